From an optimization exercise on the open Yosys and OpenROAD flow, aimed at small area; shortcuts taken in it are not production practice. The RTL was checked by simulation tests, not by an equivalence proof against the original design. Order is by start time. A run may have started before the one above it ended, and the first run may already hold edits. Some runs may be left out. An edit can pass the tests and still lose a function that they never use.

## design/flow/design.v

```verilog
module InputIEEE_8_23_to_8_23(clk, rst, X, R);
   input             clk;
   input             rst;
   input [31:0]      X;
   output [8+23+2:0] R;
   wire [7:0]        expX;
   wire [22:0]       fracX;
   wire              sX;
   wire              expZero;
   wire              expInfty;
   wire              fracZero;
   wire              reprSubNormal;
   wire [22:0]       sfracX;
   wire [22:0]       fracR;
   wire [7:0]        expR;
   wire              infinity;
   wire              zero;
   wire              NaN;
   wire [1:0]        exnR;
	assign expX = X[30:23];
   assign fracX = X[22:0];
   assign sX = X[31];
   assign expZero = (expX == 8'b00000000) ? 1'b1 : 
                    1'b0;
   assign expInfty = (expX == 8'b11111111) ? 1'b1 : 
                     1'b0;
   assign fracZero = (fracX == 23'b00000000000000000000000) ? 1'b1 : 
                     1'b0;
   assign reprSubNormal = fracX[22];
   assign sfracX = ((expZero == 1'b1 & reprSubNormal == 1'b1)) ? {fracX[21:0], 1'b0} : 
                   fracX;
   assign fracR = sfracX;
   assign expR = expX;
   assign infinity = expInfty & fracZero;
   assign zero = expZero & (~reprSubNormal);
   assign NaN = expInfty & (~fracZero);
   assign exnR = (zero == 1'b1) ? 2'b00 : 
                 (infinity == 1'b1) ? 2'b10 : 
                 (NaN == 1'b1) ? 2'b11 : 
                 2'b01;		 
   assign R = {exnR, sX, expR, fracR};
endmodule
module OutputIEEE_8_23_to_8_23(clk, rst, X, R);
   input            clk;
   input            rst;
   input [8+23+2:0] X;
   output [31:0]    R;
   wire [7:0]       expX;
   wire [22:0]      fracX;
   wire [1:0]       exnX;
   wire             sX;
   wire             expZero;
   wire [22:0]      sfracX;
   wire [22:0]      fracR;
   wire [7:0]       expR;
   assign expX = X[30:23];
   assign fracX = X[22:0];
   assign exnX = X[33:32];
   assign sX = ((exnX == 2'b01 | exnX == 2'b10 | exnX == 2'b00)) ? X[31] : 
               1'b0;
   assign expZero = (expX == 8'b00000000) ? 1'b1 : 
                    1'b0;
   assign sfracX = ((exnX == 2'b00)) ? 23'b00000000000000000000000 : 
                   ((expZero == 1'b1 & exnX == 2'b01)) ? {1'b1, fracX[22:1]} : 
                   ((exnX == 2'b01)) ? fracX : 
                   {22'b0000000000000000000000, exnX[0]};
   assign fracR = sfracX;
   assign expR = ((exnX == 2'b00)) ? 8'b00000000 : 
                 ((exnX == 2'b01)) ? expX : 
                 8'b11111111;
   assign R = {sX, expR, fracR};
endmodule
module IntAdder_42_f300_uid15(clk, rst, X, Y, Cin, R);
   input         clk;
   input         rst;
   input [41:0]  X;
   input [41:0]  Y;
   input         Cin;
   output [41:0] R;
	assign R = X + Y + Cin;
endmodule
module IntMultiplier_UsingDSP_24_24_48_unsigned_uid4(clk, rst, X, Y, R);
   input         clk;
   input         rst;
   input [23:0]  X;
   input [23:0]  Y;
   output [47:0] R;
   wire [23:0]   XX_m5;
   wire [23:0]   YY_m5;
   wire [40:0]   DSP_bh6_ch0_0;
   wire          heap_bh6_w47_0;
   reg           heap_bh6_w47_0_d1;
   wire          heap_bh6_w46_0;
   reg           heap_bh6_w46_0_d1;
   wire          heap_bh6_w45_0;
   reg           heap_bh6_w45_0_d1;
   wire          heap_bh6_w44_0;
   reg           heap_bh6_w44_0_d1;
   wire          heap_bh6_w43_0;
   reg           heap_bh6_w43_0_d1;
   wire          heap_bh6_w42_0;
   reg           heap_bh6_w42_0_d1;
   wire          heap_bh6_w41_0;
   reg           heap_bh6_w41_0_d1;
   wire          heap_bh6_w40_0;
   reg           heap_bh6_w40_0_d1;
   wire          heap_bh6_w39_0;
   reg           heap_bh6_w39_0_d1;
   wire          heap_bh6_w38_0;
   reg           heap_bh6_w38_0_d1;
   wire          heap_bh6_w37_0;
   reg           heap_bh6_w37_0_d1;
   wire          heap_bh6_w36_0;
   reg           heap_bh6_w36_0_d1;
   wire          heap_bh6_w35_0;
   reg           heap_bh6_w35_0_d1;
   wire          heap_bh6_w34_0;
   reg           heap_bh6_w34_0_d1;
   wire          heap_bh6_w33_0;
   reg           heap_bh6_w33_0_d1;
   wire          heap_bh6_w32_0;
   reg           heap_bh6_w32_0_d1;
   wire          heap_bh6_w31_0;
   reg           heap_bh6_w31_0_d1;
   wire          heap_bh6_w30_0;
   reg           heap_bh6_w30_0_d1;
   wire          heap_bh6_w29_0;
   reg           heap_bh6_w29_0_d1;
   wire          heap_bh6_w28_0;
   reg           heap_bh6_w28_0_d1;
   wire          heap_bh6_w27_0;
   reg           heap_bh6_w27_0_d1;
   wire          heap_bh6_w26_0;
   reg           heap_bh6_w26_0_d1;
   wire          heap_bh6_w25_0;
   reg           heap_bh6_w25_0_d1;
   wire          heap_bh6_w24_0;
   reg           heap_bh6_w24_0_d1;
   wire          heap_bh6_w23_0;
   reg           heap_bh6_w23_0_d1;
   wire          heap_bh6_w22_0;
   reg           heap_bh6_w22_0_d1;
   wire          heap_bh6_w21_0;
   reg           heap_bh6_w21_0_d1;
   wire          heap_bh6_w20_0;
   reg           heap_bh6_w20_0_d1;
   wire          heap_bh6_w19_0;
   reg           heap_bh6_w19_0_d1;
   wire          heap_bh6_w18_0;
   reg           heap_bh6_w18_0_d1;
   wire          heap_bh6_w17_0;
   reg           heap_bh6_w17_0_d1;
   wire          heap_bh6_w16_0;
   reg           heap_bh6_w16_0_d1;
   wire          heap_bh6_w15_0;
   reg           heap_bh6_w15_0_d1;
   wire          heap_bh6_w14_0;
   reg           heap_bh6_w14_0_d1;
   wire          heap_bh6_w13_0;
   reg           heap_bh6_w13_0_d1;
   wire          heap_bh6_w12_0;
   reg           heap_bh6_w12_0_d1;
   wire          heap_bh6_w11_0;
   reg           heap_bh6_w11_0_d1;
   wire          heap_bh6_w10_0;
   reg           heap_bh6_w10_0_d1;
   wire          heap_bh6_w9_0;
   reg           heap_bh6_w9_0_d1;
   wire          heap_bh6_w8_0;
   reg           heap_bh6_w8_0_d1;
   wire          heap_bh6_w7_0;
   reg           heap_bh6_w7_0_d1;
   wire [40:0]   DSP_bh6_ch1_0;
   wire          heap_bh6_w30_1;
   reg           heap_bh6_w30_1_d1;
   wire          heap_bh6_w29_1;
   reg           heap_bh6_w29_1_d1;
   wire          heap_bh6_w28_1;
   reg           heap_bh6_w28_1_d1;
   wire          heap_bh6_w27_1;
   reg           heap_bh6_w27_1_d1;
   wire          heap_bh6_w26_1;
   reg           heap_bh6_w26_1_d1;
   wire          heap_bh6_w25_1;
   reg           heap_bh6_w25_1_d1;
   wire          heap_bh6_w24_1;
   reg           heap_bh6_w24_1_d1;
   wire          heap_bh6_w23_1;
   reg           heap_bh6_w23_1_d1;
   wire          heap_bh6_w22_1;
   reg           heap_bh6_w22_1_d1;
   wire          heap_bh6_w21_1;
   reg           heap_bh6_w21_1_d1;
   wire          heap_bh6_w20_1;
   reg           heap_bh6_w20_1_d1;
   wire          heap_bh6_w19_1;
   reg           heap_bh6_w19_1_d1;
   wire          heap_bh6_w18_1;
   reg           heap_bh6_w18_1_d1;
   wire          heap_bh6_w17_1;
   reg           heap_bh6_w17_1_d1;
   wire          heap_bh6_w16_1;
   reg           heap_bh6_w16_1_d1;
   wire          heap_bh6_w15_1;
   reg           heap_bh6_w15_1_d1;
   wire          heap_bh6_w14_1;
   reg           heap_bh6_w14_1_d1;
   wire          heap_bh6_w13_1;
   reg           heap_bh6_w13_1_d1;
   wire          heap_bh6_w12_1;
   reg           heap_bh6_w12_1_d1;
   wire          heap_bh6_w11_1;
   reg           heap_bh6_w11_1_d1;
   wire          heap_bh6_w10_1;
   reg           heap_bh6_w10_1_d1;
   wire          heap_bh6_w9_1;
   reg           heap_bh6_w9_1_d1;
   wire          heap_bh6_w8_1;
   reg           heap_bh6_w8_1_d1;
   wire          heap_bh6_w7_1;
   reg           heap_bh6_w7_1_d1;
   wire          heap_bh6_w6_0;
   wire          heap_bh6_w5_0;
   wire          heap_bh6_w4_0;
   wire          heap_bh6_w3_0;
   wire          heap_bh6_w2_0;
   wire          heap_bh6_w1_0;
   wire          heap_bh6_w0_0;
   wire [41:0]   finalAdderIn0_bh6;
   wire [41:0]   finalAdderIn1_bh6;
   wire          finalAdderCin_bh6;
   wire [41:0]   finalAdderOut_bh6;
   wire [6:0]    tempR_bh6_0;
   reg [6:0]     tempR_bh6_0_d1;
   wire [48:0]   CompressionResult6;
   always @(posedge clk)
      begin
         heap_bh6_w47_0_d1 <= heap_bh6_w47_0;
         heap_bh6_w46_0_d1 <= heap_bh6_w46_0;
         heap_bh6_w45_0_d1 <= heap_bh6_w45_0;
         heap_bh6_w44_0_d1 <= heap_bh6_w44_0;
         heap_bh6_w43_0_d1 <= heap_bh6_w43_0;
         heap_bh6_w42_0_d1 <= heap_bh6_w42_0;
         heap_bh6_w41_0_d1 <= heap_bh6_w41_0;
         heap_bh6_w40_0_d1 <= heap_bh6_w40_0;
         heap_bh6_w39_0_d1 <= heap_bh6_w39_0;
         heap_bh6_w38_0_d1 <= heap_bh6_w38_0;
         heap_bh6_w37_0_d1 <= heap_bh6_w37_0;
         heap_bh6_w36_0_d1 <= heap_bh6_w36_0;
         heap_bh6_w35_0_d1 <= heap_bh6_w35_0;
         heap_bh6_w34_0_d1 <= heap_bh6_w34_0;
         heap_bh6_w33_0_d1 <= heap_bh6_w33_0;
         heap_bh6_w32_0_d1 <= heap_bh6_w32_0;
         heap_bh6_w31_0_d1 <= heap_bh6_w31_0;
         heap_bh6_w30_0_d1 <= heap_bh6_w30_0;
         heap_bh6_w29_0_d1 <= heap_bh6_w29_0;
         heap_bh6_w28_0_d1 <= heap_bh6_w28_0;
         heap_bh6_w27_0_d1 <= heap_bh6_w27_0;
         heap_bh6_w26_0_d1 <= heap_bh6_w26_0;
         heap_bh6_w25_0_d1 <= heap_bh6_w25_0;
         heap_bh6_w24_0_d1 <= heap_bh6_w24_0;
         heap_bh6_w23_0_d1 <= heap_bh6_w23_0;
         heap_bh6_w22_0_d1 <= heap_bh6_w22_0;
         heap_bh6_w21_0_d1 <= heap_bh6_w21_0;
         heap_bh6_w20_0_d1 <= heap_bh6_w20_0;
         heap_bh6_w19_0_d1 <= heap_bh6_w19_0;
         heap_bh6_w18_0_d1 <= heap_bh6_w18_0;
         heap_bh6_w17_0_d1 <= heap_bh6_w17_0;
         heap_bh6_w16_0_d1 <= heap_bh6_w16_0;
         heap_bh6_w15_0_d1 <= heap_bh6_w15_0;
         heap_bh6_w14_0_d1 <= heap_bh6_w14_0;
         heap_bh6_w13_0_d1 <= heap_bh6_w13_0;
         heap_bh6_w12_0_d1 <= heap_bh6_w12_0;
         heap_bh6_w11_0_d1 <= heap_bh6_w11_0;
         heap_bh6_w10_0_d1 <= heap_bh6_w10_0;
         heap_bh6_w9_0_d1 <= heap_bh6_w9_0;
         heap_bh6_w8_0_d1 <= heap_bh6_w8_0;
         heap_bh6_w7_0_d1 <= heap_bh6_w7_0;
         heap_bh6_w30_1_d1 <= heap_bh6_w30_1;
         heap_bh6_w29_1_d1 <= heap_bh6_w29_1;
         heap_bh6_w28_1_d1 <= heap_bh6_w28_1;
         heap_bh6_w27_1_d1 <= heap_bh6_w27_1;
         heap_bh6_w26_1_d1 <= heap_bh6_w26_1;
         heap_bh6_w25_1_d1 <= heap_bh6_w25_1;
         heap_bh6_w24_1_d1 <= heap_bh6_w24_1;
         heap_bh6_w23_1_d1 <= heap_bh6_w23_1;
         heap_bh6_w22_1_d1 <= heap_bh6_w22_1;
         heap_bh6_w21_1_d1 <= heap_bh6_w21_1;
         heap_bh6_w20_1_d1 <= heap_bh6_w20_1;
         heap_bh6_w19_1_d1 <= heap_bh6_w19_1;
         heap_bh6_w18_1_d1 <= heap_bh6_w18_1;
         heap_bh6_w17_1_d1 <= heap_bh6_w17_1;
         heap_bh6_w16_1_d1 <= heap_bh6_w16_1;
         heap_bh6_w15_1_d1 <= heap_bh6_w15_1;
         heap_bh6_w14_1_d1 <= heap_bh6_w14_1;
         heap_bh6_w13_1_d1 <= heap_bh6_w13_1;
         heap_bh6_w12_1_d1 <= heap_bh6_w12_1;
         heap_bh6_w11_1_d1 <= heap_bh6_w11_1;
         heap_bh6_w10_1_d1 <= heap_bh6_w10_1;
         heap_bh6_w9_1_d1 <= heap_bh6_w9_1;
         heap_bh6_w8_1_d1 <= heap_bh6_w8_1;
         heap_bh6_w7_1_d1 <= heap_bh6_w7_1;
         tempR_bh6_0_d1 <= tempR_bh6_0;
      end
   assign XX_m5 = X;
   assign YY_m5 = Y;
   assign DSP_bh6_ch0_0 = (XX_m5[23:0]) * (YY_m5[23:7]);
   assign heap_bh6_w47_0 = DSP_bh6_ch0_0[40];
   assign heap_bh6_w46_0 = DSP_bh6_ch0_0[39];
   assign heap_bh6_w45_0 = DSP_bh6_ch0_0[38];
   assign heap_bh6_w44_0 = DSP_bh6_ch0_0[37];
   assign heap_bh6_w43_0 = DSP_bh6_ch0_0[36];
   assign heap_bh6_w42_0 = DSP_bh6_ch0_0[35];
   assign heap_bh6_w41_0 = DSP_bh6_ch0_0[34];
   assign heap_bh6_w40_0 = DSP_bh6_ch0_0[33];
   assign heap_bh6_w39_0 = DSP_bh6_ch0_0[32];
   assign heap_bh6_w38_0 = DSP_bh6_ch0_0[31];
   assign heap_bh6_w37_0 = DSP_bh6_ch0_0[30];
   assign heap_bh6_w36_0 = DSP_bh6_ch0_0[29];
   assign heap_bh6_w35_0 = DSP_bh6_ch0_0[28];
   assign heap_bh6_w34_0 = DSP_bh6_ch0_0[27];
   assign heap_bh6_w33_0 = DSP_bh6_ch0_0[26];
   assign heap_bh6_w32_0 = DSP_bh6_ch0_0[25];
   assign heap_bh6_w31_0 = DSP_bh6_ch0_0[24];
   assign heap_bh6_w30_0 = DSP_bh6_ch0_0[23];
   assign heap_bh6_w29_0 = DSP_bh6_ch0_0[22];
   assign heap_bh6_w28_0 = DSP_bh6_ch0_0[21];
   assign heap_bh6_w27_0 = DSP_bh6_ch0_0[20];
   assign heap_bh6_w26_0 = DSP_bh6_ch0_0[19];
   assign heap_bh6_w25_0 = DSP_bh6_ch0_0[18];
   assign heap_bh6_w24_0 = DSP_bh6_ch0_0[17];
   assign heap_bh6_w23_0 = DSP_bh6_ch0_0[16];
   assign heap_bh6_w22_0 = DSP_bh6_ch0_0[15];
   assign heap_bh6_w21_0 = DSP_bh6_ch0_0[14];
   assign heap_bh6_w20_0 = DSP_bh6_ch0_0[13];
   assign heap_bh6_w19_0 = DSP_bh6_ch0_0[12];
   assign heap_bh6_w18_0 = DSP_bh6_ch0_0[11];
   assign heap_bh6_w17_0 = DSP_bh6_ch0_0[10];
   assign heap_bh6_w16_0 = DSP_bh6_ch0_0[9];
   assign heap_bh6_w15_0 = DSP_bh6_ch0_0[8];
   assign heap_bh6_w14_0 = DSP_bh6_ch0_0[7];
   assign heap_bh6_w13_0 = DSP_bh6_ch0_0[6];
   assign heap_bh6_w12_0 = DSP_bh6_ch0_0[5];
   assign heap_bh6_w11_0 = DSP_bh6_ch0_0[4];
   assign heap_bh6_w10_0 = DSP_bh6_ch0_0[3];
   assign heap_bh6_w9_0 = DSP_bh6_ch0_0[2];
   assign heap_bh6_w8_0 = DSP_bh6_ch0_0[1];
   assign heap_bh6_w7_0 = DSP_bh6_ch0_0[0];
   assign DSP_bh6_ch1_0 = (XX_m5[23:0]) * ({YY_m5[6:0], 10'b0000000000});
   assign heap_bh6_w30_1 = DSP_bh6_ch1_0[40];
   assign heap_bh6_w29_1 = DSP_bh6_ch1_0[39];
   assign heap_bh6_w28_1 = DSP_bh6_ch1_0[38];
   assign heap_bh6_w27_1 = DSP_bh6_ch1_0[37];
   assign heap_bh6_w26_1 = DSP_bh6_ch1_0[36];
   assign heap_bh6_w25_1 = DSP_bh6_ch1_0[35];
   assign heap_bh6_w24_1 = DSP_bh6_ch1_0[34];
   assign heap_bh6_w23_1 = DSP_bh6_ch1_0[33];
   assign heap_bh6_w22_1 = DSP_bh6_ch1_0[32];
   assign heap_bh6_w21_1 = DSP_bh6_ch1_0[31];
   assign heap_bh6_w20_1 = DSP_bh6_ch1_0[30];
   assign heap_bh6_w19_1 = DSP_bh6_ch1_0[29];
   assign heap_bh6_w18_1 = DSP_bh6_ch1_0[28];
   assign heap_bh6_w17_1 = DSP_bh6_ch1_0[27];
   assign heap_bh6_w16_1 = DSP_bh6_ch1_0[26];
   assign heap_bh6_w15_1 = DSP_bh6_ch1_0[25];
   assign heap_bh6_w14_1 = DSP_bh6_ch1_0[24];
   assign heap_bh6_w13_1 = DSP_bh6_ch1_0[23];
   assign heap_bh6_w12_1 = DSP_bh6_ch1_0[22];
   assign heap_bh6_w11_1 = DSP_bh6_ch1_0[21];
   assign heap_bh6_w10_1 = DSP_bh6_ch1_0[20];
   assign heap_bh6_w9_1 = DSP_bh6_ch1_0[19];
   assign heap_bh6_w8_1 = DSP_bh6_ch1_0[18];
   assign heap_bh6_w7_1 = DSP_bh6_ch1_0[17];
   assign heap_bh6_w6_0 = DSP_bh6_ch1_0[16];
   assign heap_bh6_w5_0 = DSP_bh6_ch1_0[15];
   assign heap_bh6_w4_0 = DSP_bh6_ch1_0[14];
   assign heap_bh6_w3_0 = DSP_bh6_ch1_0[13];
   assign heap_bh6_w2_0 = DSP_bh6_ch1_0[12];
   assign heap_bh6_w1_0 = DSP_bh6_ch1_0[11];
   assign heap_bh6_w0_0 = DSP_bh6_ch1_0[10];
   assign finalAdderIn0_bh6 = {1'b0, heap_bh6_w47_0_d1, heap_bh6_w46_0_d1, heap_bh6_w45_0_d1, heap_bh6_w44_0_d1, heap_bh6_w43_0_d1, heap_bh6_w42_0_d1, heap_bh6_w41_0_d1, heap_bh6_w40_0_d1, heap_bh6_w39_0_d1, heap_bh6_w38_0_d1, heap_bh6_w37_0_d1, heap_bh6_w36_0_d1, heap_bh6_w35_0_d1, heap_bh6_w34_0_d1, heap_bh6_w33_0_d1, heap_bh6_w32_0_d1, heap_bh6_w31_0_d1, heap_bh6_w30_1_d1, heap_bh6_w29_1_d1, heap_bh6_w28_1_d1, heap_bh6_w27_1_d1, heap_bh6_w26_1_d1, heap_bh6_w25_1_d1, heap_bh6_w24_1_d1, heap_bh6_w23_1_d1, heap_bh6_w22_1_d1, heap_bh6_w21_1_d1, heap_bh6_w20_1_d1, heap_bh6_w19_1_d1, heap_bh6_w18_1_d1, heap_bh6_w17_1_d1, heap_bh6_w16_1_d1, heap_bh6_w15_1_d1, heap_bh6_w14_1_d1, heap_bh6_w13_1_d1, heap_bh6_w12_1_d1, heap_bh6_w11_1_d1, heap_bh6_w10_1_d1, heap_bh6_w9_1_d1, heap_bh6_w8_1_d1, heap_bh6_w7_1_d1};
   assign finalAdderIn1_bh6 = {1'b0, 1'b0, 1'b0, 1'b0, 1'b0, 1'b0, 1'b0, 1'b0, 1'b0, 1'b0, 1'b0, 1'b0, 1'b0, 1'b0, 1'b0, 1'b0, 1'b0, 1'b0, heap_bh6_w30_0_d1, heap_bh6_w29_0_d1, heap_bh6_w28_0_d1, heap_bh6_w27_0_d1, heap_bh6_w26_0_d1, heap_bh6_w25_0_d1, heap_bh6_w24_0_d1, heap_bh6_w23_0_d1, heap_bh6_w22_0_d1, heap_bh6_w21_0_d1, heap_bh6_w20_0_d1, heap_bh6_w19_0_d1, heap_bh6_w18_0_d1, heap_bh6_w17_0_d1, heap_bh6_w16_0_d1, heap_bh6_w15_0_d1, heap_bh6_w14_0_d1, heap_bh6_w13_0_d1, heap_bh6_w12_0_d1, heap_bh6_w11_0_d1, heap_bh6_w10_0_d1, heap_bh6_w9_0_d1, heap_bh6_w8_0_d1, heap_bh6_w7_0_d1};
   assign finalAdderCin_bh6 = 1'b0;
   IntAdder_42_f300_uid15 Adder_final6_0(.clk(clk), .rst(rst), .Cin(finalAdderCin_bh6), .R(finalAdderOut_bh6), .X(finalAdderIn0_bh6), .Y(finalAdderIn1_bh6));
   assign tempR_bh6_0 = {heap_bh6_w6_0, heap_bh6_w5_0, heap_bh6_w4_0, heap_bh6_w3_0, heap_bh6_w2_0, heap_bh6_w1_0, heap_bh6_w0_0};
   assign CompressionResult6 = {finalAdderOut_bh6, tempR_bh6_0_d1};
   assign R = CompressionResult6[47:0];
endmodule
module IntAdder_33_f300_uid23(clk, rst, X, Y, Cin, R);
   input         clk;
   input         rst;
   input [32:0]  X;
   input [32:0]  Y;
   input         Cin;
   output [32:0] R;
   reg [32:0]    X_d1;
   reg [32:0]    Y_d1;
   reg           Cin_d1;
   always @(posedge clk)
      begin
         X_d1 <= X;
         Y_d1 <= Y;
         Cin_d1 <= Cin;
      end
   assign R = X_d1 + Y_d1 + Cin_d1;
endmodule
module FPMultiplier_8_23_8_23_8_23_uid2(clk, rst, X, Y, R);
   input             clk;
   input             rst;
   input [8+23+2:0]  X;
   input [8+23+2:0]  Y;
   output [8+23+2:0] R;
   wire              sign;
   reg               sign_d1;
   reg               sign_d2;
   wire [7:0]        expX;
   wire [7:0]        expY;
   wire [9:0]        expSumPreSub;
   wire [9:0]        bias;
   wire [9:0]        expSum;
   reg [9:0]         expSum_d1;
   wire [23:0]       sigX;
   wire [23:0]       sigY;
   wire [47:0]       sigProd;
   wire [3:0]        excSel;
   wire [1:0]        exc;
   reg [1:0]         exc_d1;
   reg [1:0]         exc_d2;
   wire              norm;
   wire [9:0]        expPostNorm;
   wire [47:0]       sigProdExt;
   wire [32:0]       expSig;
   wire              sticky;
   wire              guard;
   wire              round;
   wire [32:0]       expSigPostRound;
   wire [1:0]        excPostNorm;
   wire [1:0]        finalExc;
   always @(posedge clk)
      begin
         sign_d1 <= sign;
         sign_d2 <= sign_d1;
         expSum_d1 <= expSum;
         exc_d1 <= exc;
         exc_d2 <= exc_d1;
      end
   assign sign = X[31] ^ Y[31];
   assign expX = X[30:23];
   assign expY = Y[30:23];
   assign expSumPreSub = ({2'b00, expX}) + ({2'b00, expY});
   assign bias = 10'd127;
   assign expSum = expSumPreSub - bias;
   assign sigX = {1'b1, X[22:0]};
   assign sigY = {1'b1, Y[22:0]};
   IntMultiplier_UsingDSP_24_24_48_unsigned_uid4 SignificandMultiplication(.clk(clk), .rst(rst), .R(sigProd), .X(sigX), .Y(sigY));
   assign excSel = {X[33:32], Y[33:32]};
   assign exc = (excSel == 4'b0000 || excSel == 4'b0001 || excSel == 4'b0100) ? 2'b00 : 
                (excSel == 4'b0101) ? 2'b01 : 
                (excSel == 4'b0110 || excSel == 4'b1001 || excSel == 4'b1010) ? 2'b10 : 
                2'b11;
   assign norm = sigProd[47];
   assign expPostNorm = expSum_d1 + ({9'b000000000, norm});
   assign sigProdExt = (norm == 1'b1) ? {sigProd[46:0], 1'b0} : 
                       {sigProd[45:0], 2'b00};
   assign expSig = {expPostNorm, sigProdExt[47:25]};
   assign sticky = sigProdExt[24];
   assign guard = (sigProdExt[23:0] == 24'b000000000000000000000000) ? 1'b0 : 
                  1'b1;
   assign round = sticky & ((guard & (~(sigProdExt[25]))) | (sigProdExt[25]));
   IntAdder_33_f300_uid23 RoundingAdder(.clk(clk), .rst(rst), .Cin(round), .R(expSigPostRound), .X(expSig), .Y(33'b000000000000000000000000000000000));
   assign excPostNorm = (expSigPostRound[32:31] == 2'b00) ? 2'b01 : 
                        (expSigPostRound[32:31] == 2'b01) ? 2'b10 : 
                        (expSigPostRound[32:31] == 2'b11 || expSigPostRound[32:31] == 2'b10) ? 2'b00 : 
                        2'b11;
   assign finalExc = (exc_d2 == 2'b11 || exc_d2 == 2'b10 || exc_d2 == 2'b00) ? exc_d2 : 
                     excPostNorm;
   assign R = {finalExc, sign_d2, expSigPostRound[30:0]};
endmodule
module FPAddSub_8_23_uid2_RightShifter(clk, rst, X, S, R);
   input         clk;
   input         rst;
   input [23:0]  X;
   input [4:0]   S;
   output [49:0] R;
   wire [23:0]   level0;
   wire [4:0]    ps;
   wire [24:0]   level1;
   wire [26:0]   level2;
   wire [30:0]   level3;
   wire [38:0]   level4;
   wire [54:0]   level5;
	assign level0 = X;
   assign ps = S;
   assign level1 = (ps[0] == 1'b1) ? {1'b0, level0} : 
                   {level0, 1'b0};
   assign level2 = (ps[1] == 1'b1) ? {2'b00, level1} : 
                   {level1, 2'b00};
   assign level3 = (ps[2] == 1'b1) ? {4'b0000, level2} : 
                   {level2, 4'b0000};
   assign level4 = (ps[3] == 1'b1) ? {8'b00000000, level3} : 
                   {level3, 8'b00000000};
   assign level5 = (ps[4] == 1'b1) ? {16'b0000000000000000, level4} : 
                   {level4, 16'b0000000000000000};
   assign R = level5[54:5];
endmodule
module IntAdder_27_f180_uid7(clk, rst, X, Y, Cin, R);
   input         clk;
   input         rst;
   input [26:0]  X;
   input [26:0]  Y;
   input         Cin;
   output [26:0] R;
   assign R = X + Y + Cin;
endmodule
module LZCShifter_28_to_28_counting_32_uid15(clk, rst, I, Count, O);
   input         clk;
   input         rst;
   input [27:0]  I;
   output [4:0]  Count;
   output [27:0] O;
   wire [27:0]   level5;
   wire          count4;
   reg           count4_d1;
   wire [27:0]   level4;
   wire          count3;
   reg           count3_d1;
   wire [27:0]   level3;
   wire          count2;
   reg           count2_d1;
   wire [27:0]   level2;
   reg [27:0]    level2_d1;
   wire          count1;
   wire [27:0]   level1;
   wire          count0;
   wire [27:0]   level0;
   wire [4:0]    sCount;
   always @(posedge clk)
      begin
         count4_d1 <= count4;
         count3_d1 <= count3;
         count2_d1 <= count2;
         level2_d1 <= level2;
      end
   assign level5 = I;
   assign count4 = (level5[27:12] == 16'b0000000000000000) ? 1'b1 : 
                   1'b0;
   assign level4 = (count4 == 1'b0) ? level5[27:0] : 
                   {level5[11:0], 16'b0000000000000000};
   assign count3 = (level4[27:20] == 8'b00000000) ? 1'b1 : 
                   1'b0;
   assign level3 = (count3 == 1'b0) ? level4[27:0] : 
                   {level4[19:0], 8'b00000000};
   assign count2 = (level3[27:24] == 4'b0000) ? 1'b1 : 
                   1'b0;
   assign level2 = (count2 == 1'b0) ? level3[27:0] : 
                   {level3[23:0], 4'b0000};
   assign count1 = (level2_d1[27:26] == 2'b00) ? 1'b1 : 
                   1'b0;
   assign level1 = (count1 == 1'b0) ? level2_d1[27:0] : 
                   {level2_d1[25:0], 2'b00};
   assign count0 = (level1[27] == 1'b0) ? 1'b1 : 
                   1'b0;
   assign level0 = (count0 == 1'b0) ? level1[27:0] : 
                   {level1[26:0], 1'b0};
   assign O = level0;
   assign sCount = {count4_d1, count3_d1, count2_d1, count1, count0};
   assign Count = sCount;
endmodule
module IntAdder_34_f180_uid18(clk, rst, X, Y, Cin, R);
   input         clk;
   input         rst;
   input [33:0]  X;
   input [33:0]  Y;
   input         Cin;
   output [33:0] R;
	assign R = X + Y + Cin;
endmodule
module FPAddSub_8_23_uid2(clk, rst, X, Y, Radd, Rsub);
   input             clk;
   input             rst;
   input [8+23+2:0]  X;
   input [8+23+2:0]  Y;
   output [8+23+2:0] Radd;
   output [8+23+2:0] Rsub;
   wire [32:0]       excExpFracX;
   wire [32:0]       excExpFracY;
   wire [8:0]        eXmeY;
   wire [8:0]        eYmeX;
   wire              swap;
   wire [33:0]       newX;
   reg [33:0]        newX_d1;
   wire [33:0]       newY;
   wire [7:0]        expX;
   reg [7:0]         expX_d1;
   wire [1:0]        excX;
   wire [1:0]        excY;
   wire              signX;
   wire              signY;
   wire              diffSigns;
   reg               diffSigns_d1;
   reg               diffSigns_d2;
   reg               diffSigns_d3;
   reg               diffSigns_d4;
   wire [5:0]        sXsYExnXY;
   wire [23:0]       fracY;
   wire [1:0]        excRtRAdd;
   reg [1:0]         excRtRAdd_d1;
   reg [1:0]         excRtRAdd_d2;
   reg [1:0]         excRtRAdd_d3;
   reg [1:0]         excRtRAdd_d4;
   wire [1:0]        excRtRSub;
   reg [1:0]         excRtRSub_d1;
   reg [1:0]         excRtRSub_d2;
   reg [1:0]         excRtRSub_d3;
   reg [1:0]         excRtRSub_d4;
   wire              signRAdd;
   reg               signRAdd_d1;
   reg               signRAdd_d2;
   reg               signRAdd_d3;
   reg               signRAdd_d4;
   wire              signRSub;
   reg               signRSub_d1;
   reg               signRSub_d2;
   reg               signRSub_d3;
   reg               signRSub_d4;
   wire [8:0]        expDiff;
   wire              shiftedOut;
   wire [4:0]        shiftVal;
   wire [49:0]       shiftedFracY;
   reg [49:0]        shiftedFracY_d1;
   wire              sticky;
   reg               sticky_d1;
   wire [26:0]       shiftedFracYext;
   wire [26:0]       fracYAdd;
   wire [26:0]       fracYSub;
   wire [26:0]       fracX;
   wire              cInFracAdderSub;
   wire [26:0]       fracAdderResultAdd;
   wire [26:0]       fracAdderResultSub;
   reg [26:0]        fracAdderResultSub_d1;
   wire [9:0]        extendedExp;
   wire [9:0]        extendedExpInc;
   reg [9:0]         extendedExpInc_d1;
   reg [9:0]         extendedExpInc_d2;
   wire [27:0]       fracGRSSub;
   wire [4:0]        nZerosNew;
   wire [27:0]       shiftedFracSub;
   wire [9:0]        updatedExpSub;
   wire              eqdiffsign;
   reg               eqdiffsign_d1;
   wire [33:0]       expFracSub;
   wire              stkSub;
   wire              rndSub;
   wire              grdSub;
   wire              lsbSub;
   wire              addToRoundBitSub;
   wire [33:0]       RoundedExpFracSub;
   reg [33:0]        RoundedExpFracSub_d1;
   wire [1:0]        upExcSub;
   wire [22:0]       fracRSub;
   wire [7:0]        expRSub;
   wire [1:0]        excRtEffSub;
   wire [3:0]        exExpExcSub;
   wire [1:0]        excRt2Sub;
   wire [1:0]        excRSub;
   wire [30:0]       computedRSub;
   wire [27:0]       fracGRSAdd;
   wire [23:0]       updatedFracAdd;
   wire [9:0]        updatedExpAdd;
   wire [33:0]       expFracAdd;
   wire              stkAdd;
   wire              rndAdd;
   wire              grdAdd;
   wire              lsbAdd;
   wire              addToRoundBitAdd;
   wire [33:0]       RoundedExpFracAdd;
   reg [33:0]        RoundedExpFracAdd_d1;
   wire [1:0]        upExcAdd;
   wire [22:0]       fracRAdd;
   wire [7:0]        expRAdd;
   wire [1:0]        excRtEffAdd;
   wire [3:0]        exExpExcAdd;
   wire [1:0]        excRt2Add;
   wire [1:0]        excRAdd;
   reg [1:0]         excRAdd_d1;
   reg [1:0]         excRAdd_d2;
   wire [30:0]       computedRAdd;
   reg [30:0]        computedRAdd_d1;
   reg [30:0]        computedRAdd_d2;
   always @(posedge clk)
      begin
         newX_d1 <= newX;
         expX_d1 <= expX;
         diffSigns_d1 <= diffSigns;
         diffSigns_d2 <= diffSigns_d1;
         diffSigns_d3 <= diffSigns_d2;
         diffSigns_d4 <= diffSigns_d3;
         excRtRAdd_d1 <= excRtRAdd;
         excRtRAdd_d2 <= excRtRAdd_d1;
         excRtRAdd_d3 <= excRtRAdd_d2;
         excRtRAdd_d4 <= excRtRAdd_d3;
         excRtRSub_d1 <= excRtRSub;
         excRtRSub_d2 <= excRtRSub_d1;
         excRtRSub_d3 <= excRtRSub_d2;
         excRtRSub_d4 <= excRtRSub_d3;
         signRAdd_d1 <= signRAdd;
         signRAdd_d2 <= signRAdd_d1;
         signRAdd_d3 <= signRAdd_d2;
         signRAdd_d4 <= signRAdd_d3;
         signRSub_d1 <= signRSub;
         signRSub_d2 <= signRSub_d1;
         signRSub_d3 <= signRSub_d2;
         signRSub_d4 <= signRSub_d3;
         shiftedFracY_d1 <= shiftedFracY;
         sticky_d1 <= sticky;
         fracAdderResultSub_d1 <= fracAdderResultSub;
         extendedExpInc_d1 <= extendedExpInc;
         extendedExpInc_d2 <= extendedExpInc_d1;
         eqdiffsign_d1 <= eqdiffsign;
         RoundedExpFracSub_d1 <= RoundedExpFracSub;
         RoundedExpFracAdd_d1 <= RoundedExpFracAdd;
         excRAdd_d1 <= excRAdd;
         excRAdd_d2 <= excRAdd_d1;
         computedRAdd_d1 <= computedRAdd;
         computedRAdd_d2 <= computedRAdd_d1;
      end
   assign excExpFracX = {X[33:32], X[30:0]};
   assign excExpFracY = {Y[33:32], Y[30:0]};
   assign eXmeY = ({1'b0, X[30:23]}) - ({1'b0, Y[30:23]});
   assign eYmeX = ({1'b0, Y[30:23]}) - ({1'b0, X[30:23]});
   assign swap = (excExpFracX >= excExpFracY) ? 1'b0 : 
                 1'b1;
   assign newX = (swap == 1'b0) ? X : 
                 Y;
   assign newY = (swap == 1'b0) ? Y : 
                 X;
   assign expX = newX[30:23];
   assign excX = newX[33:32];
   assign excY = newY[33:32];
   assign signX = newX[31];
   assign signY = newY[31];
   assign diffSigns = signX ^ signY;
   assign sXsYExnXY = {signX, signY, excX, excY};
   assign fracY = (excY == 2'b00) ? 24'b000000000000000000000000 : 
                  ({1'b1, newY[22:0]});
   assign excRtRAdd = (sXsYExnXY == 6'b000000 || sXsYExnXY == 6'b010000 || sXsYExnXY == 6'b100000 || sXsYExnXY == 6'b110000) ? 2'b00 : 
                      (sXsYExnXY == 6'b000101 || sXsYExnXY == 6'b010101 || sXsYExnXY == 6'b100101 || sXsYExnXY == 6'b110101 || sXsYExnXY == 6'b000100 || sXsYExnXY == 6'b010100 || sXsYExnXY == 6'b100100 || sXsYExnXY == 6'b110100 || sXsYExnXY == 6'b000001 || sXsYExnXY == 6'b010001 || sXsYExnXY == 6'b100001 || sXsYExnXY == 6'b110001) ? 2'b01 : 
                      (sXsYExnXY == 6'b111010 || sXsYExnXY == 6'b001010 || sXsYExnXY == 6'b001000 || sXsYExnXY == 6'b011000 || sXsYExnXY == 6'b101000 || sXsYExnXY == 6'b111000 || sXsYExnXY == 6'b000010 || sXsYExnXY == 6'b010010 || sXsYExnXY == 6'b100010 || sXsYExnXY == 6'b110010 || sXsYExnXY == 6'b001001 || sXsYExnXY == 6'b011001 || sXsYExnXY == 6'b101001 || sXsYExnXY == 6'b111001 || sXsYExnXY == 6'b000110 || sXsYExnXY == 6'b010110 || sXsYExnXY == 6'b100110 || sXsYExnXY == 6'b110110) ? 2'b10 : 
                      2'b11;
   assign excRtRSub = (sXsYExnXY == 6'b000000 || sXsYExnXY == 6'b010000 || sXsYExnXY == 6'b100000 || sXsYExnXY == 6'b110000) ? 2'b00 : 
                      (sXsYExnXY == 6'b000101 || sXsYExnXY == 6'b010101 || sXsYExnXY == 6'b100101 || sXsYExnXY == 6'b110101 || sXsYExnXY == 6'b000100 || sXsYExnXY == 6'b010100 || sXsYExnXY == 6'b100100 || sXsYExnXY == 6'b110100 || sXsYExnXY == 6'b000001 || sXsYExnXY == 6'b010001 || sXsYExnXY == 6'b100001 || sXsYExnXY == 6'b110001) ? 2'b01 : 
                      (sXsYExnXY == 6'b001000 || sXsYExnXY == 6'b011000 || sXsYExnXY == 6'b101000 || sXsYExnXY == 6'b111000 || sXsYExnXY == 6'b000010 || sXsYExnXY == 6'b010010 || sXsYExnXY == 6'b100010 || sXsYExnXY == 6'b110010 || sXsYExnXY == 6'b001001 || sXsYExnXY == 6'b011001 || sXsYExnXY == 6'b101001 || sXsYExnXY == 6'b111001 || sXsYExnXY == 6'b000110 || sXsYExnXY == 6'b010110 || sXsYExnXY == 6'b100110 || sXsYExnXY == 6'b110110 || sXsYExnXY == 6'b101010 || sXsYExnXY == 6'b011010) ? 2'b10 : 
                      2'b11;
   assign signRAdd = ((sXsYExnXY == 6'b100000 | sXsYExnXY == 6'b010000)) ? 1'b0 : 
                     signX;
   assign signRSub = ((sXsYExnXY == 6'b000000 | sXsYExnXY == 6'b110000)) ? 1'b0 : 
                     (signX & ((~swap))) | (((~signX)) & swap);
   assign expDiff = ((swap == 1'b0)) ? eXmeY : 
                    eYmeX;
   assign shiftedOut = ((expDiff >= 25)) ? 1'b1 : 
                       1'b0;
   assign shiftVal = (shiftedOut == 1'b0) ? expDiff[4:0] : 
                     5'b11010;
   FPAddSub_8_23_uid2_RightShifter RightShifterComponent(.clk(clk), .rst(rst), .R(shiftedFracY), .S(shiftVal), .X(fracY));
   assign sticky = ((shiftedFracY_d1[23:0] == 24'b000000000000000000000000)) ? 1'b0 : 
                   1'b1;
   assign shiftedFracYext = {1'b0, shiftedFracY_d1[49:24]};
   assign fracYAdd = shiftedFracYext;
   assign fracYSub = shiftedFracYext ^ 27'b111111111111111111111111111;
   assign fracX = {2'b01, (newX_d1[22:0]), 2'b00};
   assign cInFracAdderSub = (~sticky);
   IntAdder_27_f180_uid7 fracAdderAdd(.clk(clk), .rst(rst), .Cin(1'b0), .R(fracAdderResultAdd), .X(fracX), .Y(fracYAdd));
   IntAdder_27_f180_uid7 fracAdderSub(.clk(clk), .rst(rst), .Cin(cInFracAdderSub), .R(fracAdderResultSub), .X(fracX), .Y(fracYSub));
   assign extendedExp = {2'b00, expX_d1};
   assign extendedExpInc = ({2'b00, expX_d1}) + 1'b1;
   assign fracGRSSub = {fracAdderResultSub_d1, sticky_d1};
   LZCShifter_28_to_28_counting_32_uid15 LZC_component(.clk(clk), .rst(rst), .Count(nZerosNew), .I(fracGRSSub), .O(shiftedFracSub));
   assign updatedExpSub = extendedExpInc_d2 - ({5'b00000, nZerosNew});
   assign eqdiffsign = (nZerosNew == 5'b11111) ? 1'b1 : 
                       1'b0;
   assign expFracSub = {updatedExpSub, shiftedFracSub[26:3]};
   assign stkSub = shiftedFracSub[1] | shiftedFracSub[0];
   assign rndSub = shiftedFracSub[2];
   assign grdSub = shiftedFracSub[3];
   assign lsbSub = shiftedFracSub[4];
   assign addToRoundBitSub = ((lsbSub == 1'b0 & grdSub == 1'b1 & rndSub == 1'b0 & stkSub == 1'b0)) ? 1'b0 : 
                             1'b1;
   IntAdder_34_f180_uid18 roundingAdderSub(.clk(clk), .rst(rst), .Cin(addToRoundBitSub), .R(RoundedExpFracSub), .X(expFracSub), .Y(34'b0000000000000000000000000000000000));
   assign upExcSub = RoundedExpFracSub_d1[33:32];
   assign fracRSub = RoundedExpFracSub_d1[23:1];
   assign expRSub = RoundedExpFracSub_d1[31:24];
   assign excRtEffSub = ((diffSigns_d4 == 1'b1)) ? excRtRAdd_d4 : 
                        excRtRSub_d4;
   assign exExpExcSub = {upExcSub, excRtEffSub};
   assign excRt2Sub = ((exExpExcSub) == 4'b0000 || (exExpExcSub) == 4'b0100 || (exExpExcSub) == 4'b1000 || (exExpExcSub) == 4'b1100 || (exExpExcSub) == 4'b1001 || (exExpExcSub) == 4'b1101) ? 2'b00 : 
                      ((exExpExcSub) == 4'b0001) ? 2'b01 : 
                      ((exExpExcSub) == 4'b0010 || (exExpExcSub) == 4'b0110 || (exExpExcSub) == 4'b0101) ? 2'b10 : 
                      2'b11;
   assign excRSub = ((eqdiffsign_d1 == 1'b1)) ? 2'b00 : 
                    excRt2Sub;
   assign computedRSub = {expRSub, fracRSub};
   assign Rsub = ((diffSigns_d4 == 1'b0)) ? {excRSub, signRSub_d4, computedRSub} : 
                 {excRAdd_d2, signRSub_d4, computedRAdd_d2};
   assign fracGRSAdd = {fracAdderResultAdd, sticky};
   assign updatedFracAdd = ((fracAdderResultAdd[26] == 1'b1)) ? fracGRSAdd[26:3] : 
                           fracGRSAdd[25:2];
   assign updatedExpAdd = ((fracAdderResultAdd[26] == 1'b1)) ? extendedExpInc : 
                          extendedExp;
   assign expFracAdd = {updatedExpAdd, updatedFracAdd};
   assign stkAdd = fracGRSAdd[1] | fracGRSAdd[0];
   assign rndAdd = fracGRSAdd[2];
   assign grdAdd = fracGRSAdd[3];
   assign lsbAdd = fracGRSAdd[4];
   assign addToRoundBitAdd = (grdAdd & rndAdd) | (grdAdd & ((~rndAdd)) & lsbAdd) | (((~grdAdd)) & rndAdd & stkAdd) | (grdAdd & ((~rndAdd)) & stkAdd);
   IntAdder_34_f180_uid18 roundingAdderAdd(.clk(clk), .rst(rst), .Cin(addToRoundBitAdd), .R(RoundedExpFracAdd), .X(expFracAdd), .Y(34'b0000000000000000000000000000000000));
   assign upExcAdd = RoundedExpFracAdd_d1[33:32];
   assign fracRAdd = RoundedExpFracAdd_d1[23:1];
   assign expRAdd = RoundedExpFracAdd_d1[31:24];
   assign excRtEffAdd = ((diffSigns_d2 == 1'b0)) ? excRtRAdd_d2 : 
                        excRtRSub_d2;
   assign exExpExcAdd = {upExcAdd, excRtEffAdd};
   assign excRt2Add = ((exExpExcAdd) == 4'b0000 || (exExpExcAdd) == 4'b0100 || (exExpExcAdd) == 4'b1000 || (exExpExcAdd) == 4'b1100 || (exExpExcAdd) == 4'b1001) ? 2'b00 : 
                      ((exExpExcAdd) == 4'b0001) ? 2'b01 : 
                      ((exExpExcAdd) == 4'b0010 || (exExpExcAdd) == 4'b0110 || (exExpExcAdd) == 4'b0101) ? 2'b10 : 
                      2'b11;
   assign excRAdd = excRt2Add;
   assign computedRAdd = {expRAdd, fracRAdd};
   assign Radd = ((diffSigns_d4 == 1'b0)) ? {excRAdd_d2, signRAdd_d4, computedRAdd_d2} : 
                 {excRSub, signRAdd_d4, computedRSub};
endmodule
`timescale 1 ns / 1 ps
module multiply (A, B, clk, ce, result);
input wire [31:0] A,B;
input clk,ce;
output wire [31:0] result;
wire[33:0] modified_A , modified_B,modified_result ,out;
InputIEEE_8_23_to_8_23 A1 (.clk(clk),.rst(1'b0),.X(A), .R( modified_A));
InputIEEE_8_23_to_8_23 A2 (.clk(clk),.rst(1'b0),.X(B), .R( modified_B));
FPMultiplier_8_23_8_23_8_23_uid2 m(.clk(clk),.rst(~ce),.X(modified_A),.Y(modified_B),.R(out)); 
OutputIEEE_8_23_to_8_23 Out1 (.clk(clk), .rst(1'b0),.X(out),.R(result));
endmodule
`timescale 1 ns / 1 ps
module adder_subtractor (A, B,result,op,clk,ce);
input wire [31:0] A,B;
input clk ,op,ce;
output wire [31:0] result;
wire[33:0] Radd,Rsub;
wire[33:0] modified_A , modified_B,modified_result ;
InputIEEE_8_23_to_8_23 A1 (.clk(clk),.rst(1'b0),.X(A), .R( modified_A));
InputIEEE_8_23_to_8_23 A2 (.clk(clk),.rst(1'b0),.X(B), .R( modified_B));
FPAddSub_8_23_uid2 adder(clk,~ce,modified_A ,modified_B, Radd, Rsub); 
assign modified_result= op? Rsub:Radd;
OutputIEEE_8_23_to_8_23 A3 (.clk(clk),.rst(1'b0),.X(modified_result), .R( result));
endmodule
module fp_dot4 (
    input  wire         clk,
    input  wire         rst,
    input  wire         in_valid,
    input  wire [127:0] a,
    input  wire [127:0] b,
    output wire         out_valid,
    output wire [31:0]  result
);
    localparam LATENCY = 10;  
    wire [127:0] products;
    wire [31:0]  zero_one_sum;
    wire [31:0]  two_three_sum;
    genvar i;
    generate
        for (i = 0; i < 4; i = i + 1) begin : mul
            multiply m (a[32*i+31:32*i], b[32*i+31:32*i], clk, 1'b1, products[32*i+31:32*i]);
        end
    endgenerate
    adder_subtractor zero_one_adder   (products[31:0],  products[63:32],  zero_one_sum,  1'b0, clk, 1'b1);
    adder_subtractor two_three_adder  (products[95:64], products[127:96], two_three_sum, 1'b0, clk, 1'b1);
    adder_subtractor zero_to_three_adder (zero_one_sum, two_three_sum, result, 1'b0, clk, 1'b1);
    reg [LATENCY-1:0] valid_pipe;
    always @(posedge clk) begin
        if (rst)
            valid_pipe <= {LATENCY{1'b0}};
        else
            valid_pipe <= {valid_pipe[LATENCY-2:0], in_valid};
    end
    assign out_valid = valid_pipe[LATENCY-1];
endmodule
```

## design/flow/run.sh

```bash
#!/bin/bash
# synth_recipe.tcl (not shown) runs the flow's synth.tcl, then flattens the netlist and writes it again
# the make line also repeats each setting of config.mk as NAME=value (left out here)
make -C /OpenROAD-flow-scripts/flow DESIGN_CONFIG=/design/flow/config.mk WORK_HOME=/design/flow/orfs CLKGATE_MAP_FILE= SYNTH_SCRIPT=/design/flow/synth_recipe.tcl finish
```

## design/flow/config.mk

```make
export PLATFORM = sky130hd
export DESIGN_NAME = fp_dot4
export DESIGN_NICKNAME = fp_dot4
export VERILOG_FILES = /design/flow/design.v
export SDC_FILE = /design/flow/constraint.sdc
export NUM_CORES = 4
export LEC_CHECK = 0
export CAP_MARGIN = 20
export CORE_MARGIN = 2
export CORE_UTILIZATION = 40
export SLEW_MARGIN = 20
```

## design/flow/constraint.sdc

```tcl
create_clock -name core_clock -period 11.0 [get_ports {clk}]
set_input_delay 2.2000 -clock core_clock [delete_from_list [all_inputs] [get_ports {clk}]]
set_output_delay 2.2000 -clock core_clock [all_outputs]
set_load 0.01 [all_outputs]
```

==> out/qor.yml, run 1 <==
outcome:
  status: "complete, no violations"
detailed_routing:
  vias: 119000
  dr.pass1.iters: 6
  vias_per_cell: 5.30
  drcViolationCount: 0
  drt_iter0_drc: 8540
  wl_per_cell_um: 18.7
  routed_wl_mm: 419
  antenna_left: 0
setup_path:
  worstSetupPathType: "input pin to flip-flop"
  crit_arrival_ps: 10720
  crit_fanout: 24
  path_delay_family: "adder cells"
  path_depth: 32
  path_buf_inv: 7
  reg2reg_setup_slack_ps: 1180
  r2r_end: "two_three_adder.adder.shiftedFracY_d1[20]"
  cp_slowest_cell: "a211oi_1"
  worstReg2RegStart: "mul[2].m.m.RoundingAdder.X_d1[14]"
  end_kind: "flip-flop"
  required_ps: 11710
  slowest_delay_ps: 560
  worstSetupStartpointType: "input pin"
  r2r_cells: 27
  crit_top_cell: "fa_1"
timing:
  finalSetupViolCount: 0
  fmax_mhz: 99.9
  finalCritPeriodShare_pct: 91.0
  drv_slew: 0
  rsz0062_at_grt: "false"
  skew_ps: 85.9
  relSlewSlack_pct: 29.1
  hold_viol: 0
  min_period_ps: 10010
  tightest_slew_ps: 1040
cts:
  cts_hold_buf: 0
  cts_inserted_buffers: 166
  cts_tree: "yes"
  clock_latency_ps: 890
  clk_pin_slew_ps: 60
  cts-root-buf: "clkbuf_16"
  ctsLongestPathBuffers: 4
  cts_setup_buffers: 0
  clkSinkCount: 1425
  cts_max_level: 4
  post_cts_resize_count: 0
die:
  die-area_um2: 371000
  die_height_um: 609
  ioPinCount: 292
  start_util_pct: 40.1
  fp.dieW_um: 609
  core_um2: 365000
  rows: 222
grt:
  grt_pass1_vias: 119000
  grt_overflow: 0
  grt_max_degree: 77
  grt_pass1_wl_mm: 664
  grt_antenna_before_repair: 11
  grt_usage_pct: 22.3
cells_and_area:
  final_nets: 20600
  fin_util_pct: 44.4
  drive_gt1_share_pct: 6.46
  synthToLayoutAreaGrowth_pct: 10.6
logic_synthesis:
  synthesis.area_um2: 147000
  synthTopCellsByArea: "fa_1 (24%), dfxtp_1 (19%), ha_1 (9.6%), nand2_1 (6.2%), inv_1 (5.9%)"
  syn_area_per_cell_um2: 8.50
  synth_cells: 17300
  yosys_register_bits: 1425
  synth_seq_area_share_pct: 19.5
  yosysTopAreaCellShare_pct: 24.2
  yosys.area.top_type: "fa_1"
  ys_types: 107
  synthFlopType: "dfxtp_1"
  yosys_warnings: 6
  synth_edf_count: 0
  async_flop_share_pct: 0
min_path:
  min_to: "zero_to_three_adder.adder.computedRAdd_d2[25]"
  hp-start: "zero_to_three_adder.adder.computedRAdd_d1[25]"
  min_path_cells: 0
  hold_class: "flip-flop to flip-flop"
place:
  gp_congestion: 0.947
  io_buffers: 291
  post-dp-hpwl_mm: 347
flow_run:
  drv_cap: 0
==> cell usage after synthesis (25+ instances only) <==
library cell	n
nor4_1	190
o21a_1	125
a221o_1	33
o22ai_1	56
mux4_2	29
a22oi_1	36
nand3_1	335
o31ai_1	53
or2_2	80
o21ai_0	645
nor3_1	262
a211o_1	25
or3_1	94
xor2_1	278
fa_1	1772
and4_1	42
and3_1	146
nor3b_1	26
nand4_1	127
a31oi_1	94
clkbuf_1	609
o41ai_1	25
inv_1	2288
nor2b_1	164
o211ai_1	68
mux2_2	214
a21oi_1	784
dfxtp_1	1425
nand2_1	2427
nand2b_1	115
nand3b_1	25
or4_1	34
ha_1	1122
a211oi_1	110
a21boi_0	37
buf_1	71
nor2_1	1483
mux2i_1	348
clkinv_1	32
and2_1	179
a21o_1	164
o21bai_1	69
xnor2_1	560
==> layer usage <==
layer / global-route usage (%) / vias to the layer above / part of all wire (%)
met2: 37.7 / 3326 / 47
li1: - / 56900 / -
met5: 0 / - / 0.0074
met3: 2.34 / 671 / 5.3
met4: 7.93 / 6 / 3.9
met1: 29.5 / 57800 / 44
==> through the flow <==
stage / cells / area, um^2 / setup slack (ps) / TNS, ps / hold WS, ps
detailed placement: 22100 / 156000 / -16.7 / -16.7 / 312
floorplan: 17300 / 147000 / 782 / 0 / 310
finish: 22400 / 162000 / 987 / 0 / 262
CTS: 22400 / 162000 / 860 / 0 / 268
global placement: 22100 / 156000 / -481 / -1420 / 310
global route: 22400 / 162000 / 366 / 0 / 277
==> final cells by class <==
| cell class | count | area, um^2 |
|---|---|---|
| well taps | 4816 | 6030 |
| clock buffers | 214 | 4650 |
| inverters | 2326 | 8730 |
| flip-flops and latches | 1425 | 28500 |
| fillers | 36000 | 203000 |
| repair buffers | 711 | 6160 |
| clock inverters | 83 | 1170 |
| diodes | 4 | 10.0 |
| multi-input cells | 12800 | 107000 |
==> flip-flops by register name, summed over array words and instances, names as in the netlist, 40 cells and up <==
signal and cells:
mul.m.m.RoundingAdder.X_d1 132, zero_one_adder.adder.shiftedFracY_d1 50, mul.m.m.expSum_d1 40, zero_to_three_adder.adder.shiftedFracY_d1 50, two_three_adder.adder.shiftedFracY_d1 50
==> worst max path at each step <==
| stage | start | endpoint | slack, ps |
|---|---|---|---|
| finish | b[59] | flip-flop | 990 |
| global route | b[55] | flip-flop | 370 |
| detailed placement | b[90] | flip-flop | -20 |
| floorplan | b[90] | flip-flop | 780 |
| global placement | b[93] | flip-flop | -480 |
| CTS | b[90] | flip-flop | 860 |
==> worst reg2reg max path: stages (launching register included) <==
cell,delay (ps)
dfxtp_1,400
nand3_1,170
nor4_1,720
nand4_1,470
or4_1,590
and3_1,320
and3b_1,320
a21oi_1,570
inv_1,200
nor3_1,660
and3_1,410
nor2_1,70
ha_1,320
nand4_1,230
nor4_1,330
nand4_1,260
and2_1,430
or3_1,400
o311ai_0,90
o21ai_0,280
nand3b_1,310
a21oi_2,280
buf_4,380
mux2i_1,570
mux2i_1,190
o21ai_0,430
mux2i_1,200
mux2i_1,160
==> placed cells by master (no fill, tap or decap), drive strengths merged, types with 262 or more instances in the layout <==
cell and n:
a21oi 785, buf 419, clkdlybuf4s50 291, dfxtp 1425
fa 1772, ha 1122, inv 2314, mux2i 348
nand2 2427, nand3 336, nor2 1485, nor3 262
o21ai 656, xnor2 560, xor2 278
==> cell families (layout without fill, tap and decap cells) <==
group | count (synthesis) | in the layout | share of synthesized area, %
AO/OA/AOI/OAI | 2670 | 2670 | 11.6
XOR/XNOR | 838 | 838 | 5.01
adder cells (fa/ha/maj) | 2895 | 2895 | 33.8
buffers and inverters | 3028 | 3334 | 7.78
flip-flops | 1425 | 1425 | 19.5
multiplexers | 592 | 592 | 4.47
other | 1 | 7 | 0.00256
AND/OR/NAND/NOR | 5805 | 5805 | 17.9
Power of run 1 is not shown: the default activity estimate is doubtful for this run.
==> run 2, diff against run 1 <==
==> design/flow/design.v (replaced) <==
module sigmul (x, y, p);
  input  [22:0] x, y;
  output [47:0] p;
  wire pp1 = ~(x[0] & y[0]);
  wire pp2 = ~(x[0] & y[1]);
  wire pp3 = ~(x[0] & y[2]);
  wire pp4 = ~(x[0] & y[3]);
  wire pp5 = ~(x[0] & y[4]);
  wire pp6 = ~(x[0] & y[5]);
  wire pp7 = ~(x[0] & y[6]);
  wire pp8 = ~(x[0] & y[7]);
  wire pp9 = ~(x[0] & y[8]);
  wire pp10 = ~(x[0] & y[9]);
  wire pp11 = ~(x[0] & y[10]);
  wire pp12 = ~(x[0] & y[11]);
  wire pp13 = ~(x[0] & y[12]);
  wire pp14 = ~(x[0] & y[13]);
  wire pp15 = ~(x[0] & y[14]);
  wire pp16 = ~(x[0] & y[15]);
  wire pp17 = ~(x[0] & y[16]);
  wire pp18 = ~(x[0] & y[17]);
  wire pp19 = ~(x[0] & y[18]);
  wire pp20 = ~(x[0] & y[19]);
  wire pp21 = ~(x[0] & y[20]);
  wire pp22 = ~(x[0] & y[21]);
  wire pp23 = ~(x[0] & y[22]);
  wire pp24 = ~x[0];
  wire pp25 = ~(x[1] & y[0]);
  wire pp26 = ~(x[1] & y[1]);
  wire pp27 = ~(x[1] & y[2]);
  wire pp28 = ~(x[1] & y[3]);
  wire pp29 = ~(x[1] & y[4]);
  wire pp30 = ~(x[1] & y[5]);
  wire pp31 = ~(x[1] & y[6]);
  wire pp32 = ~(x[1] & y[7]);
  wire pp33 = ~(x[1] & y[8]);
  wire pp34 = ~(x[1] & y[9]);
  wire pp35 = ~(x[1] & y[10]);
  wire pp36 = ~(x[1] & y[11]);
  wire pp37 = ~(x[1] & y[12]);
  wire pp38 = ~(x[1] & y[13]);
  wire pp39 = ~(x[1] & y[14]);
  wire pp40 = ~(x[1] & y[15]);
  wire pp41 = ~(x[1] & y[16]);
  wire pp42 = ~(x[1] & y[17]);
  wire pp43 = ~(x[1] & y[18]);
  wire pp44 = ~(x[1] & y[19]);
  wire pp45 = ~(x[1] & y[20]);
  wire pp46 = ~(x[1] & y[21]);
  wire pp47 = ~(x[1] & y[22]);
  wire pp48 = ~x[1];
  wire pp49 = ~(x[2] & y[0]);
  wire pp50 = ~(x[2] & y[1]);
  wire pp51 = ~(x[2] & y[2]);
  wire pp52 = ~(x[2] & y[3]);
  wire pp53 = ~(x[2] & y[4]);
  wire pp54 = ~(x[2] & y[5]);
  wire pp55 = ~(x[2] & y[6]);
  wire pp56 = ~(x[2] & y[7]);
  wire pp57 = ~(x[2] & y[8]);
  wire pp58 = ~(x[2] & y[9]);
  wire pp59 = ~(x[2] & y[10]);
  wire pp60 = ~(x[2] & y[11]);
  wire pp61 = ~(x[2] & y[12]);
  wire pp62 = ~(x[2] & y[13]);
  wire pp63 = ~(x[2] & y[14]);
  wire pp64 = ~(x[2] & y[15]);
  wire pp65 = ~(x[2] & y[16]);
  wire pp66 = ~(x[2] & y[17]);
  wire pp67 = ~(x[2] & y[18]);
  wire pp68 = ~(x[2] & y[19]);
  wire pp69 = ~(x[2] & y[20]);
  wire pp70 = ~(x[2] & y[21]);
  wire pp71 = ~(x[2] & y[22]);
  wire pp72 = ~x[2];
  wire pp73 = ~(x[3] & y[0]);
  wire pp74 = ~(x[3] & y[1]);
  wire pp75 = ~(x[3] & y[2]);
  wire pp76 = ~(x[3] & y[3]);
  wire pp77 = ~(x[3] & y[4]);
  wire pp78 = ~(x[3] & y[5]);
  wire pp79 = ~(x[3] & y[6]);
  wire pp80 = ~(x[3] & y[7]);
  wire pp81 = ~(x[3] & y[8]);
  wire pp82 = ~(x[3] & y[9]);
  wire pp83 = ~(x[3] & y[10]);
  wire pp84 = ~(x[3] & y[11]);
  wire pp85 = ~(x[3] & y[12]);
  wire pp86 = ~(x[3] & y[13]);
  wire pp87 = ~(x[3] & y[14]);
  wire pp88 = ~(x[3] & y[15]);
  wire pp89 = ~(x[3] & y[16]);
  wire pp90 = ~(x[3] & y[17]);
  wire pp91 = ~(x[3] & y[18]);
  wire pp92 = ~(x[3] & y[19]);
  wire pp93 = ~(x[3] & y[20]);
  wire pp94 = ~(x[3] & y[21]);
  wire pp95 = ~(x[3] & y[22]);
  wire pp96 = ~x[3];
  wire pp97 = ~(x[4] & y[0]);
  wire pp98 = ~(x[4] & y[1]);
  wire pp99 = ~(x[4] & y[2]);
  wire pp100 = ~(x[4] & y[3]);
  wire pp101 = ~(x[4] & y[4]);
  wire pp102 = ~(x[4] & y[5]);
  wire pp103 = ~(x[4] & y[6]);
  wire pp104 = ~(x[4] & y[7]);
  wire pp105 = ~(x[4] & y[8]);
  wire pp106 = ~(x[4] & y[9]);
  wire pp107 = ~(x[4] & y[10]);
  wire pp108 = ~(x[4] & y[11]);
  wire pp109 = ~(x[4] & y[12]);
  wire pp110 = ~(x[4] & y[13]);
  wire pp111 = ~(x[4] & y[14]);
  wire pp112 = ~(x[4] & y[15]);
  wire pp113 = ~(x[4] & y[16]);
  wire pp114 = ~(x[4] & y[17]);
  wire pp115 = ~(x[4] & y[18]);
  wire pp116 = ~(x[4] & y[19]);
  wire pp117 = ~(x[4] & y[20]);
  wire pp118 = ~(x[4] & y[21]);
  wire pp119 = ~(x[4] & y[22]);
  wire pp120 = ~x[4];
  wire pp121 = ~(x[5] & y[0]);
  wire pp122 = ~(x[5] & y[1]);
  wire pp123 = ~(x[5] & y[2]);
  wire pp124 = ~(x[5] & y[3]);
  wire pp125 = ~(x[5] & y[4]);
  wire pp126 = ~(x[5] & y[5]);
  wire pp127 = ~(x[5] & y[6]);
  wire pp128 = ~(x[5] & y[7]);
  wire pp129 = ~(x[5] & y[8]);
  wire pp130 = ~(x[5] & y[9]);
  wire pp131 = ~(x[5] & y[10]);
  wire pp132 = ~(x[5] & y[11]);
  wire pp133 = ~(x[5] & y[12]);
  wire pp134 = ~(x[5] & y[13]);
  wire pp135 = ~(x[5] & y[14]);
  wire pp136 = ~(x[5] & y[15]);
  wire pp137 = ~(x[5] & y[16]);
  wire pp138 = ~(x[5] & y[17]);
  wire pp139 = ~(x[5] & y[18]);
  wire pp140 = ~(x[5] & y[19]);
  wire pp141 = ~(x[5] & y[20]);
  wire pp142 = ~(x[5] & y[21]);
  wire pp143 = ~(x[5] & y[22]);
  wire pp144 = ~x[5];
  wire pp145 = ~(x[6] & y[0]);
  wire pp146 = ~(x[6] & y[1]);
  wire pp147 = ~(x[6] & y[2]);
  wire pp148 = ~(x[6] & y[3]);
  wire pp149 = ~(x[6] & y[4]);
  wire pp150 = ~(x[6] & y[5]);
  wire pp151 = ~(x[6] & y[6]);
  wire pp152 = ~(x[6] & y[7]);
  wire pp153 = ~(x[6] & y[8]);
  wire pp154 = ~(x[6] & y[9]);
  wire pp155 = ~(x[6] & y[10]);
  wire pp156 = ~(x[6] & y[11]);
  wire pp157 = ~(x[6] & y[12]);
  wire pp158 = ~(x[6] & y[13]);
  wire pp159 = ~(x[6] & y[14]);
  wire pp160 = ~(x[6] & y[15]);
  wire pp161 = ~(x[6] & y[16]);
  wire pp162 = ~(x[6] & y[17]);
  wire pp163 = ~(x[6] & y[18]);
  wire pp164 = ~(x[6] & y[19]);
  wire pp165 = ~(x[6] & y[20]);
  wire pp166 = ~(x[6] & y[21]);
  wire pp167 = ~(x[6] & y[22]);
  wire pp168 = ~x[6];
  wire pp169 = ~(x[7] & y[0]);
  wire pp170 = ~(x[7] & y[1]);
  wire pp171 = ~(x[7] & y[2]);
  wire pp172 = ~(x[7] & y[3]);
  wire pp173 = ~(x[7] & y[4]);
  wire pp174 = ~(x[7] & y[5]);
  wire pp175 = ~(x[7] & y[6]);
  wire pp176 = ~(x[7] & y[7]);
  wire pp177 = ~(x[7] & y[8]);
  wire pp178 = ~(x[7] & y[9]);
  wire pp179 = ~(x[7] & y[10]);
  wire pp180 = ~(x[7] & y[11]);
  wire pp181 = ~(x[7] & y[12]);
  wire pp182 = ~(x[7] & y[13]);
  wire pp183 = ~(x[7] & y[14]);
  wire pp184 = ~(x[7] & y[15]);
  wire pp185 = ~(x[7] & y[16]);
  wire pp186 = ~(x[7] & y[17]);
  wire pp187 = ~(x[7] & y[18]);
  wire pp188 = ~(x[7] & y[19]);
  wire pp189 = ~(x[7] & y[20]);
  wire pp190 = ~(x[7] & y[21]);
  wire pp191 = ~(x[7] & y[22]);
  wire pp192 = ~x[7];
  wire pp193 = ~(x[8] & y[0]);
  wire pp194 = ~(x[8] & y[1]);
  wire pp195 = ~(x[8] & y[2]);
  wire pp196 = ~(x[8] & y[3]);
  wire pp197 = ~(x[8] & y[4]);
  wire pp198 = ~(x[8] & y[5]);
  wire pp199 = ~(x[8] & y[6]);
  wire pp200 = ~(x[8] & y[7]);
  wire pp201 = ~(x[8] & y[8]);
  wire pp202 = ~(x[8] & y[9]);
  wire pp203 = ~(x[8] & y[10]);
  wire pp204 = ~(x[8] & y[11]);
  wire pp205 = ~(x[8] & y[12]);
  wire pp206 = ~(x[8] & y[13]);
  wire pp207 = ~(x[8] & y[14]);
  wire pp208 = ~(x[8] & y[15]);
  wire pp209 = ~(x[8] & y[16]);
  wire pp210 = ~(x[8] & y[17]);
  wire pp211 = ~(x[8] & y[18]);
  wire pp212 = ~(x[8] & y[19]);
  wire pp213 = ~(x[8] & y[20]);
  wire pp214 = ~(x[8] & y[21]);
  wire pp215 = ~(x[8] & y[22]);
  wire pp216 = ~x[8];
  wire pp217 = ~(x[9] & y[0]);
  wire pp218 = ~(x[9] & y[1]);
  wire pp219 = ~(x[9] & y[2]);
  wire pp220 = ~(x[9] & y[3]);
  wire pp221 = ~(x[9] & y[4]);
  wire pp222 = ~(x[9] & y[5]);
  wire pp223 = ~(x[9] & y[6]);
  wire pp224 = ~(x[9] & y[7]);
  wire pp225 = ~(x[9] & y[8]);
  wire pp226 = ~(x[9] & y[9]);
  wire pp227 = ~(x[9] & y[10]);
  wire pp228 = ~(x[9] & y[11]);
  wire pp229 = ~(x[9] & y[12]);
  wire pp230 = ~(x[9] & y[13]);
  wire pp231 = ~(x[9] & y[14]);
  wire pp232 = ~(x[9] & y[15]);
  wire pp233 = ~(x[9] & y[16]);
  wire pp234 = ~(x[9] & y[17]);
  wire pp235 = ~(x[9] & y[18]);
  wire pp236 = ~(x[9] & y[19]);
  wire pp237 = ~(x[9] & y[20]);
  wire pp238 = ~(x[9] & y[21]);
  wire pp239 = ~(x[9] & y[22]);
  wire pp240 = ~x[9];
  wire pp241 = ~(x[10] & y[0]);
  wire pp242 = ~(x[10] & y[1]);
  wire pp243 = ~(x[10] & y[2]);
  wire pp244 = ~(x[10] & y[3]);
  wire pp245 = ~(x[10] & y[4]);
  wire pp246 = ~(x[10] & y[5]);
  wire pp247 = ~(x[10] & y[6]);
  wire pp248 = ~(x[10] & y[7]);
  wire pp249 = ~(x[10] & y[8]);
  wire pp250 = ~(x[10] & y[9]);
  wire pp251 = ~(x[10] & y[10]);
  wire pp252 = ~(x[10] & y[11]);
  wire pp253 = ~(x[10] & y[12]);
  wire pp254 = ~(x[10] & y[13]);
  wire pp255 = ~(x[10] & y[14]);
  wire pp256 = ~(x[10] & y[15]);
  wire pp257 = ~(x[10] & y[16]);
  wire pp258 = ~(x[10] & y[17]);
  wire pp259 = ~(x[10] & y[18]);
  wire pp260 = ~(x[10] & y[19]);
  wire pp261 = ~(x[10] & y[20]);
  wire pp262 = ~(x[10] & y[21]);
  wire pp263 = ~(x[10] & y[22]);
  wire pp264 = ~x[10];
  wire pp265 = ~(x[11] & y[0]);
  wire pp266 = ~(x[11] & y[1]);
  wire pp267 = ~(x[11] & y[2]);
  wire pp268 = ~(x[11] & y[3]);
  wire pp269 = ~(x[11] & y[4]);
  wire pp270 = ~(x[11] & y[5]);
  wire pp271 = ~(x[11] & y[6]);
  wire pp272 = ~(x[11] & y[7]);
  wire pp273 = ~(x[11] & y[8]);
  wire pp274 = ~(x[11] & y[9]);
  wire pp275 = ~(x[11] & y[10]);
  wire pp276 = ~(x[11] & y[11]);
  wire pp277 = ~(x[11] & y[12]);
  wire pp278 = ~(x[11] & y[13]);
  wire pp279 = ~(x[11] & y[14]);
  wire pp280 = ~(x[11] & y[15]);
  wire pp281 = ~(x[11] & y[16]);
  wire pp282 = ~(x[11] & y[17]);
  wire pp283 = ~(x[11] & y[18]);
  wire pp284 = ~(x[11] & y[19]);
  wire pp285 = ~(x[11] & y[20]);
  wire pp286 = ~(x[11] & y[21]);
  wire pp287 = ~(x[11] & y[22]);
  wire pp288 = ~x[11];
  wire pp289 = ~(x[12] & y[0]);
  wire pp290 = ~(x[12] & y[1]);
  wire pp291 = ~(x[12] & y[2]);
  wire pp292 = ~(x[12] & y[3]);
  wire pp293 = ~(x[12] & y[4]);
  wire pp294 = ~(x[12] & y[5]);
  wire pp295 = ~(x[12] & y[6]);
  wire pp296 = ~(x[12] & y[7]);
  wire pp297 = ~(x[12] & y[8]);
  wire pp298 = ~(x[12] & y[9]);
  wire pp299 = ~(x[12] & y[10]);
  wire pp300 = ~(x[12] & y[11]);
  wire pp301 = ~(x[12] & y[12]);
  wire pp302 = ~(x[12] & y[13]);
  wire pp303 = ~(x[12] & y[14]);
  wire pp304 = ~(x[12] & y[15]);
  wire pp305 = ~(x[12] & y[16]);
  wire pp306 = ~(x[12] & y[17]);
  wire pp307 = ~(x[12] & y[18]);
  wire pp308 = ~(x[12] & y[19]);
  wire pp309 = ~(x[12] & y[20]);
  wire pp310 = ~(x[12] & y[21]);
  wire pp311 = ~(x[12] & y[22]);
  wire pp312 = ~x[12];
  wire pp313 = ~(x[13] & y[0]);
  wire pp314 = ~(x[13] & y[1]);
  wire pp315 = ~(x[13] & y[2]);
  wire pp316 = ~(x[13] & y[3]);
  wire pp317 = ~(x[13] & y[4]);
  wire pp318 = ~(x[13] & y[5]);
  wire pp319 = ~(x[13] & y[6]);
  wire pp320 = ~(x[13] & y[7]);
  wire pp321 = ~(x[13] & y[8]);
  wire pp322 = ~(x[13] & y[9]);
  wire pp323 = ~(x[13] & y[10]);
  wire pp324 = ~(x[13] & y[11]);
  wire pp325 = ~(x[13] & y[12]);
  wire pp326 = ~(x[13] & y[13]);
  wire pp327 = ~(x[13] & y[14]);
  wire pp328 = ~(x[13] & y[15]);
  wire pp329 = ~(x[13] & y[16]);
  wire pp330 = ~(x[13] & y[17]);
  wire pp331 = ~(x[13] & y[18]);
  wire pp332 = ~(x[13] & y[19]);
  wire pp333 = ~(x[13] & y[20]);
  wire pp334 = ~(x[13] & y[21]);
  wire pp335 = ~(x[13] & y[22]);
  wire pp336 = ~x[13];
  wire pp337 = ~(x[14] & y[0]);
  wire pp338 = ~(x[14] & y[1]);
  wire pp339 = ~(x[14] & y[2]);
  wire pp340 = ~(x[14] & y[3]);
  wire pp341 = ~(x[14] & y[4]);
  wire pp342 = ~(x[14] & y[5]);
  wire pp343 = ~(x[14] & y[6]);
  wire pp344 = ~(x[14] & y[7]);
  wire pp345 = ~(x[14] & y[8]);
  wire pp346 = ~(x[14] & y[9]);
  wire pp347 = ~(x[14] & y[10]);
  wire pp348 = ~(x[14] & y[11]);
  wire pp349 = ~(x[14] & y[12]);
  wire pp350 = ~(x[14] & y[13]);
  wire pp351 = ~(x[14] & y[14]);
  wire pp352 = ~(x[14] & y[15]);
  wire pp353 = ~(x[14] & y[16]);
  wire pp354 = ~(x[14] & y[17]);
  wire pp355 = ~(x[14] & y[18]);
  wire pp356 = ~(x[14] & y[19]);
  wire pp357 = ~(x[14] & y[20]);
  wire pp358 = ~(x[14] & y[21]);
  wire pp359 = ~(x[14] & y[22]);
  wire pp360 = ~x[14];
  wire pp361 = ~(x[15] & y[0]);
  wire pp362 = ~(x[15] & y[1]);
  wire pp363 = ~(x[15] & y[2]);
  wire pp364 = ~(x[15] & y[3]);
  wire pp365 = ~(x[15] & y[4]);
  wire pp366 = ~(x[15] & y[5]);
  wire pp367 = ~(x[15] & y[6]);
  wire pp368 = ~(x[15] & y[7]);
  wire pp369 = ~(x[15] & y[8]);
  wire pp370 = ~(x[15] & y[9]);
  wire pp371 = ~(x[15] & y[10]);
  wire pp372 = ~(x[15] & y[11]);
  wire pp373 = ~(x[15] & y[12]);
  wire pp374 = ~(x[15] & y[13]);
  wire pp375 = ~(x[15] & y[14]);
  wire pp376 = ~(x[15] & y[15]);
  wire pp377 = ~(x[15] & y[16]);
  wire pp378 = ~(x[15] & y[17]);
  wire pp379 = ~(x[15] & y[18]);
  wire pp380 = ~(x[15] & y[19]);
  wire pp381 = ~(x[15] & y[20]);
  wire pp382 = ~(x[15] & y[21]);
  wire pp383 = ~(x[15] & y[22]);
  wire pp384 = ~x[15];
  wire pp385 = ~(x[16] & y[0]);
  wire pp386 = ~(x[16] & y[1]);
  wire pp387 = ~(x[16] & y[2]);
  wire pp388 = ~(x[16] & y[3]);
  wire pp389 = ~(x[16] & y[4]);
  wire pp390 = ~(x[16] & y[5]);
  wire pp391 = ~(x[16] & y[6]);
  wire pp392 = ~(x[16] & y[7]);
  wire pp393 = ~(x[16] & y[8]);
  wire pp394 = ~(x[16] & y[9]);
  wire pp395 = ~(x[16] & y[10]);
  wire pp396 = ~(x[16] & y[11]);
  wire pp397 = ~(x[16] & y[12]);
  wire pp398 = ~(x[16] & y[13]);
  wire pp399 = ~(x[16] & y[14]);
  wire pp400 = ~(x[16] & y[15]);
  wire pp401 = ~(x[16] & y[16]);
  wire pp402 = ~(x[16] & y[17]);
  wire pp403 = ~(x[16] & y[18]);
  wire pp404 = ~(x[16] & y[19]);
  wire pp405 = ~(x[16] & y[20]);
  wire pp406 = ~(x[16] & y[21]);
  wire pp407 = ~(x[16] & y[22]);
  wire pp408 = ~x[16];
  wire pp409 = ~(x[17] & y[0]);
  wire pp410 = ~(x[17] & y[1]);
  wire pp411 = ~(x[17] & y[2]);
  wire pp412 = ~(x[17] & y[3]);
  wire pp413 = ~(x[17] & y[4]);
  wire pp414 = ~(x[17] & y[5]);
  wire pp415 = ~(x[17] & y[6]);
  wire pp416 = ~(x[17] & y[7]);
  wire pp417 = ~(x[17] & y[8]);
  wire pp418 = ~(x[17] & y[9]);
  wire pp419 = ~(x[17] & y[10]);
  wire pp420 = ~(x[17] & y[11]);
  wire pp421 = ~(x[17] & y[12]);
  wire pp422 = ~(x[17] & y[13]);
  wire pp423 = ~(x[17] & y[14]);
  wire pp424 = ~(x[17] & y[15]);
  wire pp425 = ~(x[17] & y[16]);
  wire pp426 = ~(x[17] & y[17]);
  wire pp427 = ~(x[17] & y[18]);
  wire pp428 = ~(x[17] & y[19]);
  wire pp429 = ~(x[17] & y[20]);
  wire pp430 = ~(x[17] & y[21]);
  wire pp431 = ~(x[17] & y[22]);
  wire pp432 = ~x[17];
  wire pp433 = ~(x[18] & y[0]);
  wire pp434 = ~(x[18] & y[1]);
  wire pp435 = ~(x[18] & y[2]);
  wire pp436 = ~(x[18] & y[3]);
  wire pp437 = ~(x[18] & y[4]);
  wire pp438 = ~(x[18] & y[5]);
  wire pp439 = ~(x[18] & y[6]);
  wire pp440 = ~(x[18] & y[7]);
  wire pp441 = ~(x[18] & y[8]);
  wire pp442 = ~(x[18] & y[9]);
  wire pp443 = ~(x[18] & y[10]);
  wire pp444 = ~(x[18] & y[11]);
  wire pp445 = ~(x[18] & y[12]);
  wire pp446 = ~(x[18] & y[13]);
  wire pp447 = ~(x[18] & y[14]);
  wire pp448 = ~(x[18] & y[15]);
  wire pp449 = ~(x[18] & y[16]);
  wire pp450 = ~(x[18] & y[17]);
  wire pp451 = ~(x[18] & y[18]);
  wire pp452 = ~(x[18] & y[19]);
  wire pp453 = ~(x[18] & y[20]);
  wire pp454 = ~(x[18] & y[21]);
  wire pp455 = ~(x[18] & y[22]);
  wire pp456 = ~x[18];
  wire pp457 = ~(x[19] & y[0]);
  wire pp458 = ~(x[19] & y[1]);
  wire pp459 = ~(x[19] & y[2]);
  wire pp460 = ~(x[19] & y[3]);
  wire pp461 = ~(x[19] & y[4]);
  wire pp462 = ~(x[19] & y[5]);
  wire pp463 = ~(x[19] & y[6]);
  wire pp464 = ~(x[19] & y[7]);
  wire pp465 = ~(x[19] & y[8]);
  wire pp466 = ~(x[19] & y[9]);
  wire pp467 = ~(x[19] & y[10]);
  wire pp468 = ~(x[19] & y[11]);
  wire pp469 = ~(x[19] & y[12]);
  wire pp470 = ~(x[19] & y[13]);
  wire pp471 = ~(x[19] & y[14]);
  wire pp472 = ~(x[19] & y[15]);
  wire pp473 = ~(x[19] & y[16]);
  wire pp474 = ~(x[19] & y[17]);
  wire pp475 = ~(x[19] & y[18]);
  wire pp476 = ~(x[19] & y[19]);
  wire pp477 = ~(x[19] & y[20]);
  wire pp478 = ~(x[19] & y[21]);
  wire pp479 = ~(x[19] & y[22]);
  wire pp480 = ~x[19];
  wire pp481 = ~(x[20] & y[0]);
  wire pp482 = ~(x[20] & y[1]);
  wire pp483 = ~(x[20] & y[2]);
  wire pp484 = ~(x[20] & y[3]);
  wire pp485 = ~(x[20] & y[4]);
  wire pp486 = ~(x[20] & y[5]);
  wire pp487 = ~(x[20] & y[6]);
  wire pp488 = ~(x[20] & y[7]);
  wire pp489 = ~(x[20] & y[8]);
  wire pp490 = ~(x[20] & y[9]);
  wire pp491 = ~(x[20] & y[10]);
  wire pp492 = ~(x[20] & y[11]);
  wire pp493 = ~(x[20] & y[12]);
  wire pp494 = ~(x[20] & y[13]);
  wire pp495 = ~(x[20] & y[14]);
  wire pp496 = ~(x[20] & y[15]);
  wire pp497 = ~(x[20] & y[16]);
  wire pp498 = ~(x[20] & y[17]);
  wire pp499 = ~(x[20] & y[18]);
  wire pp500 = ~(x[20] & y[19]);
  wire pp501 = ~(x[20] & y[20]);
  wire pp502 = ~(x[20] & y[21]);
  wire pp503 = ~(x[20] & y[22]);
  wire pp504 = ~x[20];
  wire pp505 = ~(x[21] & y[0]);
  wire pp506 = ~(x[21] & y[1]);
  wire pp507 = ~(x[21] & y[2]);
  wire pp508 = ~(x[21] & y[3]);
  wire pp509 = ~(x[21] & y[4]);
  wire pp510 = ~(x[21] & y[5]);
  wire pp511 = ~(x[21] & y[6]);
  wire pp512 = ~(x[21] & y[7]);
  wire pp513 = ~(x[21] & y[8]);
  wire pp514 = ~(x[21] & y[9]);
  wire pp515 = ~(x[21] & y[10]);
  wire pp516 = ~(x[21] & y[11]);
  wire pp517 = ~(x[21] & y[12]);
  wire pp518 = ~(x[21] & y[13]);
  wire pp519 = ~(x[21] & y[14]);
  wire pp520 = ~(x[21] & y[15]);
  wire pp521 = ~(x[21] & y[16]);
  wire pp522 = ~(x[21] & y[17]);
  wire pp523 = ~(x[21] & y[18]);
  wire pp524 = ~(x[21] & y[19]);
  wire pp525 = ~(x[21] & y[20]);
  wire pp526 = ~(x[21] & y[21]);
  wire pp527 = ~(x[21] & y[22]);
  wire pp528 = ~x[21];
  wire pp529 = ~(x[22] & y[0]);
  wire pp530 = ~(x[22] & y[1]);
  wire pp531 = ~(x[22] & y[2]);
  wire pp532 = ~(x[22] & y[3]);
  wire pp533 = ~(x[22] & y[4]);
  wire pp534 = ~(x[22] & y[5]);
  wire pp535 = ~(x[22] & y[6]);
  wire pp536 = ~(x[22] & y[7]);
  wire pp537 = ~(x[22] & y[8]);
  wire pp538 = ~(x[22] & y[9]);
  wire pp539 = ~(x[22] & y[10]);
  wire pp540 = ~(x[22] & y[11]);
  wire pp541 = ~(x[22] & y[12]);
  wire pp542 = ~(x[22] & y[13]);
  wire pp543 = ~(x[22] & y[14]);
  wire pp544 = ~(x[22] & y[15]);
  wire pp545 = ~(x[22] & y[16]);
  wire pp546 = ~(x[22] & y[17]);
  wire pp547 = ~(x[22] & y[18]);
  wire pp548 = ~(x[22] & y[19]);
  wire pp549 = ~(x[22] & y[20]);
  wire pp550 = ~(x[22] & y[21]);
  wire pp551 = ~(x[22] & y[22]);
  wire pp552 = ~x[22];
  wire pp553 = ~y[0];
  wire pp554 = ~y[1];
  wire pp555 = ~y[2];
  wire pp556 = ~y[3];
  wire pp557 = ~y[4];
  wire pp558 = ~y[5];
  wire pp559 = ~y[6];
  wire pp560 = ~y[7];
  wire pp561 = ~y[8];
  wire pp562 = ~y[9];
  wire pp563 = ~y[10];
  wire pp564 = ~y[11];
  wire pp565 = ~y[12];
  wire pp566 = ~y[13];
  wire pp567 = ~y[14];
  wire pp568 = ~y[15];
  wire pp569 = ~y[16];
  wire pp570 = ~y[17];
  wire pp571 = ~y[18];
  wire pp572 = ~y[19];
  wire pp573 = ~y[20];
  wire pp574 = ~y[21];
  wire pp575 = ~y[22];
  wire s576, c577;
  assign {c577, s576} = pp20 + pp43 + 1'b1;
  wire s578, c579;
  csa_fa u580 (pp21, pp44, pp67, s578, c579);
  wire s581, c582;
  assign {c582, s581} = pp90 + pp113 + 1'b1;
  wire s583, c584;
  csa_fa u585 (pp22, pp45, pp68, s583, c584);
  wire s586, c587;
  csa_fa u588 (pp91, pp114, pp137, s586, c587);
  wire s589, c590;
  assign {c590, s589} = pp160 + pp183 + 1'b1;
  wire s591, c592;
  csa_fa u593 (pp23, pp46, pp69, s591, c592);
  wire s594, c595;
  csa_fa u596 (pp92, pp115, pp138, s594, c595);
  wire s597, c598;
  csa_fa u599 (pp161, pp184, pp207, s597, c598);
  wire s600, c601;
  assign {c601, s600} = pp230 + pp253 + 1'b1;
  wire s602, c603;
  csa_fa u604 (pp24, pp47, pp70, s602, c603);
  wire s605, c606;
  csa_fa u607 (pp93, pp116, pp139, s605, c606);
  wire s608, c609;
  csa_fa u610 (pp162, pp185, pp208, s608, c609);
  wire s611, c612;
  csa_fa u613 (pp231, pp254, pp277, s611, c612);
  wire s614, c615;
  assign {c615, s614} = pp300 + pp323 + 1'b1;
  wire s616, c617;
  csa_fa u618 (pp48, pp71, pp94, s616, c617);
  wire s619, c620;
  csa_fa u621 (pp117, pp140, pp163, s619, c620);
  wire s622, c623;
  csa_fa u624 (pp186, pp209, pp232, s622, c623);
  wire s625, c626;
  csa_fa u627 (pp255, pp278, pp301, s625, c626);
  wire s628, c629;
  assign {c629, s628} = pp324 + pp347 + 1'b1;
  wire s630, c631;
  csa_fa u632 (pp72, pp95, pp118, s630, c631);
  wire s633, c634;
  csa_fa u635 (pp141, pp164, pp187, s633, c634);
  wire s636, c637;
  csa_fa u638 (pp210, pp233, pp256, s636, c637);
  wire s639, c640;
  csa_fa u641 (pp279, pp302, pp325, s639, c640);
  wire s642, c643;
  csa_fa u644 (pp96, pp119, pp142, s642, c643);
  wire s645, c646;
  csa_fa u647 (pp165, pp188, pp211, s645, c646);
  wire s648, c649;
  csa_fa u650 (pp234, pp257, pp280, s648, c649);
  wire s651, c652;
  csa_fa u653 (pp120, pp143, pp166, s651, c652);
  wire s654, c655;
  csa_fa u656 (pp189, pp212, pp235, s654, c655);
  wire s657, c658;
  csa_fa u659 (pp144, pp167, pp190, s657, c658);
  wire s660, c661;
  assign {c661, s660} = pp14 + pp37 + 1'b1;
  wire s662, c663;
  csa_fa u664 (pp15, pp38, pp61, s662, c663);
  wire s665, c666;
  assign {c666, s665} = pp84 + pp107 + 1'b1;
  wire s667, c668;
  csa_fa u669 (pp16, pp39, pp62, s667, c668);
  wire s670, c671;
  csa_fa u672 (pp85, pp108, pp131, s670, c671);
  wire s673, c674;
  assign {c674, s673} = pp154 + pp177 + 1'b1;
  wire s675, c676;
  csa_fa u677 (pp17, pp40, pp63, s675, c676);
  wire s678, c679;
  csa_fa u680 (pp86, pp109, pp132, s678, c679);
  wire s681, c682;
  csa_fa u683 (pp155, pp178, pp201, s681, c682);
  wire s684, c685;
  assign {c685, s684} = pp224 + pp247 + 1'b1;
  wire s686, c687;
  csa_fa u688 (pp18, pp41, pp64, s686, c687);
  wire s689, c690;
  csa_fa u691 (pp87, pp110, pp133, s689, c690);
  wire s692, c693;
  csa_fa u694 (pp156, pp179, pp202, s692, c693);
  wire s695, c696;
  csa_fa u697 (pp225, pp248, pp271, s695, c696);
  wire s698, c699;
  assign {c699, s698} = pp294 + pp317 + 1'b1;
  wire s700, c701;
  csa_fa u702 (pp19, pp42, pp65, s700, c701);
  wire s703, c704;
  csa_fa u705 (pp88, pp111, pp134, s703, c704);
  wire s706, c707;
  csa_fa u708 (pp157, pp180, pp203, s706, c707);
  wire s709, c710;
  csa_fa u711 (pp226, pp249, pp272, s709, c710);
  wire s712, c713;
  csa_fa u714 (pp295, pp318, pp341, s712, c713);
  wire s715, c716;
  assign {c716, s715} = pp364 + pp387 + 1'b1;
  wire s717, c718;
  csa_fa u719 (pp66, pp89, pp112, s717, c718);
  wire s720, c721;
  csa_fa u722 (pp135, pp158, pp181, s720, c721);
  wire s723, c724;
  csa_fa u725 (pp204, pp227, pp250, s723, c724);
  wire s726, c727;
  csa_fa u728 (pp273, pp296, pp319, s726, c727);
  wire s729, c730;
  csa_fa u731 (pp342, pp365, pp388, s729, c730);
  wire s732, c733;
  csa_fa u734 (pp411, pp434, pp457, s732, c733);
  wire s735, c736;
  csa_fa u737 (pp136, pp159, pp182, s735, c736);
  wire s738, c739;
  csa_fa u740 (pp205, pp228, pp251, s738, c739);
  wire s741, c742;
  csa_fa u743 (pp274, pp297, pp320, s741, c742);
  wire s744, c745;
  csa_fa u746 (pp343, pp366, pp389, s744, c745);
  wire s747, c748;
  csa_fa u749 (pp412, pp435, pp458, s747, c748);
  wire s750, c751;
  csa_fa u752 (pp481, s578, s581, s750, c751);
  wire s753, c754;
  csa_fa u755 (pp206, pp229, pp252, s753, c754);
  wire s756, c757;
  csa_fa u758 (pp275, pp298, pp321, s756, c757);
  wire s759, c760;
  csa_fa u761 (pp344, pp367, pp390, s759, c760);
  wire s762, c763;
  csa_fa u764 (pp413, pp436, pp459, s762, c763);
  wire s765, c766;
  csa_fa u767 (pp482, pp505, s583, s765, c766);
  wire s768, c769;
  csa_fa u770 (s586, s589, c579, s768, c769);
  wire s771, c772;
  csa_fa u773 (pp276, pp299, pp322, s771, c772);
  wire s774, c775;
  csa_fa u776 (pp345, pp368, pp391, s774, c775);
  wire s777, c778;
  csa_fa u779 (pp414, pp437, pp460, s777, c778);
  wire s780, c781;
  csa_fa u782 (pp483, pp506, pp529, s780, c781);
  wire s783, c784;
  csa_fa u785 (s591, s594, s597, s783, c784);
  wire s786, c787;
  csa_fa u788 (s600, c584, c587, s786, c787);
  wire s789, c790;
  csa_fa u791 (pp346, pp369, pp392, s789, c790);
  wire s792, c793;
  csa_fa u794 (pp415, pp438, pp461, s792, c793);
  wire s795, c796;
  csa_fa u797 (pp484, pp507, pp530, s795, c796);
  wire s798, c799;
  csa_fa u800 (pp553, s602, s605, s798, c799);
  wire s801, c802;
  csa_fa u803 (s608, s611, s614, s801, c802);
  wire s804, c805;
  csa_fa u806 (c592, c595, c598, s804, c805);
  wire s807, c808;
  csa_fa u809 (pp370, pp393, pp416, s807, c808);
  wire s810, c811;
  csa_fa u812 (pp439, pp462, pp485, s810, c811);
  wire s813, c814;
  csa_fa u815 (pp508, pp531, pp554, s813, c814);
  wire s816, c817;
  csa_fa u818 (s616, s619, s622, s816, c817);
  wire s819, c820;
  csa_fa u821 (s625, s628, c603, s819, c820);
  wire s822, c823;
  csa_fa u824 (c606, c609, c612, s822, c823);
  wire s825, c826;
  csa_fa u827 (pp348, pp371, pp394, s825, c826);
  wire s828, c829;
  csa_fa u830 (pp417, pp440, pp463, s828, c829);
  wire s831, c832;
  csa_fa u833 (pp486, pp509, pp532, s831, c832);
  wire s834, c835;
  csa_fa u836 (pp555, s630, s633, s834, c835);
  wire s837, c838;
  csa_fa u839 (s636, s639, c617, s837, c838);
  wire s840, c841;
  csa_fa u842 (c620, c623, c626, s840, c841);
  wire s843, c844;
  csa_fa u845 (pp303, pp326, pp349, s843, c844);
  wire s846, c847;
  csa_fa u848 (pp372, pp395, pp418, s846, c847);
  wire s849, c850;
  csa_fa u851 (pp441, pp464, pp487, s849, c850);
  wire s852, c853;
  csa_fa u854 (pp510, pp533, pp556, s852, c853);
  wire s855, c856;
  csa_fa u857 (s642, s645, s648, s855, c856);
  wire s858, c859;
  csa_fa u860 (c631, c634, c637, s858, c859);
  wire s861, c862;
  csa_fa u863 (pp258, pp281, pp304, s861, c862);
  wire s864, c865;
  csa_fa u866 (pp327, pp350, pp373, s864, c865);
  wire s867, c868;
  csa_fa u869 (pp396, pp419, pp442, s867, c868);
  wire s870, c871;
  csa_fa u872 (pp465, pp488, pp511, s870, c871);
  wire s873, c874;
  csa_fa u875 (pp534, pp557, s651, s873, c874);
  wire s876, c877;
  csa_fa u878 (s654, c643, c646, s876, c877);
  wire s879, c880;
  csa_fa u881 (pp213, pp236, pp259, s879, c880);
  wire s882, c883;
  csa_fa u884 (pp282, pp305, pp328, s882, c883);
  wire s885, c886;
  csa_fa u887 (pp351, pp374, pp397, s885, c886);
  wire s888, c889;
  csa_fa u890 (pp420, pp443, pp466, s888, c889);
  wire s891, c892;
  csa_fa u893 (pp489, pp512, pp535, s891, c892);
  wire s894, c895;
  csa_fa u896 (pp558, s657, c652, s894, c895);
  wire s897, c898;
  csa_fa u899 (pp168, pp191, pp214, s897, c898);
  wire s900, c901;
  csa_fa u902 (pp237, pp260, pp283, s900, c901);
  wire s903, c904;
  csa_fa u905 (pp306, pp329, pp352, s903, c904);
  wire s906, c907;
  csa_fa u908 (pp375, pp398, pp421, s906, c907);
  wire s909, c910;
  csa_fa u911 (pp444, pp467, pp490, s909, c910);
  wire s912, c913;
  csa_fa u914 (pp513, pp536, pp559, s912, c913);
  wire s915, c916;
  csa_fa u917 (pp192, pp215, pp238, s915, c916);
  wire s918, c919;
  csa_fa u920 (pp261, pp284, pp307, s918, c919);
  wire s921, c922;
  csa_fa u923 (pp330, pp353, pp376, s921, c922);
  wire s924, c925;
  csa_fa u926 (pp399, pp422, pp445, s924, c925);
  wire s927, c928;
  csa_fa u929 (pp468, pp491, pp514, s927, c928);
  wire s930, c931;
  csa_fa u932 (pp216, pp239, pp262, s930, c931);
  wire s933, c934;
  csa_fa u935 (pp285, pp308, pp331, s933, c934);
  wire s936, c937;
  csa_fa u938 (pp354, pp377, pp400, s936, c937);
  wire s939, c940;
  csa_fa u941 (pp423, pp446, pp469, s939, c940);
  wire s942, c943;
  csa_fa u944 (pp240, pp263, pp286, s942, c943);
  wire s945, c946;
  csa_fa u947 (pp309, pp332, pp355, s945, c946);
  wire s948, c949;
  csa_fa u950 (pp378, pp401, pp424, s948, c949);
  wire s951, c952;
  csa_fa u953 (pp264, pp287, pp310, s951, c952);
  wire s954, c955;
  csa_fa u956 (pp333, pp356, pp379, s954, c955);
  wire s957, c958;
  csa_fa u959 (pp288, pp311, pp334, s957, c958);
  wire s960, c961;
  assign {c961, s960} = pp10 + pp33 + 1'b1;
  wire s962, c963;
  csa_fa u964 (pp11, pp34, pp57, s962, c963);
  wire s965, c966;
  assign {c966, s965} = pp80 + pp103 + 1'b1;
  wire s967, c968;
  csa_fa u969 (pp12, pp35, pp58, s967, c968);
  wire s970, c971;
  csa_fa u972 (pp81, pp104, pp127, s970, c971);
  wire s973, c974;
  assign {c974, s973} = pp150 + pp173 + 1'b1;
  wire s975, c976;
  csa_fa u977 (pp13, pp36, pp59, s975, c976);
  wire s978, c979;
  csa_fa u980 (pp82, pp105, pp128, s978, c979);
  wire s981, c982;
  csa_fa u983 (pp151, pp174, pp197, s981, c982);
  wire s984, c985;
  assign {c985, s984} = pp220 + pp243 + 1'b1;
  wire s986, c987;
  csa_fa u988 (pp60, pp83, pp106, s986, c987);
  wire s989, c990;
  csa_fa u991 (pp129, pp152, pp175, s989, c990);
  wire s992, c993;
  csa_fa u994 (pp198, pp221, pp244, s992, c993);
  wire s995, c996;
  csa_fa u997 (pp267, pp290, pp313, s995, c996);
  wire s998, c999;
  csa_fa u1000 (pp130, pp153, pp176, s998, c999);
  wire s1001, c1002;
  csa_fa u1003 (pp199, pp222, pp245, s1001, c1002);
  wire s1004, c1005;
  csa_fa u1006 (pp268, pp291, pp314, s1004, c1005);
  wire s1007, c1008;
  csa_fa u1009 (pp337, s662, s665, s1007, c1008);
  wire s1010, c1011;
  csa_fa u1012 (pp200, pp223, pp246, s1010, c1011);
  wire s1013, c1014;
  csa_fa u1015 (pp269, pp292, pp315, s1013, c1014);
  wire s1016, c1017;
  csa_fa u1018 (pp338, pp361, s667, s1016, c1017);
  wire s1019, c1020;
  csa_fa u1021 (s670, s673, c663, s1019, c1020);
  wire s1022, c1023;
  csa_fa u1024 (pp270, pp293, pp316, s1022, c1023);
  wire s1025, c1026;
  csa_fa u1027 (pp339, pp362, pp385, s1025, c1026);
  wire s1028, c1029;
  csa_fa u1030 (s675, s678, s681, s1028, c1029);
  wire s1031, c1032;
  csa_fa u1033 (s684, c668, c671, s1031, c1032);
  wire s1034, c1035;
  csa_fa u1036 (pp340, pp363, pp386, s1034, c1035);
  wire s1037, c1038;
  csa_fa u1039 (pp409, s686, s689, s1037, c1038);
  wire s1040, c1041;
  csa_fa u1042 (s692, s695, s698, s1040, c1041);
  wire s1043, c1044;
  csa_fa u1045 (c676, c679, c682, s1043, c1044);
  wire s1046, c1047;
  csa_fa u1048 (pp410, pp433, s700, s1046, c1047);
  wire s1049, c1050;
  csa_fa u1051 (s703, s706, s709, s1049, c1050);
  wire s1052, c1053;
  csa_fa u1054 (s712, s715, c687, s1052, c1053);
  wire s1055, c1056;
  csa_fa u1057 (c690, c693, c696, s1055, c1056);
  wire s1058, c1059;
  csa_fa u1060 (s576, s717, s720, s1058, c1059);
  wire s1061, c1062;
  csa_fa u1063 (s723, s726, s729, s1061, c1062);
  wire s1064, c1065;
  csa_fa u1066 (s732, c701, c704, s1064, c1065);
  wire s1067, c1068;
  csa_fa u1069 (c707, c710, c713, s1067, c1068);
  wire s1070, c1071;
  csa_fa u1072 (c577, s735, s738, s1070, c1071);
  wire s1073, c1074;
  csa_fa u1075 (s741, s744, s747, s1073, c1074);
  wire s1076, c1077;
  csa_fa u1078 (s750, c718, c721, s1076, c1077);
  wire s1079, c1080;
  csa_fa u1081 (c724, c727, c730, s1079, c1080);
  wire s1082, c1083;
  csa_fa u1084 (c582, s753, s756, s1082, c1083);
  wire s1085, c1086;
  csa_fa u1087 (s759, s762, s765, s1085, c1086);
  wire s1088, c1089;
  csa_fa u1090 (s768, c736, c739, s1088, c1089);
  wire s1091, c1092;
  csa_fa u1093 (c742, c745, c748, s1091, c1092);
  wire s1094, c1095;
  csa_fa u1096 (c590, s771, s774, s1094, c1095);
  wire s1097, c1098;
  csa_fa u1099 (s777, s780, s783, s1097, c1098);
  wire s1100, c1101;
  csa_fa u1102 (s786, c754, c757, s1100, c1101);
  wire s1103, c1104;
  csa_fa u1105 (c760, c763, c766, s1103, c1104);
  wire s1106, c1107;
  csa_fa u1108 (c601, s789, s792, s1106, c1107);
  wire s1109, c1110;
  csa_fa u1111 (s795, s798, s801, s1109, c1110);
  wire s1112, c1113;
  csa_fa u1114 (s804, c772, c775, s1112, c1113);
  wire s1115, c1116;
  csa_fa u1117 (c778, c781, c784, s1115, c1116);
  wire s1118, c1119;
  csa_fa u1120 (c615, s807, s810, s1118, c1119);
  wire s1121, c1122;
  csa_fa u1123 (s813, s816, s819, s1121, c1122);
  wire s1124, c1125;
  csa_fa u1126 (s822, c790, c793, s1124, c1125);
  wire s1127, c1128;
  csa_fa u1129 (c796, c799, c802, s1127, c1128);
  wire s1130, c1131;
  csa_fa u1132 (c629, s825, s828, s1130, c1131);
  wire s1133, c1134;
  csa_fa u1135 (s831, s834, s837, s1133, c1134);
  wire s1136, c1137;
  csa_fa u1138 (s840, c808, c811, s1136, c1137);
  wire s1139, c1140;
  csa_fa u1141 (c814, c817, c820, s1139, c1140);
  wire s1142, c1143;
  csa_fa u1144 (c640, s843, s846, s1142, c1143);
  wire s1145, c1146;
  csa_fa u1147 (s849, s852, s855, s1145, c1146);
  wire s1148, c1149;
  csa_fa u1150 (s858, c826, c829, s1148, c1149);
  wire s1151, c1152;
  csa_fa u1153 (c832, c835, c838, s1151, c1152);
  wire s1154, c1155;
  csa_fa u1156 (c649, s861, s864, s1154, c1155);
  wire s1157, c1158;
  csa_fa u1159 (s867, s870, s873, s1157, c1158);
  wire s1160, c1161;
  csa_fa u1162 (s876, c844, c847, s1160, c1161);
  wire s1163, c1164;
  csa_fa u1165 (c850, c853, c856, s1163, c1164);
  wire s1166, c1167;
  csa_fa u1168 (c655, s879, s882, s1166, c1167);
  wire s1169, c1170;
  csa_fa u1171 (s885, s888, s891, s1169, c1170);
  wire s1172, c1173;
  csa_fa u1174 (s894, c862, c865, s1172, c1173);
  wire s1175, c1176;
  csa_fa u1177 (c868, c871, c874, s1175, c1176);
  wire s1178, c1179;
  csa_fa u1180 (c658, s897, s900, s1178, c1179);
  wire s1181, c1182;
  csa_fa u1183 (s903, s906, s909, s1181, c1182);
  wire s1184, c1185;
  csa_fa u1186 (s912, c880, c883, s1184, c1185);
  wire s1187, c1188;
  csa_fa u1189 (c886, c889, c892, s1187, c1188);
  wire s1190, c1191;
  csa_fa u1192 (pp537, pp560, s915, s1190, c1191);
  wire s1193, c1194;
  csa_fa u1195 (s918, s921, s924, s1193, c1194);
  wire s1196, c1197;
  csa_fa u1198 (s927, c898, c901, s1196, c1197);
  wire s1199, c1200;
  csa_fa u1201 (c904, c907, c910, s1199, c1200);
  wire s1202, c1203;
  csa_fa u1204 (pp492, pp515, pp538, s1202, c1203);
  wire s1205, c1206;
  csa_fa u1207 (pp561, s930, s933, s1205, c1206);
  wire s1208, c1209;
  csa_fa u1210 (s936, s939, c916, s1208, c1209);
  wire s1211, c1212;
  csa_fa u1213 (c919, c922, c925, s1211, c1212);
  wire s1214, c1215;
  csa_fa u1216 (pp447, pp470, pp493, s1214, c1215);
  wire s1217, c1218;
  csa_fa u1219 (pp516, pp539, pp562, s1217, c1218);
  wire s1220, c1221;
  csa_fa u1222 (s942, s945, s948, s1220, c1221);
  wire s1223, c1224;
  csa_fa u1225 (c931, c934, c937, s1223, c1224);
  wire s1226, c1227;
  csa_fa u1228 (pp402, pp425, pp448, s1226, c1227);
  wire s1229, c1230;
  csa_fa u1231 (pp471, pp494, pp517, s1229, c1230);
  wire s1232, c1233;
  csa_fa u1234 (pp540, pp563, s951, s1232, c1233);
  wire s1235, c1236;
  csa_fa u1237 (s954, c943, c946, s1235, c1236);
  wire s1238, c1239;
  csa_fa u1240 (pp357, pp380, pp403, s1238, c1239);
  wire s1241, c1242;
  csa_fa u1243 (pp426, pp449, pp472, s1241, c1242);
  wire s1244, c1245;
  csa_fa u1246 (pp495, pp518, pp541, s1244, c1245);
  wire s1247, c1248;
  csa_fa u1249 (pp564, s957, c952, s1247, c1248);
  wire s1250, c1251;
  csa_fa u1252 (pp312, pp335, pp358, s1250, c1251);
  wire s1253, c1254;
  csa_fa u1255 (pp381, pp404, pp427, s1253, c1254);
  wire s1256, c1257;
  csa_fa u1258 (pp450, pp473, pp496, s1256, c1257);
  wire s1259, c1260;
  csa_fa u1261 (pp519, pp542, pp565, s1259, c1260);
  wire s1262, c1263;
  csa_fa u1264 (pp336, pp359, pp382, s1262, c1263);
  wire s1265, c1266;
  csa_fa u1267 (pp405, pp428, pp451, s1265, c1266);
  wire s1268, c1269;
  csa_fa u1270 (pp474, pp497, pp520, s1268, c1269);
  wire s1271, c1272;
  csa_fa u1273 (pp360, pp383, pp406, s1271, c1272);
  wire s1274, c1275;
  csa_fa u1276 (pp429, pp452, pp475, s1274, c1275);
  wire s1277, c1278;
  csa_fa u1279 (pp384, pp407, pp430, s1277, c1278);
  wire s1280, c1281;
  assign {c1281, s1280} = pp7 + pp30 + 1'b1;
  wire s1282, c1283;
  csa_fa u1284 (pp8, pp31, pp54, s1282, c1283);
  wire s1285, c1286;
  assign {c1286, s1285} = pp77 + pp100 + 1'b1;
  wire s1287, c1288;
  csa_fa u1289 (pp9, pp32, pp55, s1287, c1288);
  wire s1290, c1291;
  csa_fa u1292 (pp78, pp101, pp124, s1290, c1291);
  wire s1293, c1294;
  assign {c1294, s1293} = pp147 + pp170 + 1'b1;
  wire s1295, c1296;
  csa_fa u1297 (pp56, pp79, pp102, s1295, c1296);
  wire s1298, c1299;
  csa_fa u1300 (pp125, pp148, pp171, s1298, c1299);
  wire s1301, c1302;
  csa_fa u1303 (pp194, pp217, s960, s1301, c1302);
  wire s1304, c1305;
  csa_fa u1306 (pp126, pp149, pp172, s1304, c1305);
  wire s1307, c1308;
  csa_fa u1309 (pp195, pp218, pp241, s1307, c1308);
  wire s1310, c1311;
  csa_fa u1312 (s962, s965, c961, s1310, c1311);
  wire s1313, c1314;
  csa_fa u1315 (pp196, pp219, pp242, s1313, c1314);
  wire s1316, c1317;
  csa_fa u1318 (pp265, s967, s970, s1316, c1317);
  wire s1319, c1320;
  csa_fa u1321 (s973, c963, c966, s1319, c1320);
  wire s1322, c1323;
  csa_fa u1324 (pp266, pp289, s975, s1322, c1323);
  wire s1325, c1326;
  csa_fa u1327 (s978, s981, s984, s1325, c1326);
  wire s1328, c1329;
  csa_fa u1330 (c968, c971, c974, s1328, c1329);
  wire s1331, c1332;
  csa_fa u1333 (s660, s986, s989, s1331, c1332);
  wire s1334, c1335;
  csa_fa u1336 (s992, s995, c976, s1334, c1335);
  wire s1337, c1338;
  csa_fa u1339 (c979, c982, c985, s1337, c1338);
  wire s1340, c1341;
  csa_fa u1342 (c661, s998, s1001, s1340, c1341);
  wire s1343, c1344;
  csa_fa u1345 (s1004, s1007, c987, s1343, c1344);
  wire s1346, c1347;
  csa_fa u1348 (c990, c993, c996, s1346, c1347);
  wire s1349, c1350;
  csa_fa u1351 (c666, s1010, s1013, s1349, c1350);
  wire s1352, c1353;
  csa_fa u1354 (s1016, s1019, c999, s1352, c1353);
  wire s1355, c1356;
  csa_fa u1357 (c1002, c1005, c1008, s1355, c1356);
  wire s1358, c1359;
  csa_fa u1360 (c674, s1022, s1025, s1358, c1359);
  wire s1361, c1362;
  csa_fa u1363 (s1028, s1031, c1011, s1361, c1362);
  wire s1364, c1365;
  csa_fa u1366 (c1014, c1017, c1020, s1364, c1365);
  wire s1367, c1368;
  csa_fa u1369 (c685, s1034, s1037, s1367, c1368);
  wire s1370, c1371;
  csa_fa u1372 (s1040, s1043, c1023, s1370, c1371);
  wire s1373, c1374;
  csa_fa u1375 (c1026, c1029, c1032, s1373, c1374);
  wire s1376, c1377;
  csa_fa u1378 (c699, s1046, s1049, s1376, c1377);
  wire s1379, c1380;
  csa_fa u1381 (s1052, s1055, c1035, s1379, c1380);
  wire s1382, c1383;
  csa_fa u1384 (c1038, c1041, c1044, s1382, c1383);
  wire s1385, c1386;
  csa_fa u1387 (c716, s1058, s1061, s1385, c1386);
  wire s1388, c1389;
  csa_fa u1390 (s1064, s1067, c1047, s1388, c1389);
  wire s1391, c1392;
  csa_fa u1393 (c1050, c1053, c1056, s1391, c1392);
  wire s1394, c1395;
  csa_fa u1396 (c733, s1070, s1073, s1394, c1395);
  wire s1397, c1398;
  csa_fa u1399 (s1076, s1079, c1059, s1397, c1398);
  wire s1400, c1401;
  csa_fa u1402 (c1062, c1065, c1068, s1400, c1401);
  wire s1403, c1404;
  csa_fa u1405 (c751, s1082, s1085, s1403, c1404);
  wire s1406, c1407;
  csa_fa u1408 (s1088, s1091, c1071, s1406, c1407);
  wire s1409, c1410;
  csa_fa u1411 (c1074, c1077, c1080, s1409, c1410);
  wire s1412, c1413;
  csa_fa u1414 (c769, s1094, s1097, s1412, c1413);
  wire s1415, c1416;
  csa_fa u1417 (s1100, s1103, c1083, s1415, c1416);
  wire s1418, c1419;
  csa_fa u1420 (c1086, c1089, c1092, s1418, c1419);
  wire s1421, c1422;
  csa_fa u1423 (c787, s1106, s1109, s1421, c1422);
  wire s1424, c1425;
  csa_fa u1426 (s1112, s1115, c1095, s1424, c1425);
  wire s1427, c1428;
  csa_fa u1429 (c1098, c1101, c1104, s1427, c1428);
  wire s1430, c1431;
  csa_fa u1432 (c805, s1118, s1121, s1430, c1431);
  wire s1433, c1434;
  csa_fa u1435 (s1124, s1127, c1107, s1433, c1434);
  wire s1436, c1437;
  csa_fa u1438 (c1110, c1113, c1116, s1436, c1437);
  wire s1439, c1440;
  csa_fa u1441 (c823, s1130, s1133, s1439, c1440);
  wire s1442, c1443;
  csa_fa u1444 (s1136, s1139, c1119, s1442, c1443);
  wire s1445, c1446;
  csa_fa u1447 (c1122, c1125, c1128, s1445, c1446);
  wire s1448, c1449;
  csa_fa u1450 (c841, s1142, s1145, s1448, c1449);
  wire s1451, c1452;
  csa_fa u1453 (s1148, s1151, c1131, s1451, c1452);
  wire s1454, c1455;
  csa_fa u1456 (c1134, c1137, c1140, s1454, c1455);
  wire s1457, c1458;
  csa_fa u1459 (c859, s1154, s1157, s1457, c1458);
  wire s1460, c1461;
  csa_fa u1462 (s1160, s1163, c1143, s1460, c1461);
  wire s1463, c1464;
  csa_fa u1465 (c1146, c1149, c1152, s1463, c1464);
  wire s1466, c1467;
  csa_fa u1468 (c877, s1166, s1169, s1466, c1467);
  wire s1469, c1470;
  csa_fa u1471 (s1172, s1175, c1155, s1469, c1470);
  wire s1472, c1473;
  csa_fa u1474 (c1158, c1161, c1164, s1472, c1473);
  wire s1475, c1476;
  csa_fa u1477 (c895, s1178, s1181, s1475, c1476);
  wire s1478, c1479;
  csa_fa u1480 (s1184, s1187, c1167, s1478, c1479);
  wire s1481, c1482;
  csa_fa u1483 (c1170, c1173, c1176, s1481, c1482);
  wire s1484, c1485;
  csa_fa u1486 (c913, s1190, s1193, s1484, c1485);
  wire s1487, c1488;
  csa_fa u1489 (s1196, s1199, c1179, s1487, c1488);
  wire s1490, c1491;
  csa_fa u1492 (c1182, c1185, c1188, s1490, c1491);
  wire s1493, c1494;
  csa_fa u1495 (c928, s1202, s1205, s1493, c1494);
  wire s1496, c1497;
  csa_fa u1498 (s1208, s1211, c1191, s1496, c1497);
  wire s1499, c1500;
  csa_fa u1501 (c1194, c1197, c1200, s1499, c1500);
  wire s1502, c1503;
  csa_fa u1504 (c940, s1214, s1217, s1502, c1503);
  wire s1505, c1506;
  csa_fa u1507 (s1220, s1223, c1203, s1505, c1506);
  wire s1508, c1509;
  csa_fa u1510 (c1206, c1209, c1212, s1508, c1509);
  wire s1511, c1512;
  csa_fa u1513 (c949, s1226, s1229, s1511, c1512);
  wire s1514, c1515;
  csa_fa u1516 (s1232, s1235, c1215, s1514, c1515);
  wire s1517, c1518;
  csa_fa u1519 (c1218, c1221, c1224, s1517, c1518);
  wire s1520, c1521;
  csa_fa u1522 (c955, s1238, s1241, s1520, c1521);
  wire s1523, c1524;
  csa_fa u1525 (s1244, s1247, c1227, s1523, c1524);
  wire s1526, c1527;
  csa_fa u1528 (c1230, c1233, c1236, s1526, c1527);
  wire s1529, c1530;
  csa_fa u1531 (c958, s1250, s1253, s1529, c1530);
  wire s1532, c1533;
  csa_fa u1534 (s1256, s1259, c1239, s1532, c1533);
  wire s1535, c1536;
  csa_fa u1537 (c1242, c1245, c1248, s1535, c1536);
  wire s1538, c1539;
  csa_fa u1540 (pp543, pp566, s1262, s1538, c1539);
  wire s1541, c1542;
  csa_fa u1543 (s1265, s1268, c1251, s1541, c1542);
  wire s1544, c1545;
  csa_fa u1546 (c1254, c1257, c1260, s1544, c1545);
  wire s1547, c1548;
  csa_fa u1549 (pp498, pp521, pp544, s1547, c1548);
  wire s1550, c1551;
  csa_fa u1552 (pp567, s1271, s1274, s1550, c1551);
  wire s1553, c1554;
  csa_fa u1555 (c1263, c1266, c1269, s1553, c1554);
  wire s1556, c1557;
  csa_fa u1558 (pp453, pp476, pp499, s1556, c1557);
  wire s1559, c1560;
  csa_fa u1561 (pp522, pp545, pp568, s1559, c1560);
  wire s1562, c1563;
  csa_fa u1564 (s1277, c1272, c1275, s1562, c1563);
  wire s1565, c1566;
  csa_fa u1567 (pp408, pp431, pp454, s1565, c1566);
  wire s1568, c1569;
  csa_fa u1570 (pp477, pp500, pp523, s1568, c1569);
  wire s1571, c1572;
  csa_fa u1573 (pp546, pp569, c1278, s1571, c1572);
  wire s1574, c1575;
  csa_fa u1576 (pp432, pp455, pp478, s1574, c1575);
  wire s1577, c1578;
  csa_fa u1579 (pp501, pp524, pp547, s1577, c1578);
  wire s1580, c1581;
  csa_fa u1582 (pp456, pp479, pp502, s1580, c1581);
  wire s1583, c1584;
  assign {c1584, s1583} = pp5 + pp28 + 1'b1;
  wire s1585, c1586;
  csa_fa u1587 (pp6, pp29, pp52, s1585, c1586);
  wire s1588, c1589;
  assign {c1589, s1588} = pp75 + pp98 + 1'b1;
  wire s1590, c1591;
  csa_fa u1592 (pp53, pp76, pp99, s1590, c1591);
  wire s1593, c1594;
  csa_fa u1595 (pp122, pp145, s1280, s1593, c1594);
  wire s1596, c1597;
  csa_fa u1598 (pp123, pp146, pp169, s1596, c1597);
  wire s1599, c1600;
  csa_fa u1601 (s1282, s1285, c1281, s1599, c1600);
  wire s1602, c1603;
  csa_fa u1604 (pp193, s1287, s1290, s1602, c1603);
  wire s1605, c1606;
  csa_fa u1607 (s1293, c1283, c1286, s1605, c1606);
  wire s1608, c1609;
  csa_fa u1610 (s1295, s1298, s1301, s1608, c1609);
  wire s1611, c1612;
  csa_fa u1613 (c1288, c1291, c1294, s1611, c1612);
  wire s1614, c1615;
  csa_fa u1616 (s1304, s1307, s1310, s1614, c1615);
  wire s1617, c1618;
  csa_fa u1619 (c1296, c1299, c1302, s1617, c1618);
  wire s1620, c1621;
  csa_fa u1622 (s1313, s1316, s1319, s1620, c1621);
  wire s1623, c1624;
  csa_fa u1625 (c1305, c1308, c1311, s1623, c1624);
  wire s1626, c1627;
  csa_fa u1628 (s1322, s1325, s1328, s1626, c1627);
  wire s1629, c1630;
  csa_fa u1631 (c1314, c1317, c1320, s1629, c1630);
  wire s1632, c1633;
  csa_fa u1634 (s1331, s1334, s1337, s1632, c1633);
  wire s1635, c1636;
  csa_fa u1637 (c1323, c1326, c1329, s1635, c1636);
  wire s1638, c1639;
  csa_fa u1640 (s1340, s1343, s1346, s1638, c1639);
  wire s1641, c1642;
  csa_fa u1643 (c1332, c1335, c1338, s1641, c1642);
  wire s1644, c1645;
  csa_fa u1646 (s1349, s1352, s1355, s1644, c1645);
  wire s1647, c1648;
  csa_fa u1649 (c1341, c1344, c1347, s1647, c1648);
  wire s1650, c1651;
  csa_fa u1652 (s1358, s1361, s1364, s1650, c1651);
  wire s1653, c1654;
  csa_fa u1655 (c1350, c1353, c1356, s1653, c1654);
  wire s1656, c1657;
  csa_fa u1658 (s1367, s1370, s1373, s1656, c1657);
  wire s1659, c1660;
  csa_fa u1661 (c1359, c1362, c1365, s1659, c1660);
  wire s1662, c1663;
  csa_fa u1664 (s1376, s1379, s1382, s1662, c1663);
  wire s1665, c1666;
  csa_fa u1667 (c1368, c1371, c1374, s1665, c1666);
  wire s1668, c1669;
  csa_fa u1670 (s1385, s1388, s1391, s1668, c1669);
  wire s1671, c1672;
  csa_fa u1673 (c1377, c1380, c1383, s1671, c1672);
  wire s1674, c1675;
  csa_fa u1676 (s1394, s1397, s1400, s1674, c1675);
  wire s1677, c1678;
  csa_fa u1679 (c1386, c1389, c1392, s1677, c1678);
  wire s1680, c1681;
  csa_fa u1682 (s1403, s1406, s1409, s1680, c1681);
  wire s1683, c1684;
  csa_fa u1685 (c1395, c1398, c1401, s1683, c1684);
  wire s1686, c1687;
  csa_fa u1688 (s1412, s1415, s1418, s1686, c1687);
  wire s1689, c1690;
  csa_fa u1691 (c1404, c1407, c1410, s1689, c1690);
  wire s1692, c1693;
  csa_fa u1694 (s1421, s1424, s1427, s1692, c1693);
  wire s1695, c1696;
  csa_fa u1697 (c1413, c1416, c1419, s1695, c1696);
  wire s1698, c1699;
  csa_fa u1700 (s1430, s1433, s1436, s1698, c1699);
  wire s1701, c1702;
  csa_fa u1703 (c1422, c1425, c1428, s1701, c1702);
  wire s1704, c1705;
  csa_fa u1706 (s1439, s1442, s1445, s1704, c1705);
  wire s1707, c1708;
  csa_fa u1709 (c1431, c1434, c1437, s1707, c1708);
  wire s1710, c1711;
  csa_fa u1712 (s1448, s1451, s1454, s1710, c1711);
  wire s1713, c1714;
  csa_fa u1715 (c1440, c1443, c1446, s1713, c1714);
  wire s1716, c1717;
  csa_fa u1718 (s1457, s1460, s1463, s1716, c1717);
  wire s1719, c1720;
  csa_fa u1721 (c1449, c1452, c1455, s1719, c1720);
  wire s1722, c1723;
  csa_fa u1724 (s1466, s1469, s1472, s1722, c1723);
  wire s1725, c1726;
  csa_fa u1727 (c1458, c1461, c1464, s1725, c1726);
  wire s1728, c1729;
  csa_fa u1730 (s1475, s1478, s1481, s1728, c1729);
  wire s1731, c1732;
  csa_fa u1733 (c1467, c1470, c1473, s1731, c1732);
  wire s1734, c1735;
  csa_fa u1736 (s1484, s1487, s1490, s1734, c1735);
  wire s1737, c1738;
  csa_fa u1739 (c1476, c1479, c1482, s1737, c1738);
  wire s1740, c1741;
  csa_fa u1742 (s1493, s1496, s1499, s1740, c1741);
  wire s1743, c1744;
  csa_fa u1745 (c1485, c1488, c1491, s1743, c1744);
  wire s1746, c1747;
  csa_fa u1748 (s1502, s1505, s1508, s1746, c1747);
  wire s1749, c1750;
  csa_fa u1751 (c1494, c1497, c1500, s1749, c1750);
  wire s1752, c1753;
  csa_fa u1754 (s1511, s1514, s1517, s1752, c1753);
  wire s1755, c1756;
  csa_fa u1757 (c1503, c1506, c1509, s1755, c1756);
  wire s1758, c1759;
  csa_fa u1760 (s1520, s1523, s1526, s1758, c1759);
  wire s1761, c1762;
  csa_fa u1763 (c1512, c1515, c1518, s1761, c1762);
  wire s1764, c1765;
  csa_fa u1766 (s1529, s1532, s1535, s1764, c1765);
  wire s1767, c1768;
  csa_fa u1769 (c1521, c1524, c1527, s1767, c1768);
  wire s1770, c1771;
  csa_fa u1772 (s1538, s1541, s1544, s1770, c1771);
  wire s1773, c1774;
  csa_fa u1775 (c1530, c1533, c1536, s1773, c1774);
  wire s1776, c1777;
  csa_fa u1778 (s1547, s1550, s1553, s1776, c1777);
  wire s1779, c1780;
  csa_fa u1781 (c1539, c1542, c1545, s1779, c1780);
  wire s1782, c1783;
  csa_fa u1784 (s1556, s1559, s1562, s1782, c1783);
  wire s1785, c1786;
  csa_fa u1787 (c1548, c1551, c1554, s1785, c1786);
  wire s1788, c1789;
  csa_fa u1790 (s1565, s1568, s1571, s1788, c1789);
  wire s1791, c1792;
  csa_fa u1793 (c1557, c1560, c1563, s1791, c1792);
  wire s1794, c1795;
  csa_fa u1796 (pp570, s1574, s1577, s1794, c1795);
  wire s1797, c1798;
  csa_fa u1799 (c1566, c1569, c1572, s1797, c1798);
  wire s1800, c1801;
  csa_fa u1802 (pp525, pp548, pp571, s1800, c1801);
  wire s1803, c1804;
  csa_fa u1805 (s1580, c1575, c1578, s1803, c1804);
  wire s1806, c1807;
  csa_fa u1808 (pp480, pp503, pp526, s1806, c1807);
  wire s1809, c1810;
  csa_fa u1811 (pp549, pp572, c1581, s1809, c1810);
  wire s1812, c1813;
  csa_fa u1814 (pp504, pp527, pp550, s1812, c1813);
  wire s1815, c1816;
  assign {c1816, s1815} = pp4 + pp27 + 1'b1;
  wire s1817, c1818;
  csa_fa u1819 (pp51, pp74, pp97, s1817, c1818);
  wire s1820, c1821;
  csa_fa u1822 (pp121, s1585, s1588, s1820, c1821);
  wire s1823, c1824;
  csa_fa u1825 (s1590, s1593, c1586, s1823, c1824);
  wire s1826, c1827;
  csa_fa u1828 (s1596, s1599, c1591, s1826, c1827);
  wire s1829, c1830;
  csa_fa u1831 (s1602, s1605, c1597, s1829, c1830);
  wire s1832, c1833;
  csa_fa u1834 (s1608, s1611, c1603, s1832, c1833);
  wire s1835, c1836;
  csa_fa u1837 (s1614, s1617, c1609, s1835, c1836);
  wire s1838, c1839;
  csa_fa u1840 (s1620, s1623, c1615, s1838, c1839);
  wire s1841, c1842;
  csa_fa u1843 (s1626, s1629, c1621, s1841, c1842);
  wire s1844, c1845;
  csa_fa u1846 (s1632, s1635, c1627, s1844, c1845);
  wire s1847, c1848;
  csa_fa u1849 (s1638, s1641, c1633, s1847, c1848);
  wire s1850, c1851;
  csa_fa u1852 (s1644, s1647, c1639, s1850, c1851);
  wire s1853, c1854;
  csa_fa u1855 (s1650, s1653, c1645, s1853, c1854);
  wire s1856, c1857;
  csa_fa u1858 (s1656, s1659, c1651, s1856, c1857);
  wire s1859, c1860;
  csa_fa u1861 (s1662, s1665, c1657, s1859, c1860);
  wire s1862, c1863;
  csa_fa u1864 (s1668, s1671, c1663, s1862, c1863);
  wire s1865, c1866;
  csa_fa u1867 (s1674, s1677, c1669, s1865, c1866);
  wire s1868, c1869;
  csa_fa u1870 (s1680, s1683, c1675, s1868, c1869);
  wire s1871, c1872;
  csa_fa u1873 (s1686, s1689, c1681, s1871, c1872);
  wire s1874, c1875;
  csa_fa u1876 (s1692, s1695, c1687, s1874, c1875);
  wire s1877, c1878;
  csa_fa u1879 (s1698, s1701, c1693, s1877, c1878);
  wire s1880, c1881;
  csa_fa u1882 (s1704, s1707, c1699, s1880, c1881);
  wire s1883, c1884;
  csa_fa u1885 (s1710, s1713, c1705, s1883, c1884);
  wire s1886, c1887;
  csa_fa u1888 (s1716, s1719, c1711, s1886, c1887);
  wire s1889, c1890;
  csa_fa u1891 (s1722, s1725, c1717, s1889, c1890);
  wire s1892, c1893;
  csa_fa u1894 (s1728, s1731, c1723, s1892, c1893);
  wire s1895, c1896;
  csa_fa u1897 (s1734, s1737, c1729, s1895, c1896);
  wire s1898, c1899;
  csa_fa u1900 (s1740, s1743, c1735, s1898, c1899);
  wire s1901, c1902;
  csa_fa u1903 (s1746, s1749, c1741, s1901, c1902);
  wire s1904, c1905;
  csa_fa u1906 (s1752, s1755, c1747, s1904, c1905);
  wire s1907, c1908;
  csa_fa u1909 (s1758, s1761, c1753, s1907, c1908);
  wire s1910, c1911;
  csa_fa u1912 (s1764, s1767, c1759, s1910, c1911);
  wire s1913, c1914;
  csa_fa u1915 (s1770, s1773, c1765, s1913, c1914);
  wire s1916, c1917;
  csa_fa u1918 (s1776, s1779, c1771, s1916, c1917);
  wire s1919, c1920;
  csa_fa u1921 (s1782, s1785, c1777, s1919, c1920);
  wire s1922, c1923;
  csa_fa u1924 (s1788, s1791, c1783, s1922, c1923);
  wire s1925, c1926;
  csa_fa u1927 (s1794, s1797, c1789, s1925, c1926);
  wire s1928, c1929;
  csa_fa u1930 (s1800, s1803, c1795, s1928, c1929);
  wire s1931, c1932;
  csa_fa u1933 (s1806, s1809, c1801, s1931, c1932);
  wire s1934, c1935;
  csa_fa u1936 (pp573, s1812, c1807, s1934, c1935);
  wire s1937, c1938;
  csa_fa u1939 (pp528, pp551, pp574, s1937, c1938);
  wire s1940, c1941;
  assign {c1941, s1940} = pp3 + pp26 + 1'b1;
  wire s1942, c1943;
  csa_fa u1944 (pp50, pp73, s1815, s1942, c1943);
  wire s1945, c1946;
  csa_fa u1947 (s1583, s1817, c1816, s1945, c1946);
  wire s1948, c1949;
  csa_fa u1950 (c1584, s1820, c1818, s1948, c1949);
  wire s1951, c1952;
  csa_fa u1953 (c1589, s1823, c1821, s1951, c1952);
  wire s1954, c1955;
  csa_fa u1956 (c1594, s1826, c1824, s1954, c1955);
  wire s1957, c1958;
  csa_fa u1959 (c1600, s1829, c1827, s1957, c1958);
  wire s1960, c1961;
  csa_fa u1962 (c1606, s1832, c1830, s1960, c1961);
  wire s1963, c1964;
  csa_fa u1965 (c1612, s1835, c1833, s1963, c1964);
  wire s1966, c1967;
  csa_fa u1968 (c1618, s1838, c1836, s1966, c1967);
  wire s1969, c1970;
  csa_fa u1971 (c1624, s1841, c1839, s1969, c1970);
  wire s1972, c1973;
  csa_fa u1974 (c1630, s1844, c1842, s1972, c1973);
  wire s1975, c1976;
  csa_fa u1977 (c1636, s1847, c1845, s1975, c1976);
  wire s1978, c1979;
  csa_fa u1980 (c1642, s1850, c1848, s1978, c1979);
  wire s1981, c1982;
  csa_fa u1983 (c1648, s1853, c1851, s1981, c1982);
  wire s1984, c1985;
  csa_fa u1986 (c1654, s1856, c1854, s1984, c1985);
  wire s1987, c1988;
  csa_fa u1989 (c1660, s1859, c1857, s1987, c1988);
  wire s1990, c1991;
  csa_fa u1992 (c1666, s1862, c1860, s1990, c1991);
  wire s1993, c1994;
  csa_fa u1995 (c1672, s1865, c1863, s1993, c1994);
  wire s1996, c1997;
  csa_fa u1998 (c1678, s1868, c1866, s1996, c1997);
  wire s1999, c2000;
  csa_fa u2001 (c1684, s1871, c1869, s1999, c2000);
  wire s2002, c2003;
  csa_fa u2004 (c1690, s1874, c1872, s2002, c2003);
  wire s2005, c2006;
  csa_fa u2007 (c1696, s1877, c1875, s2005, c2006);
  wire s2008, c2009;
  csa_fa u2010 (c1702, s1880, c1878, s2008, c2009);
  wire s2011, c2012;
  csa_fa u2013 (c1708, s1883, c1881, s2011, c2012);
  wire s2014, c2015;
  csa_fa u2016 (c1714, s1886, c1884, s2014, c2015);
  wire s2017, c2018;
  csa_fa u2019 (c1720, s1889, c1887, s2017, c2018);
  wire s2020, c2021;
  csa_fa u2022 (c1726, s1892, c1890, s2020, c2021);
  wire s2023, c2024;
  csa_fa u2025 (c1732, s1895, c1893, s2023, c2024);
  wire s2026, c2027;
  csa_fa u2028 (c1738, s1898, c1896, s2026, c2027);
  wire s2029, c2030;
  csa_fa u2031 (c1744, s1901, c1899, s2029, c2030);
  wire s2032, c2033;
  csa_fa u2034 (c1750, s1904, c1902, s2032, c2033);
  wire s2035, c2036;
  csa_fa u2037 (c1756, s1907, c1905, s2035, c2036);
  wire s2038, c2039;
  csa_fa u2040 (c1762, s1910, c1908, s2038, c2039);
  wire s2041, c2042;
  csa_fa u2043 (c1768, s1913, c1911, s2041, c2042);
  wire s2044, c2045;
  csa_fa u2046 (c1774, s1916, c1914, s2044, c2045);
  wire s2047, c2048;
  csa_fa u2049 (c1780, s1919, c1917, s2047, c2048);
  wire s2050, c2051;
  csa_fa u2052 (c1786, s1922, c1920, s2050, c2051);
  wire s2053, c2054;
  csa_fa u2055 (c1792, s1925, c1923, s2053, c2054);
  wire s2056, c2057;
  csa_fa u2058 (c1798, s1928, c1926, s2056, c2057);
  wire s2059, c2060;
  csa_fa u2061 (c1804, s1931, c1929, s2059, c2060);
  wire s2062, c2063;
  csa_fa u2064 (c1810, s1934, c1932, s2062, c2063);
  wire s2065, c2066;
  csa_fa u2067 (c1813, s1937, c1935, s2065, c2066);
  wire s2068, c2069;
  csa_fa u2070 (pp552, pp575, c1938, s2068, c2069);
  wire [47:0] an = {1'b1, 1'b0, s2068, s2065, s2062, s2059, s2056, s2053, s2050, s2047, s2044, s2041, s2038, s2035, s2032, s2029, s2026, s2023, s2020, s2017, s2014, s2011, s2008, s2005, s2002, s1999, s1996, s1993, s1990, s1987, s1984, s1981, s1978, s1975, s1972, s1969, s1966, s1963, s1960, s1957, s1954, s1951, s1948, s1945, s1942, pp49, pp2, pp1};
  wire [47:0] bn = {1'b1, c2069, c2066, c2063, c2060, c2057, c2054, c2051, c2048, c2045, c2042, c2039, c2036, c2033, c2030, c2027, c2024, c2021, c2018, c2015, c2012, c2009, c2006, c2003, c2000, c1997, c1994, c1991, c1988, c1985, c1982, c1979, c1976, c1973, c1970, c1967, c1964, c1961, c1958, c1955, c1952, c1949, c1946, c1943, c1941, s1940, pp25, 1'b1};
  wire [48:0] sn = {an, 1'b1} + {bn, 1'b1};
  assign p = ~sn[48:1];
endmodule
module csa_fa (a, b, c, s, co);
  input a, b, c;
  output s, co;
  assign {co, s} = a + b + c;
endmodule
module csa_ha (a, b, s, co);
  input a, b;
  output s, co;
  assign {co, s} = a + b;
endmodule
module booth_sel (a, b, one, two, neg, p);
  input a, b, one, two, neg;
  output p;
  assign p = ((a & one) | (b & two)) ^ neg;
endmodule
module mul_front (A, B, MS);
   input  [31:0] A, B;
   output [40:0] MS;    
   function [33:0] to_flopoco;
      input [31:0] w;
      reg expZero, expInfty, fracZero, sub;
      begin
         expZero  = (w[30:23] == 8'h00);
         expInfty = (w[30:23] == 8'hff);
         fracZero = (w[22:0] == 23'd0);
         sub = w[22];
         to_flopoco[31:23] = w[31:23];
         to_flopoco[22:0]  = (expZero & sub) ? {w[21:0], 1'b0} : w[22:0];
         to_flopoco[33:32] = (expZero & ~sub) ? 2'b00 :
                             (expInfty & fracZero) ? 2'b10 :
                             (expInfty & ~fracZero) ? 2'b11 : 2'b01;
      end
   endfunction
   wire [33:0] X = to_flopoco(A);
   wire [33:0] Y = to_flopoco(B);
   wire sign = X[31] ^ Y[31];
   wire [9:0] expSum = {2'b00, X[30:23]} + {2'b00, Y[30:23]} - 10'd127;
   wire [3:0] excSel = {X[33:32], Y[33:32]};
   wire [1:0] exc = (excSel == 4'b0000 || excSel == 4'b0001 || excSel == 4'b0100) ? 2'b00 :
                    (excSel == 4'b0101) ? 2'b01 :
                    (excSel == 4'b0110 || excSel == 4'b1001 || excSel == 4'b1010) ? 2'b10 :
                    2'b11;
   wire [47:0] P;
   sigmul sm (.x(X[22:0]), .y(Y[22:0]), .p(P));
   assign MS = {exc, sign, expSum, P[47:21], |P[20:0]};
endmodule
module mul_back (MS, result);
   input  [40:0] MS;
   output [31:0] result;
   wire [1:0] exc = MS[40:39];
   wire sign = MS[38];
   wire [9:0] expSum = MS[37:28];
   wire [47:21] P = MS[27:1];
   wire stk20 = MS[0];            
   wire norm = P[47];
   wire [9:0] expPostNorm = expSum + {9'd0, norm};
   wire [22:0] frac = norm ? P[46:24] : P[45:23];
   wire sticky = norm ? P[23] : P[22];
   wire guard = norm ? (P[22] | P[21] | stk20) : (P[21] | stk20);
   wire lsb = norm ? P[24] : P[23];
   wire round = sticky & (guard | lsb);
   wire [32:0] expSigPostRound = {expPostNorm, frac} + {32'd0, round};
   wire [1:0] excPostNorm = (expSigPostRound[32:31] == 2'b00) ? 2'b01 :
                            (expSigPostRound[32:31] == 2'b01) ? 2'b10 : 2'b00;
   wire [1:0] finalExc = (exc == 2'b11 || exc == 2'b10 || exc == 2'b00) ? exc : excPostNorm;
   wire [33:0] R = {finalExc, sign, expSigPostRound[30:0]};
   wire [1:0] exnX = R[33:32];
   wire expZero = (R[30:23] == 8'h00);
   assign result[31] = (exnX == 2'b11) ? 1'b0 : R[31];
   assign result[30:23] = (exnX == 2'b00) ? 8'h00 : (exnX == 2'b01) ? R[30:23] : 8'hff;
   assign result[22:0] = (exnX == 2'b00) ? 23'd0 :
                         (expZero & exnX == 2'b01) ? {1'b1, R[22:1]} :
                         (exnX == 2'b01) ? R[22:0] :
                         {22'd0, exnX[0]};
endmodule
module add_front (A, B, St);
   input  [31:0] A, B;
   output [38:0] St;    
   function [33:0] to_flopoco;
      input [31:0] w;
      reg expZero, expInfty, fracZero, sub;
      begin
         expZero  = (w[30:23] == 8'h00);
         expInfty = (w[30:23] == 8'hff);
         fracZero = (w[22:0] == 23'd0);
         sub = w[22];
         to_flopoco[31:23] = w[31:23];
         to_flopoco[22:0]  = (expZero & sub) ? {w[21:0], 1'b0} : w[22:0];
         to_flopoco[33:32] = (expZero & ~sub) ? 2'b00 :
                             (expInfty & fracZero) ? 2'b10 :
                             (expInfty & ~fracZero) ? 2'b11 : 2'b01;
      end
   endfunction
   wire [33:0] X = to_flopoco(A);
   wire [33:0] Y = to_flopoco(B);
   wire swap = ({X[33:32], X[30:0]} < {Y[33:32], Y[30:0]});
   wire [33:0] newX = swap ? Y : X;
   wire [33:0] newY = swap ? X : Y;
   wire [1:0] excX = newX[33:32];
   wire [1:0] excY = newY[33:32];
   wire signX = newX[31];
   wire signY = newY[31];
   wire diffSigns = signX ^ signY;
   wire [5:0] sXsYExnXY = {signX, signY, excX, excY};
   wire [1:0] excRt = (sXsYExnXY == 6'b000000 || sXsYExnXY == 6'b010000 || sXsYExnXY == 6'b100000 || sXsYExnXY == 6'b110000) ? 2'b00 :
                      (sXsYExnXY == 6'b000101 || sXsYExnXY == 6'b010101 || sXsYExnXY == 6'b100101 || sXsYExnXY == 6'b110101 || sXsYExnXY == 6'b000100 || sXsYExnXY == 6'b010100 || sXsYExnXY == 6'b100100 || sXsYExnXY == 6'b110100 || sXsYExnXY == 6'b000001 || sXsYExnXY == 6'b010001 || sXsYExnXY == 6'b100001 || sXsYExnXY == 6'b110001) ? 2'b01 :
                      (sXsYExnXY == 6'b111010 || sXsYExnXY == 6'b001010 || sXsYExnXY == 6'b001000 || sXsYExnXY == 6'b011000 || sXsYExnXY == 6'b101000 || sXsYExnXY == 6'b111000 || sXsYExnXY == 6'b000010 || sXsYExnXY == 6'b010010 || sXsYExnXY == 6'b100010 || sXsYExnXY == 6'b110010 || sXsYExnXY == 6'b001001 || sXsYExnXY == 6'b011001 || sXsYExnXY == 6'b101001 || sXsYExnXY == 6'b111001 || sXsYExnXY == 6'b000110 || sXsYExnXY == 6'b010110 || sXsYExnXY == 6'b100110 || sXsYExnXY == 6'b110110) ? 2'b10 :
                      2'b11;
   wire signR = (sXsYExnXY == 6'b100000 | sXsYExnXY == 6'b010000) ? 1'b0 : signX;
   wire [8:0] eXmeY = {1'b0, X[30:23]} - {1'b0, Y[30:23]};
   wire [8:0] eYmeX = {1'b0, Y[30:23]} - {1'b0, X[30:23]};
   wire [8:0] expDiff = swap ? eYmeX : eXmeY;
   wire [4:0] shiftVal = (expDiff >= 25) ? 5'd26 : expDiff[4:0];
   wire [23:0] fracY = (excY == 2'b00) ? 24'd0 : {1'b1, newY[22:0]};
   wire [25:0] fracYshift = {fracY, 2'b00} >> shiftVal;
   wire [23:0] stickyMask = ~(24'hffffff << ((shiftVal > 5'd2) ? (shiftVal - 5'd2) : 5'd0));
   wire sticky = |(fracY & stickyMask);
   wire [26:0] fracX = {2'b01, newX[22:0], 2'b00};
   wire [27:0] Tc = {fracX, 1'b1} + {({1'b0, fracYshift} ^ {27{diffSigns}}), diffSigns & ~sticky};
   assign St = {Tc[27:1], sticky, newX[30:23], signR, excRt};
endmodule
module add_back (St, result);
   input  [38:0] St;
   output [31:0] result;
   wire [27:0] G = St[38:11];
   wire [7:0] expX = St[10:3];
   wire signR = St[2];
   wire [1:0] excRt = St[1:0];
   wire count4 = (G[27:12] == 16'd0);
   wire [27:0] level4 = count4 ? {G[11:0], 16'd0} : G;
   wire count3 = (level4[27:20] == 8'd0);
   wire [27:0] level3 = count3 ? {level4[19:0], 8'd0} : level4;
   wire count2 = (level3[27:24] == 4'd0);
   wire [27:0] level2 = count2 ? {level3[23:0], 4'd0} : level3;
   wire count1 = (level2[27:26] == 2'd0);
   wire [27:0] level1 = count1 ? {level2[25:0], 2'd0} : level2;
   wire count0 = ~level1[27];
   wire [27:0] O = count0 ? {level1[26:0], 1'b0} : level1;
   wire [4:0] nZeros = {count4, count3, count2, count1, count0};
   wire [9:0] updatedExp = {2'b00, expX} + 10'd1 - {5'b00000, nZeros};
   wire zero = (nZeros == 5'b11111);
   wire stk = O[1] | O[0];
   wire rnd = O[2];
   wire grd = O[3];
   wire lsb = O[4];
   wire addToRoundBit = (~lsb & grd & ~rnd & ~stk) ? 1'b0 : 1'b1;
   wire [33:0] Rounded = {updatedExp, O[26:3]} + {33'd0, addToRoundBit};
   wire [3:0] exExpExc = {Rounded[33:32], excRt};
   wire [1:0] excRt2 = (exExpExc == 4'b0000 || exExpExc == 4'b0100 || exExpExc == 4'b1000 || exExpExc == 4'b1100 || exExpExc == 4'b1001 || exExpExc == 4'b1101) ? 2'b00 :
                       (exExpExc == 4'b0001) ? 2'b01 :
                       (exExpExc == 4'b0010 || exExpExc == 4'b0110 || exExpExc == 4'b0101) ? 2'b10 :
                       2'b11;
   wire [1:0] exnX = zero ? 2'b00 : excRt2;
   wire [7:0] expR = Rounded[31:24];
   wire [22:0] fracR = Rounded[23:1];
   assign result[31] = (exnX == 2'b11) ? 1'b0 : signR;
   assign result[30:23] = (exnX == 2'b00) ? 8'h00 : (exnX == 2'b01) ? expR : 8'hff;
   assign result[22:0] = (exnX == 2'b00) ? 23'd0 :
                         ((expR == 8'h00) & exnX == 2'b01) ? {1'b1, fracR[22:1]} :
                         (exnX == 2'b01) ? fracR :
                         {22'd0, exnX[0]};
endmodule
module fp_dot4 (
    input  wire         clk,
    input  wire         rst,
    input  wire         in_valid,
    input  wire [127:0] a,
    input  wire [127:0] b,
    output wire         out_valid,
    output wire [31:0]  result
);
    localparam LATENCY = 5;
    wire [163:0] ms;
    reg  [163:0] ms_r;
    wire [127:0] prod;
    reg  [127:0] prod_r;
    wire [38:0]  st01, st23, st;
    reg  [38:0]  st01_r, st23_r, st_r;
    wire [31:0]  sum01, sum23;
    reg  [31:0]  sum01_r, sum23_r;
    reg  [LATENCY-1:0] valid_pipe;
    genvar i;
    generate
        for (i = 0; i < 4; i = i + 1) begin : mul
            mul_front mf (.A(a[32*i+31:32*i]), .B(b[32*i+31:32*i]), .MS(ms[41*i+40:41*i]));
            mul_back  mb (.MS(ms_r[41*i+40:41*i]), .result(prod[32*i+31:32*i]));
        end
    endgenerate
    add_front af01 (.A(prod_r[31:0]),  .B(prod_r[63:32]),  .St(st01));
    add_front af23 (.A(prod_r[95:64]), .B(prod_r[127:96]), .St(st23));
    add_back  ab01 (.St(st01_r), .result(sum01));
    add_back  ab23 (.St(st23_r), .result(sum23));
    add_front af   (.A(sum01_r), .B(sum23_r), .St(st));
    add_back  ab   (.St(st_r), .result(result));
    always @(posedge clk) begin
        ms_r    <= ms;
        prod_r  <= prod;
        st01_r  <= st01;
        st23_r  <= st23;
        sum01_r <= sum01;
        sum23_r <= sum23;
        st_r    <= st;
    end
    always @(posedge clk) begin
        if (rst)
            valid_pipe <= {LATENCY{1'b0}};
        else
            valid_pipe <= {valid_pipe[LATENCY-2:0], in_valid};
    end
    assign out_valid = valid_pipe[LATENCY-1];
endmodule
--- a/design/flow/config.mk
+++ b/design/flow/config.mk
@@ -10,2 +10,4 @@
 export CORE_UTILIZATION = 40
 export SLEW_MARGIN = 20
+export SYNTH_HIERARCHICAL = 1
+export SYNTH_MINIMUM_KEEP_SIZE = 0
==> out/qor.yml, run 2 <==
cts:
  clkSinkCount: 478  # was 1425
  cts_max_level: 2  # was 4
  clk_pin_slew_ps: 60  # about the same
  cts_inserted_buffers: 59  # was 166
  ctsLongestPathBuffers: 3  # was 4
  cts_tree: "yes"  # unchanged
  clock_latency_ps: 730  # was 890 ps
  cts_setup_buffers: 0  # unchanged
  cts-root-buf: "clkbuf_16"  # unchanged
die:
  rows: 198  # was 222
  core_um2: 291000  # was 365000 um^2
  fp.dieW_um: 545  # was 609 um
  die_height_um: 545  # was 609 um
  start_util_pct: 40.2  # was 40.1%
  ioPinCount: 292  # unchanged
  die-area_um2: 297000  # was 371000 um^2
grt:
  grt_usage_pct: 27.3  # was 22.3%
  grt_pass1_wl_mm: 633  # was 664 mm
  grt_pass1_vias: 104000  # was 119000
  grt_overflow: 0  # unchanged
  grt_max_degree: 85  # was 77
  grt_antenna_before_repair: 12  # was 11
timing:
  tns_ps: 0  # unchanged
  hold_viol: 0  # unchanged
  finalCritPeriodShare_pct: 92.3  # was 91.0%
  relSlewSlack_pct: 24.5  # was 29.1%
  min_period_ps: 10150  # was 10010 ps
  fmax_mhz: 98.5  # was 99.9 MHz
  tightest_slew_ps: 1120  # was 1040 ps
  rsz0062_at_grt: "false"  # unchanged
  drv_slew: 0  # unchanged
  finalSetupViolCount: 0  # unchanged
  skew_ps: 89.1  # was 85.9 ps
setup_path:
  crit_arrival_ps: 7950  # was 10720 ps
  required_ps: 8800  # was 11710 ps
  cp_cell_sequence: "or4_1, nor4_4, buf_4, inv_2, o21a_4, o211ai_4, nand2_4, inv_2, ha_1, inv_1, ha_1, fa_1, nand3_1, nor2_1, and3_1, and2_1, nand2b_1, nor2_1, nand4_1, xor2_1, nor2_1, o221ai_2, o21a_1, clkdlybuf4s50_1"
  slowest_delay_ps: 840  # was 560 ps
  worstSetupPathType: "flip-flop to primary output"  # was input pin to flip-flop
  crit_top_cell: "nor2_1"  # was fa_1
  path_delay_family: "simple AND/OR/NAND/NOR gates"  # was adder cells
  worstSetupStartpointType: "flip-flop"  # was input pin
  end_kind: "primary output"  # was flip-flop
  cp_slowest_cell: "or4_1"  # was a211oi_1
  path_buf_inv: 5  # was 7
  crit_fanout: 24  # unchanged
logic_synthesis:
  ys_types: 122  # was 107
  synth_seq_area_share_pct: 8.18  # was 19.5%
  async_flop_share_pct: 0  # unchanged
  synth_most_common_cell: "nand2_1"  # unchanged
  yosysTopAreaCellShare_pct: 33.4  # was 24.2%
  synth_edf_count: 0  # unchanged
  yosys-top-cells-count: "nand2_1 (2772), fa_1 (1949), nor2_1 (1089)"  # was nand2_1 (2427), inv_1 (2288), fa_1 (1772)
  syn_area_per_cell_um2: 8.47  # was 8.50 um^2
  synthesis.area_um2: 117000  # was 147000 um^2
  yosys_warnings: 9  # was 6
  yosys.area.top_type: "fa_1"  # unchanged
  synth_cells: 13800  # was 17300
  synthTopCellsByArea: "fa_1 (33%), nand2_1 (8.9%), dfxtp_1 (8.2%), ha_1 (6.3%), mux2i_1 (3.8%)"  # was fa_1 (24%), dfxtp_1 (19%), ha_1 (9.6%), nand2_1 (6.2%), inv_1 (5.9%)
  synthFlopType: "dfxtp_1"  # unchanged
  yosys_register_bits: 478  # was 1425
cells_and_area:
  num-fill-cells: 29200  # was 36000
  synthToLayoutAreaGrowth_pct: 7.67  # was 10.6%
  largest_reg_flops: 164  # was 132
  final_common_cell: "nand2_1"  # unchanged
  final_nets: 16500  # was 20600
  drive_gt1_share_pct: 7.35  # was 6.46%
  reg_top3: "ms_r: 164 flops, prod_r: 128 flops"
  layout_common_cells: "nand2_1 (2772), fa_1 (1949), nor2_1 (1085)"  # was nand2_1 (2423), inv_1 (2288), fa_1 (1772)
  largest_register: "ms_r"  # was mul.m.m.RoundingAdder.X_d1
detailed_routing:
  wl_per_cell_um: 23.4  # was 18.7 um
  vias: 104000  # was 119000
  vias_per_cell: 5.91  # was 5.30
  drt_iter0_drc: 9889  # was 8540
  routed_wl_mm: 412  # was 419 mm
  drcViolationCount: 0  # unchanged
  antenna_left: 0  # unchanged
  dr.pass1.iters: 6  # unchanged
place:
  gp_congestion: 0.981  # was 0.947
  post-dp-hpwl_mm: 333  # was 347 mm
  io_buffers: 291  # unchanged
flow_run:
  drv_cap: 0  # unchanged
outcome:
  status: "complete, no violations"  # unchanged
min_path:
  hold_class: "flip-flop to flip-flop"  # unchanged
## run 2: worst paths after layout
path	from	to	slack [ps]	cells past startpoint
max	st_r[35]	result[31]	850	24
min	st23_r[2]	sum23_r[31]	420	1
max reg2reg	sum01_r[27]	st_r[36]	1580	30
min reg2reg	st23_r[2]	sum23_r[31]	420	1
## run 2: Yosys stat by module (local to each module, per instance)
module,flops+latches,times used,cells
add_back,0,3,584
add_front,0,3,1121
csa_fa,0,1932,1
fp_dot4,478,1,483
mul_back,0,4,299
mul_front,0,4,149
sigmul,0,4,1122
## run 2: area by class of cell
cell class	count	area, um^2	area share [%]
clock buffers	69	1570	1.25
diodes	4	10.0	0.00795
multi-input cells	11700	101000	80.0
well taps	3900	4880	3.87
clock inverters	42	578	0.459
inverters	766	2880	2.28
flip-flops and latches	478	9570	7.60
repair buffers	659	5710	4.54
## run 2: logic make-up (layout without fill, tap and decap cells)
logic type	after synthesis	after routing	share of synthesized area [%]
and+or+nand+nor	5299	5299	20.5
adders and majority gates	2540	2540	39.7
DFF	478	478	8.18
muxes	674	674	6.06
AOI/OAI and AO/OA	2573	2573	15.1
other	0	4	0
buffers and inverters	1621	1536	5.77
xor gates and xnor gates	625	625	4.71
## run 2: through the flow
| stage | area [um^2] | worst slack, ps | cells | util, % | hold slack (ps) |
|---|---|---|---|---|---|
| after floorplan | 117000 | 1670 | 13800 | - | 410 |
| after global placement | 124000 | 213 | 17500 | 42.6 | 418 |
| after detailed placement | 124000 | 217 | 17500 | 42.6 | 426 |
| after CTS | 126000 | 569 | 17600 | 43.3 | 396 |
| after global routing | 126000 | 259 | 17600 | 43.3 | 398 |
| final | 126000 | 846 | 17600 | 43.3 | 422 |
## run 2: metal layers
metal / vias up / global-route usage, % / routed length [um]
li1: 46800 / - / -
met2: 4961 / 42.9 / 184000
met3: 810 / 5.66 / 38600
met5: - / 0 / 41
met1: 51600 / 37.3 / 174000
met4: 6 / 9.18 / 15800
## run 2: repair_timing
action | CTS | global route
setup endpoints to repair | 0 | 4
hold buffers | 0 | 0
resized for setup | 0 | 1
Power of run 2 is not shown: default switching activity piles up to over one toggle a cycle in this logic, so the estimate is an artifact.
==> run 3, diff against run 2 <==
==> design/flow/design.v (replaced) <==
module sigmul (x, y, p);
  input  [22:0] x, y;
  output [47:0] p;
  wire neg1 = y[1];
  wire one2 = y[0] ^ 1'b0;
  wire two3 = (y[1] & ~y[0] & ~1'b0) | (~y[1] & y[0] & 1'b0);
  wire pp4, pp5;
  booth_sel2 u6 (x[1], x[0], 1'b0, one2, two3, neg1, pp5, pp4);
  wire pp7, pp8;
  booth_sel2 u9 (x[3], x[2], x[1], one2, two3, neg1, pp8, pp7);
  wire pp10, pp11;
  booth_sel2 u12 (x[5], x[4], x[3], one2, two3, neg1, pp11, pp10);
  wire pp13, pp14;
  booth_sel2 u15 (x[7], x[6], x[5], one2, two3, neg1, pp14, pp13);
  wire pp16, pp17;
  booth_sel2 u18 (x[9], x[8], x[7], one2, two3, neg1, pp17, pp16);
  wire pp19, pp20;
  booth_sel2 u21 (x[11], x[10], x[9], one2, two3, neg1, pp20, pp19);
  wire pp22, pp23;
  booth_sel2 u24 (x[13], x[12], x[11], one2, two3, neg1, pp23, pp22);
  wire pp25, pp26;
  booth_sel2 u27 (x[15], x[14], x[13], one2, two3, neg1, pp26, pp25);
  wire pp28, pp29;
  booth_sel2 u30 (x[17], x[16], x[15], one2, two3, neg1, pp29, pp28);
  wire pp31, pp32;
  booth_sel2 u33 (x[19], x[18], x[17], one2, two3, neg1, pp32, pp31);
  wire pp34, pp35;
  booth_sel2 u36 (x[21], x[20], x[19], one2, two3, neg1, pp35, pp34);
  wire pp37, pp38;
  booth_sel2 u39 (1'b1, x[22], x[21], one2, two3, neg1, pp38, pp37);
  wire pp40;
  booth_sel u41 (1'b0, 1'b1, one2, two3, neg1, pp40);
  wire ns42 = ~neg1;
  wire neg43 = y[3];
  wire one44 = y[2] ^ y[1];
  wire two45 = (y[3] & ~y[2] & ~y[1]) | (~y[3] & y[2] & y[1]);
  wire pp46, pp47;
  booth_sel2 u48 (x[1], x[0], 1'b0, one44, two45, neg43, pp47, pp46);
  wire pp49, pp50;
  booth_sel2 u51 (x[3], x[2], x[1], one44, two45, neg43, pp50, pp49);
  wire pp52, pp53;
  booth_sel2 u54 (x[5], x[4], x[3], one44, two45, neg43, pp53, pp52);
  wire pp55, pp56;
  booth_sel2 u57 (x[7], x[6], x[5], one44, two45, neg43, pp56, pp55);
  wire pp58, pp59;
  booth_sel2 u60 (x[9], x[8], x[7], one44, two45, neg43, pp59, pp58);
  wire pp61, pp62;
  booth_sel2 u63 (x[11], x[10], x[9], one44, two45, neg43, pp62, pp61);
  wire pp64, pp65;
  booth_sel2 u66 (x[13], x[12], x[11], one44, two45, neg43, pp65, pp64);
  wire pp67, pp68;
  booth_sel2 u69 (x[15], x[14], x[13], one44, two45, neg43, pp68, pp67);
  wire pp70, pp71;
  booth_sel2 u72 (x[17], x[16], x[15], one44, two45, neg43, pp71, pp70);
  wire pp73, pp74;
  booth_sel2 u75 (x[19], x[18], x[17], one44, two45, neg43, pp74, pp73);
  wire pp76, pp77;
  booth_sel2 u78 (x[21], x[20], x[19], one44, two45, neg43, pp77, pp76);
  wire pp79, pp80;
  booth_sel2 u81 (1'b1, x[22], x[21], one44, two45, neg43, pp80, pp79);
  wire pp82;
  booth_sel u83 (1'b0, 1'b1, one44, two45, neg43, pp82);
  wire ns84 = ~neg43;
  wire neg85 = y[5];
  wire one86 = y[4] ^ y[3];
  wire two87 = (y[5] & ~y[4] & ~y[3]) | (~y[5] & y[4] & y[3]);
  wire pp88, pp89;
  booth_sel2 u90 (x[1], x[0], 1'b0, one86, two87, neg85, pp89, pp88);
  wire pp91, pp92;
  booth_sel2 u93 (x[3], x[2], x[1], one86, two87, neg85, pp92, pp91);
  wire pp94, pp95;
  booth_sel2 u96 (x[5], x[4], x[3], one86, two87, neg85, pp95, pp94);
  wire pp97, pp98;
  booth_sel2 u99 (x[7], x[6], x[5], one86, two87, neg85, pp98, pp97);
  wire pp100, pp101;
  booth_sel2 u102 (x[9], x[8], x[7], one86, two87, neg85, pp101, pp100);
  wire pp103, pp104;
  booth_sel2 u105 (x[11], x[10], x[9], one86, two87, neg85, pp104, pp103);
  wire pp106, pp107;
  booth_sel2 u108 (x[13], x[12], x[11], one86, two87, neg85, pp107, pp106);
  wire pp109, pp110;
  booth_sel2 u111 (x[15], x[14], x[13], one86, two87, neg85, pp110, pp109);
  wire pp112, pp113;
  booth_sel2 u114 (x[17], x[16], x[15], one86, two87, neg85, pp113, pp112);
  wire pp115, pp116;
  booth_sel2 u117 (x[19], x[18], x[17], one86, two87, neg85, pp116, pp115);
  wire pp118, pp119;
  booth_sel2 u120 (x[21], x[20], x[19], one86, two87, neg85, pp119, pp118);
  wire pp121, pp122;
  booth_sel2 u123 (1'b1, x[22], x[21], one86, two87, neg85, pp122, pp121);
  wire pp124;
  booth_sel u125 (1'b0, 1'b1, one86, two87, neg85, pp124);
  wire ns126 = ~neg85;
  wire neg127 = y[7];
  wire one128 = y[6] ^ y[5];
  wire two129 = (y[7] & ~y[6] & ~y[5]) | (~y[7] & y[6] & y[5]);
  wire pp130, pp131;
  booth_sel2 u132 (x[1], x[0], 1'b0, one128, two129, neg127, pp131, pp130);
  wire pp133, pp134;
  booth_sel2 u135 (x[3], x[2], x[1], one128, two129, neg127, pp134, pp133);
  wire pp136, pp137;
  booth_sel2 u138 (x[5], x[4], x[3], one128, two129, neg127, pp137, pp136);
  wire pp139, pp140;
  booth_sel2 u141 (x[7], x[6], x[5], one128, two129, neg127, pp140, pp139);
  wire pp142, pp143;
  booth_sel2 u144 (x[9], x[8], x[7], one128, two129, neg127, pp143, pp142);
  wire pp145, pp146;
  booth_sel2 u147 (x[11], x[10], x[9], one128, two129, neg127, pp146, pp145);
  wire pp148, pp149;
  booth_sel2 u150 (x[13], x[12], x[11], one128, two129, neg127, pp149, pp148);
  wire pp151, pp152;
  booth_sel2 u153 (x[15], x[14], x[13], one128, two129, neg127, pp152, pp151);
  wire pp154, pp155;
  booth_sel2 u156 (x[17], x[16], x[15], one128, two129, neg127, pp155, pp154);
  wire pp157, pp158;
  booth_sel2 u159 (x[19], x[18], x[17], one128, two129, neg127, pp158, pp157);
  wire pp160, pp161;
  booth_sel2 u162 (x[21], x[20], x[19], one128, two129, neg127, pp161, pp160);
  wire pp163, pp164;
  booth_sel2 u165 (1'b1, x[22], x[21], one128, two129, neg127, pp164, pp163);
  wire pp166;
  booth_sel u167 (1'b0, 1'b1, one128, two129, neg127, pp166);
  wire ns168 = ~neg127;
  wire neg169 = y[9];
  wire one170 = y[8] ^ y[7];
  wire two171 = (y[9] & ~y[8] & ~y[7]) | (~y[9] & y[8] & y[7]);
  wire pp172, pp173;
  booth_sel2 u174 (x[1], x[0], 1'b0, one170, two171, neg169, pp173, pp172);
  wire pp175, pp176;
  booth_sel2 u177 (x[3], x[2], x[1], one170, two171, neg169, pp176, pp175);
  wire pp178, pp179;
  booth_sel2 u180 (x[5], x[4], x[3], one170, two171, neg169, pp179, pp178);
  wire pp181, pp182;
  booth_sel2 u183 (x[7], x[6], x[5], one170, two171, neg169, pp182, pp181);
  wire pp184, pp185;
  booth_sel2 u186 (x[9], x[8], x[7], one170, two171, neg169, pp185, pp184);
  wire pp187, pp188;
  booth_sel2 u189 (x[11], x[10], x[9], one170, two171, neg169, pp188, pp187);
  wire pp190, pp191;
  booth_sel2 u192 (x[13], x[12], x[11], one170, two171, neg169, pp191, pp190);
  wire pp193, pp194;
  booth_sel2 u195 (x[15], x[14], x[13], one170, two171, neg169, pp194, pp193);
  wire pp196, pp197;
  booth_sel2 u198 (x[17], x[16], x[15], one170, two171, neg169, pp197, pp196);
  wire pp199, pp200;
  booth_sel2 u201 (x[19], x[18], x[17], one170, two171, neg169, pp200, pp199);
  wire pp202, pp203;
  booth_sel2 u204 (x[21], x[20], x[19], one170, two171, neg169, pp203, pp202);
  wire pp205, pp206;
  booth_sel2 u207 (1'b1, x[22], x[21], one170, two171, neg169, pp206, pp205);
  wire pp208;
  booth_sel u209 (1'b0, 1'b1, one170, two171, neg169, pp208);
  wire ns210 = ~neg169;
  wire neg211 = y[11];
  wire one212 = y[10] ^ y[9];
  wire two213 = (y[11] & ~y[10] & ~y[9]) | (~y[11] & y[10] & y[9]);
  wire pp214, pp215;
  booth_sel2 u216 (x[1], x[0], 1'b0, one212, two213, neg211, pp215, pp214);
  wire pp217, pp218;
  booth_sel2 u219 (x[3], x[2], x[1], one212, two213, neg211, pp218, pp217);
  wire pp220, pp221;
  booth_sel2 u222 (x[5], x[4], x[3], one212, two213, neg211, pp221, pp220);
  wire pp223, pp224;
  booth_sel2 u225 (x[7], x[6], x[5], one212, two213, neg211, pp224, pp223);
  wire pp226, pp227;
  booth_sel2 u228 (x[9], x[8], x[7], one212, two213, neg211, pp227, pp226);
  wire pp229, pp230;
  booth_sel2 u231 (x[11], x[10], x[9], one212, two213, neg211, pp230, pp229);
  wire pp232, pp233;
  booth_sel2 u234 (x[13], x[12], x[11], one212, two213, neg211, pp233, pp232);
  wire pp235, pp236;
  booth_sel2 u237 (x[15], x[14], x[13], one212, two213, neg211, pp236, pp235);
  wire pp238, pp239;
  booth_sel2 u240 (x[17], x[16], x[15], one212, two213, neg211, pp239, pp238);
  wire pp241, pp242;
  booth_sel2 u243 (x[19], x[18], x[17], one212, two213, neg211, pp242, pp241);
  wire pp244, pp245;
  booth_sel2 u246 (x[21], x[20], x[19], one212, two213, neg211, pp245, pp244);
  wire pp247, pp248;
  booth_sel2 u249 (1'b1, x[22], x[21], one212, two213, neg211, pp248, pp247);
  wire pp250;
  booth_sel u251 (1'b0, 1'b1, one212, two213, neg211, pp250);
  wire ns252 = ~neg211;
  wire neg253 = y[13];
  wire one254 = y[12] ^ y[11];
  wire two255 = (y[13] & ~y[12] & ~y[11]) | (~y[13] & y[12] & y[11]);
  wire pp256, pp257;
  booth_sel2 u258 (x[1], x[0], 1'b0, one254, two255, neg253, pp257, pp256);
  wire pp259, pp260;
  booth_sel2 u261 (x[3], x[2], x[1], one254, two255, neg253, pp260, pp259);
  wire pp262, pp263;
  booth_sel2 u264 (x[5], x[4], x[3], one254, two255, neg253, pp263, pp262);
  wire pp265, pp266;
  booth_sel2 u267 (x[7], x[6], x[5], one254, two255, neg253, pp266, pp265);
  wire pp268, pp269;
  booth_sel2 u270 (x[9], x[8], x[7], one254, two255, neg253, pp269, pp268);
  wire pp271, pp272;
  booth_sel2 u273 (x[11], x[10], x[9], one254, two255, neg253, pp272, pp271);
  wire pp274, pp275;
  booth_sel2 u276 (x[13], x[12], x[11], one254, two255, neg253, pp275, pp274);
  wire pp277, pp278;
  booth_sel2 u279 (x[15], x[14], x[13], one254, two255, neg253, pp278, pp277);
  wire pp280, pp281;
  booth_sel2 u282 (x[17], x[16], x[15], one254, two255, neg253, pp281, pp280);
  wire pp283, pp284;
  booth_sel2 u285 (x[19], x[18], x[17], one254, two255, neg253, pp284, pp283);
  wire pp286, pp287;
  booth_sel2 u288 (x[21], x[20], x[19], one254, two255, neg253, pp287, pp286);
  wire pp289, pp290;
  booth_sel2 u291 (1'b1, x[22], x[21], one254, two255, neg253, pp290, pp289);
  wire pp292;
  booth_sel u293 (1'b0, 1'b1, one254, two255, neg253, pp292);
  wire ns294 = ~neg253;
  wire neg295 = y[15];
  wire one296 = y[14] ^ y[13];
  wire two297 = (y[15] & ~y[14] & ~y[13]) | (~y[15] & y[14] & y[13]);
  wire pp298, pp299;
  booth_sel2 u300 (x[1], x[0], 1'b0, one296, two297, neg295, pp299, pp298);
  wire pp301, pp302;
  booth_sel2 u303 (x[3], x[2], x[1], one296, two297, neg295, pp302, pp301);
  wire pp304, pp305;
  booth_sel2 u306 (x[5], x[4], x[3], one296, two297, neg295, pp305, pp304);
  wire pp307, pp308;
  booth_sel2 u309 (x[7], x[6], x[5], one296, two297, neg295, pp308, pp307);
  wire pp310, pp311;
  booth_sel2 u312 (x[9], x[8], x[7], one296, two297, neg295, pp311, pp310);
  wire pp313, pp314;
  booth_sel2 u315 (x[11], x[10], x[9], one296, two297, neg295, pp314, pp313);
  wire pp316, pp317;
  booth_sel2 u318 (x[13], x[12], x[11], one296, two297, neg295, pp317, pp316);
  wire pp319, pp320;
  booth_sel2 u321 (x[15], x[14], x[13], one296, two297, neg295, pp320, pp319);
  wire pp322, pp323;
  booth_sel2 u324 (x[17], x[16], x[15], one296, two297, neg295, pp323, pp322);
  wire pp325, pp326;
  booth_sel2 u327 (x[19], x[18], x[17], one296, two297, neg295, pp326, pp325);
  wire pp328, pp329;
  booth_sel2 u330 (x[21], x[20], x[19], one296, two297, neg295, pp329, pp328);
  wire pp331, pp332;
  booth_sel2 u333 (1'b1, x[22], x[21], one296, two297, neg295, pp332, pp331);
  wire pp334;
  booth_sel u335 (1'b0, 1'b1, one296, two297, neg295, pp334);
  wire ns336 = ~neg295;
  wire neg337 = y[17];
  wire one338 = y[16] ^ y[15];
  wire two339 = (y[17] & ~y[16] & ~y[15]) | (~y[17] & y[16] & y[15]);
  wire pp340, pp341;
  booth_sel2 u342 (x[1], x[0], 1'b0, one338, two339, neg337, pp341, pp340);
  wire pp343, pp344;
  booth_sel2 u345 (x[3], x[2], x[1], one338, two339, neg337, pp344, pp343);
  wire pp346, pp347;
  booth_sel2 u348 (x[5], x[4], x[3], one338, two339, neg337, pp347, pp346);
  wire pp349, pp350;
  booth_sel2 u351 (x[7], x[6], x[5], one338, two339, neg337, pp350, pp349);
  wire pp352, pp353;
  booth_sel2 u354 (x[9], x[8], x[7], one338, two339, neg337, pp353, pp352);
  wire pp355, pp356;
  booth_sel2 u357 (x[11], x[10], x[9], one338, two339, neg337, pp356, pp355);
  wire pp358, pp359;
  booth_sel2 u360 (x[13], x[12], x[11], one338, two339, neg337, pp359, pp358);
  wire pp361, pp362;
  booth_sel2 u363 (x[15], x[14], x[13], one338, two339, neg337, pp362, pp361);
  wire pp364, pp365;
  booth_sel2 u366 (x[17], x[16], x[15], one338, two339, neg337, pp365, pp364);
  wire pp367, pp368;
  booth_sel2 u369 (x[19], x[18], x[17], one338, two339, neg337, pp368, pp367);
  wire pp370, pp371;
  booth_sel2 u372 (x[21], x[20], x[19], one338, two339, neg337, pp371, pp370);
  wire pp373, pp374;
  booth_sel2 u375 (1'b1, x[22], x[21], one338, two339, neg337, pp374, pp373);
  wire pp376;
  booth_sel u377 (1'b0, 1'b1, one338, two339, neg337, pp376);
  wire ns378 = ~neg337;
  wire neg379 = y[19];
  wire one380 = y[18] ^ y[17];
  wire two381 = (y[19] & ~y[18] & ~y[17]) | (~y[19] & y[18] & y[17]);
  wire pp382, pp383;
  booth_sel2 u384 (x[1], x[0], 1'b0, one380, two381, neg379, pp383, pp382);
  wire pp385, pp386;
  booth_sel2 u387 (x[3], x[2], x[1], one380, two381, neg379, pp386, pp385);
  wire pp388, pp389;
  booth_sel2 u390 (x[5], x[4], x[3], one380, two381, neg379, pp389, pp388);
  wire pp391, pp392;
  booth_sel2 u393 (x[7], x[6], x[5], one380, two381, neg379, pp392, pp391);
  wire pp394, pp395;
  booth_sel2 u396 (x[9], x[8], x[7], one380, two381, neg379, pp395, pp394);
  wire pp397, pp398;
  booth_sel2 u399 (x[11], x[10], x[9], one380, two381, neg379, pp398, pp397);
  wire pp400, pp401;
  booth_sel2 u402 (x[13], x[12], x[11], one380, two381, neg379, pp401, pp400);
  wire pp403, pp404;
  booth_sel2 u405 (x[15], x[14], x[13], one380, two381, neg379, pp404, pp403);
  wire pp406, pp407;
  booth_sel2 u408 (x[17], x[16], x[15], one380, two381, neg379, pp407, pp406);
  wire pp409, pp410;
  booth_sel2 u411 (x[19], x[18], x[17], one380, two381, neg379, pp410, pp409);
  wire pp412, pp413;
  booth_sel2 u414 (x[21], x[20], x[19], one380, two381, neg379, pp413, pp412);
  wire pp415, pp416;
  booth_sel2 u417 (1'b1, x[22], x[21], one380, two381, neg379, pp416, pp415);
  wire pp418;
  booth_sel u419 (1'b0, 1'b1, one380, two381, neg379, pp418);
  wire ns420 = ~neg379;
  wire neg421 = y[21];
  wire one422 = y[20] ^ y[19];
  wire two423 = (y[21] & ~y[20] & ~y[19]) | (~y[21] & y[20] & y[19]);
  wire pp424, pp425;
  booth_sel2 u426 (x[1], x[0], 1'b0, one422, two423, neg421, pp425, pp424);
  wire pp427, pp428;
  booth_sel2 u429 (x[3], x[2], x[1], one422, two423, neg421, pp428, pp427);
  wire pp430, pp431;
  booth_sel2 u432 (x[5], x[4], x[3], one422, two423, neg421, pp431, pp430);
  wire pp433, pp434;
  booth_sel2 u435 (x[7], x[6], x[5], one422, two423, neg421, pp434, pp433);
  wire pp436, pp437;
  booth_sel2 u438 (x[9], x[8], x[7], one422, two423, neg421, pp437, pp436);
  wire pp439, pp440;
  booth_sel2 u441 (x[11], x[10], x[9], one422, two423, neg421, pp440, pp439);
  wire pp442, pp443;
  booth_sel2 u444 (x[13], x[12], x[11], one422, two423, neg421, pp443, pp442);
  wire pp445, pp446;
  booth_sel2 u447 (x[15], x[14], x[13], one422, two423, neg421, pp446, pp445);
  wire pp448, pp449;
  booth_sel2 u450 (x[17], x[16], x[15], one422, two423, neg421, pp449, pp448);
  wire pp451, pp452;
  booth_sel2 u453 (x[19], x[18], x[17], one422, two423, neg421, pp452, pp451);
  wire pp454, pp455;
  booth_sel2 u456 (x[21], x[20], x[19], one422, two423, neg421, pp455, pp454);
  wire pp457, pp458;
  booth_sel2 u459 (1'b1, x[22], x[21], one422, two423, neg421, pp458, pp457);
  wire pp460;
  booth_sel u461 (1'b0, 1'b1, one422, two423, neg421, pp460);
  wire ns462 = ~neg421;
  wire neg463 = 1'b1;
  wire one464 = y[22] ^ y[21];
  wire two465 = (1'b1 & ~y[22] & ~y[21]) | (~1'b1 & y[22] & y[21]);
  wire pp466, pp467;
  booth_sel2 u468 (x[1], x[0], 1'b0, one464, two465, neg463, pp467, pp466);
  wire pp469, pp470;
  booth_sel2 u471 (x[3], x[2], x[1], one464, two465, neg463, pp470, pp469);
  wire pp472, pp473;
  booth_sel2 u474 (x[5], x[4], x[3], one464, two465, neg463, pp473, pp472);
  wire pp475, pp476;
  booth_sel2 u477 (x[7], x[6], x[5], one464, two465, neg463, pp476, pp475);
  wire pp478, pp479;
  booth_sel2 u480 (x[9], x[8], x[7], one464, two465, neg463, pp479, pp478);
  wire pp481, pp482;
  booth_sel2 u483 (x[11], x[10], x[9], one464, two465, neg463, pp482, pp481);
  wire pp484, pp485;
  booth_sel2 u486 (x[13], x[12], x[11], one464, two465, neg463, pp485, pp484);
  wire pp487, pp488;
  booth_sel2 u489 (x[15], x[14], x[13], one464, two465, neg463, pp488, pp487);
  wire pp490, pp491;
  booth_sel2 u492 (x[17], x[16], x[15], one464, two465, neg463, pp491, pp490);
  wire pp493, pp494;
  booth_sel2 u495 (x[19], x[18], x[17], one464, two465, neg463, pp494, pp493);
  wire pp496, pp497;
  booth_sel2 u498 (x[21], x[20], x[19], one464, two465, neg463, pp497, pp496);
  wire pp499, pp500;
  booth_sel2 u501 (1'b1, x[22], x[21], one464, two465, neg463, pp500, pp499);
  wire pp502;
  booth_sel u503 (1'b0, 1'b1, one464, two465, neg463, pp502);
  wire ns504 = ~neg463;
  wire s505, c506;
  csa_ha u507 (ns42, pp80, s505, c506);
  wire s508, c509;
  csa_ha u510 (pp82, pp121, s508, c509);
  wire s511, c512;
  csa_ha u513 (pp28, pp67, s511, c512);
  wire s514, c515;
  csa_ha u516 (pp29, pp68, s514, c515);
  wire s517, c518;
  csa_fa u519 (pp31, pp70, pp109, s517, c518);
  wire s520, c521;
  csa_ha u522 (pp148, pp187, s520, c521);
  wire s523, c524;
  csa_fa u525 (pp32, pp71, pp110, s523, c524);
  wire s526, c527;
  csa_ha u528 (pp149, pp188, s526, c527);
  wire s529, c530;
  csa_fa u531 (pp34, pp73, pp112, s529, c530);
  wire s532, c533;
  csa_fa u534 (pp151, pp190, pp229, s532, c533);
  wire s535, c536;
  csa_ha u537 (pp268, pp307, s535, c536);
  wire s538, c539;
  csa_fa u540 (pp35, pp74, pp113, s538, c539);
  wire s541, c542;
  csa_fa u543 (pp152, pp191, pp230, s541, c542);
  wire s544, c545;
  csa_ha u546 (pp269, pp308, s544, c545);
  wire s547, c548;
  csa_fa u549 (pp37, pp76, pp115, s547, c548);
  wire s550, c551;
  csa_fa u552 (pp154, pp193, pp232, s550, c551);
  wire s553, c554;
  csa_fa u555 (pp271, pp310, pp349, s553, c554);
  wire s556, c557;
  csa_ha u558 (pp388, pp427, s556, c557);
  wire s559, c560;
  csa_fa u561 (pp38, pp77, pp116, s559, c560);
  wire s562, c563;
  csa_fa u564 (pp155, pp194, pp233, s562, c563);
  wire s565, c566;
  csa_fa u567 (pp272, pp311, pp350, s565, c566);
  wire s568, c569;
  csa_ha u570 (pp389, pp428, s568, c569);
  wire s571, c572;
  csa_fa u573 (pp40, pp79, pp118, s571, c572);
  wire s574, c575;
  csa_fa u576 (pp157, pp196, pp235, s574, c575);
  wire s577, c578;
  csa_fa u579 (pp274, pp313, pp352, s577, c578);
  wire s580, c581;
  csa_fa u582 (pp391, pp430, pp469, s580, c581);
  wire s583, c584;
  csa_fa u585 (pp119, pp158, pp197, s583, c584);
  wire s586, c587;
  csa_fa u588 (pp236, pp275, pp314, s586, c587);
  wire s589, c590;
  csa_fa u591 (pp353, pp392, pp431, s589, c590);
  wire s592, c593;
  assign s592 = ~(pp470 ^ x[1]);
  assign c593 = pp470 | x[1];
  wire s594, c595;
  csa_fa u596 (pp160, pp199, pp238, s594, c595);
  wire s597, c598;
  csa_fa u599 (pp277, pp316, pp355, s597, c598);
  wire s600, c601;
  csa_fa u602 (pp394, pp433, pp472, s600, c601);
  wire s603, c604;
  assign s603 = ~(x[2] ^ s508);
  assign c604 = x[2] | s508;
  wire s605, c606;
  csa_fa u607 (ns84, pp122, pp161, s605, c606);
  wire s608, c609;
  csa_fa u610 (pp200, pp239, pp278, s608, c609);
  wire s611, c612;
  csa_fa u613 (pp317, pp356, pp395, s611, c612);
  wire s614, c615;
  csa_fa u616 (pp434, pp473, x[3], s614, c615);
  wire s617, c618;
  csa_fa u619 (pp124, pp163, pp202, s617, c618);
  wire s620, c621;
  csa_fa u622 (pp241, pp280, pp319, s620, c621);
  wire s623, c624;
  csa_fa u625 (pp358, pp397, pp436, s623, c624);
  wire s626, c627;
  csa_ha u628 (pp475, x[4], s626, c627);
  wire s629, c630;
  csa_fa u631 (ns126, pp164, pp203, s629, c630);
  wire s632, c633;
  csa_fa u634 (pp242, pp281, pp320, s632, c633);
  wire s635, c636;
  csa_fa u637 (pp359, pp398, pp437, s635, c636);
  wire s638, c639;
  csa_fa u640 (pp166, pp205, pp244, s638, c639);
  wire s641, c642;
  csa_fa u643 (pp283, pp322, pp361, s641, c642);
  wire s644, c645;
  csa_ha u646 (pp400, pp439, s644, c645);
  wire s647, c648;
  csa_fa u649 (ns168, pp206, pp245, s647, c648);
  wire s650, c651;
  csa_fa u652 (pp284, pp323, pp362, s650, c651);
  wire s653, c654;
  csa_fa u655 (pp208, pp247, pp286, s653, c654);
  wire s656, c657;
  csa_ha u658 (pp325, pp364, s656, c657);
  wire s659, c660;
  csa_fa u661 (ns210, pp248, pp287, s659, c660);
  wire s662, c663;
  csa_ha u664 (pp250, pp289, s662, c663);
  wire s665, c666;
  csa_ha u667 (pp19, pp58, s665, c666);
  wire s668, c669;
  csa_ha u670 (pp20, pp59, s668, c669);
  wire s671, c672;
  csa_fa u673 (pp22, pp61, pp100, s671, c672);
  wire s674, c675;
  csa_ha u676 (pp139, pp178, s674, c675);
  wire s677, c678;
  csa_fa u679 (pp23, pp62, pp101, s677, c678);
  wire s680, c681;
  csa_ha u682 (pp140, pp179, s680, c681);
  wire s683, c684;
  csa_fa u685 (pp25, pp64, pp103, s683, c684);
  wire s686, c687;
  csa_fa u688 (pp142, pp181, pp220, s686, c687);
  wire s689, c690;
  csa_ha u691 (pp259, pp298, s689, c690);
  wire s692, c693;
  csa_fa u694 (pp26, pp65, pp104, s692, c693);
  wire s695, c696;
  csa_fa u697 (pp143, pp182, pp221, s695, c696);
  wire s698, c699;
  csa_ha u700 (pp260, pp299, s698, c699);
  wire s701, c702;
  csa_fa u703 (pp106, pp145, pp184, s701, c702);
  wire s704, c705;
  csa_fa u706 (pp223, pp262, pp301, s704, c705);
  wire s707, c708;
  csa_fa u709 (pp340, neg337, s511, s707, c708);
  wire s710, c711;
  csa_fa u712 (pp107, pp146, pp185, s710, c711);
  wire s713, c714;
  csa_fa u715 (pp224, pp263, pp302, s713, c714);
  wire s716, c717;
  csa_fa u718 (pp341, s514, c512, s716, c717);
  wire s719, c720;
  csa_fa u721 (pp226, pp265, pp304, s719, c720);
  wire s722, c723;
  csa_fa u724 (pp343, pp382, neg379, s722, c723);
  wire s725, c726;
  csa_fa u727 (s517, s520, c515, s725, c726);
  wire s728, c729;
  csa_fa u730 (pp227, pp266, pp305, s728, c729);
  wire s731, c732;
  csa_fa u733 (pp344, pp383, s523, s731, c732);
  wire s734, c735;
  csa_fa u736 (s526, c518, c521, s734, c735);
  wire s737, c738;
  csa_fa u739 (pp346, pp385, pp424, s737, c738);
  wire s740, c741;
  csa_fa u742 (neg421, s529, s532, s740, c741);
  wire s743, c744;
  csa_fa u745 (s535, c524, c527, s743, c744);
  wire s746, c747;
  csa_fa u748 (pp347, pp386, pp425, s746, c747);
  wire s749, c750;
  csa_fa u751 (s538, s541, s544, s749, c750);
  wire s752, c753;
  csa_fa u754 (c530, c533, c536, s752, c753);
  wire s755, c756;
  csa_fa u757 (pp466, neg463, s547, s755, c756);
  wire s758, c759;
  csa_fa u760 (s550, s553, s556, s758, c759);
  wire s761, c762;
  csa_fa u763 (c539, c542, c545, s761, c762);
  wire s764, c765;
  csa_fa u766 (pp467, s559, s562, s764, c765);
  wire s767, c768;
  csa_fa u769 (s565, s568, c548, s767, c768);
  wire s770, c771;
  csa_fa u772 (c551, c554, c557, s770, c771);
  wire s773, c774;
  csa_fa u775 (x[0], s571, s574, s773, c774);
  wire s776, c777;
  csa_fa u778 (s577, s580, c560, s776, c777);
  wire s779, c780;
  csa_fa u781 (c563, c566, c569, s779, c780);
  wire s782, c783;
  csa_fa u784 (s505, s583, s586, s782, c783);
  wire s785, c786;
  csa_fa u787 (s589, s592, c572, s785, c786);
  wire s788, c789;
  csa_fa u790 (c575, c578, c581, s788, c789);
  wire s791, c792;
  csa_fa u793 (c506, s594, s597, s791, c792);
  wire s794, c795;
  csa_fa u796 (s600, s603, c584, s794, c795);
  wire s797, c798;
  csa_fa u799 (c587, c590, c593, s797, c798);
  wire s800, c801;
  csa_fa u802 (c509, s605, s608, s800, c801);
  wire s803, c804;
  csa_fa u805 (s611, s614, c595, s803, c804);
  wire s806, c807;
  csa_fa u808 (c598, c601, c604, s806, c807);
  wire s809, c810;
  assign s809 = ~(s617 ^ s620);
  assign c810 = s617 | s620;
  wire s811, c812;
  csa_fa u813 (s623, s626, c606, s811, c812);
  wire s814, c815;
  csa_fa u816 (c609, c612, c615, s814, c815);
  wire s817, c818;
  csa_fa u819 (pp476, x[5], s629, s817, c818);
  wire s820, c821;
  csa_fa u822 (s632, s635, c618, s820, c821);
  wire s823, c824;
  csa_fa u825 (c621, c624, c627, s823, c824);
  wire s826, c827;
  assign s826 = ~(pp478 ^ x[6]);
  assign c827 = pp478 | x[6];
  wire s828, c829;
  csa_fa u830 (s638, s641, s644, s828, c829);
  wire s831, c832;
  csa_fa u833 (c630, c633, c636, s831, c832);
  wire s834, c835;
  csa_fa u836 (pp401, pp440, pp479, s834, c835);
  wire s837, c838;
  csa_fa u839 (x[7], s647, s650, s837, c838);
  wire s840, c841;
  csa_fa u842 (c639, c642, c645, s840, c841);
  wire s843, c844;
  csa_fa u845 (pp403, pp442, pp481, s843, c844);
  wire s846, c847;
  assign s846 = ~(x[8] ^ s653);
  assign c847 = x[8] | s653;
  wire s848, c849;
  csa_fa u850 (s656, c648, c651, s848, c849);
  wire s851, c852;
  csa_fa u853 (pp326, pp365, pp404, s851, c852);
  wire s854, c855;
  csa_fa u856 (pp443, pp482, x[9], s854, c855);
  wire s857, c858;
  csa_fa u859 (s659, c654, c657, s857, c858);
  wire s860, c861;
  csa_fa u862 (pp328, pp367, pp406, s860, c861);
  wire s863, c864;
  csa_fa u865 (pp445, pp484, x[10], s863, c864);
  wire s866, c867;
  assign s866 = ~(s662 ^ c660);
  assign c867 = s662 | c660;
  wire s868, c869;
  csa_fa u870 (ns252, pp290, pp329, s868, c869);
  wire s871, c872;
  csa_fa u873 (pp368, pp407, pp446, s871, c872);
  wire s874, c875;
  csa_fa u876 (pp485, x[11], c663, s874, c875);
  wire s877, c878;
  csa_fa u879 (pp292, pp331, pp370, s877, c878);
  wire s880, c881;
  csa_fa u882 (pp409, pp448, pp487, s880, c881);
  wire s883, c884;
  csa_ha u885 (x[12], 1'b1, s883, c884);
  wire s886, c887;
  csa_fa u888 (ns294, pp332, pp371, s886, c887);
  wire s889, c890;
  csa_fa u891 (pp410, pp449, pp488, s889, c890);
  wire s892, c893;
  csa_fa u894 (pp334, pp373, pp412, s892, c893);
  wire s895, c896;
  csa_ha u897 (pp451, pp490, s895, c896);
  wire s898, c899;
  csa_fa u900 (ns336, pp374, pp413, s898, c899);
  wire s901, c902;
  csa_ha u903 (pp376, pp415, s901, c902);
  wire s904, c905;
  csa_ha u906 (pp13, pp52, s904, c905);
  wire s907, c908;
  csa_ha u909 (pp14, pp53, s907, c908);
  wire s910, c911;
  csa_fa u912 (pp16, pp55, pp94, s910, c911);
  wire s913, c914;
  csa_ha u915 (pp133, pp172, s913, c914);
  wire s916, c917;
  csa_fa u918 (pp17, pp56, pp95, s916, c917);
  wire s919, c920;
  csa_ha u921 (pp134, pp173, s919, c920);
  wire s922, c923;
  csa_fa u924 (pp97, pp136, pp175, s922, c923);
  wire s925, c926;
  csa_fa u927 (pp214, neg211, s665, s925, c926);
  wire s928, c929;
  csa_fa u930 (pp98, pp137, pp176, s928, c929);
  wire s931, c932;
  csa_fa u933 (pp215, s668, c666, s931, c932);
  wire s934, c935;
  csa_fa u936 (pp217, pp256, neg253, s934, c935);
  wire s937, c938;
  csa_fa u939 (s671, s674, c669, s937, c938);
  wire s940, c941;
  csa_fa u942 (pp218, pp257, s677, s940, c941);
  wire s943, c944;
  csa_fa u945 (s680, c672, c675, s943, c944);
  wire s946, c947;
  csa_fa u948 (neg295, s683, s686, s946, c947);
  wire s949, c950;
  csa_fa u951 (s689, c678, c681, s949, c950);
  wire s952, c953;
  csa_fa u954 (s692, s695, s698, s952, c953);
  wire s955, c956;
  csa_fa u957 (c684, c687, c690, s955, c956);
  wire s958, c959;
  csa_fa u960 (s701, s704, s707, s958, c959);
  wire s961, c962;
  csa_fa u963 (c693, c696, c699, s961, c962);
  wire s964, c965;
  csa_fa u966 (s710, s713, s716, s964, c965);
  wire s967, c968;
  csa_fa u969 (c702, c705, c708, s967, c968);
  wire s970, c971;
  csa_fa u972 (s719, s722, s725, s970, c971);
  wire s973, c974;
  csa_fa u975 (c711, c714, c717, s973, c974);
  wire s976, c977;
  csa_fa u978 (s728, s731, s734, s976, c977);
  wire s979, c980;
  csa_fa u981 (c720, c723, c726, s979, c980);
  wire s982, c983;
  csa_fa u984 (s737, s740, s743, s982, c983);
  wire s985, c986;
  csa_fa u987 (c729, c732, c735, s985, c986);
  wire s988, c989;
  csa_fa u990 (s746, s749, s752, s988, c989);
  wire s991, c992;
  csa_fa u993 (c738, c741, c744, s991, c992);
  wire s994, c995;
  csa_fa u996 (s755, s758, s761, s994, c995);
  wire s997, c998;
  csa_fa u999 (c747, c750, c753, s997, c998);
  wire s1000, c1001;
  csa_fa u1002 (s764, s767, s770, s1000, c1001);
  wire s1003, c1004;
  csa_fa u1005 (c756, c759, c762, s1003, c1004);
  wire s1006, c1007;
  csa_fa u1008 (s773, s776, s779, s1006, c1007);
  wire s1009, c1010;
  csa_fa u1011 (c765, c768, c771, s1009, c1010);
  wire s1012, c1013;
  csa_fa u1014 (s782, s785, s788, s1012, c1013);
  wire s1015, c1016;
  csa_fa u1017 (c774, c777, c780, s1015, c1016);
  wire s1018, c1019;
  csa_fa u1020 (s791, s794, s797, s1018, c1019);
  wire s1021, c1022;
  csa_fa u1023 (c783, c786, c789, s1021, c1022);
  wire s1024, c1025;
  csa_fa u1026 (s800, s803, s806, s1024, c1025);
  wire s1027, c1028;
  csa_fa u1029 (c792, c795, c798, s1027, c1028);
  wire s1030, c1031;
  csa_fa u1032 (s809, s811, s814, s1030, c1031);
  wire s1033, c1034;
  csa_fa u1035 (c801, c804, c807, s1033, c1034);
  wire s1036, c1037;
  csa_fa u1038 (s817, s820, s823, s1036, c1037);
  wire s1039, c1040;
  csa_fa u1041 (c810, c812, c815, s1039, c1040);
  wire s1042, c1043;
  csa_fa u1044 (s826, s828, s831, s1042, c1043);
  wire s1045, c1046;
  csa_fa u1047 (c818, c821, c824, s1045, c1046);
  wire s1048, c1049;
  csa_fa u1050 (s834, s837, s840, s1048, c1049);
  wire s1051, c1052;
  csa_fa u1053 (c827, c829, c832, s1051, c1052);
  wire s1054, c1055;
  csa_fa u1056 (s843, s846, s848, s1054, c1055);
  wire s1057, c1058;
  csa_fa u1059 (c835, c838, c841, s1057, c1058);
  wire s1060, c1061;
  csa_fa u1062 (s851, s854, s857, s1060, c1061);
  wire s1063, c1064;
  csa_fa u1065 (c844, c847, c849, s1063, c1064);
  wire s1066, c1067;
  csa_fa u1068 (s860, s863, s866, s1066, c1067);
  wire s1069, c1070;
  csa_fa u1071 (c852, c855, c858, s1069, c1070);
  wire s1072, c1073;
  csa_fa u1074 (s868, s871, s874, s1072, c1073);
  wire s1075, c1076;
  csa_fa u1077 (c861, c864, c867, s1075, c1076);
  wire s1078, c1079;
  csa_fa u1080 (s877, s880, s883, s1078, c1079);
  wire s1081, c1082;
  csa_fa u1083 (c869, c872, c875, s1081, c1082);
  wire s1084, c1085;
  csa_fa u1086 (x[13], s886, s889, s1084, c1085);
  wire s1087, c1088;
  csa_fa u1089 (c878, c881, c884, s1087, c1088);
  wire s1090, c1091;
  assign s1090 = ~(x[14] ^ s892);
  assign c1091 = x[14] | s892;
  wire s1092, c1093;
  csa_fa u1094 (s895, c887, c890, s1092, c1093);
  wire s1095, c1096;
  csa_fa u1097 (pp452, pp491, x[15], s1095, c1096);
  wire s1098, c1099;
  csa_fa u1100 (s898, c893, c896, s1098, c1099);
  wire s1101, c1102;
  csa_fa u1103 (pp454, pp493, x[16], s1101, c1102);
  wire s1104, c1105;
  assign s1104 = ~(s901 ^ c899);
  assign c1105 = s901 | c899;
  wire s1106, c1107;
  csa_fa u1108 (ns378, pp416, pp455, s1106, c1107);
  wire s1109, c1110;
  csa_fa u1111 (pp494, x[17], c902, s1109, c1110);
  wire s1112, c1113;
  csa_fa u1114 (pp418, pp457, pp496, s1112, c1113);
  wire s1115, c1116;
  csa_ha u1117 (x[18], 1'b1, s1115, c1116);
  wire s1118, c1119;
  csa_fa u1120 (ns420, pp458, pp497, s1118, c1119);
  wire s1121, c1122;
  csa_ha u1123 (pp460, pp499, s1121, c1122);
  wire s1124, c1125;
  csa_ha u1126 (pp10, pp49, s1124, c1125);
  wire s1127, c1128;
  csa_ha u1129 (pp11, pp50, s1127, c1128);
  wire s1130, c1131;
  csa_fa u1132 (pp91, pp130, neg127, s1130, c1131);
  wire s1133, c1134;
  csa_fa u1135 (pp92, pp131, s907, s1133, c1134);
  wire s1136, c1137;
  csa_fa u1138 (neg169, s910, s913, s1136, c1137);
  wire s1139, c1140;
  csa_fa u1141 (s916, s919, c911, s1139, c1140);
  wire s1142, c1143;
  csa_fa u1144 (s922, s925, c917, s1142, c1143);
  wire s1145, c1146;
  csa_fa u1147 (s928, s931, c923, s1145, c1146);
  wire s1148, c1149;
  csa_fa u1150 (s934, s937, c929, s1148, c1149);
  wire s1151, c1152;
  csa_fa u1153 (s940, s943, c935, s1151, c1152);
  wire s1154, c1155;
  csa_fa u1156 (s946, s949, c941, s1154, c1155);
  wire s1157, c1158;
  csa_fa u1159 (s952, s955, c947, s1157, c1158);
  wire s1160, c1161;
  csa_fa u1162 (s958, s961, c953, s1160, c1161);
  wire s1163, c1164;
  csa_fa u1165 (s964, s967, c959, s1163, c1164);
  wire s1166, c1167;
  csa_fa u1168 (s970, s973, c965, s1166, c1167);
  wire s1169, c1170;
  csa_fa u1171 (s976, s979, c971, s1169, c1170);
  wire s1172, c1173;
  csa_fa u1174 (s982, s985, c977, s1172, c1173);
  wire s1175, c1176;
  csa_fa u1177 (s988, s991, c983, s1175, c1176);
  wire s1178, c1179;
  csa_fa u1180 (s994, s997, c989, s1178, c1179);
  wire s1181, c1182;
  csa_fa u1183 (s1000, s1003, c995, s1181, c1182);
  wire s1184, c1185;
  csa_fa u1186 (s1006, s1009, c1001, s1184, c1185);
  wire s1187, c1188;
  csa_fa u1189 (s1012, s1015, c1007, s1187, c1188);
  wire s1190, c1191;
  csa_fa u1192 (s1018, s1021, c1013, s1190, c1191);
  wire s1193, c1194;
  csa_fa u1195 (s1024, s1027, c1019, s1193, c1194);
  wire s1196, c1197;
  csa_fa u1198 (s1030, s1033, c1025, s1196, c1197);
  wire s1199, c1200;
  csa_fa u1201 (s1036, s1039, c1031, s1199, c1200);
  wire s1202, c1203;
  csa_fa u1204 (s1042, s1045, c1037, s1202, c1203);
  wire s1205, c1206;
  csa_fa u1207 (s1048, s1051, c1043, s1205, c1206);
  wire s1208, c1209;
  csa_fa u1210 (s1054, s1057, c1049, s1208, c1209);
  wire s1211, c1212;
  csa_fa u1213 (s1060, s1063, c1055, s1211, c1212);
  wire s1214, c1215;
  csa_fa u1216 (s1066, s1069, c1061, s1214, c1215);
  wire s1217, c1218;
  csa_fa u1219 (s1072, s1075, c1067, s1217, c1218);
  wire s1220, c1221;
  csa_fa u1222 (s1078, s1081, c1073, s1220, c1221);
  wire s1223, c1224;
  csa_fa u1225 (s1084, s1087, c1079, s1223, c1224);
  wire s1226, c1227;
  csa_fa u1228 (s1090, s1092, c1085, s1226, c1227);
  wire s1229, c1230;
  csa_fa u1231 (s1095, s1098, c1091, s1229, c1230);
  wire s1232, c1233;
  csa_fa u1234 (s1101, s1104, c1096, s1232, c1233);
  wire s1235, c1236;
  csa_fa u1237 (s1106, s1109, c1102, s1235, c1236);
  wire s1238, c1239;
  csa_fa u1240 (s1112, s1115, c1107, s1238, c1239);
  wire s1241, c1242;
  csa_fa u1243 (x[19], s1118, c1113, s1241, c1242);
  wire s1244, c1245;
  assign s1244 = ~(x[20] ^ s1121);
  assign c1245 = x[20] | s1121;
  wire s1246, c1247;
  csa_fa u1248 (ns462, pp500, x[21], s1246, c1247);
  wire s1249, c1250;
  csa_ha u1251 (pp502, x[22], s1249, c1250);
  wire s1252, c1253;
  csa_ha u1254 (pp7, pp46, s1252, c1253);
  wire s1255, c1256;
  csa_ha u1257 (pp8, pp47, s1255, c1256);
  wire s1258, c1259;
  csa_fa u1260 (pp88, neg85, s1124, s1258, c1259);
  wire s1261, c1262;
  csa_fa u1263 (pp89, s1127, c1125, s1261, c1262);
  wire s1264, c1265;
  csa_fa u1266 (s904, s1130, c1128, s1264, c1265);
  wire s1267, c1268;
  csa_fa u1269 (c905, s1133, c1131, s1267, c1268);
  wire s1270, c1271;
  csa_fa u1272 (c908, s1136, c1134, s1270, c1271);
  wire s1273, c1274;
  csa_fa u1275 (c914, s1139, c1137, s1273, c1274);
  wire s1276, c1277;
  csa_fa u1278 (c920, s1142, c1140, s1276, c1277);
  wire s1279, c1280;
  csa_fa u1281 (c926, s1145, c1143, s1279, c1280);
  wire s1282, c1283;
  csa_fa u1284 (c932, s1148, c1146, s1282, c1283);
  wire s1285, c1286;
  csa_fa u1287 (c938, s1151, c1149, s1285, c1286);
  wire s1288, c1289;
  csa_fa u1290 (c944, s1154, c1152, s1288, c1289);
  wire s1291, c1292;
  csa_fa u1293 (c950, s1157, c1155, s1291, c1292);
  wire s1294, c1295;
  csa_fa u1296 (c956, s1160, c1158, s1294, c1295);
  wire s1297, c1298;
  csa_fa u1299 (c962, s1163, c1161, s1297, c1298);
  wire s1300, c1301;
  csa_fa u1302 (c968, s1166, c1164, s1300, c1301);
  wire s1303, c1304;
  csa_fa u1305 (c974, s1169, c1167, s1303, c1304);
  wire s1306, c1307;
  csa_fa u1308 (c980, s1172, c1170, s1306, c1307);
  wire s1309, c1310;
  csa_fa u1311 (c986, s1175, c1173, s1309, c1310);
  wire s1312, c1313;
  csa_fa u1314 (c992, s1178, c1176, s1312, c1313);
  wire s1315, c1316;
  csa_fa u1317 (c998, s1181, c1179, s1315, c1316);
  wire s1318, c1319;
  csa_fa u1320 (c1004, s1184, c1182, s1318, c1319);
  wire s1321, c1322;
  csa_fa u1323 (c1010, s1187, c1185, s1321, c1322);
  wire s1324, c1325;
  csa_fa u1326 (c1016, s1190, c1188, s1324, c1325);
  wire s1327, c1328;
  csa_fa u1329 (c1022, s1193, c1191, s1327, c1328);
  wire s1330, c1331;
  csa_fa u1332 (c1028, s1196, c1194, s1330, c1331);
  wire s1333, c1334;
  csa_fa u1335 (c1034, s1199, c1197, s1333, c1334);
  wire s1336, c1337;
  csa_fa u1338 (c1040, s1202, c1200, s1336, c1337);
  wire s1339, c1340;
  csa_fa u1341 (c1046, s1205, c1203, s1339, c1340);
  wire s1342, c1343;
  csa_fa u1344 (c1052, s1208, c1206, s1342, c1343);
  wire s1345, c1346;
  csa_fa u1347 (c1058, s1211, c1209, s1345, c1346);
  wire s1348, c1349;
  csa_fa u1350 (c1064, s1214, c1212, s1348, c1349);
  wire s1351, c1352;
  csa_fa u1353 (c1070, s1217, c1215, s1351, c1352);
  wire s1354, c1355;
  csa_fa u1356 (c1076, s1220, c1218, s1354, c1355);
  wire s1357, c1358;
  csa_fa u1359 (c1082, s1223, c1221, s1357, c1358);
  wire s1360, c1361;
  csa_fa u1362 (c1088, s1226, c1224, s1360, c1361);
  wire s1363, c1364;
  csa_fa u1365 (c1093, s1229, c1227, s1363, c1364);
  wire s1366, c1367;
  csa_fa u1368 (c1099, s1232, c1230, s1366, c1367);
  wire s1369, c1370;
  csa_fa u1371 (c1105, s1235, c1233, s1369, c1370);
  wire s1372, c1373;
  csa_fa u1374 (c1110, s1238, c1236, s1372, c1373);
  wire s1375, c1376;
  csa_fa u1377 (c1116, s1241, c1239, s1375, c1376);
  wire s1378, c1379;
  csa_fa u1380 (c1119, s1244, c1242, s1378, c1379);
  wire s1381, c1382;
  csa_fa u1383 (c1122, s1246, c1245, s1381, c1382);
  wire s1384, c1385;
  assign s1384 = ~(s1249 ^ c1247);
  assign c1385 = s1249 | c1247;
  wire s1386, c1387;
  assign s1386 = ~(ns504 ^ c1250);
  assign c1387 = ns504 | c1250;
  wire [47:0] an = {s1386, s1384, s1381, s1378, s1375, s1372, s1369, s1366, s1363, s1360, s1357, s1354, s1351, s1348, s1345, s1342, s1339, s1336, s1333, s1330, s1327, s1324, s1321, s1318, s1315, s1312, s1309, s1306, s1303, s1300, s1297, s1294, s1291, s1288, s1285, s1282, s1279, s1276, s1273, s1270, s1267, s1264, s1261, s1258, s1255, neg43, pp5, pp4};
  wire [47:0] bn = {c1385, c1382, c1379, c1376, c1373, c1370, c1367, c1364, c1361, c1358, c1355, c1352, c1349, c1346, c1343, c1340, c1337, c1334, c1331, c1328, c1325, c1322, c1319, c1316, c1313, c1310, c1307, c1304, c1301, c1298, c1295, c1292, c1289, c1286, c1283, c1280, c1277, c1274, c1271, c1268, c1265, c1262, c1259, c1256, c1253, s1252, 1'b0, neg1};
  assign p = an + bn;
endmodule
module csa_fa (a, b, c, s, co);
  input a, b, c;
  output s, co;
  assign {co, s} = a + b + c;
endmodule
module csa_ha (a, b, s, co);
  input a, b;
  output s, co;
  assign {co, s} = a + b;
endmodule
module booth_sel2 (a, b, c, one, two, neg, p, q);
  input a, b, c, one, two, neg;
  output p, q;
  assign p = ((a & one) | (b & two)) ^ neg;
  assign q = ((b & one) | (c & two)) ^ neg;
endmodule
module booth_sel (a, b, one, two, neg, p);
  input a, b, one, two, neg;
  output p;
  assign p = ((a & one) | (b & two)) ^ neg;
endmodule
module mul_front (A, B, MS);
   input  [31:0] A, B;
   output [40:0] MS;    
   function [33:0] to_flopoco;
      input [31:0] w;
      reg expZero, expInfty, fracZero, sub;
      begin
         expZero  = (w[30:23] == 8'h00);
         expInfty = (w[30:23] == 8'hff);
         fracZero = (w[22:0] == 23'd0);
         sub = w[22];
         to_flopoco[31:23] = w[31:23];
         to_flopoco[22:0]  = (expZero & sub) ? {w[21:0], 1'b0} : w[22:0];
         to_flopoco[33:32] = (expZero & ~sub) ? 2'b00 :
                             (expInfty & fracZero) ? 2'b10 :
                             (expInfty & ~fracZero) ? 2'b11 : 2'b01;
      end
   endfunction
   wire [33:0] X = to_flopoco(A);
   wire [33:0] Y = to_flopoco(B);
   wire sign = X[31] ^ Y[31];
   wire [9:0] expSum = {2'b00, X[30:23]} + {2'b00, Y[30:23]} - 10'd127;
   wire [3:0] excSel = {X[33:32], Y[33:32]};
   wire [1:0] exc = (excSel == 4'b0000 || excSel == 4'b0001 || excSel == 4'b0100) ? 2'b00 :
                    (excSel == 4'b0101) ? 2'b01 :
                    (excSel == 4'b0110 || excSel == 4'b1001 || excSel == 4'b1010) ? 2'b10 :
                    2'b11;
   wire [47:0] P;
   sigmul sm (.x(X[22:0]), .y(Y[22:0]), .p(P));
   assign MS = {exc, sign, expSum, P[47:21], |P[20:0]};
endmodule
module mul_back (MS, result);
   input  [40:0] MS;
   output [31:0] result;
   wire [1:0] exc = MS[40:39];
   wire sign = MS[38];
   wire [9:0] expSum = MS[37:28];
   wire [47:21] P = MS[27:1];
   wire stk20 = MS[0];            
   wire norm = P[47];
   wire [22:0] frac = norm ? P[46:24] : P[45:23];
   wire sticky = norm ? P[23] : P[22];
   wire guard = norm ? (P[22] | P[21] | stk20) : (P[21] | stk20);
   wire lsb = norm ? P[24] : P[23];
   wire round = sticky & (guard | lsb);
   wire [32:0] expSigPostRound;
   wire [33:0] c;
   assign c[0] = round;
   genvar i;
   generate
      for (i = 0; i < 23; i = i + 1) begin : rf
         csa_ha h (.a(frac[i]), .b(c[i]), .s(expSigPostRound[i]), .co(c[i+1]));
      end
   endgenerate
   csa_fa e0 (.a(expSum[0]), .b(norm), .c(c[23]), .s(expSigPostRound[23]), .co(c[24]));
   generate
      for (i = 1; i < 10; i = i + 1) begin : re
         csa_ha h (.a(expSum[i]), .b(c[23+i]), .s(expSigPostRound[23+i]), .co(c[24+i]));
      end
   endgenerate
   wire [1:0] excPostNorm = (expSigPostRound[32:31] == 2'b00) ? 2'b01 :
                            (expSigPostRound[32:31] == 2'b01) ? 2'b10 : 2'b00;
   wire [1:0] finalExc = (exc == 2'b11 || exc == 2'b10 || exc == 2'b00) ? exc : excPostNorm;
   wire [33:0] R = {finalExc, sign, expSigPostRound[30:0]};
   wire [1:0] exnX = R[33:32];
   wire expZero = (R[30:23] == 8'h00);
   assign result[31] = (exnX == 2'b11) ? 1'b0 : R[31];
   assign result[30:23] = (exnX == 2'b00) ? 8'h00 : (exnX == 2'b01) ? R[30:23] : 8'hff;
   assign result[22:0] = (exnX == 2'b00) ? 23'd0 :
                         (expZero & exnX == 2'b01) ? {1'b1, R[22:1]} :
                         (exnX == 2'b01) ? R[22:0] :
                         {22'd0, exnX[0]};
endmodule
module add_front (A, B, St);
   input  [31:0] A, B;
   output [38:0] St;    
   function [33:0] to_flopoco;
      input [31:0] w;
      reg expZero, expInfty, fracZero, sub;
      begin
         expZero  = (w[30:23] == 8'h00);
         expInfty = (w[30:23] == 8'hff);
         fracZero = (w[22:0] == 23'd0);
         sub = w[22];
         to_flopoco[31:23] = w[31:23];
         to_flopoco[22:0]  = (expZero & sub) ? {w[21:0], 1'b0} : w[22:0];
         to_flopoco[33:32] = (expZero & ~sub) ? 2'b00 :
                             (expInfty & fracZero) ? 2'b10 :
                             (expInfty & ~fracZero) ? 2'b11 : 2'b01;
      end
   endfunction
   wire [33:0] X = to_flopoco(A);
   wire [33:0] Y = to_flopoco(B);
   wire swap = ({X[33:32], X[30:0]} < {Y[33:32], Y[30:0]});
   wire [33:0] newX = swap ? Y : X;
   wire [33:0] newY = swap ? X : Y;
   wire [1:0] excX = newX[33:32];
   wire [1:0] excY = newY[33:32];
   wire signX = newX[31];
   wire signY = newY[31];
   wire diffSigns = signX ^ signY;
   wire [5:0] sXsYExnXY = {signX, signY, excX, excY};
   wire [1:0] excRt = (sXsYExnXY == 6'b000000 || sXsYExnXY == 6'b010000 || sXsYExnXY == 6'b100000 || sXsYExnXY == 6'b110000) ? 2'b00 :
                      (sXsYExnXY == 6'b000101 || sXsYExnXY == 6'b010101 || sXsYExnXY == 6'b100101 || sXsYExnXY == 6'b110101 || sXsYExnXY == 6'b000100 || sXsYExnXY == 6'b010100 || sXsYExnXY == 6'b100100 || sXsYExnXY == 6'b110100 || sXsYExnXY == 6'b000001 || sXsYExnXY == 6'b010001 || sXsYExnXY == 6'b100001 || sXsYExnXY == 6'b110001) ? 2'b01 :
                      (sXsYExnXY == 6'b111010 || sXsYExnXY == 6'b001010 || sXsYExnXY == 6'b001000 || sXsYExnXY == 6'b011000 || sXsYExnXY == 6'b101000 || sXsYExnXY == 6'b111000 || sXsYExnXY == 6'b000010 || sXsYExnXY == 6'b010010 || sXsYExnXY == 6'b100010 || sXsYExnXY == 6'b110010 || sXsYExnXY == 6'b001001 || sXsYExnXY == 6'b011001 || sXsYExnXY == 6'b101001 || sXsYExnXY == 6'b111001 || sXsYExnXY == 6'b000110 || sXsYExnXY == 6'b010110 || sXsYExnXY == 6'b100110 || sXsYExnXY == 6'b110110) ? 2'b10 :
                      2'b11;
   wire signR = (sXsYExnXY == 6'b100000 | sXsYExnXY == 6'b010000) ? 1'b0 : signX;
   wire [8:0] eXmeY = {1'b0, X[30:23]} - {1'b0, Y[30:23]};
   wire [8:0] eYmeX = {1'b0, Y[30:23]} - {1'b0, X[30:23]};
   wire [8:0] expDiff = swap ? eYmeX : eXmeY;
   wire [4:0] shiftVal = (expDiff >= 25) ? 5'd26 : expDiff[4:0];
   wire [23:0] fracY = (excY == 2'b00) ? 24'd0 : {1'b1, newY[22:0]};
   wire [25:0] fracYshift = {fracY, 2'b00} >> shiftVal;
   wire [23:0] stickyMask = ~(24'hffffff << ((shiftVal > 5'd2) ? (shiftVal - 5'd2) : 5'd0));
   wire sticky = |(fracY & stickyMask);
   wire [26:0] fracX = {2'b01, newX[22:0], 2'b00};
   wire [27:0] Tc = {fracX, 1'b1} + {({1'b0, fracYshift} ^ {27{diffSigns}}), diffSigns & ~sticky};
   assign St = {Tc[27:1], sticky, newX[30:23], signR, excRt};
endmodule
module add_back (St, result);
   input  [38:0] St;
   output [31:0] result;
   wire [27:0] G = St[38:11];
   wire [7:0] expX = St[10:3];
   wire signR = St[2];
   wire [1:0] excRt = St[1:0];
   wire count4 = (G[27:12] == 16'd0);
   wire [27:0] level4 = count4 ? {G[11:0], 16'd0} : G;
   wire count3 = (level4[27:20] == 8'd0);
   wire [27:0] level3 = count3 ? {level4[19:0], 8'd0} : level4;
   wire count2 = (level3[27:24] == 4'd0);
   wire [27:0] level2 = count2 ? {level3[23:0], 4'd0} : level3;
   wire count1 = (level2[27:26] == 2'd0);
   wire [27:0] level1 = count1 ? {level2[25:0], 2'd0} : level2;
   wire count0 = ~level1[27];
   wire [27:0] O = count0 ? {level1[26:0], 1'b0} : level1;
   wire [4:0] nZeros = {count4, count3, count2, count1, count0};
   wire [9:0] updatedExp = {2'b00, expX} + 10'd1 - {5'b00000, nZeros};
   wire zero = (nZeros == 5'b11111);
   wire stk = O[1] | O[0];
   wire rnd = O[2];
   wire grd = O[3];
   wire lsb = O[4];
   wire addToRoundBit = (~lsb & grd & ~rnd & ~stk) ? 1'b0 : 1'b1;
   wire [33:0] Rounded = {updatedExp, O[26:3]} + {33'd0, addToRoundBit};
   wire [3:0] exExpExc = {Rounded[33:32], excRt};
   wire [1:0] excRt2 = (exExpExc == 4'b0000 || exExpExc == 4'b0100 || exExpExc == 4'b1000 || exExpExc == 4'b1100 || exExpExc == 4'b1001 || exExpExc == 4'b1101) ? 2'b00 :
                       (exExpExc == 4'b0001) ? 2'b01 :
                       (exExpExc == 4'b0010 || exExpExc == 4'b0110 || exExpExc == 4'b0101) ? 2'b10 :
                       2'b11;
   wire [1:0] exnX = zero ? 2'b00 : excRt2;
   wire [7:0] expR = Rounded[31:24];
   wire [22:0] fracR = Rounded[23:1];
   assign result[31] = (exnX == 2'b11) ? 1'b0 : signR;
   assign result[30:23] = (exnX == 2'b00) ? 8'h00 : (exnX == 2'b01) ? expR : 8'hff;
   assign result[22:0] = (exnX == 2'b00) ? 23'd0 :
                         ((expR == 8'h00) & exnX == 2'b01) ? {1'b1, fracR[22:1]} :
                         (exnX == 2'b01) ? fracR :
                         {22'd0, exnX[0]};
endmodule
module add_back_ripple (St, result);
   input  [38:0] St;
   output [31:0] result;
   wire [27:0] G = St[38:11];
   wire [7:0] expX = St[10:3];
   wire signR = St[2];
   wire [1:0] excRt = St[1:0];
   wire count4 = (G[27:12] == 16'd0);
   wire [27:0] level4 = count4 ? {G[11:0], 16'd0} : G;
   wire count3 = (level4[27:20] == 8'd0);
   wire [27:0] level3 = count3 ? {level4[19:0], 8'd0} : level4;
   wire count2 = (level3[27:24] == 4'd0);
   wire [27:0] level2 = count2 ? {level3[23:0], 4'd0} : level3;
   wire count1 = (level2[27:26] == 2'd0);
   wire [27:0] level1 = count1 ? {level2[25:0], 2'd0} : level2;
   wire count0 = ~level1[27];
   wire [27:0] O = count0 ? {level1[26:0], 1'b0} : level1;
   wire [4:0] nZeros = {count4, count3, count2, count1, count0};
   wire [9:0] updatedExp = {2'b00, expX} + 10'd1 - {5'b00000, nZeros};
   wire zero = (nZeros == 5'b11111);
   wire stk = O[1] | O[0];
   wire rnd = O[2];
   wire grd = O[3];
   wire lsb = O[4];
   wire addToRoundBit = (~lsb & grd & ~rnd & ~stk) ? 1'b0 : 1'b1;
   wire [33:0] Rounded;
   wire [34:0] c;
   assign c[0] = addToRoundBit;
   wire [33:0] v = {updatedExp, O[26:3]};
   genvar i;
   generate
      for (i = 0; i < 34; i = i + 1) begin : ri
         csa_ha h (.a(v[i]), .b(c[i]), .s(Rounded[i]), .co(c[i+1]));
      end
   endgenerate
   wire [3:0] exExpExc = {Rounded[33:32], excRt};
   wire [1:0] excRt2 = (exExpExc == 4'b0000 || exExpExc == 4'b0100 || exExpExc == 4'b1000 || exExpExc == 4'b1100 || exExpExc == 4'b1001 || exExpExc == 4'b1101) ? 2'b00 :
                       (exExpExc == 4'b0001) ? 2'b01 :
                       (exExpExc == 4'b0010 || exExpExc == 4'b0110 || exExpExc == 4'b0101) ? 2'b10 :
                       2'b11;
   wire [1:0] exnX = zero ? 2'b00 : excRt2;
   wire [7:0] expR = Rounded[31:24];
   wire [22:0] fracR = Rounded[23:1];
   assign result[31] = (exnX == 2'b11) ? 1'b0 : signR;
   assign result[30:23] = (exnX == 2'b00) ? 8'h00 : (exnX == 2'b01) ? expR : 8'hff;
   assign result[22:0] = (exnX == 2'b00) ? 23'd0 :
                         ((expR == 8'h00) & exnX == 2'b01) ? {1'b1, fracR[22:1]} :
                         (exnX == 2'b01) ? fracR :
                         {22'd0, exnX[0]};
endmodule
module fp_dot4 (
    input  wire         clk,
    input  wire         rst,
    input  wire         in_valid,
    input  wire [127:0] a,
    input  wire [127:0] b,
    output wire         out_valid,
    output wire [31:0]  result
);
    localparam LATENCY = 5;
    wire [163:0] ms;
    reg  [163:0] ms_r;
    wire [127:0] prod;
    reg  [127:0] prod_r;
    wire [38:0]  st01, st23, st;
    reg  [38:0]  st01_r, st23_r, st_r;
    wire [31:0]  sum01, sum23;
    reg  [31:0]  sum01_r, sum23_r;
    reg  [LATENCY-1:0] valid_pipe;
    genvar i;
    generate
        for (i = 0; i < 4; i = i + 1) begin : mul
            mul_front mf (.A(a[32*i+31:32*i]), .B(b[32*i+31:32*i]), .MS(ms[41*i+40:41*i]));
            mul_back  mb (.MS(ms_r[41*i+40:41*i]), .result(prod[32*i+31:32*i]));
        end
    endgenerate
    add_front af01 (.A(prod_r[31:0]),  .B(prod_r[63:32]),  .St(st01));
    add_front af23 (.A(prod_r[95:64]), .B(prod_r[127:96]), .St(st23));
    add_back_ripple ab01 (.St(st01_r), .result(sum01));
    add_back_ripple ab23 (.St(st23_r), .result(sum23));
    add_front af   (.A(sum01_r), .B(sum23_r), .St(st));
    add_back  ab   (.St(st_r), .result(result));
    always @(posedge clk) begin
        ms_r    <= ms;
        prod_r  <= prod;
        st01_r  <= st01;
        st23_r  <= st23;
        sum01_r <= sum01;
        sum23_r <= sum23;
        st_r    <= st;
    end
    always @(posedge clk) begin
        if (rst)
            valid_pipe <= {LATENCY{1'b0}};
        else
            valid_pipe <= {valid_pipe[LATENCY-2:0], in_valid};
    end
    assign out_valid = valid_pipe[LATENCY-1];
endmodule
==> out/qor.yml, run 3 <==
detailed_routing:
  routed_wl_mm: 371  # was 412 mm
  dr.pass1.iters: 6  # unchanged
  vias_per_cell: 6.11  # was 5.91
  drt_iter0_drc: 9436  # was 9889
  antenna_left: 0  # unchanged
  vias: 97000  # was 104000
  wl_per_cell_um: 23.4  # about the same
  drcViolationCount: 0  # unchanged
logic_synthesis:
  syn_area_per_cell_um2: 8.97  # was 8.47 um^2
  synth_cells: 11800  # was 13800
  synth_edf_count: 0  # unchanged
  yosys_warnings: 9  # unchanged
  async_flop_share_pct: 0  # unchanged
  yosys.area.top_type: "fa_1"  # unchanged
  yosysTopAreaCellShare_pct: 19.5  # was 33.4%
  ys_types: 138  # was 122
  synth_seq_area_share_pct: 9.07  # was 8.18%
  yosys.area_share.simple_pct: 12.4  # was 20.5%
  synth_compound_area_share_pct: 23.4  # was 15.1%
  synth_most_common_cell: "xnor2_1"  # was nand2_1
  synth_top_family_by_area: "adder cells"  # unchanged
  synthesis.area_um2: 105000  # was 117000 um^2
  yosys_register_bits: 478  # unchanged
  synthFlopType: "dfxtp_1"  # unchanged
  muxShareOfSynthArea_pct: 7.72  # was 6.06%
  synth_fa_ha_area_share_pct: 29.8  # was 39.7%
  synth_xor_area_share_pct: 13.9  # was 4.71%
  synthTopCellsByArea: "fa_1 (20%), xnor2_1 (12%), ha_1 (10%), dfxtp_1 (9.1%), a22oi_1 (8.3%)"  # was fa_1 (33%), nand2_1 (8.9%), dfxtp_1 (8.2%), ha_1 (6.3%), mux2i_1 (3.8%)
  yosys-top-cells-count: "xnor2_1 (1498), a22oi_1 (1170), fa_1 (1029)"  # was nand2_1 (2772), fa_1 (1949), nor2_1 (1089)
place:
  io_buffers: 291  # unchanged
  post-dp-hpwl_mm: 293  # was 333 mm
  pre_cts_ws_ps: 210  # was 217 ps
  placed_cells: 15800  # was 17500
  gp_congestion: 0.972  # was 0.981
timing:
  finalSetupViolCount: 0  # unchanged
  drv_slew: 0  # unchanged
  skew_ps: 58.5  # was 89.1 ps
  min_period_ps: 10360  # was 10150 ps
  finalCritPeriodShare_pct: 94.1  # was 92.3%
  tightest_slew_ps: 1140  # was 1120 ps
  fmax_mhz: 96.6  # was 98.5 MHz
  tns_ps: 0  # unchanged
  finalWorstSetupSlack_ps: 645  # was 846 ps
  hold_viol: 0  # unchanged
  relSlewSlack_pct: 22.9  # was 24.5%
cells_and_area:
  finalNonFillerCells: 15900  # was 17600
  final_common_cell: "xnor2_1"  # was nand2_1
  drive_gt1_share_pct: 9.73  # was 7.35%
  largest_register: "ms_r"  # unchanged
  synthToLayoutAreaGrowth_pct: 10.8  # was 7.67%
  layout_common_cells: "xnor2_1 (1498), a22oi_1 (1170), fa_1 (1029)"  # was nand2_1 (2772), fa_1 (1949), nor2_1 (1085)
  fin_util_pct: 44.6  # was 43.3%
  largest_reg_flops: 164  # unchanged
  final_nets: 14500  # was 16500
  reg_top3: "ms_r: 164 flops, prod_r: 128 flops"  # unchanged
outcome:
  status: "complete, no violations"  # unchanged
die:
  core_um2: 262000  # was 291000 um^2
  fp.dieW_um: 517  # was 545 um
  start_util_pct: 40.2  # about the same
  die-area_um2: 268000  # was 297000 um^2
  die_height_um: 517  # was 545 um
  rows: 188  # was 198
  ioPinCount: 292  # unchanged
cts:
  clk_pin_slew_ps: 60  # about the same
  ctsLongestPathBuffers: 3  # unchanged
  cts-root-buf: "clkbuf_16"  # unchanged
  clkSinkCount: 478  # unchanged
  clock_latency_ps: 700  # was 730 ps
  cts_tree: "yes"  # unchanged
  cts_max_level: 2  # unchanged
  cts_inserted_buffers: 57  # was 59
grt:
  grt_pass1_wl_mm: 576  # was 633 mm
  grt_pass1_vias: 96700  # was 104000
  grt_antenna_before_repair: 16  # was 12
  grt_max_degree: 69  # was 85
  grt_overflow: 0  # unchanged
  grt_usage_pct: 27.0  # was 27.3%
min_path:
  hold_class: "flip-flop to flip-flop"  # unchanged
  min_path_cells: 1  # unchanged
  min_to: "valid_pipe[4]"  # was sum23_r[31]
  hp-start: "valid_pipe[3]"  # was st23_r[2]
setup_path:
  crit_top_cell: "ha_1"  # was nor2_1
  path_depth: 49  # was 24
  crit_arrival_ps: 10950  # was 7950 ps
  cp_slowest_cell: "or4_1"  # unchanged
  r2r_cells: 49  # was 30
  worstSetupStartpointType: "flip-flop"  # unchanged
  required_ps: 11600  # was 8800 ps
  path_delay_family: "adder cells"  # was simple AND/OR/NAND/NOR gates
  reg2reg_setup_slack_ps: 640  # was 1580 ps
  slowest_delay_ps: 740  # was 840 ps
  crit_fanout: 11  # was 24
  end_kind: "flip-flop"  # was primary output
  worstSetupPathType: "flip-flop to flip-flop"  # was flip-flop to primary output
  worstReg2RegStart: "st01_r[38]"  # was sum01_r[27]
  r2r_end: "sum01_r[28]"  # was st_r[36]
  path_buf_inv: 4  # was 5
flow_run:
  drv_cap: 0  # unchanged
-- run 3: changes by cell type after synthesis, sizes merged, moves of 139 or more --
cell    before   now
a22oi       25  1218
clkbuf     613   203
fa        1949  1029
ha         591   867
inv        749   514
mux2       224   363
nand2     2778   658
nor2      1104   696
xnor2      365  1501
-- run 3: logic make-up after synthesis --
family | after synthesis
xor gates and xnor gates | 1667
and+or+nand+nor | 2566
buffers and inverters | 922
DFF | 478
muxes | 745
adders and majority gates | 1896
AOI/OAI and AO/OA | 3470
other | 8
-- run 3: cell type report --
type	instances	area [um^2]
tap	3515	4400
clock inverter	38	558
timing repair buffer	608	5330
sequential	478	9570
fill	25500	145000
multi-input combinational	10600	93500
antenna	4	10.0
clock buffer	69	1550
inverter	514	1930
-- run 3: worst max-delay path by stage --
stage	start	end
finish	st01_r[38]	sum01_r[28]
global route	st23_r[38]	sum23_r[11]
CTS	st23_r[38]	sum23_r[17]
detailed placement	b[124]	ms_r[148]
global placement	b[58]	ms_r[66]
floorplan	b[90]	ms_r[106]
-- run 3: modules after synthesis, one instance, submodules excluded --
module,copies in the design,cells,area [um^2],flops+latches
sigmul,4,467,3230,0
mul_back,4,138,888,0
fp_dot4,1,483,9600,478
add_back_ripple,2,342,2390,0
csa_ha,332,1,12.5,0
booth_sel,48,2,21.3,0
mul_front,4,149,1230,0
csa_fa,1016,1,20.0,0
booth_sel2,576,4,32.5,0
add_front,3,1082,7230,0
add_back,1,575,3770,0
-- run 3: routing by layer --
layer	wire length (um)	part of all wire, %	global-route usage [%]
met5	45	0.012	0
met4	13600	3.7	9.06
met3	27800	7.5	3.40
met2	168000	45	43.2
met1	162000	44	37.4
-- run 3: timing repair --
action                     4_1_cts  5_1_grt
setup endpoints to repair        0       24
buffers inserted                 0        1
resized for setup                0        2
hold buffers                     0        0
-- run 3: worst register-to-register path: cells and delay by family (launching register included) --
family,cells,cell delay [ps]
adders and majority gates,34,6360
muxes,1,360
AOI/OAI and AO/OA,6,870
buffers and inverters,4,660
and+or+nand+nor,4,1640
DFF,1,360
-- run 3: per-stage QoR --
| stage | cell area (um^2) | hold WS (ps) |
|---|---|---|
| 4_1_cts | 117000 | 445 |
| 3_5_place_dp | 115000 | 429 |
| 5_1_grt | 117000 | 447 |
| 6_report | 117000 | 442 |
| 3_3_place_gp | 115000 | 422 |
| 2_1_floorplan | 107000 | 406 |
Power of run 3 is left out for the same reason.
==> run 4, diff against run 3 <==
--- a/design/flow/config.mk
+++ b/design/flow/config.mk
@@ -8,5 +8,6 @@
 export CAP_MARGIN = 20
 export CORE_MARGIN = 2
-export CORE_UTILIZATION = 40
+export CORE_UTILIZATION = 60
+export PLACE_DENSITY = 0.72
 export SLEW_MARGIN = 20
 export SYNTH_HIERARCHICAL = 1
==> out/qor.yml, run 4 <==
outcome:
  status: "complete, no violations"  # unchanged
timing:
  fmax_mhz: 96.2  # was 96.6 MHz
  rsz0062_at_grt: "false"
  finalWorstSetupSlack_ps: 605  # was 645 ps
  tightest_slew_ps: 1110  # was 1140 ps
  finalSetupViolCount: 0  # unchanged
  hold_viol: 0  # unchanged
  relSlewSlack_pct: 25.2  # was 22.9%
  skew_ps: 60.7  # was 58.5 ps
  finalCritPeriodShare_pct: 94.5  # was 94.1%
  drv_slew: 0  # unchanged
  min_period_ps: 10390  # was 10360 ps
  tns_ps: 0  # unchanged
place:
  gp_congestion: 1.01  # was 0.972
  pre_cts_ws_ps: 46.0  # was 210 ps
  io_buffers: 291  # unchanged
  placed_area_um2: 113000  # was 115000 um^2
  post-dp-hpwl_mm: 278  # was 293 mm
logic_synthesis:
  synth_most_common_cell: "xnor2_1"  # unchanged
  syn_area_per_cell_um2: 8.97  # unchanged
  yosys_register_bits: 478  # unchanged
  synth_edf_count: 0  # unchanged
  synth_cells: 11800  # unchanged
  yosys.area.top_type: "fa_1"  # unchanged
  yosysTopAreaCellShare_pct: 19.5  # unchanged
  async_flop_share_pct: 0  # unchanged
  synthTopCellsByArea: "fa_1 (20%), xnor2_1 (12%), ha_1 (10%), dfxtp_1 (9.1%), a22oi_1 (8.3%)"  # unchanged
  yosys-top-cells-count: "xnor2_1 (1498), a22oi_1 (1170), fa_1 (1029)"  # unchanged
  ys_types: 138  # unchanged
  synth_seq_area_share_pct: 9.07  # unchanged
  yosys_warnings: 9  # unchanged
  synthFlopType: "dfxtp_1"  # unchanged
  synthesis.area_um2: 105000  # unchanged
detailed_routing:
  antenna_left: 0  # unchanged
  vias: 98900  # was 97000
  wl_per_cell_um: 24.4  # was 23.4 um
  met1_length_mm: 146  # was 162 mm
  routed_wl_mm: 357  # was 371 mm
  drcViolationCount: 0  # unchanged
  drt_iter0_drc: 11900  # was 9436
  vias_per_cell: 6.75  # was 6.11
  met2_length_mm: 155  # was 168 mm
  dr.pass1.iters: 10  # was 6
  route.met3.wl_mm: 37.6  # was 27.8 mm
  dr.max_layer_used: "met5"  # unchanged
die:
  ioPinCount: 292  # unchanged
  start_util_pct: 60.5  # was 40.2%
  fp.dieW_um: 423  # was 517 um
  rows: 153  # was 188
  core_um2: 174000  # was 262000 um^2
  die-area_um2: 179000  # was 268000 um^2
  die_height_um: 423  # was 517 um
cts:
  cts-root-buf: "clkbuf_16"  # unchanged
  clock_latency_ps: 700  # about the same
  ctsLongestPathBuffers: 3  # unchanged
  cts_max_level: 2  # unchanged
  clk_pin_slew_ps: 60  # about the same
  cts_hold_buf: 0  # unchanged
  cts_inserted_buffers: 54  # was 57
  clkSinkCount: 478  # unchanged
  cts_tree: "yes"  # unchanged
cells_and_area:
  regArea_um2: 9570  # about the same
  synthToLayoutAreaGrowth_pct: 9.03  # was 10.8%
  final_common_cell: "xnor2_1"  # unchanged
  finalInstanceArea_um2: 115000  # was 117000 um^2
  multi_input_area_um2: 93500  # about the same
  drive_gt1_share_pct: 9.37  # was 9.73%
  num-fill-cells: 14600  # was 25500
  final_nets: 14400  # was 14500
  layout_common_cells: "xnor2_1 (1498), a22oi_1 (1170), fa_1 (1029)"  # unchanged
  largest_reg_flops: 164  # unchanged
  reg_top3: "ms_r: 164 flops, prod_r: 128 flops"  # unchanged
  largest_register: "ms_r"  # unchanged
setup_path:
  crit_top_cell: "ha_1"  # unchanged
  worstReg2RegStart: "st01_r[38]"  # unchanged
  required_ps: 11620  # was 11600 ps
  r2r_cells: 49  # unchanged
  cp_slowest_cell: "or4_1"  # unchanged
  end_kind: "flip-flop"  # unchanged
  crit_arrival_ps: 11010  # was 10950 ps
  crit_fanout: 22  # was 11
  worstSetupStartpointType: "flip-flop"  # unchanged
  slowest_delay_ps: 710  # was 740 ps
  reg2reg_setup_slack_ps: 610  # was 640 ps
  r2r_end: "sum01_r[8]"  # was sum01_r[28]
  worstSetupPathType: "flip-flop to flip-flop"  # unchanged
grt:
  grt_overflow: 0  # unchanged
  grt_pass1_wl_mm: 559  # was 576 mm
  grt_max_degree: 137  # was 69
  grt_antenna_before_repair: 12  # was 16
  grt_usage_pct: 38.7  # was 27.0%
  grt_pass1_vias: 98400  # was 96700
min_path:
  min_path_cells: 1  # unchanged
  min_to: "valid_pipe[4]"  # unchanged
  hold_class: "flip-flop to flip-flop"  # unchanged
  hp-start: "valid_pipe[3]"  # unchanged
flow_run:
  drv_cap: 0  # unchanged
run 4: cell counts after synthesis:
No cell type changed its count.
run 4: worst max-delay path by stage:
stage / startpoint / to / slack, ps / cells past startpoint
after floorplan: b[90] / ms_r[106] / 670 / 24
after global placement: st23_r[35] / sum23_r[14] / 210 / 48
after detailed placement: st23_r[35] / sum23_r[2] / 50 / 48
after CTS: st23_r[35] / sum23_r[2] / 50 / 48
after global routing: st01_r[35] / sum01_r[22] / 40 / 49
final: st01_r[38] / sum01_r[8] / 610 / 49
run 4: area by class of cell:
cell class / instances / share of cell area, %
repair buffers: 563 / 4.35
well taps: 2325 / 2.53
flip-flops and latches: 478 / 8.32
inverters: 514 / 1.68
multi-input cells: 10600 / 81.3
clock buffers: 67 / 1.31
diodes: 13 / 0.0283
clock inverters: 34 / 0.471
run 4: cells by family after synthesis:
logic type / Yosys count / synth area share (%)
flip-flops: 478 / 9.07
AND/OR/NAND/NOR: 2566 / 12.4
AO/OA/AOI/OAI: 3470 / 23.4
multiplexers: 745 / 7.72
XOR/XNOR: 1667 / 13.9
adder cells (fa/ha/maj): 1896 / 29.8
buffers and inverters: 922 / 3.79
other: 8 / 0.0285
run 4: critical path: cells and delay by family (launching register included):
| family | cells | cell delay [ps] |
|---|---|---|
| and+or+nand+nor | 6 | 2250 |
| DFF | 1 | 360 |
| buffers and inverters | 4 | 540 |
| AOI/OAI and AO/OA | 5 | 860 |
| adders and majority gates | 34 | 6290 |
run 4: what timing repair did:
item,in CTS,in global routing
endpoints found under the setup margin,0,54
hold endpoints to repair,0,0
gates resized for setup,0,8
setup buffers,0,2
run 4: metrics by stage:
stage,cells,hold slack [ps],utilization [%]
finish,14600,438,66.0
global route,14600,463,66.0
CTS,14600,442,65.9
detailed placement,14500,424,64.7
global placement,14500,425,64.7
floorplan,12000,406,-
run 4: modules after synthesis (local to each module, per instance):
module	copies in the design	cells inside	flops+latches
mul_front	4	149	0
sigmul	4	467	0
booth_sel2	576	4	0
csa_fa	1016	1	0
mul_back	4	138	0
add_back_ripple	2	342	0
booth_sel	48	2	0
csa_ha	332	1	0
add_front	3	1082	0
fp_dot4	1	483	478
add_back	1	575	0
run 4: metal layers:
layer	track usage, %	up-vias
li1	-	44000
met1	52.8	47900
met2	58.6	5896
met3	7.82	1109
met4	18.0	8
met5	0	-
Power of run 4 is left out for the same reason.
==> run 5, diff against run 4 <==
--- a/design/flow/design.v
+++ b/design/flow/design.v
@@ -363,612 +363,614 @@
   wire ns504 = ~neg463;
   wire s505, c506;
-  csa_ha u507 (ns42, pp80, s505, c506);
+  csa_fa u507 (pp7, pp46, neg43, s505, c506);
   wire s508, c509;
-  csa_ha u510 (pp82, pp121, s508, c509);
+  csa_fa u510 (pp10, pp49, pp88, s508, c509);
   wire s511, c512;
-  csa_ha u513 (pp28, pp67, s511, c512);
+  csa_fa u513 (pp11, pp50, pp89, s511, c512);
   wire s514, c515;
-  csa_ha u516 (pp29, pp68, s514, c515);
+  csa_fa u516 (pp13, pp52, pp91, s514, c515);
   wire s517, c518;
-  csa_fa u519 (pp31, pp70, pp109, s517, c518);
+  csa_fa u519 (pp14, pp53, pp92, s517, c518);
   wire s520, c521;
-  csa_ha u522 (pp148, pp187, s520, c521);
+  csa_fa u522 (pp16, pp55, pp94, s520, c521);
   wire s523, c524;
-  csa_fa u525 (pp32, pp71, pp110, s523, c524);
+  csa_fa u525 (pp133, pp172, neg169, s523, c524);
   wire s526, c527;
-  csa_ha u528 (pp149, pp188, s526, c527);
+  csa_fa u528 (pp17, pp56, pp95, s526, c527);
   wire s529, c530;
-  csa_fa u531 (pp34, pp73, pp112, s529, c530);
+  csa_fa u531 (pp19, pp58, pp97, s529, c530);
   wire s532, c533;
-  csa_fa u534 (pp151, pp190, pp229, s532, c533);
+  csa_fa u534 (pp136, pp175, pp214, s532, c533);
   wire s535, c536;
-  csa_ha u537 (pp268, pp307, s535, c536);
+  csa_fa u537 (pp20, pp59, pp98, s535, c536);
   wire s538, c539;
-  csa_fa u540 (pp35, pp74, pp113, s538, c539);
+  csa_fa u540 (pp137, pp176, pp215, s538, c539);
   wire s541, c542;
-  csa_fa u543 (pp152, pp191, pp230, s541, c542);
+  csa_fa u543 (pp22, pp61, pp100, s541, c542);
   wire s544, c545;
-  csa_ha u546 (pp269, pp308, s544, c545);
+  csa_fa u546 (pp139, pp178, pp217, s544, c545);
   wire s547, c548;
-  csa_fa u549 (pp37, pp76, pp115, s547, c548);
+  csa_fa u549 (pp23, pp62, pp101, s547, c548);
   wire s550, c551;
-  csa_fa u552 (pp154, pp193, pp232, s550, c551);
+  csa_fa u552 (pp140, pp179, pp218, s550, c551);
   wire s553, c554;
-  csa_fa u555 (pp271, pp310, pp349, s553, c554);
+  csa_fa u555 (pp25, pp64, pp103, s553, c554);
   wire s556, c557;
-  csa_ha u558 (pp388, pp427, s556, c557);
+  csa_fa u558 (pp142, pp181, pp220, s556, c557);
   wire s559, c560;
-  csa_fa u561 (pp38, pp77, pp116, s559, c560);
+  csa_fa u561 (pp259, pp298, neg295, s559, c560);
   wire s562, c563;
-  csa_fa u564 (pp155, pp194, pp233, s562, c563);
+  csa_fa u564 (pp26, pp65, pp104, s562, c563);
   wire s565, c566;
-  csa_fa u567 (pp272, pp311, pp350, s565, c566);
+  csa_fa u567 (pp143, pp182, pp221, s565, c566);
   wire s568, c569;
-  csa_ha u570 (pp389, pp428, s568, c569);
+  csa_fa u570 (pp28, pp67, pp106, s568, c569);
   wire s571, c572;
-  csa_fa u573 (pp40, pp79, pp118, s571, c572);
+  csa_fa u573 (pp145, pp184, pp223, s571, c572);
   wire s574, c575;
-  csa_fa u576 (pp157, pp196, pp235, s574, c575);
+  csa_fa u576 (pp262, pp301, pp340, s574, c575);
   wire s577, c578;
-  csa_fa u579 (pp274, pp313, pp352, s577, c578);
+  csa_fa u579 (pp29, pp68, pp107, s577, c578);
   wire s580, c581;
-  csa_fa u582 (pp391, pp430, pp469, s580, c581);
+  csa_fa u582 (pp146, pp185, pp224, s580, c581);
   wire s583, c584;
-  csa_fa u585 (pp119, pp158, pp197, s583, c584);
+  csa_fa u585 (pp263, pp302, pp341, s583, c584);
   wire s586, c587;
-  csa_fa u588 (pp236, pp275, pp314, s586, c587);
+  csa_fa u588 (pp31, pp70, pp109, s586, c587);
   wire s589, c590;
-  csa_fa u591 (pp353, pp392, pp431, s589, c590);
+  csa_fa u591 (pp148, pp187, pp226, s589, c590);
   wire s592, c593;
-  assign s592 = ~(pp470 ^ x[1]);
-  assign c593 = pp470 | x[1];
-  wire s594, c595;
-  csa_fa u596 (pp160, pp199, pp238, s594, c595);
-  wire s597, c598;
-  csa_fa u599 (pp277, pp316, pp355, s597, c598);
-  wire s600, c601;
-  csa_fa u602 (pp394, pp433, pp472, s600, c601);
-  wire s603, c604;
-  assign s603 = ~(x[2] ^ s508);
-  assign c604 = x[2] | s508;
-  wire s605, c606;
-  csa_fa u607 (ns84, pp122, pp161, s605, c606);
-  wire s608, c609;
-  csa_fa u610 (pp200, pp239, pp278, s608, c609);
-  wire s611, c612;
-  csa_fa u613 (pp317, pp356, pp395, s611, c612);
-  wire s614, c615;
-  csa_fa u616 (pp434, pp473, x[3], s614, c615);
-  wire s617, c618;
-  csa_fa u619 (pp124, pp163, pp202, s617, c618);
-  wire s620, c621;
-  csa_fa u622 (pp241, pp280, pp319, s620, c621);
-  wire s623, c624;
-  csa_fa u625 (pp358, pp397, pp436, s623, c624);
-  wire s626, c627;
-  csa_ha u628 (pp475, x[4], s626, c627);
-  wire s629, c630;
-  csa_fa u631 (ns126, pp164, pp203, s629, c630);
-  wire s632, c633;
-  csa_fa u634 (pp242, pp281, pp320, s632, c633);
-  wire s635, c636;
-  csa_fa u637 (pp359, pp398, pp437, s635, c636);
-  wire s638, c639;
-  csa_fa u640 (pp166, pp205, pp244, s638, c639);
-  wire s641, c642;
-  csa_fa u643 (pp283, pp322, pp361, s641, c642);
-  wire s644, c645;
-  csa_ha u646 (pp400, pp439, s644, c645);
-  wire s647, c648;
-  csa_fa u649 (ns168, pp206, pp245, s647, c648);
-  wire s650, c651;
-  csa_fa u652 (pp284, pp323, pp362, s650, c651);
-  wire s653, c654;
-  csa_fa u655 (pp208, pp247, pp286, s653, c654);
-  wire s656, c657;
-  csa_ha u658 (pp325, pp364, s656, c657);
-  wire s659, c660;
-  csa_fa u661 (ns210, pp248, pp287, s659, c660);
-  wire s662, c663;
-  csa_ha u664 (pp250, pp289, s662, c663);
-  wire s665, c666;
-  csa_ha u667 (pp19, pp58, s665, c666);
-  wire s668, c669;
-  csa_ha u670 (pp20, pp59, s668, c669);
-  wire s671, c672;
-  csa_fa u673 (pp22, pp61, pp100, s671, c672);
-  wire s674, c675;
-  csa_ha u676 (pp139, pp178, s674, c675);
-  wire s677, c678;
-  csa_fa u679 (pp23, pp62, pp101, s677, c678);
-  wire s680, c681;
-  csa_ha u682 (pp140, pp179, s680, c681);
-  wire s683, c684;
-  csa_fa u685 (pp25, pp64, pp103, s683, c684);
-  wire s686, c687;
-  csa_fa u688 (pp142, pp181, pp220, s686, c687);
-  wire s689, c690;
-  csa_ha u691 (pp259, pp298, s689, c690);
-  wire s692, c693;
-  csa_fa u694 (pp26, pp65, pp104, s692, c693);
-  wire s695, c696;
-  csa_fa u697 (pp143, pp182, pp221, s695, c696);
-  wire s698, c699;
-  csa_ha u700 (pp260, pp299, s698, c699);
-  wire s701, c702;
-  csa_fa u703 (pp106, pp145, pp184, s701, c702);
-  wire s704, c705;
-  csa_fa u706 (pp223, pp262, pp301, s704, c705);
-  wire s707, c708;
-  csa_fa u709 (pp340, neg337, s511, s707, c708);
-  wire s710, c711;
-  csa_fa u712 (pp107, pp146, pp185, s710, c711);
-  wire s713, c714;
-  csa_fa u715 (pp224, pp263, pp302, s713, c714);
-  wire s716, c717;
-  csa_fa u718 (pp341, s514, c512, s716, c717);
-  wire s719, c720;
-  csa_fa u721 (pp226, pp265, pp304, s719, c720);
-  wire s722, c723;
-  csa_fa u724 (pp343, pp382, neg379, s722, c723);
-  wire s725, c726;
-  csa_fa u727 (s517, s520, c515, s725, c726);
-  wire s728, c729;
-  csa_fa u730 (pp227, pp266, pp305, s728, c729);
-  wire s731, c732;
-  csa_fa u733 (pp344, pp383, s523, s731, c732);
-  wire s734, c735;
-  csa_fa u736 (s526, c518, c521, s734, c735);
-  wire s737, c738;
-  csa_fa u739 (pp346, pp385, pp424, s737, c738);
-  wire s740, c741;
-  csa_fa u742 (neg421, s529, s532, s740, c741);
-  wire s743, c744;
-  csa_fa u745 (s535, c524, c527, s743, c744);
-  wire s746, c747;
-  csa_fa u748 (pp347, pp386, pp425, s746, c747);
-  wire s749, c750;
-  csa_fa u751 (s538, s541, s544, s749, c750);
-  wire s752, c753;
-  csa_fa u754 (c530, c533, c536, s752, c753);
-  wire s755, c756;
-  csa_fa u757 (pp466, neg463, s547, s755, c756);
-  wire s758, c759;
-  csa_fa u760 (s550, s553, s556, s758, c759);
+  csa_fa u594 (pp265, pp304, pp343, s592, c593);
+  wire s595, c596;
+  csa_fa u597 (pp32, pp71, pp110, s595, c596);
+  wire s598, c599;
+  csa_fa u600 (pp149, pp188, pp227, s598, c599);
+  wire s601, c602;
+  csa_fa u603 (pp266, pp305, pp344, s601, c602);
+  wire s604, c605;
+  csa_fa u606 (pp34, pp73, pp112, s604, c605);
+  wire s607, c608;
+  csa_fa u609 (pp151, pp190, pp229, s607, c608);
+  wire s610, c611;
+  csa_fa u612 (pp268, pp307, pp346, s610, c611);
+  wire s613, c614;
+  csa_fa u615 (pp385, pp424, neg421, s613, c614);
+  wire s616, c617;
+  csa_fa u618 (pp35, pp74, pp113, s616, c617);
+  wire s619, c620;
+  csa_fa u621 (pp152, pp191, pp230, s619, c620);
+  wire s622, c623;
+  csa_fa u624 (pp269, pp308, pp347, s622, c623);
+  wire s625, c626;
+  csa_fa u627 (pp37, pp76, pp115, s625, c626);
+  wire s628, c629;
+  csa_fa u630 (pp154, pp193, pp232, s628, c629);
+  wire s631, c632;
+  csa_fa u633 (pp271, pp310, pp349, s631, c632);
+  wire s634, c635;
+  csa_fa u636 (pp388, pp427, pp466, s634, c635);
+  wire s637, c638;
+  csa_fa u639 (pp38, pp77, pp116, s637, c638);
+  wire s640, c641;
+  csa_fa u642 (pp155, pp194, pp233, s640, c641);
+  wire s643, c644;
+  csa_fa u645 (pp272, pp311, pp350, s643, c644);
+  wire s646, c647;
+  csa_fa u648 (pp389, pp428, pp467, s646, c647);
+  wire s649, c650;
+  csa_fa u651 (pp40, pp79, pp118, s649, c650);
+  wire s652, c653;
+  csa_fa u654 (pp157, pp196, pp235, s652, c653);
+  wire s655, c656;
+  csa_fa u657 (pp274, pp313, pp352, s655, c656);
+  wire s658, c659;
+  csa_fa u660 (pp391, pp430, pp469, s658, c659);
+  wire s661, c662;
+  csa_fa u663 (ns42, pp80, pp119, s661, c662);
+  wire s664, c665;
+  csa_fa u666 (pp158, pp197, pp236, s664, c665);
+  wire s667, c668;
+  csa_fa u669 (pp275, pp314, pp353, s667, c668);
+  wire s670, c671;
+  csa_fa u672 (pp392, pp431, pp470, s670, c671);
+  wire s673, c674;
+  csa_fa u675 (pp82, pp121, pp160, s673, c674);
+  wire s676, c677;
+  csa_fa u678 (pp199, pp238, pp277, s676, c677);
+  wire s679, c680;
+  csa_fa u681 (pp316, pp355, pp394, s679, c680);
+  wire s682, c683;
+  csa_fa u684 (pp433, pp472, x[2], s682, c683);
+  wire s685, c686;
+  csa_fa u687 (ns84, pp122, pp161, s685, c686);
+  wire s688, c689;
+  csa_fa u690 (pp200, pp239, pp278, s688, c689);
+  wire s691, c692;
+  csa_fa u693 (pp317, pp356, pp395, s691, c692);
+  wire s694, c695;
+  csa_fa u696 (pp434, pp473, x[3], s694, c695);
+  wire s697, c698;
+  csa_fa u699 (pp124, pp163, pp202, s697, c698);
+  wire s700, c701;
+  csa_fa u702 (pp241, pp280, pp319, s700, c701);
+  wire s703, c704;
+  csa_fa u705 (pp358, pp397, pp436, s703, c704);
+  wire s706, c707;
+  assign s706 = ~(pp475 ^ x[4]);
+  assign c707 = pp475 | x[4];
+  wire s708, c709;
+  csa_fa u710 (ns126, pp164, pp203, s708, c709);
+  wire s711, c712;
+  csa_fa u713 (pp242, pp281, pp320, s711, c712);
+  wire s714, c715;
+  csa_fa u716 (pp359, pp398, pp437, s714, c715);
+  wire s717, c718;
+  csa_fa u719 (pp166, pp205, pp244, s717, c718);
+  wire s720, c721;
+  csa_fa u722 (pp283, pp322, pp361, s720, c721);
+  wire s723, c724;
+  csa_fa u725 (pp400, pp439, pp478, s723, c724);
+  wire s726, c727;
+  csa_fa u728 (ns168, pp206, pp245, s726, c727);
+  wire s729, c730;
+  csa_fa u731 (pp284, pp323, pp362, s729, c730);
+  wire s732, c733;
+  csa_fa u734 (pp401, pp440, pp479, s732, c733);
+  wire s735, c736;
+  csa_fa u737 (pp208, pp247, pp286, s735, c736);
+  wire s738, c739;
+  csa_fa u740 (pp325, pp364, pp403, s738, c739);
+  wire s741, c742;
+  csa_fa u743 (pp442, pp481, x[8], s741, c742);
+  wire s744, c745;
+  csa_fa u746 (ns210, pp248, pp287, s744, c745);
+  wire s747, c748;
+  csa_fa u749 (pp326, pp365, pp404, s747, c748);
+  wire s750, c751;
+  csa_fa u752 (pp443, pp482, x[9], s750, c751);
+  wire s753, c754;
+  csa_fa u755 (pp250, pp289, pp328, s753, c754);
+  wire s756, c757;
+  csa_fa u758 (pp367, pp406, pp445, s756, c757);
+  wire s759, c760;
+  assign s759 = ~(pp484 ^ x[10]);
+  assign c760 = pp484 | x[10];
   wire s761, c762;
-  csa_fa u763 (c539, c542, c545, s761, c762);
+  csa_fa u763 (ns252, pp290, pp329, s761, c762);
   wire s764, c765;
-  csa_fa u766 (pp467, s559, s562, s764, c765);
+  csa_fa u766 (pp368, pp407, pp446, s764, c765);
   wire s767, c768;
-  csa_fa u769 (s565, s568, c548, s767, c768);
+  csa_fa u769 (pp292, pp331, pp370, s767, c768);
   wire s770, c771;
-  csa_fa u772 (c551, c554, c557, s770, c771);
+  csa_fa u772 (pp409, pp448, pp487, s770, c771);
   wire s773, c774;
-  csa_fa u775 (x[0], s571, s574, s773, c774);
+  csa_fa u775 (ns294, pp332, pp371, s773, c774);
   wire s776, c777;
-  csa_fa u778 (s577, s580, c560, s776, c777);
+  csa_fa u778 (pp410, pp449, pp488, s776, c777);
   wire s779, c780;
-  csa_fa u781 (c563, c566, c569, s779, c780);
+  csa_fa u781 (pp334, pp373, pp412, s779, c780);
   wire s782, c783;
-  csa_fa u784 (s505, s583, s586, s782, c783);
+  csa_fa u784 (pp451, pp490, x[14], s782, c783);
   wire s785, c786;
-  csa_fa u787 (s589, s592, c572, s785, c786);
+  csa_fa u787 (ns336, pp374, pp413, s785, c786);
   wire s788, c789;
-  csa_fa u790 (c575, c578, c581, s788, c789);
+  csa_fa u790 (pp452, pp491, x[15], s788, c789);
   wire s791, c792;
-  csa_fa u793 (c506, s594, s597, s791, c792);
+  csa_fa u793 (pp376, pp415, pp454, s791, c792);
   wire s794, c795;
-  csa_fa u796 (s600, s603, c584, s794, c795);
-  wire s797, c798;
-  csa_fa u799 (c587, c590, c593, s797, c798);
-  wire s800, c801;
-  csa_fa u802 (c509, s605, s608, s800, c801);
-  wire s803, c804;
-  csa_fa u805 (s611, s614, c595, s803, c804);
-  wire s806, c807;
-  csa_fa u808 (c598, c601, c604, s806, c807);
-  wire s809, c810;
-  assign s809 = ~(s617 ^ s620);
-  assign c810 = s617 | s620;
+  assign s794 = ~(pp493 ^ x[16]);
+  assign c795 = pp493 | x[16];
+  wire s796, c797;
+  csa_fa u798 (ns378, pp416, pp455, s796, c797);
+  wire s799, c800;
+  csa_fa u801 (pp418, pp457, pp496, s799, c800);
+  wire s802, c803;
+  csa_fa u804 (ns420, pp458, pp497, s802, c803);
+  wire s805, c806;
+  csa_fa u807 (pp460, pp499, x[20], s805, c806);
+  wire s808, c809;
+  csa_fa u810 (ns462, pp500, x[21], s808, c809);
   wire s811, c812;
-  csa_fa u813 (s623, s626, c606, s811, c812);
-  wire s814, c815;
-  csa_fa u816 (c609, c612, c615, s814, c815);
-  wire s817, c818;
-  csa_fa u819 (pp476, x[5], s629, s817, c818);
-  wire s820, c821;
-  csa_fa u822 (s632, s635, c618, s820, c821);
-  wire s823, c824;
-  csa_fa u825 (c621, c624, c627, s823, c824);
-  wire s826, c827;
-  assign s826 = ~(pp478 ^ x[6]);
-  assign c827 = pp478 | x[6];
+  assign s811 = ~(pp502 ^ x[22]);
+  assign c812 = pp502 | x[22];
+  wire s813, c814;
+  csa_fa u815 (pp8, pp47, c506, s813, c814);
+  wire s816, c817;
+  csa_fa u818 (pp130, neg127, s514, s816, c817);
+  wire s819, c820;
+  csa_fa u821 (pp131, s517, c515, s819, c820);
+  wire s822, c823;
+  csa_fa u824 (s520, s523, c518, s822, c823);
+  wire s825, c826;
+  csa_fa u827 (pp134, pp173, s526, s825, c826);
   wire s828, c829;
-  csa_fa u830 (s638, s641, s644, s828, c829);
+  csa_fa u830 (neg211, s529, s532, s828, c829);
   wire s831, c832;
-  csa_fa u833 (c630, c633, c636, s831, c832);
+  csa_fa u833 (s535, s538, c530, s831, c832);
   wire s834, c835;
-  csa_fa u836 (pp401, pp440, pp479, s834, c835);
+  csa_fa u836 (pp256, neg253, s541, s834, c835);
   wire s837, c838;
-  csa_fa u839 (x[7], s647, s650, s837, c838);
+  csa_fa u839 (s544, c536, c539, s837, c838);
   wire s840, c841;
-  csa_fa u842 (c639, c642, c645, s840, c841);
+  csa_fa u842 (pp257, s547, s550, s840, c841);
   wire s843, c844;
-  csa_fa u845 (pp403, pp442, pp481, s843, c844);
+  csa_fa u845 (s553, s556, s559, s843, c844);
   wire s846, c847;
-  assign s846 = ~(x[8] ^ s653);
-  assign c847 = x[8] | s653;
-  wire s848, c849;
-  csa_fa u850 (s656, c648, c651, s848, c849);
-  wire s851, c852;
-  csa_fa u853 (pp326, pp365, pp404, s851, c852);
-  wire s854, c855;
-  csa_fa u856 (pp443, pp482, x[9], s854, c855);
-  wire s857, c858;
-  csa_fa u859 (s659, c654, c657, s857, c858);
-  wire s860, c861;
-  csa_fa u862 (pp328, pp367, pp406, s860, c861);
-  wire s863, c864;
-  csa_fa u865 (pp445, pp484, x[10], s863, c864);
-  wire s866, c867;
-  assign s866 = ~(s662 ^ c660);
-  assign c867 = s662 | c660;
-  wire s868, c869;
-  csa_fa u870 (ns252, pp290, pp329, s868, c869);
-  wire s871, c872;
-  csa_fa u873 (pp368, pp407, pp446, s871, c872);
-  wire s874, c875;
-  csa_fa u876 (pp485, x[11], c663, s874, c875);
-  wire s877, c878;
-  csa_fa u879 (pp292, pp331, pp370, s877, c878);
-  wire s880, c881;
-  csa_fa u882 (pp409, pp448, pp487, s880, c881);
-  wire s883, c884;
-  csa_ha u885 (x[12], 1'b1, s883, c884);
-  wire s886, c887;
-  csa_fa u888 (ns294, pp332, pp371, s886, c887);
-  wire s889, c890;
-  csa_fa u891 (pp410, pp449, pp488, s889, c890);
-  wire s892, c893;
-  csa_fa u894 (pp334, pp373, pp412, s892, c893);
-  wire s895, c896;
-  csa_ha u897 (pp451, pp490, s895, c896);
-  wire s898, c899;
-  csa_fa u900 (ns336, pp374, pp413, s898, c899);
-  wire s901, c902;
-  csa_ha u903 (pp376, pp415, s901, c902);
-  wire s904, c905;
-  csa_ha u906 (pp13, pp52, s904, c905);
-  wire s907, c908;
-  csa_ha u909 (pp14, pp53, s907, c908);
-  wire s910, c911;
-  csa_fa u912 (pp16, pp55, pp94, s910, c911);
-  wire s913, c914;
-  csa_ha u915 (pp133, pp172, s913, c914);
-  wire s916, c917;
-  csa_fa u918 (pp17, pp56, pp95, s916, c917);
-  wire s919, c920;
-  csa_ha u921 (pp134, pp173, s919, c920);
+  csa_fa u848 (pp260, pp299, s562, s846, c847);
+  wire s849, c850;
+  csa_fa u851 (s565, c554, c557, s849, c850);
+  wire s852, c853;
+  csa_fa u854 (neg337, s568, s571, s852, c853);
+  wire s855, c856;
+  csa_fa u857 (s574, c563, c566, s855, c856);
+  wire s858, c859;
+  csa_fa u860 (s577, s580, s583, s858, c859);
+  wire s861, c862;
+  csa_fa u863 (c569, c572, c575, s861, c862);
+  wire s864, c865;
+  csa_fa u866 (pp382, neg379, s586, s864, c865);
+  wire s867, c868;
+  csa_fa u869 (s589, s592, c578, s867, c868);
+  wire s870, c871;
+  csa_fa u872 (pp383, s595, s598, s870, c871);
+  wire s873, c874;
+  csa_fa u875 (s601, c587, c590, s873, c874);
+  wire s876, c877;
+  csa_fa u878 (s604, s607, s610, s876, c877);
+  wire s879, c880;
+  csa_fa u881 (s613, c596, c599, s879, c880);
+  wire s882, c883;
+  csa_fa u884 (pp386, pp425, s616, s882, c883);
+  wire s885, c886;
+  csa_fa u887 (s619, s622, c605, s885, c886);
+  wire s888, c889;
+  csa_fa u890 (c608, c611, c614, s888, c889);
+  wire s891, c892;
+  csa_fa u893 (neg463, s625, s628, s891, c892);
+  wire s894, c895;
+  csa_fa u896 (s631, s634, c617, s894, c895);
+  wire s897, c898;
+  csa_fa u899 (s637, s640, s643, s897, c898);
+  wire s900, c901;
+  csa_fa u902 (s646, c626, c629, s900, c901);
+  wire s903, c904;
+  csa_fa u905 (x[0], s649, s652, s903, c904);
+  wire s906, c907;
+  csa_fa u908 (s655, s658, c638, s906, c907);
+  wire s909, c910;
+  csa_fa u911 (c641, c644, c647, s909, c910);
+  wire s912, c913;
+  assign s912 = ~(x[1] ^ s661);
+  assign c913 = x[1] | s661;
+  wire s914, c915;
+  csa_fa u916 (s664, s667, s670, s914, c915);
+  wire s917, c918;
+  csa_fa u919 (c650, c653, c656, s917, c918);
+  wire s920, c921;
+  assign s920 = ~(s673 ^ s676);
+  assign c921 = s673 | s676;
   wire s922, c923;
-  csa_fa u924 (pp97, pp136, pp175, s922, c923);
+  csa_fa u924 (s679, s682, c662, s922, c923);
   wire s925, c926;
-  csa_fa u927 (pp214, neg211, s665, s925, c926);
+  csa_fa u927 (c665, c668, c671, s925, c926);
   wire s928, c929;
-  csa_fa u930 (pp98, pp137, pp176, s928, c929);
+  csa_fa u930 (s685, s688, s691, s928, c929);
   wire s931, c932;
-  csa_fa u933 (pp215, s668, c666, s931, c932);
+  csa_fa u933 (s694, c674, c677, s931, c932);
   wire s934, c935;
-  csa_fa u936 (pp217, pp256, neg253, s934, c935);
+  csa_fa u936 (s697, s700, s703, s934, c935);
   wire s937, c938;
-  csa_fa u939 (s671, s674, c669, s937, c938);
+  csa_fa u939 (s706, c686, c689, s937, c938);
   wire s940, c941;
-  csa_fa u942 (pp218, pp257, s677, s940, c941);
+  csa_fa u942 (pp476, x[5], s708, s940, c941);
   wire s943, c944;
-  csa_fa u945 (s680, c672, c675, s943, c944);
+  csa_fa u945 (s711, s714, c698, s943, c944);
   wire s946, c947;
-  csa_fa u948 (neg295, s683, s686, s946, c947);
+  csa_fa u948 (c701, c704, c707, s946, c947);
   wire s949, c950;
-  csa_fa u951 (s689, c678, c681, s949, c950);
-  wire s952, c953;
-  csa_fa u954 (s692, s695, s698, s952, c953);
-  wire s955, c956;
-  csa_fa u957 (c684, c687, c690, s955, c956);
-  wire s958, c959;
-  csa_fa u960 (s701, s704, s707, s958, c959);
-  wire s961, c962;
-  csa_fa u963 (c693, c696, c699, s961, c962);
-  wire s964, c965;
-  csa_fa u966 (s710, s713, s716, s964, c965);
-  wire s967, c968;
-  csa_fa u969 (c702, c705, c708, s967, c968);
-  wire s970, c971;
-  csa_fa u972 (s719, s722, s725, s970, c971);
-  wire s973, c974;
-  csa_fa u975 (c711, c714, c717, s973, c974);
-  wire s976, c977;
-  csa_fa u978 (s728, s731, s734, s976, c977);
-  wire s979, c980;
-  csa_fa u981 (c720, c723, c726, s979, c980);
-  wire s982, c983;
-  csa_fa u984 (s737, s740, s743, s982, c983);
+  assign s949 = ~(x[6] ^ s717);
+  assign c950 = x[6] | s717;
+  wire s951, c952;
+  csa_fa u953 (s720, s723, c709, s951, c952);
+  wire s954, c955;
+  csa_fa u956 (x[7], s726, s729, s954, c955);
+  wire s957, c958;
+  csa_fa u959 (s732, c718, c721, s957, c958);
+  wire s960, c961;
+  assign s960 = ~(s735 ^ s738);
+  assign c961 = s735 | s738;
+  wire s962, c963;
+  csa_fa u964 (s741, c727, c730, s962, c963);
+  wire s965, c966;
+  csa_fa u967 (s744, s747, s750, s965, c966);
+  wire s968, c969;
+  csa_fa u970 (c736, c739, c742, s968, c969);
+  wire s971, c972;
+  csa_fa u973 (s753, s756, s759, s971, c972);
+  wire s974, c975;
+  csa_fa u976 (c745, c748, c751, s974, c975);
+  wire s977, c978;
+  csa_fa u979 (pp485, x[11], s761, s977, c978);
+  wire s980, c981;
+  csa_fa u982 (s764, c754, c757, s980, c981);
+  wire s983, c984;
+  assign s983 = ~(x[12] ^ s767);
+  assign c984 = x[12] | s767;
   wire s985, c986;
-  csa_fa u987 (c729, c732, c735, s985, c986);
+  csa_fa u987 (s770, c762, c765, s985, c986);
   wire s988, c989;
-  csa_fa u990 (s746, s749, s752, s988, c989);
+  csa_fa u990 (x[13], s773, s776, s988, c989);
   wire s991, c992;
-  csa_fa u993 (c738, c741, c744, s991, c992);
-  wire s994, c995;
-  csa_fa u996 (s755, s758, s761, s994, c995);
-  wire s997, c998;
-  csa_fa u999 (c747, c750, c753, s997, c998);
-  wire s1000, c1001;
-  csa_fa u1002 (s764, s767, s770, s1000, c1001);
-  wire s1003, c1004;
-  csa_fa u1005 (c756, c759, c762, s1003, c1004);
-  wire s1006, c1007;
-  csa_fa u1008 (s773, s776, s779, s1006, c1007);
+  assign s991 = ~(s779 ^ s782);
+  assign c992 = s779 | s782;
+  wire s993, c994;
+  csa_fa u995 (s785, s788, c780, s993, c994);
+  wire s996, c997;
+  csa_fa u998 (s791, s794, c786, s996, c997);
+  wire s999, c1000;
+  csa_fa u1001 (pp494, x[17], s796, s999, c1000);
+  wire s1002, c1003;
+  assign s1002 = ~(x[18] ^ s799);
+  assign c1003 = x[18] | s799;
+  wire s1004, c1005;
+  csa_fa u1006 (x[19], s802, c800, s1004, c1005);
+  wire s1007, c1008;
+  assign s1007 = ~(s805 ^ c803);
+  assign c1008 = s805 | c803;
   wire s1009, c1010;
-  csa_fa u1011 (c765, c768, c771, s1009, c1010);
-  wire s1012, c1013;
-  csa_fa u1014 (s782, s785, s788, s1012, c1013);
-  wire s1015, c1016;
-  csa_fa u1017 (c774, c777, c780, s1015, c1016);
-  wire s1018, c1019;
-  csa_fa u1020 (s791, s794, s797, s1018, c1019);
-  wire s1021, c1022;
-  csa_fa u1023 (c783, c786, c789, s1021, c1022);
-  wire s1024, c1025;
-  csa_fa u1026 (s800, s803, s806, s1024, c1025);
-  wire s1027, c1028;
-  csa_fa u1029 (c792, c795, c798, s1027, c1028);
-  wire s1030, c1031;
-  csa_fa u1032 (s809, s811, s814, s1030, c1031);
-  wire s1033, c1034;
-  csa_fa u1035 (c801, c804, c807, s1033, c1034);
-  wire s1036, c1037;
-  csa_fa u1038 (s817, s820, s823, s1036, c1037);
-  wire s1039, c1040;
-  csa_fa u1041 (c810, c812, c815, s1039, c1040);
-  wire s1042, c1043;
-  csa_fa u1044 (s826, s828, s831, s1042, c1043);
-  wire s1045, c1046;
-  csa_fa u1047 (c818, c821, c824, s1045, c1046);
-  wire s1048, c1049;
-  csa_fa u1050 (s834, s837, s840, s1048, c1049);
-  wire s1051, c1052;
-  csa_fa u1053 (c827, c829, c832, s1051, c1052);
-  wire s1054, c1055;
-  csa_fa u1056 (s843, s846, s848, s1054, c1055);
-  wire s1057, c1058;
-  csa_fa u1059 (c835, c838, c841, s1057, c1058);
-  wire s1060, c1061;
-  csa_fa u1062 (s851, s854, s857, s1060, c1061);
-  wire s1063, c1064;
-  csa_fa u1065 (c844, c847, c849, s1063, c1064);
-  wire s1066, c1067;
-  csa_fa u1068 (s860, s863, s866, s1066, c1067);
-  wire s1069, c1070;
-  csa_fa u1071 (c852, c855, c858, s1069, c1070);
-  wire s1072, c1073;
-  csa_fa u1074 (s868, s871, s874, s1072, c1073);
-  wire s1075, c1076;
-  csa_fa u1077 (c861, c864, c867, s1075, c1076);
-  wire s1078, c1079;
-  csa_fa u1080 (s877, s880, s883, s1078, c1079);
-  wire s1081, c1082;
-  csa_fa u1083 (c869, c872, c875, s1081, c1082);
-  wire s1084, c1085;
-  csa_fa u1086 (x[13], s886, s889, s1084, c1085);
-  wire s1087, c1088;
-  csa_fa u1089 (c878, c881, c884, s1087, c1088);
-  wire s1090, c1091;
-  assign s1090 = ~(x[14] ^ s892);
-  assign c1091 = x[14] | s892;
+  assign s1009 = ~(ns504 ^ c812);
+  assign c1010 = ns504 | c812;
+  wire s1011, c1012;
+  csa_fa u1013 (neg85, s508, c814, s1011, c1012);
+  wire s1014, c1015;
+  csa_fa u1016 (c521, c524, s825, s1014, c1015);
+  wire s1017, c1018;
+  csa_fa u1019 (c527, s828, c826, s1017, c1018);
+  wire s1020, c1021;
+  csa_fa u1022 (c533, s831, c829, s1020, c1021);
+  wire s1023, c1024;
+  csa_fa u1025 (s834, s837, c832, s1023, c1024);
+  wire s1026, c1027;
+  csa_fa u1028 (c542, c545, s840, s1026, c1027);
+  wire s1029, c1030;
+  csa_fa u1031 (c548, c551, s843, s1029, c1030);
+  wire s1032, c1033;
+  csa_fa u1034 (c560, s846, s849, s1032, c1033);
+  wire s1035, c1036;
+  csa_fa u1037 (s852, s855, c847, s1035, c1036);
+  wire s1038, c1039;
+  csa_fa u1040 (s858, s861, c853, s1038, c1039);
+  wire s1041, c1042;
+  csa_fa u1043 (c581, c584, s864, s1041, c1042);
+  wire s1044, c1045;
+  csa_fa u1046 (s867, c859, c862, s1044, c1045);
+  wire s1047, c1048;
+  csa_fa u1049 (c593, s870, s873, s1047, c1048);
+  wire s1050, c1051;
+  csa_fa u1052 (c602, s876, s879, s1050, c1051);
+  wire s1053, c1054;
+  csa_fa u1055 (s882, s885, s888, s1053, c1054);
+  wire s1056, c1057;
+  csa_fa u1058 (c620, c623, s891, s1056, c1057);
+  wire s1059, c1060;
+  csa_fa u1061 (s894, c883, c886, s1059, c1060);
+  wire s1062, c1063;
+  csa_fa u1064 (c632, c635, s897, s1062, c1063);
+  wire s1065, c1066;
+  csa_fa u1067 (s900, c892, c895, s1065, c1066);
+  wire s1068, c1069;
+  csa_fa u1070 (s903, s906, s909, s1068, c1069);
+  wire s1071, c1072;
+  csa_fa u1073 (c659, s912, s914, s1071, c1072);
+  wire s1074, c1075;
+  csa_fa u1076 (s917, c904, c907, s1074, c1075);
+  wire s1077, c1078;
+  csa_fa u1079 (s920, s922, s925, s1077, c1078);
+  wire s1080, c1081;
+  csa_fa u1082 (c913, c915, c918, s1080, c1081);
+  wire s1083, c1084;
+  csa_fa u1085 (c680, c683, s928, s1083, c1084);
+  wire s1086, c1087;
+  csa_fa u1088 (s931, c921, c923, s1086, c1087);
+  wire s1089, c1090;
+  csa_fa u1091 (c692, c695, s934, s1089, c1090);
   wire s1092, c1093;
-  csa_fa u1094 (s895, c887, c890, s1092, c1093);
+  csa_fa u1094 (s937, c929, c932, s1092, c1093);
   wire s1095, c1096;
-  csa_fa u1097 (pp452, pp491, x[15], s1095, c1096);
+  csa_fa u1097 (s940, s943, s946, s1095, c1096);
   wire s1098, c1099;
-  csa_fa u1100 (s898, c893, c896, s1098, c1099);
+  csa_fa u1100 (c712, c715, s949, s1098, c1099);
   wire s1101, c1102;
-  csa_fa u1103 (pp454, pp493, x[16], s1101, c1102);
+  csa_fa u1103 (s951, c941, c944, s1101, c1102);
   wire s1104, c1105;
-  assign s1104 = ~(s901 ^ c899);
-  assign c1105 = s901 | c899;
-  wire s1106, c1107;
-  csa_fa u1108 (ns378, pp416, pp455, s1106, c1107);
-  wire s1109, c1110;
-  csa_fa u1111 (pp494, x[17], c902, s1109, c1110);
-  wire s1112, c1113;
-  csa_fa u1114 (pp418, pp457, pp496, s1112, c1113);
-  wire s1115, c1116;
-  csa_ha u1117 (x[18], 1'b1, s1115, c1116);
-  wire s1118, c1119;
-  csa_fa u1120 (ns420, pp458, pp497, s1118, c1119);
-  wire s1121, c1122;
-  csa_ha u1123 (pp460, pp499, s1121, c1122);
-  wire s1124, c1125;
-  csa_ha u1126 (pp10, pp49, s1124, c1125);
-  wire s1127, c1128;
-  csa_ha u1129 (pp11, pp50, s1127, c1128);
-  wire s1130, c1131;
-  csa_fa u1132 (pp91, pp130, neg127, s1130, c1131);
-  wire s1133, c1134;
-  csa_fa u1135 (pp92, pp131, s907, s1133, c1134);
-  wire s1136, c1137;
-  csa_fa u1138 (neg169, s910, s913, s1136, c1137);
-  wire s1139, c1140;
-  csa_fa u1141 (s916, s919, c911, s1139, c1140);
-  wire s1142, c1143;
-  csa_fa u1144 (s922, s925, c917, s1142, c1143);
-  wire s1145, c1146;
-  csa_fa u1147 (s928, s931, c923, s1145, c1146);
-  wire s1148, c1149;
-  csa_fa u1150 (s934, s937, c929, s1148, c1149);
-  wire s1151, c1152;
-  csa_fa u1153 (s940, s943, c935, s1151, c1152);
-  wire s1154, c1155;
-  csa_fa u1156 (s946, s949, c941, s1154, c1155);
-  wire s1157, c1158;
-  csa_fa u1159 (s952, s955, c947, s1157, c1158);
-  wire s1160, c1161;
-  csa_fa u1162 (s958, s961, c953, s1160, c1161);
-  wire s1163, c1164;
-  csa_fa u1165 (s964, s967, c959, s1163, c1164);
-  wire s1166, c1167;
-  csa_fa u1168 (s970, s973, c965, s1166, c1167);
-  wire s1169, c1170;
-  csa_fa u1171 (s976, s979, c971, s1169, c1170);
-  wire s1172, c1173;
-  csa_fa u1174 (s982, s985, c977, s1172, c1173);
-  wire s1175, c1176;
-  csa_fa u1177 (s988, s991, c983, s1175, c1176);
-  wire s1178, c1179;
-  csa_fa u1180 (s994, s997, c989, s1178, c1179);
-  wire s1181, c1182;
-  csa_fa u1183 (s1000, s1003, c995, s1181, c1182);
-  wire s1184, c1185;
-  csa_fa u1186 (s1006, s1009, c1001, s1184, c1185);
-  wire s1187, c1188;
-  csa_fa u1189 (s1012, s1015, c1007, s1187, c1188);
-  wire s1190, c1191;
-  csa_fa u1192 (s1018, s1021, c1013, s1190, c1191);
-  wire s1193, c1194;
-  csa_fa u1195 (s1024, s1027, c1019, s1193, c1194);
-  wire s1196, c1197;
-  csa_fa u1198 (s1030, s1033, c1025, s1196, c1197);
-  wire s1199, c1200;
-  csa_fa u1201 (s1036, s1039, c1031, s1199, c1200);
-  wire s1202, c1203;
-  csa_fa u1204 (s1042, s1045, c1037, s1202, c1203);
-  wire s1205, c1206;
-  csa_fa u1207 (s1048, s1051, c1043, s1205, c1206);
-  wire s1208, c1209;
-  csa_fa u1210 (s1054, s1057, c1049, s1208, c1209);
-  wire s1211, c1212;
-  csa_fa u1213 (s1060, s1063, c1055, s1211, c1212);
-  wire s1214, c1215;
-  csa_fa u1216 (s1066, s1069, c1061, s1214, c1215);
-  wire s1217, c1218;
-  csa_fa u1219 (s1072, s1075, c1067, s1217, c1218);
-  wire s1220, c1221;
-  csa_fa u1222 (s1078, s1081, c1073, s1220, c1221);
-  wire s1223, c1224;
-  csa_fa u1225 (s1084, s1087, c1079, s1223, c1224);
-  wire s1226, c1227;
-  csa_fa u1228 (s1090, s1092, c1085, s1226, c1227);
-  wire s1229, c1230;
-  csa_fa u1231 (s1095, s1098, c1091, s1229, c1230);
-  wire s1232, c1233;
-  csa_fa u1234 (s1101, s1104, c1096, s1232, c1233);
-  wire s1235, c1236;
-  csa_fa u1237 (s1106, s1109, c1102, s1235, c1236);
-  wire s1238, c1239;
-  csa_fa u1240 (s1112, s1115, c1107, s1238, c1239);
-  wire s1241, c1242;
-  csa_fa u1243 (x[19], s1118, c1113, s1241, c1242);
-  wire s1244, c1245;
-  assign s1244 = ~(x[20] ^ s1121);
-  assign c1245 = x[20] | s1121;
-  wire s1246, c1247;
-  csa_fa u1248 (ns462, pp500, x[21], s1246, c1247);
-  wire s1249, c1250;
-  csa_ha u1251 (pp502, x[22], s1249, c1250);
-  wire s1252, c1253;
-  csa_ha u1254 (pp7, pp46, s1252, c1253);
-  wire s1255, c1256;
-  csa_ha u1257 (pp8, pp47, s1255, c1256);
-  wire s1258, c1259;
-  csa_fa u1260 (pp88, neg85, s1124, s1258, c1259);
-  wire s1261, c1262;
-  csa_fa u1263 (pp89, s1127, c1125, s1261, c1262);
-  wire s1264, c1265;
-  csa_fa u1266 (s904, s1130, c1128, s1264, c1265);
-  wire s1267, c1268;
-  csa_fa u1269 (c905, s1133, c1131, s1267, c1268);
-  wire s1270, c1271;
-  csa_fa u1272 (c908, s1136, c1134, s1270, c1271);
-  wire s1273, c1274;
-  csa_fa u1275 (c914, s1139, c1137, s1273, c1274);
-  wire s1276, c1277;
-  csa_fa u1278 (c920, s1142, c1140, s1276, c1277);
-  wire s1279, c1280;
-  csa_fa u1281 (c926, s1145, c1143, s1279, c1280);
-  wire s1282, c1283;
-  csa_fa u1284 (c932, s1148, c1146, s1282, c1283);
-  wire s1285, c1286;
-  csa_fa u1287 (c938, s1151, c1149, s1285, c1286);
-  wire s1288, c1289;
-  csa_fa u1290 (c944, s1154, c1152, s1288, c1289);
-  wire s1291, c1292;
-  csa_fa u1293 (c950, s1157, c1155, s1291, c1292);
-  wire s1294, c1295;
-  csa_fa u1296 (c956, s1160, c1158, s1294, c1295);
-  wire s1297, c1298;
-  csa_fa u1299 (c962, s1163, c1161, s1297, c1298);
-  wire s1300, c1301;
-  csa_fa u1302 (c968, s1166, c1164, s1300, c1301);
-  wire s1303, c1304;
-  csa_fa u1305 (c974, s1169, c1167, s1303, c1304);
-  wire s1306, c1307;
-  csa_fa u1308 (c980, s1172, c1170, s1306, c1307);
-  wire s1309, c1310;
-  csa_fa u1311 (c986, s1175, c1173, s1309, c1310);
-  wire s1312, c1313;
-  csa_fa u1314 (c992, s1178, c1176, s1312, c1313);
-  wire s1315, c1316;
-  csa_fa u1317 (c998, s1181, c1179, s1315, c1316);
-  wire s1318, c1319;
-  csa_fa u1320 (c1004, s1184, c1182, s1318, c1319);
-  wire s1321, c1322;
-  csa_fa u1323 (c1010, s1187, c1185, s1321, c1322);
-  wire s1324, c1325;
-  csa_fa u1326 (c1016, s1190, c1188, s1324, c1325);
-  wire s1327, c1328;
-  csa_fa u1329 (c1022, s1193, c1191, s1327, c1328);
-  wire s1330, c1331;
-  csa_fa u1332 (c1028, s1196, c1194, s1330, c1331);
-  wire s1333, c1334;
-  csa_fa u1335 (c1034, s1199, c1197, s1333, c1334);
-  wire s1336, c1337;
-  csa_fa u1338 (c1040, s1202, c1200, s1336, c1337);
-  wire s1339, c1340;
-  csa_fa u1341 (c1046, s1205, c1203, s1339, c1340);
-  wire s1342, c1343;
-  csa_fa u1344 (c1052, s1208, c1206, s1342, c1343);
-  wire s1345, c1346;
-  csa_fa u1347 (c1058, s1211, c1209, s1345, c1346);
-  wire s1348, c1349;
-  csa_fa u1350 (c1064, s1214, c1212, s1348, c1349);
-  wire s1351, c1352;
-  csa_fa u1353 (c1070, s1217, c1215, s1351, c1352);
-  wire s1354, c1355;
-  csa_fa u1356 (c1076, s1220, c1218, s1354, c1355);
-  wire s1357, c1358;
-  csa_fa u1359 (c1082, s1223, c1221, s1357, c1358);
-  wire s1360, c1361;
-  csa_fa u1362 (c1088, s1226, c1224, s1360, c1361);
-  wire s1363, c1364;
-  csa_fa u1365 (c1093, s1229, c1227, s1363, c1364);
-  wire s1366, c1367;
-  csa_fa u1368 (c1099, s1232, c1230, s1366, c1367);
-  wire s1369, c1370;
-  csa_fa u1371 (c1105, s1235, c1233, s1369, c1370);
-  wire s1372, c1373;
-  csa_fa u1374 (c1110, s1238, c1236, s1372, c1373);
-  wire s1375, c1376;
-  csa_fa u1377 (c1116, s1241, c1239, s1375, c1376);
-  wire s1378, c1379;
-  csa_fa u1380 (c1119, s1244, c1242, s1378, c1379);
-  wire s1381, c1382;
-  csa_fa u1383 (c1122, s1246, c1245, s1381, c1382);
-  wire s1384, c1385;
-  assign s1384 = ~(s1249 ^ c1247);
-  assign c1385 = s1249 | c1247;
-  wire s1386, c1387;
-  assign s1386 = ~(ns504 ^ c1250);
-  assign c1387 = ns504 | c1250;
-  wire [47:0] an = {s1386, s1384, s1381, s1378, s1375, s1372, s1369, s1366, s1363, s1360, s1357, s1354, s1351, s1348, s1345, s1342, s1339, s1336, s1333, s1330, s1327, s1324, s1321, s1318, s1315, s1312, s1309, s1306, s1303, s1300, s1297, s1294, s1291, s1288, s1285, s1282, s1279, s1276, s1273, s1270, s1267, s1264, s1261, s1258, s1255, neg43, pp5, pp4};
-  wire [47:0] bn = {c1385, c1382, c1379, c1376, c1373, c1370, c1367, c1364, c1361, c1358, c1355, c1352, c1349, c1346, c1343, c1340, c1337, c1334, c1331, c1328, c1325, c1322, c1319, c1316, c1313, c1310, c1307, c1304, c1301, c1298, c1295, c1292, c1289, c1286, c1283, c1280, c1277, c1274, c1271, c1268, c1265, c1262, c1259, c1256, c1253, s1252, 1'b0, neg1};
+  csa_fa u1106 (c724, s954, s957, s1104, c1105);
+  wire s1107, c1108;
+  csa_fa u1109 (c733, s960, s962, s1107, c1108);
+  wire s1110, c1111;
+  csa_fa u1112 (s965, s968, c961, s1110, c1111);
+  wire s1113, c1114;
+  csa_fa u1115 (s971, s974, c966, s1113, c1114);
+  wire s1116, c1117;
+  csa_fa u1118 (c760, s977, s980, s1116, c1117);
+  wire s1119, c1120;
+  csa_fa u1121 (s983, s985, c978, s1119, c1120);
+  wire s1122, c1123;
+  csa_fa u1124 (c768, c771, s988, s1122, c1123);
+  wire s1125, c1126;
+  csa_fa u1127 (c774, c777, s991, s1125, c1126);
+  wire s1128, c1129;
+  csa_fa u1130 (c783, s993, c992, s1128, c1129);
+  wire s1131, c1132;
+  csa_fa u1133 (c789, s996, c994, s1131, c1132);
+  wire s1134, c1135;
+  csa_fa u1136 (c792, c795, s999, s1134, c1135);
+  wire s1137, c1138;
+  csa_fa u1139 (c797, s1002, c1000, s1137, c1138);
+  wire s1140, c1141;
+  csa_fa u1142 (s808, c806, c1008, s1140, c1141);
+  wire s1143, c1144;
+  csa_fa u1145 (s511, c509, c1012, s1143, c1144);
+  wire s1146, c1147;
+  csa_fa u1148 (c835, c838, s1026, s1146, c1147);
+  wire s1149, c1150;
+  csa_fa u1151 (c841, s1029, c1027, s1149, c1150);
+  wire s1152, c1153;
+  csa_fa u1154 (c844, s1032, c1030, s1152, c1153);
+  wire s1155, c1156;
+  csa_fa u1157 (c850, s1035, c1033, s1155, c1156);
+  wire s1158, c1159;
+  csa_fa u1160 (c856, s1038, c1036, s1158, c1159);
+  wire s1161, c1162;
+  csa_fa u1163 (s1041, s1044, c1039, s1161, c1162);
+  wire s1164, c1165;
+  csa_fa u1166 (c865, c868, s1047, s1164, c1165);
+  wire s1167, c1168;
+  csa_fa u1169 (c871, c874, s1050, s1167, c1168);
+  wire s1170, c1171;
+  csa_fa u1172 (c877, c880, s1053, s1170, c1171);
+  wire s1173, c1174;
+  csa_fa u1175 (c889, s1056, s1059, s1173, c1174);
+  wire s1176, c1177;
+  csa_fa u1178 (s1062, s1065, c1057, s1176, c1177);
+  wire s1179, c1180;
+  csa_fa u1181 (c898, c901, s1068, s1179, c1180);
+  wire s1182, c1183;
+  csa_fa u1184 (c910, s1071, s1074, s1182, c1183);
+  wire s1185, c1186;
+  csa_fa u1187 (s1077, s1080, c1072, s1185, c1186);
+  wire s1188, c1189;
+  csa_fa u1190 (c926, s1083, s1086, s1188, c1189);
+  wire s1191, c1192;
+  csa_fa u1193 (s1089, s1092, c1084, s1191, c1192);
+  wire s1194, c1195;
+  csa_fa u1196 (c935, c938, s1095, s1194, c1195);
+  wire s1197, c1198;
+  csa_fa u1199 (c947, s1098, s1101, s1197, c1198);
+  wire s1200, c1201;
+  csa_fa u1202 (c950, c952, s1104, s1200, c1201);
+  wire s1203, c1204;
+  csa_fa u1205 (c955, c958, s1107, s1203, c1204);
+  wire s1206, c1207;
+  csa_fa u1208 (c963, s1110, c1108, s1206, c1207);
+  wire s1209, c1210;
+  csa_fa u1211 (c969, s1113, c1111, s1209, c1210);
+  wire s1212, c1213;
+  csa_fa u1214 (c972, c975, s1116, s1212, c1213);
+  wire s1215, c1216;
+  csa_fa u1217 (c981, s1119, c1117, s1215, c1216);
+  wire s1218, c1219;
+  csa_fa u1220 (c984, c986, s1122, s1218, c1219);
+  wire s1221, c1222;
+  csa_fa u1223 (c989, s1125, c1123, s1221, c1222);
+  wire s1224, c1225;
+  csa_fa u1226 (c997, s1134, c1132, s1224, c1225);
+  wire s1227, c1228;
+  csa_fa u1229 (s1004, c1003, c1138, s1227, c1228);
+  wire s1230, c1231;
+  csa_fa u1232 (s811, c809, c1141, s1230, c1231);
+  wire s1233, c1234;
+  csa_fa u1235 (c512, s816, c1144, s1233, c1234);
+  wire s1236, c1237;
+  csa_fa u1238 (c1042, c1045, s1164, s1236, c1237);
+  wire s1239, c1240;
+  csa_fa u1241 (c1048, s1167, c1165, s1239, c1240);
+  wire s1242, c1243;
+  csa_fa u1244 (c1051, s1170, c1168, s1242, c1243);
+  wire s1245, c1246;
+  csa_fa u1247 (c1054, s1173, c1171, s1245, c1246);
+  wire s1248, c1249;
+  csa_fa u1250 (c1060, s1176, c1174, s1248, c1249);
+  wire s1251, c1252;
+  csa_fa u1253 (c1063, c1066, s1179, s1251, c1252);
+  wire s1254, c1255;
+  csa_fa u1256 (c1069, s1182, c1180, s1254, c1255);
+  wire s1257, c1258;
+  csa_fa u1259 (c1075, s1185, c1183, s1257, c1258);
+  wire s1260, c1261;
+  csa_fa u1262 (c1078, c1081, s1188, s1260, c1261);
+  wire s1263, c1264;
+  csa_fa u1265 (c1087, s1191, c1189, s1263, c1264);
+  wire s1266, c1267;
+  csa_fa u1268 (c1090, c1093, s1194, s1266, c1267);
+  wire s1269, c1270;
+  csa_fa u1271 (c1096, s1197, c1195, s1269, c1270);
+  wire s1272, c1273;
+  csa_fa u1274 (c1099, c1102, s1200, s1272, c1273);
+  wire s1275, c1276;
+  csa_fa u1277 (c1105, s1203, c1201, s1275, c1276);
+  wire s1278, c1279;
+  csa_fa u1280 (c1114, s1212, c1210, s1278, c1279);
+  wire s1281, c1282;
+  csa_fa u1283 (c1120, s1218, c1216, s1281, c1282);
+  wire s1284, c1285;
+  csa_fa u1286 (s1128, c1126, c1222, s1284, c1285);
+  wire s1287, c1288;
+  csa_fa u1289 (s1137, c1135, c1225, s1287, c1288);
+  wire s1290, c1291;
+  csa_fa u1292 (s1007, c1005, c1228, s1290, c1291);
+  wire s1293, c1294;
+  csa_fa u1295 (s819, c817, c1234, s1293, c1294);
+  wire s1296, c1297;
+  csa_ha u1298 (s822, c820, s1296, c1297);
+  wire s1299, c1300;
+  csa_ha u1301 (c823, s1014, s1299, c1300);
+  wire s1302, c1303;
+  csa_ha u1304 (s1017, c1015, s1302, c1303);
+  wire s1305, c1306;
+  csa_ha u1307 (s1020, c1018, s1305, c1306);
+  wire s1308, c1309;
+  csa_ha u1310 (s1023, c1021, s1308, c1309);
+  wire s1311, c1312;
+  csa_ha u1313 (c1024, s1146, s1311, c1312);
+  wire s1314, c1315;
+  csa_ha u1316 (s1149, c1147, s1314, c1315);
+  wire s1317, c1318;
+  csa_ha u1319 (s1152, c1150, s1317, c1318);
+  wire s1320, c1321;
+  csa_ha u1322 (s1155, c1153, s1320, c1321);
+  wire s1323, c1324;
+  csa_ha u1325 (s1158, c1156, s1323, c1324);
+  wire s1326, c1327;
+  csa_ha u1328 (s1161, c1159, s1326, c1327);
+  wire s1329, c1330;
+  csa_ha u1331 (c1162, s1236, s1329, c1330);
+  wire s1332, c1333;
+  csa_ha u1334 (s1239, c1237, s1332, c1333);
+  wire s1335, c1336;
+  csa_ha u1337 (s1242, c1240, s1335, c1336);
+  wire s1338, c1339;
+  csa_ha u1340 (s1245, c1243, s1338, c1339);
+  wire s1341, c1342;
+  csa_ha u1343 (s1248, c1246, s1341, c1342);
+  wire s1344, c1345;
+  csa_fa u1346 (c1177, s1251, c1249, s1344, c1345);
+  wire s1347, c1348;
+  csa_ha u1349 (s1254, c1252, s1347, c1348);
+  wire s1350, c1351;
+  csa_ha u1352 (s1257, c1255, s1350, c1351);
+  wire s1353, c1354;
+  csa_fa u1355 (c1186, s1260, c1258, s1353, c1354);
+  wire s1356, c1357;
+  csa_ha u1358 (s1263, c1261, s1356, c1357);
+  wire s1359, c1360;
+  csa_fa u1361 (c1192, s1266, c1264, s1359, c1360);
+  wire s1362, c1363;
+  csa_ha u1364 (s1269, c1267, s1362, c1363);
+  wire s1365, c1366;
+  csa_fa u1367 (c1198, s1272, c1270, s1365, c1366);
+  wire s1368, c1369;
+  csa_ha u1370 (s1275, c1273, s1368, c1369);
+  wire s1371, c1372;
+  csa_fa u1373 (s1206, c1204, c1276, s1371, c1372);
+  wire s1374, c1375;
+  csa_ha u1376 (s1209, c1207, s1374, c1375);
+  wire s1377, c1378;
+  csa_fa u1379 (s1215, c1213, c1279, s1377, c1378);
+  wire s1380, c1381;
+  csa_fa u1382 (s1221, c1219, c1282, s1380, c1381);
+  wire s1383, c1384;
+  csa_fa u1385 (s1131, c1129, c1285, s1383, c1384);
+  wire [47:0] an = {s1009, s1230, s1140, s1290, s1227, s1287, s1224, s1383, s1284, s1380, s1281, s1377, s1278, s1374, s1371, s1368, s1365, s1362, s1359, s1356, s1353, s1350, s1347, s1344, s1341, s1338, s1335, s1332, s1329, s1326, s1323, s1320, s1317, s1314, s1311, s1308, s1305, s1302, s1299, s1296, s1293, s1233, s1143, s1011, s813, s505, pp5, pp4};
+  wire [47:0] bn = {c1231, 1'b0, c1291, 1'b0, c1288, 1'b0, c1384, 1'b0, c1381, 1'b0, c1378, 1'b0, c1375, c1372, c1369, c1366, c1363, c1360, c1357, c1354, c1351, c1348, c1345, c1342, c1339, c1336, c1333, c1330, c1327, c1324, c1321, c1318, c1315, c1312, c1309, c1306, c1303, c1300, c1297, c1294, 1'b0, 1'b0, 1'b0, 1'b0, 1'b0, 1'b0, 1'b0, neg1};
   assign p = an + bn;
 endmodule
--- a/design/flow/config.mk
+++ b/design/flow/config.mk
@@ -8,6 +8,6 @@
 export CAP_MARGIN = 20
 export CORE_MARGIN = 2
-export CORE_UTILIZATION = 60
-export PLACE_DENSITY = 0.72
+export CORE_UTILIZATION = 68
+export PLACE_DENSITY = 0.78
 export SLEW_MARGIN = 20
 export SYNTH_HIERARCHICAL = 1
==> out/qor.yml, run 5 <==
outcome:
  status: "complete, no violations"  # unchanged
timing:
  finalSetupViolCount: 0  # unchanged
  finalCritPeriodShare_pct: 96.2  # was 94.5%
  rsz0062_at_grt: "true"  # was false
  drv_slew: 0  # unchanged
  hold_viol: 0  # unchanged
  fmax_mhz: 94.5  # was 96.2 MHz
  relSlewSlack_pct: 13.3  # was 25.2%
  tightest_slew_ps: 1290  # was 1110 ps
  min_period_ps: 10580  # was 10390 ps
  tns_ps: 0  # unchanged
  skew_ps: 39.0  # was 60.7 ps
place:
  io_buffers: 291  # unchanged
  post-dp-hpwl_mm: 278  # about the same
  gp_congestion: 1.04  # was 1.01
detailed_routing:
  drt_iter0_drc: 13900  # was 11900
  wl_per_cell_um: 25.3  # was 24.4 um
  vias_per_cell: 7.06  # was 6.75
  vias: 101000  # was 98900
  antenna_left: 0  # unchanged
  routed_wl_mm: 360  # was 357 mm
  drcViolationCount: 0  # unchanged
  dr.pass1.iters: 9  # was 10
cts:
  cts_tree: "yes"  # unchanged
  clock_latency_ps: 680  # was 700 ps
  cts-root-buf: "clkbuf_16"  # unchanged
  clk_pin_slew_ps: 70  # was 60 ps
  ctsLongestPathBuffers: 3  # unchanged
  cts_max_level: 2  # unchanged
  cts_inserted_buffers: 50  # was 54
  clkSinkCount: 478  # unchanged
setup_path:
  worstSetupPathType: "flip-flop to flip-flop"  # unchanged
  worstReg2RegStart: "st23_r[35]"  # was st01_r[38]
  crit_arrival_ps: 11150  # was 11010 ps
  crit_top_cell: "ha_1"  # unchanged
  r2r_end: "sum23_r[12]"  # was sum01_r[8]
  r2r_cells: 48  # was 49
  worstSetupStartpointType: "flip-flop"  # unchanged
  required_ps: 11570  # was 11620 ps
  end_kind: "flip-flop"  # unchanged
  slowest_delay_ps: 650  # was 710 ps
  reg2reg_setup_slack_ps: 420  # was 610 ps
  cp_slowest_cell: "nor4_2"  # was or4_1
  crit_fanout: 22  # unchanged
logic_synthesis:
  synth_edf_count: 0  # unchanged
  syn_area_per_cell_um2: 8.97  # about the same
  synth_seq_area_share_pct: 9.23  # was 9.07%
  synthFlopType: "dfxtp_1"  # unchanged
  synth_most_common_cell: "xnor2_1"  # unchanged
  yosys-top-cells-count: "xnor2_1 (1502), a22oi_1 (1174), fa_1 (1069)"  # was xnor2_1 (1498), a22oi_1 (1170), fa_1 (1029)
  yosys.area.top_type: "fa_1"  # unchanged
  yosysTopAreaCellShare_pct: 20.7  # was 19.5%
  synthTopCellsByArea: "fa_1 (21%), xnor2_1 (13%), ha_1 (9.4%), dfxtp_1 (9.2%), a22oi_1 (8.5%)"  # was fa_1 (20%), xnor2_1 (12%), ha_1 (10%), dfxtp_1 (9.1%), a22oi_1 (8.3%)
  ys_types: 132  # was 138
  async_flop_share_pct: 0  # unchanged
  synth_cells: 11600  # was 11800
  yosys_register_bits: 478  # unchanged
  synthesis.area_um2: 104000  # was 105000 um^2
  yosys_warnings: 9  # unchanged
die:
  die-area_um2: 156000  # was 179000 um^2
  start_util_pct: 68.3  # was 60.5%
  rows: 143  # was 153
  ioPinCount: 292  # unchanged
  core_um2: 152000  # was 174000 um^2
  die_height_um: 394  # was 423 um
  fp.dieW_um: 394  # was 423 um
cells_and_area:
  reg_top3: "ms_r: 164 flops, prod_r: 128 flops"  # unchanged
  largest_register: "ms_r"  # unchanged
  final_common_cell: "xnor2_1"  # unchanged
  synthToLayoutAreaGrowth_pct: 9.25  # was 9.03%
  drive_gt1_share_pct: 9.36  # was 9.37%
  layout_common_cells: "xnor2_1 (1502), a22oi_1 (1174), fa_1 (1069)"  # was xnor2_1 (1498), a22oi_1 (1170), fa_1 (1029)
  regArea_um2: 9570  # unchanged
  largest_reg_flops: 164  # unchanged
  final_nets: 14300  # was 14400
  num-fill-cells: 11100  # was 14600
  multi_input_area_um2: 91700  # was 93500 um^2
grt:
  grt_antenna_before_repair: 23  # was 12
  grt_max_degree: 109  # was 137
  grt_usage_pct: 44.6  # was 38.7%
  grt_overflow: 0  # unchanged
  grt_pass1_vias: 101000  # was 98400
  grt_pass1_wl_mm: 559  # about the same
min_path:
  hold_class: "flip-flop to flip-flop"  # unchanged
  hp-start: "valid_pipe[1]"  # was valid_pipe[3]
  min_to: "valid_pipe[2]"  # was valid_pipe[4]
  min_path_cells: 1  # unchanged
flow_run:
  drv_cap: 0  # unchanged
run 5: changes by cell type in the layout (fill, tap and decap cells not counted), sizes merged, moves of 16 or more:
cell	delta
o21bai	-16
buf	+64
a31oi	+24
fa	+40
o21a	-24
a21oi	-36
a21o	-44
ha	-88
nand3	+24
a211oi	-16
nor2	+16
inv	+35
run 5: Yosys stat by module, one instance, submodules excluded, excerpt:
module,copies in the design,cells inside,flip-flops and latches
add_back,1,575,0
fp_dot4,1,483,478
booth_sel,48,2,0
csa_fa,1056,1,0
add_back_ripple,2,342,0
mul_back,4,138,0
add_front,3,1082,0
run 5: worst max-delay path by stage:
stage,endpoint,slack (ps),start
4_1_cts,sum23_r[17],140,st23_r[35]
3_5_place_dp,ms_r[108],160,b[86]
3_3_place_gp,ms_r[103],140,b[86]
6_report,sum23_r[12],420,st23_r[35]
2_1_floorplan,ms_r[108],560,b[90]
5_1_grt,sum23_r[17],-100,st23_r[35]
run 5: routing by layer:
layer / routed length, um / GRT usage, % / vias to the layer above
met5: 124 / 0.0924 / -
met2: 156000 / 68.1 / 7561
met3: 49300 / 12.9 / 1661
met4: 20100 / 20.9 / 18
met1: 135000 / 58.3 / 48000
li1: - / - / 43300
run 5: timing repair:
item | 4_1_cts | 5_1_grt
setup endpoints to repair | 0 | 46
setup buffers | 0 | 5
hold buffers | 0 | 0
gates resized for setup | 0 | 2
endpoints found under the hold margin | 0 | 0
run 5: metrics by stage:
step                area [um^2]  hold WS (ps)  cells  utilization (%)  setup WS (ps)
finish                   113000           453  14200             74.6            421
global route             113000           473  14200             74.6          -98.9
CTS                      113000           453  14200             74.5            137
detailed placement       111000           422  14100             73.3            160
global placement         111000           417  14100             73.3            138
floorplan                105000           406  11800                -            563
run 5: critical path: cells and delay by family, from the launching register on:
kind,cells,cell delay (ps)
and+or+nand+nor,5,1880
buffers and inverters,3,360
adders and majority gates,34,6330
AOI/OAI and AO/OA,6,1550
DFF,1,330
run 5: cell type report:
| cell class | instances | share of cell area, % |
|---|---|---|
| inverter | 550 | 1.83 |
| clock inverter | 30 | 0.387 |
| sequential | 478 | 8.45 |
| tap | 2030 | 2.24 |
| clock buffer | 63 | 1.20 |
| antenna | 10 | 0.0221 |
| timing repair buffer | 622 | 4.85 |
| multi-input combinational | 10500 | 81.0 |
run 5: cells by family (layout without fill, tap and decap cells):
group | Yosys count | in the layout | share of synthesized area [%]
multiplexers | 745 | 745 | 7.86
flip-flops | 478 | 478 | 9.23
other | 8 | 306 | 0.0290
XOR/XNOR | 1663 | 1663 | 14.1
adder cells (fa/ha/maj) | 1848 | 1848 | 30.1
AND/OR/NAND/NOR | 2582 | 2582 | 12.6
buffers and inverters | 902 | 1265 | 3.76
AO/OA/AOI/OAI | 3326 | 3326 | 22.4
Power of run 5 is left out for the same reason.
==> run 6, diff against run 5 <==
--- a/design/flow/design.v
+++ b/design/flow/design.v
@@ -1109,8 +1109,14 @@
    wire [23:0] fracY = (excY == 2'b00) ? 24'd0 : {1'b1, newY[22:0]};
    wire [25:0] fracYshift = {fracY, 2'b00} >> shiftVal;
-   wire [23:0] stickyMask = ~(24'hffffff << ((shiftVal > 5'd2) ? (shiftVal - 5'd2) : 5'd0));
-   wire sticky = |(fracY & stickyMask);
+   reg [4:0] tz;
+   integer k;
+   always @* begin
+      tz = 5'd24;
+      for (k = 23; k >= 0; k = k - 1) if (fracY[k]) tz = k[4:0];
+   end
+   wire sticky = ({1'b0, shiftVal} > {1'b0, tz} + 6'd2);
    wire [26:0] fracX = {2'b01, newX[22:0], 2'b00};
-   wire [27:0] Tc = {fracX, 1'b1} + {({1'b0, fracYshift} ^ {27{diffSigns}}), diffSigns & ~sticky};
+   wire [27:0] Tc;
+   bk_add28 tadd (.a({fracX, 1'b1}), .b({({1'b0, fracYshift} ^ {27{diffSigns}}), diffSigns & ~sticky}), .s(Tc));
    assign St = {Tc[27:1], sticky, newX[30:23], signR, excRt};
 endmodule
@@ -1140,5 +1146,6 @@
    wire lsb = O[4];
    wire addToRoundBit = (~lsb & grd & ~rnd & ~stk) ? 1'b0 : 1'b1;
-   wire [33:0] Rounded = {updatedExp, O[26:3]} + {33'd0, addToRoundBit};
+   wire [33:0] Rounded;
+   bk_inc34 rinc (.a({updatedExp, O[26:3]}), .cin(addToRoundBit), .s(Rounded));
    wire [3:0] exExpExc = {Rounded[33:32], excRt};
    wire [1:0] excRt2 = (exExpExc == 4'b0000 || exExpExc == 4'b0100 || exExpExc == 4'b1000 || exExpExc == 4'b1100 || exExpExc == 4'b1001 || exExpExc == 4'b1101) ? 2'b00 :
@@ -1206,4 +1213,173 @@
                          {22'd0, exnX[0]};
 endmodule
+module bk_add28 (a, b, s);
+   input [27:0] a, b;
+   output [27:0] s;
+   wire [27:0] g = a & b;
+   wire [27:0] p = a ^ b;
+   wire G1 = g[1] | (p[1] & g[0]);
+   wire P1 = p[1] & p[0];
+   wire G2 = g[3] | (p[3] & g[2]);
+   wire P2 = p[3] & p[2];
+   wire G3 = g[5] | (p[5] & g[4]);
+   wire P3 = p[5] & p[4];
+   wire G4 = g[7] | (p[7] & g[6]);
+   wire P4 = p[7] & p[6];
+   wire G5 = g[9] | (p[9] & g[8]);
+   wire P5 = p[9] & p[8];
+   wire G6 = g[11] | (p[11] & g[10]);
+   wire P6 = p[11] & p[10];
+   wire G7 = g[13] | (p[13] & g[12]);
+   wire P7 = p[13] & p[12];
+   wire G8 = g[15] | (p[15] & g[14]);
+   wire P8 = p[15] & p[14];
+   wire G9 = g[17] | (p[17] & g[16]);
+   wire P9 = p[17] & p[16];
+   wire G10 = g[19] | (p[19] & g[18]);
+   wire P10 = p[19] & p[18];
+   wire G11 = g[21] | (p[21] & g[20]);
+   wire P11 = p[21] & p[20];
+   wire G12 = g[23] | (p[23] & g[22]);
+   wire P12 = p[23] & p[22];
+   wire G13 = g[25] | (p[25] & g[24]);
+   wire P13 = p[25] & p[24];
+   wire G14 = g[27] | (p[27] & g[26]);
+   wire P14 = p[27] & p[26];
+   wire G15 = G2 | (P2 & G1);
+   wire P15 = P2 & P1;
+   wire G16 = G4 | (P4 & G3);
+   wire P16 = P4 & P3;
+   wire G17 = G6 | (P6 & G5);
+   wire P17 = P6 & P5;
+   wire G18 = G8 | (P8 & G7);
+   wire P18 = P8 & P7;
+   wire G19 = G10 | (P10 & G9);
+   wire P19 = P10 & P9;
+   wire G20 = G12 | (P12 & G11);
+   wire P20 = P12 & P11;
+   wire G21 = G14 | (P14 & G13);
+   wire P21 = P14 & P13;
+   wire G22 = G16 | (P16 & G15);
+   wire P22 = P16 & P15;
+   wire G23 = G18 | (P18 & G17);
+   wire P23 = P18 & P17;
+   wire G24 = G20 | (P20 & G19);
+   wire P24 = P20 & P19;
+   wire G25 = G23 | (P23 & G22);
+   wire P25 = P23 & P22;
+   wire G26 = G24 | (P24 & G25);
+   wire P26 = P24 & P25;
+   wire G27 = G17 | (P17 & G22);
+   wire P27 = P17 & P22;
+   wire G28 = G19 | (P19 & G25);
+   wire P28 = P19 & P25;
+   wire G29 = G21 | (P21 & G26);
+   wire P29 = P21 & P26;
+   wire G30 = G3 | (P3 & G15);
+   wire P30 = P3 & P15;
+   wire G31 = G5 | (P5 & G22);
+   wire P31 = P5 & P22;
+   wire G32 = G7 | (P7 & G27);
+   wire P32 = P7 & P27;
+   wire G33 = G9 | (P9 & G25);
+   wire P33 = P9 & P25;
+   wire G34 = G11 | (P11 & G28);
+   wire P34 = P11 & P28;
+   wire G35 = G13 | (P13 & G26);
+   wire P35 = P13 & P26;
+   wire G36 = g[2] | (p[2] & G1);
+   wire P36 = p[2] & P1;
+   wire G37 = g[4] | (p[4] & G15);
+   wire P37 = p[4] & P15;
+   wire G38 = g[6] | (p[6] & G30);
+   wire P38 = p[6] & P30;
+   wire G39 = g[8] | (p[8] & G22);
+   wire P39 = p[8] & P22;
+   wire G40 = g[10] | (p[10] & G31);
+   wire P40 = p[10] & P31;
+   wire G41 = g[12] | (p[12] & G27);
+   wire P41 = p[12] & P27;
+   wire G42 = g[14] | (p[14] & G32);
+   wire P42 = p[14] & P32;
+   wire G43 = g[16] | (p[16] & G25);
+   wire P43 = p[16] & P25;
+   wire G44 = g[18] | (p[18] & G33);
+   wire P44 = p[18] & P33;
+   wire G45 = g[20] | (p[20] & G28);
+   wire P45 = p[20] & P28;
+   wire G46 = g[22] | (p[22] & G34);
+   wire P46 = p[22] & P34;
+   wire G47 = g[24] | (p[24] & G26);
+   wire P47 = p[24] & P26;
+   wire G48 = g[26] | (p[26] & G35);
+   wire P48 = p[26] & P35;
+   assign s = p ^ {G48, G35, G47, G26, G46, G34, G45, G28, G44, G33, G43, G25, G42, G32, G41, G27, G40, G31, G39, G22, G38, G30, G37, G15, G36, G1, g[0], 1'b0};
+endmodule
+module bk_inc34 (a, cin, s);
+   input [33:0] a;
+   input cin;
+   output [33:0] s;
+   wire P1 = a[1] & a[0];
+   wire P2 = a[3] & a[2];
+   wire P3 = a[5] & a[4];
+   wire P4 = a[7] & a[6];
+   wire P5 = a[9] & a[8];
+   wire P6 = a[11] & a[10];
+   wire P7 = a[13] & a[12];
+   wire P8 = a[15] & a[14];
+   wire P9 = a[17] & a[16];
+   wire P10 = a[19] & a[18];
+   wire P11 = a[21] & a[20];
+   wire P12 = a[23] & a[22];
+   wire P13 = a[25] & a[24];
+   wire P14 = a[27] & a[26];
+   wire P15 = a[29] & a[28];
+   wire P16 = a[31] & a[30];
+   wire P17 = a[33] & a[32];
+   wire P18 = P2 & P1;
+   wire P19 = P4 & P3;
+   wire P20 = P6 & P5;
+   wire P21 = P8 & P7;
+   wire P22 = P10 & P9;
+   wire P23 = P12 & P11;
+   wire P24 = P14 & P13;
+   wire P25 = P16 & P15;
+   wire P26 = P19 & P18;
+   wire P27 = P21 & P20;
+   wire P28 = P23 & P22;
+   wire P29 = P25 & P24;
+   wire P30 = P27 & P26;
+   wire P31 = P29 & P28;
+   wire P32 = P31 & P30;
+   wire P33 = P28 & P30;
+   wire P34 = P20 & P26;
+   wire P35 = P22 & P30;
+   wire P36 = P24 & P33;
+   wire P37 = P3 & P18;
+   wire P38 = P5 & P26;
+   wire P39 = P7 & P34;
+   wire P40 = P9 & P30;
+   wire P41 = P11 & P35;
+   wire P42 = P13 & P33;
+   wire P43 = P15 & P36;
+   wire P44 = P17 & P32;
+   wire P45 = a[2] & P1;
+   wire P46 = a[4] & P18;
+   wire P47 = a[6] & P37;
+   wire P48 = a[8] & P26;
+   wire P49 = a[10] & P38;
+   wire P50 = a[12] & P34;
+   wire P51 = a[14] & P39;
+   wire P52 = a[16] & P30;
+   wire P53 = a[18] & P40;
+   wire P54 = a[20] & P35;
+   wire P55 = a[22] & P41;
+   wire P56 = a[24] & P33;
+   wire P57 = a[26] & P42;
+   wire P58 = a[28] & P36;
+   wire P59 = a[30] & P43;
+   wire P60 = a[32] & P32;
+   assign s = a ^ ({P60, P32, P59, P43, P58, P36, P57, P42, P56, P33, P55, P41, P54, P35, P53, P40, P52, P30, P51, P39, P50, P34, P49, P38, P48, P26, P47, P37, P46, P18, P45, P1, a[0], 1'b1} & {34{cin}});
+endmodule
 module fp_dot4 (
     input  wire         clk,
==> out/qor.yml, run 6 <==
outcome:
  status: "complete, no violations"  # unchanged
cells_and_area:
  drive_gt1_share_pct: 10.1  # was 9.36%
  reg_top3: "ms_r: 164 flops, prod_r: 128 flops"  # unchanged
  largest_reg_flops: 164  # unchanged
  synthToLayoutAreaGrowth_pct: 9.77  # was 9.25%
  layout_common_cells: "xnor2_1 (1469), a22oi_1 (1177), fa_1 (1111)"  # was xnor2_1 (1502), a22oi_1 (1174), fa_1 (1069)
  final_nets: 13900  # was 14300
  final_common_cell: "xnor2_1"  # unchanged
  largest_register: "ms_r"  # unchanged
grt:
  top_usage_layer: "met2"  # unchanged
  met2_usage_pct: 70.5  # was 68.1%
  use_met3_pct: 10.5  # was 12.9%
  grt_pass1_wl_mm: 540  # was 559 mm
  grt_pass1_vias: 97100  # was 101000
  grt_antenna_before_repair: 13  # was 23
  grt_overflow: 0  # unchanged
  grt_max_degree: 39  # was 109
  grt_usage_pct: 44.3  # was 44.6%
  globalRouteMet1Util_pct: 54.6  # was 58.3%
die:
  die-area_um2: 153000  # was 156000 um^2
  start_util_pct: 68.3  # about the same
  rows: 142  # was 143
  ioPinCount: 292  # unchanged
  core_um2: 149000  # was 152000 um^2
  fp.dieW_um: 391  # was 394 um
  die_height_um: 391  # was 394 um
setup_path:
  crit_top_cell: "ha_1"  # unchanged
  slowest_delay_ps: 710  # was 650 ps
  r2r_end: "sum01_r[1]"  # was sum23_r[12]
  worstSetupStartpointType: "flip-flop"  # unchanged
  end_kind: "flip-flop"  # unchanged
  worstReg2RegStart: "st01_r[35]"  # was st23_r[35]
  worstSetupPathType: "flip-flop to flip-flop"  # unchanged
  crit_arrival_ps: 11100  # was 11150 ps
  cp_slowest_cell: "nor4_2"  # unchanged
  required_ps: 11590  # was 11570 ps
  path_delay_family: "adder cells"  # unchanged
  path_buf_inv: 2  # was 3
  crit_fanout: 23  # was 22
  r2r_cells: 49  # was 48
  reg2reg_setup_slack_ps: 490  # was 420 ps
timing:
  tns_ps: 0  # unchanged
  finalSetupViolCount: 0  # unchanged
  drv_slew: 0  # unchanged
  tightest_slew_ps: 1100  # was 1290 ps
  rsz0062_at_grt: "false"  # was true
  min_period_ps: 10510  # was 10580 ps
  relSlewSlack_pct: 26.0  # was 13.3%
  finalCritPeriodShare_pct: 95.6  # was 96.2%
  skew_ps: 39.7  # was 39.0 ps
  fmax_mhz: 95.1  # was 94.5 MHz
  hold_viol: 0  # unchanged
logic_synthesis:
  synthesis.area_um2: 102000  # was 104000 um^2
  ys_types: 118  # was 132
  yosys_register_bits: 478  # unchanged
  async_flop_share_pct: 0  # unchanged
  synth_edf_count: 0  # unchanged
  yosys-top-cells-count: "xnor2_1 (1469), a22oi_1 (1177), fa_1 (1111)"  # was xnor2_1 (1502), a22oi_1 (1174), fa_1 (1069)
  synthFlopType: "dfxtp_1"  # unchanged
  synth_xor_area_share_pct: 14.0  # was 14.1%
  synth_most_common_cell: "xnor2_1"  # unchanged
  synth_seq_area_share_pct: 9.39  # was 9.23%
  muxShareOfSynthArea_pct: 7.16  # was 7.86%
  synthTopCellsByArea: "fa_1 (22%), xnor2_1 (13%), ha_1 (9.7%), dfxtp_1 (9.4%), a22oi_1 (8.7%)"  # was fa_1 (21%), xnor2_1 (13%), ha_1 (9.4%), dfxtp_1 (9.2%), a22oi_1 (8.5%)
  syn_area_per_cell_um2: 9.23  # was 8.97 um^2
  yosys.area.top_type: "fa_1"  # unchanged
  synth_top_family_by_area: "adder cells"  # unchanged
  yosys.area_share.simple_pct: 11.6  # was 12.6%
  yosysTopAreaCellShare_pct: 21.8  # was 20.7%
  synth_fa_ha_area_share_pct: 31.6  # was 30.1%
  synth_cells: 11000  # was 11600
  yosys_warnings: 9  # unchanged
  synth_compound_area_share_pct: 22.4  # about the same
min_path:
  hp-start: "st01_r[2]"  # was valid_pipe[1]
  min_to: "sum01_r[31]"  # was valid_pipe[2]
  hold_class: "flip-flop to flip-flop"  # unchanged
  min_path_cells: 1  # unchanged
detailed_routing:
  vias: 96200  # was 101000
  antenna_left: 0  # unchanged
  wl_per_cell_um: 25.3  # about the same
  routed_wl_mm: 347  # was 360 mm
  drcViolationCount: 0  # unchanged
  vias_per_cell: 7.02  # was 7.06
  drt_iter0_drc: 11700  # was 13900
  dr.pass1.iters: 10  # was 9
place:
  gp_congestion: 1.03  # was 1.04
  io_buffers: 291  # unchanged
  post-dp-hpwl_mm: 268  # was 278 mm
cts:
  clk_pin_slew_ps: 70  # about the same
  ctsLongestPathBuffers: 3  # unchanged
  cts_inserted_buffers: 52  # was 50
  cts_max_level: 2  # unchanged
  clock_latency_ps: 680  # about the same
  cts-root-buf: "clkbuf_16"  # unchanged
  cts_tree: "yes"  # unchanged
  clkSinkCount: 478  # unchanged
flow_run:
  drv_cap: 0  # unchanged
-- run 6: cell count changes after synthesis, moves of 59 or more --
cell,before,now
inv_1,537,605
o21ai_0,431,340
mux2_2,347,256
nand2_1,644,462
mux2_4,9,76
nor2_1,705,529
a21oi_1,636,523
mux2i_1,362,303
-- run 6: final cells by class --
type	count	area, um^2
flip-flops and latches	478	9570
fillers	10700	37400
diodes	4	10.0
clock inverters	37	529
multi-input cells	9908	89900
well taps	1944	2430
inverters	632	2370
clock buffers	61	1400
repair buffers	643	5590
-- run 6: what timing repair did --
action	in CTS	in global routing
resized for setup	0	5
endpoints found under the hold margin	0	0
hold buffers	0	0
setup endpoints to repair	0	67
buffers inserted	0	4
-- run 6: cell families after synthesis --
group / Yosys count
AO/OA/AOI/OAI: 3175
AND/OR/NAND/NOR: 2236
adder cells (fa/ha/maj): 1903
XOR/XNOR: 1626
buffers and inverters: 951
multiplexers: 653
flip-flops: 478
other: 14
-- run 6: layer usage --
metal / vias up / wire, um
li1: 41600 / -
met1: 46100 / 126000
met2: 6730 / 156000
met3: 1765 / 39600
met4: 12 / 25000
met5: - / 84
-- run 6: worst max-delay path by stage --
stage                     from         end  slack, ps  cells past startpoint
floorplan                b[92]   ms_r[106]         40                     23
global placement         b[87]   ms_r[106]         40                     27
detailed placement      b[124]   ms_r[147]         80                     27
CTS                 st01_r[35]  sum01_r[1]        140                     50
global route        st01_r[35]  sum01_r[1]         20                     49
finish              st01_r[35]  sum01_r[1]        490                     49
-- run 6: worst register-to-register path, delay by kind of cell, from the launching register on --
family                     cells  cell delay (ps)
AOI/OAI and AO/OA              6             1320
adders and majority gates     34             6420
buffers and inverters          2              280
DFF                            1              330
and+or+nand+nor                7             2090
-- run 6: through the flow --
step / std cells / util [%] / hold WS, ps / instance area [um^2] / worst slack, ps
finish: 13700 / 74.9 / 436 / 112000 / 488
global route: 13700 / 74.9 / 466 / 112000 / 18.5
CTS: 13700 / 74.8 / 445 / 112000 / 142
detailed placement: 13600 / 73.5 / 425 / 110000 / 82.3
global placement: 13600 / 73.5 / 413 / 110000 / 35.3
floorplan: 11300 / - / 406 / 103000 / 41.3
-- run 6: modules after synthesis, one instance, submodules excluded --
module | times used | cells inside
fp_dot4 | 1 | 483
add_back_ripple | 2 | 342
csa_ha | 284 | 1
sigmul | 4 | 408
bk_add28 | 3 | 136
booth_sel2 | 576 | 4
mul_front | 4 | 147
booth_sel | 48 | 2
csa_fa | 1056 | 1
mul_back | 4 | 138
add_back | 1 | 342
add_front | 3 | 838
bk_inc34 | 1 | 93
Power of run 6 is left out for the same reason.
## Run 7: large edit since run 6, in outline
design/flow/design.v: 1432 -> 1462 lines; modules unchanged: 12
  sigmul: edited, 976 -> 1000 lines, shown in part
  booth_sel2n: new, 6 lines
==> module sigmul, changes in run 7, first 40 of 1844 lines <==
@@ -6,5 +6,6 @@
   wire two3 = (y[1] & ~y[0] & ~1'b0) | (~y[1] & y[0] & 1'b0);
   wire pp4, pp5;
-  booth_sel2 u6 (x[1], x[0], 1'b0, one2, two3, neg1, pp5, pp4);
+  booth_sel u6 (x[1], x[0], one2, two3, neg1, pp5);
+  assign pp4 = ((x[0] & one2) | (1'b0 & two3)) ^ neg1;
   wire pp7, pp8;
   booth_sel2 u9 (x[3], x[2], x[1], one2, two3, neg1, pp8, pp7);
@@ -28,949 +29,972 @@
   booth_sel2 u36 (x[21], x[20], x[19], one2, two3, neg1, pp35, pp34);
   wire pp37, pp38;
-  booth_sel2 u39 (1'b1, x[22], x[21], one2, two3, neg1, pp38, pp37);
+  assign pp38 = ((1'b1 & one2) | (x[22] & two3)) ^ neg1;
+  booth_sel u39 (x[22], x[21], one2, two3, neg1, pp37);
   wire pp40;
-  booth_sel u41 (1'b0, 1'b1, one2, two3, neg1, pp40);
-  wire ns42 = ~neg1;
-  wire neg43 = y[3];
-  wire one44 = y[2] ^ y[1];
-  wire two45 = (y[3] & ~y[2] & ~y[1]) | (~y[3] & y[2] & y[1]);
-  wire pp46, pp47;
-  booth_sel2 u48 (x[1], x[0], 1'b0, one44, two45, neg43, pp47, pp46);
-  wire pp49, pp50;
-  booth_sel2 u51 (x[3], x[2], x[1], one44, two45, neg43, pp50, pp49);
-  wire pp52, pp53;
-  booth_sel2 u54 (x[5], x[4], x[3], one44, two45, neg43, pp53, pp52);
-  wire pp55, pp56;
-  booth_sel2 u57 (x[7], x[6], x[5], one44, two45, neg43, pp56, pp55);
-  wire pp58, pp59;
-  booth_sel2 u60 (x[9], x[8], x[7], one44, two45, neg43, pp59, pp58);
-  wire pp61, pp62;
-  booth_sel2 u63 (x[11], x[10], x[9], one44, two45, neg43, pp62, pp61);
-  wire pp64, pp65;
-  booth_sel2 u66 (x[13], x[12], x[11], one44, two45, neg43, pp65, pp64);
-  wire pp67, pp68;
-  booth_sel2 u69 (x[15], x[14], x[13], one44, two45, neg43, pp68, pp67);
-  wire pp70, pp71;
-  booth_sel2 u72 (x[17], x[16], x[15], one44, two45, neg43, pp71, pp70);
-  wire pp73, pp74;
-  booth_sel2 u75 (x[19], x[18], x[17], one44, two45, neg43, pp74, pp73);
==> module booth_sel2n as of run 7 <==
module booth_sel2n (a, b, c, one, two, p, q);
  input a, b, c, one, two;
  output p, q;
  assign p = ~((a & one) | (b & two));
  assign q = ~((b & one) | (c & two));
endmodule
==> out/qor.yml, run 7 <==
logic_synthesis:
  synth_seq_area_share_pct: 9.43  # was 9.39%
  yosys_register_bits: 478  # unchanged
  yosys.area_share.simple_pct: 12.6  # was 11.6%
  yosys-top-cells-count: "xnor2_1 (1305), fa_1 (1111), a22oi_1 (997)"  # was xnor2_1 (1469), a22oi_1 (1177), fa_1 (1111)
  synth_edf_count: 0  # unchanged
  synth_xor_area_share_pct: 12.4  # was 14.0%
  synth_compound_area_share_pct: 22.3  # was 22.4%
  synthFlopType: "dfxtp_1"  # unchanged
  async_flop_share_pct: 0  # unchanged
  ys_types: 121  # was 118
  yosys.area.top_type: "fa_1"  # unchanged
  syn_area_per_cell_um2: 9.09  # was 9.23 um^2
  synthTopCellsByArea: "fa_1 (22%), xnor2_1 (11%), ha_1 (9.8%), dfxtp_1 (9.4%), a22oi_1 (7.4%)"  # was fa_1 (22%), xnor2_1 (13%), ha_1 (9.7%), dfxtp_1 (9.4%), a22oi_1 (8.7%)
  synth_fa_ha_area_share_pct: 32.1  # was 31.6%
  yosys_warnings: 9  # unchanged
  yosysTopAreaCellShare_pct: 21.9  # was 21.8%
  synthesis.area_um2: 101000  # was 102000 um^2
  synth_cells: 11200  # was 11000
  synth_top_family_by_area: "adder cells"  # unchanged
  synth_most_common_cell: "xnor2_1"  # unchanged
  muxShareOfSynthArea_pct: 7.19  # was 7.16%
die:
  fp.dieW_um: 390  # was 391 um
  core_um2: 148000  # was 149000 um^2
  ioPinCount: 292  # unchanged
  die-area_um2: 152000  # was 153000 um^2
  rows: 141  # was 142
  start_util_pct: 68.6  # was 68.3%
  die_height_um: 390  # was 391 um
timing:
  finalSetupViolCount: 0  # unchanged
  finalCritPeriodShare_pct: 95.0  # was 95.6%
  tns_ps: 0  # unchanged
  rsz0062_at_grt: "false"  # unchanged
  tightest_slew_ps: 1190  # was 1100 ps
  relSlewSlack_pct: 20.3  # was 26.0%
  drv_slew: 0  # unchanged
  skew_ps: 25.3  # was 39.7 ps
  hold_viol: 0  # unchanged
  fmax_mhz: 95.7  # was 95.1 MHz
  min_period_ps: 10450  # was 10510 ps
setup_path:
  r2r_end: "sum23_r[19]"  # was sum01_r[1]
  required_ps: 8800  # was 11590 ps
  worstSetupStartpointType: "flip-flop"  # unchanged
  worstSetupPathType: "flip-flop to primary output"  # was flip-flop to flip-flop
  slowest_delay_ps: 820  # was 710 ps
  crit_fanout: 33  # was 23
  end_kind: "primary output"  # was flip-flop
  cp_slowest_cell: "o21ai_4"  # was nor4_2
  worstReg2RegStart: "st23_r[31]"  # was st01_r[35]
  reg2reg_setup_slack_ps: 620  # was 490 ps
  crit_arrival_ps: 8250  # was 11100 ps
  r2r_cells: 50  # was 49
  crit_top_cell: "inv_1"  # was ha_1
detailed_routing:
  vias: 96100  # was 96200
  vias_per_cell: 7.15  # was 7.02
  drcViolationCount: 0  # unchanged
  wl_per_cell_um: 25.4  # was 25.3 um
  antenna_left: 0  # unchanged
  dr.pass1.iters: 10  # unchanged
  drt_iter0_drc: 13400  # was 11700
  routed_wl_mm: 342  # was 347 mm
grt:
  grt_overflow: 0  # unchanged
  grt_antenna_before_repair: 10  # was 13
  grt_pass1_vias: 96000  # was 97100
  grt_usage_pct: 43.9  # was 44.3%
  grt_max_degree: 41  # was 39
  grt_pass1_wl_mm: 537  # was 540 mm
place:
  io_buffers: 291  # unchanged
  placed_cells: 13300  # was 13600
  gp_congestion: 0.997  # was 1.03
  post-dp-hpwl_mm: 264  # was 268 mm
cts:
  clkSinkCount: 478  # unchanged
  cts_max_level: 2  # unchanged
  clk_pin_slew_ps: 60  # was 70 ps
  ctsLongestPathBuffers: 3  # unchanged
  clock_latency_ps: 670  # was 680 ps
  cts-root-buf: "clkbuf_16"  # unchanged
  cts_tree: "yes"  # unchanged
  cts_inserted_buffers: 54  # was 52
min_path:
  min_to: "sum23_r[31]"  # was sum01_r[31]
  hp-start: "st23_r[2]"  # was st01_r[2]
  hold_class: "flip-flop to flip-flop"  # unchanged
  min_path_cells: 1  # unchanged
outcome:
  status: "complete, no violations"  # unchanged
cells_and_area:
  synthToLayoutAreaGrowth_pct: 7.95  # was 9.77%
  finalNonFillerCells: 13400  # was 13700
  fin_util_pct: 74.0  # was 74.9%
  largest_reg_flops: 164  # unchanged
  final_common_cell: "xnor2_1"  # unchanged
  final_nets: 13600  # was 13900
  drive_gt1_share_pct: 10.2  # was 10.1%
  num-fill-cells: 10600  # was 10700
  layout_common_cells: "xnor2_1 (1305), fa_1 (1111), a22oi_1 (997)"  # was xnor2_1 (1469), a22oi_1 (1177), fa_1 (1111)
  multi_input_area_um2: 88000  # was 89900 um^2
  largest_register: "ms_r"  # unchanged
  regArea_um2: 9570  # about the same
  reg_top3: "ms_r: 164 flops, prod_r: 128 flops"  # unchanged
flow_run:
  drv_cap: 0  # unchanged
==> run 7: cell count changes after synthesis, moves of 20 or more <==
cell      delta
nand2_1    +102
nor3_1      +40
nand3_1     +49
a21o_1      -20
nor2_1      +49
xor2_1      -24
a22oi_2     +40
o21ai_0    +124
buf_1       +20
maj3_1      +32
a22oi_1    -180
clkbuf_1    +28
xnor2_1    -164
a21oi_1     +29
==> run 7: area by class of cell <==
class	instances	area share, %
Multi-Input combinational cell	9700	80.3
Sequential cell	478	8.74
Timing Repair Buffer	614	4.88
Tap cell	1930	2.20
Inverter	620	2.12
Clock buffer	65	1.36
Clock inverter	36	0.393
Antenna cell	2	0.00457
==> run 7: metrics by stage <==
step                      setup slack, ps  area [um^2]  hold WS, ps
after floorplan                       205       102000          406
after global placement                213       107000          413
after detailed placement             74.8       107000          432
after CTS                            15.4       109000          447
after global routing                 14.1       110000          464
final                                 546       110000          443
==> run 7: logic make-up (layout without fill, tap and decap cells) <==
logic type / Yosys count / after routing
adders and majority gates: 1939 / 1939
and+or+nand+nor: 2476 / 2476
xor gates and xnor gates: 1438 / 1438
muxes: 653 / 653
AOI/OAI and AO/OA: 3172 / 3172
buffers and inverters: 999 / 1335
other: 10 / 24
DFF: 478 / 478
==> run 7: repair_timing <==
action	4_1_cts	5_1_grt
hold buffers	0	0
setup endpoints to repair	0	70
resized for setup	0	12
buffers inserted	0	7
==> run 7: layer usage <==
layer	global-route usage, %	vias up	wire length, um
li1	-	41500	-
met1	55.8	46200	127000
met2	69.2	6707	153000
met3	11.2	1628	40400
met4	22.3	16	21600
met5	0.0319	-	113
==> run 7: per-module statistics from Yosys (local to each module, per instance), a selection <==
| module | flip-flops and latches | times used |
|---|---|---|
| csa_fa | 0 | 1056 |
| booth_sel2n | 0 | 40 |
| add_front | 0 | 3 |
| sigmul | 0 | 4 |
| csa_ha | 0 | 284 |
| bk_inc34 | 0 | 1 |
| mul_front | 0 | 4 |
| fp_dot4 | 478 | 1 |
| add_back_ripple | 0 | 2 |
| booth_sel | 0 | 88 |
| mul_back | 0 | 4 |
| add_back | 0 | 1 |
| booth_sel2 | 0 | 440 |
==> run 7: worst max-delay path by stage <==
stage / from / to / slack [ps] / depth (start not counted)
after floorplan: b[92] / ms_r[108] / 210 / 24
after global placement: st01_r[35] / sum01_r[7] / 210 / 48
after detailed placement: st01_r[35] / sum01_r[13] / 70 / 48
after CTS: st01_r[35] / sum01_r[16] / 20 / 48
after global routing: st01_r[36] / sum01_r[2] / 10 / 48
final: st_r[25] / result[8] / 550 / 25
==> run 7: worst max-delay path, delay by kind of cell, from the launching register on <==
family	cells	cell delay, ps
AOI/OAI and AO/OA	6	1960
xor gates and xnor gates	2	490
adders and majority gates	3	860
buffers and inverters	6	1300
DFF	1	370
and+or+nand+nor	8	2600
Power of run 7 is left out for the same reason.
==> run 8, diff against run 7 <==
--- a/design/flow/config.mk
+++ b/design/flow/config.mk
@@ -6,9 +6,9 @@
 export NUM_CORES = 4
 export LEC_CHECK = 0
-export CAP_MARGIN = 20
+export CAP_MARGIN = 5
 export CORE_MARGIN = 2
 export CORE_UTILIZATION = 68
 export PLACE_DENSITY = 0.78
-export SLEW_MARGIN = 20
+export SLEW_MARGIN = 5
 export SYNTH_HIERARCHICAL = 1
 export SYNTH_MINIMUM_KEEP_SIZE = 0
==> out/qor.yml, run 8 <==
timing:
  hold_viol: 0  # unchanged
  fmax_mhz: 95.5  # was 95.7 MHz
  relSlewSlack_pct: 21.3  # was 20.3%
  finalCritPeriodShare_pct: 95.2  # was 95.0%
  skew_ps: 24.2  # was 25.3 ps
  min_period_ps: 10470  # was 10450 ps
  drv_slew: 0  # unchanged
  rsz0062_at_grt: "false"  # unchanged
  finalSetupViolCount: 0  # unchanged
  tns_ps: 0  # unchanged
  tightest_slew_ps: 1180  # was 1190 ps
setup_path:
  crit_top_cell: "inv_1"  # unchanged
  end_kind: "primary output"  # unchanged
  reg2reg_setup_slack_ps: 640  # was 620 ps
  crit_arrival_ps: 8270  # was 8250 ps
  worstSetupPathType: "flip-flop to primary output"  # unchanged
  crit_fanout: 25  # was 33
  cp_slowest_cell: "or4_1"  # was o21ai_4
  cp_cell_sequence: "or4_1, nor4_4, inv_2, o221a_2, o21ai_2, inv_2, ha_1, inv_1, ha_1, inv_1, fa_1, inv_1, a21oi_1, o21bai_1, xor2_1, nand3_1, or4_1, nor3_2, xor2_1, inv_1, a31oi_1, nand2_2, nor2_1, clkdlybuf4s50_1"
  path_delay_family: "simple AND/OR/NAND/NOR gates"  # unchanged
  slowest_delay_ps: 770  # was 820 ps
  required_ps: 8800  # about the same
  path_buf_inv: 7  # was 6
  worstSetupStartpointType: "flip-flop"  # unchanged
cells_and_area:
  final_nets: 13600  # about the same
  synthToLayoutAreaGrowth_pct: 7.91  # was 7.95%
  num-fill-cells: 10600  # about the same
  layout_common_cells: "xnor2_1 (1305), fa_1 (1111), a22oi_1 (997)"  # unchanged
  final_common_cell: "xnor2_1"  # unchanged
  largest_reg_flops: 164  # unchanged
  drive_gt1_share_pct: 10.2  # about the same
  largest_register: "ms_r"  # unchanged
  reg_top3: "ms_r: 164 flops, prod_r: 128 flops"  # unchanged
logic_synthesis:
  ys_types: 121  # unchanged
  synth_edf_count: 0  # unchanged
  synthFlopType: "dfxtp_1"  # unchanged
  async_flop_share_pct: 0  # unchanged
  yosys.area.top_type: "fa_1"  # unchanged
  synth_most_common_cell: "xnor2_1"  # unchanged
  synthTopCellsByArea: "fa_1 (22%), xnor2_1 (11%), ha_1 (9.8%), dfxtp_1 (9.4%), a22oi_1 (7.4%)"  # unchanged
  yosysTopAreaCellShare_pct: 21.9  # unchanged
  yosys-top-cells-count: "xnor2_1 (1305), fa_1 (1111), a22oi_1 (997)"  # unchanged
  yosys_warnings: 9  # unchanged
  synthesis.area_um2: 101000  # unchanged
  syn_area_per_cell_um2: 9.09  # unchanged
  synth_seq_area_share_pct: 9.43  # unchanged
  yosys_register_bits: 478  # unchanged
  synth_cells: 11200  # unchanged
place:
  post-dp-hpwl_mm: 264  # unchanged
  io_buffers: 291  # unchanged
  gp_congestion: 0.997  # unchanged
cts:
  cts-root-buf: "clkbuf_16"  # unchanged
  cts_max_level: 2  # unchanged
  ctsLongestPathBuffers: 3  # unchanged
  clock_latency_ps: 670  # about the same
  cts_inserted_buffers: 54  # unchanged
  clkSinkCount: 478  # unchanged
  cts_tree: "yes"  # unchanged
  clk_pin_slew_ps: 60  # about the same
detailed_routing:
  routed_wl_mm: 342  # about the same
  drcViolationCount: 0  # unchanged
  antenna_left: 0  # unchanged
  vias: 96200  # was 96100
  wl_per_cell_um: 25.4  # about the same
  drt_iter0_drc: 13100  # was 13400
  vias_per_cell: 7.16  # was 7.15
  dr.pass1.iters: 10  # unchanged
die:
  start_util_pct: 68.6  # unchanged
  ioPinCount: 292  # unchanged
  core_um2: 148000  # unchanged
  rows: 141  # unchanged
  die-area_um2: 152000  # unchanged
  fp.dieW_um: 390  # unchanged
  die_height_um: 390  # unchanged
grt:
  grt_pass1_vias: 96000  # unchanged
  grt_max_degree: 41  # unchanged
  grt_usage_pct: 43.9  # unchanged
  grt_antenna_before_repair: 10  # unchanged
  grt_overflow: 0  # unchanged
  grt_pass1_wl_mm: 537  # unchanged
outcome:
  status: "complete, no violations"  # unchanged
min_path:
  hold_class: "flip-flop to flip-flop"  # unchanged
flow_run:
  drv_cap: 0  # unchanged
run 8: cell counts after synthesis:
Identical to the previous run, type by type.
run 8: cells by family after synthesis:
group,share of synthesized area (%)
AO/OA/AOI/OAI,22.3
AND/OR/NAND/NOR,12.6
adder cells (fa/ha/maj),32.1
XOR/XNOR,12.4
buffers and inverters,4.05
multiplexers,7.19
flip-flops,9.43
other,0.0370
run 8: timing repair:
item,CTS,global route
setup endpoints to repair,0,70
hold buffers,0,0
buffers inserted,0,7
resized for setup,0,12
run 8: cell type report:
cell class	count	area [um^2]	share of cell area, %
Inverter	620	2330	2.13
Sequential cell	478	9570	8.74
Multi-Input combinational cell	9700	88000	80.3
Clock buffer	65	1490	1.36
Antenna cell	2	5.00	0.00457
Clock inverter	36	430	0.393
Timing Repair Buffer	610	5310	4.85
Tap cell	1930	2410	2.21
run 8: per-module statistics from Yosys, one instance, submodules excluded:
module	area, um^2	cells	times used
add_back	2390	342	1
fp_dot4	9600	483	1
csa_fa	20.0	1	1056
csa_ha	12.5	1	284
sigmul	3420	534	4
mul_back	888	138	4
booth_sel2	32.5	4	440
bk_inc34	674	93	1
add_back_ripple	2390	342	2
bk_add28	1160	139	3
add_front	5530	838	3
booth_sel2n	15.0	2	40
mul_front	1310	147	4
booth_sel	21.3	2	88
run 8: path summary, 6_finish.rpt:
check             start          end  cells after the start
max            st_r[35]    result[8]                     24
min           st23_r[2]  sum23_r[31]                      1
max reg2reg  st23_r[31]  sum23_r[19]                     50
min reg2reg   st23_r[2]  sum23_r[31]                      1
run 8: metal layers:
| metal | track usage, % | routed length (um) | vias up |
|---|---|---|---|
| met5 | 0.0319 | 113 | - |
| met4 | 22.3 | 21300 | 16 |
| met1 | 55.8 | 128000 | 46300 |
| met2 | 69.2 | 153000 | 6815 |
| met3 | 11.2 | 40200 | 1611 |
| li1 | - | - | 41500 |
run 8: metrics by stage:
stage / worst slack [ps] / instance area, um^2 / hold slack (ps) / cells / util [%]
finish: 529 / 109000 / 443 / 13400 / 74.0
global route: 14.1 / 109000 / 464 / 13400 / 74.0
CTS: 15.4 / 109000 / 447 / 13400 / 73.9
detailed placement: 74.8 / 107000 / 432 / 13300 / 72.6
global placement: 213 / 107000 / 413 / 13300 / 72.6
floorplan: 205 / 102000 / 406 / 11200 / -
Power of run 8 is left out for the same reason.
==> run 9, diff against run 8 <==
==> design/flow/flow/run.sh (new file) <==
#!/bin/bash
# The standard layout (standard.sh: ORFS from synthesis to the final
# layout), with two ORFS options the standard layout leaves at their
# defaults:
#  - the port buffers are sky130_fd_sc_hd__buf_1 instead of the delay cell
#    buffer_ports picks by default (the resizer still upsizes them where
#    timing or slew needs it);
#  - after synthesis, flow/downsize.tcl sets combinational cells to drive
#    strength 1 (ORFS's POST_SYNTH_TCL hook), leaving sizing to the resizer.
# make's full output goes to standard_make.log in this folder; each ORFS step
# also keeps its own log under orfs/logs/.
set -euo pipefail
export BUFFER_PORTS_ARGS="-buffer_cell sky130_fd_sc_hd__buf_1"
export POST_SYNTH_TCL="$PWD/flow/downsize.tcl"
bash standard.sh > standard_make.log 2>&1
==> design/flow/flow/downsize.tcl (new file) <==
# Sourced by ORFS's synth_odb step (POST_SYNTH_TCL), after the synthesised
# netlist is loaded: every combinational cell that synthesis mapped to a
# drive strength above 1 goes back to the drive-1 cell of the same function
# and pins (ABC sizes gates for loads it only guesses at). Flip-flops, clock
# cells and tie cells keep theirs. The resizer in the later steps sizes up
# again where slew, capacitance or timing need it.
set db [ord::get_db]
set n 0
foreach inst [[ord::get_db_block] getInsts] {
  set name [[$inst getMaster] getName]
  if {![regexp {^(sky130_fd_sc_hd__[a-z0-9]+)_([0-9]+)$} $name -> base drive]} { continue }
  if {$drive <= 1} { continue }
  if {[regexp {dfxtp|dfrtp|dfstp|clk|conb|lpflow|probe|tap|fill|decap|dlygate|dlymetal} $base]} { continue }
  set nm [$db findMaster ${base}_1]
  if {$nm eq "NULL"} { continue }
  if {[catch {$inst swapMaster $nm} err]} { puts "downsize: kept $name ([$inst getName]): $err"; continue }
  incr n
}
puts "downsize: $n instances set to drive strength 1"
==> design/flow/standard.sh (new file) <==
#!/bin/bash
# synth_recipe.tcl (not shown) runs the flow's synth.tcl, then flattens the netlist and writes it again
# the make line also repeats each setting of config.mk as NAME=value (left out here)
make -C /OpenROAD-flow-scripts/flow DESIGN_CONFIG=/design/flow/config.mk WORK_HOME=/design/flow/orfs CLKGATE_MAP_FILE= SYNTH_SCRIPT=/design/flow/synth_recipe.tcl "${@:-finish}"
--- a/design/flow/config.mk
+++ b/design/flow/config.mk
@@ -6,9 +6,9 @@
 export NUM_CORES = 4
 export LEC_CHECK = 0
-export CAP_MARGIN = 5
+export CAP_MARGIN = 20
 export CORE_MARGIN = 2
 export CORE_UTILIZATION = 68
 export PLACE_DENSITY = 0.78
-export SLEW_MARGIN = 5
+export SLEW_MARGIN = 20
 export SYNTH_HIERARCHICAL = 1
 export SYNTH_MINIMUM_KEEP_SIZE = 0
removed: design/flow/run.sh
==> out/qor.yml, run 9 <==
cells_and_area:
  reg_top3: "ms_r: 164 flops, prod_r: 128 flops"  # unchanged
  synthToLayoutAreaGrowth_pct: 7.04  # was 7.91%
  final_common_cell: "xnor2_1"  # unchanged
  largest_register: "ms_r"  # unchanged
  largest_reg_flops: 164  # unchanged
  drive_gt1_share_pct: 4.44  # was 10.2%
  num-fill-cells: 10800  # was 10600
  final_nets: 13700  # was 13600
  layout_common_cells: "xnor2_1 (1305), fa_1 (1111), a22oi_1 (1085)"  # was xnor2_1 (1305), fa_1 (1111), a22oi_1 (997)
die:
  start_util_pct: 68.7  # was 68.6%
  rows: 139  # was 141
  core_um2: 144000  # was 148000 um^2
  die-area_um2: 149000  # was 152000 um^2
  fp.dieW_um: 385  # was 390 um
  ioPinCount: 292  # unchanged
  die_height_um: 385  # was 390 um
cts:
  ctsLongestPathBuffers: 3  # unchanged
  clk_pin_slew_ps: 70  # was 60 ps
  cts_setup_buffers: 0  # unchanged
  clkSinkCount: 478  # unchanged
  cts_tree: "yes"  # unchanged
  cts-root-buf: "clkbuf_16"  # unchanged
  cts_inserted_buffers: 51  # was 54
  clock_latency_ps: 660  # was 670 ps
  cts_max_level: 2  # unchanged
setup_path:
  required_ps: 11570  # was 8800 ps
  crit_arrival_ps: 10970  # was 8270 ps
  end_kind: "flip-flop"  # was primary output
  worstSetupStartpointType: "flip-flop"  # unchanged
  crit_top_cell: "ha_1"  # was inv_1
  worstSetupPathType: "flip-flop to flip-flop"  # was flip-flop to primary output
  crit_fanout: 22  # was 25
  cp_slowest_cell: "nor4_1"  # was or4_1
  reg2reg_setup_slack_ps: 610  # was 640 ps
  slowest_delay_ps: 620  # was 770 ps
grt:
  grt_pass1_vias: 94800  # was 96000
  grt_pass1_wl_mm: 523  # was 537 mm
  grt_antenna_before_repair: 17  # was 10
  grt_usage_pct: 43.8  # was 43.9%
  grt_max_degree: 75  # was 41
  grt_overflow: 0  # unchanged
detailed_routing:
  wl_per_cell_um: 24.7  # was 25.4 um
  antenna_left: 0  # unchanged
  routed_wl_mm: 333  # was 342 mm
  drcViolationCount: 0  # unchanged
  dr.pass1.iters: 10  # unchanged
  vias: 95700  # was 96200
  vias_per_cell: 7.09  # was 7.16
  drt_iter0_drc: 13200  # was 13100
logic_synthesis:
  synth_cells: 11200  # unchanged
  syn_area_per_cell_um2: 8.86  # was 9.09 um^2
  synthesis.area_um2: 98900  # was 101000 um^2
  yosys_warnings: 9  # unchanged
place:
  gp_congestion: 1.04  # was 0.997
  post-dp-hpwl_mm: 260  # was 264 mm
  io_buffers: 291  # unchanged
timing:
  min_period_ps: 10390  # was 10470 ps
  fmax_mhz: 96.2  # was 95.5 MHz
  drv_slew: 0  # unchanged
  finalCritPeriodShare_pct: 94.5  # was 95.2%
  rsz0062_at_grt: "false"  # unchanged
  skew_ps: 33.0  # was 24.2 ps
  relSlewSlack_pct: 22.6  # was 21.3%
  finalSetupViolCount: 0  # unchanged
  tns_ps: 0  # unchanged
  hold_viol: 0  # unchanged
  tightest_slew_ps: 1160  # was 1180 ps
outcome:
  status: "complete, no violations"  # unchanged
min_path:
  hold_class: "flip-flop to flip-flop"  # unchanged
flow_run:
  drv_cap: 0  # unchanged
[run 9: metrics by stage]
| step | setup WS, ps | cells | util (%) | hold WS, ps | cell area [um^2] |
|---|---|---|---|---|---|
| 2_1_floorplan | 30.5 | 11200 | - | 406 | 99000 |
| 3_3_place_gp | 549 | 13400 | 72.3 | 418 | 104000 |
| 3_5_place_dp | 290 | 13400 | 72.3 | 418 | 104000 |
| 4_1_cts | 247 | 13500 | 73.4 | 434 | 106000 |
| 5_1_grt | 5.76 | 13500 | 73.5 | 457 | 106000 |
| 6_report | 606 | 13500 | 73.5 | 434 | 106000 |
[run 9: final cells by class]
type / count / area (um^2) / share of cell area (%)
multi-input combinational: 9700 / 85800 / 81.1
sequential: 478 / 9570 / 9.04
timing repair buffer: 683 / 4050 / 3.82
tap: 1903 / 2380 / 2.25
inverter: 620 / 2330 / 2.20
clock buffer: 66 / 1380 / 1.31
clock inverter: 29 / 299 / 0.282
antenna: 12 / 30.0 / 0.0284
[run 9: path summary, 6_finish.rpt]
check	end	start	cells past startpoint
worst max-delay path	sum01_r[22]	st01_r[31]	48
worst max register to register	sum01_r[22]	st01_r[31]	48
worst min-delay path	sum01_r[31]	st01_r[2]	1
worst min register to register	sum01_r[31]	st01_r[2]	1
[run 9: what timing repair did]
item | 4_1_cts | 5_1_grt
hold buffers | 0 | 0
resized for setup | 0 | 15
setup endpoints to repair | 0 | 64
[run 9: per-layer routing]
metal | routed length (um) | vias to the layer above | share of wire (%) | track usage (%)
met2 | 147000 | 6608 | 44 | 68.0
met5 | 94 | - | 0.028 | 0
met4 | 20600 | 16 | 6.2 | 22.8
met1 | 125000 | 45900 | 37 | 56.2
li1 | - | 41700 | - | -
met3 | 40100 | 1478 | 12 | 11.5
[run 9: critical path: cells and delay by family, from the launching register on]
kind,cells,cell delay [ps]
AO/OA/AOI/OAI,7,1520
buffers and inverters,1,180
AND/OR/NAND/NOR,6,1910
flip-flops,1,320
adder cells (fa/ha/maj),34,6360
Power of run 9 is left out for the same reason.
==> run 10, diff against run 9 <==
--- a/design/flow/config.mk
+++ b/design/flow/config.mk
@@ -8,6 +8,6 @@
 export CAP_MARGIN = 20
 export CORE_MARGIN = 2
-export CORE_UTILIZATION = 68
-export PLACE_DENSITY = 0.78
+export CORE_UTILIZATION = 75
+export PLACE_DENSITY = 0.85
 export SLEW_MARGIN = 20
 export SYNTH_HIERARCHICAL = 1
==> out/qor.yml, run 10 <==
cells_and_area:
  largest_reg_flops: 164  # unchanged
  layout_common_cells: "xnor2_1 (1305), fa_1 (1111), a22oi_1 (1085)"  # unchanged
  num-fill-cells: 8548  # was 10800
  synthToLayoutAreaGrowth_pct: 6.85  # was 7.04%
  largest_register: "ms_r"  # unchanged
  final_common_cell: "xnor2_1"  # unchanged
  reg_top3: "ms_r: 164 flops, prod_r: 128 flops"  # unchanged
  finalInstanceArea_um2: 106000  # about the same
  drive_gt1_share_pct: 4.32  # was 4.44%
  final_nets: 13700  # about the same
die:
  core_um2: 131000  # was 144000 um^2
  fp.dieW_um: 367  # was 385 um
  rows: 133  # was 139
  start_util_pct: 75.4  # was 68.7%
  die_height_um: 367  # was 385 um
  die-area_um2: 135000  # was 149000 um^2
  ioPinCount: 292  # unchanged
setup_path:
  required_ps: 11550  # was 11570 ps
  slowest_delay_ps: 700  # was 620 ps
  worstSetupPathType: "flip-flop to flip-flop"  # unchanged
  crit_fanout: 11  # was 22
  cp_slowest_cell: "or4_1"  # was nor4_1
  path_delay_family: "adder cells"  # unchanged
  crit_arrival_ps: 11130  # was 10970 ps
  end_kind: "flip-flop"  # unchanged
  worstSetupStartpointType: "flip-flop"  # unchanged
  crit_top_cell: "ha_1"  # unchanged
  path_buf_inv: 6  # was 1
logic_synthesis:
  syn_area_per_cell_um2: 8.86  # unchanged
  yosys_warnings: 9  # unchanged
  synthesis.area_um2: 98900  # unchanged
  synth_cells: 11200  # unchanged
cts:
  cts_inserted_buffers: 50  # was 51
  cts_max_level: 2  # unchanged
  clkSinkCount: 478  # unchanged
  clock_latency_ps: 660  # about the same
  cts-root-buf: "clkbuf_16"  # unchanged
  clk_pin_slew_ps: 70  # about the same
  cts_tree: "yes"  # unchanged
  ctsLongestPathBuffers: 3  # unchanged
  cts_hold_buf: 0  # unchanged
detailed_routing:
  drcViolationCount: 0  # unchanged
  wl_per_cell_um: 25.0  # was 24.7 um
  vias: 97900  # was 95700
  vias_per_cell: 7.34  # was 7.09
  drt_iter0_drc: 14900  # was 13200
  routed_wl_mm: 333  # about the same
  dr.pass1.iters: 10  # unchanged
  antenna_left: 0  # unchanged
place:
  placed_area_um2: 104000  # about the same
  post-dp-hpwl_mm: 256  # was 260 mm
  gp_congestion: 1.07  # was 1.04
  io_buffers: 291  # unchanged
timing:
  tns_ps: 0  # unchanged
  fmax_mhz: 94.5  # was 96.2 MHz
  hold_viol: 0  # unchanged
  finalSetupViolCount: 0  # unchanged
  finalCritPeriodShare_pct: 96.2  # was 94.5%
  relSlewSlack_pct: 20.0  # was 22.6%
  drv_slew: 0  # unchanged
  min_period_ps: 10580  # was 10390 ps
  tightest_slew_ps: 1200  # was 1160 ps
  skew_ps: 30.6  # was 33.0 ps
grt:
  grt_max_degree: 76  # was 75
  grt_pass1_wl_mm: 526  # was 523 mm
  grt_antenna_before_repair: 22  # was 17
  grt_usage_pct: 48.1  # was 43.8%
  grt_overflow: 0  # unchanged
  grt_pass1_vias: 97300  # was 94800
min_path:
  hold_class: "flip-flop to flip-flop"  # unchanged
outcome:
  status: "complete, no violations"  # unchanged
flow_run:
  drv_cap: 0  # unchanged
[run 10: cell types whose count changed in the layout (fill, tap and decap cells not counted), moves of 3 or more]
cell / delta
bufinv_16: +4
buf_4: -15
a21oi_1: +3
diode_2: -5
clkinv_2: -3
clkbuf_8: +3
inv_6: +4
clkbuf_1: -4
[run 10: routing by layer]
metal | vias to the layer above | share of wire (%) | GRT usage (%)
met4 | 26 | 7.7 | 29.5
met1 | 46300 | 35 | 59.4
met2 | 7868 | 44 | 74.3
li1 | 41600 | - | -
met3 | 2063 | 13 | 13.7
met5 | - | 0.086 | 0.712
[run 10: metrics by stage]
step	setup slack [ps]	util (%)	hold WS, ps	instances
after global routing	-103	80.6	467	13300
after detailed placement	103	79.1	427	13200
after global placement	414	79.1	425	13200
after CTS	13.2	80.5	441	13300
after floorplan	30.5	-	406	11200
final	423	80.6	437	13300
[run 10: repair_timing]
action / 4_1_cts / 5_1_grt
setup buffers: 0 / 0
setup endpoints to repair: 0 / 79
resized for setup: 0 / 18
[run 10: worst paths after layout]
check             endpoint  depth (start not counted)     startpoint  slack, ps
min          valid_pipe[3]                          1  valid_pipe[2]        440
min reg2reg  valid_pipe[3]                          1  valid_pipe[2]        440
max reg2reg    sum23_r[31]                         52     st23_r[31]        420
max            sum23_r[31]                         52     st23_r[31]        420
[run 10: cell type report]
cell class / instances / area, um^2 / share of cell area, %
Antenna cell: 7 / 17.5 / 0.0166
Clock buffer: 64 / 1380 / 1.31
Clock inverter: 30 / 402 / 0.380
Inverter: 620 / 2330 / 2.20
Multi-Input combinational cell: 9700 / 85800 / 81.2
Sequential cell: 478 / 9570 / 9.05
Tap cell: 1755 / 2200 / 2.08
Timing Repair Buffer: 669 / 3960 / 3.74
Power of run 10 is left out for the same reason.
==> run 11, diff against run 10 <==
--- a/design/flow/config.mk
+++ b/design/flow/config.mk
@@ -9,4 +9,5 @@
 export CORE_MARGIN = 2
 export CORE_UTILIZATION = 75
+export GPL_TIMING_DRIVEN = 0
 export PLACE_DENSITY = 0.85
 export SLEW_MARGIN = 20
==> out/qor.yml, run 11 <==
cts:
  cts_max_level: 2  # unchanged
  cts_hold_buf: 0  # unchanged
  cts-root-buf: "clkbuf_16"  # unchanged
  ctsLongestPathBuffers: 3  # unchanged
  cts_inserted_buffers: 50  # unchanged
die:
  die_height_um: 367  # unchanged
  ioPinCount: 292  # unchanged
  rows: 133  # unchanged
  fp.dieW_um: 367  # unchanged
  start_util_pct: 75.4  # unchanged
logic_synthesis:
  synth_cells: 11200  # unchanged
  yosys_warnings: 9  # unchanged
  syn_area_per_cell_um2: 8.86  # unchanged
  synthesis.area_um2: 98900  # unchanged
place:
  post-dp-hpwl_mm: 286  # was 256 mm
  io_buffers: 291  # unchanged
  gp_congestion: 1.08  # was 1.07
  placed_cells: 13300  # was 13200
grt:
  grt_overflow: 300
  grt_max_degree: 27
  grt_usage_pct: 72.2
outcome:
  status: "aborted with a tool error"  # was complete, no violations
  tool.error: "[ERROR GRT-0232] Routing congestion too high. Check the congestion heatmap in the GUI."
  lastStage: "global routing (5_1_grt)"
run 11: timing repair:
action	CTS
pin swaps	4
setup endpoints to repair	181
buffers inserted	1
cloned	2
endpoints found under the hold margin	0
resized for setup	111
run 11: how the worst min path moves through the flow:
stage | start | endpoint | slack (ps) | cells past startpoint
4_1_cts | st23_r[2] | sum23_r[31] | 440 | 1
3_5_place_dp | valid_pipe[3] | valid_pipe[4] | 420 | 1
3_3_place_gp | st23_r[2] | sum23_r[31] | 410 | 1
2_1_floorplan | st01_r[2] | sum01_r[31] | 410 | 1
run 11: metrics by stage:
step	setup TNS [ps]	instance area [um^2]	util (%)	setup slack (ps)
3_5_place_dp	-154510	104000	79.7	-1640
2_1_floorplan	0	99000	-	30.5
4_1_cts	0	107000	81.4	2.70
3_3_place_gp	-353460	102000	78.0	-3750
run 11: metal layers:
metal / overflow / track usage, %
met1: 35 / 75.6
met2: 97 / 87.9
met3: 56 / 57.7
met4: 107 / 60.7
met5: 5 / 39.3

## separate check: timing with driven ports
Ports are ideal in the flow. The routed layouts listed here were re-timed in OpenROAD.
Step 1 assumes that a clkbuf_16 drives the clock port and a buf_2 every other input.
Step 2, shift: input delay + t, output delay - t, t = (earliest + latest rising clock arrival at the registers) / 2. This alone moves slack from input paths to output paths.
Slacks: no drivers / after step 1 / after step 2; pairs: no drivers / after step 1.
run | shift t [ns] | slack for setup (ns) | latest minus earliest clock arrival (ns) | worst slew at a driven data input, ns | cell pins on the clock port's net
run 1 | 0.954 | 0.987 / 1.074 / 0.120 | 0.097 / 0.098 | 0.06 | 1
run 2 | 0.772 | 0.846 / 0.766 / 0.148 | 0.094 / 0.094 | 0.08 | 1
run 3 | 0.778 | 0.645 / 0.645 / 0.080 | 0.061 / 0.061 | 0.08 | 1
run 4 | 0.738 | 0.605 / 0.605 / -0.053 | 0.061 / 0.061 | 0.22 | 1
run 5 | 0.720 | 0.421 / 0.421 / -0.192 | 0.057 / 0.057 | 0.24 | 1
run 6 | 0.744 | 0.488 / 0.488 / -0.052 | 0.040 / 0.040 | 0.06 | 1
run 7 | 0.737 | 0.546 / 0.467 / 0.003 | 0.026 / 0.026 | 0.09 | 1
run 8 | 0.737 | 0.529 / 0.451 / -0.041 | 0.028 / 0.028 | 0.09 | 1
run 9 | 0.726 | 0.606 / 0.606 / 0.045 | 0.038 / 0.037 | 0.19 | 1
run 10 | 0.726 | 0.423 / 0.423 / 0.073 | 0.036 / 0.035 | 0.26 | 1
Met with ideal ports but missed after step 2: setup timing in run 4, run 5, run 6 and run 8. For run 1, which loses most, drivers alone change the setup slack by +0.087 ns; drivers and shift together by -0.867 ns.
